From an optimization exercise on the open Yosys and OpenROAD flow, aimed at small area, a short achievable clock period and few clock cycles per item; shortcuts taken in it are not production practice.
Only simulation tests tie the RTL to the original design; equivalence was not proved.
Runs are listed by start time; runs that overlapped did not see each other's results, and the first one shown may already differ from the original design.
Some runs may be left out. An edit can pass the tests and still lose a function that they never use.
Power figures rest on the tool's default switching activity, not on a simulated workload.

==> design/flow/design.v <==
module counter_4_bit  
     (
         input  wire       clk          ,
         input  wire       rst          ,
         input  wire       enable       ,
		 output wire [3:0] count       
     );
reg [3:0] data ;
always @(posedge clk or negedge rst)
     begin
	     if(!rst)
	         begin			 
			     data <= 4'b0000 ; 	
			 end
	     else if (enable)
		     begin
                 data <= data + 4'b0001  ; 					     
	         end	
	 end
assign count =  data ;
endmodule
module ifft_add_sub  
     (
         input  wire  signed [15:0]  op_1       ,      
         input  wire  signed [15:0]  op_2       ,      
		 output wire  signed [15:0]  sum_out    ,      
		 output wire  signed [15:0]  sub_out           
     );
assign sum_out = op_1 + op_2 ;
assign sub_out = op_1 - op_2 ;
endmodule
module ifft_complex_multipier  
     (
         input  wire signed [15:0] op_1_real   ,
         input  wire signed [15:0] op_1_imag   ,
         input  wire signed [15:0] op_2_real   ,		 
         input  wire signed [15:0] op_2_imag   ,
         output wire signed [15:0] result_real ,
         output wire signed [15:0] result_imag 
     );
reg signed [31:0] op1r_x_op2r ;
reg signed [31:0] op1r_x_op2i ;
reg signed [31:0] op1i_x_op2r ;
reg signed [31:0] op1i_x_op2i ;
reg signed [31:0] o_r ;
reg signed [31:0] o_i ;
always @(*)
     begin	 
         op1r_x_op2r = op_1_real*op_2_real;  
         op1r_x_op2i = op_1_real*op_2_imag;  
         op1i_x_op2r = op_1_imag*op_2_real;  
         op1i_x_op2i = op_1_imag*op_2_imag; 
         o_r = op1r_x_op2r-op1i_x_op2i;  
         o_i = op1i_x_op2r+op1r_x_op2i;
	 end	 
assign result_real = o_r[25:10];
assign result_imag = o_i[25:10];
endmodule
module ifft_controller  
     (
         input  wire       clk               ,
         input  wire       rst               ,
         input  wire       enable            ,
		 input wire [3:0]  count             ,
         output reg        wr_enable_ram_3   ,
         output reg        wr_enable_ram_1_2 ,
         output reg        i_o_ctrl          ,       
		 output reg        ctrl              ,
         output reg        shift             ,
		 output reg        sel               ,       
		 output reg        count_en          ,       
		 output reg        done              ,    
		 output reg [3:0]  ram_1_rd_add      ,
         output reg [3:0]  ram_2_rd_add      ,
		 output reg [2:0]  ram_3_rd_add      ,
		 output reg [3:0]  ram_1_2_wr_add    ,
		 output reg [2:0]  ram_3_wr_add      ,
		 output reg [3:0]  rom_rd_add        
     );
localparam  [6:0] idle            = 7'b0000000,
                  phase_a         = 7'b0000001,
                  phase_b_1       = 7'b0000011,
                  phase_b_2       = 7'b0000010,
                  phase_b_3       = 7'b0000110,
                  phase_b_4       = 7'b0000111,
                  phase_b_5       = 7'b0000101,
                  phase_b_6       = 7'b0000100,
                  phase_b_7       = 7'b0001100,
                  phase_b_8       = 7'b0001101,
                  phase_b_9       = 7'b0001111,
                  phase_b_10      = 7'b0001110,
                  phase_b_11      = 7'b0001010,
                  phase_b_12      = 7'b0001011,
                  phase_b_13      = 7'b0001001,
                  phase_b_14      = 7'b0001000,
                  phase_b_15      = 7'b0011000,
                  phase_b_16      = 7'b0011001,
                  phase_c_1       = 7'b0011011,
                  phase_c_2       = 7'b0011010,
                  phase_c_3       = 7'b0011110,
                  phase_c_4       = 7'b0011111,
                  phase_c_5       = 7'b0011101,
                  phase_c_6       = 7'b0011100,
                  phase_c_7       = 7'b0010100,
                  phase_c_8       = 7'b0010101,
                  phase_c_9       = 7'b0010111,
                  phase_c_10      = 7'b0010110,
                  phase_c_11      = 7'b0010010,
                  phase_c_12      = 7'b0010011,
                  phase_c_13      = 7'b0010001,
                  phase_c_14      = 7'b0010000,
                  phase_c_15      = 7'b0110000,
                  phase_c_16      = 7'b0110001,
                  phase_d_1       = 7'b0110011,
                  phase_d_2       = 7'b0110010,
                  phase_d_3       = 7'b0110110,
                  phase_d_4       = 7'b0110111,
                  phase_d_5       = 7'b0110101,
                  phase_d_6       = 7'b0110100,
                  phase_d_7       = 7'b0111100,
                  phase_d_8       = 7'b0111101,
                  phase_d_9       = 7'b0111111,
                  phase_d_10      = 7'b0111110,
                  phase_d_11      = 7'b0111010,
                  phase_d_12      = 7'b0111011,
                  phase_d_13      = 7'b0111001,
                  phase_d_14      = 7'b0111000,
                  phase_d_15      = 7'b0101000,
                  phase_d_16      = 7'b0101001,
                  phase_e_1       = 7'b0101011,
                  phase_e_2       = 7'b0101010,
                  phase_e_3       = 7'b0101110,
                  phase_e_4       = 7'b0101111,
                  phase_e_5       = 7'b0101101,
                  phase_e_6       = 7'b0101100,
                  phase_e_7       = 7'b0100100,
                  phase_e_8       = 7'b0100101,
                  phase_e_9       = 7'b0100111,
                  phase_e_10      = 7'b0100110,
                  phase_e_11      = 7'b0100010,
                  phase_e_12      = 7'b0100011,
                  phase_e_13      = 7'b0100001,
                  phase_e_14      = 7'b0100000,
                  phase_e_15      = 7'b1100000,
                  phase_e_16      = 7'b1100001;	
reg         [6:0] current_state , next_state ;
always @(posedge clk or negedge rst)
     begin
	     if(!rst)
	         begin			 
			     current_state <= idle ; 	
			 end	    
	     else 
		     begin
			     current_state <= next_state ; 	
			 end 			 
	 end	 
always @(*)
     begin
         wr_enable_ram_3   = 1'b0 ;
         wr_enable_ram_1_2 = 1'b0 ;
         i_o_ctrl          = 1'b0 ;           
		 ctrl              = 1'b0 ;           
         shift             = 1'b0 ;
         count_en          = 1'b0 ;
		 sel               = 1'b0 ;           
		 done              = 1'b0 ;           
		 ram_1_rd_add      = 4'b0000 ;
         ram_2_rd_add      = 4'b0000 ;
		 ram_3_rd_add      = 3'b000  ;
		 ram_1_2_wr_add    = 4'b0000 ;
		 ram_3_wr_add      = 3'b000  ;
		 rom_rd_add        = 4'b0000  ;
	     case(current_state)
		     idle : 
			         begin
					     wr_enable_ram_3   = 1'b0 ;
					     wr_enable_ram_1_2 = 1'b0 ;
					     i_o_ctrl          = 1'b0 ;   
					     ctrl              = 1'b0 ;   
					     shift             = 1'b0 ;
					     count_en          = 1'b0 ;
					     sel               = 1'b0 ;   
					     done              = 1'b0 ;   
					     ram_1_rd_add      = 4'b0000 ;
					     ram_2_rd_add      = 4'b0000 ;
					     ram_3_rd_add      = 3'b000  ;
					     ram_1_2_wr_add    = 4'b0000 ;
					     ram_3_wr_add      = 3'b000  ;
						 rom_rd_add        = 4'b0000  ;
					 end
		     phase_a : 
			         begin
					     wr_enable_ram_1_2 = 1'b1 ;
					     i_o_ctrl          = 1'b1 ;   
					     shift             = 1'b1 ;
					     count_en          = 1'b1 ;
					     sel               = 1'b1 ;    
					 end					 
             phase_b_1 : 
			         begin
                         wr_enable_ram_3   = 1'b1 ;
                         wr_enable_ram_1_2 = 1'b1 ;  
                         ram_1_rd_add      = 4'b0000 ;
                         ram_2_rd_add      = 4'b1000 ;
                         ram_1_2_wr_add    = 4'b0000 ;
                         ram_3_wr_add      = 3'b000  ;
					 end
             phase_b_2 : 
			         begin
                         wr_enable_ram_3   = 1'b1 ;
                         wr_enable_ram_1_2 = 1'b1 ;  
                         ram_1_rd_add      = 4'b0001 ;
                         ram_2_rd_add      = 4'b1001 ;
                         ram_1_2_wr_add    = 4'b0001 ;
                         ram_3_wr_add      = 3'b001  ;
					 end
             phase_b_3 : 
			         begin
					     wr_enable_ram_3   = 1'b1 ;
						 wr_enable_ram_1_2 = 1'b1 ;  
						 ram_1_rd_add      = 4'b0010 ;
						 ram_2_rd_add      = 4'b1010 ;
						 ram_1_2_wr_add    = 4'b0010 ;
						 ram_3_wr_add      = 3'b010  ;
					 end
             phase_b_4 : 
			         begin
					     wr_enable_ram_3   = 1'b1 ;
						 wr_enable_ram_1_2 = 1'b1 ;  
						 ram_1_rd_add      = 4'b0011 ;
						 ram_2_rd_add      = 4'b1011 ;
						 ram_1_2_wr_add    = 4'b0011 ;
						 ram_3_wr_add      = 3'b011  ;
					 end
             phase_b_5 : 
			         begin
					     wr_enable_ram_3   = 1'b1 ;
						 wr_enable_ram_1_2 = 1'b1 ;  
						 ram_1_rd_add      = 4'b0100 ;
						 ram_2_rd_add      = 4'b1100 ;
						 ram_1_2_wr_add    = 4'b1000 ;
						 ram_3_wr_add      = 3'b100  ;
					 end
             phase_b_6 : 
			         begin
					     wr_enable_ram_3   = 1'b1 ;
						 wr_enable_ram_1_2 = 1'b1 ;  
						 ram_1_rd_add      = 4'b0101 ;
						 ram_2_rd_add      = 4'b1101 ;
						 ram_1_2_wr_add    = 4'b1001 ;
						 ram_3_wr_add      = 3'b101  ;					    
					 end
             phase_b_7 : 
			         begin						    
					     wr_enable_ram_3   = 1'b1 ;
						 wr_enable_ram_1_2 = 1'b1 ;  
						 ram_1_rd_add      = 4'b0110 ;
						 ram_2_rd_add      = 4'b1110 ;
						 ram_1_2_wr_add    = 4'b1010 ;
						 ram_3_wr_add      = 3'b110  ;					  		 
					 end
             phase_b_8 : 
			         begin
					     wr_enable_ram_3   = 1'b1 ;
						 wr_enable_ram_1_2 = 1'b1 ;  
						 ram_1_rd_add      = 4'b0111 ;
						 ram_2_rd_add      = 4'b1111 ;
						 ram_1_2_wr_add    = 4'b1011 ;
						 ram_3_wr_add      = 3'b111  ;	
					 end
             phase_b_9 : 
			         begin
						 wr_enable_ram_1_2 = 1'b1 ;
						 ctrl              = 1'b1 ;    
						 ram_3_rd_add      = 3'b000  ;
						 ram_1_2_wr_add    = 4'b0100 ;
						 rom_rd_add        = 4'b0000  ;
					 end
             phase_b_10 : 
			         begin
						 wr_enable_ram_1_2 = 1'b1 ;
						 ctrl              = 1'b1 ;    
						 ram_3_rd_add      = 3'b001  ;
						 ram_1_2_wr_add    = 4'b0101 ;
						 rom_rd_add        = 3'b001  ;
					 end
             phase_b_11 : 
			         begin
						 wr_enable_ram_1_2 = 1'b1 ;
						 ctrl              = 1'b1 ;    
						 ram_3_rd_add      = 3'b010  ;
						 ram_1_2_wr_add    = 4'b0110 ;
						 rom_rd_add        = 4'b0010  ;
					 end
             phase_b_12 : 
			         begin
						 wr_enable_ram_1_2 = 1'b1 ;
						 ctrl              = 1'b1 ;    
						 ram_3_rd_add      = 3'b011  ;
						 ram_1_2_wr_add    = 4'b0111 ;
						 rom_rd_add        = 4'b0011  ;
					 end
             phase_b_13 : 
			         begin
						 wr_enable_ram_1_2 = 1'b1 ;
						 ctrl              = 1'b1 ;    
						 ram_3_rd_add      = 3'b100  ;
						 ram_1_2_wr_add    = 4'b1100 ;
						 rom_rd_add        = 4'b0100  ;
					 end
             phase_b_14 : 
			         begin
						 wr_enable_ram_1_2 = 1'b1 ;
						 ctrl              = 1'b1 ;    
						 ram_3_rd_add      = 3'b101  ;
						 ram_1_2_wr_add    = 4'b1101 ;
						 rom_rd_add        = 4'b0101  ;				    
					 end
             phase_b_15 : 
			         begin
						 wr_enable_ram_1_2 = 1'b1 ;
						 ctrl              = 1'b1 ;    
						 ram_3_rd_add      = 3'b110  ;
						 ram_1_2_wr_add    = 4'b1110 ;
						 rom_rd_add        = 4'b0110  ;	
					 end
             phase_b_16 : 
			         begin
						 wr_enable_ram_1_2 = 1'b1 ;
						 ctrl              = 1'b1 ;    
						 ram_3_rd_add      = 3'b111  ;
						 ram_1_2_wr_add    = 4'b1111 ;
						 rom_rd_add        = 4'b0111  ;	
					 end
             phase_c_1 : 
			         begin
                         wr_enable_ram_3   = 1'b1 ;
                         wr_enable_ram_1_2 = 1'b1 ;  
                         ram_1_rd_add      = 4'b0000 ;
                         ram_2_rd_add      = 4'b1000 ;
                         ram_1_2_wr_add    = 4'b0000 ;
                         ram_3_wr_add      = 3'b000  ;					     
					 end
             phase_c_2 : 
			         begin
                         wr_enable_ram_3   = 1'b1 ;
                         wr_enable_ram_1_2 = 1'b1 ;  
                         ram_1_rd_add      = 4'b0001 ;
                         ram_2_rd_add      = 4'b1001 ;
                         ram_1_2_wr_add    = 4'b0001 ;
                         ram_3_wr_add      = 3'b001  ;						    
					 end
             phase_c_3 : 
			         begin
                         wr_enable_ram_3   = 1'b1 ;
                         wr_enable_ram_1_2 = 1'b1 ;  
                         ram_1_rd_add      = 4'b0010 ;
                         ram_2_rd_add      = 4'b1010 ;
                         ram_1_2_wr_add    = 4'b1000 ;
                         ram_3_wr_add      = 3'b010  ;						    
					 end
             phase_c_4 : 
			         begin
                         wr_enable_ram_3   = 1'b1 ;
                         wr_enable_ram_1_2 = 1'b1 ;  
                         ram_1_rd_add      = 4'b0011 ;
                         ram_2_rd_add      = 4'b1011 ;
                         ram_1_2_wr_add    = 4'b1001 ;
                         ram_3_wr_add      = 3'b011  ;
					 end
             phase_c_5 :                                           
			         begin
						 wr_enable_ram_1_2 = 1'b1 ;
						 ctrl              = 1'b1 ;    
						 ram_3_rd_add      = 3'b000  ;
						 ram_1_2_wr_add    = 4'b0010 ;
						 rom_rd_add        = 4'b1000  ;						    
					 end
             phase_c_6 : 
			         begin
						 wr_enable_ram_1_2 = 1'b1 ;
						 ctrl              = 1'b1 ;    
						 ram_3_rd_add      = 3'b001  ;
						 ram_1_2_wr_add    = 4'b0011 ;
						 rom_rd_add        = 4'b1001  ;						    
					 end
             phase_c_7 : 
			         begin
						 wr_enable_ram_1_2 = 1'b1 ;
						 ctrl              = 1'b1 ;    
						 ram_3_rd_add      = 3'b010  ;
						 ram_1_2_wr_add    = 4'b1010 ;
						 rom_rd_add        = 4'b1010  ;						    
					 end
             phase_c_8 : 
			         begin
						 wr_enable_ram_1_2 = 1'b1 ;
						 ctrl              = 1'b1 ;    
						 ram_3_rd_add      = 3'b011  ;
						 ram_1_2_wr_add    = 4'b1011 ;
						 rom_rd_add        = 4'b1011  ;						    
					 end
             phase_c_9 :                                   
			         begin
                         wr_enable_ram_3   = 1'b1 ;
                         wr_enable_ram_1_2 = 1'b1 ;  
                         ram_1_rd_add      = 4'b0100 ;
                         ram_2_rd_add      = 4'b1100 ;
                         ram_1_2_wr_add    = 4'b0100 ;
                         ram_3_wr_add      = 3'b000  ;					    
					 end
             phase_c_10 : 
			         begin
                         wr_enable_ram_3   = 1'b1 ;
                         wr_enable_ram_1_2 = 1'b1 ;  
                         ram_1_rd_add      = 4'b0101 ;
                         ram_2_rd_add      = 4'b1101 ;
                         ram_1_2_wr_add    = 4'b0101 ;
                         ram_3_wr_add      = 3'b001  ;						    
					 end
             phase_c_11 : 
			         begin
                         wr_enable_ram_3   = 1'b1 ;
                         wr_enable_ram_1_2 = 1'b1 ;  
                         ram_1_rd_add      = 4'b0110 ;
                         ram_2_rd_add      = 4'b1110 ;
                         ram_1_2_wr_add    = 4'b1100 ;
                         ram_3_wr_add      = 3'b010  ;						    
					 end
             phase_c_12 : 
			         begin
                         wr_enable_ram_3   = 1'b1 ;
                         wr_enable_ram_1_2 = 1'b1 ;  
                         ram_1_rd_add      = 4'b0111 ;
                         ram_2_rd_add      = 4'b1111 ;
                         ram_1_2_wr_add    = 4'b1101 ;
                         ram_3_wr_add      = 3'b011  ;						    
					 end
             phase_c_13 : 
			         begin
						 wr_enable_ram_1_2 = 1'b1 ;
						 ctrl              = 1'b1 ;    
						 ram_3_rd_add      = 3'b000  ;
						 ram_1_2_wr_add    = 4'b0110 ;
						 rom_rd_add        = 4'b1000  ;							    
					 end
             phase_c_14 : 
			         begin
						 wr_enable_ram_1_2 = 1'b1 ;
						 ctrl              = 1'b1 ;    
						 ram_3_rd_add      = 3'b001  ;
						 ram_1_2_wr_add    = 4'b0111 ;
						 rom_rd_add        = 4'b1001  ;						    
					 end
             phase_c_15 : 
			         begin
						 wr_enable_ram_1_2 = 1'b1 ;
						 ctrl              = 1'b1 ;    
						 ram_3_rd_add      = 3'b010  ;
						 ram_1_2_wr_add    = 4'b1110 ;
						 rom_rd_add        = 4'b1010  ;						    
					 end
             phase_c_16 : 
			         begin
						 wr_enable_ram_1_2 = 1'b1 ;
						 ctrl              = 1'b1 ;    
						 ram_3_rd_add      = 3'b011  ;
						 ram_1_2_wr_add    = 4'b1111 ;
						 rom_rd_add        = 4'b1011  ;						    
					 end
             phase_d_1 :                                        
			         begin
                         wr_enable_ram_3   = 1'b1 ;
                         wr_enable_ram_1_2 = 1'b1 ;  
                         ram_1_rd_add      = 4'b0000 ;
                         ram_2_rd_add      = 4'b1000 ;
                         ram_1_2_wr_add    = 4'b0000 ;
                         ram_3_wr_add      = 3'b000  ;
					 end
             phase_d_2 : 
			         begin
                         wr_enable_ram_3   = 1'b1 ;
                         wr_enable_ram_1_2 = 1'b1 ;  
                         ram_1_rd_add      = 4'b0001 ;
                         ram_2_rd_add      = 4'b1001 ;
                         ram_1_2_wr_add    = 4'b1000 ;
                         ram_3_wr_add      = 3'b001  ;					    
					 end
             phase_d_3 : 
			         begin
						 wr_enable_ram_1_2 = 1'b1 ;
						 ctrl              = 1'b1 ;    
						 ram_3_rd_add      = 3'b000  ;
						 ram_1_2_wr_add    = 4'b0001;
						 rom_rd_add        = 4'b1100  ;						    
					 end
             phase_d_4 : 
			         begin
						 wr_enable_ram_1_2 = 1'b1 ;
						 ctrl              = 1'b1 ;    
						 ram_3_rd_add      = 3'b001  ;
						 ram_1_2_wr_add    = 4'b1001 ;
						 rom_rd_add        = 4'b1101  ;						    
					 end
             phase_d_5 :                                          
			         begin
					     wr_enable_ram_3   = 1'b1 ;
						 wr_enable_ram_1_2 = 1'b1 ;  
						 ram_1_rd_add      = 4'b0010 ;
						 ram_2_rd_add      = 4'b1010 ;
						 ram_1_2_wr_add    = 4'b0010 ;
						 ram_3_wr_add      = 3'b000  ;	 
					 end
             phase_d_6 : 
			         begin
					     wr_enable_ram_3   = 1'b1 ;
						 wr_enable_ram_1_2 = 1'b1 ;  
						 ram_1_rd_add      = 4'b0011 ;
						 ram_2_rd_add      = 4'b1011 ;
						 ram_1_2_wr_add    = 4'b1010 ;
						 ram_3_wr_add      = 3'b001  ;						    					  		 
					 end
             phase_d_7 : 
			         begin
						 wr_enable_ram_1_2 = 1'b1 ;
						 ctrl              = 1'b1 ;    
						 ram_3_rd_add      = 3'b000 ;
						 ram_1_2_wr_add    = 4'b0011 ;
						 rom_rd_add        = 4'b1100  ;						    
					 end
             phase_d_8 : 
			         begin
						 wr_enable_ram_1_2 = 1'b1 ;
						 ctrl              = 1'b1 ;    
						 ram_3_rd_add      = 3'b001 ;
						 ram_1_2_wr_add    = 4'b1011 ;
						 rom_rd_add        = 4'b1101  ;						    					  		 
					 end
             phase_d_9 :                                              
			         begin
					     wr_enable_ram_3   = 1'b1 ;
						 wr_enable_ram_1_2 = 1'b1 ;  
						 ram_1_rd_add      = 4'b0100 ;
						 ram_2_rd_add      = 4'b1100 ;
						 ram_1_2_wr_add    = 4'b0100 ;
						 ram_3_wr_add      = 3'b000  ;						    
					 end
             phase_d_10 : 
			         begin
					     wr_enable_ram_3   = 1'b1 ;
						 wr_enable_ram_1_2 = 1'b1 ;  
						 ram_1_rd_add      = 4'b0101 ;
						 ram_2_rd_add      = 4'b1101 ;
						 ram_1_2_wr_add    = 4'b1100 ;
						 ram_3_wr_add      = 3'b001  ;					    
					 end
             phase_d_11 : 
			         begin
						 wr_enable_ram_1_2 = 1'b1 ;
						 ctrl              = 1'b1 ;    
						 ram_3_rd_add      = 3'b000 ;
						 ram_1_2_wr_add    = 4'b0101 ;
						 rom_rd_add        = 4'b1100  ;						    
					 end
             phase_d_12 : 
			         begin
						 wr_enable_ram_1_2 = 1'b1 ;
						 ctrl              = 1'b1 ;    
						 ram_3_rd_add      = 3'b001 ;
						 ram_1_2_wr_add    = 4'b1101 ;
						 rom_rd_add        = 4'b1101  ;	
					 end
             phase_d_13 :                                          
			         begin
					     wr_enable_ram_3   = 1'b1 ;
						 wr_enable_ram_1_2 = 1'b1 ;  
						 ram_1_rd_add      = 4'b0110 ;
						 ram_2_rd_add      = 4'b1110 ;
						 ram_1_2_wr_add    = 4'b0110 ;
						 ram_3_wr_add      = 3'b000  ;						    					  		 
					 end
             phase_d_14 : 
			         begin
					     wr_enable_ram_3   = 1'b1 ;
						 wr_enable_ram_1_2 = 1'b1 ;  
						 ram_1_rd_add      = 4'b0111 ;
						 ram_2_rd_add      = 4'b1111 ;
						 ram_1_2_wr_add    = 4'b1110 ;
						 ram_3_wr_add      = 3'b001  ;						    					  		 
					 end
             phase_d_15 : 
			         begin
						 wr_enable_ram_1_2 = 1'b1 ;
						 ctrl              = 1'b1 ;    
						 ram_3_rd_add      = 3'b000 ;
						 ram_1_2_wr_add    = 4'b0111 ;
						 rom_rd_add        = 4'b1100  ;						    
					 end
             phase_d_16 : 
			         begin
						 wr_enable_ram_1_2 = 1'b1 ;
						 ctrl              = 1'b1 ;    
						 ram_3_rd_add      = 3'b001 ;
						 ram_1_2_wr_add    = 4'b1111 ;
						 rom_rd_add        = 4'b1101  ;						    					  		 
					 end
             phase_e_1 :                                                     
			         begin
					     wr_enable_ram_3   = 1'b1 ;
						 ram_1_rd_add      = 4'b0000 ;
						 ram_2_rd_add      = 4'b1000 ;
						 ram_3_wr_add      = 3'b000  ;
						 done              = 1'b1 ;						 
					 end
             phase_e_2 : 
			         begin
						 ctrl              = 1'b1 ;    
						 ram_3_rd_add      = 3'b000 ;
						 rom_rd_add        = 4'b1110  ;	
						 done              = 1'b1 ;						 
					 end
             phase_e_3 : 
			         begin
					     wr_enable_ram_3   = 1'b1 ;
						 ram_1_rd_add      = 4'b0001 ;
						 ram_2_rd_add      = 4'b1001 ;
						 ram_3_wr_add      = 3'b000  ;	
						 done              = 1'b1 ;						 
					 end
             phase_e_4 : 
			         begin
						 ctrl              = 1'b1 ;    
						 ram_3_rd_add      = 3'b000 ;
						 rom_rd_add        = 4'b1110  ;	
						 done              = 1'b1 ;						 
					 end
             phase_e_5 : 
			         begin
					     wr_enable_ram_3   = 1'b1 ;
						 ram_1_rd_add      = 4'b0010 ;
						 ram_2_rd_add      = 4'b1010 ;
						 ram_3_wr_add      = 3'b000  ;	
						 done              = 1'b1 ;						 
					 end
             phase_e_6 : 
			         begin
						 ctrl              = 1'b1 ;    
						 ram_3_rd_add      = 3'b000 ;
						 rom_rd_add        = 4'b1110  ;	
						 done              = 1'b1 ;						 
					 end
             phase_e_7 : 
			         begin
					     wr_enable_ram_3   = 1'b1 ;
						 ram_1_rd_add      = 4'b0011 ;
						 ram_2_rd_add      = 4'b1011;
						 ram_3_wr_add      = 3'b000  ;	
						 done              = 1'b1 ;						 
					 end
             phase_e_8 : 
			         begin
						 ctrl              = 1'b1 ;    
						 ram_3_rd_add      = 3'b000 ;
						 rom_rd_add        = 4'b1110  ;	
						 done              = 1'b1 ;						 
					 end
             phase_e_9 : 
			         begin
					     wr_enable_ram_3   = 1'b1 ;
						 ram_1_rd_add      = 4'b0100 ;
						 ram_2_rd_add      = 4'b1100 ;
						 ram_3_wr_add      = 3'b000  ;	
						 done              = 1'b1 ;						 
					 end
             phase_e_10 : 
			         begin
						 ctrl              = 1'b1 ;    
						 ram_3_rd_add      = 3'b000 ;
						 rom_rd_add        = 4'b1110  ;	
						 done              = 1'b1 ;						 
					 end
             phase_e_11 : 
			         begin
					     wr_enable_ram_3   = 1'b1 ;
						 ram_1_rd_add      = 4'b0101 ;
						 ram_2_rd_add      = 4'b1101 ;
						 ram_3_wr_add      = 3'b000  ;	
						 done              = 1'b1 ;						 
					 end
             phase_e_12 : 
			         begin
						 ctrl              = 1'b1 ;    
						 ram_3_rd_add      = 3'b000 ;
						 rom_rd_add        = 4'b1110  ;	
						 done              = 1'b1 ;						 
					 end
             phase_e_13 : 
			         begin
					     wr_enable_ram_3   = 1'b1 ;
						 ram_1_rd_add      = 4'b0110 ;
						 ram_2_rd_add      = 4'b1110 ;
						 ram_3_wr_add      = 3'b000  ;	
						 done              = 1'b1 ;						 
					 end
             phase_e_14 : 
			         begin
						 ctrl              = 1'b1 ;    
						 ram_3_rd_add      = 3'b000 ;
						 rom_rd_add        = 4'b1110  ;	
						 done              = 1'b1 ;						 
					 end
             phase_e_15 : 
			         begin
					     wr_enable_ram_3   = 1'b1 ;
						 ram_1_rd_add      = 4'b0111 ;
						 ram_2_rd_add      = 4'b1111 ;
						 ram_3_wr_add      = 3'b000  ;	
						 done              = 1'b1 ;			
						 done              = 1'b1 ;						 
					 end
             phase_e_16 : 
			         begin
						 ctrl              = 1'b1 ;    
						 ram_3_rd_add      = 3'b000 ;
						 rom_rd_add        = 4'b1110  ;
						 done              = 1'b1 ;						 
					 end				 
             default :
			 	     begin
					     wr_enable_ram_3   = 1'b0 ;
					     wr_enable_ram_1_2 = 1'b0 ;
					     i_o_ctrl          = 1'b0 ;   
					     ctrl              = 1'b0 ;   
					     shift             = 1'b0 ;
					     count_en          = 1'b0 ;
					     sel               = 1'b0 ;   
					     done              = 1'b0 ;   
					     ram_1_rd_add      = 4'b0000 ;
					     ram_2_rd_add      = 4'b0000 ;
					     ram_3_rd_add      = 3'b000  ;
					     ram_1_2_wr_add    = 4'b0000 ;
					     ram_3_wr_add      = 3'b000  ;
					     rom_rd_add        = 3'b000  ;
					 end						 
		 endcase
     end		 
always @(*)
     begin
	     case(current_state)
		     idle : 
			         begin
					     if (enable==1'b1)
					         begin
					 	  	     next_state = phase_a ;			 							 
					         end
					     else 
						     begin
							     next_state = idle ;							 							 
							 end					 
					 end
		     phase_a : 
			         begin
					     if (count == 4'b1111)
					         begin
					 	  	     next_state = phase_b_1 ;			 	  					 
					         end
					     else 
						     begin
							     next_state = phase_a ;							 							 
							 end					 
					 end					 
             phase_b_1 : 
			         begin
					 	 next_state = phase_b_2 ;			 							 
					 end
             phase_b_2 : 
			         begin
					 	 next_state = phase_b_3 ;			 							 
					 end
             phase_b_3 : 
			         begin
					 	 next_state = phase_b_4 ;			 							 
					 end
             phase_b_4 : 
			         begin
					 	 next_state = phase_b_5 ;			 							 
					 end
             phase_b_5 : 
			         begin
					 	 next_state = phase_b_6 ;			 							 
					 end
             phase_b_6 : 
			         begin
					 	 next_state = phase_b_7 ;			 							 
					 end
             phase_b_7 : 
			         begin
					 	 next_state = phase_b_8 ;			 							 
					 end
             phase_b_8 : 
			         begin
					 	 next_state = phase_b_9 ;			 							 
					 end
             phase_b_9 : 
			         begin
					 	 next_state = phase_b_10 ;			 							 
					 end
             phase_b_10 : 
			         begin
					 	 next_state = phase_b_11 ;			 							 
					 end
             phase_b_11 : 
			         begin
					 	 next_state = phase_b_12 ;			 							 
					 end
             phase_b_12 : 
			         begin
					 	 next_state = phase_b_13 ;			 							 
					 end
             phase_b_13 : 
			         begin
					 	 next_state = phase_b_14 ;			 							 
					 end
             phase_b_14 : 
			         begin
					 	 next_state = phase_b_15 ;			 							 
					 end
             phase_b_15 : 
			         begin
					 	 next_state = phase_b_16 ;			 							 
					 end
             phase_b_16 : 
			         begin
					 	 next_state = phase_c_1 ;		                 							 
					 end
             phase_c_1 : 
			         begin
					 	 next_state = phase_c_2 ;			 							 
					 end
             phase_c_2 : 
			         begin
					 	 next_state = phase_c_3 ;			 							 
					 end
             phase_c_3 : 
			         begin
					 	 next_state = phase_c_4 ;			 							 
					 end
             phase_c_4 : 
			         begin
					 	 next_state = phase_c_5 ;			 							 
					 end
             phase_c_5 : 
			         begin
					 	 next_state = phase_c_6 ;			 							 
					 end
             phase_c_6 : 
			         begin
					 	 next_state = phase_c_7 ;			 							 
					 end
             phase_c_7 : 
			         begin
					 	 next_state = phase_c_8 ;			 							 
					 end
             phase_c_8 : 
			         begin
					 	 next_state = phase_c_9 ;			 							 
					 end
             phase_c_9 : 
			         begin
					 	 next_state = phase_c_10 ;			 							 
					 end
             phase_c_10 : 
			         begin
					 	 next_state = phase_c_11 ;			 							 
					 end
             phase_c_11 : 
			         begin
					 	 next_state = phase_c_12 ;			 							 
					 end
             phase_c_12 : 
			         begin
					 	 next_state = phase_c_13 ;			 							 
					 end
             phase_c_13 : 
			         begin
					 	 next_state = phase_c_14 ;			 							 
					 end
             phase_c_14 : 
			         begin
					 	 next_state = phase_c_15 ;			 							 
					 end
             phase_c_15 : 
			         begin
					 	 next_state = phase_c_16 ;			 							 
					 end
             phase_c_16 : 
			         begin
					 	 next_state = phase_d_1 ;			 							 
					 end
             phase_d_1 : 
			         begin
					 	 next_state = phase_d_2 ;			 							 
					 end
             phase_d_2 : 
			         begin
					 	 next_state = phase_d_3 ;			 							 
					 end
             phase_d_3 : 
			         begin
					 	 next_state = phase_d_4 ;			 							 
					 end
             phase_d_4 : 
			         begin
					 	 next_state = phase_d_5 ;			 							 
					 end
             phase_d_5 : 
			         begin
					 	 next_state = phase_d_6 ;			 							 
					 end
             phase_d_6 : 
			         begin
					 	 next_state = phase_d_7 ;			 							 
					 end
             phase_d_7 : 
			         begin
					 	 next_state = phase_d_8 ;			 							 
					 end
             phase_d_8 : 
			         begin
					 	 next_state = phase_d_9 ;			 							 
					 end
             phase_d_9 : 
			         begin
					 	 next_state = phase_d_10 ;			 							 
					 end
             phase_d_10 : 
			         begin
					 	 next_state = phase_d_11 ;			 							 
					 end
             phase_d_11 : 
			         begin
					 	 next_state = phase_d_12 ;			 							 
					 end
             phase_d_12 : 
			         begin
					 	 next_state = phase_d_13 ;			 							 
					 end
             phase_d_13 : 
			         begin
					 	 next_state = phase_d_14 ;			 							 
					 end
             phase_d_14 : 
			         begin
					 	 next_state = phase_d_15 ;			 							 
					 end
             phase_d_15 : 
			         begin
					 	 next_state = phase_d_16 ;			 							 
					 end
             phase_d_16 : 
			         begin
					 	 next_state = phase_e_1 ;			 							 
					 end
             phase_e_1 : 
			         begin
					 	 next_state = phase_e_2 ;			 							 
					 end
             phase_e_2 : 
			         begin
					 	 next_state = phase_e_3 ;			 							 
					 end
             phase_e_3 : 
			         begin
					 	 next_state = phase_e_4 ;			 							 
					 end
             phase_e_4 : 
			         begin
					 	 next_state = phase_e_5 ;			 							 
					 end
             phase_e_5 : 
			         begin
					 	 next_state = phase_e_6 ;			 							 
					 end
             phase_e_6 : 
			         begin
					 	 next_state = phase_e_7 ;			 							 
					 end
             phase_e_7 : 
			         begin
					 	 next_state = phase_e_8 ;			 							 
					 end
             phase_e_8 : 
			         begin
					 	 next_state = phase_e_9 ;			 							 
					 end
             phase_e_9 : 
			         begin
					 	 next_state = phase_e_10 ;			 							 
					 end
             phase_e_10 : 
			         begin
					 	 next_state = phase_e_11 ;			 							 
					 end
             phase_e_11 : 
			         begin
					 	 next_state = phase_e_12 ;			 							 
					 end
             phase_e_12 : 
			         begin
					 	 next_state = phase_e_13 ;			 							 
					 end
             phase_e_13 : 
			         begin
					 	 next_state = phase_e_14 ;			 							 
					 end
             phase_e_14 : 
			         begin
					 	 next_state = phase_e_15 ;			 							 
					 end
             phase_e_15 : 
			         begin
					 	 next_state = phase_e_16 ;			 							 
					 end
             phase_e_16 : 
			         begin
					 	 next_state = idle ;			 							 
					 end					 
             default :
			 	     begin
				         next_state = idle ;			 							 
					 end						 
		 endcase
	 end			 
endmodule
module ifft_mux  
     (
         input  wire [15:0] in_0,
         input  wire [15:0] in_1,
         input  wire        sel ,
         output reg  [15:0] out 
     );
always @(*)
     begin
	     case(sel)
			 2'b0:  
			     begin
				     out = in_0;
				 end
			 2'b1:  
			     begin
				     out = in_1;
				 end
         endcase		 
	 end	 
endmodule
module ifft_mux_add  
     (
         input  wire [3:0] in_0,
         input  wire [3:0] in_1,
         input  wire        sel ,
         output reg  [3:0] out 
     );
always @(*)
     begin
	     case(sel)
			 2'b0:  
			     begin
				     out = in_0;
				 end
			 2'b1:  
			     begin
				     out = in_1;
				 end
         endcase		 
	 end	 
endmodule
module ifft_p2s  
     (
	     input   wire           clk      ,
	     input   wire           rst      ,
	     input   wire           wr_en    ,
	     input   wire           shift    ,
		 input   wire  [3:0]    count    ,   
         input   wire  [15:0]   in_0     ,
         input   wire  [15:0]   in_1     ,
         input   wire  [15:0]   in_2     ,
         input   wire  [15:0]   in_3     ,
         input   wire  [15:0]   in_4     ,
         input   wire  [15:0]   in_5     ,
         input   wire  [15:0]   in_6     ,
         input   wire  [15:0]   in_7     ,
         input   wire  [15:0]   in_8     ,
         input   wire  [15:0]   in_9     ,
         input   wire  [15:0]   in_10    ,
         input   wire  [15:0]   in_11    ,
		 output  wire  [15:0]   data_out     
     );
reg    [15:0] r_0     ;
reg    [15:0] r_1     ;
reg    [15:0] r_2     ;
reg    [15:0] r_3     ;
reg    [15:0] r_4     ;
reg    [15:0] r_5     ;
reg    [15:0] r_6     ;
reg    [15:0] r_7     ;
reg    [15:0] r_8     ;
reg    [15:0] r_9     ;
reg    [15:0] r_10    ;
reg    [15:0] r_11    ;
always @(posedge clk or negedge rst )
     begin
	     if(!rst)
		     begin
			     r_0   <= 16'h0000;
				 r_1   <= 16'h0000;
				 r_2   <= 16'h0000;
				 r_3   <= 16'h0000;
				 r_4   <= 16'h0000;
				 r_5   <= 16'h0000;
				 r_6   <= 16'h0000;
				 r_7   <= 16'h0000;
				 r_8   <= 16'h0000;
				 r_9   <= 16'h0000;
				 r_10  <= 16'h0000;
				 r_11  <= 16'h0000;
			 end
         else if(shift)
		     begin         
			     r_0   <= r_1      ;
			     r_1   <= r_2      ;
			     r_2   <= r_3      ;
			     r_3   <= r_4      ;
			     r_4   <= r_5      ;
			     r_5   <= r_6      ;
			     r_6   <= r_7      ;
			     r_7   <= r_8      ;
			     r_8   <= r_9      ;
			     r_9   <= r_10     ;
			     r_10  <= r_11     ;
			     r_11  <= 16'h0000 ;
             end			 
	     else if(wr_en) 
		     begin
 			     r_0   <= in_0 ;
			     r_1   <= in_1 ;
			     r_2   <= in_2 ;
			     r_3   <= in_3 ;
			     r_4   <= in_4 ;
			     r_5   <= in_5 ;
			     r_6   <= in_6 ;
			     r_7   <= in_7 ;
			     r_8   <= in_8 ;
			     r_9   <= in_9 ;
			     r_10  <= in_10;
			     r_11  <= in_11;	
			 end	
	 end	 
assign data_out = r_0 ;
endmodule
module ifft_ram  
    #( 
	     parameter DATA_WIDTH = 16, 
	     parameter ADDR_WIDTH = 4, 
	     parameter DEPTH      = 16
     )
     (
         input   wire                        clk                       ,
         input   wire                        rst                       ,
         input   wire                        wr_en                     ,
         input   wire  [ADDR_WIDTH-1:0]      rd_add                    ,
         input   wire  [ADDR_WIDTH-1:0]      wr_add                    ,
		   input   wire  [DATA_WIDTH-1:0]      data_in                   ,
		   output  wire   [DATA_WIDTH-1:0]      data_out                  
     );
reg   [DATA_WIDTH-1:0] mem [2**ADDR_WIDTH-1:0];
always @(posedge clk )
     begin
         if(wr_en) 
		     begin
 			     mem[wr_add] <= data_in ;
			 end				 
	 end	 
			assign	  data_out  = mem [rd_add] ;
endmodule
module ifft_tf_rom  
     (
         input  wire  [3 :0]   rd_add    ,
		 output reg   [15:0]   data_out_imag ,
		 output reg   [15:0]   data_out_real
     );
always @(*)
     begin
	     case(rd_add)
             4'b0000: data_out_imag=16'b0000000000000000;     
             4'b0001: data_out_imag=16'b0000000110000111;     
             4'b0010: data_out_imag=16'b0000001011010100;     
             4'b0011: data_out_imag=16'b0000001110110010;     
             4'b0100: data_out_imag=16'b0000010000000000;     
             4'b0101: data_out_imag=16'b0000001110110010;     
             4'b0110: data_out_imag=16'b0000001011010100;     
             4'b0111: data_out_imag=16'b0000000110000111;     
             4'b1000: data_out_imag=16'b0000000000000000;     
             4'b1001: data_out_imag=16'b0000001011010100;     
             4'b1010: data_out_imag=16'b0000010000000000;     
             4'b1011: data_out_imag=16'b0000001011010100;     
             4'b1100: data_out_imag=16'b0000000000000000;     
             4'b1101: data_out_imag=16'b0000010000000000;     
             4'b1110: data_out_imag=16'b0000000000000000;     
			 default: data_out_imag=16'b0000000000000000;     
         endcase    
	 end
always @(*)
     begin
	     case(rd_add)
             4'b0000: data_out_real=16'b0000010000000000;     
             4'b0001: data_out_real=16'b0000001110110010;     
             4'b0010: data_out_real=16'b0000001011010100;     
             4'b0011: data_out_real=16'b0000000110000111;     
             4'b0100: data_out_real=16'b0000000000000000;     
             4'b0101: data_out_real=16'b1111111001111000;     
             4'b0110: data_out_real=16'b1111110100101011;     
             4'b0111: data_out_real=16'b1111110001001101;     
             4'b1000: data_out_real=16'b0000010000000000;     
             4'b1001: data_out_real=16'b0000001011010100;     
             4'b1010: data_out_real=16'b0000000000000000;     
             4'b1011: data_out_real=16'b1111110100101011;     
             4'b1100: data_out_real=16'b0000010000000000;     
             4'b1101: data_out_real=16'b0000000000000000;     
             4'b1110: data_out_real=16'b0000010000000000;     
			 default: data_out_real=16'b0000000000000000;     
         endcase    
	 end
endmodule
module ifft_top 
     (
         input   wire           clk           ,                 
         input   wire           rst           ,                 
		 input   wire           ifft_enable   ,                 
		 input   wire  [15:0]   in_0_real     ,                 
         input   wire  [15:0]   in_1_real     ,                 
         input   wire  [15:0]   in_2_real     ,                 
         input   wire  [15:0]   in_3_real     ,                 
         input   wire  [15:0]   in_4_real     ,                 
         input   wire  [15:0]   in_5_real     ,                 
         input   wire  [15:0]   in_6_real     ,                 
         input   wire  [15:0]   in_7_real     ,                 
         input   wire  [15:0]   in_8_real     ,                 
         input   wire  [15:0]   in_9_real     ,                 
         input   wire  [15:0]   in_10_real    ,                 
         input   wire  [15:0]   in_11_real    ,                 
		 input   wire  [15:0]   in_0_imag     ,                 
         input   wire  [15:0]   in_1_imag     ,                 
         input   wire  [15:0]   in_2_imag     ,                 
         input   wire  [15:0]   in_3_imag     ,                 
         input   wire  [15:0]   in_4_imag     ,                 
         input   wire  [15:0]   in_5_imag     ,                 
         input   wire  [15:0]   in_6_imag     ,                 
         input   wire  [15:0]   in_7_imag     ,                 
         input   wire  [15:0]   in_8_imag     ,                 
         input   wire  [15:0]   in_9_imag     ,                 
         input   wire  [15:0]   in_10_imag    ,                 
         input   wire  [15:0]   in_11_imag    ,                 
		 output  wire  [15:0]   ifft_out_real ,                 
		 output  wire  [15:0]   ifft_out_imag ,                 
		 output  wire           finish                          
     );
wire [15:0] w_1 ;                                           
wire [15:0] w_2 ;                                           
wire [15:0] w_3 ;                                           
wire [15:0] w_4 ;                                           
wire [15:0] w_5 ;                                           
wire [15:0] w_6 ;                                           
wire [15:0] w_7 ;                                           
wire [15:0] w_8 ;                                           
wire [15:0] w_9 ;                                           
wire [15:0] w_10 ;                                          
wire [15:0] w_11;                                           
wire [15:0] w_12 ;                                          
wire [15:0] w_13;                                           
wire [15:0] w_14 ;                                          
wire [15:0] w_15;                                           
wire [15:0] w_16 ;                                          
wire [15:0] w_17;                                           
wire [15:0] w_18 ;                                          
wire [15:0] w_19;                                           
wire [15:0] w_20 ;                                          
wire [3:0]  wr_add_ram_1_2;                                 
wire [3:0]  wr_add_ctrl ;                                   
wire [3:0]  count ;                                         
wire [3:0]  ram_1_rd_add ;                                  
wire [3:0]  ram_2_rd_add ;                                  
wire [3:0]  rom_rd_add   ;                                  
wire [2:0]  ram_3_rd_add ;                                  
wire [2:0]  ram_3_wr_add ;                                  
wire        shift ;                                         
wire        sel ;                                           
wire        ctrl ;                                          
wire        count_en ;                                      
wire        wr_enable_ram_3  ;                              
wire        wr_enable_ram_1_2;                              
wire        i_o_ctrl ;                                      
ifft_controller  control_unit
     (
         .clk               (clk) ,
         .rst               (rst) ,
         .enable            (ifft_enable) ,
		 .count             (count) ,
         .wr_enable_ram_3   (wr_enable_ram_3) ,
         .wr_enable_ram_1_2 (wr_enable_ram_1_2) ,
         .i_o_ctrl          (i_o_ctrl) ,       
		 .ctrl              (ctrl) ,
         .shift             (shift) ,
		 .sel               (sel) ,            
		 .count_en          (count_en) ,       
		 .done              (finish) ,      
		 .ram_1_rd_add      (ram_1_rd_add) ,
         .ram_2_rd_add      (ram_2_rd_add) ,
		 .ram_3_rd_add      (ram_3_rd_add) ,
		 .ram_1_2_wr_add    (wr_add_ctrl) ,
		 .ram_3_wr_add      (ram_3_wr_add) ,
		 .rom_rd_add        (rom_rd_add) 
     );
ifft_add_sub   butterfly_real 
     (
         .op_1    (w_9)   ,      
         .op_2    (w_11)  ,      
		 .sum_out (w_17)  ,      
		 .sub_out (w_18)         
     );
ifft_add_sub   butterfly_imag 
     (
         .op_1    (w_10)  ,      
         .op_2    (w_12)  ,      
		 .sum_out (w_19)  ,      
		 .sub_out (w_20)         
     );
ifft_complex_multipier  complex_multipier
     (
         .op_1_real   (w_13),
         .op_1_imag   (w_14),
         .op_2_real   (w_7),		 
         .op_2_imag   (w_8),
         .result_real (w_15),
         .result_imag (w_16)
     );
ifft_tf_rom  rom_tf
     (
         .rd_add        (rom_rd_add),
		 .data_out_imag (w_8),
		 .data_out_real (w_7)
     );
ifft_ram   
    #( 
	     .DATA_WIDTH(16) , 
	     .ADDR_WIDTH(4 ) , 
	     .DEPTH     (16) 
     )
	 ram_1_real
     (
         .clk       (clk)   ,
         .rst       (rst)   ,
         .wr_en     (wr_enable_ram_1_2)   ,
         .rd_add    (ram_1_rd_add)   ,
         .wr_add    (wr_add_ram_1_2)   ,
		 .data_in   (w_3)   ,
		 .data_out  (w_9)   
     );
ifft_ram   
    #( 
	     .DATA_WIDTH(16) , 
	     .ADDR_WIDTH(4 ) , 
	     .DEPTH     (16) 
     )
	 ram_1_imag
     (
         .clk       (clk)   ,
         .rst       (rst)   ,
         .wr_en     (wr_enable_ram_1_2)   ,
         .rd_add    (ram_1_rd_add)   ,
         .wr_add    (wr_add_ram_1_2)   ,
		 .data_in   (w_4)   ,
		 .data_out  (w_10)   
     );
ifft_ram   
    #( 
	     .DATA_WIDTH(16) , 
	     .ADDR_WIDTH(4 ) , 
	     .DEPTH     (16) 
     )
	 ram_2_real
     (
         .clk       (clk)   ,
         .rst       (rst)   ,
         .wr_en     (wr_enable_ram_1_2)   ,
         .rd_add    (ram_2_rd_add)   ,
         .wr_add    (wr_add_ram_1_2)   ,
		 .data_in   (w_3)   ,
		 .data_out  (w_11)   
     );
ifft_ram   
    #( 
	     .DATA_WIDTH(16) , 
	     .ADDR_WIDTH(4 ) , 
	     .DEPTH     (16) 
     )
	 ram_2_imag
     (
         .clk       (clk)   ,
         .rst       (rst)   ,
         .wr_en     (wr_enable_ram_1_2)   ,
         .rd_add    (ram_2_rd_add)   ,
         .wr_add    (wr_add_ram_1_2)   ,
		 .data_in   (w_4)   ,
		 .data_out  (w_12)   
     );
ifft_ram   
    #( 
	     .DATA_WIDTH(16) , 
	     .ADDR_WIDTH(3 ) , 
	     .DEPTH     (16) 
     )
	 ram_3_real
     (
         .clk       (clk)   ,
         .rst       (rst)   ,
         .wr_en     (wr_enable_ram_3)   ,
         .rd_add    (ram_3_rd_add)   ,
         .wr_add    (ram_3_wr_add)   ,
		 .data_in   (w_18)   ,
		 .data_out  (w_13)   
     );
ifft_ram   
    #( 
	     .DATA_WIDTH(16) , 
	     .ADDR_WIDTH(3 ) , 
	     .DEPTH     (16) 
     )
	 ram_3_imag
     (
         .clk       (clk)   ,
         .rst       (rst)   ,
         .wr_en     (wr_enable_ram_3)   ,
         .rd_add    (ram_3_rd_add)   ,
         .wr_add    (ram_3_wr_add)   ,
		 .data_in   (w_20)   ,
		 .data_out  (w_14)   
     );
ifft_p2s  p2s_real
     (
	     .clk      (clk),
	     .rst      (rst),
	     .wr_en    (ifft_enable),
	     .shift    (shift),
		 .count    (count),   
         .in_0     (in_0_real ),
         .in_1     (in_1_real ),
         .in_2     (in_2_real ),
         .in_3     (in_3_real ),
         .in_4     (in_4_real ),
         .in_5     (in_5_real ),
         .in_6     (in_6_real ),
         .in_7     (in_7_real ),
         .in_8     (in_8_real ),
         .in_9     (in_9_real ),
         .in_10    (in_10_real),
         .in_11    (in_11_real),
		 .data_out (w_1)    
     );
ifft_p2s  p2s_imag
     (
	     .clk      (clk),
	     .rst      (rst),
	     .wr_en    (ifft_enable),
	     .shift    (shift),
		 .count    (count),   
         .in_0     (in_0_imag ),
         .in_1     (in_1_imag ),
         .in_2     (in_2_imag ),
         .in_3     (in_3_imag ),
         .in_4     (in_4_imag ),
         .in_5     (in_5_imag ),
         .in_6     (in_6_imag ),
         .in_7     (in_7_imag ),
         .in_8     (in_8_imag ),
         .in_9     (in_9_imag ),
         .in_10    (in_10_imag),
         .in_11    (in_11_imag),
		 .data_out (w_2)    
     );
counter_4_bit  counter_phase_a
     (
         .clk      (clk)         ,
         .rst      (rst)         ,
         .enable   (count_en)    ,
		 .count    (count)   
     );
ifft_mux_add   wr_address_mux_ram_1
     (
         .in_0 (wr_add_ctrl) ,
         .in_1 (count) ,
         .sel  (sel) ,
         .out  (wr_add_ram_1_2)
     );
ifft_mux  input_mux_real
     (
         .in_0 (w_5),
         .in_1 (w_1),
         .sel  (i_o_ctrl),
         .out  (w_3)
     );
ifft_mux  input_mux_imag
     (
         .in_0 (w_6),
         .in_1 (w_2),
         .sel  (i_o_ctrl),
         .out  (w_4)
     );	 
ifft_mux  ctrl_mux_real
     (
         .in_0 (w_17),
         .in_1 (w_15),
         .sel  (ctrl),
         .out  (w_5)
     );
ifft_mux  ctrl_mux_imag
     (
         .in_0 (w_19),
         .in_1 (w_16),
         .sel  (ctrl),
         .out  (w_6)
     );	 
assign ifft_out_real = w_3 ;                                           
assign ifft_out_imag = w_4 ;                                           
endmodule
==> design/flow/run.sh <==
#!/bin/bash
# synth_recipe.tcl (not shown) runs the flow's synth.tcl, then flattens the netlist and writes it again
# the make line also repeats each setting of config.mk as NAME=value (left out here)
make -C /OpenROAD-flow-scripts/flow DESIGN_CONFIG=/design/flow/config.mk WORK_HOME=/design/flow/orfs CLKGATE_MAP_FILE= SYNTH_SCRIPT=/design/flow/synth_recipe.tcl finish
==> design/flow/config.mk <==
export PLATFORM = sky130hd
export DESIGN_NAME = ifft_top
export DESIGN_NICKNAME = ifft_top
export VERILOG_FILES = /design/flow/design.v
export SDC_FILE = /design/flow/constraint.sdc
export NUM_CORES = 4
export LEC_CHECK = 0
export CAP_MARGIN = 20
export CORE_MARGIN = 2
export CORE_UTILIZATION = 40
export SLEW_MARGIN = 20
==> design/flow/constraint.sdc <==
create_clock -name core_clock -period 13.6 [get_ports {clk}]
set_input_delay 2.7200 -clock core_clock [delete_from_list [all_inputs] [get_ports {clk}]]
set_output_delay 2.7200 -clock core_clock [all_outputs]
set_load 0.01 [all_outputs]
==> results.txt, run 1 <==
Post-synth top area share - 0.2868
Setup violations, final - 0
Vert. Die Dim - 452.3 um
Max Fclk - 74.43 MHz
Hpwl dp - 197,300 um
Net load switching power - 1.609 mW
Core ar. - 199,700 um^2
Comb power frac - 0.042
Worst slack, placed - -0.2149 ns
Pwr Total - 7.431 mW
Relative slew slack - 0.1769
Worst vdd ir - 0.0001042 V
Max-Cap Viols - 0
Most common cell after layout, fill and taps aside - nand2_1
# IOs - 420
Hold Path Class - reg2reg
Final net count - 9,858
Initial antenna violation count - 29
Syn Area/Cell - 10.40 um^2
Die area - 204,600 um^2
Initial core utilization - 0.4027
Fillcell total - 18,290
Fraction of registers with async set or reset after synthesis - 0.3396
Fin crit period - 13.43 ns
CTS tree - yes
Non-Filler Instances - 11,080
Final worst slack - 0.1654 ns
Top post-synthesis cells by area - edfxtp_1, fa_1, dfrtp_1
Clock sink count - 1,163
Total Neg Setup Slack - 0 ns
Startpoint types - register
Arrival time worst endpoint - 10.71 ns
Residual DRC - 0
Rows - 164
Via count - 58,780
WL final - 267,200 um
Max FO, Critical Path - 8
Tcrit/Tclk final - 0.9878
Finished Core Util - 0.4786
Slowest library cell on the worst path - fa_1
Top_reg_cell synth - edfxtp_1
Post-DRT Antenna Nets - 0
Worst Tran Pin Value - 1.235 ns
Lkg Pwr - 41.95 nW
Critical path type - reg2out
Slew Viols, Final - 0
CP max stage delay - 0.58 ns
Total GRT Usage - 0.2587
Synthesized cell area - 80,400 um^2
Share of layout cells above drive strength 1 - 0.1096
Post-synth top area cell - edfxtp_1
Outcome - no timing/DRC/antenna violations
Area growth syn-to-layout - 18.85%
Port bufs - 419
Placed cells - 10,780
H-Tree Depth - 3
Gpl congestion - 0.9670
DR WL/cell - 24.12 um
Yosys reg bits - 1,163
Clock-pin slew on the worst setup and hold paths - 0.07 ns
Vias in the first global route - 59,920
Power Internal - 5.822 mW
CTS Buffer Depth - 3
Worst-Skew Late Latency - 0.76 ns
Pin count of the biggest net entering global routing - 269
Sequential power share - 0.529
Data required, critical path - 10.88 ns
Pwr per Cell Area - 77.76 nW/um^2
Area post-placement - 89,940 um^2
Die span in x - 452.3 um
First-pass GRT wire length - 394,300 um
Synth cell types - 95
Ys Warns - 9
Root Buffer - clkbuf_16
Hold Slack - 0.4596 ns
Net Sw Frac - 0.2165
Initial DRC count - 5,454
Worst Setup End Kind - primary output
Overflow left after global routing - 0
EDFF count, synth - 768
Clock buffer count from CTS - 109
Unrepaired setup endpoints after global routing - yes
CTS Hold Bufs - 0
Seq/Total Area, Yosys - 0.4098
Final Hold Viols - 0
Clock skew - 0.02926 ns
Vias/cell - 5.306
Design Area, Final - 95,560 um^2
Synth Instances - 7,734
Most frequent cells in the layout - nand2_1, inv_1, edfxtp_1
First drt pass iteration count - 5
Clock power frac - 0.429
-- worst max-delay path: cells and delay by family, from the launching register on --
kind / cells / cell delay [ns]
XOR/XNOR: 1 / 0.19
adder cells (fa/ha/maj): 11 / 4.76
buffers and inverters: 13 / 2.02
AND/OR/NAND/NOR: 2 / 0.32
AO/OA/AOI/OAI: 12 / 1.96
multiplexers: 1 / 0.30
flip-flops: 1 / 0.40
-- synth_stat cells, types with 250 or more instances --
| cell | count |
|---|---|
| nand2_1 | 1341 |
| inv_1 | 1052 |
| edfxtp_1 | 768 |
| fa_1 | 764 |
| nor2_1 | 523 |
| o21ai_0 | 479 |
| mux2i_1 | 432 |
| dfrtp_1 | 395 |
| ha_1 | 390 |
| clkbuf_1 | 337 |
| nand3_1 | 262 |
| a21oi_1 | 250 |
-- area by class of cell --
cell class	instances	area, um^2	share of cell area
antenna	12	30.03	0.0003142
clock buffer	140	2965	0.03103
inverter	1056	3979	0.04164
tap	2656	3323	0.03478
multi-input combinational	5107	43130	0.4514
sequential	1163	32950	0.3448
timing repair buffer	880	8423	0.08814
clock inverter	64	759.5	0.007948
-- power by group through the flow --
stage	registers, mW	clock network [mW]	logic [mW]
detailed placement	4.00	0	0.315
finish	3.93	3.19	0.311
floorplan	3.97	0	0.147
global route	3.94	3.37	0.345
CTS	3.93	3.24	0.315
global placement	4.00	0	0.305
-- flip-flops by register name, indices dropped and copies added (netlist names), 48 cells and up --
signal,flops
ram_2_imag.mem,176
ram_1_real.mem,48
ram_3_real.mem,128
ram_3_imag.mem,128
ram_1_imag.mem,80
ram_2_real.mem,208
-- logic make-up after synthesis --
logic type      Yosys count  synth area share
buf+inv                1466           0.06941
flops                  1163            0.4098
mux                     441           0.05551
xor+xnor                183           0.02071
compound gates         1029           0.07644
fa+ha+maj              1155            0.2510
simple gates           2297            0.1171
-- what timing repair did --
action | in CTS | in global routing
resized for setup | 119 | 153
buffers inserted | 34 | 41
setup endpoints to repair | 31 | 30
pin swaps | 30 | 59
hold endpoints to repair | 0 | 0
gates cloned | 3 | 4
-- routing by layer --
| metal | routed length (um) | GRT usage |
|---|---|---|
| met5 | 216 | 0 |
| met4 | 9141 | 0.08224 |
| met3 | 19050 | 0.04585 |
| met2 | 128500 | 0.4261 |
| met1 | 110300 | 0.3468 |
-- worst paths after layout --
path / from / slack [ns] / cells after the start / to
worst max-delay path: control_unit.current_state[1]$_DFF_PN0_ / 0.17 / 40 / ifft_out_imag[14]
worst min-delay path: p2s_imag.r_6[15]$_DFFE_PN0P_ / 0.46 / 2 / p2s_imag.r_5[15]$_DFFE_PN0P_
worst max register to register: control_unit.current_state[1]$_DFF_PN0_ / 3.30 / 40 / ram_2_real.mem[14][14]$_DFFE_PP_
worst min register to register: p2s_imag.r_6[15]$_DFFE_PN0P_ / 0.46 / 2 / p2s_imag.r_5[15]$_DFFE_PN0P_
max in group asynchronous: rst / 9.95 / 2 / control_unit.current_state[5]$_DFF_PN0_
min in group asynchronous: rst / 2.06 / 1 / p2s_imag.r_9[4]$_DFFE_PN0P_
Testbench counts, summed over its fixed seeds: cycles 41,472, items 512.
==> inputs of run 2 (changes only) <==
==> design/flow/design.v (replaced) <==
module ifft_top (
    input  wire        clk,
    input  wire        rst,
    input  wire        ifft_enable,
    input  wire [15:0] in_0_real,
    input  wire [15:0] in_1_real,
    input  wire [15:0] in_2_real,
    input  wire [15:0] in_3_real,
    input  wire [15:0] in_4_real,
    input  wire [15:0] in_5_real,
    input  wire [15:0] in_6_real,
    input  wire [15:0] in_7_real,
    input  wire [15:0] in_8_real,
    input  wire [15:0] in_9_real,
    input  wire [15:0] in_10_real,
    input  wire [15:0] in_11_real,
    input  wire [15:0] in_0_imag,
    input  wire [15:0] in_1_imag,
    input  wire [15:0] in_2_imag,
    input  wire [15:0] in_3_imag,
    input  wire [15:0] in_4_imag,
    input  wire [15:0] in_5_imag,
    input  wire [15:0] in_6_imag,
    input  wire [15:0] in_7_imag,
    input  wire [15:0] in_8_imag,
    input  wire [15:0] in_9_imag,
    input  wire [15:0] in_10_imag,
    input  wire [15:0] in_11_imag,
    output wire [15:0] ifft_out_real,
    output wire [15:0] ifft_out_imag,
    output wire        finish
);
  reg       busy;
  reg [4:0] t;
  reg       fin;
  wire      start = ~busy & ifft_enable;
  always @(posedge clk or negedge rst) begin
    if (!rst) begin
      busy <= 1'b0;
      t    <= 5'd0;
      fin  <= 1'b0;
    end else begin
      if (start) begin
        busy <= 1'b1;
        t    <= 5'd1;
      end else if (busy) begin
        t <= t + 5'd1;
        if (t == 5'd23) busy <= 1'b0;
      end
      fin <= busy & (t >= 5'd7) & (t <= 5'd22);
    end
  end
  assign finish = fin;
  wire [4:0] phA = t - 5'd1;    
  wire [4:0] phB = t - 5'd2;    
  wire [4:0] phC = t - 5'd3;    
  wire [1:0] rA = phA[3:2];
  wire [1:0] rB = phB[3:2], pB = phB[1:0];
  wire [1:0] rC = phC[3:2], pC = phC[1:0];
  wire [1:0] kO = t[1:0] + 2'd1;  
  reg [15:0] ar[0:3], ai[0:3], br[0:3], bi[0:3], cr[0:3], ci[0:3];
  integer i;
  always @(posedge clk) begin
    if (start) begin
      ar[0] <= in_0_real;  ai[0] <= in_0_imag;
      ar[1] <= in_1_real;  ai[1] <= in_1_imag;
      ar[2] <= in_2_real;  ai[2] <= in_2_imag;
      ar[3] <= in_3_real;  ai[3] <= in_3_imag;
      br[0] <= in_4_real;  bi[0] <= in_4_imag;
      br[1] <= in_5_real;  bi[1] <= in_5_imag;
      br[2] <= in_6_real;  bi[2] <= in_6_imag;
      br[3] <= in_7_real;  bi[3] <= in_7_imag;
      cr[0] <= in_8_real;  ci[0] <= in_8_imag;
      cr[1] <= in_9_real;  ci[1] <= in_9_imag;
      cr[2] <= in_10_real; ci[2] <= in_10_imag;
      cr[3] <= in_11_real; ci[3] <= in_11_imag;
    end else begin
      for (i = 0; i < 4; i = i + 1) begin
        ar[i] <= ar[(i+1)%4]; ai[i] <= ai[(i+1)%4];
        br[i] <= br[(i+1)%4]; bi[i] <= bi[(i+1)%4];
        cr[i] <= cr[(i+1)%4]; ci[i] <= ci[(i+1)%4];
      end
    end
  end
  reg [15:0] zr[0:3], zi[0:3];
  wire [15:0] zin_r, zin_i;
  always @(posedge clk) begin
    zr[0] <= zin_r; zi[0] <= zin_i;
    for (i = 1; i < 4; i = i + 1) begin
      zr[i] <= zr[i-1]; zi[i] <= zi[i-1];
    end
  end
  wire [15:0] ur = ar[0], ui = ai[0], vr = br[0], vi = bi[0], wr = cr[0], wi = ci[0];
  wire        sub_w = (rA == 2'd1);
  wire [15:0] s1r = sub_w ? ur - wr : ur + wr;
  wire [15:0] s1i = sub_w ? ui - wi : ui + wi;
  wire [15:0] pa_r = s1r + vr, pa_i = s1i + vi;
  wire [15:0] pm_r = s1r - vr, pm_i = s1i - vi;
  reg  [15:0] PAr, PAi, PBr, PBi, PA2r, PA2i;
  always @(posedge clk) begin
    PAr <= pa_r; PAi <= pa_i;
    case (rA)
      2'd0: begin PBr <= pm_r;  PBi <= pm_i;  end
      2'd1: begin PBr <= s1r;   PBi <= s1i;   end
      2'd2: begin PBr <= vr;    PBi <= vi;    end
      2'd3: begin PBr <= zr[1]; PBi <= zi[1]; end
    endcase
    PA2r <= PAr; PA2i <= PAi;
  end
  localparam M_ID = 3'd0, M_J = 3'd1, M_T1 = 3'd2, M_T3 = 3'd3,
             M_W1 = 3'd4, M_W3 = 3'd5, M_W5 = 3'd6, M_W7 = 3'd7;
  reg [2:0] mode;
  always @(*) begin
    case ({rB, pB})
      4'b00_00: mode = M_ID; 4'b00_01: mode = M_T1; 4'b00_10: mode = M_J;  4'b00_11: mode = M_T3;
      4'b01_00: mode = M_ID; 4'b01_01: mode = M_W1; 4'b01_10: mode = M_T1; 4'b01_11: mode = M_W3;
      4'b10_00: mode = M_J;  4'b10_01: mode = M_W5; 4'b10_10: mode = M_T3; 4'b10_11: mode = M_W7;
      default:  begin
        case (pB) 2'd0: mode = M_ID; 2'd1: mode = M_T1; 2'd2: mode = M_J; default: mode = M_T3; endcase
      end
    endcase
  end
  wire [25:0] dr = {{10{PBr[15]}}, PBr};
  wire [25:0] di = {{10{PBi[15]}}, PBi};
  reg        x1d, x1n, y1d, y1n, x2d, x2n, y2d, y2n, zc;    
  always @(*) begin
    case (mode)
      M_W1:    {x1d,x1n,y1d,y1n,x2d,x2n,y2d,y2n,zc} = 9'b00_11_10_00_0;
      M_W3:    {x1d,x1n,y1d,y1n,x2d,x2n,y2d,y2n,zc} = 9'b11_00_00_10_0;
      M_W5:    {x1d,x1n,y1d,y1n,x2d,x2n,y2d,y2n,zc} = 9'b11_01_00_11_1;
      default: {x1d,x1n,y1d,y1n,x2d,x2n,y2d,y2n,zc} = 9'b01_11_11_00_1;  
    endcase
  end
  wire [25:0] X1 = (x1d ? di : dr) ^ {26{x1n}};
  wire [25:0] Y1 = (y1d ? di : dr) ^ {26{y1n}};
  wire [25:0] X2 = (x2d ? di : dr) ^ {26{x2n}};
  wire [25:0] Y2 = (y2d ? di : dr) ^ {26{y2n}};
  wire [25:0] Z1 = zc ? ~dr : 26'd0;
  wire [25:0] Z2 = zc ? ~di : 26'd0;
  wire [25:0] k1 = (x1n ? 26'd946 : 26'd0) + (y1n ? 26'd391 : 26'd0) + {25'd0, zc};
  wire [25:0] k2 = (x2n ? 26'd946 : 26'd0) + (y2n ? 26'd391 : 26'd0) + {25'd0, zc};
  wire [25:0] cs_re = (X1 << 10) - (X1 << 6) - (X1 << 4) + (X1 << 1)
                    + (Y1 << 9) - (Y1 << 7) + (Y1 << 3) - Y1 + Z1 + k1;
  wire [25:0] cs_im = (X2 << 10) - (X2 << 6) - (X2 << 4) + (X2 << 1)
                    + (Y2 << 9) - (Y2 << 7) + (Y2 << 3) - Y2 + Z2 + k2;
  wire        t3 = (mode == M_T3);
  wire [25:0] hu = dr - di, hv = dr + di;
  wire [25:0] H1 = t3 ? ~hv : hu;
  wire [25:0] H2 = t3 ? hu : hv;
  wire [25:0] Zh1 = t3 ? ~dr : 26'd0;
  wire [25:0] Zh2 = t3 ? ~di : 26'd0;
  wire [25:0] kh1 = t3 ? 26'd725 : 26'd0;   
  wire [25:0] kh2 = t3 ? 26'd1 : 26'd0;
  wire [25:0] h_re = (H1 << 9) + (H1 << 8) - (H1 << 5) - (H1 << 3) - (H1 << 2) + Zh1 + kh1;
  wire [25:0] h_im = (H2 << 9) + (H2 << 8) - (H2 << 5) - (H2 << 3) - (H2 << 2) + Zh2 + kh2;
  reg [15:0] m_r, m_i;
  always @(*) begin
    case (mode)
      M_ID:       begin m_r = PBr;         m_i = PBi;         end
      M_J:        begin m_r = -PBi;        m_i = PBr;         end
      M_T1, M_T3: begin m_r = h_re[25:10]; m_i = h_im[25:10]; end
      default:    begin m_r = cs_re[25:10]; m_i = cs_im[25:10]; end
    endcase
  end
  reg [15:0] MRr, MRi;
  always @(posedge clk) begin
    MRr <= m_r; MRi <= m_i;
  end
  wire [15:0] za_r = zr[3], za_i = zi[3];
  wire [15:0] sum_r = za_r + MRr, sum_i = za_i + MRi;
  wire [15:0] dif_r = za_r - MRr, dif_i = za_i - MRi;
  reg  [15:0] gv_r, gv_i, zn_r, zn_i;
  always @(*) begin
    case (rC)
      2'd0:    begin gv_r = PA2r;  gv_i = PA2i;  zn_r = MRr;   zn_i = MRi;   end
      2'd1:    begin gv_r = za_r;  gv_i = za_i;  zn_r = MRr;   zn_i = MRi;   end
      2'd2:    begin gv_r = sum_r; gv_i = sum_i; zn_r = dif_r; zn_i = dif_i; end
      default: begin gv_r = MRr;   gv_i = MRi;   zn_r = dif_r; zn_i = dif_i; end
    endcase
  end
  assign zin_r = zn_r;
  assign zin_i = zn_i;
  reg [15:0] sr[0:2], si[0:2];
  reg [15:0] g0r, g0i, g1r, g1i, g2r, g2i, g3r, g3i;
  always @(posedge clk) begin
    sr[0] <= gv_r; si[0] <= gv_i;
    sr[1] <= sr[0]; si[1] <= si[0];
    sr[2] <= sr[1]; si[2] <= si[1];
    if (pC == 2'd3) begin
      g0r <= sr[2]; g0i <= si[2];
      g1r <= sr[1]; g1i <= si[1];
      g2r <= sr[0]; g2i <= si[0];
      g3r <= gv_r;  g3i <= gv_i;
    end
  end
  wire        swp = kO[1];               
  wire        n2  = kO[1];               
  wire        nr1 = (kO == 2'd1) | (kO == 2'd2);
  wire        nr3 = (kO == 2'd1) | (kO == 2'd3);
  wire        ni1 = (kO == 2'd1) | (kO == 2'd3);
  wire        ni3 = (kO == 2'd1) | (kO == 2'd2);
  wire [15:0] or1 = (swp ? g1i : g1r) ^ {16{nr1}};
  wire [15:0] or3 = (swp ? g3i : g3r) ^ {16{nr3}};
  wire [15:0] or2 = g2r ^ {16{n2}};
  wire [15:0] oi1 = (swp ? g1r : g1i) ^ {16{ni1}};
  wire [15:0] oi3 = (swp ? g3r : g3i) ^ {16{ni3}};
  wire [15:0] oi2 = g2i ^ {16{n2}};
  wire [1:0]  cor = nr1 + nr3 + n2;
  wire [1:0]  coi = ni1 + ni3 + n2;
  wire [15:0] o_r = g0r + or1 + or2 + or3 + {14'd0, cor};
  wire [15:0] o_i = g0i + oi1 + oi2 + oi3 + {14'd0, coi};
  reg  [15:0] OR, OI;
  always @(posedge clk) begin
    OR <= o_r; OI <= o_i;
  end
  assign ifft_out_real = OR;
  assign ifft_out_imag = OI;
endmodule
==> results.txt, run 2 <==
First-pass GRT wire length - 246,700 um (was 394,300 um)
Relative slew slack - 0.2343 (was 0.1769)
Startpoint types - register (unchanged)
Vert. Die Dim - 381.5 um (was 452.3 um)
Share of layout cells above drive strength 1 - 0.1189 (was 0.1096)
Synthesized cell area - 57,000 um^2 (was 80,400 um^2)
Initial antenna violation count - 20 (was 29)
Via count - 39,840 (was 58,780)
Residual DRC - 0 (unchanged)
Max-Cap Viols - 0 (unchanged)
Gpl congestion - 0.9482 (was 0.9670)
Total Neg Setup Slack - 0 ns (unchanged)
Post-synth top area share - 0.2698 (was 0.2868)
Post-DRT Antenna Nets - 0 (unchanged)
Total GRT Usage - 0.2214 (was 0.2587)
Worst-Skew Late Latency - 0.72 ns (was 0.76 ns)
Initial DRC count - 2,677 (was 5,454)
Yosys reg bits - 903 (was 1,163)
Synth cell types - 90 (was 95)
Clock buffer count from CTS - 94 (was 109)
R2r startpoint - t[0]$_DFFE_PN0P_ (was control_unit.current_state[1]$_DFF_PN0_)
Post-synth top area cell - dfxtp_1 (was edfxtp_1)
Most common cell after layout, fill and taps aside - inv_1 (was nand2_1)
Top post-synthesis cells by area - dfxtp_1, fa_1, ha_1 (was edfxtp_1, fa_1, dfrtp_1)
Die area - 145,500 um^2 (was 204,600 um^2)
Hold Path Class - reg2reg (unchanged)
Data required, critical path - 14.14 ns (was 10.88 ns)
Outcome - no timing/DRC/antenna violations (unchanged)
Syn Area/Cell - 10.44 um^2 (was 10.40 um^2)
H-Tree Depth - 3 (unchanged)
Reg2Reg Depth - 29 (was 40)
EDFF count, synth - 128 (was 768)
CP max stage delay - 0.76 ns (was 0.58 ns)
Pin count of the biggest net entering global routing - 183 (was 269)
Slew Viols, Final - 0 (unchanged)
WL final - 161,200 um (was 267,200 um)
Arrival time worst endpoint - 10.58 ns (was 10.71 ns)
Hpwl dp - 129,500 um (was 197,300 um)
Crit path to - MRi[8]$_DFF_P_ (was ifft_out_imag[14])
Critical path type - reg2reg (was reg2out)
DR WL/cell - 20.65 um (was 24.12 um)
Hold Slack - 0.3078 ns (was 0.4596 ns)
Core ar. - 141,400 um^2 (was 199,700 um^2)
Final Hold Viols - 0 (unchanged)
Worst Setup End Kind - register (was primary output)
Most frequent cells in the layout - inv_1, dfxtp_1, fa_1 (was nand2_1, inv_1, edfxtp_1)
Setup bufs post-CTS - 0 (was 34)
CTS Buffer Depth - 3 (unchanged)
Cts repair resizes - 0 (was 119)
Fillcell total - 13,100 (was 18,290)
Max Fclk - 99.58 MHz (was 74.43 MHz)
Worst reg-to-reg setup slack - 3.56 ns (was 3.30 ns)
Tcrit/Tclk final - 0.7384 (was 0.9878)
Clock-pin slew on the worst setup and hold paths - 0.06 ns (was 0.07 ns)
Count leader, synth - inv_1 (was nand2_1)
Initial core utilization - 0.4030 (was 0.4027)
Fraction of registers with async set or reset after synthesis - 0.007752 (was 0.3396)
Setup violations, final - 0 (unchanged)
CTS tree - yes (unchanged)
Slowest library cell on the worst path - clkinv_1 (was fa_1)
Worst path depth - 29 (was 40)
Area growth syn-to-layout - 16.90% (was 18.85%)
Worst Setup SP - t[0]$_DFFE_PN0P_ (was control_unit.current_state[1]$_DFF_PN0_)
Hold path start - zi[2][0]$_DFF_P_ (was p2s_imag.r_6[15]$_DFFE_PN0P_)
Worst R2R End - MRi[8]$_DFF_P_ (was ram_2_real.mem[14][14]$_DFFE_PP_)
Rows - 138 (was 164)
CP bufs+invs - 8 (was 13)
Fin crit period - 10.04 ns (was 13.43 ns)
Clock skew - 0.03708 ns (was 0.02926 ns)
Final net count - 7,055 (was 9,858)
Vias/cell - 5.105 (was 5.306)
Top delay family on crit path - adder cells (unchanged)
Max FO, Critical Path - 53 (was 8)
CTS Hold Bufs - 0 (unchanged)
Unrepaired setup endpoints after global routing - no (was yes)
Seq/Total Area, Yosys - 0.3403 (was 0.4098)
Vias in the first global route - 41,130 (was 59,920)
Port bufs - 419 (unchanged)
Synth Instances - 5,459 (was 7,734)
# IOs - 420 (unchanged)
Die span in x - 381.5 um (was 452.3 um)
Worst Tran Pin Value - 1.149 ns (was 1.235 ns)
Root Buffer - clkbuf_16 (unchanged)
Top_reg_cell synth - dfxtp_1 (was edfxtp_1)
First drt pass iteration count - 8 (was 5)
Post-synth top cells - inv_1, dfxtp_1, fa_1 (was nand2_1, inv_1, edfxtp_1)
Clock sink count - 903 (was 1,163)
Overflow left after global routing - 0 (unchanged)
Ys Warns - 11 (was 9)
-- run 2: area by class of cell --
class	instances	area, um^2	share of cell area
Sequential cell	903	19390	0.2911
Clock inverter	52	609.3	0.009145
Timing Repair Buffer	487	4717	0.07079
Multi-Input combinational cell	3530	33860	0.5082
Antenna cell	10	25.02	0.0003756
Inverter	808	3035	0.04556
Tap cell	1890	2365	0.03549
Clock buffer	124	2625	0.03940
-- run 2: how the worst min path moves through the flow --
stage	end	slack [ns]	cells past startpoint
6_report	zi[3][0]$_DFF_P_	0.31	0
5_1_grt	zi[3][0]$_DFF_P_	0.31	0
4_1_cts	zi[3][0]$_DFF_P_	0.31	0
3_5_place_dp	PA2i[3]$_DFF_P_	0.31	0
3_3_place_gp	zi[3][9]$_DFF_P_	0.31	0
2_1_floorplan	PA2i[0]$_DFF_P_	0.31	0
-- run 2: worst reg2reg max path: cells and delay by family, from the launching register on --
kind / cells / cell delay, ns
AO/OA/AOI/OAI: 7 / 1.62
adder cells (fa/ha/maj): 6 / 3.02
flip-flops: 1 / 0.57
XOR/XNOR: 1 / 0.18
buffers and inverters: 8 / 2.26
AND/OR/NAND/NOR: 7 / 2.23
-- run 2: per-layer routing --
layer / routed length [um] / vias up / track usage
li1: - / 18910 / -
met1: 67870 / 19400 / 0.2796
met2: 75600 / 1209 / 0.3679
met3: 12060 / 300 / 0.05677
met4: 5533 / 18 / 0.07305
met5: 111 / - / 0
-- run 2: kinds of logic (layout without fill, tap and decap cells) --
group	Yosys count	in the layout	share of synthesized area
fa+ha+maj	844	844	0.2430
mux	483	483	0.1054
xor+xnor	465	465	0.07170
flops	903	903	0.3403
other cells	0	10	0
simple gates	892	892	0.07350
buf+inv	1026	1471	0.06810
compound gates	846	846	0.09811
-- run 2: metrics by stage --
step / cells / instance area [um^2] / util / setup WS [ns]
3_5_place_dp: 7618 / 63370 / 0.4481 / 3.562
6_report: 7804 / 66630 / 0.4712 / 3.558
4_1_cts: 7794 / 66610 / 0.4710 / 3.549
3_3_place_gp: 7618 / 63370 / 0.4481 / 3.777
2_1_floorplan: 5459 / 57000 / - / 1.571
5_1_grt: 7797 / 66610 / 0.4711 / 2.754
Testbench counts for the RTL of run 2, summed over its fixed seeds: cycles 12,288, items 512.
Power of run 2 is left out: the tool's default activity adds up to more than one toggle a clock period on the data nets, which glitch-free logic cannot reach.
==> inputs of run 3 (changes only) <==
==> design/flow/design.v (replaced) <==
module ifft_top (
    input  wire        clk,
    input  wire        rst,
    input  wire        ifft_enable,
    input  wire [15:0] in_0_real,
    input  wire [15:0] in_1_real,
    input  wire [15:0] in_2_real,
    input  wire [15:0] in_3_real,
    input  wire [15:0] in_4_real,
    input  wire [15:0] in_5_real,
    input  wire [15:0] in_6_real,
    input  wire [15:0] in_7_real,
    input  wire [15:0] in_8_real,
    input  wire [15:0] in_9_real,
    input  wire [15:0] in_10_real,
    input  wire [15:0] in_11_real,
    input  wire [15:0] in_0_imag,
    input  wire [15:0] in_1_imag,
    input  wire [15:0] in_2_imag,
    input  wire [15:0] in_3_imag,
    input  wire [15:0] in_4_imag,
    input  wire [15:0] in_5_imag,
    input  wire [15:0] in_6_imag,
    input  wire [15:0] in_7_imag,
    input  wire [15:0] in_8_imag,
    input  wire [15:0] in_9_imag,
    input  wire [15:0] in_10_imag,
    input  wire [15:0] in_11_imag,
    output wire [15:0] ifft_out_real,
    output wire [15:0] ifft_out_imag,
    output wire        finish
);
  integer i;
  reg       busy;
  reg [4:0] t;
  reg       fin;
  wire      start = ~busy & ifft_enable;
  always @(posedge clk or negedge rst) begin
    if (!rst) begin
      busy <= 1'b0;
      t    <= 5'd0;
      fin  <= 1'b0;
    end else begin
      if (start) begin
        busy <= 1'b1;
        t    <= 5'd1;
      end else if (busy) begin
        t <= t + 5'd1;
        if (t == 5'd24) busy <= 1'b0;
      end
      fin <= busy & (t >= 5'd8) & (t <= 5'd23);
    end
  end
  assign finish = fin;
  reg [3:0] phA, phB1, phB2, phC;
  reg [1:0] kO;
  always @(posedge clk) begin
    phA  <= start ? 4'd0 : phA + 4'd1;
    phB1 <= phA;
    phB2 <= phB1;
    phC  <= phB2;
    kO   <= t[1:0] + 2'd2;    
  end
  wire [1:0] rA = phA[3:2];
  wire [1:0] rC = phC[3:2], pC = phC[1:0];
  reg [15:0] ar[0:3], ai[0:3], br[0:3], bi[0:3], cr[0:3], ci[0:3];
  always @(posedge clk) begin
    if (!busy) begin
      ar[0] <= in_0_real;  ai[0] <= in_0_imag;
      ar[1] <= in_1_real;  ai[1] <= in_1_imag;
      ar[2] <= in_2_real;  ai[2] <= in_2_imag;
      ar[3] <= in_3_real;  ai[3] <= in_3_imag;
      br[0] <= in_4_real;  bi[0] <= in_4_imag;
      br[1] <= in_5_real;  bi[1] <= in_5_imag;
      br[2] <= in_6_real;  bi[2] <= in_6_imag;
      br[3] <= in_7_real;  bi[3] <= in_7_imag;
      cr[0] <= in_8_real;  ci[0] <= in_8_imag;
      cr[1] <= in_9_real;  ci[1] <= in_9_imag;
      cr[2] <= in_10_real; ci[2] <= in_10_imag;
      cr[3] <= in_11_real; ci[3] <= in_11_imag;
    end else begin
      for (i = 0; i < 4; i = i + 1) begin
        ar[i] <= ar[(i+1)%4]; ai[i] <= ai[(i+1)%4];
        br[i] <= br[(i+1)%4]; bi[i] <= bi[(i+1)%4];
        cr[i] <= cr[(i+1)%4]; ci[i] <= ci[(i+1)%4];
      end
    end
  end
  reg  [15:0] zr[0:3], zi[0:3];
  wire [15:0] zin_r, zin_i;
  always @(posedge clk) begin
    zr[0] <= zin_r; zi[0] <= zin_i;
    for (i = 1; i < 4; i = i + 1) begin
      zr[i] <= zr[i-1]; zi[i] <= zi[i-1];
    end
  end
  wire        r0A = (rA == 2'd0), r1A = (rA == 2'd1);
  wire [15:0] wopr = cr[0] ^ {16{r1A}}, wopi = ci[0] ^ {16{r1A}};
  wire [15:0] vopr = r0A ? ~br[0] : 16'd0, vopi = r0A ? ~bi[0] : 16'd0;
  wire [1:0]  kA = {1'b0, r1A} + {1'b0, r0A};
  wire [15:0] pre_r = ar[0] + wopr + vopr + {14'd0, kA};
  wire [15:0] pre_i = ai[0] + wopi + vopi + {14'd0, kA};
  reg  [15:0] PBr, PBi;
  always @(posedge clk) begin
    case (rA)
      2'd0, 2'd1: begin PBr <= pre_r; PBi <= pre_i; end
      2'd2:       begin PBr <= br[0]; PBi <= bi[0]; end
      default:    begin PBr <= zr[0]; PBi <= zi[0]; end
    endcase
  end
  localparam M_ID = 3'd0, M_J = 3'd1, M_T1 = 3'd2, M_T3 = 3'd3,
             M_W1 = 3'd4, M_W3 = 3'd5, M_W5 = 3'd6, M_W7 = 3'd7;
  reg [2:0] modeA;
  always @(*) begin
    case (phA)
      4'd0:  modeA = M_ID; 4'd1:  modeA = M_T1; 4'd2:  modeA = M_J;  4'd3:  modeA = M_T3;
      4'd4:  modeA = M_ID; 4'd5:  modeA = M_W1; 4'd6:  modeA = M_T1; 4'd7:  modeA = M_W3;
      4'd8:  modeA = M_J;  4'd9:  modeA = M_W5; 4'd10: modeA = M_T3; 4'd11: modeA = M_W7;
      4'd12: modeA = M_ID; 4'd13: modeA = M_T1; 4'd14: modeA = M_J;  default: modeA = M_T3;
    endcase
  end
  reg [4:0]  cre, cim;
  reg        hs;
  always @(*) begin
    case (modeA)
      M_W1:    begin cre = 5'b00_11_0; cim = 5'b10_00_0; hs = 1'b0; end
      M_W3:    begin cre = 5'b11_00_0; cim = 5'b00_10_0; hs = 1'b0; end
      M_W5:    begin cre = 5'b11_01_1; cim = 5'b00_11_1; hs = 1'b0; end
      M_W7:    begin cre = 5'b01_11_1; cim = 5'b11_00_1; hs = 1'b0; end
      M_T1:    begin cre = 5'b00_11_0; cim = 5'b10_00_0; hs = 1'b1; end
      default: begin cre = 5'b01_11_1; cim = 5'b00_11_1; hs = 1'b1; end  
    endcase
  end
  function [10:0] kconst(input [4:0] c, input h);
    kconst = 11'd4 + {10'd0, h} + {10'd0, c[0]}
           + (c[3] ? (h ? 11'd724 : 11'd946) : 11'd0)
           + (c[1] ? (h ? 11'd724 : 11'd391) : 11'd0);
  endfunction
  reg [4:0]  creB, cimB;
  reg        hsB, byB, jB;
  reg [10:0] kreB, kimB;
  reg        byB2, jB2;
  always @(posedge clk) begin
    creB <= cre; cimB <= cim; hsB <= hs;
    kreB <= kconst(cre, hs); kimB <= kconst(cim, hs);
    byB  <= (modeA == M_ID) | (modeA == M_J);
    jB   <= (modeA == M_J);
    byB2 <= byB; jB2 <= jB;
  end
  wire [25:0] s_re, c_re, s_im, c_im;
  ifft_tw_comp u_re (.dr(PBr), .di(PBi), .src_im(1'b0), .ctl(creB), .hsel(hsB), .kc(kreB),
                     .s(s_re), .c(c_re));
  ifft_tw_comp u_im (.dr(PBr), .di(PBi), .src_im(1'b1), .ctl(cimB), .hsel(hsB), .kc(kimB),
                     .s(s_im), .c(c_im));
  wire [10:0] lo_re = {1'b0, s_re[9:0]} + {1'b0, c_re[9:0]};
  wire [10:0] lo_im = {1'b0, s_im[9:0]} + {1'b0, c_im[9:0]};
  reg  [15:0] SRr, CRr, SRi, CRi, BPr, BPi;
  reg         LCr, LCi;
  always @(posedge clk) begin
    SRr <= s_re[25:10]; CRr <= c_re[25:10]; LCr <= lo_re[10];
    SRi <= s_im[25:10]; CRi <= c_im[25:10]; LCi <= lo_im[10];
    BPr <= jB ? -PBi : PBr;
    BPi <= jB ? PBr : PBi;
  end
  wire [15:0] prod_r = SRr + CRr + {15'd0, LCr};
  wire [15:0] prod_i = SRi + CRi + {15'd0, LCi};
  reg  [15:0] MRr, MRi;
  always @(posedge clk) begin
    MRr <= byB2 ? BPr : prod_r;
    MRi <= byB2 ? BPi : prod_i;
  end
  wire        r0C = (rC == 2'd0);
  wire [15:0] z3r = zr[3], z3i = zi[3];
  wire [15:0] a1r = r0C ? ar[1] : z3r,  a1i = r0C ? ai[1] : z3i;
  wire [15:0] a2r = r0C ? cr[1] : MRr,  a2i = r0C ? ci[1] : MRi;
  wire [15:0] a3r = r0C ? br[1] : 16'd0, a3i = r0C ? bi[1] : 16'd0;
  wire [15:0] sum_r = a1r + a2r + a3r, sum_i = a1i + a2i + a3i;
  wire [15:0] dif_r = z3r - MRr, dif_i = z3i - MRi;
  reg  [15:0] gv_r, gv_i;
  always @(*) begin
    case (rC)
      2'd1:       begin gv_r = z3r;   gv_i = z3i;   end
      2'd3:       begin gv_r = MRr;   gv_i = MRi;   end
      default:    begin gv_r = sum_r; gv_i = sum_i; end
    endcase
  end
  assign zin_r = (rC == 2'd2) ? dif_r : MRr;
  assign zin_i = (rC == 2'd2) ? dif_i : MRi;
  reg [15:0] sr[0:2], si[0:2];
  reg [15:0] g0r, g0i, g1r, g1i, g2r, g2i, g3r, g3i;
  always @(posedge clk) begin
    sr[0] <= gv_r;  si[0] <= gv_i;
    sr[1] <= sr[0]; si[1] <= si[0];
    sr[2] <= sr[1]; si[2] <= si[1];
    if (pC == 2'd3) begin
      g0r <= sr[2]; g0i <= si[2];
      g1r <= sr[1]; g1i <= si[1];
      g2r <= sr[0]; g2i <= si[0];
      g3r <= gv_r;  g3i <= gv_i;
    end
  end
  reg swp, nr1, nr3, ni1, ni3;
  always @(posedge clk) begin
    swp <= kO[1];
    nr1 <= (kO == 2'd1) | (kO == 2'd2);
    nr3 <= (kO == 2'd1) | (kO == 2'd3);
    ni1 <= (kO == 2'd1) | (kO == 2'd3);
    ni3 <= (kO == 2'd1) | (kO == 2'd2);
  end
  wire        n2  = swp;
  wire [15:0] or1 = (swp ? g1i : g1r) ^ {16{nr1}};
  wire [15:0] or3 = (swp ? g3i : g3r) ^ {16{nr3}};
  wire [15:0] or2 = g2r ^ {16{n2}};
  wire [15:0] oi1 = (swp ? g1r : g1i) ^ {16{ni1}};
  wire [15:0] oi3 = (swp ? g3r : g3i) ^ {16{ni3}};
  wire [15:0] oi2 = g2i ^ {16{n2}};
  wire [1:0]  cor = nr1 + nr3 + n2;
  wire [1:0]  coi = ni1 + ni3 + n2;
  wire [15:0] o_r = g0r + or1 + or2 + or3 + {14'd0, cor};
  wire [15:0] o_i = g0i + oi1 + oi2 + oi3 + {14'd0, coi};
  reg  [15:0] OR, OI;
  always @(posedge clk) begin
    OR <= o_r; OI <= o_i;
  end
  assign ifft_out_real = OR;
  assign ifft_out_imag = OI;
endmodule
module ifft_tw_comp (
    input  wire [15:0] dr,
    input  wire [15:0] di,
    input  wire        src_im,
    input  wire [4:0]  ctl,      
    input  wire        hsel,
    input  wire [10:0] kc,
    output wire [25:0] s,
    output wire [25:0] c
);
  wire xs = ctl[4], xn = ctl[3], ys = ctl[2], yn = ctl[1], zc = ctl[0];
  wire [25:0] er = {{10{dr[15]}}, dr};
  wire [25:0] ei = {{10{di[15]}}, di};
  wire [25:0] X  = (xs ? ei : er) ^ {26{xn}};
  wire [25:0] Y  = (ys ? ei : er) ^ {26{yn}};
  wire [25:0] sv = src_im ? ei : er;
  wire [25:0] o0  = X << 10;
  wire [25:0] o1  = ~(X << 6);
  wire [25:0] o2  = hsel ? ~(X << 8) : ~(X << 4);
  wire [25:0] o3  = hsel ? (X << 4) : (X << 1);
  wire [25:0] o4  = hsel ? (X << 2) : 26'd0;
  wire [25:0] o5  = Y << 9;
  wire [25:0] o6  = hsel ? (Y << 8) : ~(Y << 7);
  wire [25:0] o7  = hsel ? ~(Y << 5) : (Y << 3);
  wire [25:0] o8  = hsel ? ~(Y << 3) : ~Y;
  wire [25:0] o9  = hsel ? ~(Y << 2) : 26'd0;
  wire [25:0] o10 = zc ? ~sv : 26'd0;
  wire [25:0] o11 = {15'd0, kc};
  wire [25:0] s1a, c1a, s1b, c1b, s1c, c1c, s1d, c1d;
  ifft_csa l1a (o0, o1, o2,  s1a, c1a);
  ifft_csa l1b (o3, o4, o5,  s1b, c1b);
  ifft_csa l1c (o6, o7, o8,  s1c, c1c);
  ifft_csa l1d (o9, o10, o11, s1d, c1d);
  wire [25:0] s2a, c2a, s2b, c2b;
  ifft_csa l2a (s1a, c1a, s1b, s2a, c2a);
  ifft_csa l2b (c1b, s1c, c1c, s2b, c2b);
  wire [25:0] s3a, c3a, s3b, c3b;
  ifft_csa l3a (s2a, c2a, s2b, s3a, c3a);
  ifft_csa l3b (c2b, s1d, c1d, s3b, c3b);
  wire [25:0] s4, c4;
  ifft_csa l4 (s3a, c3a, s3b, s4, c4);
  ifft_csa l5 (s4, c4, c3b, s, c);
endmodule
module ifft_csa (
    input  wire [25:0] a,
    input  wire [25:0] b,
    input  wire [25:0] d,
    output wire [25:0] s,
    output wire [25:0] c
);
  assign s = a ^ b ^ d;
  wire [25:0] m = (a & b) | (a & d) | (b & d);
  assign c = {m[24:0], 1'b0};
endmodule
--- a/design/flow/config.mk
+++ b/design/flow/config.mk
@@ -6,4 +6,5 @@
 export NUM_CORES = 4
 export LEC_CHECK = 0
+export ABC_CLOCK_PERIOD_IN_PS = 3500
 export CAP_MARGIN = 20
 export CORE_MARGIN = 2
==> results.txt, run 3 <==
# IOs - 420 (unchanged)
Post-synth top area cell - dfxtp_1 (unchanged)
CTS tree - yes (unchanged)
Top Usage Layer GRT - met2 (unchanged)
CP max stage delay - 0.90 ns (was 0.76 ns)
DR WL/cell - 20.28 um (was 20.65 um)
Outcome - no timing/DRC/antenna violations (unchanged)
Rows - 137 (was 138)
Slowest library cell on the worst path - dfxtp_4 (was clkinv_1)
First drt pass iteration count - 6 (was 8)
Share of layout cells above drive strength 1 - 0.1224 (was 0.1189)
Vias in the first global route - 38,010 (was 41,130)
Worst-Skew Late Latency - 0.77 ns (was 0.72 ns)
Port bufs - 419 (unchanged)
CTS Buffer Depth - 3 (unchanged)
Max-Cap Viols - 0 (unchanged)
Die span in x - 378.1 um (was 381.5 um)
Synth Instances - 5,171 (was 5,459)
Fillcell total - 12,880 (was 13,100)
Most common cell after layout, fill and taps aside - dfxtp_1 (was inv_1)
Final Hold Viols - 0 (unchanged)
Seq/Total Area, Yosys - 0.3793 (was 0.3403)
Pin count of the biggest net entering global routing - 86 (was 183)
Clock buffer count from CTS - 107 (was 94)
Top delay family on crit path - adder cells (unchanged)
Clock skew - 0.06467 ns (was 0.03708 ns)
Gpl congestion - 0.9268 (was 0.9482)
Post-synth top cells - dfxtp_1, inv_1, fa_1 (was inv_1, dfxtp_1, fa_1)
Hold Path Class - reg2reg (unchanged)
Tcrit/Tclk final - 0.4308 (was 0.7384)
Fraction of registers with async set or reset after synthesis - 0.007035 (was 0.007752)
Area growth syn-to-layout - 17.96% (was 16.90%)
Total Neg Setup Slack - 0 ns (unchanged)
Max FO, Critical Path - 82 (was 53)
Crit path to - LCr$_DFF_P_ (was MRi[8]$_DFF_P_)
Overflow left after global routing - 0 (unchanged)
Initial core utilization - 0.4022 (was 0.4030)
Post-synth top area share - 0.3075 (was 0.2698)
Yosys reg bits - 995 (was 903)
Hpwl dp - 121,000 um (was 129,500 um)
Final net count - 6,685 (was 7,055)
Top post-synthesis cells by area - dfxtp_1, fa_1, mux2_2 (was dfxtp_1, fa_1, ha_1)
Multi-input logic area - 31,070 um^2 (was 33,860 um^2)
Synth cell types - 76 (was 90)
Core ar. - 139,200 um^2 (was 141,400 um^2)
Setup bufs post-CTS - 0 (unchanged)
CP Cell Sequence - clkinv_2, buf_4, nand2_1, nand2_1, fa_1, inv_1, fa_1, inv_1, fa_1, fa_1, inv_1, fa_1, ha_1, or3_1, o21ai_0, a21oi_1
Clock sink count - 995 (was 903)
Die area - 143,000 um^2 (was 145,500 um^2)
Data required, critical path - 14.23 ns (was 14.14 ns)
Via count - 36,770 (was 39,840)
Vert. Die Dim - 378.1 um (was 381.5 um)
CP bufs+invs - 5 (was 8)
Worst R2R End - LCr$_DFF_P_ (was MRi[8]$_DFF_P_)
Clock-pin slew on the worst setup and hold paths - 0.06 ns (about the same)
Count leader, synth - dfxtp_1 (was inv_1)
Unrepaired setup endpoints after global routing - no (unchanged)
Ys Warns - 11 (unchanged)
Most frequent cells in the layout - dfxtp_1, inv_1, fa_1 (was inv_1, dfxtp_1, fa_1)
Worst Setup SP - hsB$_DFF_P_ (was t[0]$_DFFE_PN0P_)
CTS Hold Bufs - 0 (unchanged)
Most used cell, CP - fa_1
Post-DRT Antenna Nets - 0 (unchanged)
Slew Viols, Final - 0 (unchanged)
Syn Area/Cell - 10.83 um^2 (was 10.44 um^2)
Met2 Resource Use GR - 0.3550 (was 0.3679)
Residual DRC - 0 (unchanged)
Worst path depth - 16 (was 29)
Worst Tran Pin Value - 1.106 ns (was 1.149 ns)
Top_reg_cell synth - dfxtp_1 (unchanged)
Root Buffer - clkbuf_16 (unchanged)
GR met3 Demand/Resource - 0.04251 (was 0.05677)
Vias/cell - 4.895 (was 5.105)
Cts repair resizes - 0 (unchanged)
Critical path type - reg2reg (unchanged)
First-pass GRT wire length - 228,300 um (was 246,700 um)
Max Fclk - 170.7 MHz (was 99.58 MHz)
Relative slew slack - 0.2629 (was 0.2343)
H-Tree Depth - 3 (unchanged)
Initial antenna violation count - 7 (was 20)
Initial DRC count - 2,480 (was 2,677)
Worst reg-to-reg setup slack - 7.74 ns (was 3.56 ns)
Met1 usage - 0.2767 (was 0.2796)
Arrival time worst endpoint - 6.49 ns (was 10.58 ns)
Synthesized cell area - 55,980 um^2 (was 57,000 um^2)
FF+latch area - 21,260 um^2 (was 19,390 um^2)
Startpoint types - register (unchanged)
Total GRT Usage - 0.2123 (was 0.2214)
EDFF count, synth - 128 (unchanged)
Fin crit period - 5.859 ns (was 10.04 ns)
Reg2Reg Depth - 16 (was 29)
Worst Setup End Kind - register (unchanged)
Setup violations, final - 0 (unchanged)
R2r startpoint - hsB$_DFF_P_ (was t[0]$_DFFE_PN0P_)
WL final - 152,300 um (was 161,200 um)
[run 3: cell count changes after synthesis, moves of 37 or more]
| cell | previous run | this run |
|---|---|---|
| mux2_2 | 356 | 423 |
| xor2_1 | 133 | 96 |
| fa_1 | 438 | 499 |
| o21ai_0 | 174 | 211 |
| mux4_2 | 58 | 0 |
| dfxtp_1 | 768 | 860 |
| nor2_1 | 274 | 181 |
| a21oi_1 | 240 | 143 |
| nand2_1 | 269 | 320 |
| ha_1 | 406 | 260 |
| mux2i_1 | 69 | 200 |
[run 3: cell type report]
cell class / instances / area share
clock inverters: 51 / 0.01154
repair buffers: 449 / 0.06698
multi-input cells: 3195 / 0.4706
flip-flops and latches: 995 / 0.3219
well taps: 1876 / 0.03554
clock buffers: 150 / 0.04837
inverters: 791 / 0.04498
diodes: 4 / 0.0001516
[run 3: stage by stage]
| stage | instances | utilization | cell area, um^2 | hold slack (ns) | setup slack [ns] |
|---|---|---|---|---|---|
| floorplan | 5177 | - | 56010 | 0.3096 | 8.387 |
| global route | 7508 | 0.4744 | 66030 | 0.2759 | 7.362 |
| global placement | 7306 | 0.4459 | 62070 | 0.3098 | 7.763 |
| CTS | 7507 | 0.4743 | 66020 | 0.2707 | 7.734 |
| detailed placement | 7306 | 0.4459 | 62070 | 0.3121 | 7.728 |
| finish | 7511 | 0.4744 | 66040 | 0.2850 | 7.741 |
[run 3: cells by family (layout without fill, tap and decap cells)]
logic type / count (synthesis) / after routing / share of synthesized area
flip-flops: 995 / 995 / 0.3793
buffers and inverters: 987 / 1441 / 0.06640
AND/OR/NAND/NOR: 801 / 801 / 0.06660
adder cells (fa/ha/maj): 759 / 759 / 0.2365
multiplexers: 624 / 624 / 0.1211
AO/OA/AOI/OAI: 603 / 603 / 0.06732
XOR/XNOR: 400 / 400 / 0.06258
other: 2 / 12 / 0.0001341
[run 3: worst reg2reg max path, cell delays in order (launching register included)]
cell	delay (ns)
dfxtp_4	0.90
clkinv_2	0.65
buf_4	0.53
nand2_1	0.24
nand2_1	0.11
fa_1	0.49
inv_1	0.05
fa_1	0.50
inv_1	0.06
fa_1	0.50
fa_1	0.50
inv_1	0.05
fa_1	0.44
ha_1	0.31
or3_1	0.34
o21ai_0	0.09
a21oi_1	0.06
[run 3: worst min-delay path by stage]
stage / from / end / slack [ns] / cells past startpoint
floorplan: byB$_DFF_P_ / byB2$_DFF_P_ / 0.31 / 0
global placement: zr[1][15]$_DFF_P_ / zr[2][15]$_DFF_P_ / 0.31 / 0
detailed placement: phB2[0]$_DFF_P_ / phC[0]$_DFF_P_ / 0.31 / 0
CTS: zi[1][13]$_DFF_P_ / zi[2][13]$_DFF_P_ / 0.27 / 0
global route: zi[2][8]$_DFF_P_ / zi[3][8]$_DFF_P_ / 0.28 / 0
finish: zi[1][13]$_DFF_P_ / zi[2][13]$_DFF_P_ / 0.29 / 0
[run 3: per-layer routing]
metal	vias to the layer above	part of all wire	routed length, um
li1	17520	-	-
met1	18140	0.44	66310
met2	923	0.47	72220
met3	190	0.063	9548
met4	0	0.028	4274
met5	-	0	0
Testbench counts for the RTL of run 3, summed over its fixed seeds: cycles 12,800, items 512.
Power of run 3 is left out for the same reason.
==> inputs of run 4 (changes only) <==
--- a/design/flow/design.v
+++ b/design/flow/design.v
@@ -55,13 +55,23 @@
   reg [3:0] phA, phB1, phB2, phC;
   reg [1:0] kO;
-  always @(posedge clk) begin
-    phA  <= start ? 4'd0 : phA + 4'd1;
+  wire [3:0] phA_n = busy ? phA + 4'd1 : 4'd0;
+  reg  r0A, r1A, r2A, r3A;
+  reg  r0C, r1C, r2C, r3C, p3C;
+  always @(posedge clk) begin
+    phA  <= phA_n;
     phB1 <= phA;
     phB2 <= phB1;
     phC  <= phB2;
+    r0A  <= (phA_n[3:2] == 2'd0);
+    r1A  <= (phA_n[3:2] == 2'd1);
+    r2A  <= (phA_n[3:2] == 2'd2);
+    r3A  <= (phA_n[3:2] == 2'd3);
+    r0C  <= (phB2[3:2] == 2'd0);
+    r1C  <= (phB2[3:2] == 2'd1);
+    r2C  <= (phB2[3:2] == 2'd2);
+    r3C  <= (phB2[3:2] == 2'd3);
+    p3C  <= (phB2[1:0] == 2'd3);
     kO   <= t[1:0] + 2'd2;    
   end
-  wire [1:0] rA = phA[3:2];
-  wire [1:0] rC = phC[3:2], pC = phC[1:0];
   reg [15:0] ar[0:3], ai[0:3], br[0:3], bi[0:3], cr[0:3], ci[0:3];
   always @(posedge clk) begin
@@ -95,5 +105,4 @@
     end
   end
-  wire        r0A = (rA == 2'd0), r1A = (rA == 2'd1);
   wire [15:0] wopr = cr[0] ^ {16{r1A}}, wopi = ci[0] ^ {16{r1A}};
   wire [15:0] vopr = r0A ? ~br[0] : 16'd0, vopi = r0A ? ~bi[0] : 16'd0;
@@ -101,21 +110,16 @@
   wire [15:0] pre_r = ar[0] + wopr + vopr + {14'd0, kA};
   wire [15:0] pre_i = ai[0] + wopi + vopi + {14'd0, kA};
-  reg  [15:0] PBr, PBi;
-  always @(posedge clk) begin
-    case (rA)
-      2'd0, 2'd1: begin PBr <= pre_r; PBi <= pre_i; end
-      2'd2:       begin PBr <= br[0]; PBi <= bi[0]; end
-      default:    begin PBr <= zr[0]; PBi <= zi[0]; end
-    endcase
-  end
+  wire [15:0] pbr = r2A ? br[0] : r3A ? zr[0] : pre_r;
+  wire [15:0] pbi = r2A ? bi[0] : r3A ? zi[0] : pre_i;
   localparam M_ID = 3'd0, M_J = 3'd1, M_T1 = 3'd2, M_T3 = 3'd3,
              M_W1 = 3'd4, M_W3 = 3'd5, M_W5 = 3'd6, M_W7 = 3'd7;
-  reg [2:0] modeA;
+  reg [2:0] modeN, modeA;
+  always @(posedge clk) modeA <= modeN;
   always @(*) begin
-    case (phA)
-      4'd0:  modeA = M_ID; 4'd1:  modeA = M_T1; 4'd2:  modeA = M_J;  4'd3:  modeA = M_T3;
-      4'd4:  modeA = M_ID; 4'd5:  modeA = M_W1; 4'd6:  modeA = M_T1; 4'd7:  modeA = M_W3;
-      4'd8:  modeA = M_J;  4'd9:  modeA = M_W5; 4'd10: modeA = M_T3; 4'd11: modeA = M_W7;
-      4'd12: modeA = M_ID; 4'd13: modeA = M_T1; 4'd14: modeA = M_J;  default: modeA = M_T3;
+    case (phA_n)
+      4'd0:  modeN = M_ID; 4'd1:  modeN = M_T1; 4'd2:  modeN = M_J;  4'd3:  modeN = M_T3;
+      4'd4:  modeN = M_ID; 4'd5:  modeN = M_W1; 4'd6:  modeN = M_T1; 4'd7:  modeN = M_W3;
+      4'd8:  modeN = M_J;  4'd9:  modeN = M_W5; 4'd10: modeN = M_T3; 4'd11: modeN = M_W7;
+      4'd12: modeN = M_ID; 4'd13: modeN = M_T1; 4'd14: modeN = M_J;  default: modeN = M_T3;
     endcase
   end
@@ -137,38 +141,39 @@
            + (c[1] ? (h ? 11'd724 : 11'd391) : 11'd0);
   endfunction
-  reg [4:0]  creB, cimB;
-  reg        hsB, byB, jB;
-  reg [10:0] kreB, kimB;
-  reg        byB2, jB2;
-  always @(posedge clk) begin
-    creB <= cre; cimB <= cim; hsB <= hs;
+  wire byA = (modeA == M_ID) | (modeA == M_J);
+  wire jA  = (modeA == M_J);
+  reg [15:0] XRr, YRr, ZRr, XRi, YRi, ZRi;
+  reg        hsB, byB, byB2;
+  reg [10:0] kreB, kimB, kreB2, kimB2;
+  always @(posedge clk) begin
+    XRr <= byA ? (jA ? -pbi : pbr) : (cre[4] ? pbi : pbr) ^ {16{cre[3]}};
+    YRr <= (cre[2] ? pbi : pbr) ^ {16{cre[1]}};
+    ZRr <= cre[0] ? ~pbr : 16'd0;
+    XRi <= byA ? (jA ? pbr : pbi) : (cim[4] ? pbi : pbr) ^ {16{cim[3]}};
+    YRi <= (cim[2] ? pbi : pbr) ^ {16{cim[1]}};
+    ZRi <= cim[0] ? ~pbi : 16'd0;
+    hsB  <= hs;
+    byB  <= byA;
+    byB2 <= byB;
     kreB <= kconst(cre, hs); kimB <= kconst(cim, hs);
-    byB  <= (modeA == M_ID) | (modeA == M_J);
-    jB   <= (modeA == M_J);
-    byB2 <= byB; jB2 <= jB;
+    kreB2 <= kreB; kimB2 <= kimB;
   end
   wire [25:0] s_re, c_re, s_im, c_im;
-  ifft_tw_comp u_re (.dr(PBr), .di(PBi), .src_im(1'b0), .ctl(creB), .hsel(hsB), .kc(kreB),
-                     .s(s_re), .c(c_re));
-  ifft_tw_comp u_im (.dr(PBr), .di(PBi), .src_im(1'b1), .ctl(cimB), .hsel(hsB), .kc(kimB),
-                     .s(s_im), .c(c_im));
-  wire [10:0] lo_re = {1'b0, s_re[9:0]} + {1'b0, c_re[9:0]};
-  wire [10:0] lo_im = {1'b0, s_im[9:0]} + {1'b0, c_im[9:0]};
-  reg  [15:0] SRr, CRr, SRi, CRi, BPr, BPi;
-  reg         LCr, LCi;
-  always @(posedge clk) begin
-    SRr <= s_re[25:10]; CRr <= c_re[25:10]; LCr <= lo_re[10];
-    SRi <= s_im[25:10]; CRi <= c_im[25:10]; LCi <= lo_im[10];
-    BPr <= jB ? -PBi : PBr;
-    BPi <= jB ? PBr : PBi;
-  end
-  wire [15:0] prod_r = SRr + CRr + {15'd0, LCr};
-  wire [15:0] prod_i = SRi + CRi + {15'd0, LCi};
+  ifft_tw_comp u_re (.x(XRr), .y(YRr), .z(ZRr), .hsel(hsB), .s(s_re), .c(c_re));
+  ifft_tw_comp u_im (.x(XRi), .y(YRi), .z(ZRi), .hsel(hsB), .s(s_im), .c(c_im));
+  reg  [25:0] SRr, CRr, SRi, CRi;
+  reg  [15:0] BPr, BPi;
+  always @(posedge clk) begin
+    SRr <= s_re; CRr <= c_re;
+    SRi <= s_im; CRi <= c_im;
+    BPr <= XRr;  BPi <= XRi;
+  end
+  wire [25:0] prod_r = SRr + CRr + {15'd0, kreB2};
+  wire [25:0] prod_i = SRi + CRi + {15'd0, kimB2};
   reg  [15:0] MRr, MRi;
   always @(posedge clk) begin
-    MRr <= byB2 ? BPr : prod_r;
-    MRi <= byB2 ? BPi : prod_i;
-  end
-  wire        r0C = (rC == 2'd0);
+    MRr <= byB2 ? BPr : prod_r[25:10];
+    MRi <= byB2 ? BPi : prod_i[25:10];
+  end
   wire [15:0] z3r = zr[3], z3i = zi[3];
   wire [15:0] a1r = r0C ? ar[1] : z3r,  a1i = r0C ? ai[1] : z3i;
@@ -177,14 +182,8 @@
   wire [15:0] sum_r = a1r + a2r + a3r, sum_i = a1i + a2i + a3i;
   wire [15:0] dif_r = z3r - MRr, dif_i = z3i - MRi;
-  reg  [15:0] gv_r, gv_i;
-  always @(*) begin
-    case (rC)
-      2'd1:       begin gv_r = z3r;   gv_i = z3i;   end
-      2'd3:       begin gv_r = MRr;   gv_i = MRi;   end
-      default:    begin gv_r = sum_r; gv_i = sum_i; end
-    endcase
-  end
-  assign zin_r = (rC == 2'd2) ? dif_r : MRr;
-  assign zin_i = (rC == 2'd2) ? dif_i : MRi;
+  wire [15:0] gv_r = r1C ? z3r : r3C ? MRr : sum_r;
+  wire [15:0] gv_i = r1C ? z3i : r3C ? MRi : sum_i;
+  assign zin_r = r2C ? dif_r : MRr;
+  assign zin_i = r2C ? dif_i : MRi;
   reg [15:0] sr[0:2], si[0:2];
   reg [15:0] g0r, g0i, g1r, g1i, g2r, g2i, g3r, g3i;
@@ -193,5 +192,5 @@
     sr[1] <= sr[0]; si[1] <= si[0];
     sr[2] <= sr[1]; si[2] <= si[1];
-    if (pC == 2'd3) begin
+    if (p3C) begin
       g0r <= sr[2]; g0i <= si[2];
       g1r <= sr[1]; g1i <= si[1];
@@ -227,19 +226,13 @@
 endmodule
 module ifft_tw_comp (
-    input  wire [15:0] dr,
-    input  wire [15:0] di,
-    input  wire        src_im,
-    input  wire [4:0]  ctl,      
+    input  wire [15:0] x,
+    input  wire [15:0] y,
+    input  wire [15:0] z,
     input  wire        hsel,
-    input  wire [10:0] kc,
     output wire [25:0] s,
     output wire [25:0] c
 );
-  wire xs = ctl[4], xn = ctl[3], ys = ctl[2], yn = ctl[1], zc = ctl[0];
-  wire [25:0] er = {{10{dr[15]}}, dr};
-  wire [25:0] ei = {{10{di[15]}}, di};
-  wire [25:0] X  = (xs ? ei : er) ^ {26{xn}};
-  wire [25:0] Y  = (ys ? ei : er) ^ {26{yn}};
-  wire [25:0] sv = src_im ? ei : er;
+  wire [25:0] X = {{10{x[15]}}, x};
+  wire [25:0] Y = {{10{y[15]}}, y};
   wire [25:0] o0  = X << 10;
   wire [25:0] o1  = ~(X << 6);
@@ -252,11 +245,9 @@
   wire [25:0] o8  = hsel ? ~(Y << 3) : ~Y;
   wire [25:0] o9  = hsel ? ~(Y << 2) : 26'd0;
-  wire [25:0] o10 = zc ? ~sv : 26'd0;
-  wire [25:0] o11 = {15'd0, kc};
-  wire [25:0] s1a, c1a, s1b, c1b, s1c, c1c, s1d, c1d;
+  wire [25:0] o10 = {{10{z[15]}}, z};
+  wire [25:0] s1a, c1a, s1b, c1b, s1c, c1c;
   ifft_csa l1a (o0, o1, o2,  s1a, c1a);
   ifft_csa l1b (o3, o4, o5,  s1b, c1b);
   ifft_csa l1c (o6, o7, o8,  s1c, c1c);
-  ifft_csa l1d (o9, o10, o11, s1d, c1d);
   wire [25:0] s2a, c2a, s2b, c2b;
   ifft_csa l2a (s1a, c1a, s1b, s2a, c2a);
@@ -264,5 +255,5 @@
   wire [25:0] s3a, c3a, s3b, c3b;
   ifft_csa l3a (s2a, c2a, s2b, s3a, c3a);
-  ifft_csa l3b (c2b, s1d, c1d, s3b, c3b);
+  ifft_csa l3b (c2b, o9, o10, s3b, c3b);
   wire [25:0] s4, c4;
   ifft_csa l4 (s3a, c3a, s3b, s4, c4);
==> results.txt, run 4 <==
Arrival time worst endpoint - 6.48 ns (was 6.49 ns)
Port bufs - 419 (unchanged)
Total GRT Usage - 0.2189 (was 0.2123)
Finished Core Util - 0.4740 (was 0.4744)
Slowest library cell on the worst path - a21oi_1 (was dfxtp_4)
Top delay family on crit path - adder cells (unchanged)
Worst Tran Pin Value - 1.203 ns (was 1.106 ns)
Synth cell types - 90 (was 76)
CP bufs+invs - 3 (was 5)
Fillcell total - 13,140 (was 12,880)
Fin crit period - 5.831 ns (was 5.859 ns)
Root Buffer - clkbuf_16 (unchanged)
Max FO, Critical Path - 33 (was 82)
Data required, critical path - 14.25 ns (was 14.23 ns)
Outcome - no timing/DRC/antenna violations (unchanged)
Vert. Die Dim - 382.9 um (was 378.1 um)
Most used cell, CP - fa_1 (unchanged)
Post-synth top cells - dfxtp_1, inv_1, fa_1 (unchanged)
CTS Hold Bufs - 0 (unchanged)
Ys Warns - 11 (unchanged)
Synthesized cell area - 57,440 um^2 (was 55,980 um^2)
Initial core utilization - 0.4013 (was 0.4022)
Clock buffer count from CTS - 118 (was 107)
Total Neg Setup Slack - 0 ns (unchanged)
Hold Path Class - reg2reg (unchanged)
Top_reg_cell synth - dfxtp_1 (unchanged)
Hpwl dp - 128,500 um (was 121,000 um)
# IOs - 420 (unchanged)
Vias/cell - 4.949 (was 4.895)
Synth Instances - 5,195 (was 5,171)
Final net count - 6,744 (was 6,685)
Design Area, Final - 67,840 um^2 (was 66,040 um^2)
Setup bufs post-CTS - 0 (unchanged)
Startpoint types - register (unchanged)
H-Tree Depth - 3 (unchanged)
Initial antenna violation count - 14 (was 7)
Seq/Total Area, Yosys - 0.4088 (was 0.3793)
Max Fclk - 171.5 MHz (was 170.7 MHz)
Overflow left after global routing - 0 (unchanged)
Placed cells - 7,365 (was 7,306)
Setup violations, final - 0 (unchanged)
GR met3 Demand/Resource - 0.04976 (was 0.04251)
Syn Area/Cell - 11.06 um^2 (was 10.83 um^2)
Met2 Resource Use GR - 0.3584 (was 0.3550)
Die area - 146,600 um^2 (was 143,000 um^2)
Initial DRC count - 2,380 (was 2,480)
Clock-pin slew on the worst setup and hold paths - 0.06 ns (about the same)
Pin count of the biggest net entering global routing - 96 (was 86)
Yosys reg bits - 1,107 (was 995)
Post-DRT Antenna Nets - 0 (unchanged)
CTS tree - yes (unchanged)
Final Hold Viols - 0 (unchanged)
Post-synth top area cell - dfxtp_1 (unchanged)
Unrepaired setup endpoints after global routing - no (unchanged)
DR WL/cell - 21.12 um (was 20.28 um)
Non-Filler Instances - 7,592 (was 7,511)
Fraction of registers with async set or reset after synthesis - 0.006323 (was 0.007035)
Core ar. - 143,100 um^2 (was 139,200 um^2)
First drt pass iteration count - 5 (was 6)
Most frequent cells in the layout - dfxtp_1, inv_1, fa_1 (unchanged)
Top post-synthesis cells by area - dfxtp_1, fa_1, mux2_2 (unchanged)
Clock sink count - 1,107 (was 995)
Gpl congestion - 0.9143 (was 0.9268)
Count leader, synth - dfxtp_1 (unchanged)
EDFF count, synth - 128 (unchanged)
Most common cell after layout, fill and taps aside - dfxtp_1 (unchanged)
Post-synth top area share - 0.3388 (was 0.3075)
Relative slew slack - 0.1982 (was 0.2629)
WL final - 160,400 um (was 152,300 um)
Tcrit/Tclk final - 0.4287 (was 0.4308)
Slew Viols, Final - 0 (unchanged)
Area post-placement - 63,590 um^2 (was 62,070 um^2)
Max-Cap Viols - 0 (unchanged)
First-pass GRT wire length - 239,400 um (was 228,300 um)
Share of layout cells above drive strength 1 - 0.1281 (was 0.1224)
Worst Setup End Kind - register (unchanged)
Top Usage Layer GRT - met2 (unchanged)
Area growth syn-to-layout - 18.11% (was 17.96%)
Clock skew - 0.04646 ns (was 0.06467 ns)
Critical path type - reg2reg (unchanged)
Die span in x - 382.9 um (was 378.1 um)
Vias in the first global route - 38,480 (was 38,010)
Residual DRC - 0 (unchanged)
CP max stage delay - 0.64 ns (was 0.90 ns)
Met1 usage - 0.2896 (was 0.2767)
Rows - 139 (was 137)
CTS Buffer Depth - 3 (unchanged)
Worst-Skew Late Latency - 0.76 ns (was 0.77 ns)
CP Cell Sequence - buf_4, ha_1, inv_1, fa_1, inv_1, fa_1, ha_1, fa_1, a211oi_2, o21ai_1, a211o_1, a2111oi_0, or3_1, o21ai_1, xnor2_1, a21oi_1, mux2_2, a211o_1 (was clkinv_2, buf_4, nand2_1, nand2_1, fa_1, inv_1, fa_1, inv_1, fa_1, fa_1, inv_1, fa_1, ha_1, or3_1, o21ai_0, a21oi_1)
Via count - 37,570 (was 36,770)
Cts repair resizes - 0 (unchanged)
[run 4: cell count changes in the layout (fill, tap and decap cells not counted), sizes merged, moves of 36 or more]
cell and delta:
o21ai +36, nand2 +73, xnor2 -54, and2 +46
dfxtp +112, mux2i -116, inv -142
[run 4: layout make-up]
type                    instances  area [um^2]  share of cell area
inverters                     652         2447             0.03608
multi-input cells            3252        30820              0.4542
clock inverters                69        984.7             0.01451
well taps                    1903         2381             0.03510
clock buffers                 153         3256             0.04799
repair buffers                451         4434             0.06536
diodes                          5        12.51           0.0001844
flip-flops and latches       1107        23510              0.3465
[run 4: per-stage QoR]
step	hold WS (ns)	setup WS, ns
after floorplan	0.3096	8.348
after global placement	0.3096	7.809
after detailed placement	0.3121	7.745
after CTS	0.2951	7.776
after global routing	0.3054	7.484
final	0.2924	7.769
[run 4: worst paths after layout]
path	cells past startpoint	to	startpoint	slack (ns)
worst min-delay path	0	phB2[3]$_DFF_P_	phB1[3]$_DFF_P_	0.29
min in group asynchronous	1	t[1]$_DFFE_PN0P_	rst	2.24
worst max register to register	18	XRr[15]$_DFF_P_	r1A$_DFF_P_	7.77
worst min register to register	0	phB2[3]$_DFF_P_	phB1[3]$_DFF_P_	0.29
worst max-delay path	18	XRr[15]$_DFF_P_	r1A$_DFF_P_	7.77
max in group asynchronous	1	busy$_DFF_PN0_	rst	11.08
[run 4: logic make-up after synthesis]
family / Yosys count / synth area share
other: 2 / 0.0001308
buffers and inverters: 842 / 0.05527
multiplexers: 524 / 0.1011
AND/OR/NAND/NOR: 901 / 0.07226
flip-flops: 1107 / 0.4088
XOR/XNOR: 330 / 0.05032
adder cells (fa/ha/maj): 775 / 0.2335
AO/OA/AOI/OAI: 714 / 0.07862
[run 4: metal layers]
layer,share of wire,vias up
met4,0.025,2
met5,0.000062,-
met1,0.43,18470
li1,-,17830
met3,0.072,213
met2,0.47,1058
Testbench counts for the RTL of run 4, summed over its fixed seeds: cycles 12,800, items 512.
Power of run 4 is left out for the same reason.
==> inputs of run 5 (changes only) <==
--- a/design/flow/config.mk
+++ b/design/flow/config.mk
@@ -6,5 +6,5 @@
 export NUM_CORES = 4
 export LEC_CHECK = 0
-export ABC_CLOCK_PERIOD_IN_PS = 3500
+export ABC_CLOCK_PERIOD_IN_PS = 2500
 export CAP_MARGIN = 20
 export CORE_MARGIN = 2
==> results.txt, run 5 <==
Overflow left after global routing - 0 (unchanged)
Setup violations, final - 0 (unchanged)
Worst slack, placed - 7.745 ns (unchanged)
Vias in the first global route - 38,480 (unchanged)
Initial core utilization - 0.4013 (unchanged)
Startpoint types - register (unchanged)
Gpl congestion - 0.9143 (unchanged)
Slowest library cell on the worst path - a21oi_1 (unchanged)
Syn Area/Cell - 11.06 um^2 (unchanged)
# IOs - 420 (unchanged)
Clock buffer count from CTS - 118 (unchanged)
Top delay family on crit path - adder cells (unchanged)
EDFF count, synth - 128 (unchanged)
Unrepaired setup endpoints after global routing - no (unchanged)
Fin crit period - 5.831 ns (unchanged)
Initial DRC count - 2,380 (unchanged)
Top_reg_cell synth - dfxtp_1 (unchanged)
Most common cell after layout, fill and taps aside - dfxtp_1 (unchanged)
Total Neg Setup Slack - 0 ns (unchanged)
Worst-Skew Late Latency - 0.76 ns (about the same)
Critical path type - reg2reg (unchanged)
CP max stage delay - 0.64 ns (about the same)
Count leader, synth - dfxtp_1 (unchanged)
Fillcell total - 13,140 (unchanged)
Post-synth top area share - 0.3388 (unchanged)
First drt pass iteration count - 5 (unchanged)
Die span in x - 382.9 um (unchanged)
Arrival time worst endpoint - 6.48 ns (about the same)
Relative slew slack - 0.1982 (unchanged)
Via count - 37,570 (unchanged)
Clock sink count - 1,107 (unchanged)
Synth Instances - 5,195 (unchanged)
Max FO, Critical Path - 33 (unchanged)
Setup bufs post-CTS - 0 (unchanged)
Area post-placement - 63,590 um^2 (unchanged)
Clock skew - 0.04646 ns (unchanged)
CP Cell Sequence - buf_4, ha_1, inv_1, fa_1, inv_1, fa_1, ha_1, fa_1, a211oi_2, o21ai_1, a211o_1, a2111oi_0, or3_1, o21ai_1, xnor2_1, a21oi_1, mux2_2, a211o_1 (unchanged)
Die area - 146,600 um^2 (unchanged)
CTS Buffer Depth - 3 (unchanged)
Top post-synthesis cells by area - dfxtp_1, fa_1, mux2_2 (unchanged)
Design Area, Final - 67,840 um^2 (unchanged)
Pin count of the biggest net entering global routing - 96 (unchanged)
Fraction of registers with async set or reset after synthesis - 0.006323 (unchanged)
Synth cell types - 90 (unchanged)
Outcome - no timing/DRC/antenna violations (unchanged)
Rows - 139 (unchanged)
Hold Path Class - reg2reg (unchanged)
Placed cells - 7,365 (unchanged)
Ys Warns - 11 (unchanged)
Vias/cell - 4.949 (unchanged)
Non-Filler Instances - 7,592 (unchanged)
Final net count - 6,744 (unchanged)
Core ar. - 143,100 um^2 (unchanged)
Data required, critical path - 14.25 ns (about the same)
CTS Hold Bufs - 0 (unchanged)
Port bufs - 419 (unchanged)
Multi-input logic area - 30,820 um^2 (unchanged)
Slew Viols, Final - 0 (unchanged)
Max-Cap Viols - 0 (unchanged)
Synthesized cell area - 57,440 um^2 (unchanged)
Post-synth top area cell - dfxtp_1 (unchanged)
First-pass GRT wire length - 239,400 um (unchanged)
Most used cell, CP - fa_1 (unchanged)
CTS tree - yes (unchanged)
FF+latch area - 23,510 um^2 (unchanged)
Initial antenna violation count - 14 (unchanged)
CP bufs+invs - 3 (unchanged)
Final worst slack - 7.769 ns (unchanged)
Share of layout cells above drive strength 1 - 0.1281 (unchanged)
H-Tree Depth - 3 (unchanged)
Cts repair resizes - 0 (unchanged)
Total GRT Usage - 0.2189 (unchanged)
Area growth syn-to-layout - 18.11% (unchanged)
Residual DRC - 0 (unchanged)
DR WL/cell - 21.12 um (unchanged)
Yosys reg bits - 1,107 (unchanged)
Worst Tran Pin Value - 1.203 ns (unchanged)
Post-DRT Antenna Nets - 0 (unchanged)
Most frequent cells in the layout - dfxtp_1, inv_1, fa_1 (unchanged)
Hpwl dp - 128,500 um (unchanged)
Seq/Total Area, Yosys - 0.4088 (unchanged)
Tcrit/Tclk final - 0.4287 (unchanged)
Clock-pin slew on the worst setup and hold paths - 0.06 ns (about the same)
Worst Setup End Kind - register (unchanged)
Root Buffer - clkbuf_16 (unchanged)
Post-synth top cells - dfxtp_1, inv_1, fa_1 (unchanged)
Max Fclk - 171.5 MHz (unchanged)
Vert. Die Dim - 382.9 um (unchanged)
Final Hold Viols - 0 (unchanged)
WL final - 160,400 um (unchanged)
run 5: layout make-up:
| cell class | instances | share of cell area |
|---|---|---|
| antenna | 5 | 0.0001844 |
| clock buffer | 153 | 0.04799 |
| clock inverter | 69 | 0.01451 |
| inverter | 652 | 0.03608 |
| multi-input combinational | 3252 | 0.4542 |
| sequential | 1107 | 0.3465 |
| tap | 1903 | 0.03510 |
| timing repair buffer | 451 | 0.06536 |
run 5: routing by layer:
layer	vias up	track usage	share of wire
met3	213	0.04976	0.072
met5	-	0	0.000062
met2	1058	0.3584	0.47
met1	18470	0.2896	0.43
li1	17830	-	-
met4	2	0.06139	0.025
run 5: worst paths after layout:
kind	startpoint	depth (start not counted)	slack, ns	end
max reg2reg	r1A$_DFF_P_	18	7.77	XRr[15]$_DFF_P_
min in group asynchronous	rst	1	2.24	t[1]$_DFFE_PN0P_
max	r1A$_DFF_P_	18	7.77	XRr[15]$_DFF_P_
min	phB1[3]$_DFF_P_	0	0.29	phB2[3]$_DFF_P_
max in group asynchronous	rst	1	11.08	busy$_DFF_PN0_
min reg2reg	phB1[3]$_DFF_P_	0	0.29	phB2[3]$_DFF_P_
run 5: metrics by stage:
step                      hold WS, ns    util
after floorplan                0.3096       -
after global placement         0.3096  0.4442
after detailed placement       0.3121  0.4442
after CTS                      0.2951  0.4739
after global routing           0.3054  0.4739
final                          0.2924  0.4740
run 5: kinds of logic (layout without fill, tap and decap cells):
family                     after synthesis  count (layout)  share of synthesized area
DFF                                   1107            1107                     0.4088
and+or+nand+nor                        901             901                    0.07226
buffers and inverters                  842            1325                    0.05527
adders and majority gates              775             775                     0.2335
AOI/OAI and AO/OA                      714             714                    0.07862
muxes                                  524             524                     0.1011
xor gates and xnor gates               330             330                    0.05032
other                                    2              13                  0.0001308
Power of run 5 is left out for the same reason.
==> inputs of run 6 (changes only) <==
--- a/design/flow/design.v
+++ b/design/flow/design.v
@@ -107,13 +107,19 @@
   wire [15:0] wopr = cr[0] ^ {16{r1A}}, wopi = ci[0] ^ {16{r1A}};
   wire [15:0] vopr = r0A ? ~br[0] : 16'd0, vopi = r0A ? ~bi[0] : 16'd0;
-  wire [1:0]  kA = {1'b0, r1A} + {1'b0, r0A};
-  wire [15:0] pre_r = ar[0] + wopr + vopr + {14'd0, kA};
-  wire [15:0] pre_i = ai[0] + wopi + vopi + {14'd0, kA};
-  wire [15:0] pbr = r2A ? br[0] : r3A ? zr[0] : pre_r;
-  wire [15:0] pbi = r2A ? bi[0] : r3A ? zi[0] : pre_i;
+  wire [15:0] pre_r, pre_i;
+  ifft_add3 #(16) u_prr (ar[0], wopr, vopr, r0A | r1A, pre_r);
+  ifft_add3 #(16) u_pri (ai[0], wopi, vopi, r0A | r1A, pre_i);
+  reg  [15:0] PBr, PBi;
+  always @(posedge clk) begin
+    PBr <= r2A ? br[0] : r3A ? zr[0] : pre_r;
+    PBi <= r2A ? bi[0] : r3A ? zi[0] : pre_i;
+  end
   localparam M_ID = 3'd0, M_J = 3'd1, M_T1 = 3'd2, M_T3 = 3'd3,
              M_W1 = 3'd4, M_W3 = 3'd5, M_W5 = 3'd6, M_W7 = 3'd7;
-  reg [2:0] modeN, modeA;
-  always @(posedge clk) modeA <= modeN;
+  reg [2:0] modeN, modeA, modeA2;
+  always @(posedge clk) begin
+    modeA  <= modeN;
+    modeA2 <= modeA;
+  end
   always @(*) begin
     case (phA_n)
@@ -127,5 +133,5 @@
   reg        hs;
   always @(*) begin
-    case (modeA)
+    case (modeA2)
       M_W1:    begin cre = 5'b00_11_0; cim = 5'b10_00_0; hs = 1'b0; end
       M_W3:    begin cre = 5'b11_00_0; cim = 5'b00_10_0; hs = 1'b0; end
@@ -136,26 +142,21 @@
     endcase
   end
-  function [10:0] kconst(input [4:0] c, input h);
-    kconst = 11'd4 + {10'd0, h} + {10'd0, c[0]}
-           + (c[3] ? (h ? 11'd724 : 11'd946) : 11'd0)
-           + (c[1] ? (h ? 11'd724 : 11'd391) : 11'd0);
-  endfunction
-  wire byA = (modeA == M_ID) | (modeA == M_J);
-  wire jA  = (modeA == M_J);
+  wire byA2 = (modeA2 == M_ID) | (modeA2 == M_J);
+  wire jA2  = (modeA2 == M_J);
   reg [15:0] XRr, YRr, ZRr, XRi, YRi, ZRi;
-  reg        hsB, byB, byB2;
-  reg [10:0] kreB, kimB, kreB2, kimB2;
+  reg        hsB, byB, byC;
+  reg [3:0]  kreB, kimB, kreC, kimC;    
   always @(posedge clk) begin
-    XRr <= byA ? (jA ? -pbi : pbr) : (cre[4] ? pbi : pbr) ^ {16{cre[3]}};
-    YRr <= (cre[2] ? pbi : pbr) ^ {16{cre[1]}};
-    ZRr <= cre[0] ? ~pbr : 16'd0;
-    XRi <= byA ? (jA ? pbr : pbi) : (cim[4] ? pbi : pbr) ^ {16{cim[3]}};
-    YRi <= (cim[2] ? pbi : pbr) ^ {16{cim[1]}};
-    ZRi <= cim[0] ? ~pbi : 16'd0;
+    XRr <= byA2 ? (jA2 ? -PBi : PBr) : (cre[4] ? PBi : PBr) ^ {16{cre[3]}};
+    YRr <= (cre[2] ? PBi : PBr) ^ {16{cre[1]}};
+    ZRr <= cre[0] ? ~PBr : 16'd0;
+    XRi <= byA2 ? (jA2 ? PBr : PBi) : (cim[4] ? PBi : PBr) ^ {16{cim[3]}};
+    YRi <= (cim[2] ? PBi : PBr) ^ {16{cim[1]}};
+    ZRi <= cim[0] ? ~PBi : 16'd0;
     hsB  <= hs;
-    byB  <= byA;
-    byB2 <= byB;
-    kreB <= kconst(cre, hs); kimB <= kconst(cim, hs);
-    kreB2 <= kreB; kimB2 <= kimB;
+    byB  <= byA2;
+    byC  <= byB;
+    kreB <= {hs, cre[3], cre[1], cre[0]}; kimB <= {hs, cim[3], cim[1], cim[0]};
+    kreC <= kreB; kimC <= kimB;
   end
   wire [25:0] s_re, c_re, s_im, c_im;
@@ -163,29 +164,98 @@
   ifft_tw_comp u_im (.x(XRi), .y(YRi), .z(ZRi), .hsel(hsB), .s(s_im), .c(c_im));
   reg  [25:0] SRr, CRr, SRi, CRi;
-  reg  [15:0] BPr, BPi;
   always @(posedge clk) begin
-    SRr <= s_re; CRr <= c_re;
-    SRi <= s_im; CRi <= c_im;
-    BPr <= XRr;  BPi <= XRi;
-  end
-  wire [25:0] prod_r = SRr + CRr + {15'd0, kreB2};
-  wire [25:0] prod_i = SRi + CRi + {15'd0, kimB2};
-  reg  [15:0] MRr, MRi;
-  always @(posedge clk) begin
-    MRr <= byB2 ? BPr : prod_r[25:10];
-    MRi <= byB2 ? BPi : prod_i[25:10];
+    SRr <= byB ? {XRr, 10'd0} : s_re;  CRr <= byB ? 26'd0 : c_re;
+    SRi <= byB ? {XRi, 10'd0} : s_im;  CRi <= byB ? 26'd0 : c_im;
+  end
+  reg  [25:0] kpr, kmr, kpi, kmi;
+  always @(*) begin
+    case ({byC, kreC})
+      5'd0: begin kpr = 26'h08e00d1; kmr = 26'h3720330; end
+      5'd1: begin kpr = 26'h08e00d2; kmr = 26'h372032f; end
+      5'd2: begin kpr = 26'h08e0258; kmr = 26'h37201a9; end
+      5'd3: begin kpr = 26'h08e0259; kmr = 26'h37201a8; end
+      5'd4: begin kpr = 26'h08e0483; kmr = 26'h371ff7e; end
+      5'd5: begin kpr = 26'h08e0484; kmr = 26'h371ff7d; end
+      5'd6: begin kpr = 26'h08e060a; kmr = 26'h371fdf7; end
+      5'd7: begin kpr = 26'h08e060b; kmr = 26'h371fdf6; end
+      5'd8: begin kpr = 26'h3bf816c; kmr = 26'h0408295; end
+      5'd9: begin kpr = 26'h3bf816d; kmr = 26'h0408294; end
+      5'd10: begin kpr = 26'h3bf8440; kmr = 26'h0407fc1; end
+      5'd11: begin kpr = 26'h3bf8441; kmr = 26'h0407fc0; end
+      5'd12: begin kpr = 26'h3bf8440; kmr = 26'h0407fc1; end
+      5'd13: begin kpr = 26'h3bf8441; kmr = 26'h0407fc0; end
+      5'd14: begin kpr = 26'h3bf8714; kmr = 26'h0407ced; end
+      5'd15: begin kpr = 26'h3bf8715; kmr = 26'h0407cec; end
+      5'd16: begin kpr = 26'h0000000; kmr = 26'h0000401; end
+      5'd17: begin kpr = 26'h0000000; kmr = 26'h0000401; end
+      5'd18: begin kpr = 26'h0000000; kmr = 26'h0000401; end
+      5'd19: begin kpr = 26'h0000000; kmr = 26'h0000401; end
+      5'd20: begin kpr = 26'h0000000; kmr = 26'h0000401; end
+      5'd21: begin kpr = 26'h0000000; kmr = 26'h0000401; end
+      5'd22: begin kpr = 26'h0000000; kmr = 26'h0000401; end
+      5'd23: begin kpr = 26'h0000000; kmr = 26'h0000401; end
+      5'd24: begin kpr = 26'h0000000; kmr = 26'h0000401; end
+      5'd25: begin kpr = 26'h0000000; kmr = 26'h0000401; end
+      5'd26: begin kpr = 26'h0000000; kmr = 26'h0000401; end
+      5'd27: begin kpr = 26'h0000000; kmr = 26'h0000401; end
+      5'd28: begin kpr = 26'h0000000; kmr = 26'h0000401; end
+      5'd29: begin kpr = 26'h0000000; kmr = 26'h0000401; end
+      5'd30: begin kpr = 26'h0000000; kmr = 26'h0000401; end
+      5'd31: begin kpr = 26'h0000000; kmr = 26'h0000401; end
+    endcase
+  end
+  always @(*) begin
+    case ({byC, kimC})
+      5'd0: begin kpi = 26'h08e00d1; kmi = 26'h3720330; end
+      5'd1: begin kpi = 26'h08e00d2; kmi = 26'h372032f; end
+      5'd2: begin kpi = 26'h08e0258; kmi = 26'h37201a9; end
+      5'd3: begin kpi = 26'h08e0259; kmi = 26'h37201a8; end
+      5'd4: begin kpi = 26'h08e0483; kmi = 26'h371ff7e; end
+      5'd5: begin kpi = 26'h08e0484; kmi = 26'h371ff7d; end
+      5'd6: begin kpi = 26'h08e060a; kmi = 26'h371fdf7; end
+      5'd7: begin kpi = 26'h08e060b; kmi = 26'h371fdf6; end
+      5'd8: begin kpi = 26'h3bf816c; kmi = 26'h0408295; end
+      5'd9: begin kpi = 26'h3bf816d; kmi = 26'h0408294; end
+      5'd10: begin kpi = 26'h3bf8440; kmi = 26'h0407fc1; end
+      5'd11: begin kpi = 26'h3bf8441; kmi = 26'h0407fc0; end
+      5'd12: begin kpi = 26'h3bf8440; kmi = 26'h0407fc1; end
+      5'd13: begin kpi = 26'h3bf8441; kmi = 26'h0407fc0; end
+      5'd14: begin kpi = 26'h3bf8714; kmi = 26'h0407ced; end
+      5'd15: begin kpi = 26'h3bf8715; kmi = 26'h0407cec; end
+      5'd16: begin kpi = 26'h0000000; kmi = 26'h0000401; end
+      5'd17: begin kpi = 26'h0000000; kmi = 26'h0000401; end
+      5'd18: begin kpi = 26'h0000000; kmi = 26'h0000401; end
+      5'd19: begin kpi = 26'h0000000; kmi = 26'h0000401; end
+      5'd20: begin kpi = 26'h0000000; kmi = 26'h0000401; end
+      5'd21: begin kpi = 26'h0000000; kmi = 26'h0000401; end
+      5'd22: begin kpi = 26'h0000000; kmi = 26'h0000401; end
+      5'd23: begin kpi = 26'h0000000; kmi = 26'h0000401; end
+      5'd24: begin kpi = 26'h0000000; kmi = 26'h0000401; end
+      5'd25: begin kpi = 26'h0000000; kmi = 26'h0000401; end
+      5'd26: begin kpi = 26'h0000000; kmi = 26'h0000401; end
+      5'd27: begin kpi = 26'h0000000; kmi = 26'h0000401; end
+      5'd28: begin kpi = 26'h0000000; kmi = 26'h0000401; end
+      5'd29: begin kpi = 26'h0000000; kmi = 26'h0000401; end
+      5'd30: begin kpi = 26'h0000000; kmi = 26'h0000401; end
+      5'd31: begin kpi = 26'h0000000; kmi = 26'h0000401; end
+    endcase
   end
   wire [15:0] z3r = zr[3], z3i = zi[3];
-  wire [15:0] a1r = r0C ? ar[1] : z3r,  a1i = r0C ? ai[1] : z3i;
-  wire [15:0] a2r = r0C ? cr[1] : MRr,  a2i = r0C ? ci[1] : MRi;
-  wire [15:0] a3r = r0C ? br[1] : 16'd0, a3i = r0C ? bi[1] : 16'd0;
-  wire [15:0] sum_r = a1r + a2r + a3r, sum_i = a1i + a2i + a3i;
-  wire [15:0] dif_r = z3r - MRr, dif_i = z3i - MRi;
-  wire [15:0] gv_r = r1C ? z3r : r3C ? MRr : sum_r;
-  wire [15:0] gv_i = r1C ? z3i : r3C ? MRi : sum_i;
-  assign zin_r = r2C ? dif_r : MRr;
-  assign zin_i = r2C ? dif_i : MRi;
+  wire [15:0] zsr = r2C ? z3r : 16'd0, zsi = r2C ? z3i : 16'd0;
+  wire [25:0] psum_r, psum_i, pdif_r, pdif_i;
+  ifft_add4 #(26) u_psr (SRr, CRr, kpr, {zsr, 10'd0}, 1'b0, psum_r);
+  ifft_add4 #(26) u_psi (SRi, CRi, kpi, {zsi, 10'd0}, 1'b0, psum_i);
+  ifft_add4 #(26) u_pdr (~SRr, ~CRr, kmr, {z3r, 10'd0}, 1'b0, pdif_r);
+  ifft_add4 #(26) u_pdi (~SRi, ~CRi, kmi, {z3i, 10'd0}, 1'b0, pdif_i);
+  wire [15:0] q0r, q0i;
+  ifft_add3 #(16) u_q0r (ar[1], br[1], cr[1], 1'b0, q0r);
+  ifft_add3 #(16) u_q0i (ai[1], bi[1], ci[1], 1'b0, q0i);
+  wire [15:0] gv_r = r0C ? q0r : r1C ? z3r : psum_r[25:10];
+  wire [15:0] gv_i = r0C ? q0i : r1C ? z3i : psum_i[25:10];
+  assign zin_r = r2C ? pdif_r[25:10] : psum_r[25:10];
+  assign zin_i = r2C ? pdif_i[25:10] : psum_i[25:10];
   reg [15:0] sr[0:2], si[0:2];
   reg [15:0] g0r, g0i, g1r, g1i, g2r, g2i, g3r, g3i;
+  reg        rot;
   always @(posedge clk) begin
     sr[0] <= gv_r;  si[0] <= gv_i;
@@ -197,25 +267,20 @@
       g2r <= sr[0]; g2i <= si[0];
       g3r <= gv_r;  g3i <= gv_i;
+    end else if (rot) begin
+      g1r <= ~g1i; g1i <= g1r;
+      g3r <= ~g3i; g3i <= g3r;
     end
   end
-  reg swp, nr1, nr3, ni1, ni3;
+  reg n0, n1, n2, n3;
   always @(posedge clk) begin
-    swp <= kO[1];
-    nr1 <= (kO == 2'd1) | (kO == 2'd2);
-    nr3 <= (kO == 2'd1) | (kO == 2'd3);
-    ni1 <= (kO == 2'd1) | (kO == 2'd3);
-    ni3 <= (kO == 2'd1) | (kO == 2'd2);
-  end
-  wire        n2  = swp;
-  wire [15:0] or1 = (swp ? g1i : g1r) ^ {16{nr1}};
-  wire [15:0] or3 = (swp ? g3i : g3r) ^ {16{nr3}};
-  wire [15:0] or2 = g2r ^ {16{n2}};
-  wire [15:0] oi1 = (swp ? g1r : g1i) ^ {16{ni1}};
-  wire [15:0] oi3 = (swp ? g3r : g3i) ^ {16{ni3}};
-  wire [15:0] oi2 = g2i ^ {16{n2}};
-  wire [1:0]  cor = nr1 + nr3 + n2;
-  wire [1:0]  coi = ni1 + ni3 + n2;
-  wire [15:0] o_r = g0r + or1 + or2 + or3 + {14'd0, cor};
-  wire [15:0] o_i = g0i + oi1 + oi2 + oi3 + {14'd0, coi};
+    rot <= (kO == 2'd1);
+    n0  <= (kO != 2'd0);
+    n1  <= (kO == 2'd1) | (kO == 2'd3);
+    n2  <= kO[1];
+    n3  <= (kO == 2'd1) | (kO == 2'd2);
+  end
+  wire [15:0] o_r, o_i;
+  ifft_add4 #(16) u_or (g0r, g2r ^ {16{n2}}, g1r ^ {16{n1}}, g3r ^ {16{n3}}, n0, o_r);
+  ifft_add4 #(16) u_oi (g0i, g2i ^ {16{n2}}, g1i ^ {16{n1}}, g3i ^ {16{n3}}, n0, o_i);
   reg  [15:0] OR, OI;
   always @(posedge clk) begin
@@ -233,17 +298,21 @@
     output wire [25:0] c
 );
-  wire [25:0] X = {{10{x[15]}}, x};
-  wire [25:0] Y = {{10{y[15]}}, y};
-  wire [25:0] o0  = X << 10;
-  wire [25:0] o1  = ~(X << 6);
-  wire [25:0] o2  = hsel ? ~(X << 8) : ~(X << 4);
-  wire [25:0] o3  = hsel ? (X << 4) : (X << 1);
-  wire [25:0] o4  = hsel ? (X << 2) : 26'd0;
-  wire [25:0] o5  = Y << 9;
-  wire [25:0] o6  = hsel ? (Y << 8) : ~(Y << 7);
-  wire [25:0] o7  = hsel ? ~(Y << 5) : (Y << 3);
-  wire [25:0] o8  = hsel ? ~(Y << 3) : ~Y;
-  wire [25:0] o9  = hsel ? ~(Y << 2) : 26'd0;
-  wire [25:0] o10 = {{10{z[15]}}, z};
+  function [25:0] t(input [15:0] v, input integer k);
+    t = {10'd0, ~v[15], v[14:0]} << k;
+  endfunction
+  wire [15:0] nx = ~x, ny = ~y;
+  wire [15:0] xg = hsel ? x : 16'd0;
+  wire [15:0] yg = hsel ? ny : 16'd0;
+  wire [25:0] o0  = t(x, 10);
+  wire [25:0] o1  = t(nx, 6);
+  wire [25:0] o2  = hsel ? t(nx, 8) : t(nx, 4);
+  wire [25:0] o3  = hsel ? t(x, 4)  : t(x, 1);
+  wire [25:0] o4  = t(xg, 2);
+  wire [25:0] o5  = t(y, 9);
+  wire [25:0] o6  = hsel ? t(y, 8)  : t(ny, 7);
+  wire [25:0] o7  = hsel ? t(ny, 5) : t(y, 3);
+  wire [25:0] o8  = hsel ? t(ny, 3) : t(ny, 0);
+  wire [25:0] o9  = t(yg, 2);
+  wire [25:0] o10 = t(z, 0);
   wire [25:0] s1a, c1a, s1b, c1b, s1c, c1c;
   ifft_csa l1a (o0, o1, o2,  s1a, c1a);
@@ -260,4 +329,30 @@
   ifft_csa l5 (s4, c4, c3b, s, c);
 endmodule
+module ifft_add3 #(parameter W = 16) (
+    input  wire [W-1:0] a,
+    input  wire [W-1:0] b,
+    input  wire [W-1:0] d,
+    input  wire         ci,
+    output wire [W-1:0] y
+);
+  wire [W-1:0] s = a ^ b ^ d;
+  wire [W-1:0] m = (a & b) | (a & d) | (b & d);
+  assign y = s + {m[W-2:0], ci};
+endmodule
+module ifft_add4 #(parameter W = 16) (
+    input  wire [W-1:0] a,
+    input  wire [W-1:0] b,
+    input  wire [W-1:0] d,
+    input  wire [W-1:0] e,
+    input  wire         ci,
+    output wire [W-1:0] y
+);
+  wire [W-1:0] s1 = a ^ b ^ d;
+  wire [W-1:0] m1 = (a & b) | (a & d) | (b & d);
+  wire [W-1:0] c1 = {m1[W-2:0], ci};
+  wire [W-1:0] s2 = s1 ^ c1 ^ e;
+  wire [W-1:0] m2 = (s1 & c1) | (s1 & e) | (c1 & e);
+  assign y = s2 + {m2[W-2:0], ci};
+endmodule
 module ifft_csa (
     input  wire [25:0] a,
--- a/design/flow/config.mk
+++ b/design/flow/config.mk
@@ -6,5 +6,4 @@
 export NUM_CORES = 4
 export LEC_CHECK = 0
-export ABC_CLOCK_PERIOD_IN_PS = 2500
 export CAP_MARGIN = 20
 export CORE_MARGIN = 2
==> results.txt, run 6 <==
First-pass GRT wire length - 243,700 um (was 239,400 um)
Arrival time worst endpoint - 5.93 ns (was 6.48 ns)
Unrepaired setup endpoints after global routing - no (unchanged)
Setup violations, final - 0 (unchanged)
Top_reg_cell synth - dfxtp_1 (unchanged)
Initial DRC count - 2,091 (was 2,380)
Root Buffer - clkbuf_16 (unchanged)
Initial core utilization - 0.4036 (was 0.4013)
Vert. Die Dim - 390.2 um (was 382.9 um)
CTS tree - yes (unchanged)
Fin crit period - 5.326 ns (was 5.831 ns)
Slew Viols, Final - 0 (unchanged)
Clock sink count - 1,093 (was 1,107)
Synthesized cell area - 59,660 um^2 (was 57,440 um^2)
Most used cell, CP - fa_1 (unchanged)
Met2 Resource Use GR - 0.3578 (was 0.3584)
DR WL/cell - 20.30 um (was 21.12 um)
Max Fclk - 187.8 MHz (was 171.5 MHz)
Relative slew slack - 0.3083 (was 0.1982)
Fraction of registers with async set or reset after synthesis - 0.006404 (was 0.006323)
Hpwl dp - 128,800 um (was 128,500 um)
Post-synth top cells - dfxtp_1, inv_1, fa_1 (unchanged)
Yosys reg bits - 1,093 (was 1,107)
Clock buffer count from CTS - 118 (unchanged)
Cts repair resizes - 0 (unchanged)
Setup bufs post-CTS - 0 (unchanged)
Most frequent cells in the layout - dfxtp_1, inv_1, fa_1 (unchanged)
Gpl congestion - 0.9412 (was 0.9143)
Count leader, synth - dfxtp_1 (unchanged)
Overflow left after global routing - 0 (unchanged)
Ys Warns - 22 (was 11)
Vias/cell - 4.857 (was 4.949)
Max-Cap Viols - 0 (unchanged)
Met1 usage - 0.2744 (was 0.2896)
CTS Buffer Depth - 3 (unchanged)
Top Usage Layer GRT - met2 (unchanged)
Final net count - 7,123 (was 6,744)
Total GRT Usage - 0.2117 (was 0.2189)
GR met3 Demand/Resource - 0.04273 (was 0.04976)
Rows - 141 (was 139)
Via count - 38,300 (was 37,570)
Core ar. - 147,800 um^2 (was 143,100 um^2)
H-Tree Depth - 3 (unchanged)
Startpoint types - register (unchanged)
Post-synth top area cell - dfxtp_1 (unchanged)
Area post-placement - 65,790 um^2 (was 63,590 um^2)
Clock-pin slew on the worst setup and hold paths - 0.07 ns (was 0.06 ns)
Area growth syn-to-layout - 17.58% (was 18.11%)
Clock skew - 0.06899 ns (was 0.04646 ns)
Die area - 152,300 um^2 (was 146,600 um^2)
Share of layout cells above drive strength 1 - 0.1268 (was 0.1281)
Outcome - no timing/DRC/antenna violations (unchanged)
Top post-synthesis cells by area - dfxtp_1, fa_1, mux2_2 (unchanged)
Vias in the first global route - 40,210 (was 38,480)
EDFF count, synth - 128 (unchanged)
Die span in x - 390.2 um (was 382.9 um)
Critical path type - reg2reg (unchanged)
Fillcell total - 13,730 (was 13,140)
Total Neg Setup Slack - 0 ns (unchanged)
Tcrit/Tclk final - 0.3916 (was 0.4287)
Max FO, Critical Path - 93 (was 33)
Hold Path Class - reg2reg (unchanged)
Worst Setup End Kind - register (unchanged)
CTS Hold Bufs - 0 (unchanged)
Design Area, Final - 70,150 um^2 (was 67,840 um^2)
First drt pass iteration count - 5 (unchanged)
Synth Instances - 5,488 (was 5,195)
Post-synth top area share - 0.3214 (was 0.3388)
Pin count of the biggest net entering global routing - 174 (was 96)
CP max stage delay - 0.93 ns (was 0.64 ns)
Initial antenna violation count - 11 (was 14)
Worst-Skew Late Latency - 0.76 ns (about the same)
Port bufs - 419 (unchanged)
Post-DRT Antenna Nets - 0 (unchanged)
# IOs - 420 (unchanged)
Final Hold Viols - 0 (unchanged)
Data required, critical path - 14.20 ns (was 14.25 ns)
Worst Tran Pin Value - 1.035 ns (was 1.203 ns)
Residual DRC - 0 (unchanged)
Syn Area/Cell - 10.87 um^2 (was 11.06 um^2)
Slowest library cell on the worst path - dfxtp_4 (was a21oi_1)
CP Cell Sequence - inv_2, buf_4, nor2_1, a21oi_1, fa_1, fa_1, fa_1, fa_1, inv_1, fa_1, mux2_2 (was buf_4, ha_1, inv_1, fa_1, inv_1, fa_1, ha_1, fa_1, a211oi_2, o21ai_1, a211o_1, a2111oi_0, or3_1, o21ai_1, xnor2_1, a21oi_1, mux2_2, a211o_1)
Synth cell types - 89 (was 90)
Seq/Total Area, Yosys - 0.3888 (was 0.4088)
Most common cell after layout, fill and taps aside - dfxtp_1 (unchanged)
WL final - 160,000 um (was 160,400 um)
-- run 6: cells by family after synthesis --
family,after synthesis,synth area share
AO/OA/AOI/OAI,719,0.07675
XOR/XNOR,331,0.04859
adder cells (fa/ha/maj),885,0.2528
buffers and inverters,1087,0.06847
flip-flops,1093,0.3888
multiplexers,522,0.09735
other,2,0.0001259
AND/OR/NAND/NOR,849,0.06715
-- run 6: worst max-delay path, delay by kind of cell, from the launching register on --
kind                       cells  cell delay (ns)
AOI/OAI and AO/OA              1             0.10
adders and majority gates      5             2.47
buffers and inverters          3             0.97
muxes                          1             0.27
and+or+nand+nor                1             0.32
DFF                            1             0.93
-- run 6: metal layers --
layer	up-vias	routed length [um]
li1	18420	-
met1	18700	69310
met2	964	77020
met3	203	9563
met4	8	4093
met5	-	55
-- run 6: area by class of cell --
| type | count | area (um^2) | area share |
|---|---|---|---|
| multi-input combinational | 3310 | 32400 | 0.4618 |
| sequential | 1093 | 23220 | 0.3310 |
| timing repair buffer | 452 | 4467 | 0.06367 |
| clock buffer | 163 | 3364 | 0.04796 |
| inverter | 876 | 3288 | 0.04687 |
| tap | 1930 | 2415 | 0.03442 |
| clock inverter | 60 | 996.0 | 0.01420 |
| antenna | 1 | 2.502 | 0.00003567 |
-- run 6: through the flow --
step / hold slack (ns) / std cells / utilization / setup slack, ns
6_report: 0.3026 / 7885 / 0.4745 / 8.274
5_1_grt: 0.3117 / 7884 / 0.4745 / 8.123
4_1_cts: 0.2906 / 7884 / 0.4745 / 8.411
3_5_place_dp: 0.3121 / 7661 / 0.4450 / 8.425
3_3_place_gp: 0.3100 / 7661 / 0.4450 / 8.491
2_1_floorplan: 0.3096 / 5490 / - / 9.183
-- run 6: worst paths after layout --
kind	slack [ns]	endpoint	start	cells after the start
setup reg to reg	8.27	SRr[10]$_DFF_P_	hsB$_DFF_P_	11
hold reg to reg	0.30	zr[3][9]$_DFF_P_	zr[2][9]$_DFF_P_	0
setup / recovery	8.27	SRr[10]$_DFF_P_	hsB$_DFF_P_	11
min in group asynchronous	2.29	fin$_DFF_PN0_	rst	1
max in group asynchronous	10.93	busy$_DFF_PN0_	rst	1
hold / removal	0.30	zr[3][9]$_DFF_P_	zr[2][9]$_DFF_P_	0
Testbench counts for the RTL of run 6, summed over its fixed seeds: cycles 12,800, items 512.
Power of run 6 is left out for the same reason.
--- run 7: outline of the changes from run 6 ---
design/flow/design.v: 367 -> 383 lines; modules unchanged: 3
  ifft_top: edited, 291 -> 306 lines, shown in part
  ifft_add4: edited, 15 -> 16 lines
==> module ifft_top, changes in run 7, first 26 of 233 lines <==
@@ -47,59 +47,91 @@
       end else if (busy) begin
         t <= t + 5'd1;
-        if (t == 5'd24) busy <= 1'b0;
+        if (t == 5'd21) busy <= 1'b0;
       end
-      fin <= busy & (t >= 5'd8) & (t <= 5'd23);
+      fin <= busy & (t >= 5'd5) & (t <= 5'd20);
     end
   end
   assign finish = fin;
-  reg [3:0] phA, phB1, phB2, phC;
-  reg [1:0] kO;
-  wire [3:0] phA_n = busy ? phA + 4'd1 : 4'd0;
-  reg  r0A, r1A, r2A, r3A;
-  reg  r0C, r1C, r2C, r3C, p3C;
-  always @(posedge clk) begin
-    phA  <= phA_n;
-    phB1 <= phA;
-    phB2 <= phB1;
-    phC  <= phB2;
-    r0A  <= (phA_n[3:2] == 2'd0);
-    r1A  <= (phA_n[3:2] == 2'd1);
-    r2A  <= (phA_n[3:2] == 2'd2);
-    r3A  <= (phA_n[3:2] == 2'd3);
-    r0C  <= (phB2[3:2] == 2'd0);
==> module ifft_add4 as of run 7 <==
module ifft_add4 #(parameter W = 16) (
    input  wire [W-1:0] a,
    input  wire [W-1:0] b,
    input  wire [W-1:0] d,
    input  wire [W-1:0] e,
    input  wire         ci1,
    input  wire         ci2,
    output wire [W-1:0] y
);
  wire [W-1:0] s1 = a ^ b ^ d;
  wire [W-1:0] m1 = (a & b) | (a & d) | (b & d);
  wire [W-1:0] c1 = {m1[W-2:0], ci1};
  wire [W-1:0] s2 = s1 ^ c1 ^ e;
  wire [W-1:0] m2 = (s1 & c1) | (s1 & e) | (c1 & e);
  assign y = s2 + {m2[W-2:0], ci2};
endmodule
==> results.txt, run 7 <==
Outcome - no timing/DRC/antenna violations (unchanged)
CP Cell Sequence - nor2_4, buf_4, mux2i_1, xnor2_1, mux2_2, fa_1, ha_1, ha_1, o21a_1, o21ai_0, nand2b_1, and4_1, a2111oi_2, o31ai_1, a21oi_1, xor2_1, mux2i_1 (was inv_2, buf_4, nor2_1, a21oi_1, fa_1, fa_1, fa_1, fa_1, inv_1, fa_1, mux2_2)
Via count - 41,170 (was 38,300)
Syn Area/Cell - 10.97 um^2 (was 10.87 um^2)
Clock-pin slew on the worst setup and hold paths - 0.06 ns (was 0.07 ns)
H-Tree Depth - 3 (unchanged)
Most frequent cells in the layout - inv_1, dfxtp_1, fa_1 (was dfxtp_1, inv_1, fa_1)
Synthesized cell area - 62,850 um^2 (was 59,660 um^2)
Setup bufs post-CTS - 0 (unchanged)
Main combinational cell family by area after synthesis - adder cells (unchanged)
Clock skew - 0.07029 ns (was 0.06899 ns)
Gpl congestion - 0.9047 (was 0.9412)
Die area - 160,300 um^2 (was 152,300 um^2)
Final Hold Viols - 0 (unchanged)
Max FO, Critical Path - 48 (was 93)
Hpwl dp - 141,000 um (was 128,800 um)
# IOs - 420 (unchanged)
First drt pass iteration count - 6 (was 5)
Hold endpoint - zr[2][10]$_DFF_P_ (was zr[3][9]$_DFF_P_)
Adder-Cell Fraction of Synth Area - 0.2465 (was 0.2528)
Max-Cap Viols - 0 (unchanged)
First-pass GRT wire length - 267,200 um (was 243,700 um)
Relative slew slack - 0.2306 (was 0.3083)
Die span in x - 400.4 um (was 390.2 um)
DR WL/cell - 21.57 um (was 20.30 um)
Total GRT Usage - 0.2212 (was 0.2117)
CP bufs+invs - 1 (was 3)
Worst Setup SP - g0Q3$_DFF_P_ (was hsB$_DFF_P_)
Top_reg_cell synth - dfxtp_1 (unchanged)
Compound-gate portion of the synthesized area - 0.07788 (was 0.07675)
Root Buffer - clkbuf_16 (unchanged)
Residual DRC - 0 (unchanged)
Cts repair resizes - 0 (unchanged)
Pin count of the biggest net entering global routing - 96 (was 174)
Data required, critical path - 14.08 ns (was 14.20 ns)
Share of layout cells above drive strength 1 - 0.1142 (was 0.1268)
Post-synth top area cell - dfxtp_1 (unchanged)
Seq/Total Area, Yosys - 0.3904 (was 0.3888)
Synth Area in XOR/XNOR - 0.05596 (was 0.04859)
Setup violations, final - 0 (unchanged)
Top post-synthesis cells by area - dfxtp_1, fa_1, edfxtp_1 (was dfxtp_1, fa_1, mux2_2)
R2r startpoint - g0Q3$_DFF_P_ (was hsB$_DFF_P_)
Arrival time worst endpoint - 6.27 ns (was 5.93 ns)
Multi-input logic area - 34,330 um^2 (was 32,400 um^2)
Most common cell after layout, fill and taps aside - inv_1 (was dfxtp_1)
Max Fclk - 172.8 MHz (was 187.8 MHz)
Placed cells - 8,010 (was 7,661)
Area growth syn-to-layout - 16.11% (was 17.58%)
Port bufs - 419 (unchanged)
Synth Area in Simple Gates - 0.06980 (was 0.06715)
Final net count - 7,373 (was 7,123)
Post-synthesis mux area share - 0.09558 (was 0.09735)
Clock buffer count from CTS - 114 (was 118)
Worst-Skew Late Latency - 0.77 ns (was 0.76 ns)
Slowest library cell on the worst path - buf_4 (was dfxtp_4)
Fin crit period - 5.785 ns (was 5.326 ns)
Count leader, synth - inv_1 (was dfxtp_1)
Post-synth top area share - 0.2348 (was 0.3214)
EDFF count, synth - 320 (was 128)
Total Neg Setup Slack - 0 ns (unchanged)
FF+latch area - 24,570 um^2 (was 23,220 um^2)
Vias/cell - 5.004 (was 4.857)
Initial DRC count - 3,233 (was 2,091)
CP max stage delay - 0.74 ns (was 0.93 ns)
CTS Hold Bufs - 0 (unchanged)
CTS tree - yes (unchanged)
Tcrit/Tclk final - 0.4254 (was 0.3916)
WL final - 177,500 um (was 160,000 um)
Worst reg-to-reg setup slack - 7.81 ns (was 8.27 ns)
Hold path start - zr[1][10]$_DFF_P_ (was zr[2][9]$_DFF_P_)
Vias in the first global route - 42,730 (was 40,210)
Synth Instances - 5,727 (was 5,488)
Initial antenna violation count - 7 (was 11)
CTS Buffer Depth - 3 (unchanged)
Worst Setup End Kind - register (unchanged)
Top delay family on crit path - compound AO/OA/AOI/OAI gates (was adder cells)
Hold Path Class - reg2reg (unchanged)
Critical path type - reg2reg (unchanged)
Yosys reg bits - 1,064 (was 1,093)
Startpoint types - register (unchanged)
Overflow left after global routing - 0 (unchanged)
Clock sink count - 1,064 (was 1,093)
Hold Path Depth - 0 (unchanged)
Fillcell total - 14,440 (was 13,730)
Non-Filler Instances - 8,227 (was 7,885)
Unrepaired setup endpoints after global routing - no (unchanged)
Slew Viols, Final - 0 (unchanged)
Fraction of registers with async set or reset after synthesis - 0.006579 (was 0.006404)
Post-DRT Antenna Nets - 0 (unchanged)
Initial core utilization - 0.4024 (was 0.4036)
Vert. Die Dim - 400.4 um (was 390.2 um)
Worst Tran Pin Value - 1.146 ns (was 1.035 ns)
Rows - 145 (was 141)
Worst R2R End - s1i[15]$_DFFE_PP_ (was SRr[10]$_DFF_P_)
Core ar. - 156,200 um^2 (was 147,800 um^2)
Post-synth top cells - inv_1, dfxtp_1, fa_1 (was dfxtp_1, inv_1, fa_1)
Ys Warns - 18 (was 22)
Synth cell types - 83 (was 89)
Reg2Reg Depth - 17 (was 11)
## run 7: cell count changes in the layout (fill, tap and decap cells not counted), sizes merged, moves of 32 or more
| cell | change |
|---|---|
| dfxtp | -221 |
| o21ai | +42 |
| inv | -55 |
| nand2 | +66 |
| xor2 | +48 |
| a211oi | +32 |
| ha | +33 |
| mux2 | -38 |
| edfxtp | +192 |
| mux2i | +63 |
## run 7: final cells by class
| cell class | count | share of cell area |
|---|---|---|
| clock buffer | 171 | 0.04509 |
| tap | 2058 | 0.03529 |
| multi-input combinational | 3601 | 0.4704 |
| sequential | 1064 | 0.3367 |
| timing repair buffer | 458 | 0.06149 |
| inverter | 829 | 0.04269 |
| clock inverter | 41 | 0.008110 |
| antenna | 5 | 0.0001715 |
## run 7: how the worst max path moves through the flow
| stage | to | slack [ns] | cells after the start |
|---|---|---|---|
| after floorplan | s1i[15]$_DFFE_PP_ | 8.67 | 18 |
| after global placement | s3i[15]$_DFFE_PP_ | 7.98 | 17 |
| after detailed placement | s1i[15]$_DFFE_PP_ | 7.84 | 17 |
| after CTS | s1i[15]$_DFFE_PP_ | 7.85 | 17 |
| after global routing | s3i[15]$_DFFE_PP_ | 7.50 | 17 |
| final | s1i[15]$_DFFE_PP_ | 7.81 | 17 |
## run 7: cell families (layout without fill, tap and decap cells)
group                      after synthesis  after routing
AOI/OAI and AO/OA                      788            788
xor gates and xnor gates               399            399
adders and majority gates              918            918
buffers and inverters                 1064           1499
DFF                                   1064           1064
muxes                                  547            547
other                                    2              9
and+or+nand+nor                        945            945
## run 7: stage by stage
| stage | setup WS, ns | util | cell area [um^2] | hold WS, ns |
|---|---|---|---|---|
| final | 7.815 | 0.4672 | 72970 | 0.3029 |
| after detailed placement | 7.837 | 0.4422 | 69080 | 0.3121 |
| after floorplan | 8.667 | - | 62860 | 0.3096 |
| after CTS | 7.845 | 0.4671 | 72960 | 0.3168 |
| after global placement | 7.982 | 0.4422 | 69070 | 0.3100 |
| after global routing | 7.503 | 0.4671 | 72960 | 0.3230 |
## run 7: layer usage
layer	wire, um	GRT usage	up-vias
li1	-	-	19460
met3	11500	0.04203	247
met2	84450	0.3706	1240
met1	75070	0.2850	20230
met4	6459	0.07915	2
met5	12	0	-
Testbench counts for the RTL of run 7, summed over its fixed seeds: cycles 11,264, items 512.
Power of run 7 is left out for the same reason.
## Run 8: large edit since run 7, in outline
design/flow/design.v: 383 -> 394 lines; modules unchanged: 2
  ifft_top: edited, 306 -> 315 lines, shown in part
  ifft_tw_comp: edited, 39 -> 40 lines, not shown
  ifft_add3: edited, 11 -> 12 lines
==> module ifft_top, changes in run 8, first 25 of 270 lines <==
@@ -71,5 +71,5 @@
   reg        r2B1, r2B2, r2C;               
   reg  [3:1] weB1, weB2, weC;               
-  reg        ringG, g0Q1, g0Q2, g0Q3;       
+  reg        n8, sw4, n4r, n4i;             
   reg  [3:1] weG;                           
   reg        bl, bp3;                       
@@ -90,11 +90,11 @@
     weB2 <= weB1;
     weC  <= weB2;
-    ringG <= (tn <= 5'd3);
     weG[1] <= (tn == 5'd1);
     weG[2] <= (tn == 5'd2);
     weG[3] <= (tn == 5'd3);
-    g0Q1 <= (tn == 5'd8);
-    g0Q2 <= (tn == 5'd12);
-    g0Q3 <= (tn == 5'd16);
+    n8   <= (tn == 5'd11) | (tn == 5'd15);
+    sw4  <= (tn == 5'd11) | (tn == 5'd15);
+    n4r  <= (tn == 5'd7)  | (tn == 5'd11);
+    n4i  <= (tn == 5'd7)  | (tn == 5'd15);
     bl   <= (tn == 5'd4) | (tn == 5'd8) | (tn == 5'd12) | (tn == 5'd16);
     bp3  <= (tn == 5'd12) | (tn == 5'd16);
@@ -129,21 +129,24 @@
     end
==> module ifft_add3 as of run 8 <==
module ifft_add3 #(parameter W = 16) (
    input  wire [W-1:0] a,
    input  wire [W-1:0] b,
    input  wire [W-1:0] d,
    input  wire         ci1,
    input  wire         ci2,
    output wire [W-1:0] y
);
  wire [W-1:0] s = a ^ b ^ d;
  wire [W-1:0] m = (a & b) | (a & d) | (b & d);
  assign y = s + {m[W-2:0], ci1} + {{(W-1){1'b0}}, ci2};
endmodule
==> results.txt, run 8 <==
DR WL/cell - 21.20 um (was 21.57 um)
Final Hold Viols - 0 (unchanged)
Initial antenna violation count - 10 (was 7)
Share of layout cells above drive strength 1 - 0.1119 (was 0.1142)
Synth cell types - 89 (was 83)
Fraction of registers with async set or reset after synthesis - 0.006329 (was 0.006579)
CTS Buffer Depth - 3 (unchanged)
Root Buffer - clkbuf_16 (unchanged)
Data required, critical path - 14.29 ns (was 14.08 ns)
Vias in the first global route - 39,800 (was 42,730)
Pin count of the biggest net entering global routing - 186 (was 96)
Biggest regs - zi x63, zr x63
Most frequent cells in the layout - dfxtp_1, inv_1, fa_1 (was inv_1, dfxtp_1, fa_1)
H-Tree Depth - 3 (unchanged)
Post-synth top area share - 0.2572 (was 0.2348)
Clock-pin slew on the worst setup and hold paths - 0.06 ns (about the same)
Setup bufs post-CTS - 0 (unchanged)
Outcome - no timing/DRC/antenna violations (unchanged)
CTS Hold Bufs - 0 (unchanged)
Clock skew - 0.03520 ns (was 0.07029 ns)
Area growth syn-to-layout - 16.77% (was 16.11%)
Die span in x - 393.4 um (was 400.4 um)
CP max stage delay - 0.71 ns (was 0.74 ns)
# IOs - 420 (unchanged)
Tcrit/Tclk final - 0.3408 (was 0.4254)
Total GRT Usage - 0.2158 (was 0.2212)
Cts repair resizes - 0 (unchanged)
Vert. Die Dim - 393.4 um (was 400.4 um)
Worst reg-to-reg setup slack - 8.97 ns (was 7.81 ns)
CP bufs+invs - 3 (was 1)
Synthesized cell area - 60,640 um^2 (was 62,850 um^2)
Worst Setup End Kind - register (unchanged)
Relative slew slack - 0.2364 (was 0.2306)
CP Cell Sequence - buf_4, o21ai_0, fa_1, inv_1, fa_1, inv_1, fa_1, nor2b_1, o21ai_1, a21boi_0, o21ai_0, a21boi_1, o21bai_1, a31oi_1, or3_1, nand3_1 (was nor2_4, buf_4, mux2i_1, xnor2_1, mux2_2, fa_1, ha_1, ha_1, o21a_1, o21ai_0, nand2b_1, and4_1, a2111oi_2, o31ai_1, a21oi_1, xor2_1, mux2i_1)
Max Fclk - 215.8 MHz (was 172.8 MHz)
Final net count - 6,977 (was 7,373)
Synth Instances - 5,433 (was 5,727)
Startpoint types - register (unchanged)
Post-synth top cells - dfxtp_1, inv_1, fa_1 (was inv_1, dfxtp_1, fa_1)
Vias/cell - 4.941 (was 5.004)
Clock sink count - 1,106 (was 1,064)
Initial DRC count - 2,978 (was 3,233)
EDFF count, synth - 320 (unchanged)
Hold Path Class - reg2reg (unchanged)
Fin crit period - 4.634 ns (was 5.785 ns)
Slew Viols, Final - 0 (unchanged)
Overflow left after global routing - 0 (unchanged)
Slowest library cell on the worst path - dfxtp_4 (was buf_4)
Total Neg Setup Slack - 0 ns (unchanged)
Via count - 39,030 (was 41,170)
Seq/Total Area, Yosys - 0.4185 (was 0.3904)
Post-synth top area cell - dfxtp_1 (unchanged)
Residual DRC - 0 (unchanged)
Rows - 142 (was 145)
Top post-synthesis cells by area - dfxtp_1, fa_1, edfxtp_1 (unchanged)
Unrepaired setup endpoints after global routing - no (unchanged)
Ys Warns - 18 (unchanged)
Gpl congestion - 0.9019 (was 0.9047)
WL final - 167,500 um (was 177,500 um)
Hpwl dp - 133,400 um (was 141,000 um)
Clock buffer count from CTS - 118 (was 114)
Yosys reg bits - 1,106 (was 1,064)
Post-DRT Antenna Nets - 0 (unchanged)
Top delay family on crit path - compound AO/OA/AOI/OAI gates (unchanged)
Worst Tran Pin Value - 1.145 ns (was 1.146 ns)
Core ar. - 150,100 um^2 (was 156,200 um^2)
Syn Area/Cell - 11.16 um^2 (was 10.97 um^2)
Initial core utilization - 0.4039 (was 0.4024)
Max-Cap Viols - 0 (unchanged)
Top_reg_cell synth - dfxtp_1 (unchanged)
Hold Slack - 0.3195 ns (was 0.3029 ns)
Critical path type - reg2reg (unchanged)
First drt pass iteration count - 5 (was 6)
CTS tree - yes (unchanged)
First-pass GRT wire length - 251,100 um (was 267,200 um)
Worst-Skew Late Latency - 0.76 ns (was 0.77 ns)
Setup violations, final - 0 (unchanged)
Port bufs - 419 (unchanged)
Die area - 154,700 um^2 (was 160,300 um^2)
Max FO, Critical Path - 51 (was 48)
Most used cell, CP - fa_1
Count leader, synth - dfxtp_1 (was inv_1)
Arrival time worst endpoint - 5.33 ns (was 6.27 ns)
Most common cell after layout, fill and taps aside - dfxtp_1 (was inv_1)
[run 8: cells by family (layout without fill, tap and decap cells)]
family	Yosys count	after routing	share of synthesized area
AOI/OAI and AO/OA	708	708	0.07269
xor gates and xnor gates	371	371	0.05408
adders and majority gates	820	820	0.2300
buffers and inverters	965	1411	0.06008
DFF	1106	1106	0.4185
muxes	503	503	0.09070
other	1	5	0.00006184
and+or+nand+nor	959	959	0.07391
[run 8: area by class of cell]
class	instances	area [um^2]
Fill cell	13750	79320
Inverter	735	2763
Antenna cell	2	5.005
Timing Repair Buffer	457	4492
Clock inverter	46	571.8
Sequential cell	1106	25410
Multi-Input combinational cell	3364	31660
Tap cell	2016	2522
Clock buffer	173	3391
[run 8: path summary, 6_finish.rpt]
path | start | end | cells after the start
setup reg to reg | r3A$_DFF_P_ | PBr[14]$_DFF_P_ | 16
hold reg to reg | zr[1][10]$_DFF_P_ | zr[2][10]$_DFF_P_ | 0
min in group asynchronous | rst | t[4]$_DFFE_PN0P_ | 1
hold / removal | zr[1][10]$_DFF_P_ | zr[2][10]$_DFF_P_ | 0
max in group asynchronous | rst | busy$_DFF_PN0_ | 1
setup / recovery | r3A$_DFF_P_ | PBr[14]$_DFF_P_ | 16
[run 8: stage by stage]
stage | cell area (um^2) | util | setup WS (ns) | std cells
2_1_floorplan | 60650 | - | 9.071 | 5435
3_3_place_gp | 66840 | 0.4452 | 9.117 | 7678
3_5_place_dp | 66840 | 0.4452 | 9.011 | 7678
4_1_cts | 70800 | 0.4716 | 9.018 | 7897
5_1_grt | 70810 | 0.4717 | 8.629 | 7898
6_report | 70810 | 0.4717 | 8.966 | 7899
[run 8: routing by layer]
layer	part of all wire	wire length [um]	global-route usage	vias to the layer above
li1	-	-	-	18510
met1	0.43	71240	0.2818	19040
met2	0.45	75700	0.3374	1249
met3	0.082	13670	0.06021	231
met4	0.041	6833	0.08736	6
met5	0.00023	39	0	-
Testbench counts for the RTL of run 8, summed over its fixed seeds: cycles 11,264, items 512.
Power of run 8 is left out for the same reason.
==> inputs of run 9 (changes only) <==
--- a/design/flow/config.mk
+++ b/design/flow/config.mk
@@ -8,4 +8,4 @@
 export CAP_MARGIN = 20
 export CORE_MARGIN = 2
-export CORE_UTILIZATION = 40
+export CORE_UTILIZATION = 65
 export SLEW_MARGIN = 20
==> results.txt, run 9 <==
Hpwl dp - 127,000 um (was 133,400 um)
Biggest regs - zi x63, zr x63 (unchanged)
Worst reg-to-reg setup slack - 8.84 ns (was 8.97 ns)
Count leader, synth - dfxtp_1 (unchanged)
Vias/cell - 5.593 (was 4.941)
Worst Setup SP - sw4$_DFF_P_ (was r3A$_DFF_P_)
# IOs - 420 (unchanged)
Seq/Total Area, Yosys - 0.4185 (unchanged)
Fraction of registers with async set or reset after synthesis - 0.006329 (unchanged)
Post-synth top area share - 0.2572 (unchanged)
Hold Path Depth - 0 (unchanged)
Port bufs - 419 (unchanged)
Post-synth top cells - dfxtp_1, inv_1, fa_1 (unchanged)
Share of layout cells above drive strength 1 - 0.1093 (was 0.1119)
Data required, critical path - 14.12 ns (was 14.29 ns)
Finished Core Util - 0.7487 (was 0.4717)
Syn Area/Cell - 11.16 um^2 (unchanged)
Max FO, Critical Path - 34 (was 51)
Outcome - no timing/DRC/antenna violations (unchanged)
CTS tree - yes (unchanged)
Area post-placement - 65,790 um^2 (was 66,840 um^2)
Metal2 WL - 75,110 um (was 75,700 um)
Core ar. - 92,910 um^2 (was 150,100 um^2)
Worst Setup End Kind - register (unchanged)
R2r startpoint - sw4$_DFF_P_ (was r3A$_DFF_P_)
Fin crit period - 4.756 ns (was 4.634 ns)
Via count - 39,850 (was 39,030)
H-Tree Depth - 3 (unchanged)
Setup bufs post-CTS - 0 (unchanged)
Most frequent cells in the layout - dfxtp_1, inv_1, fa_1 (unchanged)
Slew Viols, Final - 0 (unchanged)
Tcrit/Tclk final - 0.3497 (was 0.3408)
Die span in x - 309.4 um (was 393.4 um)
Synthesized cell area - 60,640 um^2 (unchanged)
Synth Instances - 5,433 (unchanged)
Total GRT Usage - 0.3423 (was 0.2158)
CP Cell Sequence - buf_4, mux2i_1, xnor2_1, fa_1, fa_1, fa_1, a21o_1, a21oi_1, o21bai_1, a21o_1, a21oi_1, o21ai_0, a21oi_1, o311ai_0 (was buf_4, o21ai_0, fa_1, inv_1, fa_1, inv_1, fa_1, nor2b_1, o21ai_1, a21boi_0, o21ai_0, a21boi_1, o21bai_1, a31oi_1, or3_1, nand3_1)
Clock-pin slew on the worst setup and hold paths - 0.06 ns (about the same)
First-pass GRT wire length - 244,200 um (was 251,100 um)
Unrepaired setup endpoints after global routing - no (unchanged)
Design Area, Final - 69,560 um^2 (was 70,810 um^2)
Critical path type - reg2reg (unchanged)
Initial DRC count - 3,510 (was 2,978)
CP bufs+invs - 1 (was 3)
Top delay family on crit path - compound AO/OA/AOI/OAI gates (unchanged)
CP max stage delay - 0.66 ns (was 0.71 ns)
Gpl congestion - 0.9683 (was 0.9019)
Cts repair resizes - 0 (unchanged)
Final Hold Viols - 0 (unchanged)
Placed cells - 6,906 (was 7,678)
First drt pass iteration count - 6 (was 5)
Slowest library cell on the worst path - dfxtp_4 (unchanged)
Area growth syn-to-layout - 14.71% (was 16.77%)
Die area - 95,750 um^2 (was 154,700 um^2)
Worst path depth - 14 (was 16)
Vias in the first global route - 40,410 (was 39,800)
Clock sink count - 1,106 (unchanged)
Clock skew - 0.03118 ns (was 0.03520 ns)
Hold path start - weB2[2]$_DFF_P_ (was zr[1][10]$_DFF_P_)
Non-Filler Instances - 7,125 (was 7,899)
Reg2Reg Depth - 14 (was 16)
DR WL/cell - 22.65 um (was 21.20 um)
Yosys reg bits - 1,106 (unchanged)
Top sig layer - met5 (unchanged)
Top post-synthesis cells by area - dfxtp_1, fa_1, edfxtp_1 (unchanged)
Residual DRC - 0 (unchanged)
Total Neg Setup Slack - 0 ns (unchanged)
Arrival time worst endpoint - 5.28 ns (was 5.33 ns)
Ys Warns - 18 (unchanged)
Relative slew slack - 0.2591 (was 0.2364)
Synth cell types - 89 (unchanged)
Post-DRT Antenna Nets - 0 (unchanged)
Metal-1 WL - 66,450 um (was 71,240 um)
EDFF count, synth - 320 (unchanged)
Overflow left after global routing - 0 (unchanged)
Root Buffer - clkbuf_16 (unchanged)
Hold Path Class - reg2reg (unchanged)
WL final - 161,400 um (was 167,500 um)
Final net count - 6,962 (was 6,977)
Rows - 112 (was 142)
Initial core utilization - 0.6527 (was 0.4039)
Worst Tran Pin Value - 1.111 ns (was 1.145 ns)
Setup violations, final - 0 (unchanged)
Clock buffer count from CTS - 112 (was 118)
Metal3 WL - 13,650 um (was 13,670 um)
Pin count of the biggest net entering global routing - 164 (was 186)
Max Fclk - 210.3 MHz (was 215.8 MHz)
Vert. Die Dim - 309.4 um (was 393.4 um)
Post-synth top area cell - dfxtp_1 (unchanged)
Most common cell after layout, fill and taps aside - dfxtp_1 (unchanged)
Initial antenna violation count - 13 (was 10)
Worst-Skew Late Latency - 0.71 ns (was 0.76 ns)
Top_reg_cell synth - dfxtp_1 (unchanged)
CTS Buffer Depth - 3 (unchanged)
CTS Hold Bufs - 0 (unchanged)
Startpoint types - register (unchanged)
Max-Cap Viols - 0 (unchanged)
-- run 9: cell counts after synthesis --
Identical to the previous run, type by type.
-- run 9: metal layers --
layer	vias up	GRT usage
li1	18500	-
met1	19470	0.4645
met2	1572	0.5444
met3	291	0.07275
met4	12	0.1262
met5	-	0
-- run 9: worst paths after layout --
kind	to
worst max register to register	G0r[14]$_DFF_P_
min in group asynchronous	busy$_DFF_PN0_
worst max-delay path	G0r[14]$_DFF_P_
worst min-delay path	weC[2]$_DFF_P_
worst min register to register	weC[2]$_DFF_P_
max in group asynchronous	busy$_DFF_PN0_
-- run 9: cell type report --
type / instances / area, um^2
Antenna cell: 5 / 12.51
Clock buffer: 162 / 3244
Clock inverter: 51 / 480.5
Fill cell: 6484 / 23340
Inverter: 735 / 2763
Multi-Input combinational cell: 3364 / 31640
Sequential cell: 1106 / 25410
Tap cell: 1254 / 1569
Timing Repair Buffer: 448 / 4444
-- run 9: through the flow --
stage	setup slack (ns)	hold slack, ns
detailed placement	8.873	0.3121
finish	8.844	0.3120
global route	8.519	0.3195
global placement	8.969	0.3096
floorplan	9.071	0.3096
CTS	8.861	0.3156
-- run 9: kinds of logic (layout without fill, tap and decap cells) --
logic type                 Yosys count  after routing  share of synthesized area
muxes                              503            503                    0.09070
adders and majority gates          820            820                     0.2300
and+or+nand+nor                    959            959                    0.07391
other                                1              8                 0.00006184
buffers and inverters              965           1396                    0.06008
AOI/OAI and AO/OA                  708            708                    0.07269
DFF                               1106           1106                     0.4185
xor gates and xnor gates           371            371                    0.05408
Power of run 9 is left out for the same reason.
==> inputs of run 10 (changes only) <==
--- a/design/flow/config.mk
+++ b/design/flow/config.mk
@@ -8,4 +8,5 @@
 export CAP_MARGIN = 20
 export CORE_MARGIN = 2
-export CORE_UTILIZATION = 65
+export CORE_UTILIZATION = 60
+export PLACE_DENSITY = 0.8
 export SLEW_MARGIN = 20
==> results.txt, run 10 <==
Total Neg Setup Slack - 0 ns (unchanged)
Fraction of registers with async set or reset after synthesis - 0.006329 (unchanged)
H-Tree Depth - 3 (unchanged)
Slowest library cell on the worst path - xnor2_1 (was dfxtp_4)
Worst path depth - 13 (was 14)
Seq/Total Area, Yosys - 0.4185 (unchanged)
Reg2Reg Depth - 13 (was 14)
Die area - 103,600 um^2 (was 95,750 um^2)
Initial DRC count - 3,804 (was 3,510)
Top_reg_cell synth - dfxtp_1 (unchanged)
Hold path start - weB1[3]$_DFF_P_ (was weB2[2]$_DFF_P_)
Clock skew - 0.02599 ns (was 0.03118 ns)
Port bufs - 419 (unchanged)
Clock sink count - 1,106 (unchanged)
Synthesized cell area - 60,640 um^2 (unchanged)
Max Fclk - 213.2 MHz (was 210.3 MHz)
Top post-synthesis cells by area - dfxtp_1, fa_1, edfxtp_1 (unchanged)
Arrival time worst endpoint - 5.24 ns (was 5.28 ns)
Initial core utilization - 0.6055 (was 0.6527)
Most frequent cells in the layout - dfxtp_1, inv_1, fa_1 (unchanged)
Hpwl dp - 125,300 um (was 127,000 um)
Cts repair resizes - 0 (unchanged)
First drt pass iteration count - 8 (was 6)
Worst R2R End - g3i[5]$_DFFE_PP_ (was G0r[14]$_DFF_P_)
CTS Buffer Depth - 3 (unchanged)
CTS Hold Bufs - 0 (unchanged)
Vert. Die Dim - 321.9 um (was 309.4 um)
CTS tree - yes (unchanged)
First-pass GRT wire length - 244,800 um (was 244,200 um)
Clock-pin slew on the worst setup and hold paths - 0.07 ns (was 0.06 ns)
Most used cell, CP - a21oi_1
Final net count - 6,965 (was 6,962)
Root Buffer - clkbuf_16 (unchanged)
Biggest regs - zi x63, zr x63 (unchanged)
Worst Tran Pin Value - 1.257 ns (was 1.111 ns)
Syn Area/Cell - 11.16 um^2 (unchanged)
Max-Cap Viols - 0 (unchanged)
Synth Area in Simple Gates - 0.07391 (unchanged)
Relative slew slack - 0.1541 (was 0.2591)
Critical path type - reg2reg (unchanged)
Post-synthesis mux area share - 0.09070 (unchanged)
Core ar. - 100,100 um^2 (was 92,910 um^2)
Data required, critical path - 14.15 ns (was 14.12 ns)
Hold Path Class - reg2reg (unchanged)
Synth Instances - 5,433 (unchanged)
Synth cell types - 89 (unchanged)
Fin crit period - 4.690 ns (was 4.756 ns)
Area growth syn-to-layout - 15.07% (was 14.71%)
Pin count of the biggest net entering global routing - 84 (was 164)
Total GRT Usage - 0.3144 (was 0.3423)
Vias/cell - 5.597 (was 5.593)
Hold endpoint - weB2[3]$_DFF_P_ (was weC[2]$_DFF_P_)
Yosys reg bits - 1,106 (unchanged)
Compound-gate portion of the synthesized area - 0.07269 (unchanged)
Unrepaired setup endpoints after global routing - no (unchanged)
Worst slack, placed - 9.073 ns (was 8.873 ns)
Worst Setup End Kind - register (unchanged)
Max FO, Critical Path - 30 (was 34)
Main combinational cell family by area after synthesis - adder cells (unchanged)
Worst reg-to-reg setup slack - 8.91 ns (was 8.84 ns)
FF+latch area - 25,410 um^2 (unchanged)
Gpl congestion - 0.9841 (was 0.9683)
Slew Viols, Final - 0 (unchanged)
Most common cell after layout, fill and taps aside - dfxtp_1 (unchanged)
Synth Area in XOR/XNOR - 0.05408 (unchanged)
Fillcell total - 7,228 (was 6,484)
Startpoint types - register (unchanged)
Post-DRT Antenna Nets - 0 (unchanged)
CP max stage delay - 0.93 ns (was 0.66 ns)
CP Cell Sequence - buf_4, nand2_1, fa_1, inv_1, ha_1, nand3_1, or3_4, a21oi_4, nand2b_1, a21oi_1, xnor2_1, mux2i_1, a21oi_1 (was buf_4, mux2i_1, xnor2_1, fa_1, fa_1, fa_1, a21o_1, a21oi_1, o21bai_1, a21o_1, a21oi_1, o21ai_0, a21oi_1, o311ai_0)
EDFF count, synth - 320 (unchanged)
Tcrit/Tclk final - 0.3448 (was 0.3497)
Setup bufs post-CTS - 0 (unchanged)
CP bufs+invs - 2 (was 1)
# IOs - 420 (unchanged)
Clock buffer count from CTS - 113 (was 112)
DR WL/cell - 22.46 um (was 22.65 um)
Worst-Skew Late Latency - 0.71 ns (about the same)
R2r startpoint - r2C$_DFF_P_ (was sw4$_DFF_P_)
Multi-input logic area - 31,640 um^2 (about the same)
Rows - 116 (was 112)
Final Hold Viols - 0 (unchanged)
Top delay family on crit path - simple AND/OR/NAND/NOR gates (was compound AO/OA/AOI/OAI gates)
Overflow left after global routing - 0 (unchanged)
Setup violations, final - 0 (unchanged)
Ys Warns - 18 (unchanged)
Adder-Cell Fraction of Synth Area - 0.2300 (unchanged)
Post-synth top cells - dfxtp_1, inv_1, fa_1 (unchanged)
Outcome - no timing/DRC/antenna violations (unchanged)
Share of layout cells above drive strength 1 - 0.1118 (was 0.1093)
Initial antenna violation count - 6 (was 13)
Vias in the first global route - 41,230 (was 40,410)
Post-synth top area share - 0.2572 (unchanged)
Via count - 40,120 (was 39,850)
WL final - 161,000 um (was 161,400 um)
Hold Path Depth - 0 (unchanged)
Count leader, synth - dfxtp_1 (unchanged)
Final worst slack - 8.910 ns (was 8.844 ns)
Die span in x - 321.9 um (was 309.4 um)
Residual DRC - 0 (unchanged)
Post-synth top area cell - dfxtp_1 (unchanged)
-- run 10: cell counts after synthesis --
No cell type changed its count.
-- run 10: cells by family (layout without fill, tap and decap cells) --
| family | count (synthesis) | in the layout |
|---|---|---|
| other cells | 1 | 5 |
| compound gates | 708 | 708 |
| mux | 503 | 503 |
| xor+xnor | 371 | 371 |
| simple gates | 959 | 959 |
| buf+inv | 965 | 1398 |
| fa+ha+maj | 820 | 820 |
| flops | 1106 | 1106 |
-- run 10: stage by stage --
step	util	std cells	hold WS [ns]	cell area, um^2
floorplan	-	5435	0.3096	60650
global placement	0.6576	6953	0.3099	65860
detailed placement	0.6576	6953	0.3120	65860
CTS	0.6967	7166	0.3236	69770
global route	0.6967	7166	0.3234	69770
finish	0.6968	7168	0.3210	69780
-- run 10: how the worst max path moves through the flow --
stage,to,from
6_report,g3i[5]$_DFFE_PP_,r2C$_DFF_P_
5_1_grt,OR[14]$_DFF_P_,n2$_DFF_P_
2_1_floorplan,G0i[12]$_DFF_P_,sw4$_DFF_P_
3_3_place_gp,g3i[5]$_DFFE_PP_,r2C$_DFF_P_
3_5_place_dp,OR[14]$_DFF_P_,n2$_DFF_P_
4_1_cts,OR[14]$_DFF_P_,n2$_DFF_P_
-- run 10: cell type report --
| cell class | count | share of cell area |
|---|---|---|
| Sequential cell | 1106 | 0.3641 |
| Antenna cell | 2 | 0.00007172 |
| Timing Repair Buffer | 450 | 0.06344 |
| Multi-Input combinational cell | 3364 | 0.4534 |
| Inverter | 735 | 0.03957 |
| Tap cell | 1298 | 0.02327 |
| Clock buffer | 144 | 0.04436 |
| Clock inverter | 69 | 0.01174 |
-- run 10: metal layers --
metal  GRT usage  wire length [um]  up-vias
met4      0.1060              5881        6
li1            -                 -    18500
met1      0.4213             65800    19690
met5           0                36        -
met3     0.07577             14290      298
met2      0.5024             74970     1622
Power of run 10 is left out for the same reason.
--- run 11: outline of the changes from run 10 ---
design/flow/design.v: 394 -> 436 lines; modules unchanged: 4
  ifft_top: edited, 315 -> 283 lines, shown in part
  ifft_ctl: new, 74 lines, not shown
==> module ifft_top as of run 11, first 30 of 283 lines <==
module ifft_top (
    input  wire        clk,
    input  wire        rst,
    input  wire        ifft_enable,
    input  wire [15:0] in_0_real,
    input  wire [15:0] in_1_real,
    input  wire [15:0] in_2_real,
    input  wire [15:0] in_3_real,
    input  wire [15:0] in_4_real,
    input  wire [15:0] in_5_real,
    input  wire [15:0] in_6_real,
    input  wire [15:0] in_7_real,
    input  wire [15:0] in_8_real,
    input  wire [15:0] in_9_real,
    input  wire [15:0] in_10_real,
    input  wire [15:0] in_11_real,
    input  wire [15:0] in_0_imag,
    input  wire [15:0] in_1_imag,
    input  wire [15:0] in_2_imag,
    input  wire [15:0] in_3_imag,
    input  wire [15:0] in_4_imag,
    input  wire [15:0] in_5_imag,
    input  wire [15:0] in_6_imag,
    input  wire [15:0] in_7_imag,
    input  wire [15:0] in_8_imag,
    input  wire [15:0] in_9_imag,
    input  wire [15:0] in_10_imag,
    input  wire [15:0] in_11_imag,
    output wire [15:0] ifft_out_real,
    output wire [15:0] ifft_out_imag,
--- a/design/flow/config.mk
+++ b/design/flow/config.mk
@@ -8,5 +8,4 @@
 export CAP_MARGIN = 20
 export CORE_MARGIN = 2
-export CORE_UTILIZATION = 60
-export PLACE_DENSITY = 0.8
+export CORE_UTILIZATION = 40
 export SLEW_MARGIN = 20
==> results.txt, run 11 <==
Clock sink count - 1,153 (was 1,106)
Critical path type - reg2reg (unchanged)
Biggest regs - zi x63, zr x63 (unchanged)
Fraction of registers with async set or reset after synthesis - 0.01474 (was 0.006329)
Post-synth top area share - 0.2569 (was 0.2572)
Total Neg Setup Slack - 0 ns (unchanged)
Share of layout cells above drive strength 1 - 0.1025 (was 0.1118)
Synth Instances - 5,878 (was 5,433)
Clock-pin slew on the worst setup and hold paths - 0.06 ns (was 0.07 ns)
Max-Cap Viols - 0 (unchanged)
Final net count - 7,414 (was 6,965)
Vert. Die Dim - 402.7 um (was 321.9 um)
Outcome - no timing/DRC/antenna violations (unchanged)
Worst Tran Pin Value - 1.151 ns (was 1.257 ns)
Top post-synthesis cells by area - dfxtp_1, fa_1, edfxtp_1 (unchanged)
Fin crit period - 4.602 ns (was 4.690 ns)
Die area - 162,200 um^2 (was 103,600 um^2)
Hold Path Class - reg2reg (unchanged)
Vias/cell - 5.044 (was 5.597)
Post-DRT Antenna Nets - 0 (unchanged)
Most frequent cells in the layout - dfxtp_1, inv_1, fa_1 (unchanged)
Initial antenna violation count - 4 (was 6)
CTS tree - yes (unchanged)
Syn Area/Cell - 10.82 um^2 (was 11.16 um^2)
Max Fclk - 217.3 MHz (was 213.2 MHz)
Ys Warns - 20 (was 18)
CTS Buffer Depth - 3 (unchanged)
Die span in x - 402.7 um (was 321.9 um)
Overflow left after global routing - 0 (unchanged)
Most common cell after layout, fill and taps aside - dfxtp_1 (unchanged)
Unrepaired setup endpoints after global routing - no (unchanged)
CTS Hold Bufs - 0 (unchanged)
First drt pass iteration count - 5 (was 8)
Pin count of the biggest net entering global routing - 85 (was 84)
Area growth syn-to-layout - 16.99% (was 15.07%)
Arrival time worst endpoint - 5.25 ns (was 5.24 ns)
Initial DRC count - 3,292 (was 3,804)
Vias in the first global route - 43,060 (was 41,230)
Count leader, synth - dfxtp_1 (unchanged)
H-Tree Depth - 4 (was 3)
# IOs - 420 (unchanged)
Setup bufs post-CTS - 0 (unchanged)
Rows - 146 (was 116)
Tcrit/Tclk final - 0.3384 (was 0.3448)
Post-synth top area cell - dfxtp_1 (unchanged)
Clock buffer count from CTS - 131 (was 113)
Max FO, Critical Path - 16 (was 30)
Slew Viols, Final - 0 (unchanged)
EDFF count, synth - 320 (unchanged)
Startpoint types - register (unchanged)
Hpwl dp - 133,100 um (was 125,300 um)
DR WL/cell - 20.27 um (was 22.46 um)
Yosys reg bits - 1,153 (was 1,106)
Data required, critical path - 14.25 ns (was 14.15 ns)
Setup violations, final - 0 (unchanged)
Root Buffer - clkbuf_16 (unchanged)
ANT cells - 0 (was 2)
Top_reg_cell synth - dfxtp_1 (unchanged)
Port bufs - 419 (unchanged)
Via count - 42,330 (was 40,120)
First-pass GRT wire length - 260,500 um (was 244,800 um)
Post-synth top cells - dfxtp_1, inv_1, fa_1 (unchanged)
Relative slew slack - 0.2275 (was 0.1541)
WL final - 170,100 um (was 161,000 um)
Initial core utilization - 0.4020 (was 0.6055)
Synthesized cell area - 63,590 um^2 (was 60,640 um^2)
Synth cell types - 79 (was 89)
Final Hold Viols - 0 (unchanged)
Cts repair resizes - 0 (unchanged)
Residual DRC - 0 (unchanged)
Gpl congestion - 0.9192 (was 0.9841)
Clock skew - 0.06172 ns (was 0.02599 ns)
Total GRT Usage - 0.2099 (was 0.3144)
Worst-Skew Late Latency - 0.79 ns (was 0.71 ns)
Core ar. - 158,200 um^2 (was 100,100 um^2)
Worst Setup End Kind - register (unchanged)
Seq/Total Area, Yosys - 0.4147 (was 0.4185)
-- run 11: layout make-up --
cell class / count / area, um^2
multi-input cells: 3717 / 33440
repair buffers: 461 / 4509
clock buffers: 181 / 3699
flip-flops and latches: 1153 / 26390
well taps: 2072 / 2592
inverters: 749 / 2814
clock inverters: 59 / 942.2
fillers: 14720 / 83810
-- run 11: cells by family after synthesis --
family,share of synthesized area
xor+xnor,0.04819
flops,0.4147
other cells,0.00005897
compound gates,0.08813
buf+inv,0.05968
simple gates,0.08477
fa+ha+maj,0.2187
mux,0.08573
-- run 11: path summary, 6_finish.rpt --
check / start / endpoint / slack (ns) / depth (start not counted)
setup / recovery: u_ci.n1$_DFF_P_ / OI[15]$_DFF_P_ / 9.00 / 12
hold / removal: zi[1][10]$_DFF_P_ / zi[2][10]$_DFF_P_ / 0.31 / 0
setup reg to reg: u_ci.n1$_DFF_P_ / OI[15]$_DFF_P_ / 9.00 / 12
hold reg to reg: zi[1][10]$_DFF_P_ / zi[2][10]$_DFF_P_ / 0.31 / 0
max in group asynchronous: rst / busy$_DFF_PN0_ / 10.46 / 1
min in group asynchronous: rst / u_ci.tc[0]$_DFFE_PN0P_ / 2.46 / 1
-- run 11: metrics by stage --
step | util | worst slack, ns | instances | instance area (um^2) | hold slack, ns
floorplan | - | 9.204 | 5881 | 63600 | 0.3096
global placement | 0.4408 | 9.191 | 8151 | 69740 | 0.3097
detailed placement | 0.4408 | 9.043 | 8151 | 69740 | 0.3121
CTS | 0.4702 | 8.951 | 8391 | 74380 | 0.3092
global route | 0.4702 | 8.725 | 8392 | 74390 | 0.3101
finish | 0.4702 | 8.998 | 8392 | 74390 | 0.3094
-- run 11: worst max-delay path, cell delays in order, from the launching register on --
cell and delay, ns:
dfxtp_1 0.86, xor2_1 0.19, fa_1 0.57, fa_1 0.45, ha_1 0.31, a21o_1 0.17, a21oi_1 0.21, o21ai_0 0.14
a2111oi_0 0.61, o31a_1 0.25, nor3_1 0.10, o211ai_1 0.17, or3b_2 0.45
-- run 11: metal layers --
layer	GRT usage	vias up	share of wire
li1	-	20190	-
met1	0.2865	20660	0.45
met2	0.3416	1260	0.47
met3	0.04041	225	0.061
met4	0.05506	0	0.023
met5	0	-	0
Testbench counts for the RTL of run 11, summed over its fixed seeds: cycles 11,264, items 512.
Power of run 11 is left out for the same reason.
==> inputs of run 12 (changes only) <==
==> design/flow/design.v: back to that of run 8 <==
--- a/design/flow/config.mk
+++ b/design/flow/config.mk
@@ -9,3 +9,4 @@
 export CORE_MARGIN = 2
 export CORE_UTILIZATION = 40
+export CTS_BUF_LIST = sky130_fd_sc_hd__clkbuf_4 sky130_fd_sc_hd__clkbuf_8
 export SLEW_MARGIN = 20
==> results.txt, run 12 <==
Outcome - no timing/DRC/antenna violations (unchanged)
Worst reg-to-reg setup slack - 8.94 ns (was 9.00 ns)
Root Buffer - clkbuf_8 (was clkbuf_16)
Max Fclk - 214.4 MHz (was 217.3 MHz)
Compound-gate portion of the synthesized area - 0.07269 (was 0.08813)
Clock-pin slew on the worst setup and hold paths - 0.06 ns (about the same)
Max FO, Critical Path - 51 (was 16)
Synth cell types - 89 (was 79)
Die area - 154,700 um^2 (was 162,200 um^2)
Hold Path Class - reg2reg (unchanged)
Hold endpoint - modeA2[0]$_DFF_P_ (was zi[2][10]$_DFF_P_)
Post-synthesis mux area share - 0.09070 (was 0.08573)
Most common cell after layout, fill and taps aside - dfxtp_1 (unchanged)
Core ar. - 150,100 um^2 (was 158,200 um^2)
Hold Path Depth - 0 (unchanged)
Share of layout cells above drive strength 1 - 0.1345 (was 0.1025)
Vert. Die Dim - 393.4 um (was 402.7 um)
EDFF count, synth - 320 (unchanged)
Most frequent cells in the layout - dfxtp_1, inv_1, fa_1 (unchanged)
Worst-Skew Late Latency - 0.94 ns (was 0.79 ns)
Worst Tran Pin Value - 1.138 ns (was 1.151 ns)
Hold path start - modeA[0]$_DFF_P_ (was zi[1][10]$_DFF_P_)
Clock skew - 0.05768 ns (was 0.06172 ns)
First-pass GRT wire length - 253,800 um (was 260,500 um)
Top_reg_cell synth - dfxtp_1 (unchanged)
Worst slack, placed - 9.011 ns (was 9.043 ns)
R2r startpoint - r3A$_DFF_P_ (was u_ci.n1$_DFF_P_)
Startpoint types - register (unchanged)
Top post-synthesis cells by area - dfxtp_1, fa_1, edfxtp_1 (unchanged)
Yosys reg bits - 1,106 (was 1,153)
Data required, critical path - 14.44 ns (was 14.25 ns)
Area post-placement - 66,840 um^2 (was 69,740 um^2)
Initial antenna violation count - 10 (was 4)
Post-synth top cells - dfxtp_1, inv_1, fa_1 (unchanged)
CTS Hold Bufs - 0 (unchanged)
Main combinational cell family by area after synthesis - adder cells (unchanged)
DR WL/cell - 21.04 um (was 20.27 um)
Overflow left after global routing - 0 (unchanged)
Worst R2R End - PBr[14]$_DFF_P_ (was OI[15]$_DFF_P_)
Setup bufs post-CTS - 0 (unchanged)
Arrival time worst endpoint - 5.51 ns (was 5.25 ns)
Area growth syn-to-layout - 17.03% (was 16.99%)
Relative slew slack - 0.2409 (was 0.2275)
Initial core utilization - 0.4039 (was 0.4020)
Seq/Total Area, Yosys - 0.4185 (was 0.4147)
Hpwl dp - 133,400 um (was 133,100 um)
First drt pass iteration count - 7 (was 5)
Total GRT Usage - 0.2174 (was 0.2099)
Synthesized cell area - 60,640 um^2 (was 63,590 um^2)
Biggest regs - zi x63, zr x63 (unchanged)
Final Hold Viols - 0 (unchanged)
Total Neg Setup Slack - 0 ns (unchanged)
Ys Warns - 18 (was 20)
Slew Viols, Final - 0 (unchanged)
Synth Area in XOR/XNOR - 0.05408 (was 0.04819)
CTS Buffer Depth - 3 (unchanged)
Post-DRT Antenna Nets - 0 (unchanged)
Rows - 142 (was 146)
Syn Area/Cell - 11.16 um^2 (was 10.82 um^2)
Residual DRC - 0 (unchanged)
Worst Setup End Kind - register (unchanged)
Adder-Cell Fraction of Synth Area - 0.2300 (was 0.2187)
Max-Cap Viols - 0 (unchanged)
CTS tree - yes (unchanged)
Post-synth top area share - 0.2572 (was 0.2569)
Critical path type - reg2reg (unchanged)
Final net count - 7,043 (was 7,414)
H-Tree Depth - 4 (unchanged)
Fraction of registers with async set or reset after synthesis - 0.006329 (was 0.01474)
Reg2Reg Depth - 16 (was 12)
Port bufs - 419 (unchanged)
Pin count of the biggest net entering global routing - 186 (was 85)
Initial DRC count - 3,051 (was 3,292)
Synth Instances - 5,433 (was 5,878)
Design Area, Final - 70,970 um^2 (was 74,390 um^2)
Clock buffer count from CTS - 184 (was 131)
Post-synth top area cell - dfxtp_1 (unchanged)
Via count - 39,520 (was 42,330)
Gpl congestion - 0.9019 (was 0.9192)
Fin crit period - 4.665 ns (was 4.602 ns)
Vias/cell - 4.929 (was 5.044)
Cts repair resizes - 0 (unchanged)
Count leader, synth - dfxtp_1 (unchanged)
Die span in x - 393.4 um (was 402.7 um)
Finished Core Util - 0.4727 (was 0.4702)
Setup violations, final - 0 (unchanged)
Vias in the first global route - 40,210 (was 43,060)
Synth Area in Simple Gates - 0.07391 (was 0.08477)
Unrepaired setup endpoints after global routing - no (unchanged)
WL final - 168,700 um (was 170,100 um)
Tcrit/Tclk final - 0.3430 (was 0.3384)
# IOs - 420 (unchanged)
Final worst slack - 8.935 ns (was 8.998 ns)
Clock sink count - 1,106 (was 1,153)
Fillcell total - 13,740 (was 14,720)
## run 12: cell type report
type / count / area (um^2) / share of cell area
antenna: 3 / 7.507 / 0.0001058
clock buffer: 290 / 3566 / 0.05025
clock inverter: 46 / 551.8 / 0.007775
inverter: 735 / 2763 / 0.03893
multi-input combinational: 3364 / 31660 / 0.4461
sequential: 1106 / 25410 / 0.3580
tap: 2016 / 2522 / 0.03554
timing repair buffer: 457 / 4492 / 0.06329
## run 12: critical path, cell delays in order, from the launching register on
cell and delay [ns]:
dfxtp_4 0.71, buf_4 0.58, o21ai_0 0.24, fa_1 0.54, inv_1 0.05, fa_1 0.40, inv_1 0.09, fa_1 0.21
nor2b_1 0.06, o21ai_1 0.18, a21boi_0 0.14, o21ai_0 0.23, a21boi_1 0.16, o21bai_1 0.27, a31oi_1 0.20, or3_1 0.41
nand3_1 0.08
## run 12: kinds of logic (layout without fill, tap and decap cells)
group / after synthesis / count (layout)
buffers and inverters: 965 / 1528
flip-flops: 1106 / 1106
adder cells (fa/ha/maj): 820 / 820
XOR/XNOR: 371 / 371
AND/OR/NAND/NOR: 959 / 959
multiplexers: 503 / 503
AO/OA/AOI/OAI: 708 / 708
other: 1 / 6
## run 12: per-stage QoR
| stage | hold WS (ns) | cells |
|---|---|---|
| final | 0.3160 | 8017 |
| after global routing | 0.3212 | 8016 |
| after CTS | 0.3156 | 8014 |
| after detailed placement | 0.3121 | 7678 |
| after global placement | 0.3099 | 7678 |
| after floorplan | 0.3096 | 5435 |
## run 12: how the worst max path moves through the flow
stage / cells past startpoint / from / end
after floorplan: 16 / sw4$_DFF_P_ / G0i[12]$_DFF_P_
after global placement: 13 / u_psi.d[24]$_SDFF_PP0_ / g3r[15]$_DFFE_PP_
after detailed placement: 13 / u_psi.d[24]$_SDFF_PP0_ / g3r[15]$_DFFE_PP_
after CTS: 1 / OI[15]$_DFF_P_ / ifft_out_imag[15]
after global routing: 16 / r3A$_DFF_P_ / PBr[14]$_DFF_P_
final: 16 / r3A$_DFF_P_ / PBr[14]$_DFF_P_
## run 12: routing by layer
metal | vias up | track usage | share of wire
li1 | 18700 | - | -
met1 | 19430 | 0.2930 | 0.44
met2 | 1177 | 0.3523 | 0.47
met3 | 212 | 0.04842 | 0.065
met4 | 2 | 0.05790 | 0.023
met5 | - | 0 | 0.000042
Testbench counts for the RTL of run 12, summed over its fixed seeds: cycles 11,264, items 512.
Power of run 12 is left out for the same reason.
## Run 13: large edit since run 12, in outline
design/flow/design.v: 394 -> 440 lines; modules unchanged: 4
  ifft_top: edited, 315 -> 282 lines, shown in part
  ifft_ctl: new, 79 lines, not shown
==> module ifft_top as of run 13, first 30 of 282 lines <==
module ifft_top (
    input  wire        clk,
    input  wire        rst,
    input  wire        ifft_enable,
    input  wire [15:0] in_0_real,
    input  wire [15:0] in_1_real,
    input  wire [15:0] in_2_real,
    input  wire [15:0] in_3_real,
    input  wire [15:0] in_4_real,
    input  wire [15:0] in_5_real,
    input  wire [15:0] in_6_real,
    input  wire [15:0] in_7_real,
    input  wire [15:0] in_8_real,
    input  wire [15:0] in_9_real,
    input  wire [15:0] in_10_real,
    input  wire [15:0] in_11_real,
    input  wire [15:0] in_0_imag,
    input  wire [15:0] in_1_imag,
    input  wire [15:0] in_2_imag,
    input  wire [15:0] in_3_imag,
    input  wire [15:0] in_4_imag,
    input  wire [15:0] in_5_imag,
    input  wire [15:0] in_6_imag,
    input  wire [15:0] in_7_imag,
    input  wire [15:0] in_8_imag,
    input  wire [15:0] in_9_imag,
    input  wire [15:0] in_10_imag,
    input  wire [15:0] in_11_imag,
    output wire [15:0] ifft_out_real,
    output wire [15:0] ifft_out_imag,
--- a/design/flow/config.mk
+++ b/design/flow/config.mk
@@ -9,4 +9,3 @@
 export CORE_MARGIN = 2
 export CORE_UTILIZATION = 40
-export CTS_BUF_LIST = sky130_fd_sc_hd__clkbuf_4 sky130_fd_sc_hd__clkbuf_8
 export SLEW_MARGIN = 20
==> results.txt, run 13 <==
Clock skew - 0.06705 ns (was 0.05768 ns)
CTS Buffer Depth - 3 (unchanged)
Vert. Die Dim - 398.9 um (was 393.4 um)
Rows - 144 (was 142)
Synthesized cell area - 62,390 um^2 (was 60,640 um^2)
Fraction of registers with async set or reset after synthesis - 0.01081 (was 0.006329)
First-pass GRT wire length - 267,300 um (was 253,800 um)
Residual DRC - 0 (unchanged)
CP max stage delay - 0.82 ns (was 0.71 ns)
Synth Instances - 5,703 (was 5,433)
Max Fclk - 189.4 MHz (was 214.4 MHz)
Clock buffer count from CTS - 118 (was 184)
Final net count - 7,240 (was 7,043)
Initial antenna violation count - 16 (was 10)
EDFF count, synth - 320 (unchanged)
Tcrit/Tclk final - 0.3883 (was 0.3430)
First drt pass iteration count - 7 (unchanged)
Worst Setup SP - u_ctl.jm$_DFF_P_ (was r3A$_DFF_P_)
Arrival time worst endpoint - 5.75 ns (was 5.51 ns)
Clock-pin slew on the worst setup and hold paths - 0.07 ns (was 0.06 ns)
Via count - 41,240 (was 39,520)
Clock sink count - 1,110 (was 1,106)
Synth cell types - 82 (was 89)
Setup violations, final - 0 (unchanged)
Non-Filler Instances - 8,196 (was 8,017)
Top post-synthesis cells by area - dfxtp_1, fa_1, edfxtp_1 (unchanged)
Vias in the first global route - 42,700 (was 40,210)
Data required, critical path - 14.07 ns (was 14.44 ns)
H-Tree Depth - 3 (was 4)
Slowest library cell on the worst path - dfxtp_4 (unchanged)
Post-DRT Antenna Nets - 0 (unchanged)
Vias/cell - 5.032 (was 4.929)
CTS Hold Bufs - 0 (unchanged)
Setup bufs post-CTS - 0 (unchanged)
Worst-Skew Late Latency - 0.76 ns (was 0.94 ns)
Gpl congestion - 0.8968 (was 0.9019)
Initial core utilization - 0.4041 (was 0.4039)
Ys Warns - 11 (was 18)
Hpwl dp - 139,200 um (was 133,400 um)
Cts repair resizes - 0 (unchanged)
Die area - 159,200 um^2 (was 154,700 um^2)
Max-Cap Viols - 0 (unchanged)
Count leader, synth - inv_1 (was dfxtp_1)
Port bufs - 419 (unchanged)
Die span in x - 398.9 um (was 393.4 um)
Post-synth top area share - 0.2496 (was 0.2572)
Placed cells - 7,964 (was 7,678)
Fin crit period - 5.281 ns (was 4.665 ns)
Pin count of the biggest net entering global routing - 163 (was 186)
Core ar. - 154,400 um^2 (was 150,100 um^2)
Worst Tran Pin Value - 1.171 ns (was 1.138 ns)
Max FO, Critical Path - 68 (was 51)
Total GRT Usage - 0.2238 (was 0.2174)
Initial DRC count - 2,750 (was 3,051)
Top_reg_cell synth - dfxtp_1 (unchanged)
Startpoint types - register (unchanged)
Most common cell after layout, fill and taps aside - inv_1 (was dfxtp_1)
WL final - 176,900 um (was 168,700 um)
Critical path type - reg2reg (unchanged)
Final Hold Viols - 0 (unchanged)
Worst Setup End Kind - register (unchanged)
Post-synth top area cell - dfxtp_1 (unchanged)
Hold path start - u_ctl.weB2[3]$_DFF_P_ (was modeA[0]$_DFF_P_)
Area growth syn-to-layout - 16.77% (was 17.03%)
Hold Path Class - reg2reg (unchanged)
Biggest regs - zi x63, zr x63 (unchanged)
Relative slew slack - 0.2135 (was 0.2409)
Yosys reg bits - 1,110 (was 1,106)
Seq/Total Area, Yosys - 0.4085 (was 0.4185)
Root Buffer - clkbuf_16 (was clkbuf_8)
Overflow left after global routing - 0 (unchanged)
Outcome - no timing/DRC/antenna violations (unchanged)
Slew Viols, Final - 0 (unchanged)
# IOs - 420 (unchanged)
Post-synth top cells - inv_1, dfxtp_1, fa_1 (was dfxtp_1, inv_1, fa_1)
DR WL/cell - 21.58 um (was 21.04 um)
Most frequent cells in the layout - inv_1, dfxtp_1, fa_1 (was dfxtp_1, inv_1, fa_1)
Share of layout cells above drive strength 1 - 0.1121 (was 0.1345)
Top delay family on crit path - compound AO/OA/AOI/OAI gates (unchanged)
Unrepaired setup endpoints after global routing - no (unchanged)
CTS tree - yes (unchanged)
Total Neg Setup Slack - 0 ns (unchanged)
CP bufs+invs - 2 (was 3)
CP Cell Sequence - buf_4, mux2i_1, fa_1, inv_1, ha_1, a21o_1, a21oi_1, o21a_1, nor3_1, nor3_1, o31ai_1, a21oi_1, xor2_1, mux2i_1 (was buf_4, o21ai_0, fa_1, inv_1, fa_1, inv_1, fa_1, nor2b_1, o21ai_1, a21boi_0, o21ai_0, a21boi_1, o21bai_1, a31oi_1, or3_1, nand3_1)
Syn Area/Cell - 10.94 um^2 (was 11.16 um^2)
R2r startpoint - u_ctl.jm$_DFF_P_ (was r3A$_DFF_P_)
==> run 13: cell types whose count changed after synthesis, sizes merged, moves of 13 or more <==
cell	before	now
nor2	218	241
nand2b	48	34
xnor2	200	187
nand2	369	390
o21ai	252	278
inv	734	782
and3	16	37
mux2i	131	213
clkbuf	189	209
a21oi	179	227
==> run 13: routing by layer <==
metal,vias to the layer above,part of all wire,track usage
met5,-,0.00015,0
met4,4,0.032,0.07466
met3,245,0.060,0.03355
met2,1217,0.47,0.3668
met1,20320,0.44,0.3025
li1,19450,-,-
==> run 13: worst paths after layout <==
check                                       end  slack (ns)  cells past startpoint
hold reg to reg            u_ctl.weC[3]$_DFF_P_        0.32                      0
setup / recovery              s3i[13]$_DFFE_PP_        8.32                     14
setup reg to reg              s3i[13]$_DFFE_PP_        8.32                     14
hold / removal             u_ctl.weC[3]$_DFF_P_        0.32                      0
min in group asynchronous      t[1]$_DFFE_PN0P_        2.33                      1
max in group asynchronous        busy$_DFF_PN0_       10.84                      1
==> run 13: area by class of cell <==
cell class | instances | area (um^2)
Fill cell | 14150 | 81550
Multi-Input combinational cell | 3569 | 33050
Sequential cell | 1110 | 25520
Timing Repair Buffer | 460 | 4527
Clock buffer | 152 | 3356
Inverter | 782 | 2938
Tap cell | 2044 | 2557
Clock inverter | 73 | 895.9
Antenna cell | 6 | 15.01
==> run 13: cell families (layout without fill, tap and decap cells) <==
kind of cell / after synthesis / after routing / share of synthesized area
multiplexers: 592 / 592 / 0.1026
XOR/XNOR: 370 / 370 / 0.05218
other: 1 / 9 / 0.00006010
AND/OR/NAND/NOR: 1000 / 1000 / 0.07422
flip-flops: 1110 / 1110 / 0.4085
adder cells (fa/ha/maj): 812 / 812 / 0.2224
AO/OA/AOI/OAI: 792 / 792 / 0.07769
buffers and inverters: 1026 / 1467 / 0.06241
==> run 13: worst reg2reg max path, stage by stage, from the launching register on <==
cell     delay, ns
dfxtp_4       0.82
buf_4         0.82
mux2i_1       0.25
fa_1          0.63
inv_1         0.06
ha_1          0.28
a21o_1        0.17
a21oi_1       0.27
o21a_1        0.18
nor3_1        0.08
nor3_1        0.54
o31ai_1       0.17
a21oi_1       0.21
xor2_1        0.33
mux2i_1       0.18
==> run 13: through the flow <==
stage | setup WS [ns] | cell area (um^2) | hold WS, ns | util
2_1_floorplan | 8.670 | 62400 | 0.3096 | -
3_3_place_gp | 8.601 | 68570 | 0.3096 | 0.4441
3_5_place_dp | 8.444 | 68570 | 0.3121 | 0.4441
4_1_cts | 8.408 | 72820 | 0.3088 | 0.4716
5_1_grt | 8.032 | 72840 | 0.3283 | 0.4717
6_report | 8.319 | 72850 | 0.3169 | 0.4718
Testbench counts for the RTL of run 13, summed over its fixed seeds: cycles 10,752, items 512.
Power of run 13 is left out for the same reason.
==> inputs of run 14 (changes only) <==
--- a/design/flow/design.v
+++ b/design/flow/design.v
@@ -55,20 +55,23 @@
   localparam M_ID = 3'd0, M_J = 3'd1, M_T1 = 3'd2, M_T3 = 3'd3,
              M_W1 = 3'd4, M_W3 = 3'd5, M_W5 = 3'd6, M_W7 = 3'd7;
-  wire [2:0] modeA2_r;
-  wire       r0A_r, r1A_r, r2A_r, r3A_r, r2C_r, n8_r, sw4_r, n4_r, n4_i, bl_r, bp3_r, rot_r;
-  wire       jm_r, bp2_r, n0_r, n1_r, n2_r, n3_r, hsx_r, hsy_r, byB_r, byC_r;
+  wire [2:0] modeA2_r, modeA2_i;
+  wire       r0A_r, r1A_r, r2A_r, r3A_r, r2C_r, n8_r, sw4_r, n4_r, bl_r, bp3_r, rot_r, jm_r, bp2_r;
+  wire       n0_r, n1_r, n2_r, n3_r, hsx_r, hsy_r, byB_r, byC_r;
   wire [3:1] weC_r, weG_r;
-  ifft_ctl u_ctl (
+  wire       r0A_i, r1A_i, r2A_i, r3A_i, r2C_i, n8_i, sw4_i, n4_i, bl_i, bp3_i, rot_i, jm_i, bp2_i;
+  wire       n0_i, n1_i, n2_i, n3_i, hsx_i, hsy_i, byB_i, byC_i;
+  wire [3:1] weC_i, weG_i;
+  ifft_ctl #(.IM(0)) u_cr (
     .clk(clk), .rst(rst), .start(start), .busy(busy),
     .modeA2(modeA2_r), .r0A(r0A_r), .r1A(r1A_r), .r2A(r2A_r), .r3A(r3A_r), .r2C(r2C_r),
-    .weC(weC_r), .weG(weG_r), .n8(n8_r), .sw4(sw4_r), .n4r(n4_r), .n4i(n4_i), .bl(bl_r),
-    .bp3(bp3_r), .rot(rot_r), .n0(n0_r), .n1(n1_r), .n2(n2_r), .n3(n3_r), .hsx(hsx_r),
-    .hsy(hsy_r), .byB(byB_r), .byC(byC_r), .jm(jm_r), .bp2(bp2_r));
-  wire [2:0] modeA2_i = modeA2_r;
-  wire       r0A_i = r0A_r, r1A_i = r1A_r, r2A_i = r2A_r, r3A_i = r3A_r, r2C_i = r2C_r;
-  wire       n8_i = n8_r, sw4_i = sw4_r, bl_i = bl_r, bp3_i = bp3_r, rot_i = rot_r;
-  wire       jm_i = jm_r, bp2_i = bp2_r, n0_i = n0_r, n1_i = n1_r, n2_i = n2_r, n3_i = n3_r;
-  wire       hsx_i = hsx_r, hsy_i = hsy_r, byB_i = byB_r, byC_i = byC_r;
-  wire [3:1] weC_i = weC_r, weG_i = weG_r;
+    .weC(weC_r), .weG(weG_r), .n8(n8_r), .sw4(sw4_r), .n4(n4_r), .bl(bl_r), .bp3(bp3_r),
+    .rot(rot_r), .n0(n0_r), .n1(n1_r), .n2(n2_r), .n3(n3_r), .hsx(hsx_r), .hsy(hsy_r),
+    .byB(byB_r), .byC(byC_r), .jm(jm_r), .bp2(bp2_r));
+  ifft_ctl #(.IM(1)) u_ci (
+    .clk(clk), .rst(rst), .start(start), .busy(busy),
+    .modeA2(modeA2_i), .r0A(r0A_i), .r1A(r1A_i), .r2A(r2A_i), .r3A(r3A_i), .r2C(r2C_i),
+    .weC(weC_i), .weG(weG_i), .n8(n8_i), .sw4(sw4_i), .n4(n4_i), .bl(bl_i), .bp3(bp3_i),
+    .rot(rot_i), .n0(n0_i), .n1(n1_i), .n2(n2_i), .n3(n3_i), .hsx(hsx_i), .hsy(hsy_i),
+    .byB(byB_i), .byC(byC_i), .jm(jm_i), .bp2(bp2_i));
   reg [15:0] x0r, x0i, x4r, x4i, x8r, x8i;
   reg [15:0] ar[0:2], ai[0:2], br[0:2], bi[0:2], cr[0:2], ci[0:2];
@@ -360,5 +363,5 @@
   assign c = {m[24:0], 1'b0};
 endmodule
-module ifft_ctl (
+module ifft_ctl #(parameter IM = 0) (
     input  wire       clk,
     input  wire       rst,
@@ -370,5 +373,5 @@
     output reg  [3:1] weC,         
     output reg  [3:1] weG,         
-    output reg        n8, sw4, n4r, n4i,  
+    output reg        n8, sw4, n4,  
     output reg        bl, bp3,     
     output reg        rot, n0, n1, n2, n3,    
@@ -422,6 +425,5 @@
     n8   <= (tp == 5'd9) | (tp == 5'd13);
     sw4  <= (tp == 5'd9) | (tp == 5'd13);
-    n4r  <= (tp == 5'd5) | (tp == 5'd9);
-    n4i  <= (tp == 5'd5) | (tp == 5'd13);
+    n4   <= (tp == 5'd5) | (tp == (IM ? 5'd13 : 5'd9));
     bl   <= (tp == 5'd2) | (tp == 5'd6) | (tp == 5'd10) | (tp == 5'd14);
     bp3  <= (tp == 5'd10) | (tp == 5'd14);
==> results.txt, run 14 <==
EDFF count, synth - 320 (unchanged)
Post-synthesis mux area share - 0.1010 (was 0.1026)
Post-DRT Antenna Nets - 0 (unchanged)
Top post-synthesis cells by area - dfxtp_1, fa_1, edfxtp_1 (unchanged)
Vias/cell - 5.026 (was 5.032)
Max FO, Critical Path - 67 (was 68)
Biggest regs - zi x63, zr x63 (unchanged)
Hold path start - u_ci.hq$_DFF_P_ (was u_ctl.weB2[3]$_DFF_P_)
Final Hold Viols - 0 (unchanged)
WL final - 184,300 um (was 176,900 um)
Die span in x - 404.8 um (was 398.9 um)
Unrepaired setup endpoints after global routing - no (unchanged)
Arrival time worst endpoint - 5.55 ns (was 5.75 ns)
Initial DRC count - 3,126 (was 2,750)
Syn Area/Cell - 10.84 um^2 (was 10.94 um^2)
Worst path depth - 14 (unchanged)
Ys Warns - 12 (was 11)
Worst reg-to-reg setup slack - 8.65 ns (was 8.32 ns)
Post-synth top area share - 0.2554 (was 0.2496)
Compound-gate portion of the synthesized area - 0.07665 (was 0.07769)
Slowest library cell on the worst path - dfxtp_4 (unchanged)
Total Neg Setup Slack - 0 ns (unchanged)
Max Fclk - 202.0 MHz (was 189.4 MHz)
Outcome - no timing/DRC/antenna violations (unchanged)
Vert. Die Dim - 404.8 um (was 398.9 um)
First-pass GRT wire length - 274,400 um (was 267,300 um)
Fin crit period - 4.951 ns (was 5.281 ns)
CTS tree - yes (unchanged)
Relative slew slack - 0.1425 (was 0.2135)
CTS Hold Bufs - 0 (unchanged)
CP bufs+invs - 1 (was 2)
Hold Path Class - reg2reg (unchanged)
Hold endpoint - u_ci.hsy$_DFF_P_ (was u_ctl.weC[3]$_DFF_P_)
Cts repair resizes - 0 (unchanged)
Post-synth top area cell - dfxtp_1 (unchanged)
First drt pass iteration count - 5 (was 7)
Synth Area in Simple Gates - 0.07917 (was 0.07422)
Worst R2R End - g2r[14]$_DFFE_PP_ (was s3i[13]$_DFFE_PP_)
Pin count of the biggest net entering global routing - 89 (was 163)
Data required, critical path - 14.20 ns (was 14.07 ns)
Fraction of registers with async set or reset after synthesis - 0.01469 (was 0.01081)
Gpl congestion - 0.9257 (was 0.8968)
Port bufs - 419 (unchanged)
Yosys reg bits - 1,157 (was 1,110)
Die area - 163,900 um^2 (was 159,200 um^2)
Area growth syn-to-layout - 16.28% (was 16.77%)
Share of layout cells above drive strength 1 - 0.1074 (was 0.1121)
Slew Viols, Final - 0 (unchanged)
Final net count - 7,457 (was 7,240)
CP Cell Sequence - mux2i_1, fa_1, inv_1, ha_1, nor2_1, fa_1, nor2b_1, o21ai_0, a21boi_0, o21ai_0, a21oi_1, o21a_1, o311ai_0, mux2_2 (was buf_4, mux2i_1, fa_1, inv_1, ha_1, a21o_1, a21oi_1, o21a_1, nor3_1, nor3_1, o31ai_1, a21oi_1, xor2_1, mux2i_1)
Worst-Skew Late Latency - 0.79 ns (was 0.76 ns)
Synth Instances - 5,926 (was 5,703)
# IOs - 420 (unchanged)
Startpoint types - register (unchanged)
R2r startpoint - u_cr.jm$_DFF_P_ (was u_ctl.jm$_DFF_P_)
Worst Setup End Kind - register (unchanged)
DR WL/cell - 21.81 um (was 21.58 um)
Clock skew - 0.06826 ns (was 0.06705 ns)
Post-synth top cells - dfxtp_1, inv_1, fa_1 (was inv_1, dfxtp_1, fa_1)
Most common cell after layout, fill and taps aside - dfxtp_1 (was inv_1)
Critical path type - reg2reg (unchanged)
Most frequent cells in the layout - dfxtp_1, inv_1, fa_1 (was inv_1, dfxtp_1, fa_1)
Setup violations, final - 0 (unchanged)
Hold Path Depth - 0 (unchanged)
Overflow left after global routing - 0 (unchanged)
Initial core utilization - 0.4016 (was 0.4041)
Count leader, synth - dfxtp_1 (was inv_1)
Residual DRC - 0 (unchanged)
Hpwl dp - 145,700 um (was 139,200 um)
Synth cell types - 75 (was 82)
Setup bufs post-CTS - 0 (unchanged)
Total GRT Usage - 0.2252 (was 0.2238)
Clock sink count - 1,157 (was 1,110)
Clock buffer count from CTS - 121 (was 118)
CP max stage delay - 0.90 ns (was 0.82 ns)
Seq/Total Area, Yosys - 0.4116 (was 0.4085)
Main combinational cell family by area after synthesis - adder cells (unchanged)
Initial antenna violation count - 12 (was 16)
Vias in the first global route - 42,970 (was 42,700)
Clock-pin slew on the worst setup and hold paths - 0.07 ns (about the same)
Reg2Reg Depth - 14 (unchanged)
Tcrit/Tclk final - 0.3641 (was 0.3883)
Synth Area in XOR/XNOR - 0.05247 (was 0.05218)
Worst Tran Pin Value - 1.278 ns (was 1.171 ns)
CTS Buffer Depth - 3 (unchanged)
Synthesized cell area - 64,260 um^2 (was 62,390 um^2)
Core ar. - 160,000 um^2 (was 154,400 um^2)
H-Tree Depth - 3 (unchanged)
Max-Cap Viols - 0 (unchanged)
Adder-Cell Fraction of Synth Area - 0.2168 (was 0.2224)
Root Buffer - clkbuf_16 (unchanged)
Rows - 147 (was 144)
Hold Slack - 0.2779 ns (was 0.3169 ns)
Top_reg_cell synth - dfxtp_1 (unchanged)
Top delay family on crit path - compound AO/OA/AOI/OAI gates (unchanged)
Via count - 42,480 (was 41,240)
-- run 14: cell types whose count changed after synthesis, sizes merged, moves of 21 or more --
cell	previous run	this run
nor2	241	288
dfxtp	778	820
o211ai	33	70
a21oi	227	196
clkbuf	209	232
nand3	36	57
-- run 14: through the flow --
step,std cells,setup slack (ns),utilization,cell area [um^2]
floorplan,5929,9.262,-,64270
global placement,8216,8.888,0.4404,70470
detailed placement,8217,8.803,0.4404,70470
CTS,8446,8.748,0.4669,74710
global route,8450,8.356,0.4670,74720
finish,8452,8.649,0.4670,74730
-- run 14: logic make-up (layout without fill, tap and decap cells) --
| group | Yosys count | after routing |
|---|---|---|
| other cells | 1 | 10 |
| simple gates | 1103 | 1103 |
| mux | 601 | 601 |
| fa+ha+maj | 816 | 816 |
| xor+xnor | 385 | 385 |
| buf+inv | 1065 | 1496 |
| flops | 1157 | 1157 |
| compound gates | 798 | 798 |
-- run 14: metal layers --
metal | vias to the layer above | wire (um) | global-route usage
met3 | 213 | 9625 | 0.02704
met5 | - | 0 | 0
li1 | 20170 | - | -
met4 | 0 | 5085 | 0.06710
met2 | 1143 | 89530 | 0.3819
met1 | 20950 | 80100 | 0.3010
-- run 14: worst max path at each step --
stage	start	to	slack (ns)
2_1_floorplan	u_cr.r3A$_DFF_P_	PBr[14]$_DFF_P_	9.26
4_1_cts	u_cr.jm$_DFF_P_	g2r[15]$_DFFE_PP_	8.75
6_report	u_cr.jm$_DFF_P_	g2r[14]$_DFFE_PP_	8.65
3_5_place_dp	u_cr.jm$_DFF_P_	g2r[15]$_DFFE_PP_	8.80
3_3_place_gp	u_cr.jm$_DFF_P_	g2r[15]$_DFFE_PP_	8.89
5_1_grt	u_cr.jm$_DFF_P_	g2r[15]$_DFFE_PP_	8.36
-- run 14: cell type report --
cell class | instances | area [um^2]
diodes | 6 | 15.01
clock inverters | 50 | 666.9
well taps | 2086 | 2610
repair buffers | 464 | 4532
clock buffers | 179 | 3567
fillers | 14750 | 85290
inverters | 803 | 3017
flip-flops and latches | 1157 | 26470
multi-input cells | 3707 | 33840
-- run 14: worst reg2reg max path: stages (launching register included) --
cell and delay, ns:
dfxtp_4 0.90, mux2i_1 0.29, fa_1 0.61, inv_1 0.05, ha_1 0.18, nor2_1 0.15, fa_1 0.24, nor2b_1 0.05
o21ai_0 0.26, a21boi_0 0.17, o21ai_0 0.34, a21oi_1 0.24, o21a_1 0.26, o311ai_0 0.74, mux2_2 0.30
Testbench counts for the RTL of run 14, summed over its fixed seeds: cycles 10,752, items 512.
Power of run 14 is left out for the same reason.
==> inputs of run 15 (changes only) <==
--- a/design/flow/design.v
+++ b/design/flow/design.v
@@ -55,23 +55,21 @@
   localparam M_ID = 3'd0, M_J = 3'd1, M_T1 = 3'd2, M_T3 = 3'd3,
              M_W1 = 3'd4, M_W3 = 3'd5, M_W5 = 3'd6, M_W7 = 3'd7;
-  wire [2:0] modeA2_r, modeA2_i;
-  wire       r0A_r, r1A_r, r2A_r, r3A_r, r2C_r, n8_r, sw4_r, n4_r, bl_r, bp3_r, rot_r, jm_r, bp2_r;
-  wire       n0_r, n1_r, n2_r, n3_r, hsx_r, hsy_r, byB_r, byC_r;
+  wire [2:0] modeA2_r;
+  wire       r0A_r, r1A_r, r2A_r, r3A_r, r2C_r, n8_r, sw4_r, n4_r, n4_i, bl_r, bp3_r, rot_r;
+  wire       jm_r, bp2_r, n0_r, n1_r, n2_r, n3_r, hsx_r, hsy_r, byB_r, byC_r, injA, injC;
   wire [3:1] weC_r, weG_r;
-  wire       r0A_i, r1A_i, r2A_i, r3A_i, r2C_i, n8_i, sw4_i, n4_i, bl_i, bp3_i, rot_i, jm_i, bp2_i;
-  wire       n0_i, n1_i, n2_i, n3_i, hsx_i, hsy_i, byB_i, byC_i;
-  wire [3:1] weC_i, weG_i;
-  ifft_ctl #(.IM(0)) u_cr (
+  ifft_ctl u_ctl (
     .clk(clk), .rst(rst), .start(start), .busy(busy),
     .modeA2(modeA2_r), .r0A(r0A_r), .r1A(r1A_r), .r2A(r2A_r), .r3A(r3A_r), .r2C(r2C_r),
-    .weC(weC_r), .weG(weG_r), .n8(n8_r), .sw4(sw4_r), .n4(n4_r), .bl(bl_r), .bp3(bp3_r),
-    .rot(rot_r), .n0(n0_r), .n1(n1_r), .n2(n2_r), .n3(n3_r), .hsx(hsx_r), .hsy(hsy_r),
-    .byB(byB_r), .byC(byC_r), .jm(jm_r), .bp2(bp2_r));
-  ifft_ctl #(.IM(1)) u_ci (
-    .clk(clk), .rst(rst), .start(start), .busy(busy),
-    .modeA2(modeA2_i), .r0A(r0A_i), .r1A(r1A_i), .r2A(r2A_i), .r3A(r3A_i), .r2C(r2C_i),
-    .weC(weC_i), .weG(weG_i), .n8(n8_i), .sw4(sw4_i), .n4(n4_i), .bl(bl_i), .bp3(bp3_i),
-    .rot(rot_i), .n0(n0_i), .n1(n1_i), .n2(n2_i), .n3(n3_i), .hsx(hsx_i), .hsy(hsy_i),
-    .byB(byB_i), .byC(byC_i), .jm(jm_i), .bp2(bp2_i));
+    .weC(weC_r), .weG(weG_r), .n8(n8_r), .sw4(sw4_r), .n4r(n4_r), .n4i(n4_i), .bl(bl_r),
+    .bp3(bp3_r), .rot(rot_r), .n0(n0_r), .n1(n1_r), .n2(n2_r), .n3(n3_r), .hsx(hsx_r),
+    .hsy(hsy_r), .byB(byB_r), .byC(byC_r), .jm(jm_r), .bp2(bp2_r),
+    .injA(injA), .injC(injC));
+  wire [2:0] modeA2_i = modeA2_r;
+  wire       r0A_i = r0A_r, r1A_i = r1A_r, r2A_i = r2A_r, r3A_i = r3A_r, r2C_i = r2C_r;
+  wire       n8_i = n8_r, sw4_i = sw4_r, bl_i = bl_r, bp3_i = bp3_r, rot_i = rot_r;
+  wire       jm_i = jm_r, bp2_i = bp2_r, n0_i = n0_r, n1_i = n1_r, n2_i = n2_r, n3_i = n3_r;
+  wire       hsx_i = hsx_r, hsy_i = hsy_r, byB_i = byB_r, byC_i = byC_r;
+  wire [3:1] weC_i = weC_r, weG_i = weG_r;
   reg [15:0] x0r, x0i, x4r, x4i, x8r, x8i;
   reg [15:0] ar[0:2], ai[0:2], br[0:2], bi[0:2], cr[0:2], ci[0:2];
@@ -96,18 +94,13 @@
         cr[i] <= cr[(i+1)%3]; ci[i] <= ci[(i+1)%3];
       end
-    end
-  end
-  reg  [15:0] zr[0:3], zi[0:3];
-  always @(posedge clk) begin
-    zr[0] <= gv_r; zi[0] <= gv_i;
-    for (i = 1; i < 4; i = i + 1) begin
-      zr[i] <= zr[i-1]; zi[i] <= zi[i-1];
+      if (injA) begin ar[2] <= gv_r; ai[2] <= gv_i; end
+      if (injC) begin cr[0] <= gv_r; ci[0] <= gv_i; end
     end
   end
   wire        subA_r = r1A_r | r3A_r, subA_i = r1A_i | r3A_i;
-  wire [15:0] uopr = r3A_r ? {zr[3][14:0], 1'b0} : ar[0];
-  wire [15:0] uopi = r3A_i ? {zi[3][14:0], 1'b0} : ai[0];
-  wire [15:0] wopr = (r3A_r ? zr[0] : cr[0]) ^ {16{subA_r}};
-  wire [15:0] wopi = (r3A_i ? zi[0] : ci[0]) ^ {16{subA_i}};
+  wire [15:0] uopr = r3A_r ? {ar[2][14:0], 1'b0} : ar[0];
+  wire [15:0] uopi = r3A_i ? {ai[2][14:0], 1'b0} : ai[0];
+  wire [15:0] wopr = cr[0] ^ {16{subA_r}};
+  wire [15:0] wopi = ci[0] ^ {16{subA_i}};
   wire [15:0] vopr = r0A_r ? ~br[0] : 16'd0, vopi = r0A_i ? ~bi[0] : 16'd0;
   wire [15:0] pre_r, pre_i;
@@ -234,5 +227,5 @@
     endcase
   end
-  wire [15:0] zsr = r2C_r ? zr[2] : 16'd0, zsi = r2C_i ? zi[2] : 16'd0;
+  wire [15:0] zsr = r2C_r ? ar[0] : 16'd0, zsi = r2C_i ? ai[0] : 16'd0;
   wire [25:0] psum_r, psum_i;
   ifft_add4 #(26) u_psr (SRr, CRr, kpr, {zsr, 10'd0}, 1'b0, 1'b0, psum_r);
@@ -240,14 +233,15 @@
   wire [15:0] gv_r = psum_r[25:10], gv_i = psum_i[25:10];
   wire [15:0] q0v_r, q0v_i;
-  ifft_add3 #(16) u_q0r (jm_r ? ~ai[0] : ar[0], jm_r ? ~ci[0] : cr[0], jm_r ? bi[0] : br[0],
-                         jm_r, jm_r, q0v_r);
-  ifft_add3 #(16) u_q0i (jm_i ? ar[0] : ai[0], jm_i ? cr[0] : ci[0], jm_i ? ~br[0] : bi[0],
-                         jm_i, 1'b0, q0v_i);
-  wire [15:0] gbr = x8r ^ {16{n8_r}}, gbi = x8i ^ {16{n8_i}};
-  wire [15:0] gcr = (sw4_r ? x4i : x4r) ^ {16{n4_r}};
-  wire [15:0] gci = (sw4_i ? x4r : x4i) ^ {16{n4_i}};
+  ifft_add3 #(16) u_q0r (ar[0], br[0], cr[0], 1'b0, 1'b0, q0v_r);
+  ifft_add3 #(16) u_q0i (ai[0], bi[0], ci[0], 1'b0, 1'b0, q0v_i);
+  wire [15:0] gar = jm_r ? ~ai[2] : x0r;
+  wire [15:0] gai = jm_i ?  ar[2] : x0i;
+  wire [15:0] gbr = jm_r ? ~ci[2] : x8r ^ {16{n8_r}};
+  wire [15:0] gbi = jm_i ?  cr[2] : x8i ^ {16{n8_i}};
+  wire [15:0] gcr = jm_r ?  bi[2] : (sw4_r ? x4i : x4r) ^ {16{n4_r}};
+  wire [15:0] gci = jm_i ? ~br[2] : (sw4_i ? x4r : x4i) ^ {16{n4_i}};
   wire [15:0] g0v_r, g0v_i;
-  ifft_add3 #(16) u_g0r (x0r, gbr, gcr, n8_r, n4_r, g0v_r);
-  ifft_add3 #(16) u_g0i (x0i, gbi, gci, n8_i, n4_i, g0v_i);
+  ifft_add3 #(16) u_g0r (gar, gbr, gcr, n8_r | jm_r, n4_r | jm_r, g0v_r);
+  ifft_add3 #(16) u_g0i (gai, gbi, gci, n8_i, n4_i | jm_i, g0v_i);
   reg  [15:0] G0r, G0i;
   always @(posedge clk) begin
@@ -259,6 +253,6 @@
     if (weG_r[1] | weC_r[1]) s1r <= weG_r[1] ? q0v_r : gv_r;
     if (weG_i[1] | weC_i[1]) s1i <= weG_i[1] ? q0v_i : gv_i;
-    if (weG_r[2] | weC_r[2]) s2r <= weG_r[2] ? q0v_r : gv_r;
-    if (weG_i[2] | weC_i[2]) s2i <= weG_i[2] ? q0v_i : gv_i;
+    if (weG_r[2] | weC_r[2]) s2r <= weG_r[2] ? G0r : gv_r;
+    if (weG_i[2] | weC_i[2]) s2i <= weG_i[2] ? G0i : gv_i;
     if (weG_r[3] | weC_r[3]) s3r <= weG_r[3] ? q0v_r : gv_r;
     if (weG_i[3] | weC_i[3]) s3i <= weG_i[3] ? q0v_i : gv_i;
@@ -363,5 +357,5 @@
   assign c = {m[24:0], 1'b0};
 endmodule
-module ifft_ctl #(parameter IM = 0) (
+module ifft_ctl (
     input  wire       clk,
     input  wire       rst,
@@ -373,5 +367,5 @@
     output reg  [3:1] weC,         
     output reg  [3:1] weG,         
-    output reg        n8, sw4, n4,  
+    output reg        n8, sw4, n4r, n4i,  
     output reg        bl, bp3,     
     output reg        rot, n0, n1, n2, n3,    
@@ -379,5 +373,6 @@
     output reg        byB, byC,    
     output reg        jm,          
-    output reg        bp2          
+    output reg        bp2,         
+    output reg        injA, injC   
 );
   localparam M_ID = 3'd0, M_J = 3'd1, M_T1 = 3'd2, M_T3 = 3'd3,
@@ -420,13 +415,16 @@
     weC  <= weB2;
     weG[1] <= (tp == 5'd0);
-    weG[2] <= (tp == 5'd2) | (tp == 5'd5);
+    weG[2] <= (tp == 5'd4);
     weG[3] <= (tp == 5'd1);
-    jm   <= (tp == 5'd5);
+    jm   <= (tp == 5'd3);
     n8   <= (tp == 5'd9) | (tp == 5'd13);
     sw4  <= (tp == 5'd9) | (tp == 5'd13);
-    n4   <= (tp == 5'd5) | (tp == (IM ? 5'd13 : 5'd9));
+    n4r  <= (tp == 5'd5) | (tp == 5'd9);
+    n4i  <= (tp == 5'd5) | (tp == 5'd13);
     bl   <= (tp == 5'd2) | (tp == 5'd6) | (tp == 5'd10) | (tp == 5'd14);
     bp3  <= (tp == 5'd10) | (tp == 5'd14);
     bp2  <= (tp == 5'd2);
+    injA <= (tp >= 5'd5) & (tp <= 5'd7);
+    injC <= (tp >= 5'd8) & (tp <= 5'd10);
     rot  <= (kn == 2'd1);
     n0   <= (kn != 2'd0);
==> results.txt, run 15 <==
Outcome - no timing/DRC/antenna violations (unchanged)
Worst R2R End - g3r[13]$_DFFE_PP_ (was g2r[14]$_DFFE_PP_)
Top post-synthesis cells by area - dfxtp_1, fa_1, edfxtp_1 (unchanged)
Rows - 141 (was 147)
Most frequent cells in the layout - inv_1, dfxtp_1, fa_1 (was dfxtp_1, inv_1, fa_1)
Final net count - 7,148 (was 7,457)
Synth cell types - 82 (was 75)
Slew Viols, Final - 0 (unchanged)
Clock skew - 0.07629 ns (was 0.06826 ns)
H-Tree Depth - 3 (unchanged)
Post-synth top cells - inv_1, dfxtp_1, fa_1 (was dfxtp_1, inv_1, fa_1)
Initial DRC count - 4,114 (was 3,126)
Total Neg Setup Slack - 0 ns (unchanged)
Pin count of the biggest net entering global routing - 90 (was 89)
Worst Setup End Kind - register (unchanged)
WL final - 202,500 um (was 184,300 um)
Gpl congestion - 0.9468 (was 0.9257)
Metal-1 WL - 87,570 um (was 80,100 um)
Vias/cell - 5.284 (was 5.026)
Overflow left after global routing - 0 (unchanged)
Max Fclk - 195.7 MHz (was 202.0 MHz)
Post-synth top area cell - dfxtp_1 (unchanged)
R2r startpoint - u_psr.d[24]$_DFF_P_ (was u_cr.jm$_DFF_P_)
Hpwl dp - 161,200 um (was 145,700 um)
Hold Slack - 0.3238 ns (was 0.2779 ns)
Setup violations, final - 0 (unchanged)
Post-DRT Antenna Nets - 0 (unchanged)
Synth Instances - 5,621 (was 5,926)
Seq/Total Area, Yosys - 0.3848 (was 0.4116)
CTS Buffer Depth - 3 (unchanged)
Ys Warns - 15 (was 12)
Die area - 152,400 um^2 (was 163,900 um^2)
Critical path type - reg2reg (unchanged)
Worst Tran Pin Value - 1.195 ns (was 1.278 ns)
Metal3 WL - 15,240 um (was 9625 um)
Share of layout cells above drive strength 1 - 0.1023 (was 0.1074)
CTS Hold Bufs - 0 (unchanged)
Clock sink count - 985 (was 1,157)
Metal2 WL - 92,110 um (was 89,530 um)
Hold Path Class - reg2reg (unchanged)
Hold path start - u_ctl.hq$_DFF_P_ (was u_ci.hq$_DFF_P_)
First drt pass iteration count - 6 (was 5)
Setup bufs post-CTS - 0 (unchanged)
Post-synth top area share - 0.2189 (was 0.2554)
Yosys reg bits - 985 (was 1,157)
Synthesized cell area - 59,730 um^2 (was 64,260 um^2)
Hold endpoint - u_ctl.hsy$_DFF_P_ (was u_ci.hsy$_DFF_P_)
Port bufs - 419 (unchanged)
Vert. Die Dim - 390.4 um (was 404.8 um)
EDFF count, synth - 320 (unchanged)
Arrival time worst endpoint - 5.59 ns (was 5.55 ns)
Syn Area/Cell - 10.63 um^2 (was 10.84 um^2)
Root Buffer - clkbuf_16 (unchanged)
Cts repair resizes - 0 (unchanged)
Hold Path Depth - 0 (unchanged)
Area post-placement - 65,900 um^2 (was 70,470 um^2)
Unrepaired setup endpoints after global routing - no (unchanged)
Residual DRC - 0 (unchanged)
Top sig layer - met5 (was met4)
Tcrit/Tclk final - 0.3756 (was 0.3641)
Total GRT Usage - 0.2642 (was 0.2252)
Startpoint types - register (unchanged)
Fraction of registers with async set or reset after synthesis - 0.01218 (was 0.01469)
Core ar. - 148,000 um^2 (was 160,000 um^2)
Max FO, Critical Path - 9 (was 67)
Via count - 42,210 (was 42,480)
Area growth syn-to-layout - 16.78% (was 16.28%)
Reg2Reg Depth - 14 (unchanged)
Die span in x - 390.4 um (was 404.8 um)
Design Area, Final - 69,750 um^2 (was 74,730 um^2)
Fin crit period - 5.109 ns (was 4.951 ns)
First-pass GRT wire length - 291,900 um (was 274,400 um)
Count leader, synth - inv_1 (was dfxtp_1)
Worst reg-to-reg setup slack - 8.49 ns (was 8.65 ns)
Clock buffer count from CTS - 110 (was 121)
Vias in the first global route - 42,210 (was 42,970)
DR WL/cell - 25.35 um (was 21.81 um)
Initial antenna violation count - 32 (was 12)
Relative slew slack - 0.1974 (was 0.1425)
Final Hold Viols - 0 (unchanged)
CTS tree - yes (unchanged)
Initial core utilization - 0.4035 (was 0.4016)
# IOs - 420 (unchanged)
Max-Cap Viols - 0 (unchanged)
Data required, critical path - 14.08 ns (was 14.20 ns)
Most common cell after layout, fill and taps aside - inv_1 (was dfxtp_1)
Clock-pin slew on the worst setup and hold paths - 0.07 ns (about the same)
Top_reg_cell synth - dfxtp_1 (unchanged)
Worst-Skew Late Latency - 0.80 ns (was 0.79 ns)
Finished Core Util - 0.4712 (was 0.4670)
-- run 15: cell types whose count changed after synthesis, sizes merged, moves of 32 or more --
| cell | delta |
|---|---|
| o21ai | +38 |
| nand3 | -33 |
| mux2 | -53 |
| dfxtp | -167 |
| a21oi | +38 |
| inv | -72 |
| xor2 | +32 |
| o211ai | -47 |
-- run 15: critical path: stages (launching register included) --
cell and delay, ns:
dfxtp_1 0.79, fa_1 0.53, inv_1 0.07, fa_1 0.40, inv_1 0.07, ha_1 0.30
a21oi_1 0.16, o21ai_0 0.14, a221o_1 0.36, or3_1 0.33, o211ai_1 0.22, and2b_1 0.23
o21bai_1 0.10, xnor2_1 0.92, a221oi_1 0.18
-- run 15: cell type report --
| class | instances | area (um^2) |
|---|---|---|
| clock buffers | 153 | 3084 |
| diodes | 10 | 25.02 |
| multi-input cells | 3645 | 33080 |
| repair buffers | 481 | 4684 |
| well taps | 1930 | 2415 |
| flip-flops and latches | 985 | 23020 |
| fillers | 13630 | 78270 |
| clock inverters | 56 | 698.2 |
| inverters | 729 | 2741 |
-- run 15: kinds of logic after synthesis --
group / Yosys count / share of synthesized area
and+or+nand+nor: 1068 / 0.08210
buffers and inverters: 993 / 0.06262
DFF: 985 / 0.3848
AOI/OAI and AO/OA: 831 / 0.08382
adders and majority gates: 821 / 0.2337
muxes: 520 / 0.09398
xor gates and xnor gates: 402 / 0.05895
other: 1 / 0.00006279
-- run 15: through the flow --
step           worst slack (ns)  cells
3_5_place_dp              8.588   7768
4_1_cts                   8.591   7977
5_1_grt                   8.276   7983
6_report                  8.491   7989
3_3_place_gp              8.657   7768
2_1_floorplan             9.048   5623
-- run 15: worst max path at each step --
stage,start,to,cells past startpoint
after global placement,u_psr.d[24]$_DFF_P_,g3r[13]$_DFFE_PP_,14
after detailed placement,u_psr.d[23]$_DFF_P_,g3r[13]$_DFFE_PP_,13
final,u_psr.d[24]$_DFF_P_,g3r[13]$_DFFE_PP_,14
after global routing,u_ctl.jm$_DFF_P_,G0r[15]$_DFF_P_,13
after CTS,u_psr.d[24]$_DFF_P_,g3r[13]$_DFFE_PP_,14
after floorplan,u_ctl.n8$_DFF_P_,G0i[14]$_DFF_P_,19
-- run 15: metal layers --
metal  track usage  vias to the layer above
met5             0                        -
met4       0.09589                       18
met3       0.04807                      285
met2        0.4185                     1731
met1        0.3611                    20990
li1              -                    19180
Testbench counts for the RTL of run 15, summed over its fixed seeds: cycles 10,752, items 512.
Power of run 15 is left out for the same reason.
==> inputs of run 16 (changes only) <==
--- a/design/flow/design.v
+++ b/design/flow/design.v
@@ -56,6 +56,7 @@
              M_W1 = 3'd4, M_W3 = 3'd5, M_W5 = 3'd6, M_W7 = 3'd7;
   wire [2:0] modeA2_r;
-  wire       r0A_r, r1A_r, r2A_r, r3A_r, r2C_r, n8_r, sw4_r, n4_r, n4_i, bl_r, bp3_r, rot_r;
-  wire       jm_r, bp2_r, n0_r, n1_r, n2_r, n3_r, hsx_r, hsy_r, byB_r, byC_r, injA, injC;
+  wire       r0A_r, r1A_r, r2A_r, r3A_r, r2C_r, n8_r, sw4_r, n4_r, n4_i, bl_r, bp3_r;
+  wire       jm_r, bp2_r, n0_r, t01_r, t12_r, t23_r, hsx_r, hsy_r, byB_r, byC_r, injA, injC;
+  wire       hsx_i, hsy_i;
   wire [3:1] weC_r, weG_r;
   ifft_ctl u_ctl (
@@ -63,12 +64,12 @@
     .modeA2(modeA2_r), .r0A(r0A_r), .r1A(r1A_r), .r2A(r2A_r), .r3A(r3A_r), .r2C(r2C_r),
     .weC(weC_r), .weG(weG_r), .n8(n8_r), .sw4(sw4_r), .n4r(n4_r), .n4i(n4_i), .bl(bl_r),
-    .bp3(bp3_r), .rot(rot_r), .n0(n0_r), .n1(n1_r), .n2(n2_r), .n3(n3_r), .hsx(hsx_r),
-    .hsy(hsy_r), .byB(byB_r), .byC(byC_r), .jm(jm_r), .bp2(bp2_r),
+    .bp3(bp3_r), .n0(n0_r), .t01(t01_r), .t12(t12_r), .t23(t23_r), .hsx(hsx_r),
+    .hsy(hsy_r), .hsx2(hsx_i), .hsy2(hsy_i), .byB(byB_r), .byC(byC_r), .jm(jm_r), .bp2(bp2_r),
     .injA(injA), .injC(injC));
   wire [2:0] modeA2_i = modeA2_r;
   wire       r0A_i = r0A_r, r1A_i = r1A_r, r2A_i = r2A_r, r3A_i = r3A_r, r2C_i = r2C_r;
-  wire       n8_i = n8_r, sw4_i = sw4_r, bl_i = bl_r, bp3_i = bp3_r, rot_i = rot_r;
-  wire       jm_i = jm_r, bp2_i = bp2_r, n0_i = n0_r, n1_i = n1_r, n2_i = n2_r, n3_i = n3_r;
-  wire       hsx_i = hsx_r, hsy_i = hsy_r, byB_i = byB_r, byC_i = byC_r;
+  wire       n8_i = n8_r, sw4_i = sw4_r, bl_i = bl_r, bp3_i = bp3_r;
+  wire       jm_i = jm_r, bp2_i = bp2_r, n0_i = n0_r, t01_i = t01_r, t12_i = t12_r, t23_i = t23_r;
+  wire       byB_i = byB_r, byC_i = byC_r;
   wire [3:1] weC_i = weC_r, weG_i = weG_r;
   reg [15:0] x0r, x0i, x4r, x4i, x8r, x8i;
@@ -99,9 +100,10 @@
   end
   wire        subA_r = r1A_r | r3A_r, subA_i = r1A_i | r3A_i;
-  wire [15:0] uopr = r3A_r ? {ar[2][14:0], 1'b0} : ar[0];
-  wire [15:0] uopi = r3A_i ? {ai[2][14:0], 1'b0} : ai[0];
-  wire [15:0] wopr = cr[0] ^ {16{subA_r}};
-  wire [15:0] wopi = ci[0] ^ {16{subA_i}};
-  wire [15:0] vopr = r0A_r ? ~br[0] : 16'd0, vopi = r0A_i ? ~bi[0] : 16'd0;
+  wire [15:0] uopr = r3A_r ? {ar[2][14:0], 1'b0} : ar[0] & {16{~r2A_r}};
+  wire [15:0] uopi = r3A_i ? {ai[2][14:0], 1'b0} : ai[0] & {16{~r2A_i}};
+  wire [15:0] wopr = (cr[0] ^ {16{subA_r}}) & {16{~r2A_r}};
+  wire [15:0] wopi = (ci[0] ^ {16{subA_i}}) & {16{~r2A_i}};
+  wire [15:0] vopr = (br[0] ^ {16{r0A_r}}) & {16{r0A_r | r2A_r}};
+  wire [15:0] vopi = (bi[0] ^ {16{r0A_i}}) & {16{r0A_i | r2A_i}};
   wire [15:0] pre_r, pre_i;
   ifft_add3 #(16) u_prr (uopr, wopr, vopr, r0A_r, subA_r, pre_r);
@@ -109,6 +111,6 @@
   reg  [15:0] PBr, PBi;
   always @(posedge clk) begin
-    PBr <= r2A_r ? br[0] : pre_r;
-    PBi <= r2A_i ? bi[0] : pre_i;
+    PBr <= pre_r;
+    PBi <= pre_i;
   end
   reg [4:0]  cre, cim;
@@ -259,16 +261,20 @@
     if (bl_r) begin
       g0r <= G0r; g1r <= s1r; g2r <= bp2_r ? q0v_r : s2r; g3r <= bp3_r ? gv_r : s3r;
-    end else if (rot_r) begin
-      g1r <= ~g1i; g3r <= ~g3i;
+    end else if (t12_r) begin
+      g1r <= g1i; g2r <= ~g2r; g3r <= ~g3i;
+    end else if (t01_r | t23_r) begin
+      g1r <= ~g1r; g3r <= ~g3r;
     end
     if (bl_i) begin
       g0i <= G0i; g1i <= s1i; g2i <= bp2_i ? q0v_i : s2i; g3i <= bp3_i ? gv_i : s3i;
-    end else if (rot_i) begin
-      g1i <= g1r; g3i <= g3r;
+    end else if (t12_i) begin
+      g1i <= ~g1r; g2i <= ~g2i; g3i <= g3r;
+    end else if (t01_i | t23_i) begin
+      g1i <= ~g1i; g3i <= ~g3i;
     end
   end
   wire [15:0] o_r, o_i;
-  ifft_add4 #(16) u_or (g0r, g2r ^ {16{n2_r}}, g1r ^ {16{n1_r}}, g3r ^ {16{n3_r}}, n0_r, n0_r, o_r);
-  ifft_add4 #(16) u_oi (g0i, g2i ^ {16{n2_i}}, g1i ^ {16{n1_i}}, g3i ^ {16{n3_i}}, n0_i, n0_i, o_i);
+  ifft_add4 #(16) u_or (g0r, g2r, g1r, g3r, n0_r, n0_r, o_r);
+  ifft_add4 #(16) u_oi (g0i, g2i, g1i, g3i, n0_i, n0_i, o_i);
   reg  [15:0] OR, OI;
   always @(posedge clk) begin
@@ -369,6 +375,6 @@
     output reg        n8, sw4, n4r, n4i,  
     output reg        bl, bp3,     
-    output reg        rot, n0, n1, n2, n3,    
-    output reg        hsx, hsy,    
+    output reg        n0, t01, t12, t23,      
+    output reg        hsx, hsy, hsx2, hsy2,   
     output reg        byB, byC,    
     output reg        jm,          
@@ -397,5 +403,5 @@
   wire [1:0] kn = tp[1:0] + 2'd1;           
   reg  [2:0] modeA;
-  reg        r2B1, r2B2, hq, byA2n;
+  reg        r2B1, r2B2, hq, hq2;
   reg  [3:1] weB1, weB2;
   always @(posedge clk) begin
@@ -427,12 +433,14 @@
     injA <= (tp >= 5'd5) & (tp <= 5'd7);
     injC <= (tp >= 5'd8) & (tp <= 5'd10);
-    rot  <= (kn == 2'd1);
     n0   <= (kn != 2'd0);
-    n1   <= (kn == 2'd1) | (kn == 2'd3);
-    n2   <= kn[1];
-    n3   <= (kn == 2'd1) | (kn == 2'd2);
+    t01  <= (kn == 2'd0);
+    t12  <= (kn == 2'd1);
+    t23  <= (kn == 2'd2);
     hsx  <= (modeA2 == M_T1) | (modeA2 == M_T3);
     hq   <= (modeA == M_T1) | (modeA == M_T3);
     hsy  <= hq;
+    hsx2 <= (tp == 5'd2) | (tp == 5'd3) | (tp == 5'd4) | (tp == 5'd7) | (tp == 5'd12) | (tp == 5'd13);
+    hq2  <= (tp == 5'd1) | (tp == 5'd2) | (tp == 5'd3) | (tp == 5'd6) | (tp == 5'd11) | (tp == 5'd12);
+    hsy2 <= hq2;
     byB  <= (modeA2 == M_ID) | (modeA2 == M_J);
     byC  <= byB;
==> results.txt, run 16 <==
Root Buffer - clkbuf_16 (unchanged)
Worst R2R End - PBi[14]$_DFF_P_ (was g3r[13]$_DFFE_PP_)
Data required, critical path - 14.23 ns (was 14.08 ns)
Final Hold Viols - 0 (unchanged)
Top delay family on crit path - buffers and inverters (was adder cells)
Total Neg Setup Slack - 0 ns (unchanged)
First drt pass iteration count - 6 (unchanged)
Initial DRC count - 4,294 (was 4,114)
CP max stage delay - 0.60 ns (was 0.92 ns)
Startpoint types - register (unchanged)
Vias in the first global route - 42,720 (was 42,210)
Vias/cell - 5.358 (was 5.284)
Ys Warns - 15 (unchanged)
Tcrit/Tclk final - 0.3784 (was 0.3756)
WL final - 210,000 um (was 202,500 um)
Clock skew - 0.04449 ns (was 0.07629 ns)
Max Fclk - 194.3 MHz (was 195.7 MHz)
Relative slew slack - 0.1199 (was 0.1974)
Critical path type - reg2reg (unchanged)
Fraction of registers with async set or reset after synthesis - 0.01216 (was 0.01218)
Hold Path Class - reg2reg (unchanged)
Gpl congestion - 0.9612 (was 0.9468)
Seq/Total Area, Yosys - 0.3852 (was 0.3848)
Most frequent cells in the layout - inv_1, dfxtp_1, fa_1 (unchanged)
Hpwl dp - 168,600 um (was 161,200 um)
Worst Setup End Kind - register (unchanged)
# IOs - 420 (unchanged)
H-Tree Depth - 3 (unchanged)
Count leader, synth - inv_1 (unchanged)
Area post-placement - 65,870 um^2 (was 65,900 um^2)
CTS Buffer Depth - 3 (unchanged)
Initial antenna violation count - 24 (was 32)
Worst-Skew Late Latency - 0.75 ns (was 0.80 ns)
Die area - 152,500 um^2 (was 152,400 um^2)
Syn Area/Cell - 10.51 um^2 (was 10.63 um^2)
Worst slack, placed - 8.571 ns (was 8.588 ns)
Via count - 43,000 (was 42,210)
Post-synth top cells - inv_1, dfxtp_1, fa_1 (unchanged)
Synthesized cell area - 59,760 um^2 (was 59,730 um^2)
Overflow left after global routing - 0 (unchanged)
Synth cell types - 80 (was 82)
Final worst slack - 8.454 ns (was 8.491 ns)
CTS tree - yes (unchanged)
Most common cell after layout, fill and taps aside - inv_1 (unchanged)
Vert. Die Dim - 390.5 um (was 390.4 um)
CP bufs+invs - 4 (was 2)
Max-Cap Viols - 0 (unchanged)
Pin count of the biggest net entering global routing - 163 (was 90)
Rows - 141 (unchanged)
Unrepaired setup endpoints after global routing - no (unchanged)
R2r startpoint - u_ctl.injA$_DFF_P_ (was u_psr.d[24]$_DFF_P_)
Cts repair resizes - 0 (unchanged)
Slew Viols, Final - 0 (unchanged)
Synth Instances - 5,686 (was 5,621)
Reg2Reg Depth - 17 (was 14)
Design Area, Final - 69,530 um^2 (was 69,750 um^2)
Outcome - no timing/DRC/antenna violations (unchanged)
Finished Core Util - 0.4698 (was 0.4712)
Clock sink count - 987 (was 985)
CP Cell Sequence - buf_4, inv_2, nor2_2, buf_4, mux2i_1, fa_1, fa_1, inv_1, fa_1, a21o_1, a21o_1, a21oi_1, o21ai_0, a311o_1, a31oi_1, o21bai_1, xor2_1 (was fa_1, inv_1, fa_1, inv_1, ha_1, a21oi_1, o21ai_0, a221o_1, or3_1, o211ai_1, and2b_1, o21bai_1, xnor2_1, a221oi_1)
First-pass GRT wire length - 300,900 um (was 291,900 um)
Share of layout cells above drive strength 1 - 0.09928 (was 0.1023)
CTS Hold Bufs - 0 (unchanged)
Clock buffer count from CTS - 106 (was 110)
Setup violations, final - 0 (unchanged)
Slowest library cell on the worst path - fa_1 (was xnor2_1)
Yosys reg bits - 987 (was 985)
Top post-synthesis cells by area - dfxtp_1, fa_1, edfxtp_1 (unchanged)
Post-synth top area share - 0.2194 (was 0.2189)
Die span in x - 390.5 um (was 390.4 um)
Core ar. - 148,000 um^2 (unchanged)
Clock-pin slew on the worst setup and hold paths - 0.07 ns (about the same)
Setup bufs post-CTS - 0 (unchanged)
Fin crit period - 5.146 ns (was 5.109 ns)
Worst reg-to-reg setup slack - 8.45 ns (was 8.49 ns)
Port bufs - 419 (unchanged)
DR WL/cell - 26.17 um (was 25.35 um)
Worst Tran Pin Value - 1.314 ns (was 1.195 ns)
Most used cell, CP - fa_1
Arrival time worst endpoint - 5.77 ns (was 5.59 ns)
Final net count - 7,185 (was 7,148)
Max FO, Critical Path - 58 (was 9)
Crit path to - PBi[14]$_DFF_P_ (was g3r[13]$_DFFE_PP_)
Total GRT Usage - 0.2738 (was 0.2642)
Worst path depth - 17 (was 14)
Top_reg_cell synth - dfxtp_1 (unchanged)
Initial core utilization - 0.4038 (was 0.4035)
EDFF count, synth - 320 (unchanged)
Area growth syn-to-layout - 16.35% (was 16.78%)
Post-synth top area cell - dfxtp_1 (unchanged)
Worst Setup SP - u_ctl.injA$_DFF_P_ (was u_psr.d[24]$_DFF_P_)
Post-DRT Antenna Nets - 0 (unchanged)
Residual DRC - 0 (unchanged)
==> run 16: changes by cell type in the layout (fill, tap and decap cells not counted), sizes merged, moves of 17 or more <==
cell,change
inv,-57
xor2,-81
a211oi,+30
nand2b,-31
nor2,+17
mux2i,+29
nand2,+70
o21ai,+38
a31oi,+21
a21oi,+39
==> run 16: kinds of logic after synthesis <==
| group | Yosys count | synth area share |
|---|---|---|
| AND/OR/NAND/NOR | 1126 | 0.08429 |
| flip-flops | 987 | 0.3852 |
| AO/OA/AOI/OAI | 961 | 0.09564 |
| buffers and inverters | 945 | 0.05988 |
| adder cells (fa/ha/maj) | 803 | 0.2304 |
| multiplexers | 543 | 0.09764 |
| XOR/XNOR | 320 | 0.04690 |
| other | 1 | 0.00006275 |
==> run 16: layer usage <==
metal	share of wire	vias up	track usage	wire [um]
li1	-	19530	-	-
met1	0.43	21290	0.3836	90910
met2	0.44	1857	0.4184	92720
met3	0.088	312	0.05854	18540
met4	0.037	10	0.09442	7792
met5	0.00032	-	0	67
==> run 16: cell type report <==
class,count,area (um^2)
clock buffers,152,3156
multi-input cells,3757,33290
diodes,11,27.53
flip-flops and latches,987,23060
inverters,676,2542
well taps,1930,2415
clock inverters,44,476.7
repair buffers,468,4574
fillers,13700,78480
==> run 16: worst min path at each step <==
stage | startpoint | endpoint | depth (start not counted)
global placement | u_ctl.weB2[2]$_DFF_P_ | u_ctl.weC[2]$_DFF_P_ | 0
global route | u_ctl.r2B1$_DFF_P_ | u_ctl.r2B2$_DFF_P_ | 0
floorplan | u_ctl.hq$_DFF_P_ | u_ctl.hsy$_DFF_P_ | 0
finish | u_ctl.weB1[1]$_DFF_P_ | u_ctl.weB2[1]$_DFF_P_ | 0
detailed placement | u_ctl.weB2[2]$_DFF_P_ | u_ctl.weC[2]$_DFF_P_ | 0
CTS | u_ctl.weB2[2]$_DFF_P_ | u_ctl.weC[2]$_DFF_P_ | 0
==> run 16: stage by stage <==
| stage | hold WS [ns] | cells |
|---|---|---|
| 3_5_place_dp | 0.3121 | 7818 |
| 6_report | 0.3260 | 8025 |
| 3_3_place_gp | 0.3109 | 7818 |
| 2_1_floorplan | 0.3096 | 5689 |
| 4_1_cts | 0.3154 | 8014 |
| 5_1_grt | 0.3321 | 8015 |
Testbench counts for the RTL of run 16, summed over its fixed seeds: cycles 10,752, items 512.
Power of run 16 is left out for the same reason.
==> inputs of run 17 (changes only) <==
--- a/design/flow/design.v
+++ b/design/flow/design.v
@@ -136,19 +136,65 @@
   wire byA2_r = (modeA2_r == M_ID) | (modeA2_r == M_J), jA2_r = (modeA2_r == M_J);
   wire byA2_i = (modeA2_i == M_ID) | (modeA2_i == M_J), jA2_i = (modeA2_i == M_J);
-  reg [15:0] XRr, YRr, ZRr, XRi, YRi, ZRi;
+  reg [15:0] XRr, YRr, XRi, YRi;
+  reg        zcr, zyr, zci, zyi;
   reg [3:0]  kreB, kimB, kreC, kimC;    
   always @(posedge clk) begin
     XRr <= byA2_r ? (jA2_r ? -PBi : PBr) : (cre[4] ? PBi : PBr) ^ {16{cre[3]}};
     YRr <= (cre[2] ? PBi : PBr) ^ {16{cre[1]}};
-    ZRr <= cre[0] ? ~PBr : 16'd0;
+    zcr <= cre[0];
+    zyr <= (modeA2_r == M_W5);
     XRi <= byA2_i ? (jA2_i ? PBr : PBi) : (cim[4] ? PBi : PBr) ^ {16{cim[3]}};
     YRi <= (cim[2] ? PBi : PBr) ^ {16{cim[1]}};
-    ZRi <= cim[0] ? ~PBi : 16'd0;
+    zci <= cim[0];
+    zyi <= (modeA2_i == M_W5) | (modeA2_i == M_T3);
     kreB <= {hs_r, cre[3], cre[1], cre[0]}; kimB <= {hs_i, cim[3], cim[1], cim[0]};
     kreC <= kreB; kimC <= kimB;
   end
   wire [25:0] s_re, c_re, s_im, c_im;
-  ifft_tw_comp u_re (.x(XRr), .y(YRr), .z(ZRr), .hx(hsx_r), .hy(hsy_r), .s(s_re), .c(c_re));
-  ifft_tw_comp u_im (.x(XRi), .y(YRi), .z(ZRi), .hx(hsx_i), .hy(hsy_i), .s(s_im), .c(c_im));
+  wire [15:0] ZRr = (zyr ? YRr : XRr) & {16{zcr}};
+  wire [15:0] ZRi = (zyi ? YRi : XRi) & {16{zci}};
+  reg  [9:0]  klr, kli;    
+  always @(*) begin
+    case (kreB)
+      4'd0: klr = 10'h0d1;
+      4'd1: klr = 10'h0d2;
+      4'd2: klr = 10'h258;
+      4'd3: klr = 10'h259;
+      4'd4: klr = 10'h083;
+      4'd5: klr = 10'h084;
+      4'd6: klr = 10'h20a;
+      4'd7: klr = 10'h20b;
+      4'd8: klr = 10'h16c;
+      4'd9: klr = 10'h16d;
+      4'd10: klr = 10'h040;
+      4'd11: klr = 10'h041;
+      4'd12: klr = 10'h040;
+      4'd13: klr = 10'h041;
+      4'd14: klr = 10'h314;
+      4'd15: klr = 10'h315;
+    endcase
+  end
+  always @(*) begin
+    case (kimB)
+      4'd0: kli = 10'h0d1;
+      4'd1: kli = 10'h0d2;
+      4'd2: kli = 10'h258;
+      4'd3: kli = 10'h259;
+      4'd4: kli = 10'h083;
+      4'd5: kli = 10'h084;
+      4'd6: kli = 10'h20a;
+      4'd7: kli = 10'h20b;
+      4'd8: kli = 10'h16c;
+      4'd9: kli = 10'h16d;
+      4'd10: kli = 10'h040;
+      4'd11: kli = 10'h041;
+      4'd12: kli = 10'h040;
+      4'd13: kli = 10'h041;
+      4'd14: kli = 10'h314;
+      4'd15: kli = 10'h315;
+    endcase
+  end
+  ifft_tw_comp u_re (.x(XRr), .y(YRr), .z(ZRr), .kl(klr), .hx(hsx_r), .hy(hsy_r), .s(s_re), .c(c_re));
+  ifft_tw_comp u_im (.x(XRi), .y(YRi), .z(ZRi), .kl(kli), .hx(hsx_i), .hy(hsy_i), .s(s_im), .c(c_im));
   reg  [25:0] SRr, CRr, SRi, CRi;
   always @(posedge clk) begin
@@ -156,82 +202,83 @@
     SRi <= byB_i ? {XRi, 10'd0} : s_im;  CRi <= byB_i ? 26'd0 : c_im;
   end
-  reg  [25:0] kpr, kpi;
+  reg  [15:0] kpr, kpi;    
   always @(*) begin
     case ({byC_r, kreC})
-      5'd0: kpr = 26'h08e00d1;
-      5'd1: kpr = 26'h08e00d2;
-      5'd2: kpr = 26'h08e0258;
-      5'd3: kpr = 26'h08e0259;
-      5'd4: kpr = 26'h08e0483;
-      5'd5: kpr = 26'h08e0484;
-      5'd6: kpr = 26'h08e060a;
-      5'd7: kpr = 26'h08e060b;
-      5'd8: kpr = 26'h3bf816c;
-      5'd9: kpr = 26'h3bf816d;
-      5'd10: kpr = 26'h3bf8440;
-      5'd11: kpr = 26'h3bf8441;
-      5'd12: kpr = 26'h3bf8440;
-      5'd13: kpr = 26'h3bf8441;
-      5'd14: kpr = 26'h3bf8714;
-      5'd15: kpr = 26'h3bf8715;
-      5'd16: kpr = 26'h0000000;
-      5'd17: kpr = 26'h0000000;
-      5'd18: kpr = 26'h0000000;
-      5'd19: kpr = 26'h0000000;
-      5'd20: kpr = 26'h0000000;
-      5'd21: kpr = 26'h0000000;
-      5'd22: kpr = 26'h0000000;
-      5'd23: kpr = 26'h0000000;
-      5'd24: kpr = 26'h0000000;
-      5'd25: kpr = 26'h0000000;
-      5'd26: kpr = 26'h0000000;
-      5'd27: kpr = 26'h0000000;
-      5'd28: kpr = 26'h0000000;
-      5'd29: kpr = 26'h0000000;
-      5'd30: kpr = 26'h0000000;
-      5'd31: kpr = 26'h0000000;
+      5'd0: kpr = 16'h2380;
+      5'd1: kpr = 16'h2380;
+      5'd2: kpr = 16'h2380;
+      5'd3: kpr = 16'h2380;
+      5'd4: kpr = 16'h2381;
+      5'd5: kpr = 16'h2381;
+      5'd6: kpr = 16'h2381;
+      5'd7: kpr = 16'h2381;
+      5'd8: kpr = 16'hefe0;
+      5'd9: kpr = 16'hefe0;
+      5'd10: kpr = 16'hefe1;
+      5'd11: kpr = 16'hefe1;
+      5'd12: kpr = 16'hefe1;
+      5'd13: kpr = 16'hefe1;
+      5'd14: kpr = 16'hefe1;
+      5'd15: kpr = 16'hefe1;
+      5'd16: kpr = 16'h0000;
+      5'd17: kpr = 16'h0000;
+      5'd18: kpr = 16'h0000;
+      5'd19: kpr = 16'h0000;
+      5'd20: kpr = 16'h0000;
+      5'd21: kpr = 16'h0000;
+      5'd22: kpr = 16'h0000;
+      5'd23: kpr = 16'h0000;
+      5'd24: kpr = 16'h0000;
+      5'd25: kpr = 16'h0000;
+      5'd26: kpr = 16'h0000;
+      5'd27: kpr = 16'h0000;
+      5'd28: kpr = 16'h0000;
+      5'd29: kpr = 16'h0000;
+      5'd30: kpr = 16'h0000;
+      5'd31: kpr = 16'h0000;
     endcase
   end
   always @(*) begin
     case ({byC_i, kimC})
-      5'd0: kpi = 26'h08e00d1;
-      5'd1: kpi = 26'h08e00d2;
-      5'd2: kpi = 26'h08e0258;
-      5'd3: kpi = 26'h08e0259;
-      5'd4: kpi = 26'h08e0483;
-      5'd5: kpi = 26'h08e0484;
-      5'd6: kpi = 26'h08e060a;
-      5'd7: kpi = 26'h08e060b;
-      5'd8: kpi = 26'h3bf816c;
-      5'd9: kpi = 26'h3bf816d;
-      5'd10: kpi = 26'h3bf8440;
-      5'd11: kpi = 26'h3bf8441;
-      5'd12: kpi = 26'h3bf8440;
-      5'd13: kpi = 26'h3bf8441;
-      5'd14: kpi = 26'h3bf8714;
-      5'd15: kpi = 26'h3bf8715;
-      5'd16: kpi = 26'h0000000;
-      5'd17: kpi = 26'h0000000;
-      5'd18: kpi = 26'h0000000;
-      5'd19: kpi = 26'h0000000;
-      5'd20: kpi = 26'h0000000;
-      5'd21: kpi = 26'h0000000;
-      5'd22: kpi = 26'h0000000;
-      5'd23: kpi = 26'h0000000;
-      5'd24: kpi = 26'h0000000;
-      5'd25: kpi = 26'h0000000;
-      5'd26: kpi = 26'h0000000;
-      5'd27: kpi = 26'h0000000;
-      5'd28: kpi = 26'h0000000;
-      5'd29: kpi = 26'h0000000;
-      5'd30: kpi = 26'h0000000;
-      5'd31: kpi = 26'h0000000;
+      5'd0: kpi = 16'h2380;
+      5'd1: kpi = 16'h2380;
+      5'd2: kpi = 16'h2380;
+      5'd3: kpi = 16'h2380;
+      5'd4: kpi = 16'h2381;
+      5'd5: kpi = 16'h2381;
+      5'd6: kpi = 16'h2381;
+      5'd7: kpi = 16'h2381;
+      5'd8: kpi = 16'hefe0;
+      5'd9: kpi = 16'hefe0;
+      5'd10: kpi = 16'hefe1;
+      5'd11: kpi = 16'hefe1;
+      5'd12: kpi = 16'hefe1;
+      5'd13: kpi = 16'hefe1;
+      5'd14: kpi = 16'hefe1;
+      5'd15: kpi = 16'hefe1;
+      5'd16: kpi = 16'h0000;
+      5'd17: kpi = 16'h0000;
+      5'd18: kpi = 16'h0000;
+      5'd19: kpi = 16'h0000;
+      5'd20: kpi = 16'h0000;
+      5'd21: kpi = 16'h0000;
+      5'd22: kpi = 16'h0000;
+      5'd23: kpi = 16'h0000;
+      5'd24: kpi = 16'h0000;
+      5'd25: kpi = 16'h0000;
+      5'd26: kpi = 16'h0000;
+      5'd27: kpi = 16'h0000;
+      5'd28: kpi = 16'h0000;
+      5'd29: kpi = 16'h0000;
+      5'd30: kpi = 16'h0000;
+      5'd31: kpi = 16'h0000;
     endcase
   end
   wire [15:0] zsr = r2C_r ? ar[0] : 16'd0, zsi = r2C_i ? ai[0] : 16'd0;
-  wire [25:0] psum_r, psum_i;
-  ifft_add4 #(26) u_psr (SRr, CRr, kpr, {zsr, 10'd0}, 1'b0, 1'b0, psum_r);
-  ifft_add4 #(26) u_psi (SRi, CRi, kpi, {zsi, 10'd0}, 1'b0, 1'b0, psum_i);
-  wire [15:0] gv_r = psum_r[25:10], gv_i = psum_i[25:10];
+  wire [10:0] plo_r = {1'b0, SRr[9:0]} + {1'b0, CRr[9:0]};
+  wire [10:0] plo_i = {1'b0, SRi[9:0]} + {1'b0, CRi[9:0]};
+  wire [15:0] gv_r, gv_i;
+  ifft_add4 #(16) u_psr (SRr[25:10], CRr[25:10], kpr, zsr, plo_r[10], 1'b0, gv_r);
+  ifft_add4 #(16) u_psi (SRi[25:10], CRi[25:10], kpi, zsi, plo_i[10], 1'b0, gv_i);
   wire [15:0] q0v_r, q0v_i;
   ifft_add3 #(16) u_q0r (ar[0], br[0], cr[0], 1'b0, 1'b0, q0v_r);
@@ -288,4 +335,5 @@
     input  wire [15:0] y,
     input  wire [15:0] z,
+    input  wire [9:0]  kl,       
     input  wire        hx,       
     input  wire        hy,       
@@ -299,5 +347,5 @@
   wire [15:0] xg = hx ? x : 16'd0;
   wire [15:0] yg = hy ? ny : 16'd0;
-  wire [25:0] o0  = t(x, 10);
+  wire [25:0] o0  = t(x, 10) | {16'd0, kl};
   wire [25:0] o1  = t(nx, 6);
   wire [25:0] o5  = t(y, 9);
==> results.txt, run 17 <==
First-pass GRT wire length - 297,900 um (was 300,900 um)
WL final - 205,500 um (was 210,000 um)
Die span in x - 388.7 um (was 390.5 um)
Rows - 141 (unchanged)
Arrival time worst endpoint - 6.10 ns (was 5.77 ns)
Setup violations, final - 0 (unchanged)
Initial antenna violation count - 24 (unchanged)
Slew Viols, Final - 0 (unchanged)
Vert. Die Dim - 388.7 um (was 390.5 um)
Most used cell, CP - a21o_1 (was fa_1)
Core ar. - 147,300 um^2 (was 148,000 um^2)
CTS Buffer Depth - 3 (unchanged)
Port bufs - 419 (unchanged)
Fillcell total - 13,730 (was 13,700)
Vias in the first global route - 43,300 (was 42,720)
Final worst slack - 7.970 ns (was 8.454 ns)
Hold Path Class - reg2reg (unchanged)
EDFF count, synth - 320 (unchanged)
Total Neg Setup Slack - 0 ns (unchanged)
Total GRT Usage - 0.2700 (was 0.2738)
Top post-synthesis cells by area - dfxtp_1, fa_1, edfxtp_1 (unchanged)
Initial DRC count - 3,968 (was 4,294)
Overflow left after global routing - 0 (unchanged)
Most common cell after layout, fill and taps aside - inv_1 (unchanged)
Pin count of the biggest net entering global routing - 84 (was 163)
Critical path type - reg2reg (unchanged)
Clock sink count - 952 (was 987)
Gpl congestion - 0.9602 (was 0.9612)
Count leader, synth - inv_1 (unchanged)
Synth Instances - 5,666 (was 5,686)
Vias/cell - 5.386 (was 5.358)
Unrepaired setup endpoints after global routing - no (unchanged)
Top_reg_cell synth - dfxtp_1 (unchanged)
Share of layout cells above drive strength 1 - 0.1014 (was 0.09928)
Ys Warns - 15 (unchanged)
CTS Hold Bufs - 0 (unchanged)
Outcome - no timing/DRC/antenna violations (unchanged)
Clock skew - 0.04483 ns (was 0.04449 ns)
Via count - 43,200 (was 43,000)
CTS tree - yes (unchanged)
Clock-pin slew on the worst setup and hold paths - 0.06 ns (was 0.07 ns)
Cts repair resizes - 0 (unchanged)
Worst-Skew Late Latency - 0.76 ns (was 0.75 ns)
Synth cell types - 88 (was 80)
Slowest library cell on the worst path - a211oi_1 (was fa_1)
Clock buffer count from CTS - 108 (was 106)
Max-Cap Viols - 0 (unchanged)
Most frequent cells in the layout - inv_1, dfxtp_1, fa_1 (unchanged)
DR WL/cell - 25.62 um (was 26.17 um)
Yosys reg bits - 952 (was 987)
First drt pass iteration count - 6 (unchanged)
Area growth syn-to-layout - 16.57% (was 16.35%)
Worst slack, placed - 7.942 ns (was 8.571 ns)
Fraction of registers with async set or reset after synthesis - 0.01261 (was 0.01216)
# IOs - 420 (unchanged)
Synthesized cell area - 59,210 um^2 (was 59,760 um^2)
Worst Setup End Kind - register (unchanged)
Initial core utilization - 0.4019 (was 0.4038)
Post-DRT Antenna Nets - 0 (unchanged)
CP Cell Sequence - ha_1, a31o_2, a21o_1, a21o_1, a21o_1, a21oi_1, nor2_1, a211oi_1, fa_1, inv_1, ha_1, inv_1, fa_1, nor2b_1, o31a_1, o21ai_1, a21oi_1, and4_1, nor3_2, mux2i_1 (was buf_4, inv_2, nor2_2, buf_4, mux2i_1, fa_1, fa_1, inv_1, fa_1, a21o_1, a21o_1, a21oi_1, o21ai_0, a311o_1, a31oi_1, o21bai_1, xor2_1)
Residual DRC - 0 (unchanged)
Post-synth top area cell - dfxtp_1 (unchanged)
Die area - 151,100 um^2 (was 152,500 um^2)
Final Hold Viols - 0 (unchanged)
Setup bufs post-CTS - 0 (unchanged)
Seq/Total Area, Yosys - 0.3770 (was 0.3852)
Syn Area/Cell - 10.45 um^2 (was 10.51 um^2)
Worst Tran Pin Value - 1.246 ns (was 1.314 ns)
H-Tree Depth - 3 (unchanged)
Fin crit period - 5.630 ns (was 5.146 ns)
Root Buffer - clkbuf_16 (unchanged)
Final net count - 7,154 (was 7,185)
Post-synth top cells - inv_1, dfxtp_1, fa_1 (unchanged)
Hpwl dp - 164,700 um (was 168,600 um)
Max Fclk - 177.6 MHz (was 194.3 MHz)
Post-synth top area share - 0.2096 (was 0.2194)
Tcrit/Tclk final - 0.4140 (was 0.3784)
Max FO, Critical Path - 6 (was 58)
Relative slew slack - 0.1663 (was 0.1199)
Data required, critical path - 14.07 ns (was 14.23 ns)
CP max stage delay - 0.81 ns (was 0.60 ns)
Startpoint types - register (unchanged)
[run 17: changes by cell type in the layout (fill, tap and decap cells not counted), sizes merged, moves of 10 or more]
cell    previous run  this run
o21ai            350       340
nor3              38        60
mux2             320       340
clkbuf           152       162
nand2            467       449
inv              678       645
dfxtp            655       620
nor2             321       362
a22oi             16         6
a21oi            273       285
nor2b            120       142
nand3             35        45
xnor2            187       154
ha               306       275
[run 17: path summary, 6_finish.rpt]
check                                          start  slack, ns                 endpoint  cells after the start
max                                SRi[3]$_SDFF_PP0_       7.97        s3i[15]$_DFFE_PP_                     20
min                        u_ctl.modeA[0]$_SDFF_PP0_       0.33  u_ctl.modeA2[0]$_DFF_P_                      0
max reg2reg                        SRi[3]$_SDFF_PP0_       7.97        s3i[15]$_DFFE_PP_                     20
min reg2reg                u_ctl.modeA[0]$_SDFF_PP0_       0.33  u_ctl.modeA2[0]$_DFF_P_                      0
max in group asynchronous                        rst      10.53           busy$_DFF_PN0_                      1
min in group asynchronous                        rst       2.45         t[1]$_DFFE_PN0P_                      1
[run 17: metal layers]
metal,part of all wire,vias to the layer above,global-route usage
met1,0.41,21310,0.3509
met3,0.078,398,0.05359
met4,0.052,26,0.1290
met5,0.00078,-,0
li1,-,19680,-
met2,0.46,1791,0.4314
[run 17: area by class of cell]
cell class	count	area, um^2	area share
sequential	952	22360	0.3239
clock inverter	43	510.5	0.007396
antenna	6	15.01	0.0002175
multi-input combinational	3821	33520	0.4857
tap	1930	2415	0.03499
timing repair buffer	467	4567	0.06617
clock buffer	162	3227	0.04675
inverter	640	2407	0.03488
[run 17: worst max-delay path: cells and delay by family, from the launching register on]
family,cells,cell delay [ns]
AO/OA/AOI/OAI,9,2.57
AND/OR/NAND/NOR,4,1.13
adder cells (fa/ha/maj),4,1.06
flip-flops,1,0.30
buffers and inverters,2,0.15
multiplexers,1,0.15
[run 17: logic make-up after synthesis]
group / share of synthesized area
AO/OA/AOI/OAI: 0.1005
other: 0.0001268
buffers and inverters: 0.05746
XOR/XNOR: 0.04142
AND/OR/NAND/NOR: 0.09408
adder cells (fa/ha/maj): 0.2279
multiplexers: 0.1015
flip-flops: 0.3770
[run 17: through the flow]
step           utilization  instances  area, um^2  hold slack, ns
3_3_place_gp        0.4429       7809       65240          0.3104
2_1_floorplan            -       5669       59220          0.3096
3_5_place_dp        0.4429       7809       65250          0.3147
6_report            0.4685       8021       69020          0.3293
4_1_cts             0.4683       8014       68980          0.3305
5_1_grt             0.4684       8015       69000          0.3302
Testbench counts for the RTL of run 17, summed over its fixed seeds: cycles 10,752, items 512.
Power of run 17 is left out for the same reason.
==> inputs of run 18 (changes only) <==
--- a/design/flow/design.v
+++ b/design/flow/design.v
@@ -47,7 +47,7 @@
       end else if (busy) begin
         t <= t + 5'd1;
-        if (t == 5'd20) busy <= 1'b0;
+        if (t == 5'd21) busy <= 1'b0;
       end
-      fin <= busy & (t >= 5'd4) & (t <= 5'd19);
+      fin <= busy & (t >= 5'd5) & (t <= 5'd20);
     end
   end
@@ -57,5 +57,5 @@
   wire [2:0] modeA2_r;
   wire       r0A_r, r1A_r, r2A_r, r3A_r, r2C_r, n8_r, sw4_r, n4_r, n4_i, bl_r, bp3_r;
-  wire       jm_r, bp2_r, n0_r, t01_r, t12_r, t23_r, hsx_r, hsy_r, byB_r, byC_r, injA, injC;
+  wire       n0_r, t01_r, t12_r, t23_r, hsx_r, hsy_r, byB_r, byC_r, injA, injC;
   wire       hsx_i, hsy_i;
   wire [3:1] weC_r, weG_r;
@@ -65,10 +65,10 @@
     .weC(weC_r), .weG(weG_r), .n8(n8_r), .sw4(sw4_r), .n4r(n4_r), .n4i(n4_i), .bl(bl_r),
     .bp3(bp3_r), .n0(n0_r), .t01(t01_r), .t12(t12_r), .t23(t23_r), .hsx(hsx_r),
-    .hsy(hsy_r), .hsx2(hsx_i), .hsy2(hsy_i), .byB(byB_r), .byC(byC_r), .jm(jm_r), .bp2(bp2_r),
+    .hsy(hsy_r), .hsx2(hsx_i), .hsy2(hsy_i), .byB(byB_r), .byC(byC_r), 
     .injA(injA), .injC(injC));
   wire [2:0] modeA2_i = modeA2_r;
   wire       r0A_i = r0A_r, r1A_i = r1A_r, r2A_i = r2A_r, r3A_i = r3A_r, r2C_i = r2C_r;
   wire       n8_i = n8_r, sw4_i = sw4_r, bl_i = bl_r, bp3_i = bp3_r;
-  wire       jm_i = jm_r, bp2_i = bp2_r, n0_i = n0_r, t01_i = t01_r, t12_i = t12_r, t23_i = t23_r;
+  wire       n0_i = n0_r, t01_i = t01_r, t12_i = t12_r, t23_i = t23_r;
   wire       byB_i = byB_r, byC_i = byC_r;
   wire [3:1] weC_i = weC_r, weG_i = weG_r;
@@ -81,12 +81,12 @@
       x8r <= in_8_real;   x8i <= in_8_imag;
       ar[0] <= in_1_real;  ai[0] <= in_1_imag;
-      ar[1] <= in_3_real;  ai[1] <= in_3_imag;
-      ar[2] <= in_2_real;  ai[2] <= in_2_imag;
+      ar[1] <= in_2_real;  ai[1] <= in_2_imag;
+      ar[2] <= in_3_real;  ai[2] <= in_3_imag;
       br[0] <= in_5_real;  bi[0] <= in_5_imag;
-      br[1] <= in_7_real;  bi[1] <= in_7_imag;
-      br[2] <= in_6_real;  bi[2] <= in_6_imag;
+      br[1] <= in_6_real;  bi[1] <= in_6_imag;
+      br[2] <= in_7_real;  bi[2] <= in_7_imag;
       cr[0] <= in_9_real;  ci[0] <= in_9_imag;
-      cr[1] <= in_11_real; ci[1] <= in_11_imag;
-      cr[2] <= in_10_real; ci[2] <= in_10_imag;
+      cr[1] <= in_10_real; ci[1] <= in_10_imag;
+      cr[2] <= in_11_real; ci[2] <= in_11_imag;
     end else begin
       for (i = 0; i < 3; i = i + 1) begin
@@ -284,13 +284,10 @@
   ifft_add3 #(16) u_q0r (ar[0], br[0], cr[0], 1'b0, 1'b0, q0v_r);
   ifft_add3 #(16) u_q0i (ai[0], bi[0], ci[0], 1'b0, 1'b0, q0v_i);
-  wire [15:0] gar = jm_r ? ~ai[2] : x0r;
-  wire [15:0] gai = jm_i ?  ar[2] : x0i;
-  wire [15:0] gbr = jm_r ? ~ci[2] : x8r ^ {16{n8_r}};
-  wire [15:0] gbi = jm_i ?  cr[2] : x8i ^ {16{n8_i}};
-  wire [15:0] gcr = jm_r ?  bi[2] : (sw4_r ? x4i : x4r) ^ {16{n4_r}};
-  wire [15:0] gci = jm_i ? ~br[2] : (sw4_i ? x4r : x4i) ^ {16{n4_i}};
+  wire [15:0] gbr = x8r ^ {16{n8_r}}, gbi = x8i ^ {16{n8_i}};
+  wire [15:0] gcr = (sw4_r ? x4i : x4r) ^ {16{n4_r}};
+  wire [15:0] gci = (sw4_i ? x4r : x4i) ^ {16{n4_i}};
   wire [15:0] g0v_r, g0v_i;
-  ifft_add3 #(16) u_g0r (gar, gbr, gcr, n8_r | jm_r, n4_r | jm_r, g0v_r);
-  ifft_add3 #(16) u_g0i (gai, gbi, gci, n8_i, n4_i | jm_i, g0v_i);
+  ifft_add3 #(16) u_g0r (x0r, gbr, gcr, n8_r, n4_r, g0v_r);
+  ifft_add3 #(16) u_g0i (x0i, gbi, gci, n8_i, n4_i, g0v_i);
   reg  [15:0] G0r, G0i;
   always @(posedge clk) begin
@@ -302,10 +299,10 @@
     if (weG_r[1] | weC_r[1]) s1r <= weG_r[1] ? q0v_r : gv_r;
     if (weG_i[1] | weC_i[1]) s1i <= weG_i[1] ? q0v_i : gv_i;
-    if (weG_r[2] | weC_r[2]) s2r <= weG_r[2] ? G0r : gv_r;
-    if (weG_i[2] | weC_i[2]) s2i <= weG_i[2] ? G0i : gv_i;
+    if (weG_r[2] | weC_r[2]) s2r <= weG_r[2] ? q0v_r : gv_r;
+    if (weG_i[2] | weC_i[2]) s2i <= weG_i[2] ? q0v_i : gv_i;
     if (weG_r[3] | weC_r[3]) s3r <= weG_r[3] ? q0v_r : gv_r;
     if (weG_i[3] | weC_i[3]) s3i <= weG_i[3] ? q0v_i : gv_i;
     if (bl_r) begin
-      g0r <= G0r; g1r <= s1r; g2r <= bp2_r ? q0v_r : s2r; g3r <= bp3_r ? gv_r : s3r;
+      g0r <= G0r; g1r <= s1r; g2r <= s2r; g3r <= bp3_r ? gv_r : s3r;
     end else if (t12_r) begin
       g1r <= g1i; g2r <= ~g2r; g3r <= ~g3i;
@@ -314,5 +311,5 @@
     end
     if (bl_i) begin
-      g0i <= G0i; g1i <= s1i; g2i <= bp2_i ? q0v_i : s2i; g3i <= bp3_i ? gv_i : s3i;
+      g0i <= G0i; g1i <= s1i; g2i <= s2i; g3i <= bp3_i ? gv_i : s3i;
     end else if (t12_i) begin
       g1i <= ~g1r; g2i <= ~g2i; g3i <= g3r;
@@ -426,6 +423,4 @@
     output reg        hsx, hsy, hsx2, hsy2,   
     output reg        byB, byC,    
-    output reg        jm,          
-    output reg        bp2,         
     output reg        injA, injC   
 );
@@ -442,12 +437,12 @@
   always @(*) begin
     case (tp)
-      5'd0:  modeN = M_T1; 5'd1:  modeN = M_T3;
-      5'd2:  modeN = M_T1; 5'd3:  modeN = M_W1; 5'd4:  modeN = M_W3;
-      5'd5:  modeN = M_T3; 5'd6:  modeN = M_W5; 5'd7:  modeN = M_W7;
-      5'd9:  modeN = M_J;  5'd10: modeN = M_T1; 5'd11: modeN = M_T3;
+      5'd0:  modeN = M_T1; 5'd1:  modeN = M_J;  5'd2:  modeN = M_T3;
+      5'd3:  modeN = M_W1; 5'd4:  modeN = M_T1; 5'd5:  modeN = M_W3;
+      5'd6:  modeN = M_W5; 5'd7:  modeN = M_T3; 5'd8:  modeN = M_W7;
+      5'd10: modeN = M_T1; 5'd11: modeN = M_J;  5'd12: modeN = M_T3;
       default: modeN = M_ID;
     endcase
   end
-  wire [1:0] kn = tp[1:0] + 2'd1;           
+  wire [1:0] kn = tp[1:0];                  
   reg  [2:0] modeA;
   reg        r2B1, r2B2, hq, hq2;
@@ -456,29 +451,27 @@
     modeA  <= modeN;
     modeA2 <= modeA;
-    r0A  <= (tp <= 5'd1);
-    r1A  <= (tp >= 5'd2)  & (tp <= 5'd4);
-    r2A  <= (tp >= 5'd5)  & (tp <= 5'd7);
-    r3A  <= (tp >= 5'd9)  & (tp <= 5'd11);
-    r2B1 <= (tp >= 5'd6)  & (tp <= 5'd8);
+    r0A  <= (tp <= 5'd2);
+    r1A  <= (tp >= 5'd3)  & (tp <= 5'd5);
+    r2A  <= (tp >= 5'd6)  & (tp <= 5'd8);
+    r3A  <= (tp >= 5'd10) & (tp <= 5'd12);
+    r2B1 <= (tp >= 5'd7)  & (tp <= 5'd9);
     r2B2 <= r2B1;
     r2C  <= r2B2;
     weB1[1] <= (tp == 5'd1) | (tp == 5'd7) | (tp == 5'd11);
-    weB1[2] <= (tp == 5'd6) | (tp == 5'd10);
-    weB1[3] <= (tp == 5'd2) | (tp == 5'd8) | (tp == 5'd12);
+    weB1[2] <= (tp == 5'd2) | (tp == 5'd8) | (tp == 5'd12);
+    weB1[3] <= (tp == 5'd3) | (tp == 5'd9) | (tp == 5'd13);
     weB2 <= weB1;
     weC  <= weB2;
     weG[1] <= (tp == 5'd0);
-    weG[2] <= (tp == 5'd4);
-    weG[3] <= (tp == 5'd1);
-    jm   <= (tp == 5'd3);
-    n8   <= (tp == 5'd9) | (tp == 5'd13);
-    sw4  <= (tp == 5'd9) | (tp == 5'd13);
-    n4r  <= (tp == 5'd5) | (tp == 5'd9);
-    n4i  <= (tp == 5'd5) | (tp == 5'd13);
-    bl   <= (tp == 5'd2) | (tp == 5'd6) | (tp == 5'd10) | (tp == 5'd14);
-    bp3  <= (tp == 5'd10) | (tp == 5'd14);
-    bp2  <= (tp == 5'd2);
-    injA <= (tp >= 5'd5) & (tp <= 5'd7);
-    injC <= (tp >= 5'd8) & (tp <= 5'd10);
+    weG[2] <= (tp == 5'd1);
+    weG[3] <= (tp == 5'd2);
+    n8   <= (tp == 5'd10) | (tp == 5'd14);
+    sw4  <= (tp == 5'd10) | (tp == 5'd14);
+    n4r  <= (tp == 5'd6)  | (tp == 5'd10);
+    n4i  <= (tp == 5'd6)  | (tp == 5'd14);
+    bl   <= (tp == 5'd3) | (tp == 5'd7) | (tp == 5'd11) | (tp == 5'd15);
+    bp3  <= (tp == 5'd11) | (tp == 5'd15);
+    injA <= (tp >= 5'd6) & (tp <= 5'd8);
+    injC <= (tp >= 5'd9) & (tp <= 5'd11);
     n0   <= (kn != 2'd0);
     t01  <= (kn == 2'd0);
@@ -488,6 +481,6 @@
     hq   <= (modeA == M_T1) | (modeA == M_T3);
     hsy  <= hq;
-    hsx2 <= (tp == 5'd2) | (tp == 5'd3) | (tp == 5'd4) | (tp == 5'd7) | (tp == 5'd12) | (tp == 5'd13);
-    hq2  <= (tp == 5'd1) | (tp == 5'd2) | (tp == 5'd3) | (tp == 5'd6) | (tp == 5'd11) | (tp == 5'd12);
+    hsx2 <= (tp == 5'd2) | (tp == 5'd4) | (tp == 5'd6) | (tp == 5'd9) | (tp == 5'd12) | (tp == 5'd14);
+    hq2  <= (tp == 5'd1) | (tp == 5'd3) | (tp == 5'd5) | (tp == 5'd8) | (tp == 5'd11) | (tp == 5'd13);
     hsy2 <= hq2;
     byB  <= (modeA2 == M_ID) | (modeA2 == M_J);
==> results.txt, run 18 <==
Ys Warns - 15 (unchanged)
Yosys reg bits - 950 (was 952)
First-pass GRT wire length - 261,200 um (was 297,900 um)
WL final - 174,900 um (was 205,500 um)
Unrepaired setup endpoints after global routing - no (unchanged)
Final Hold Viols - 0 (unchanged)
Port bufs - 419 (unchanged)
Initial antenna violation count - 9 (was 24)
Worst Tran Pin Value - 1.175 ns (was 1.246 ns)
Total GRT Usage - 0.2367 (was 0.2700)
Top_reg_cell synth - dfxtp_1 (unchanged)
Top post-synthesis cells by area - dfxtp_1, fa_1, edfxtp_1 (unchanged)
Post-DRT Antenna Nets - 0 (unchanged)
Fraction of registers with async set or reset after synthesis - 0.01263 (was 0.01261)
Hold Path Class - reg2reg (unchanged)
Core ar. - 143,500 um^2 (was 147,300 um^2)
Post-synth top area cell - dfxtp_1 (unchanged)
Setup bufs post-CTS - 0 (unchanged)
Cts repair resizes - 0 (unchanged)
Rows - 139 (was 141)
Outcome - no timing/DRC/antenna violations (unchanged)
Via count - 40,480 (was 43,200)
Fin crit period - 5.326 ns (was 5.630 ns)
CTS Hold Bufs - 0 (unchanged)
Pin count of the biggest net entering global routing - 94 (was 84)
Synth cell types - 83 (was 88)
Max FO, Critical Path - 6 (unchanged)
Most frequent cells in the layout - inv_1, dfxtp_1, fa_1 (unchanged)
Slew Viols, Final - 0 (unchanged)
First drt pass iteration count - 6 (unchanged)
DR WL/cell - 22.48 um (was 25.62 um)
Final net count - 6,958 (was 7,154)
Worst Setup End Kind - register (unchanged)
Root Buffer - clkbuf_16 (unchanged)
Syn Area/Cell - 10.56 um^2 (was 10.45 um^2)
Arrival time worst endpoint - 5.78 ns (was 6.10 ns)
Critical path type - reg2reg (unchanged)
Data required, critical path - 14.06 ns (was 14.07 ns)
Gpl congestion - 0.9480 (was 0.9602)
Die span in x - 383.9 um (was 388.7 um)
Post-synth top area share - 0.2144 (was 0.2096)
CTS Buffer Depth - 3 (unchanged)
Initial DRC count - 3,542 (was 3,968)
Post-synth top cells - dfxtp_1, inv_1, fa_1 (was inv_1, dfxtp_1, fa_1)
Clock-pin slew on the worst setup and hold paths - 0.06 ns (about the same)
Overflow left after global routing - 0 (unchanged)
Worst-Skew Late Latency - 0.76 ns (about the same)
Most common cell after layout, fill and taps aside - inv_1 (unchanged)
Die area - 147,300 um^2 (was 151,100 um^2)
Total Neg Setup Slack - 0 ns (unchanged)
Clock skew - 0.06546 ns (was 0.04483 ns)
CTS tree - yes (unchanged)
Count leader, synth - dfxtp_1 (was inv_1)
Relative slew slack - 0.2083 (was 0.1663)
Clock buffer count from CTS - 103 (was 108)
Vias/cell - 5.203 (was 5.386)
Area growth syn-to-layout - 16.79% (was 16.57%)
Synthesized cell area - 57,720 um^2 (was 59,210 um^2)
Synth Instances - 5,468 (was 5,666)
Clock sink count - 950 (was 952)
Max-Cap Viols - 0 (unchanged)
Setup violations, final - 0 (unchanged)
Max Fclk - 187.8 MHz (was 177.6 MHz)
Vert. Die Dim - 383.9 um (was 388.7 um)
Share of layout cells above drive strength 1 - 0.1021 (was 0.1014)
Residual DRC - 0 (unchanged)
H-Tree Depth - 3 (unchanged)
Seq/Total Area, Yosys - 0.3860 (was 0.3770)
Startpoint types - register (unchanged)
# IOs - 420 (unchanged)
Initial core utilization - 0.4023 (was 0.4019)
Vias in the first global route - 40,800 (was 43,300)
Hpwl dp - 137,900 um (was 164,700 um)
EDFF count, synth - 320 (unchanged)
Tcrit/Tclk final - 0.3916 (was 0.4140)
## run 18: cell types whose count changed after synthesis, moves of 10 or more
cell,change
mux2i_1,-76
a21oi_1,-12
o21ai_0,+16
o21ai_1,-11
xor2_1,-20
a31oi_1,+18
inv_1,-23
nor3_1,-19
mux2_2,-10
nor2_1,-38
o21bai_1,+10
## run 18: cell families after synthesis
group / after synthesis / share of synthesized area
AOI/OAI and AO/OA: 999 / 0.1048
xor gates and xnor gates: 261 / 0.03961
adders and majority gates: 783 / 0.2350
buffers and inverters: 867 / 0.05686
DFF: 950 / 0.3860
muxes: 472 / 0.08901
other: 2 / 0.0001301
and+or+nand+nor: 1134 / 0.08847
## run 18: path summary, 6_finish.rpt
kind / startpoint / endpoint / slack, ns / depth (start not counted)
worst max-delay path: SRr[3]$_SDFF_PP0_ / s2r[15]$_DFFE_PP_ / 8.27 / 20
worst min-delay path: u_ctl.r2B1$_DFF_P_ / u_ctl.r2B2$_DFF_P_ / 0.32 / 0
worst max register to register: SRr[3]$_SDFF_PP0_ / s2r[15]$_DFFE_PP_ / 8.27 / 20
worst min register to register: u_ctl.r2B1$_DFF_P_ / u_ctl.r2B2$_DFF_P_ / 0.32 / 0
max in group asynchronous: rst / busy$_DFF_PN0_ / 10.88 / 1
min in group asynchronous: rst / u_ctl.tc[4]$_DFFE_PN0P_ / 2.32 / 1
## run 18: per-layer routing
| metal | up-vias | track usage | routed length (um) |
|---|---|---|---|
| met5 | - | 0 | 18 |
| met4 | 2 | 0.07255 | 5200 |
| li1 | 18950 | - | - |
| met3 | 211 | 0.03928 | 11640 |
| met2 | 1345 | 0.3787 | 80610 |
| met1 | 19980 | 0.3282 | 77450 |
## run 18: critical path: stages, from the launching register on
cell and delay [ns]:
dfxtp_1 0.30, ha_1 0.27, a31o_2 0.24, a21o_1 0.17, a21o_1 0.16, a21o_1 0.17
a21oi_1 0.14, nor2_1 0.06, a211oi_1 0.84, fa_1 0.32, inv_1 0.05, ha_1 0.22
inv_1 0.09, fa_1 0.25, nor2b_1 0.07, o21a_1 0.17, o21ai_0 0.35, a21oi_1 0.29
a221oi_1 0.39, xnor2_1 0.34, mux2i_1 0.14
## run 18: area by class of cell
class | count | area (um^2)
Tap cell | 1903 | 2381
Multi-Input combinational cell | 3654 | 32190
Antenna cell | 2 | 5.005
Fill cell | 13240 | 76080
Inverter | 616 | 2315
Timing Repair Buffer | 463 | 4524
Clock inverter | 53 | 664.4
Clock buffer | 139 | 3017
Sequential cell | 950 | 22310
## run 18: stage by stage
stage	cell area (um^2)	setup slack, ns	instances	utilization	hold WS, ns
floorplan	57730	9.216	5471	-	0.3096
global placement	63710	8.295	7586	0.4441	0.3098
detailed placement	63720	8.320	7586	0.4441	0.3120
CTS	67400	8.303	7778	0.4697	0.3256
global route	67400	7.823	7778	0.4697	0.3312
finish	67400	8.274	7780	0.4698	0.3238
Testbench counts for the RTL of run 18, summed over its fixed seeds: cycles 11,264, items 512.
Power of run 18 is left out for the same reason.
## Run 19: large edit since run 18, in outline
design/flow/design.v: 489 -> 447 lines; modules unchanged: 3
  ifft_top: edited, 329 -> 290 lines, not shown
  ifft_tw_comp: edited, 41 -> 40 lines
  ifft_ctl: edited, 80 -> 78 lines, not shown
==> module ifft_tw_comp, changes in run 19 <==
@@ -3,5 +3,4 @@
     input  wire [15:0] y,
     input  wire [15:0] z,
-    input  wire [9:0]  kl,       
     input  wire        hx,       
     input  wire        hy,       
@@ -15,5 +14,5 @@
   wire [15:0] xg = hx ? x : 16'd0;
   wire [15:0] yg = hy ? ny : 16'd0;
-  wire [25:0] o0  = t(x, 10) | {16'd0, kl};
+  wire [25:0] o0  = t(x, 10);
   wire [25:0] o1  = t(nx, 6);
   wire [25:0] o5  = t(y, 9);
==> results.txt, run 19 <==
Die area - 155,600 um^2 (was 147,300 um^2)
Clock skew - 0.1207 ns (was 0.06546 ns)
Vert. Die Dim - 394.5 um (was 383.9 um)
Top delay family on crit path - compound AO/OA/AOI/OAI gates (unchanged)
First drt pass iteration count - 6 (unchanged)
CP Cell Sequence - buf_4, nor2b_1, mux2i_1, fa_1, fa_1, inv_1, fa_1, a21o_1, a21oi_1, nor2b_1, o21ai_0, a211o_1, a21boi_0, o41a_1, xor2_1 (was ha_1, a31o_2, a21o_1, a21o_1, a21o_1, a21oi_1, nor2_1, a211oi_1, fa_1, inv_1, ha_1, inv_1, fa_1, nor2b_1, o21a_1, o21ai_0, a21oi_1, a221oi_1, xnor2_1, mux2i_1)
GR met3 Demand/Resource - 0.04108 (was 0.03928)
CP max stage delay - 0.86 ns (was 0.84 ns)
Most frequent cells in the layout - inv_1, dfxtp_1, fa_1 (unchanged)
Top Usage Layer GRT - met2 (unchanged)
Crit path to - PBr[14]$_DFF_P_ (was s2r[15]$_DFFE_PP_)
Synth Instances - 5,850 (was 5,468)
Setup bufs post-CTS - 0 (unchanged)
Yosys reg bits - 1,005 (was 950)
Share of layout cells above drive strength 1 - 0.09835 (was 0.1021)
Area growth syn-to-layout - 16.30% (was 16.79%)
First-pass GRT wire length - 272,800 um (was 261,200 um)
Startpoint types - register (unchanged)
Outcome - no timing/DRC/antenna violations (unchanged)
WL final - 182,800 um (was 174,900 um)
CTS tree - yes (unchanged)
Worst reg-to-reg setup slack - 8.77 ns (was 8.27 ns)
R2r startpoint - u_cr.r2A$_DFF_P_ (was SRr[3]$_SDFF_PP0_)
Placed cells - 8,062 (was 7,586)
Most used cell, CP - fa_1 (was a21o_1)
Critical path type - reg2reg (unchanged)
Die span in x - 394.5 um (was 383.9 um)
EDFF count, synth - 320 (unchanged)
Syn Area/Cell - 10.43 um^2 (was 10.56 um^2)
Residual DRC - 0 (unchanged)
Vias/cell - 5.189 (was 5.203)
Met1 usage - 0.3152 (was 0.3282)
Worst R2R End - PBr[14]$_DFF_P_ (was s2r[15]$_DFFE_PP_)
Unrepaired setup endpoints after global routing - no (unchanged)
Total GRT Usage - 0.2319 (was 0.2367)
Clock buffer count from CTS - 110 (was 103)
Seq/Total Area, Yosys - 0.3838 (was 0.3860)
CTS Hold Bufs - 0 (unchanged)
Hpwl dp - 144,300 um (was 137,900 um)
Ys Warns - 16 (was 15)
Post-DRT Antenna Nets - 0 (unchanged)
Fin crit period - 4.828 ns (was 5.326 ns)
Worst-Skew Late Latency - 0.78 ns (was 0.76 ns)
Slew Viols, Final - 0 (unchanged)
H-Tree Depth - 3 (unchanged)
Gpl congestion - 0.9542 (was 0.9480)
Via count - 42,890 (was 40,480)
Final Hold Viols - 0 (unchanged)
Initial antenna violation count - 2 (was 9)
Non-Filler Instances - 8,265 (was 7,780)
Slowest library cell on the worst path - nor2b_1 (was a211oi_1)
Port bufs - 419 (unchanged)
Hold Path Class - reg2reg (unchanged)
Synthesized cell area - 60,990 um^2 (was 57,720 um^2)
Most common cell after layout, fill and taps aside - inv_1 (unchanged)
Clock sink count - 1,005 (was 950)
Arrival time worst endpoint - 5.45 ns (was 5.78 ns)
Clock-pin slew on the worst setup and hold paths - 0.06 ns (about the same)
Count leader, synth - inv_1 (was dfxtp_1)
Overflow left after global routing - 0 (unchanged)
Root Buffer - clkbuf_16 (unchanged)
Met2 Resource Use GR - 0.3725 (was 0.3787)
Pin count of the biggest net entering global routing - 96 (was 94)
Synth cell types - 78 (was 83)
Worst Setup End Kind - register (unchanged)
CP bufs+invs - 2 (unchanged)
# IOs - 420 (unchanged)
Total Neg Setup Slack - 0 ns (unchanged)
Max FO, Critical Path - 33 (was 6)
Fillcell total - 14,250 (was 13,240)
Setup violations, final - 0 (unchanged)
Tcrit/Tclk final - 0.3550 (was 0.3916)
DR WL/cell - 22.12 um (was 22.48 um)
Worst Setup SP - u_cr.r2A$_DFF_P_ (was SRr[3]$_SDFF_PP0_)
Worst path depth - 15 (was 20)
Fraction of registers with async set or reset after synthesis - 0.01692 (was 0.01263)
CTS Buffer Depth - 3 (unchanged)
Reg2Reg Depth - 15 (was 20)
Initial DRC count - 3,306 (was 3,542)
Top_reg_cell synth - dfxtp_1 (unchanged)
Rows - 143 (was 139)
Post-synth top area cell - dfxtp_1 (unchanged)
Max Fclk - 207.1 MHz (was 187.8 MHz)
Data required, critical path - 14.22 ns (was 14.06 ns)
Hold Slack - 0.3143 ns (was 0.3238 ns)
Vias in the first global route - 43,440 (was 40,800)
Max-Cap Viols - 0 (unchanged)
Top post-synthesis cells by area - dfxtp_1, fa_1, edfxtp_1 (unchanged)
Post-synth top area share - 0.2192 (was 0.2144)
Final net count - 7,345 (was 6,958)
Cts repair resizes - 0 (unchanged)
Relative slew slack - 0.1948 (was 0.2083)
Initial core utilization - 0.4020 (was 0.4023)
Worst Tran Pin Value - 1.192 ns (was 1.175 ns)
Post-synth top cells - inv_1, dfxtp_1, fa_1 (was dfxtp_1, inv_1, fa_1)
Core ar. - 151,700 um^2 (was 143,500 um^2)
-- run 19: changes by cell type in the layout (fill, tap and decap cells not counted), moves of 19 or more --
| cell | before | now |
|---|---|---|
| inv_1 | 612 | 671 |
| xnor2_1 | 155 | 177 |
| ha_1 | 281 | 318 |
| and3_1 | 30 | 57 |
| a21oi_1 | 271 | 303 |
| a31oi_1 | 56 | 37 |
| a211oi_1 | 47 | 72 |
| mux2i_1 | 142 | 173 |
| nand2_1 | 457 | 420 |
| nand3_1 | 38 | 58 |
| nand2b_1 | 20 | 40 |
| nor2b_1 | 149 | 170 |
| dfxtp_1 | 604 | 660 |
| nor3_1 | 37 | 57 |
-- run 19: kinds of logic (layout without fill, tap and decap cells) --
kind of cell	after synthesis	after routing	share of synthesized area
fa+ha+maj	814	814	0.2280
xor+xnor	286	286	0.04107
flops	1005	1005	0.3838
buf+inv	958	1338	0.05896
compound gates	1055	1055	0.1046
other cells	1	6	0.00006148
mux	504	504	0.08950
simple gates	1227	1227	0.09403
-- run 19: worst min-delay path by stage --
| stage | endpoint | depth (start not counted) | slack, ns | from |
|---|---|---|---|---|
| 6_report | u_cr.weB2[3]$_DFF_P_ | 0 | 0.31 | u_cr.weB1[3]$_DFF_P_ |
| 5_1_grt | u_cr.weB2[3]$_DFF_P_ | 0 | 0.32 | u_cr.weB1[3]$_DFF_P_ |
| 4_1_cts | u_cr.weB2[3]$_DFF_P_ | 0 | 0.31 | u_cr.weB1[3]$_DFF_P_ |
| 3_5_place_dp | u_ci.weB2[3]$_DFF_P_ | 0 | 0.31 | u_ci.weB1[3]$_DFF_P_ |
| 3_3_place_gp | u_cr.injA$_DFF_P_ | 0 | 0.31 | u_cr.ia1$_DFF_P_ |
| 2_1_floorplan | u_ci.hsy$_DFF_P_ | 0 | 0.31 | u_ci.hq$_DFF_P_ |
-- run 19: layer usage --
layer | routed length (um) | part of all wire | vias to the layer above
met2 | 83660 | 0.46 | 1463
met1 | 80700 | 0.44 | 20960
met3 | 12040 | 0.066 | 272
met5 | 15 | 0.000082 | -
li1 | - | - | 20190
met4 | 6402 | 0.035 | 2
-- run 19: through the flow --
| step | area (um^2) | util | setup slack (ns) |
|---|---|---|---|
| floorplan | 61010 | - | 9.343 |
| global placement | 67020 | 0.4417 | 8.913 |
| detailed placement | 67030 | 0.4418 | 8.843 |
| CTS | 70930 | 0.4675 | 8.794 |
| global route | 70930 | 0.4675 | 8.502 |
| finish | 70940 | 0.4675 | 8.772 |
-- run 19: layout make-up --
type                       count  area [um^2]  share of cell area
antenna                        2        5.005          0.00007055
clock buffer                 148         3197             0.04507
clock inverter                53        703.2            0.009913
inverter                     676         2542             0.03584
multi-input combinational   3890        34020              0.4795
sequential                  1005        23420              0.3302
tap                         2030         2540             0.03581
timing repair buffer         461         4509             0.06357
Testbench counts for the RTL of run 19, summed over its fixed seeds: cycles 11,264, items 512.
Power of run 19 is left out for the same reason.
==> inputs of run 20 (changes only) <==
--- a/design/flow/design.v
+++ b/design/flow/design.v
@@ -55,23 +55,22 @@
   localparam M_ID = 3'd0, M_J = 3'd1, M_T1 = 3'd2, M_T3 = 3'd3,
              M_W1 = 3'd4, M_W3 = 3'd5, M_W5 = 3'd6, M_W7 = 3'd7;
-  wire [2:0] modeA2_r, modeA2_i;
-  wire       r0A_r, r1A_r, r2A_r, r3A_r, r2C_r, n8_r, sw4_r, n4_r, bl_r, bp3_r;
-  wire       n0_r, t01_r, t12_r, t23_r, hsx_r, hsy_r, byB_r, byC_r, injA_r, injC_r;
+  wire [2:0] modeA2_r;
+  wire       r0A_r, r1A_r, r2A_r, r3A_r, r2C_r, n8_r, sw4_r, n4_r, n4_i, bl_r, bp3_r;
+  wire       n0_r, t01_r, t12_r, t23_r, hsx_r, hsy_r, byB_r, byC_r, injA, injC;
+  wire       hsx_i, hsy_i;
   wire [3:1] weC_r, weG_r;
-  wire       r0A_i, r1A_i, r2A_i, r3A_i, r2C_i, n8_i, sw4_i, n4_i, bl_i, bp3_i;
-  wire       n0_i, t01_i, t12_i, t23_i, hsx_i, hsy_i, byB_i, byC_i, injA_i, injC_i;
-  wire [3:1] weC_i, weG_i;
-  ifft_ctl #(.IM(0)) u_cr (
+  ifft_ctl u_ctl (
     .clk(clk), .rst(rst), .start(start), .busy(busy),
     .modeA2(modeA2_r), .r0A(r0A_r), .r1A(r1A_r), .r2A(r2A_r), .r3A(r3A_r), .r2C(r2C_r),
-    .weC(weC_r), .weG(weG_r), .n8(n8_r), .sw4(sw4_r), .n4(n4_r), .bl(bl_r), .bp3(bp3_r),
-    .n0(n0_r), .t01(t01_r), .t12(t12_r), .t23(t23_r), .hsx(hsx_r), .hsy(hsy_r),
-    .byB(byB_r), .byC(byC_r), .injA(injA_r), .injC(injC_r));
-  ifft_ctl #(.IM(1)) u_ci (
-    .clk(clk), .rst(rst), .start(start), .busy(busy),
-    .modeA2(modeA2_i), .r0A(r0A_i), .r1A(r1A_i), .r2A(r2A_i), .r3A(r3A_i), .r2C(r2C_i),
-    .weC(weC_i), .weG(weG_i), .n8(n8_i), .sw4(sw4_i), .n4(n4_i), .bl(bl_i), .bp3(bp3_i),
-    .n0(n0_i), .t01(t01_i), .t12(t12_i), .t23(t23_i), .hsx(hsx_i), .hsy(hsy_i),
-    .byB(byB_i), .byC(byC_i), .injA(injA_i), .injC(injC_i));
+    .weC(weC_r), .weG(weG_r), .n8(n8_r), .sw4(sw4_r), .n4r(n4_r), .n4i(n4_i), .bl(bl_r),
+    .bp3(bp3_r), .n0(n0_r), .t01(t01_r), .t12(t12_r), .t23(t23_r), .hsx(hsx_r),
+    .hsy(hsy_r), .hsx2(hsx_i), .hsy2(hsy_i), .byB(byB_r), .byC(byC_r), 
+    .injA(injA), .injC(injC));
+  wire [2:0] modeA2_i = modeA2_r;
+  wire       r0A_i = r0A_r, r1A_i = r1A_r, r2A_i = r2A_r, r3A_i = r3A_r, r2C_i = r2C_r;
+  wire       n8_i = n8_r, sw4_i = sw4_r, bl_i = bl_r, bp3_i = bp3_r;
+  wire       n0_i = n0_r, t01_i = t01_r, t12_i = t12_r, t23_i = t23_r;
+  wire       byB_i = byB_r, byC_i = byC_r;
+  wire [3:1] weC_i = weC_r, weG_i = weG_r;
   reg [15:0] x0r, x0i, x4r, x4i, x8r, x8i;
   reg [15:0] ar[0:2], ai[0:2], br[0:2], bi[0:2], cr[0:2], ci[0:2];
@@ -96,8 +95,6 @@
         cr[i] <= cr[(i+1)%3]; ci[i] <= ci[(i+1)%3];
       end
-      if (injA_r) ar[2] <= gv_r;
-      if (injA_i) ai[2] <= gv_i;
-      if (injC_r) cr[0] <= gv_r;
-      if (injC_i) ci[0] <= gv_i;
+      if (injA) begin ar[2] <= gv_r; ai[2] <= gv_i; end
+      if (injC) begin cr[0] <= gv_r; ci[0] <= gv_i; end
     end
   end
@@ -368,5 +365,5 @@
   assign c = {m[24:0], 1'b0};
 endmodule
-module ifft_ctl #(parameter IM = 0) (
+module ifft_ctl (
     input  wire       clk,
     input  wire       rst,
@@ -378,8 +375,8 @@
     output reg  [3:1] weC,         
     output reg  [3:1] weG,         
-    output reg        n8, sw4, n4,  
+    output reg        n8, sw4, n4r, n4i,  
     output reg        bl, bp3,     
     output reg        n0, t01, t12, t23,      
-    output reg        hsx, hsy,    
+    output reg        hsx, hsy, hsx2, hsy2,   
     output reg        byB, byC,    
     output reg        injA, injC   
@@ -406,5 +403,5 @@
   wire [1:0] kn = tp[1:0];                  
   reg  [2:0] modeA;
-  reg        r2B1, r2B2, hq, ia1, sw1;
+  reg        r2B1, r2B2, hq, hq2;
   reg  [3:1] weB1, weB2;
   always @(posedge clk) begin
@@ -427,11 +424,10 @@
     weG[3] <= (tp == 5'd2);
     n8   <= (tp == 5'd10) | (tp == 5'd14);
-    sw1  <= (tp == 5'd9)  | (tp == 5'd13);
-    sw4  <= sw1;
-    n4   <= (tp == 5'd6)  | (tp == (IM ? 5'd14 : 5'd10));
+    sw4  <= (tp == 5'd10) | (tp == 5'd14);
+    n4r  <= (tp == 5'd6)  | (tp == 5'd10);
+    n4i  <= (tp == 5'd6)  | (tp == 5'd14);
     bl   <= (tp == 5'd3) | (tp == 5'd7) | (tp == 5'd11) | (tp == 5'd15);
     bp3  <= (tp == 5'd11) | (tp == 5'd15);
-    ia1  <= (tp >= 5'd5) & (tp <= 5'd7);
-    injA <= ia1;
+    injA <= (tp >= 5'd6) & (tp <= 5'd8);
     injC <= (tp >= 5'd9) & (tp <= 5'd11);
     n0   <= (kn != 2'd0);
@@ -442,4 +438,7 @@
     hq   <= (modeA == M_T1) | (modeA == M_T3);
     hsy  <= hq;
+    hsx2 <= (tp == 5'd2) | (tp == 5'd4) | (tp == 5'd6) | (tp == 5'd9) | (tp == 5'd12) | (tp == 5'd14);
+    hq2  <= (tp == 5'd1) | (tp == 5'd3) | (tp == 5'd5) | (tp == 5'd8) | (tp == 5'd11) | (tp == 5'd13);
+    hsy2 <= hq2;
     byB  <= (modeA2 == M_ID) | (modeA2 == M_J);
     byC  <= byB;
==> results.txt, run 20 <==
Gpl congestion - 0.9559 (was 0.9542)
Top delay family on crit path - compound AO/OA/AOI/OAI gates (unchanged)
Yosys reg bits - 955 (was 1,005)
Most frequent cells in the layout - inv_1, dfxtp_1, fa_1 (unchanged)
Max FO, Critical Path - 17 (was 33)
Count leader, synth - inv_1 (unchanged)
Initial DRC count - 3,401 (was 3,306)
DR WL/cell - 23.43 um (was 22.12 um)
Tcrit/Tclk final - 0.4013 (was 0.3550)
Synthesized cell area - 58,070 um^2 (was 60,990 um^2)
Clock skew - 0.05173 ns (was 0.1207 ns)
Worst R2R End - g3i[14]$_DFFE_PP_ (was PBr[14]$_DFF_P_)
Max Fclk - 183.2 MHz (was 207.1 MHz)
Die span in x - 385.0 um (was 394.5 um)
Hold path start - u_ctl.r2B2$_DFF_P_ (was u_cr.weB1[3]$_DFF_P_)
Seq/Total Area, Yosys - 0.3854 (was 0.3838)
Adder-Cell Fraction of Synth Area - 0.2387 (was 0.2280)
CP Cell Sequence - nand2_1, fa_1, inv_1, ha_1, a21o_1, a221oi_1, o21ba_2, o221a_2, o211ai_1, a21oi_1, o21bai_1, xnor2_1, o21ai_0 (was buf_4, nor2b_1, mux2i_1, fa_1, fa_1, inv_1, fa_1, a21o_1, a21oi_1, nor2b_1, o21ai_0, a211o_1, a21boi_0, o41a_1, xor2_1)
Post-synth top area share - 0.2148 (was 0.2192)
First-pass GRT wire length - 266,000 um (was 272,800 um)
CP max stage delay - 0.95 ns (was 0.86 ns)
Fin crit period - 5.458 ns (was 4.828 ns)
Post-synth top cells - inv_1, dfxtp_1, fa_1 (unchanged)
Synth Instances - 5,440 (was 5,850)
Post-synthesis mux area share - 0.09541 (was 0.08950)
Top sig layer - met5 (unchanged)
Max-Cap Viols - 0 (unchanged)
Fraction of registers with async set or reset after synthesis - 0.01257 (was 0.01692)
WL final - 182,000 um (was 182,800 um)
CTS tree - yes (unchanged)
Metal3 WL - 13,700 um (was 12,040 um)
Slowest library cell on the worst path - dfxtp_1 (was nor2b_1)
Compound-gate portion of the synthesized area - 0.08684 (was 0.1046)
Hpwl dp - 144,100 um (was 144,300 um)
Root Buffer - clkbuf_16 (unchanged)
Synth Area in Simple Gates - 0.08949 (was 0.09403)
Startpoint types - register (unchanged)
Clock buffer count from CTS - 107 (was 110)
Critical path type - reg2reg (unchanged)
Initial antenna violation count - 17 (was 2)
Final net count - 6,968 (was 7,345)
Worst path depth - 13 (was 15)
Setup bufs post-CTS - 0 (unchanged)
Cts repair resizes - 0 (unchanged)
Reg2Reg Depth - 13 (was 15)
Relative slew slack - 0.1514 (was 0.1948)
Pin count of the biggest net entering global routing - 167 (was 96)
Slew Viols, Final - 0 (unchanged)
Worst-Skew Late Latency - 0.75 ns (was 0.78 ns)
Data required, critical path - 14.05 ns (was 14.22 ns)
Vias/cell - 5.199 (was 5.189)
Overflow left after global routing - 0 (unchanged)
Clock-pin slew on the worst setup and hold paths - 0.06 ns (about the same)
Port bufs - 419 (unchanged)
Synth cell types - 74 (was 78)
Final Hold Viols - 0 (unchanged)
Via count - 40,380 (was 42,890)
Final worst slack - 8.142 ns (was 8.772 ns)
H-Tree Depth - 3 (unchanged)
Syn Area/Cell - 10.67 um^2 (was 10.43 um^2)
Residual DRC - 0 (unchanged)
Finished Core Util - 0.4711 (was 0.4675)
Synth Area in XOR/XNOR - 0.04631 (was 0.04107)
CTS Buffer Depth - 3 (unchanged)
Total GRT Usage - 0.2449 (was 0.2319)
Area growth syn-to-layout - 16.68% (was 16.30%)
Vert. Die Dim - 385.0 um (was 394.5 um)
# IOs - 420 (unchanged)
Main combinational cell family by area after synthesis - adder cells (unchanged)
Unrepaired setup endpoints after global routing - no (unchanged)
Initial core utilization - 0.4037 (was 0.4020)
Arrival time worst endpoint - 5.90 ns (was 5.45 ns)
Clock sink count - 955 (was 1,005)
Worst reg-to-reg setup slack - 8.14 ns (was 8.77 ns)
Die area - 148,200 um^2 (was 155,600 um^2)
CP bufs+invs - 1 (was 2)
R2r startpoint - u_ctl.r2C$_DFF_P_ (was u_cr.r2A$_DFF_P_)
Metal2 WL - 81,630 um (was 83,660 um)
Most common cell after layout, fill and taps aside - inv_1 (unchanged)
Fillcell total - 13,360 (was 14,250)
Post-synth top area cell - dfxtp_1 (unchanged)
Setup violations, final - 0 (unchanged)
Metal-1 WL - 81,310 um (was 80,700 um)
EDFF count, synth - 320 (unchanged)
Vias in the first global route - 39,980 (was 43,440)
Rows - 139 (was 143)
Core ar. - 143,800 um^2 (was 151,700 um^2)
Hold endpoint - u_ctl.r2C$_DFF_P_ (was u_cr.weB2[3]$_DFF_P_)
Post-DRT Antenna Nets - 0 (unchanged)
CTS Hold Bufs - 0 (unchanged)
Top_reg_cell synth - dfxtp_1 (unchanged)
Top post-synthesis cells by area - dfxtp_1, fa_1, edfxtp_1 (unchanged)
Worst Setup End Kind - register (unchanged)
First drt pass iteration count - 5 (was 6)
Share of layout cells above drive strength 1 - 0.1022 (was 0.09835)
Outcome - no timing/DRC/antenna violations (unchanged)
Worst slack, placed - 8.310 ns (was 8.843 ns)
Hold Path Depth - 0 (unchanged)
Hold Path Class - reg2reg (unchanged)
Ys Warns - 15 (was 16)
Worst Tran Pin Value - 1.264 ns (was 1.192 ns)
Total Neg Setup Slack - 0 ns (unchanged)
## run 20: metrics by stage
step | area [um^2] | hold WS [ns] | std cells
detailed placement | 64180 | 0.3121 | 7565
finish | 67750 | 0.3256 | 7767
global route | 67750 | 0.3309 | 7765
floorplan | 58080 | 0.3096 | 5443
CTS | 67750 | 0.3253 | 7765
global placement | 64170 | 0.3115 | 7565
## run 20: worst max-delay path by stage
stage	start	endpoint	slack (ns)
2_1_floorplan	u_ctl.n8$_DFF_P_	G0r[14]$_DFF_P_	8.79
3_3_place_gp	u_ctl.injA$_DFF_P_	PBi[14]$_DFF_P_	8.41
3_5_place_dp	u_ctl.injA$_DFF_P_	PBi[14]$_DFF_P_	8.31
4_1_cts	u_ctl.injA$_DFF_P_	PBi[14]$_DFF_P_	8.29
5_1_grt	u_ctl.r2C$_DFF_P_	ar[2][12]$_DFF_P_	7.89
6_report	u_ctl.r2C$_DFF_P_	g3i[14]$_DFFE_PP_	8.14
## run 20: cell type report
class | instances | area [um^2] | area share
tap | 1903 | 2381 | 0.03514
inverter | 639 | 2401 | 0.03544
multi-input combinational | 3597 | 32380 | 0.4779
antenna | 2 | 5.005 | 0.00007387
sequential | 955 | 22420 | 0.3308
clock inverter | 54 | 543.0 | 0.008015
timing repair buffer | 471 | 4597 | 0.06785
clock buffer | 146 | 3029 | 0.04471
## run 20: worst register-to-register path, stage by stage (launching register included)
cell      delay, ns
dfxtp_1        0.95
nand2_1        0.23
fa_1           0.58
inv_1          0.04
ha_1           0.38
a21o_1         0.20
a221oi_1       0.66
o21ba_2        0.22
o221a_2        0.26
o211ai_1       0.16
a21oi_1        0.25
o21bai_1       0.11
xnor2_1        0.92
o21ai_0        0.21
## run 20: metal layers
metal | vias to the layer above | track usage
li1 | 18780 | -
met1 | 19970 | 0.3452
met2 | 1397 | 0.3801
met3 | 224 | 0.04773
met4 | 8 | 0.07400
met5 | - | 0
## run 20: kinds of logic after synthesis
kind of cell	count (synthesis)
and+or+nand+nor	1112
DFF	955
buffers and inverters	891
AOI/OAI and AO/OA	851
adders and majority gates	810
muxes	513
xor gates and xnor gates	307
other	1
Testbench counts for the RTL of run 20, summed over its fixed seeds: cycles 11,264, items 512.
Power of run 20 is left out for the same reason.
==> inputs of run 21 (changes only) <==
==> design/flow/design.v: back to that of run 19 <==
--- a/design/flow/config.mk
+++ b/design/flow/config.mk
@@ -6,6 +6,6 @@
 export NUM_CORES = 4
 export LEC_CHECK = 0
-export CAP_MARGIN = 20
+export CAP_MARGIN = 80
 export CORE_MARGIN = 2
 export CORE_UTILIZATION = 40
-export SLEW_MARGIN = 20
+export SLEW_MARGIN = 80
==> results.txt, run 21 <==
Synth Area in Simple Gates - 0.09403 (was 0.08949)
Share of layout cells above drive strength 1 - 0.1959 (was 0.1022)
Max Fclk - 203.2 MHz (was 183.2 MHz)
EDFF count, synth - 320 (unchanged)
Synth Area in XOR/XNOR - 0.04107 (was 0.04631)
Met2 Resource Use GR - 0.3778 (was 0.3801)
Cts repair resizes - 0 (unchanged)
CP bufs+invs - 6 (was 1)
Most frequent cells in the layout - inv_1, fa_1, dfxtp_1 (was inv_1, dfxtp_1, fa_1)
Vias/cell - 5.204 (was 5.199)
Startpoint types - register (unchanged)
GR met3 Demand/Resource - 0.04389 (was 0.04773)
Unrepaired setup endpoints after global routing - no (unchanged)
WL final - 186,200 um (was 182,000 um)
H-Tree Depth - 3 (unchanged)
Vias in the first global route - 44,710 (was 39,980)
Post-DRT Antenna Nets - 0 (unchanged)
Syn Area/Cell - 10.43 um^2 (was 10.67 um^2)
Ys Warns - 16 (was 15)
Synth Instances - 5,850 (was 5,440)
Post-synth top cells - inv_1, dfxtp_1, fa_1 (unchanged)
Hold Path Class - reg2reg (unchanged)
CP Cell Sequence - inv_1, fa_1, inv_1, ha_1, inv_1, fa_1, nor2b_1, o21a_1, o21ai_2, a2111oi_4, clkdlybuf4s50_1, clkdlybuf4s50_1, o211ai_1, clkdlybuf4s50_1, a21boi_1, xnor2_2, mux2i_1 (was nand2_1, fa_1, inv_1, ha_1, a21o_1, a221oi_1, o21ba_2, o221a_2, o211ai_1, a21oi_1, o21bai_1, xnor2_1, o21ai_0)
Rows - 143 (was 139)
Post-synthesis mux area share - 0.08950 (was 0.09541)
Yosys reg bits - 1,005 (was 955)
Slew Viols, Final - 0 (unchanged)
Worst Setup End Kind - register (unchanged)
Top Usage Layer GRT - met2 (unchanged)
Hold path start - u_cr.weB1[2]$_DFF_P_ (was u_ctl.r2B2$_DFF_P_)
Count leader, synth - inv_1 (unchanged)
Critical path type - reg2reg (unchanged)
Top post-synthesis cells by area - dfxtp_1, fa_1, edfxtp_1 (unchanged)
Root Buffer - clkbuf_16 (unchanged)
CP max stage delay - 0.57 ns (was 0.95 ns)
Top delay family on crit path - buffers and inverters (was compound AO/OA/AOI/OAI gates)
Overflow left after global routing - 0 (unchanged)
Total Neg Setup Slack - 0 ns (unchanged)
Initial DRC count - 3,441 (was 3,401)
Compound-gate portion of the synthesized area - 0.1046 (was 0.08684)
Main combinational cell family by area after synthesis - adder cells (unchanged)
Clock skew - 0.08474 ns (was 0.05173 ns)
Die span in x - 394.5 um (was 385.0 um)
Initial antenna violation count - 6 (was 17)
Synthesized cell area - 60,990 um^2 (was 58,070 um^2)
Worst path depth - 17 (was 13)
Data required, critical path - 14.10 ns (was 14.05 ns)
Final Hold Viols - 0 (unchanged)
Seq/Total Area, Yosys - 0.3838 (was 0.3854)
Clock-pin slew on the worst setup and hold paths - 0.06 ns (about the same)
Slowest library cell on the worst path - clkdlybuf4s50_1 (was dfxtp_1)
FF+latch area - 23,770 um^2 (was 22,420 um^2)
Residual DRC - 0 (unchanged)
Via count - 43,830 (was 40,380)
Reg2Reg Depth - 17 (was 13)
Synth cell types - 78 (was 74)
DR WL/cell - 22.11 um (was 23.43 um)
Fin crit period - 4.922 ns (was 5.458 ns)
Setup violations, final - 0 (unchanged)
Final net count - 7,498 (was 6,968)
Tcrit/Tclk final - 0.3619 (was 0.4013)
Top_reg_cell synth - dfxtp_1 (unchanged)
Gpl congestion - 0.9542 (was 0.9559)
Max-Cap Viols - 0 (unchanged)
Multi-input logic area - 36,200 um^2 (was 32,380 um^2)
CTS Hold Bufs - 0 (unchanged)
Arrival time worst endpoint - 5.43 ns (was 5.90 ns)
Worst Setup SP - bi[0][0]$_DFF_P_ (was u_ctl.r2C$_DFF_P_)
First-pass GRT wire length - 278,800 um (was 266,000 um)
Met1 usage - 0.3170 (was 0.3452)
First drt pass iteration count - 5 (unchanged)
# IOs - 420 (unchanged)
Outcome - no timing/DRC/antenna violations (unchanged)
Finished Core Util - 0.4961 (was 0.4711)
Post-synth top area cell - dfxtp_1 (unchanged)
CTS Buffer Depth - 3 (unchanged)
Post-synth top area share - 0.2192 (was 0.2148)
Initial core utilization - 0.4020 (was 0.4037)
Setup bufs post-CTS - 0 (unchanged)
Worst-Skew Late Latency - 0.77 ns (was 0.75 ns)
Most common cell after layout, fill and taps aside - inv_1 (unchanged)
Hpwl dp - 149,200 um (was 144,100 um)
Port bufs - 419 (unchanged)
Area growth syn-to-layout - 23.41% (was 16.68%)
Clock sink count - 1,005 (was 955)
Core ar. - 151,700 um^2 (was 143,800 um^2)
Vert. Die Dim - 394.5 um (was 385.0 um)
Clock buffer count from CTS - 109 (was 107)
R2r startpoint - bi[0][0]$_DFF_P_ (was u_ctl.r2C$_DFF_P_)
Hold Path Depth - 0 (unchanged)
Pin count of the biggest net entering global routing - 56 (was 167)
Fraction of registers with async set or reset after synthesis - 0.01692 (was 0.01257)
Fillcell total - 13,820 (was 13,360)
CTS tree - yes (unchanged)
Die area - 155,600 um^2 (was 148,200 um^2)
Placed cells - 8,197 (was 7,565)
Non-Filler Instances - 8,423 (was 7,767)
Total GRT Usage - 0.2362 (was 0.2449)
Max FO, Critical Path - 3 (was 17)
Adder-Cell Fraction of Synth Area - 0.2280 (was 0.2387)
-- run 21: cell count changes after synthesis, moves of 13 or more --
cell	before	now
o21ai_0	279	356
dfxtp_1	623	668
clkbuf_1	211	254
inv_1	637	671
nand2_1	388	420
a21oi_1	273	303
nand3_1	34	58
nor2b_1	149	170
mux2i_1	189	173
a211oi_1	58	72
xor2_1	123	109
and3_1	44	57
nor3_1	44	57
-- run 21: worst reg2reg max path: cells and delay by family, from the launching register on --
kind | cells | cell delay (ns)
xor gates and xnor gates | 1 | 0.19
adders and majority gates | 3 | 1.02
DFF | 1 | 0.48
buffers and inverters | 6 | 1.81
AOI/OAI and AO/OA | 5 | 0.87
and+or+nand+nor | 1 | 0.14
muxes | 1 | 0.15
-- run 21: layout make-up --
cell class | instances | area share
flip-flops and latches | 1005 | 0.3158
multi-input cells | 3890 | 0.4809
diodes | 2 | 0.00006649
repair buffers | 615 | 0.08544
clock inverters | 49 | 0.007380
clock buffers | 156 | 0.04249
well taps | 2030 | 0.03374
inverters | 676 | 0.03418
-- run 21: cell families (layout without fill, tap and decap cells) --
family | Yosys count | after routing
buffers and inverters | 958 | 1496
flip-flops | 1005 | 1005
other | 1 | 6
AO/OA/AOI/OAI | 1055 | 1055
multiplexers | 504 | 504
adder cells (fa/ha/maj) | 814 | 814
XOR/XNOR | 286 | 286
AND/OR/NAND/NOR | 1227 | 1227
-- run 21: final timing paths --
| path | slack (ns) | to |
|---|---|---|
| max | 8.68 | s2i[13]$_DFFE_PP_ |
| min | 0.32 | u_cr.weB2[2]$_DFF_P_ |
| max reg2reg | 8.68 | s2i[13]$_DFFE_PP_ |
| min reg2reg | 0.32 | u_cr.weB2[2]$_DFF_P_ |
| max in group asynchronous | 11.55 | u_cr.tc[3]$_DFFE_PN0P_ |
| min in group asynchronous | 1.78 | t[0]$_DFFE_PN0P_ |
-- run 21: routing by layer --
layer | share of wire | vias to the layer above
li1 | - | 20500
met1 | 0.44 | 21610
met2 | 0.46 | 1442
met3 | 0.067 | 284
met4 | 0.040 | 2
met5 | 0.000086 | -
-- run 21: through the flow --
stage          hold WS (ns)  instance area (um^2)  worst slack (ns)
3_3_place_gp         0.3102                 67020             8.913
5_1_grt              0.3303                 75270             8.494
3_5_place_dp         0.3121                 70670             8.934
6_report             0.3192                 75270             8.678
4_1_cts              0.3235                 74420             8.876
2_1_floorplan        0.3096                 61010             9.343
Testbench counts for the RTL of run 21, summed over its fixed seeds: cycles 11,264, items 512.
Power of run 21 is left out for the same reason.
==> inputs of run 22 (changes only) <==
==> design/flow/design.v: back to that of run 8 <==
==> results.txt, run 22 <==
Fin crit period - 4.415 ns (was 4.922 ns)
Rows - 142 (was 143)
CP bufs+invs - 1 (was 6)
Syn Area/Cell - 11.16 um^2 (was 10.43 um^2)
First drt pass iteration count - 5 (unchanged)
CP Cell Sequence - clkdlybuf4s50_1 (was inv_1, fa_1, inv_1, ha_1, inv_1, fa_1, nor2b_1, o21a_1, o21ai_2, a2111oi_4, clkdlybuf4s50_1, clkdlybuf4s50_1, o211ai_1, clkdlybuf4s50_1, a21boi_1, xnor2_2, mux2i_1)
Hold Path Class - reg2reg (unchanged)
Residual DRC - 0 (unchanged)
Yosys reg bits - 1,106 (was 1,005)
Root Buffer - clkbuf_16 (unchanged)
Setup bufs post-CTS - 0 (unchanged)
Hpwl dp - 138,400 um (was 149,200 um)
Metal2 WL - 81,030 um (was 85,260 um)
Area growth syn-to-layout - 23.75% (was 23.41%)
Ys Warns - 18 (was 16)
Worst-Skew Late Latency - 0.79 ns (was 0.77 ns)
Clock buffer count from CTS - 116 (was 109)
Tcrit/Tclk final - 0.3246 (was 0.3619)
Final Hold Viols - 0 (unchanged)
Max FO, Critical Path - 1 (was 3)
Clock sink count - 1,106 (was 1,005)
Port bufs - 419 (unchanged)
DR WL/cell - 21.17 um (was 22.11 um)
Synth cell types - 89 (was 78)
Top delay family on crit path - buffers and inverters (unchanged)
Synth Instances - 5,433 (was 5,850)
CTS Hold Bufs - 0 (unchanged)
Arrival time worst endpoint - 1.69 ns (was 5.43 ns)
Final net count - 7,114 (was 7,498)
Top_reg_cell synth - dfxtp_1 (unchanged)
Post-synth top area cell - dfxtp_1 (unchanged)
Total GRT Usage - 0.2190 (was 0.2362)
Outcome - no timing/DRC/antenna violations (unchanged)
Metal-1 WL - 75,430 um (was 81,200 um)
Post-synth top cells - dfxtp_1, inv_1, fa_1 (was inv_1, dfxtp_1, fa_1)
Pin count of the biggest net entering global routing - 52 (was 56)
Max-Cap Viols - 0 (unchanged)
Seq/Total Area, Yosys - 0.4185 (was 0.3838)
CP max stage delay - 0.55 ns (was 0.57 ns)
CTS tree - yes (unchanged)
Clock-pin slew on the worst setup and hold paths - 0.06 ns (about the same)
Die span in x - 393.4 um (was 394.5 um)
Synthesized cell area - 60,640 um^2 (was 60,990 um^2)
Initial DRC count - 2,737 (was 3,441)
Via count - 39,800 (was 43,830)
H-Tree Depth - 3 (unchanged)
Vias in the first global route - 41,020 (was 44,710)
Slew Viols, Final - 0 (unchanged)
Fraction of registers with async set or reset after synthesis - 0.006329 (was 0.01692)
Setup violations, final - 0 (unchanged)
EDFF count, synth - 320 (unchanged)
Vias/cell - 4.953 (was 5.204)
Gpl congestion - 0.9019 (was 0.9542)
Startpoint types - register (unchanged)
Most frequent cells in the layout - inv_1, dfxtp_1, fa_1 (was inv_1, fa_1, dfxtp_1)
First-pass GRT wire length - 257,200 um (was 278,800 um)
Data required, critical path - 10.88 ns (was 14.10 ns)
Biggest regs - zi x63, zr x63
Unrepaired setup endpoints after global routing - no (unchanged)
Post-synth top area share - 0.2572 (was 0.2192)
Post-DRT Antenna Nets - 0 (unchanged)
Initial antenna violation count - 7 (was 6)
Top sig layer - met5 (unchanged)
WL final - 170,100 um (was 186,200 um)
Overflow left after global routing - 0 (unchanged)
Initial core utilization - 0.4039 (was 0.4020)
Worst Setup End Kind - primary output (was register)
ANT cells - 0 (was 2)
Vert. Die Dim - 393.4 um (was 394.5 um)
Most common cell after layout, fill and taps aside - inv_1 (unchanged)
Critical path type - reg2out (was reg2reg)
Share of layout cells above drive strength 1 - 0.1953 (was 0.1959)
Cts repair resizes - 0 (unchanged)
Top post-synthesis cells by area - dfxtp_1, fa_1, edfxtp_1 (unchanged)
# IOs - 420 (unchanged)
Max Fclk - 226.5 MHz (was 203.2 MHz)
Count leader, synth - dfxtp_1 (was inv_1)
Metal3 WL - 9869 um (was 12,390 um)
Worst reg-to-reg setup slack - 9.20 ns (was 8.68 ns)
CTS Buffer Depth - 3 (unchanged)
Core ar. - 150,100 um^2 (was 151,700 um^2)
Die area - 154,700 um^2 (was 155,600 um^2)
Clock skew - 0.08589 ns (was 0.08474 ns)
Total Neg Setup Slack - 0 ns (unchanged)
Slowest library cell on the worst path - clkdlybuf4s50_1 (unchanged)
==> run 22: logic make-up (layout without fill, tap and decap cells) <==
group / Yosys count / after routing / synth area share
DFF: 1106 / 1106 / 0.4185
buffers and inverters: 965 / 1550 / 0.06008
and+or+nand+nor: 959 / 959 / 0.07391
adders and majority gates: 820 / 820 / 0.2300
AOI/OAI and AO/OA: 708 / 708 / 0.07269
muxes: 503 / 503 / 0.09070
xor gates and xnor gates: 371 / 371 / 0.05408
other: 1 / 3 / 0.00006184
==> run 22: area by class of cell <==
cell class,instances,area [um^2]
flip-flops and latches,1106,25630
clock inverters,60,650.6
repair buffers,596,6431
multi-input cells,3364,33600
well taps,2016,2522
clock buffers,159,3431
inverters,735,2780
fillers,13310,75090
==> run 22: worst paths after layout <==
path | start | to | cells past startpoint
worst max-delay path | OI[15]$_DFF_P_ | ifft_out_imag[15] | 1
worst min-delay path | zi[1][0]$_DFF_P_ | zi[2][0]$_DFF_P_ | 0
worst max register to register | n1$_DFF_P_ | OI[15]$_DFF_P_ | 16
worst min register to register | zi[1][0]$_DFF_P_ | zi[2][0]$_DFF_P_ | 0
max in group asynchronous | rst | t[0]$_DFFE_PN0P_ | 1
min in group asynchronous | rst | busy$_DFF_PN0_ | 1
==> run 22: layer usage <==
layer / vias to the layer above / global-route usage
li1: 18830 / -
met1: 19740 / 0.2981
met2: 1040 / 0.3620
met3: 195 / 0.03625
met4: 6 / 0.05570
met5: - / 0
==> run 22: through the flow <==
| step | hold WS [ns] | area (um^2) | worst slack (ns) | utilization | cells |
|---|---|---|---|---|---|
| 4_1_cts | 0.3259 | 74320 | 9.095 | 0.4951 | 8029 |
| 6_report | 0.3226 | 75050 | 9.185 | 0.4999 | 8036 |
| 2_1_floorplan | 0.3096 | 60650 | 9.071 | - | 5435 |
| 3_3_place_gp | 0.3099 | 66840 | 9.117 | 0.4452 | 7678 |
| 5_1_grt | 0.3284 | 75050 | 8.916 | 0.4999 | 8036 |
| 3_5_place_dp | 0.3121 | 70240 | 9.203 | 0.4679 | 7810 |
Testbench counts for the RTL of run 22, summed over its fixed seeds: cycles 11,264, items 512.
Power of run 22 is left out for the same reason.
--- run 23: outline of the changes from run 22 ---
design/flow/design.v: 394 -> 454 lines; modules unchanged: 4
  ifft_top: edited, 315 -> 293 lines, shown in part
  ifft_ctl: new, 82 lines, not shown
==> module ifft_top as of run 23, first 29 of 293 lines <==
module ifft_top (
    input  wire        clk,
    input  wire        rst,
    input  wire        ifft_enable,
    input  wire [15:0] in_0_real,
    input  wire [15:0] in_1_real,
    input  wire [15:0] in_2_real,
    input  wire [15:0] in_3_real,
    input  wire [15:0] in_4_real,
    input  wire [15:0] in_5_real,
    input  wire [15:0] in_6_real,
    input  wire [15:0] in_7_real,
    input  wire [15:0] in_8_real,
    input  wire [15:0] in_9_real,
    input  wire [15:0] in_10_real,
    input  wire [15:0] in_11_real,
    input  wire [15:0] in_0_imag,
    input  wire [15:0] in_1_imag,
    input  wire [15:0] in_2_imag,
    input  wire [15:0] in_3_imag,
    input  wire [15:0] in_4_imag,
    input  wire [15:0] in_5_imag,
    input  wire [15:0] in_6_imag,
    input  wire [15:0] in_7_imag,
    input  wire [15:0] in_8_imag,
    input  wire [15:0] in_9_imag,
    input  wire [15:0] in_10_imag,
    input  wire [15:0] in_11_imag,
    output wire [15:0] ifft_out_real,
--- a/design/flow/config.mk
+++ b/design/flow/config.mk
@@ -6,6 +6,6 @@
 export NUM_CORES = 4
 export LEC_CHECK = 0
-export CAP_MARGIN = 80
+export CAP_MARGIN = 20
 export CORE_MARGIN = 2
 export CORE_UTILIZATION = 40
-export SLEW_MARGIN = 80
+export SLEW_MARGIN = 20
==> results.txt, run 23 <==
Outcome - no timing/DRC/antenna violations (unchanged)
Fin crit period - 4.949 ns (was 4.415 ns)
Total GRT Usage - 0.2536 (was 0.2190)
Via count - 44,510 (was 39,800)
Post-synth top area cell - dfxtp_1 (unchanged)
Most frequent cells in the layout - inv_1, dfxtp_1, fa_1 (unchanged)
Synth cell types - 81 (was 89)
Setup violations, final - 0 (unchanged)
Startpoint types - register (unchanged)
Data required, critical path - 14.28 ns (was 10.88 ns)
Residual DRC - 0 (unchanged)
EDFF count, synth - 320 (unchanged)
H-Tree Depth - 3 (unchanged)
Slew Viols, Final - 0 (unchanged)
Unrepaired setup endpoints after global routing - no (unchanged)
Critical path type - reg2reg (was reg2out)
Pin count of the biggest net entering global routing - 86 (was 52)
Post-synth top area share - 0.2179 (was 0.2572)
Top_reg_cell synth - dfxtp_1 (unchanged)
Hold Slack - 0.3193 ns (was 0.3226 ns)
Vias in the first global route - 44,550 (was 41,020)
Synth Instances - 5,945 (was 5,433)
Die span in x - 396.9 um (was 393.4 um)
Gpl congestion - 0.9712 (was 0.9019)
Die area - 157,500 um^2 (was 154,700 um^2)
Most common cell after layout, fill and taps aside - inv_1 (unchanged)
Clock skew - 0.09891 ns (was 0.08589 ns)
WL final - 202,300 um (was 170,100 um)
Share of layout cells above drive strength 1 - 0.1002 (was 0.1953)
Seq/Total Area, Yosys - 0.3804 (was 0.4185)
Initial DRC count - 4,119 (was 2,737)
CTS Hold Bufs - 0 (unchanged)
Hold path start - u_ci.r2B2$_DFF_P_ (was zi[1][0]$_DFF_P_)
Core ar. - 153,700 um^2 (was 150,100 um^2)
DR WL/cell - 24.15 um (was 21.17 um)
Area post-placement - 67,790 um^2 (was 70,240 um^2)
Clock buffer count from CTS - 110 (was 116)
Max FO, Critical Path - 33 (was 1)
# IOs - 420 (unchanged)
Arrival time worst endpoint - 5.63 ns (was 1.69 ns)
Hold Path Class - reg2reg (unchanged)
First-pass GRT wire length - 295,000 um (was 257,200 um)
Reg2Reg Depth - 16 (unchanged)
Worst reg-to-reg setup slack - 8.65 ns (was 9.20 ns)
Vias/cell - 5.314 (was 4.953)
Port bufs - 419 (unchanged)
Post-DRT Antenna Nets - 0 (unchanged)
Vert. Die Dim - 396.9 um (was 393.4 um)
Initial core utilization - 0.4018 (was 0.4039)
Max-Cap Viols - 0 (unchanged)
Clock sink count - 1,009 (was 1,106)
Tcrit/Tclk final - 0.3639 (was 0.3246)
Ys Warns - 16 (was 18)
Max Fclk - 202.1 MHz (was 226.5 MHz)
Hold Path Depth - 0 (unchanged)
Cts repair resizes - 0 (unchanged)
Yosys reg bits - 1,009 (was 1,106)
Initial antenna violation count - 21 (was 7)
Count leader, synth - inv_1 (was dfxtp_1)
Worst R2R End - PBi[14]$_DFF_P_ (was OI[15]$_DFF_P_)
Rows - 144 (was 142)
Overflow left after global routing - 0 (unchanged)
CTS tree - yes (unchanged)
R2r startpoint - u_ci.r2A$_DFF_P_ (was n1$_DFF_P_)
Syn Area/Cell - 10.39 um^2 (was 11.16 um^2)
Multi-input logic area - 34,600 um^2 (was 33,600 um^2)
Synthesized cell area - 61,740 um^2 (was 60,640 um^2)
Clock-pin slew on the worst setup and hold paths - 0.07 ns (was 0.06 ns)
Root Buffer - clkbuf_16 (unchanged)
Fraction of registers with async set or reset after synthesis - 0.01685 (was 0.006329)
Relative slew slack - 0.2167
Top post-synthesis cells by area - dfxtp_1, fa_1, edfxtp_1 (unchanged)
Total Neg Setup Slack - 0 ns (unchanged)
Worst Setup End Kind - register (was primary output)
Hpwl dp - 163,300 um (was 138,400 um)
FF+latch area - 23,520 um^2 (was 25,630 um^2)
First drt pass iteration count - 6 (was 5)
Final Hold Viols - 0 (unchanged)
Worst-Skew Late Latency - 0.80 ns (was 0.79 ns)
Area growth syn-to-layout - 16.21% (was 23.75%)
Setup bufs post-CTS - 0 (unchanged)
Hold endpoint - u_ci.r2C$_DFF_P_ (was zi[2][0]$_DFF_P_)
CTS Buffer Depth - 3 (unchanged)
Fillcell total - 14,290 (was 13,310)
Final net count - 7,423 (was 7,114)
Worst Tran Pin Value - 1.145 ns
Post-synth top cells - inv_1, dfxtp_1, fa_1 (was dfxtp_1, inv_1, fa_1)
Design Area, Final - 71,760 um^2 (was 75,050 um^2)
run 23: critical path, stage by stage, from the launching register on:
cell and delay [ns]:
dfxtp_1 0.31, buf_4 0.30, nor2b_1 0.89, mux2i_1 0.25
fa_1 0.62, fa_1 0.21, inv_1 0.08, fa_1 0.46
a21o_1 0.20, a21oi_1 0.24, o21bai_1 0.09, a21o_1 0.20
a21oi_1 0.28, o211ai_1 0.18, a31o_2 0.25, a21oi_1 0.19
xnor2_1 0.16
run 23: per-stage QoR:
stage,util,setup WS [ns],cells
CTS,0.4666,8.792,8370
global route,0.4668,8.385,8372
detailed placement,0.4411,8.783,8163
finish,0.4669,8.651,8377
floorplan,-,9.343,5948
global placement,0.4411,8.871,8163
run 23: per-layer routing:
metal / share of wire / global-route usage / vias to the layer above
met5: 0.00027 / 0 / -
met4: 0.031 / 0.07747 / 8
met1: 0.42 / 0.3392 / 22060
met2: 0.48 / 0.4206 / 1623
li1: - / - / 20530
met3: 0.069 / 0.04068 / 290
run 23: worst max path at each step:
stage,from,to
2_1_floorplan,zyi$_DFF_P_,SRi[12]$_DFF_P_
3_3_place_gp,u_ci.r2A$_DFF_P_,PBi[14]$_DFF_P_
3_5_place_dp,u_ci.r2A$_DFF_P_,PBi[14]$_DFF_P_
4_1_cts,u_ci.r2A$_DFF_P_,PBi[14]$_DFF_P_
5_1_grt,u_ci.r2A$_DFF_P_,PBi[15]$_DFF_P_
6_report,u_ci.r2A$_DFF_P_,PBi[14]$_DFF_P_
run 23: area by class of cell:
cell class                 instances  area share
multi-input combinational       3958      0.4822
clock inverter                    50    0.009660
inverter                         687     0.03601
antenna                            5   0.0001744
clock buffer                     157     0.04499
timing repair buffer             467     0.06358
tap                             2044     0.03564
sequential                      1009      0.3277
run 23: logic make-up (layout without fill, tap and decap cells):
logic type                 after synthesis  count (layout)  share of synthesized area
and+or+nand+nor                       1248            1248                    0.09494
AOI/OAI and AO/OA                     1067            1067                     0.1052
DFF                                   1009            1009                     0.3804
buffers and inverters                  981            1361                    0.05964
adders and majority gates              803             803                     0.2230
muxes                                  564             564                    0.09818
xor gates and xnor gates               272             272                    0.03858
other                                    1               9                 0.00006073
Testbench counts for the RTL of run 23, summed over its fixed seeds: cycles 10,752, items 512.
Power of run 23 is left out for the same reason.
==> run 24: too many edits to list; what changed since run 23 <==
design/flow/design.v: 454 -> 447 lines; modules unchanged: 4
  ifft_top: edited, 293 -> 264 lines, not shown
  ifft_ctl: edited, 82 -> 104 lines, not shown
==> results.txt, run 24 <==
Most common cell after layout, fill and taps aside - inv_1 (unchanged)
Max FO, Critical Path - 16 (was 33)
WL final - 183,100 um (was 202,300 um)
EDFF count, synth - 320 (unchanged)
Clock skew - 0.04431 ns (was 0.09891 ns)
Yosys reg bits - 923 (was 1,009)
Finished Core Util - 0.4700 (was 0.4669)
Pin count of the biggest net entering global routing - 87 (was 86)
Post-synth top area cell - dfxtp_1 (unchanged)
Max-Cap Viols - 0 (unchanged)
Unrepaired setup endpoints after global routing - no (unchanged)
Critical path type - reg2reg (unchanged)
Seq/Total Area, Yosys - 0.3705 (was 0.3804)
Arrival time worst endpoint - 6.10 ns (was 5.63 ns)
First drt pass iteration count - 5 (was 6)
CP max stage delay - 0.92 ns (was 0.89 ns)
Vias/cell - 5.232 (was 5.314)
Worst Setup End Kind - register (unchanged)
Core ar. - 145,700 um^2 (was 153,700 um^2)
Area growth syn-to-layout - 16.62% (was 16.21%)
Fillcell total - 13,580 (was 14,290)
Cts repair resizes - 0 (unchanged)
Final Hold Viols - 0 (unchanged)
Synth cell types - 92 (was 81)
Hold Slack - 0.3254 ns (was 0.3193 ns)
H-Tree Depth - 3 (unchanged)
Most used cell, CP - fa_1
Fin crit period - 5.516 ns (was 4.949 ns)
Share of layout cells above drive strength 1 - 0.09876 (was 0.1002)
Startpoint types - register (unchanged)
Synth Instances - 5,568 (was 5,945)
Outcome - no timing/DRC/antenna violations (unchanged)
Total GRT Usage - 0.2425 (was 0.2536)
CTS Hold Bufs - 0 (unchanged)
Tcrit/Tclk final - 0.4056 (was 0.3639)
Clock-pin slew on the worst setup and hold paths - 0.06 ns (was 0.07 ns)
Ys Warns - 16 (unchanged)
Root Buffer - clkbuf_16 (unchanged)
Initial core utilization - 0.4031 (was 0.4018)
Final net count - 7,087 (was 7,423)
CTS Buffer Depth - 3 (unchanged)
Area post-placement - 64,740 um^2 (was 67,790 um^2)
Clock sink count - 923 (was 1,009)
Vias in the first global route - 42,430 (was 44,550)
Hpwl dp - 145,500 um (was 163,300 um)
Initial antenna violation count - 9 (was 21)
Clock buffer count from CTS - 106 (was 110)
Via count - 41,340 (was 44,510)
Overflow left after global routing - 0 (unchanged)
Port bufs - 419 (unchanged)
Worst Tran Pin Value - 1.177 ns (was 1.145 ns)
Residual DRC - 0 (unchanged)
Post-synth top cells - inv_1, dfxtp_1, fa_1 (unchanged)
Synthesized cell area - 58,740 um^2 (was 61,740 um^2)
Syn Area/Cell - 10.55 um^2 (was 10.39 um^2)
Total Neg Setup Slack - 0 ns (unchanged)
Slew Viols, Final - 0 (unchanged)
Die area - 149,900 um^2 (was 157,500 um^2)
Hold Path Class - reg2reg (unchanged)
Worst-Skew Late Latency - 0.75 ns (was 0.80 ns)
Initial DRC count - 2,810 (was 4,119)
Post-DRT Antenna Nets - 0 (unchanged)
CP Cell Sequence - mux2i_1, xnor2_1, inv_1, fa_1, inv_1, fa_1, fa_1, inv_1, fa_1, fa_1, inv_1, fa_1, nor2_1, a21oi_1 (was buf_4, nor2b_1, mux2i_1, fa_1, fa_1, inv_1, fa_1, a21o_1, a21oi_1, o21bai_1, a21o_1, a21oi_1, o211ai_1, a31o_2, a21oi_1, xnor2_1)
Vert. Die Dim - 387.2 um (was 396.9 um)
Post-synth top area share - 0.1997 (was 0.2179)
Top post-synthesis cells by area - dfxtp_1, fa_1, edfxtp_1 (unchanged)
Multi-input logic area - 33,590 um^2 (was 34,600 um^2)
Rows - 140 (was 144)
DR WL/cell - 23.18 um (was 24.15 um)
FF+latch area - 21,780 um^2 (was 23,520 um^2)
Setup violations, final - 0 (unchanged)
Design Area, Final - 68,500 um^2 (was 71,760 um^2)
CTS tree - yes (unchanged)
Data required, critical path - 14.19 ns (was 14.28 ns)
Count leader, synth - inv_1 (unchanged)
Relative slew slack - 0.2126 (was 0.2167)
Gpl congestion - 0.9523 (was 0.9712)
Setup bufs post-CTS - 0 (unchanged)
First-pass GRT wire length - 273,400 um (was 295,000 um)
Max Fclk - 181.3 MHz (was 202.1 MHz)
ANT cells - 0 (was 5)
Die span in x - 387.2 um (was 396.9 um)
Slowest library cell on the worst path - dfxtp_1 (was nor2b_1)
Most frequent cells in the layout - inv_1, dfxtp_1, fa_1 (unchanged)
Top_reg_cell synth - dfxtp_1 (unchanged)
Fraction of registers with async set or reset after synthesis - 0.01842 (was 0.01685)
# IOs - 420 (unchanged)
run 24: logic make-up after synthesis:
family / Yosys count / synth area share
simple gates: 1122 / 0.08899
other cells: 1 / 0.00006384
flops: 923 / 0.3705
compound gates: 914 / 0.09634
fa+ha+maj: 813 / 0.2354
xor+xnor: 370 / 0.05530
buf+inv: 901 / 0.05809
mux: 524 / 0.09532
run 24: worst paths after layout:
| path | from | endpoint | slack (ns) | depth (start not counted) |
|---|---|---|---|---|
| max | u_ci.cB[2]$_SDFF_PP1_ | SRi[15]$_DFF_P_ | 8.08 | 14 |
| min | u_cr.ic1$_DFF_P_ | u_cr.injC$_DFF_P_ | 0.33 | 0 |
| max reg2reg | u_ci.cB[2]$_SDFF_PP1_ | SRi[15]$_DFF_P_ | 8.08 | 14 |
| min reg2reg | u_cr.ic1$_DFF_P_ | u_cr.injC$_DFF_P_ | 0.33 | 0 |
| max in group asynchronous | rst | busy$_DFF_PN0_ | 11.15 | 1 |
| min in group asynchronous | rst | u_cr.tc[2]$_DFFE_PN0P_ | 2.00 | 1 |
run 24: cell type report:
class	count	share of cell area
clock inverter	72	0.01229
tap	1917	0.03501
multi-input combinational	3745	0.4903
clock buffer	129	0.04252
timing repair buffer	466	0.06630
inverter	649	0.03563
sequential	923	0.3179
run 24: worst max-delay path, delay by kind of cell, from the launching register on:
family          cells  cell delay [ns]
mux                 1             0.20
flops               1             0.92
compound gates      1             0.06
fa+ha+maj           6             3.02
buf+inv             4             0.33
simple gates        1             0.10
xor+xnor            1             0.71
run 24: per-layer routing:
layer	vias up	routed length (um)	track usage
met3	314	12740	0.05015
met4	8	7185	0.08580
li1	19280	-	-
met5	-	57	0
met2	1382	83790	0.3909
met1	20350	79350	0.3225
run 24: through the flow:
step	setup WS, ns	cells
6_report	8.084	7901
5_1_grt	7.850	7901
4_1_cts	8.113	7901
3_5_place_dp	8.181	7700
3_3_place_gp	8.196	7700
2_1_floorplan	8.722	5569
Testbench counts for the RTL of run 24, summed over its fixed seeds: cycles 10,752, items 512.
Power of run 24 is left out for the same reason.
## Run 25: large edit since run 24, in outline
design/flow/design.v: 447 -> 459 lines; modules unchanged: 3
  ifft_top: edited, 264 -> 272 lines, not shown
  ifft_tw_comp: edited, 40 -> 40 lines, not shown
  ifft_ctl: edited, 104 -> 108 lines, not shown
==> results.txt, run 25 <==
Post-DRT Antenna Nets - 0 (unchanged)
CP bufs+invs - 2 (was 4)
Setup bufs post-CTS - 0 (unchanged)
Rows - 142 (was 140)
Syn Area/Cell - 10.37 um^2 (was 10.55 um^2)
Fillcell total - 14,240 (was 13,580)
Multi-input logic area - 35,280 um^2 (was 33,590 um^2)
Post-synth top area cell - dfxtp_1 (unchanged)
Total Neg Setup Slack - 0 ns (unchanged)
Initial DRC count - 4,297 (was 2,810)
Worst Setup End Kind - register (unchanged)
Via count - 44,100 (was 41,340)
Fin crit period - 5.693 ns (was 5.516 ns)
Worst slack, placed - 8.037 ns (was 8.181 ns)
Final worst slack - 7.907 ns (was 8.084 ns)
Unrepaired setup endpoints after global routing - no (unchanged)
Synthesized cell area - 60,720 um^2 (was 58,740 um^2)
Most frequent cells in the layout - inv_1, dfxtp_1, fa_1 (unchanged)
CP max stage delay - 0.94 ns (was 0.92 ns)
Clock skew - 0.09018 ns (was 0.04431 ns)
Initial core utilization - 0.4040 (was 0.4031)
Slew Viols, Final - 0 (unchanged)
Setup violations, final - 0 (unchanged)
Count leader, synth - inv_1 (unchanged)
Area growth syn-to-layout - 16.46% (was 16.62%)
Design Area, Final - 70,710 um^2 (was 68,500 um^2)
# IOs - 420 (unchanged)
Gpl congestion - 0.9479 (was 0.9523)
CTS Hold Bufs - 0 (unchanged)
Top post-synthesis cells by area - dfxtp_1, fa_1, edfxtp_1 (unchanged)
Arrival time worst endpoint - 6.33 ns (was 6.10 ns)
Yosys reg bits - 925 (was 923)
Data required, critical path - 14.24 ns (was 14.19 ns)
CP Cell Sequence - clkinv_1, nor2_1, mux2i_1, fa_1, fa_1, inv_1, fa_1, a21o_1, a21oi_1, o21bai_1, a21oi_1, o21bai_1, a211oi_1, o21ai_1, a31o_1, a21oi_1, xnor2_1 (was mux2i_1, xnor2_1, inv_1, fa_1, inv_1, fa_1, fa_1, inv_1, fa_1, fa_1, inv_1, fa_1, nor2_1, a21oi_1)
Ys Warns - 16 (unchanged)
DR WL/cell - 25.71 um (was 23.18 um)
Die span in x - 393.6 um (was 387.2 um)
Max-Cap Viols - 0 (unchanged)
Fraction of registers with async set or reset after synthesis - 0.01838 (was 0.01842)
Max Fclk - 175.6 MHz (was 181.3 MHz)
CTS tree - yes (unchanged)
FF+latch area - 21,830 um^2 (was 21,780 um^2)
First drt pass iteration count - 6 (was 5)
Top delay family on crit path - compound AO/OA/AOI/OAI gates (was adder cells)
Worst R2R End - PBi[14]$_DFF_P_ (was SRi[15]$_DFF_P_)
Seq/Total Area, Yosys - 0.3591 (was 0.3705)
Hold path start - u_cr.ic1$_DFF_P_ (unchanged)
Most common cell after layout, fill and taps aside - inv_1 (unchanged)
Vias in the first global route - 44,330 (was 42,430)
Vert. Die Dim - 393.6 um (was 387.2 um)
Outcome - no timing/DRC/antenna violations (unchanged)
Post-synth top cells - inv_1, dfxtp_1, fa_1 (unchanged)
Share of layout cells above drive strength 1 - 0.09517 (was 0.09876)
Slowest library cell on the worst path - nor2_1 (was dfxtp_1)
Overflow left after global routing - 0 (unchanged)
Final net count - 7,440 (was 7,087)
Reg2Reg Depth - 17 (was 14)
Synth cell types - 83 (was 92)
H-Tree Depth - 3 (unchanged)
Worst-Skew Late Latency - 0.77 ns (was 0.75 ns)
Hold Path Class - reg2reg (unchanged)
Max FO, Critical Path - 18 (was 16)
WL final - 213,500 um (was 183,100 um)
Pin count of the biggest net entering global routing - 83 (was 87)
Relative slew slack - 0.2176 (was 0.2126)
Worst reg-to-reg setup slack - 7.91 ns (was 8.08 ns)
Clock-pin slew on the worst setup and hold paths - 0.06 ns (about the same)
Area post-placement - 67,040 um^2 (was 64,740 um^2)
Top_reg_cell synth - dfxtp_1 (unchanged)
Critical path type - reg2reg (unchanged)
Startpoint types - register (unchanged)
Clock sink count - 925 (was 923)
Vias/cell - 5.311 (was 5.232)
Post-synth top area share - 0.1939 (was 0.1997)
First-pass GRT wire length - 307,900 um (was 273,400 um)
Initial antenna violation count - 17 (was 9)
Cts repair resizes - 0 (unchanged)
Synth Instances - 5,853 (was 5,568)
Die area - 154,900 um^2 (was 149,900 um^2)
Root Buffer - clkbuf_16 (unchanged)
Hold endpoint - u_cr.injC$_DFF_P_ (unchanged)
R2r startpoint - u_ci.r2A$_DFF_P_ (was u_ci.cB[2]$_SDFF_PP1_)
Worst Tran Pin Value - 1.172 ns (was 1.177 ns)
Port bufs - 419 (unchanged)
Final Hold Viols - 0 (unchanged)
CTS Buffer Depth - 3 (unchanged)
Clock buffer count from CTS - 104 (was 106)
Hpwl dp - 172,100 um (was 145,500 um)
EDFF count, synth - 320 (unchanged)
Residual DRC - 0 (unchanged)
Total GRT Usage - 0.2717 (was 0.2425)
Tcrit/Tclk final - 0.4186 (was 0.4056)
Core ar. - 150,300 um^2 (was 145,700 um^2)
Hold Path Depth - 0 (unchanged)
==> run 25: cell count changes in the layout (fill, tap and decap cells not counted), sizes merged, moves of 15 or more <==
cell	before	now
inv	655	740
fa	488	532
mux2	283	298
and2	68	52
clkbuf	129	160
clkinv	47	26
mux2i	241	282
diode	0	15
o21a	35	16
o21ai	290	323
a21oi	254	303
nand2	364	458
==> run 25: worst max-delay path by stage <==
stage / from / endpoint / slack [ns] / cells past startpoint
floorplan: u_ci.cB[2]$_SDFF_PP1_ / SRi[18]$_DFF_P_ / 8.91 / 16
global placement: u_cr.r2A$_DFF_P_ / PBr[14]$_DFF_P_ / 8.15 / 16
detailed placement: u_ci.r2A$_DFF_P_ / PBi[14]$_DFF_P_ / 8.04 / 17
CTS: u_ci.r2A$_DFF_P_ / PBi[14]$_DFF_P_ / 8.00 / 17
global route: u_ci.r2A$_DFF_P_ / PBi[14]$_DFF_P_ / 7.32 / 17
finish: u_ci.r2A$_DFF_P_ / PBi[14]$_DFF_P_ / 7.91 / 17
==> run 25: cell type report <==
cell class / count / share of cell area
multi-input combinational: 3937 / 0.4989
sequential: 925 / 0.3087
timing repair buffer: 481 / 0.06589
clock buffer: 160 / 0.04577
inverter: 737 / 0.03916
tap: 2016 / 0.03567
clock inverter: 33 / 0.005450
antenna: 15 / 0.0005308
==> run 25: cell families after synthesis <==
| group | Yosys count | synth area share |
|---|---|---|
| simple gates | 1184 | 0.08787 |
| compound gates | 922 | 0.09028 |
| fa+ha+maj | 867 | 0.2444 |
| flops | 925 | 0.3591 |
| other cells | 2 | 0.0001237 |
| xor+xnor | 380 | 0.05494 |
| mux | 580 | 0.1018 |
| buf+inv | 993 | 0.06147 |
==> run 25: per-layer routing <==
layer | share of wire | track usage | wire length, um | vias to the layer above
met1 | 0.44 | 0.3865 | 94920 | 21900
li1 | - | - | - | 20070
met3 | 0.084 | 0.05361 | 17900 | 289
met2 | 0.44 | 0.4159 | 94030 | 1837
met4 | 0.031 | 0.08463 | 6664 | 2
met5 | 0.000061 | 0 | 13 | -
==> run 25: stage by stage <==
step	hold slack, ns	instances	util
detailed placement	0.3121	8096	0.4460
CTS	0.3290	8289	0.4701
finish	0.3269	8304	0.4705
floorplan	0.3096	5855	-
global route	0.3365	8295	0.4703
global placement	0.3139	8096	0.4459
==> run 25: worst register-to-register path: stages, from the launching register on <==
cell,delay [ns]
dfxtp_1,0.69
clkinv_1,0.61
nor2_1,0.94
mux2i_1,0.24
fa_1,0.62
fa_1,0.20
inv_1,0.07
fa_1,0.45
a21o_1,0.17
a21oi_1,0.21
o21bai_1,0.09
a21oi_1,0.23
o21bai_1,0.12
a211oi_1,0.30
o21ai_1,0.14
a31o_1,0.22
a21oi_1,0.17
xnor2_1,0.14
Testbench counts for the RTL of run 25, summed over its fixed seeds: cycles 10,240, items 512.
Power of run 25 is left out for the same reason.
==> inputs of run 26 (changes only) <==
--- a/design/flow/design.v
+++ b/design/flow/design.v
@@ -297,17 +297,17 @@
   wire [25:0] o8  = hy ? t(ny, 3) : t(ny, 0);
   wire [25:0] o9  = t(yg, 2);
+  wire [25:0] a1, b1, a2, b2;
+  ifft_csa l0a (o0, o1, o5, a1, b1);
+  ifft_csa l0b (a1, b1, o10, a2, b2);
   wire [25:0] s1a, c1a, s1b, c1b, s1c, c1c;
-  ifft_csa l1a (o0, o1, o2,  s1a, c1a);
-  ifft_csa l1b (o3, o4, o5,  s1b, c1b);
-  ifft_csa l1c (o6, o7, o8,  s1c, c1c);
+  ifft_csa l1a (o2, o3, o4, s1a, c1a);
+  ifft_csa l1b (o6, o7, o8, s1b, c1b);
+  ifft_csa l1c (o9, a2, b2, s1c, c1c);
   wire [25:0] s2a, c2a, s2b, c2b;
   ifft_csa l2a (s1a, c1a, s1b, s2a, c2a);
   ifft_csa l2b (c1b, s1c, c1c, s2b, c2b);
-  wire [25:0] s3a, c3a, s3b, c3b;
-  ifft_csa l3a (s2a, c2a, s2b, s3a, c3a);
-  ifft_csa l3b (c2b, o9, o10, s3b, c3b);
-  wire [25:0] s4, c4;
-  ifft_csa l4 (s3a, c3a, s3b, s4, c4);
-  ifft_csa l5 (s4, c4, c3b, s, c);
+  wire [25:0] s3, c3;
+  ifft_csa l3 (s2a, c2a, s2b, s3, c3);
+  ifft_csa l4 (s3, c3, c2b, s, c);
 endmodule
 module ifft_add3 #(parameter W = 16) (
==> results.txt, run 26 <==
Most frequent cells in the layout - inv_1, dfxtp_1, fa_1 (unchanged)
Initial antenna violation count - 21 (was 17)
Hold Path Class - reg2reg (unchanged)
First-pass GRT wire length - 309,600 um (was 307,900 um)
Outcome - no timing/DRC/antenna violations (unchanged)
Initial core utilization - 0.4036 (was 0.4040)
CTS Hold Bufs - 0 (unchanged)
Fraction of registers with async set or reset after synthesis - 0.01838 (unchanged)
Port bufs - 419 (unchanged)
Slowest library cell on the worst path - dfxtp_1 (was nor2_1)
Seq/Total Area, Yosys - 0.3553 (was 0.3591)
Total Neg Setup Slack - 0 ns (unchanged)
Vert. Die Dim - 395.7 um (was 393.6 um)
Fin crit period - 5.662 ns (was 5.693 ns)
Hpwl dp - 173,900 um (was 172,100 um)
Unrepaired setup endpoints after global routing - no (unchanged)
Root Buffer - clkbuf_16 (unchanged)
Synth Instances - 5,953 (was 5,853)
WL final - 213,800 um (was 213,500 um)
Most common cell after layout, fill and taps aside - inv_1 (unchanged)
Max Fclk - 176.6 MHz (was 175.6 MHz)
Count leader, synth - inv_1 (unchanged)
Clock skew - 0.08895 ns (was 0.09018 ns)
First drt pass iteration count - 6 (unchanged)
Arrival time worst endpoint - 6.24 ns (was 6.33 ns)
Worst-Skew Late Latency - 0.75 ns (was 0.77 ns)
CP bufs+invs - 3 (was 2)
Final Hold Viols - 0 (unchanged)
Overflow left after global routing - 0 (unchanged)
Core ar. - 152,100 um^2 (was 150,300 um^2)
CP max stage delay - 0.77 ns (was 0.94 ns)
Via count - 44,750 (was 44,100)
Tcrit/Tclk final - 0.4163 (was 0.4186)
Critical path type - reg2reg (unchanged)
Worst Tran Pin Value - 1.206 ns (was 1.172 ns)
Residual DRC - 0 (unchanged)
# IOs - 420 (unchanged)
Die span in x - 395.7 um (was 393.6 um)
Post-DRT Antenna Nets - 0 (unchanged)
Total GRT Usage - 0.2702 (was 0.2717)
Gpl congestion - 0.9462 (was 0.9479)
Vias in the first global route - 44,910 (was 44,330)
Post-synth top area share - 0.1918 (was 0.1939)
Setup violations, final - 0 (unchanged)
Final net count - 7,548 (was 7,440)
Post-synth top cells - inv_1, dfxtp_1, fa_1 (unchanged)
Vias/cell - 5.319 (was 5.311)
Rows - 143 (was 142)
H-Tree Depth - 3 (unchanged)
Pin count of the biggest net entering global routing - 99 (was 83)
Top post-synthesis cells by area - dfxtp_1, fa_1, edfxtp_1 (unchanged)
Max FO, Critical Path - 19 (was 18)
Clock-pin slew on the worst setup and hold paths - 0.07 ns (was 0.06 ns)
Syn Area/Cell - 10.31 um^2 (was 10.37 um^2)
Clock buffer count from CTS - 104 (unchanged)
Setup bufs post-CTS - 0 (unchanged)
CTS tree - yes (unchanged)
Cts repair resizes - 0 (unchanged)
Most used cell, CP - fa_1
Yosys reg bits - 925 (unchanged)
Share of layout cells above drive strength 1 - 0.09095 (was 0.09517)
Relative slew slack - 0.1932 (was 0.2176)
Synth cell types - 79 (was 83)
DR WL/cell - 25.41 um (was 25.71 um)
Data required, critical path - 14.17 ns (was 14.24 ns)
Startpoint types - register (unchanged)
Finished Core Util - 0.4686 (was 0.4705)
Slew Viols, Final - 0 (unchanged)
Synthesized cell area - 61,380 um^2 (was 60,720 um^2)
EDFF count, synth - 320 (unchanged)
Post-synth top area cell - dfxtp_1 (unchanged)
Initial DRC count - 3,840 (was 4,297)
Ys Warns - 16 (unchanged)
Die area - 156,600 um^2 (was 154,900 um^2)
Clock sink count - 925 (unchanged)
CP Cell Sequence - nor2b_1, buf_6, mux2i_1, fa_1, inv_1, fa_1, inv_1, fa_1, nor2b_1, o21ai_0, a21boi_0, o21ai_0, a21boi_0, o2111ai_1, a31oi_1, or4b_2, nand3_1 (was clkinv_1, nor2_1, mux2i_1, fa_1, fa_1, inv_1, fa_1, a21o_1, a21oi_1, o21bai_1, a21oi_1, o21bai_1, a211oi_1, o21ai_1, a31o_1, a21oi_1, xnor2_1)
Worst Setup End Kind - register (unchanged)
Max-Cap Viols - 0 (unchanged)
Top_reg_cell synth - dfxtp_1 (unchanged)
Top delay family on crit path - simple AND/OR/NAND/NOR gates (was compound AO/OA/AOI/OAI gates)
CTS Buffer Depth - 3 (unchanged)
Area growth syn-to-layout - 16.11% (was 16.46%)
==> run 26: cell count changes in the layout (fill, tap and decap cells not counted), moves of 18 or more <==
cell      change
nor3_1       +20
nor2_1       +34
o21ai_0      +20
ha_1         +18
o21ai_1      -23
inv_1        -35
nand2b_1     +25
nand2_1      -27
==> run 26: worst register-to-register path: cells and delay by family (launching register included) <==
kind	cells	cell delay, ns
mux	1	0.11
flops	1	0.77
simple gates	4	1.79
fa+ha+maj	3	1.20
compound gates	6	1.26
buf+inv	3	0.37
==> run 26: cell families (layout without fill, tap and decap cells) <==
logic type	Yosys count	in the layout	synth area share
buffers and inverters	959	1382	0.05885
other	1	9	0.00006110
adders and majority gates	875	875	0.2419
xor gates and xnor gates	383	383	0.05466
muxes	581	581	0.1008
DFF	925	925	0.3553
AOI/OAI and AO/OA	933	933	0.09049
and+or+nand+nor	1296	1296	0.09798
==> run 26: path summary, 6_finish.rpt <==
path,startpoint,endpoint,slack [ns],depth (start not counted)
min in group asynchronous,rst,u_cr.tc[2]$_DFFE_PN0P_,2.51,1
min reg2reg,u_cr.ic1$_DFF_P_,u_cr.injC$_DFF_P_,0.33,0
max reg2reg,u_cr.r2A$_DFF_P_,PBr[14]$_DFF_P_,7.94,17
max,u_cr.r2A$_DFF_P_,PBr[14]$_DFF_P_,7.94,17
max in group asynchronous,rst,busy$_DFF_PN0_,10.37,1
min,u_cr.ic1$_DFF_P_,u_cr.injC$_DFF_P_,0.33,0
==> run 26: layer usage <==
| layer | global-route usage | share of wire | vias to the layer above |
|---|---|---|---|
| li1 | - | - | 20500 |
| met1 | 0.3734 | 0.44 | 22250 |
| met2 | 0.4275 | 0.46 | 1690 |
| met3 | 0.04336 | 0.065 | 306 |
| met4 | 0.09825 | 0.040 | 10 |
| met5 | 0 | 0.00029 | - |
==> run 26: cell type report <==
type                    instances  area (um^2)
inverters                     697         2619
fillers                     14390        80820
repair buffers                490         4731
multi-input cells            4070        36030
clock inverters                47        501.7
diodes                          7        17.52
clock buffers                 148         3000
flip-flops and latches        925        21830
well taps                    2030         2540
==> run 26: stage by stage <==
step                      hold slack [ns]  worst slack, ns  cells  instance area, um^2
after floorplan                    0.3096            8.520   5954                61380
after global placement             0.3124            7.771   8211                67690
after detailed placement           0.3154            8.031   8212                67730
after CTS                          0.3289            8.020   8407                71230
after global routing               0.3308            7.632   8412                71260
final                              0.3291            7.938   8414                71260
Testbench counts for the RTL of run 26, summed over its fixed seeds: cycles 10,240, items 512.
Power of run 26 is left out for the same reason.
==> inputs of run 27 (changes only) <==
==> design/flow/design.v: back to that of run 20 <==
--- a/design/flow/config.mk
+++ b/design/flow/config.mk
@@ -6,6 +6,6 @@
 export NUM_CORES = 4
 export LEC_CHECK = 0
-export CAP_MARGIN = 20
+export CAP_MARGIN = 80
 export CORE_MARGIN = 2
 export CORE_UTILIZATION = 40
-export SLEW_MARGIN = 20
+export SLEW_MARGIN = 80
==> results.txt, run 27 <==
Outcome - no timing/DRC/antenna violations (unchanged)
Post-synth top area share - 0.2148 (was 0.1918)
Vert. Die Dim - 385.0 um (was 395.7 um)
Slew Viols, Final - 0 (unchanged)
Clock sink count - 955 (was 925)
Hold path start - u_ctl.weB1[3]$_DFF_P_ (was u_cr.ic1$_DFF_P_)
Die area - 148,200 um^2 (was 156,600 um^2)
Ys Warns - 15 (was 16)
Setup bufs post-CTS - 0 (unchanged)
Root Buffer - clkbuf_16 (unchanged)
Worst-Skew Late Latency - 0.78 ns (was 0.75 ns)
# IOs - 420 (unchanged)
Worst R2R End - G0r[14]$_DFF_P_ (was PBr[14]$_DFF_P_)
Synth Instances - 5,440 (was 5,953)
Clock buffer count from CTS - 109 (was 104)
Overflow left after global routing - 0 (unchanged)
Hold endpoint - u_ctl.weB2[3]$_DFF_P_ (was u_cr.injC$_DFF_P_)
Synth cell types - 74 (was 79)
Rows - 139 (was 143)
CP Cell Sequence - buf_6, buf_6, buf_8, buf_16, mux2i_1, xnor2_1, fa_1, fa_2, fa_2, a21o_1, a21oi_1, o21bai_1, a21o_1, a21oi_1, o21ai_1, a2111oi_2, nor3_1, xor2_1 (was nor2b_1, buf_6, mux2i_1, fa_1, inv_1, fa_1, inv_1, fa_1, nor2b_1, o21ai_0, a21boi_0, o21ai_0, a21boi_0, o2111ai_1, a31oi_1, or4b_2, nand3_1)
Total Neg Setup Slack - 0 ns (unchanged)
Syn Area/Cell - 10.67 um^2 (was 10.31 um^2)
Clock-pin slew on the worst setup and hold paths - 0.06 ns (was 0.07 ns)
Initial DRC count - 3,210 (was 3,840)
Startpoint types - register (unchanged)
Max-Cap Viols - 0 (unchanged)
Core ar. - 143,800 um^2 (was 152,100 um^2)
Port bufs - 419 (unchanged)
Initial core utilization - 0.4037 (was 0.4036)
H-Tree Depth - 3 (unchanged)
Fin crit period - 4.759 ns (was 5.662 ns)
Hold Path Class - reg2reg (unchanged)
Vias/cell - 5.172 (was 5.319)
Via count - 41,020 (was 44,750)
Top post-synthesis cells by area - dfxtp_1, fa_1, edfxtp_1 (unchanged)
DR WL/cell - 23.28 um (was 25.41 um)
CTS tree - yes (unchanged)
Slowest library cell on the worst path - fa_1 (was dfxtp_1)
CTS Hold Bufs - 0 (unchanged)
Worst Setup End Kind - register (unchanged)
WL final - 184,600 um (was 213,800 um)
First drt pass iteration count - 5 (was 6)
Fillcell total - 12,800 (was 14,390)
Tcrit/Tclk final - 0.3499 (was 0.4163)
Seq/Total Area, Yosys - 0.3854 (was 0.3553)
Post-synth top area cell - dfxtp_1 (unchanged)
EDFF count, synth - 320 (unchanged)
Gpl congestion - 0.9559 (was 0.9462)
Share of layout cells above drive strength 1 - 0.2045 (was 0.09095)
Area growth syn-to-layout - 25.03% (was 16.11%)
Cts repair resizes - 0 (unchanged)
Most frequent cells in the layout - inv_1, fa_1, dfxtp_1 (was inv_1, dfxtp_1, fa_1)
CTS Buffer Depth - 3 (unchanged)
Pin count of the biggest net entering global routing - 51 (was 99)
Yosys reg bits - 955 (was 925)
Final net count - 7,125 (was 7,548)
Residual DRC - 0 (unchanged)
Hpwl dp - 150,400 um (was 173,900 um)
Clock skew - 0.1153 ns (was 0.08895 ns)
Post-synth top cells - inv_1, dfxtp_1, fa_1 (unchanged)
Die span in x - 385.0 um (was 395.7 um)
Worst reg-to-reg setup slack - 8.84 ns (was 7.94 ns)
Reg2Reg Depth - 18 (was 17)
Most common cell after layout, fill and taps aside - inv_1 (unchanged)
CP max stage delay - 0.47 ns (was 0.77 ns)
First-pass GRT wire length - 272,100 um (was 309,600 um)
Final Hold Viols - 0 (unchanged)
R2r startpoint - u_ctl.n8$_DFF_P_ (was u_cr.r2A$_DFF_P_)
Top_reg_cell synth - dfxtp_1 (unchanged)
Max FO, Critical Path - 17 (was 19)
Post-DRT Antenna Nets - 0 (unchanged)
Hold Path Depth - 0 (unchanged)
Setup violations, final - 0 (unchanged)
Synthesized cell area - 58,070 um^2 (was 61,380 um^2)
Count leader, synth - inv_1 (unchanged)
Fraction of registers with async set or reset after synthesis - 0.01257 (was 0.01838)
Unrepaired setup endpoints after global routing - no (unchanged)
Vias in the first global route - 41,160 (was 44,910)
Worst Setup SP - u_ctl.n8$_DFF_P_ (was u_cr.r2A$_DFF_P_)
Arrival time worst endpoint - 5.41 ns (was 6.24 ns)
Total GRT Usage - 0.2492 (was 0.2702)
Max Fclk - 210.1 MHz (was 176.6 MHz)
Critical path type - reg2reg (unchanged)
Initial antenna violation count - 22 (was 21)
Data required, critical path - 14.25 ns (was 14.17 ns)
-- run 27: cell families (layout without fill, tap and decap cells) --
kind of cell	Yosys count	after routing	share of synthesized area
AND/OR/NAND/NOR	1112	1112	0.08949
other	1	6	0.00006458
adder cells (fa/ha/maj)	810	810	0.2387
multiplexers	513	513	0.09541
AO/OA/AOI/OAI	851	851	0.08684
buffers and inverters	891	1473	0.05779
flip-flops	955	955	0.3854
XOR/XNOR	307	307	0.04631
-- run 27: layout make-up --
cell class / instances / area [um^2] / area share
clock inverters: 57 / 760.7 / 0.01048
repair buffers: 626 / 6680 / 0.09201
multi-input cells: 3597 / 34560 / 0.4760
clock buffers: 151 / 3082 / 0.04245
flip-flops and latches: 955 / 22700 / 0.3127
diodes: 2 / 5.005 / 0.00006894
inverters: 639 / 2434 / 0.03352
well taps: 1903 / 2381 / 0.03280
-- run 27: how the worst max path moves through the flow --
stage | depth (start not counted) | slack (ns) | to
global route | 18 | 8.57 | G0r[14]$_DFF_P_
finish | 18 | 8.84 | G0r[14]$_DFF_P_
global placement | 16 | 8.41 | PBi[14]$_DFF_P_
CTS | 18 | 8.82 | G0r[14]$_DFF_P_
floorplan | 16 | 8.79 | G0r[14]$_DFF_P_
detailed placement | 18 | 8.82 | G0r[14]$_DFF_P_
-- run 27: critical path, delay by kind of cell, from the launching register on --
family	cells	cell delay, ns
compound gates	7	1.44
fa+ha+maj	3	1.31
buf+inv	4	0.86
flops	1	0.38
xor+xnor	2	0.31
mux	1	0.23
simple gates	1	0.11
-- run 27: per-layer routing --
metal | vias to the layer above | part of all wire | track usage
met5 | - | 0.00075 | 0
met4 | 22 | 0.030 | 0.06930
met3 | 251 | 0.076 | 0.05584
met2 | 1376 | 0.45 | 0.3867
met1 | 20300 | 0.44 | 0.3493
li1 | 19060 | - | -
-- run 27: through the flow --
step | utilization | hold slack, ns | instances | cell area, um^2 | setup slack, ns
3_3_place_gp | 0.4461 | 0.3115 | 7565 | 64170 | 8.409
2_1_floorplan | - | 0.3096 | 5443 | 58080 | 8.794
4_1_cts | 0.5000 | 0.3236 | 7916 | 71910 | 8.815
3_5_place_dp | 0.4733 | 0.3121 | 7708 | 68070 | 8.824
5_1_grt | 0.5047 | 0.3322 | 7928 | 72590 | 8.572
6_report | 0.5048 | 0.3116 | 7930 | 72600 | 8.841
Testbench counts for the RTL of run 27, summed over its fixed seeds: cycles 11,264, items 512.
Power of run 27 is left out for the same reason.
==> inputs of run 28 (changes only) <==
--- a/design/flow/config.mk
+++ b/design/flow/config.mk
@@ -6,6 +6,6 @@
 export NUM_CORES = 4
 export LEC_CHECK = 0
-export CAP_MARGIN = 80
+export CAP_MARGIN = 50
 export CORE_MARGIN = 2
 export CORE_UTILIZATION = 40
-export SLEW_MARGIN = 80
+export SLEW_MARGIN = 50
==> results.txt, run 28 <==
Outcome - no timing/DRC/antenna violations (unchanged)
Vias in the first global route - 40,230 (was 41,160)
Pin count of the biggest net entering global routing - 96 (was 51)
Port bufs - 419 (unchanged)
Initial DRC count - 3,278 (was 3,210)
Yosys reg bits - 955 (unchanged)
Initial antenna violation count - 24 (was 22)
Hold path start - u_ctl.hq2$_DFF_P_ (was u_ctl.weB1[3]$_DFF_P_)
Synthesized cell area - 58,070 um^2 (unchanged)
Hold Path Class - reg2reg (unchanged)
Data required, critical path - 14.23 ns (was 14.25 ns)
Worst slack, placed - 8.498 ns (was 8.824 ns)
CP bufs+invs - 1 (was 4)
Clock skew - 0.04118 ns (was 0.1153 ns)
# IOs - 420 (unchanged)
DR WL/cell - 23.34 um (was 23.28 um)
CTS Buffer Depth - 3 (unchanged)
Setup violations, final - 0 (unchanged)
CTS Hold Bufs - 0 (unchanged)
Post-synth top area share - 0.2148 (unchanged)
Setup bufs post-CTS - 0 (unchanged)
Crit path to - G0r[14]$_DFF_P_ (unchanged)
Startpoint types - register (unchanged)
Worst Setup End Kind - register (unchanged)
Initial core utilization - 0.4037 (unchanged)
Die span in x - 385.0 um (unchanged)
Unrepaired setup endpoints after global routing - no (unchanged)
First-pass GRT wire length - 267,300 um (was 272,100 um)
Multi-input logic area - 32,560 um^2 (was 34,560 um^2)
Fillcell total - 13,280 (was 12,800)
Area growth syn-to-layout - 17.55% (was 25.03%)
CP max stage delay - 0.70 ns (was 0.47 ns)
Finished Core Util - 0.4746 (was 0.5048)
Top delay family on crit path - compound AO/OA/AOI/OAI gates (unchanged)
Slowest library cell on the worst path - dfxtp_4 (was fa_1)
Total GRT Usage - 0.2453 (was 0.2492)
Worst reg-to-reg setup slack - 8.52 ns (was 8.84 ns)
Final Hold Viols - 0 (unchanged)
Share of layout cells above drive strength 1 - 0.1088 (was 0.2045)
Vert. Die Dim - 385.0 um (unchanged)
Post-synth top area cell - dfxtp_1 (unchanged)
Gpl congestion - 0.9559 (unchanged)
CP Cell Sequence - buf_4, mux2i_1, xnor2_1, fa_1, fa_1, fa_1, a21o_1, a21oi_1, o21bai_1, a21o_1, a21oi_1, o21ai_0, a2111oi_0, nor3_1, xor2_1 (was buf_6, buf_6, buf_8, buf_16, mux2i_1, xnor2_1, fa_1, fa_2, fa_2, a21o_1, a21oi_1, o21bai_1, a21o_1, a21oi_1, o21ai_1, a2111oi_2, nor3_1, xor2_1)
Overflow left after global routing - 0 (unchanged)
Clock-pin slew on the worst setup and hold paths - 0.06 ns (about the same)
Cts repair resizes - 0 (unchanged)
Seq/Total Area, Yosys - 0.3854 (unchanged)
Critical path type - reg2reg (unchanged)
Most common cell after layout, fill and taps aside - inv_1 (unchanged)
First drt pass iteration count - 6 (was 5)
Post-synth top cells - inv_1, dfxtp_1, fa_1 (unchanged)
Final net count - 6,970 (was 7,125)
CTS tree - yes (unchanged)
Tcrit/Tclk final - 0.3737 (was 0.3499)
Vias/cell - 5.181 (was 5.172)
Via count - 40,290 (was 41,020)
Total Neg Setup Slack - 0 ns (unchanged)
Synth Instances - 5,440 (unchanged)
Top_reg_cell synth - dfxtp_1 (unchanged)
Worst Tran Pin Value - 0.7419 ns
Worst Setup SP - u_ctl.n8$_DFF_P_ (unchanged)
Max Fclk - 196.8 MHz (was 210.1 MHz)
R2r startpoint - u_ctl.n8$_DFF_P_ (unchanged)
Root Buffer - clkbuf_16 (unchanged)
Syn Area/Cell - 10.67 um^2 (unchanged)
Clock sink count - 955 (unchanged)
EDFF count, synth - 320 (unchanged)
Max FO, Critical Path - 33 (was 17)
WL final - 181,500 um (was 184,600 um)
FF+latch area - 22,420 um^2 (was 22,700 um^2)
Reg2Reg Depth - 15 (was 18)
Hpwl dp - 144,100 um (was 150,400 um)
Clock buffer count from CTS - 106 (was 109)
Top post-synthesis cells by area - dfxtp_1, fa_1, edfxtp_1 (unchanged)
Residual DRC - 0 (unchanged)
Count leader, synth - inv_1 (unchanged)
Worst path depth - 15 (was 18)
Post-DRT Antenna Nets - 0 (unchanged)
Slew Viols, Final - 0 (unchanged)
Synth cell types - 74 (unchanged)
Relative slew slack - 0.5029
Final worst slack - 8.518 ns (was 8.841 ns)
Most frequent cells in the layout - inv_1, dfxtp_1, fa_1 (was inv_1, fa_1, dfxtp_1)
Worst-Skew Late Latency - 0.75 ns (was 0.78 ns)
Most used cell, CP - fa_1
Non-Filler Instances - 7,775 (was 7,930)
Worst R2R End - G0r[14]$_DFF_P_ (unchanged)
Placed cells - 7,566 (was 7,708)
Max-Cap Viols - 0 (unchanged)
Rows - 139 (unchanged)
Fin crit period - 5.082 ns (was 4.759 ns)
Core ar. - 143,800 um^2 (unchanged)
Die area - 148,200 um^2 (unchanged)
H-Tree Depth - 3 (unchanged)
Arrival time worst endpoint - 5.71 ns (was 5.41 ns)
Fraction of registers with async set or reset after synthesis - 0.01257 (unchanged)
Ys Warns - 15 (unchanged)
[run 28: cell counts after synthesis]
No cell type changed its count.
[run 28: final cells by class]
cell class,instances,area share
diodes,6,0.0002200
multi-input cells,3597,0.4770
repair buffers,474,0.06872
flip-flops and latches,955,0.3285
clock inverters,61,0.01204
inverters,639,0.03521
clock buffers,140,0.04337
well taps,1903,0.03488
[run 28: how the worst min path moves through the flow]
stage                                 to  slack [ns]  cells past startpoint
floorplan              u_ctl.hsy$_DFF_P_        0.31                      0
global placement    u_ctl.weC[1]$_DFF_P_        0.31                      0
detailed placement  u_ctl.weC[1]$_DFF_P_        0.31                      0
CTS                   u_ctl.r2B2$_DFF_P_        0.32                      0
global route        u_ctl.weC[3]$_DFF_P_        0.33                      0
finish                u_ctl.hsy2$_DFF_P_        0.33                      0
[run 28: worst register-to-register path, delay by kind of cell, from the launching register on]
| family | cells | cell delay [ns] |
|---|---|---|
| DFF | 1 | 0.70 |
| muxes | 1 | 0.31 |
| adders and majority gates | 3 | 1.36 |
| buffers and inverters | 1 | 0.62 |
| xor gates and xnor gates | 2 | 0.34 |
| AOI/OAI and AO/OA | 7 | 1.53 |
| and+or+nand+nor | 1 | 0.12 |
[run 28: metal layers]
layer	wire length (um)	part of all wire	global-route usage
met5	92	0.00051	0
met2	82630	0.46	0.3816
met4	4277	0.024	0.06720
met1	80550	0.44	0.3448
met3	13940	0.077	0.05247
[run 28: through the flow]
step	area [um^2]	hold WS (ns)
2_1_floorplan	58080	0.3096
3_3_place_gp	64170	0.3115
3_5_place_dp	64410	0.3121
4_1_cts	68190	0.3245
5_1_grt	68240	0.3318
6_report	68260	0.3264
[run 28: kinds of logic (layout without fill, tap and decap cells)]
group	count (synthesis)	count (layout)	synth area share
AO/OA/AOI/OAI	851	851	0.08684
buffers and inverters	891	1314	0.05779
other	1	10	0.00006458
flip-flops	955	955	0.3854
adder cells (fa/ha/maj)	810	810	0.2387
XOR/XNOR	307	307	0.04631
AND/OR/NAND/NOR	1112	1112	0.08949
multiplexers	513	513	0.09541
Power of run 28 is left out for the same reason.
==> inputs of run 29 (changes only) <==
==> design/flow/design.v: back to that of run 23 <==
--- a/design/flow/config.mk
+++ b/design/flow/config.mk
@@ -6,6 +6,6 @@
 export NUM_CORES = 4
 export LEC_CHECK = 0
-export CAP_MARGIN = 50
+export CAP_MARGIN = 80
 export CORE_MARGIN = 2
 export CORE_UTILIZATION = 40
-export SLEW_MARGIN = 50
+export SLEW_MARGIN = 80
==> results.txt, run 29 <==
Outcome - no timing/DRC/antenna violations (unchanged)
Hold Path Depth - 0 (unchanged)
Top_reg_cell synth - dfxtp_1 (unchanged)
Slew Viols, Final - 0 (unchanged)
Residual DRC - 0 (unchanged)
CP Cell Sequence - buf_6, nor2_4, buf_2, buf_2, xnor2_1, nand2b_1, fa_1, inv_1, ha_1, nor2b_1, o21ai_1, a21boi_2, o211ai_1, a21oi_2, a2111oi_4, clkdlybuf4s50_1, clkdlybuf4s50_1, o311ai_1, a21oi_1, xnor2_1 (was buf_4, mux2i_1, xnor2_1, fa_1, fa_1, fa_1, a21o_1, a21oi_1, o21bai_1, a21o_1, a21oi_1, o21ai_0, a2111oi_0, nor3_1, xor2_1)
DR WL/cell - 23.97 um (was 23.34 um)
Synthesized cell area - 61,740 um^2 (was 58,070 um^2)
Pin count of the biggest net entering global routing - 55 (was 96)
Via count - 45,620 (was 40,290)
Post-synth top area cell - dfxtp_1 (unchanged)
Slowest library cell on the worst path - clkdlybuf4s50_1 (was dfxtp_4)
Cts repair resizes - 0 (unchanged)
Final Hold Viols - 0 (unchanged)
Vias/cell - 5.318 (was 5.181)
Max-Cap Viols - 0 (unchanged)
EDFF count, synth - 320 (unchanged)
Ys Warns - 16 (was 15)
Non-Filler Instances - 8,578 (was 7,775)
CTS Hold Bufs - 0 (unchanged)
Setup violations, final - 0 (unchanged)
Top delay family on crit path - buffers and inverters (was compound AO/OA/AOI/OAI gates)
Initial antenna violation count - 30 (was 24)
Worst reg-to-reg setup slack - 8.69 ns (was 8.52 ns)
Final net count - 7,620 (was 6,970)
First drt pass iteration count - 5 (was 6)
Post-DRT Antenna Nets - 0 (unchanged)
Initial core utilization - 0.4018 (was 0.4037)
Post-synth top cells - inv_1, dfxtp_1, fa_1 (unchanged)
CTS Buffer Depth - 3 (unchanged)
Total Neg Setup Slack - 0 ns (unchanged)
CP max stage delay - 0.58 ns (was 0.70 ns)
Worst path depth - 20 (was 15)
Vert. Die Dim - 396.9 um (was 385.0 um)
First-pass GRT wire length - 302,000 um (was 267,300 um)
Max Fclk - 203.8 MHz (was 196.8 MHz)
Worst Setup SP - u_ci.r3A$_DFF_P_ (was u_ctl.n8$_DFF_P_)
Die span in x - 396.9 um (was 385.0 um)
CTS tree - yes (unchanged)
Setup bufs post-CTS - 0 (unchanged)
Clock skew - 0.08614 ns (was 0.04118 ns)
Crit path to - PBi[15]$_DFF_P_ (was G0r[14]$_DFF_P_)
Tcrit/Tclk final - 0.3608 (was 0.3737)
Area post-placement - 72,580 um^2 (was 64,410 um^2)
Clock buffer count from CTS - 111 (was 106)
Initial DRC count - 4,055 (was 3,278)
Syn Area/Cell - 10.39 um^2 (was 10.67 um^2)
Root Buffer - clkbuf_16 (unchanged)
Count leader, synth - inv_1 (unchanged)
Most common cell after layout, fill and taps aside - inv_1 (unchanged)
Hold Path Class - reg2reg (unchanged)
Worst R2R End - PBi[15]$_DFF_P_ (was G0r[14]$_DFF_P_)
Design Area, Final - 77,260 um^2 (was 68,260 um^2)
Synth cell types - 81 (was 74)
Arrival time worst endpoint - 5.58 ns (was 5.71 ns)
Worst slack, placed - 8.670 ns (was 8.498 ns)
Startpoint types - register (unchanged)
Critical path type - reg2reg (unchanged)
Synth Instances - 5,945 (was 5,440)
Overflow left after global routing - 0 (unchanged)
Post-synth top area share - 0.2179 (was 0.2148)
R2r startpoint - u_ci.r3A$_DFF_P_ (was u_ctl.n8$_DFF_P_)
Final worst slack - 8.694 ns (was 8.518 ns)
Worst Setup End Kind - register (unchanged)
Max FO, Critical Path - 32 (was 33)
Vias in the first global route - 46,130 (was 40,230)
Fin crit period - 4.906 ns (was 5.082 ns)
Area growth syn-to-layout - 25.12% (was 17.55%)
Hold path start - u_ci.r2B2$_DFF_P_ (was u_ctl.hq2$_DFF_P_)
Unrepaired setup endpoints after global routing - no (unchanged)
Yosys reg bits - 1,009 (was 955)
Data required, critical path - 14.28 ns (was 14.23 ns)
Clock-pin slew on the worst setup and hold paths - 0.07 ns (was 0.06 ns)
Clock sink count - 1,009 (was 955)
H-Tree Depth - 3 (unchanged)
Seq/Total Area, Yosys - 0.3804 (was 0.3854)
Die area - 157,500 um^2 (was 148,200 um^2)
Port bufs - 419 (unchanged)
Share of layout cells above drive strength 1 - 0.2151 (was 0.1088)
Worst-Skew Late Latency - 0.78 ns (was 0.75 ns)
Most frequent cells in the layout - inv_1, fa_1, dfxtp_1 (was inv_1, dfxtp_1, fa_1)
Hpwl dp - 169,000 um (was 144,100 um)
Top post-synthesis cells by area - dfxtp_1, fa_1, edfxtp_1 (unchanged)
Rows - 144 (was 139)
WL final - 205,600 um (was 181,500 um)
Reg2Reg Depth - 20 (was 15)
Fraction of registers with async set or reset after synthesis - 0.01685 (was 0.01257)
# IOs - 420 (unchanged)
CP bufs+invs - 6 (was 1)
Placed cells - 8,346 (was 7,566)
Gpl congestion - 0.9712 (was 0.9559)
Core ar. - 153,700 um^2 (was 143,800 um^2)
Total GRT Usage - 0.2584 (was 0.2453)
[run 29: cell types whose count changed in the layout (fill, tap and decap cells not counted), moves of 29 or more]
| cell | change |
|---|---|
| buf_1 | +30 |
| buf_2 | +62 |
| buf_6 | +29 |
| buf_8 | +30 |
| dfxtp_1 | -166 |
| dfxtp_2 | +184 |
| dfxtp_4 | +31 |
| inv_1 | +43 |
| o21ai_1 | +99 |
| xnor2_1 | -79 |
| xnor2_2 | +56 |
| xor2_1 | -45 |
[run 29: routing by layer]
metal	wire length, um	part of all wire	GRT usage	vias up
li1	-	-	-	20960
met1	84600	0.41	0.3392	22650
met2	98030	0.48	0.4278	1668
met3	15790	0.077	0.04875	332
met4	7126	0.035	0.08603	14
met5	81	0.00039	0	-
[run 29: area by class of cell]
cell class                      count  area, um^2
Antenna cell                        6       15.01
Multi-Input combinational cell   3958       37530
Clock buffer                      151        3152
Inverter                          687        2615
Clock inverter                     60       665.6
Tap cell                         2044        2557
Fill cell                       13680       76430
Sequential cell                  1009       23910
Timing Repair Buffer              663        6819
[run 29: worst min-delay path by stage]
stage / end / slack [ns]
final: u_ci.r2C$_DFF_P_ / 0.32
after global routing: u_ci.r2C$_DFF_P_ / 0.33
after CTS: u_ci.weB2[1]$_DFF_P_ / 0.32
after detailed placement: u_ci.weB2[1]$_DFF_P_ / 0.31
after global placement: u_cr.weC[3]$_DFF_P_ / 0.31
after floorplan: u_ci.hsy$_DFF_P_ / 0.31
[run 29: cell families after synthesis]
family	share of synthesized area
AOI/OAI and AO/OA	0.1052
xor gates and xnor gates	0.03858
adders and majority gates	0.2230
buffers and inverters	0.05964
DFF	0.3804
muxes	0.09818
other	0.00006073
and+or+nand+nor	0.09494
[run 29: worst reg2reg max path: stages (launching register included)]
cell and delay, ns:
dfxtp_1 0.31, buf_6 0.18, nor2_4 0.16, buf_2 0.20, buf_2 0.23, xnor2_1 0.14
nand2b_1 0.09, fa_1 0.50, inv_1 0.08, ha_1 0.30, nor2b_1 0.13, o21ai_1 0.19
a21boi_2 0.12, o211ai_1 0.24, a21oi_2 0.13, a2111oi_4 0.35, clkdlybuf4s50_1 0.58, clkdlybuf4s50_1 0.52
o311ai_1 0.11, a21oi_1 0.18, xnor2_1 0.14
[run 29: per-stage QoR]
stage	util	hold slack (ns)
after floorplan	-	0.3096
after global placement	0.4411	0.3096
after detailed placement	0.4722	0.3121
after CTS	0.4971	0.3227
after global routing	0.5026	0.3251
final	0.5027	0.3219
Testbench counts for the RTL of run 29, summed over its fixed seeds: cycles 10,752, items 512.
Power of run 29 is left out for the same reason.
==> inputs of run 30 (changes only) <==
--- a/design/flow/design.v
+++ b/design/flow/design.v
@@ -55,23 +55,22 @@
   localparam M_ID = 3'd0, M_J = 3'd1, M_T1 = 3'd2, M_T3 = 3'd3,
              M_W1 = 3'd4, M_W3 = 3'd5, M_W5 = 3'd6, M_W7 = 3'd7;
-  wire [2:0] modeA2_r, modeA2_i;
-  wire       r0A_r, r1A_r, r2A_r, r3A_r, r2C_r, n8_r, sw4_r, n4_r, bl_r, bp3_r, jm_r, bp2_r;
-  wire       n0_r, t01_r, t12_r, t23_r, hsx_r, hsy_r, byB_r, byC_r, injA_r, injC_r;
+  wire [2:0] modeA2_r;
+  wire       r0A_r, r1A_r, r2A_r, r3A_r, r2C_r, n8_r, sw4_r, n4_r, n4_i, bl_r, bp3_r;
+  wire       jm_r, bp2_r, n0_r, t01_r, t12_r, t23_r, hsx_r, hsy_r, byB_r, byC_r, injA, injC;
+  wire       hsx_i, hsy_i;
   wire [3:1] weC_r, weG_r;
-  wire       r0A_i, r1A_i, r2A_i, r3A_i, r2C_i, n8_i, sw4_i, n4_i, bl_i, bp3_i, jm_i, bp2_i;
-  wire       n0_i, t01_i, t12_i, t23_i, hsx_i, hsy_i, byB_i, byC_i, injA_i, injC_i;
-  wire [3:1] weC_i, weG_i;
-  ifft_ctl #(.IM(0)) u_cr (
+  ifft_ctl u_ctl (
     .clk(clk), .rst(rst), .start(start), .busy(busy),
     .modeA2(modeA2_r), .r0A(r0A_r), .r1A(r1A_r), .r2A(r2A_r), .r3A(r3A_r), .r2C(r2C_r),
-    .weC(weC_r), .weG(weG_r), .n8(n8_r), .sw4(sw4_r), .n4(n4_r), .bl(bl_r), .bp3(bp3_r),
-    .n0(n0_r), .t01(t01_r), .t12(t12_r), .t23(t23_r), .hsx(hsx_r), .hsy(hsy_r),
-    .byB(byB_r), .byC(byC_r), .jm(jm_r), .bp2(bp2_r), .injA(injA_r), .injC(injC_r));
-  ifft_ctl #(.IM(1)) u_ci (
-    .clk(clk), .rst(rst), .start(start), .busy(busy),
-    .modeA2(modeA2_i), .r0A(r0A_i), .r1A(r1A_i), .r2A(r2A_i), .r3A(r3A_i), .r2C(r2C_i),
-    .weC(weC_i), .weG(weG_i), .n8(n8_i), .sw4(sw4_i), .n4(n4_i), .bl(bl_i), .bp3(bp3_i),
-    .n0(n0_i), .t01(t01_i), .t12(t12_i), .t23(t23_i), .hsx(hsx_i), .hsy(hsy_i),
-    .byB(byB_i), .byC(byC_i), .jm(jm_i), .bp2(bp2_i), .injA(injA_i), .injC(injC_i));
+    .weC(weC_r), .weG(weG_r), .n8(n8_r), .sw4(sw4_r), .n4r(n4_r), .n4i(n4_i), .bl(bl_r),
+    .bp3(bp3_r), .n0(n0_r), .t01(t01_r), .t12(t12_r), .t23(t23_r), .hsx(hsx_r),
+    .hsy(hsy_r), .hsx2(hsx_i), .hsy2(hsy_i), .byB(byB_r), .byC(byC_r), .jm(jm_r), .bp2(bp2_r),
+    .injA(injA), .injC(injC));
+  wire [2:0] modeA2_i = modeA2_r;
+  wire       r0A_i = r0A_r, r1A_i = r1A_r, r2A_i = r2A_r, r3A_i = r3A_r, r2C_i = r2C_r;
+  wire       n8_i = n8_r, sw4_i = sw4_r, bl_i = bl_r, bp3_i = bp3_r;
+  wire       jm_i = jm_r, bp2_i = bp2_r, n0_i = n0_r, t01_i = t01_r, t12_i = t12_r, t23_i = t23_r;
+  wire       byB_i = byB_r, byC_i = byC_r;
+  wire [3:1] weC_i = weC_r, weG_i = weG_r;
   reg [15:0] x0r, x0i, x4r, x4i, x8r, x8i;
   reg [15:0] ar[0:2], ai[0:2], br[0:2], bi[0:2], cr[0:2], ci[0:2];
@@ -96,8 +95,6 @@
         cr[i] <= cr[(i+1)%3]; ci[i] <= ci[(i+1)%3];
       end
-      if (injA_r) ar[2] <= gv_r;
-      if (injA_i) ai[2] <= gv_i;
-      if (injC_r) cr[0] <= gv_r;
-      if (injC_i) ci[0] <= gv_i;
+      if (injA) begin ar[2] <= gv_r; ai[2] <= gv_i; end
+      if (injC) begin cr[0] <= gv_r; ci[0] <= gv_i; end
     end
   end
@@ -371,5 +368,5 @@
   assign c = {m[24:0], 1'b0};
 endmodule
-module ifft_ctl #(parameter IM = 0) (
+module ifft_ctl (
     input  wire       clk,
     input  wire       rst,
@@ -381,8 +378,8 @@
     output reg  [3:1] weC,         
     output reg  [3:1] weG,         
-    output reg        n8, sw4, n4,  
+    output reg        n8, sw4, n4r, n4i,  
     output reg        bl, bp3,     
     output reg        n0, t01, t12, t23,      
-    output reg        hsx, hsy,    
+    output reg        hsx, hsy, hsx2, hsy2,   
     output reg        byB, byC,    
     output reg        jm,          
@@ -411,5 +408,5 @@
   wire [1:0] kn = tp[1:0] + 2'd1;           
   reg  [2:0] modeA;
-  reg        r2B1, r2B2, hq, ia1, sw1;
+  reg        r2B1, r2B2, hq, hq2;
   reg  [3:1] weB1, weB2;
   always @(posedge clk) begin
@@ -433,12 +430,11 @@
     jm   <= (tp == 5'd3);
     n8   <= (tp == 5'd9) | (tp == 5'd13);
-    sw1  <= (tp == 5'd8) | (tp == 5'd12);
-    sw4  <= sw1;
-    n4   <= (tp == 5'd5) | (tp == (IM ? 5'd13 : 5'd9));
+    sw4  <= (tp == 5'd9) | (tp == 5'd13);
+    n4r  <= (tp == 5'd5) | (tp == 5'd9);
+    n4i  <= (tp == 5'd5) | (tp == 5'd13);
     bl   <= (tp == 5'd2) | (tp == 5'd6) | (tp == 5'd10) | (tp == 5'd14);
     bp3  <= (tp == 5'd10) | (tp == 5'd14);
     bp2  <= (tp == 5'd2);
-    ia1  <= (tp >= 5'd4) & (tp <= 5'd6);
-    injA <= ia1;
+    injA <= (tp >= 5'd5) & (tp <= 5'd7);
     injC <= (tp >= 5'd8) & (tp <= 5'd10);
     n0   <= (kn != 2'd0);
@@ -449,4 +445,7 @@
     hq   <= (modeA == M_T1) | (modeA == M_T3);
     hsy  <= hq;
+    hsx2 <= (tp == 5'd2) | (tp == 5'd3) | (tp == 5'd4) | (tp == 5'd7) | (tp == 5'd12) | (tp == 5'd13);
+    hq2  <= (tp == 5'd1) | (tp == 5'd2) | (tp == 5'd3) | (tp == 5'd6) | (tp == 5'd11) | (tp == 5'd12);
+    hsy2 <= hq2;
     byB  <= (modeA2 == M_ID) | (modeA2 == M_J);
     byC  <= byB;
==> results.txt, run 30 <==
Synth Instances - 5,833 (was 5,945)
# IOs - 420 (unchanged)
Total GRT Usage - 0.2859 (was 0.2584)
Via count - 46,010 (was 45,620)
Compound-gate portion of the synthesized area - 0.1080 (was 0.1052)
Clock-pin slew on the worst setup and hold paths - 0.06 ns (was 0.07 ns)
Seq/Total Area, Yosys - 0.3714 (was 0.3804)
Fraction of registers with async set or reset after synthesis - 0.01254 (was 0.01685)
Post-synth top cells - inv_1, dfxtp_1, fa_1 (unchanged)
Post-synth top area cell - dfxtp_1 (unchanged)
Residual DRC - 0 (unchanged)
Critical path type - reg2reg (unchanged)
First drt pass iteration count - 6 (was 5)
Clock buffer count from CTS - 106 (was 111)
Tcrit/Tclk final - 0.4133 (was 0.3608)
First-pass GRT wire length - 316,700 um (was 302,000 um)
Worst Setup End Kind - register (unchanged)
Yosys reg bits - 957 (was 1,009)
Data required, critical path - 14.27 ns (was 14.28 ns)
EDFF count, synth - 320 (unchanged)
Root Buffer - clkbuf_16 (unchanged)
Ys Warns - 15 (was 16)
Final net count - 7,533 (was 7,620)
Final Hold Viols - 0 (unchanged)
Initial core utilization - 0.4031 (was 0.4018)
Clock skew - 0.04878 ns (was 0.08614 ns)
Synth Area in XOR/XNOR - 0.04106 (was 0.03858)
Synth cell types - 85 (was 81)
Port bufs - 419 (unchanged)
Vias/cell - 5.438 (was 5.318)
H-Tree Depth - 3 (unchanged)
Die area - 154,000 um^2 (was 157,500 um^2)
Unrepaired setup endpoints after global routing - no (unchanged)
Rows - 142 (was 144)
Worst-Skew Late Latency - 0.76 ns (was 0.78 ns)
Clock sink count - 957 (was 1,009)
Post-DRT Antenna Nets - 0 (unchanged)
Multi-input logic area - 37,010 um^2 (was 37,530 um^2)
Share of layout cells above drive strength 1 - 0.2163 (was 0.2151)
Synthesized cell area - 60,370 um^2 (was 61,740 um^2)
Setup bufs post-CTS - 0 (unchanged)
Startpoint types - register (unchanged)
Hold Path Class - reg2reg (unchanged)
Post-synth top area share - 0.2073 (was 0.2179)
Core ar. - 149,800 um^2 (was 153,700 um^2)
Post-synthesis mux area share - 0.09753 (was 0.09818)
Hpwl dp - 181,600 um (was 169,000 um)
Syn Area/Cell - 10.35 um^2 (was 10.39 um^2)
CTS Buffer Depth - 3 (unchanged)
WL final - 221,900 um (was 205,600 um)
Max-Cap Viols - 0 (unchanged)
Max Fclk - 177.9 MHz (was 203.8 MHz)
Area growth syn-to-layout - 25.89% (was 25.12%)
Fillcell total - 13,400 (was 13,680)
Slew Viols, Final - 0 (unchanged)
Top post-synthesis cells by area - dfxtp_1, fa_1, edfxtp_1 (unchanged)
Overflow left after global routing - 0 (unchanged)
Setup violations, final - 0 (unchanged)
Worst slack, placed - 8.007 ns (was 8.670 ns)
CTS Hold Bufs - 0 (unchanged)
Vert. Die Dim - 392.5 um (was 396.9 um)
Worst reg-to-reg setup slack - 7.98 ns (was 8.69 ns)
DR WL/cell - 26.22 um (was 23.97 um)
FF+latch area - 22,850 um^2 (was 23,910 um^2)
Fin crit period - 5.621 ns (was 4.906 ns)
Die span in x - 392.5 um (was 396.9 um)
Total Neg Setup Slack - 0 ns (unchanged)
Most common cell after layout, fill and taps aside - inv_1 (unchanged)
Initial DRC count - 4,988 (was 4,055)
CTS tree - yes (unchanged)
Synth Area in Simple Gates - 0.09393 (was 0.09494)
Arrival time worst endpoint - 6.29 ns (was 5.58 ns)
Outcome - no timing/DRC/antenna violations (unchanged)
Most frequent cells in the layout - inv_1, fa_1, nand2_1 (was inv_1, fa_1, dfxtp_1)
Max FO, Critical Path - 28 (was 32)
Gpl congestion - 0.9770 (was 0.9712)
Top_reg_cell synth - dfxtp_1 (unchanged)
Cts repair resizes - 0 (unchanged)
Adder-Cell Fraction of Synth Area - 0.2279 (was 0.2230)
Vias in the first global route - 45,150 (was 46,130)
Final worst slack - 7.979 ns (was 8.694 ns)
Count leader, synth - inv_1 (unchanged)
Pin count of the biggest net entering global routing - 50 (was 55)
Main combinational cell family by area after synthesis - adder cells (unchanged)
Initial antenna violation count - 20 (was 30)
==> run 30: final timing paths <==
path | from | end | depth (start not counted)
min reg2reg | u_ctl.weB2[3]$_DFF_P_ | u_ctl.weC[3]$_DFF_P_ | 0
max | u_ctl.jm$_DFF_P_ | G0r[13]$_DFF_P_ | 18
min | u_ctl.weB2[3]$_DFF_P_ | u_ctl.weC[3]$_DFF_P_ | 0
min in group asynchronous | rst | u_ctl.tc[3]$_DFFE_PN0P_ | 1
max reg2reg | u_ctl.jm$_DFF_P_ | G0r[13]$_DFF_P_ | 18
max in group asynchronous | rst | busy$_DFF_PN0_ | 1
==> run 30: per-stage QoR <==
| stage | hold WS, ns | util | area (um^2) | std cells |
|---|---|---|---|---|
| 2_1_floorplan | 0.3096 | - | 60380 | 5836 |
| 3_3_place_gp | 0.3103 | 0.4440 | 66500 | 8036 |
| 3_5_place_dp | 0.3118 | 0.4780 | 71590 | 8238 |
| 4_1_cts | 0.3247 | 0.5025 | 75260 | 8438 |
| 5_1_grt | 0.3244 | 0.5073 | 75980 | 8453 |
| 6_report | 0.3238 | 0.5074 | 76000 | 8461 |
==> run 30: cells by family after synthesis <==
kind of cell             Yosys count
adder cells (fa/ha/maj)          802
other                              1
AO/OA/AOI/OAI                   1064
multiplexers                     547
AND/OR/NAND/NOR                 1218
flip-flops                       957
XOR/XNOR                         283
buffers and inverters            961
==> run 30: critical path, cell delays in order (launching register included) <==
cell and delay, ns:
dfxtp_4 0.43, buf_6 0.21, buf_6 0.21, buf_8 0.23, buf_16 0.20, o21ai_0 0.15
fa_1 0.52, fa_1 0.44, a21o_1 0.21, a21oi_4 0.23, o2111ai_4 0.16, a2111oi_4 0.32
clkdlybuf4s50_1 0.53, clkdlybuf4s50_1 0.47, clkdlybuf4s25_1 0.27, clkdlybuf4s50_1 0.49, nor2_1 0.07, a31oi_1 0.23
xnor2_1 0.14
==> run 30: routing by layer <==
layer	track usage	share of wire
met1	0.3951	0.43
met2	0.4369	0.44
met3	0.06085	0.087
met4	0.1115	0.044
met5	0	0.00026
==> run 30: final cells by class <==
cell class	instances	area share
Sequential cell	957	0.3006
Clock inverter	46	0.006799
Antenna cell	9	0.0002963
Timing Repair Buffer	690	0.09705
Inverter	671	0.03362
Multi-Input combinational cell	3918	0.4870
Tap cell	2016	0.03319
Clock buffer	154	0.04149
Testbench counts for the RTL of run 30, summed over its fixed seeds: cycles 10,752, items 512.
Power of run 30 is left out for the same reason.
--- run 31: outline of the changes from run 30 ---
design/flow/design.v: 453 -> 399 lines; modules unchanged: 4
  ifft_top: edited, 290 -> 320 lines, not shown
  removed: ifft_ctl
--- a/design/flow/config.mk
+++ b/design/flow/config.mk
@@ -6,6 +6,6 @@
 export NUM_CORES = 4
 export LEC_CHECK = 0
-export CAP_MARGIN = 80
+export CAP_MARGIN = 20
 export CORE_MARGIN = 2
 export CORE_UTILIZATION = 40
-export SLEW_MARGIN = 80
+export SLEW_MARGIN = 20
==> results.txt, run 31 <==
Die area - 162,200 um^2 (was 154,000 um^2)
Slew Viols, Final - 0 (unchanged)
Share of layout cells above drive strength 1 - 0.1104 (was 0.2163)
Die span in x - 402.8 um (was 392.5 um)
Biggest regs - zi x63, zr x63
Worst reg-to-reg setup slack - 8.75 ns (was 7.98 ns)
Fraction of registers with async set or reset after synthesis - 0.006323 (was 0.01254)
Top_reg_cell synth - dfxtp_1 (unchanged)
First-pass GRT wire length - 276,400 um (was 316,700 um)
Total GRT Usage - 0.2282 (was 0.2859)
CTS tree - yes (unchanged)
Most common cell after layout, fill and taps aside - inv_1 (unchanged)
Worst-Skew Late Latency - 0.79 ns (was 0.76 ns)
Syn Area/Cell - 10.89 um^2 (was 10.35 um^2)
Fin crit period - 4.854 ns (was 5.621 ns)
CTS Buffer Depth - 3 (unchanged)
Core ar. - 158,200 um^2 (was 149,800 um^2)
Via count - 42,440 (was 46,010)
Max FO, Critical Path - 60 (was 28)
Outcome - no timing/DRC/antenna violations (unchanged)
# IOs - 420 (unchanged)
Tcrit/Tclk final - 0.3569 (was 0.4133)
Relative slew slack - 0.2442
CTS Hold Bufs - 0 (unchanged)
Arrival time worst endpoint - 5.55 ns (was 6.29 ns)
Hold path start - zr[1][6]$_DFF_P_ (was u_ctl.weB2[3]$_DFF_P_)
Worst R2R End - PBi[14]$_DFF_P_ (was G0r[13]$_DFF_P_)
Initial core utilization - 0.4021 (was 0.4031)
Cts repair resizes - 0 (unchanged)
Most frequent cells in the layout - inv_1, dfxtp_1, fa_1 (was inv_1, fa_1, nand2_1)
Worst Setup End Kind - register (unchanged)
Overflow left after global routing - 0 (unchanged)
Hold Path Class - reg2reg (unchanged)
Design Area, Final - 74,170 um^2 (was 76,000 um^2)
First drt pass iteration count - 6 (unchanged)
Finished Core Util - 0.4689 (was 0.5074)
Hpwl dp - 148,500 um (was 181,600 um)
Gpl congestion - 0.9348 (was 0.9770)
Hold endpoint - zr[2][6]$_DFF_P_ (was u_ctl.weC[3]$_DFF_P_)
Area growth syn-to-layout - 16.62% (was 25.89%)
H-Tree Depth - 3 (unchanged)
Reg2Reg Depth - 16 (was 18)
Post-synth top cells - inv_1, dfxtp_1, fa_1 (unchanged)
Vias in the first global route - 43,560 (was 45,150)
EDFF count, synth - 320 (unchanged)
Post-synth top area share - 0.2455 (was 0.2073)
Critical path type - reg2reg (unchanged)
Rows - 146 (was 142)
Placed cells - 8,137 (was 8,238)
Residual DRC - 0 (unchanged)
WL final - 185,900 um (was 221,900 um)
Vias/cell - 5.071 (was 5.438)
Initial DRC count - 3,233 (was 4,988)
Max-Cap Viols - 0 (unchanged)
Startpoint types - register (unchanged)
Clock buffer count from CTS - 121 (was 106)
Final Hold Viols - 0 (unchanged)
Hold Path Depth - 0 (unchanged)
R2r startpoint - r3A$_DFF_P_ (was u_ctl.jm$_DFF_P_)
Synth Instances - 5,842 (was 5,833)
Post-DRT Antenna Nets - 0 (unchanged)
DR WL/cell - 22.21 um (was 26.22 um)
Post-synth top area cell - dfxtp_1 (unchanged)
Area post-placement - 69,880 um^2 (was 71,590 um^2)
Worst Tran Pin Value - 1.131 ns
Port bufs - 419 (unchanged)
Ys Warns - 18 (was 15)
Yosys reg bits - 1,107 (was 957)
Total Neg Setup Slack - 0 ns (unchanged)
Clock-pin slew on the worst setup and hold paths - 0.07 ns (was 0.06 ns)
Multi-input logic area - 34,130 um^2 (was 37,010 um^2)
Setup bufs post-CTS - 0 (unchanged)
Initial antenna violation count - 24 (was 20)
Clock sink count - 1,107 (was 957)
Count leader, synth - inv_1 (unchanged)
Synth cell types - 83 (was 85)
Root Buffer - clkbuf_16 (unchanged)
Clock skew - 0.1132 ns (was 0.04878 ns)
Unrepaired setup endpoints after global routing - no (unchanged)
Synthesized cell area - 63,600 um^2 (was 60,370 um^2)
FF+latch area - 25,440 um^2 (was 22,850 um^2)
Setup violations, final - 0 (unchanged)
Fillcell total - 14,610 (was 13,400)
Max Fclk - 206.0 MHz (was 177.9 MHz)
Data required, critical path - 14.30 ns (was 14.27 ns)
Vert. Die Dim - 402.8 um (was 392.5 um)
Seq/Total Area, Yosys - 0.3993 (was 0.3714)
Pin count of the biggest net entering global routing - 166 (was 50)
Top post-synthesis cells by area - dfxtp_1, fa_1, edfxtp_1 (unchanged)
Final net count - 7,444 (was 7,533)
Non-Filler Instances - 8,369 (was 8,461)
run 31: area by class of cell:
type / count / area share
multi-input combinational: 3650 / 0.4601
sequential: 1107 / 0.3430
timing repair buffer: 465 / 0.06137
clock buffer: 170 / 0.04828
inverter: 843 / 0.04269
tap: 2072 / 0.03495
clock inverter: 60 / 0.009581
antenna: 2 / 0.00006747
run 31: worst max-delay path by stage:
stage	slack, ns	endpoint	from
after CTS	8.79	PBi[14]$_DFF_P_	r3A$_DFF_P_
final	8.75	PBi[14]$_DFF_P_	r3A$_DFF_P_
after global placement	8.92	PBi[14]$_DFF_P_	r3A$_DFF_P_
after global routing	8.37	PBi[14]$_DFF_P_	r3A$_DFF_P_
after detailed placement	8.83	PBi[14]$_DFF_P_	r3A$_DFF_P_
after floorplan	9.06	G0r[12]$_DFF_P_	sw4$_DFF_P_
run 31: per-layer routing:
| metal | routed length, um | part of all wire | up-vias | GRT usage |
|---|---|---|---|---|
| met4 | 6682 | 0.036 | 18 | 0.07517 |
| met1 | 80830 | 0.43 | 20880 | 0.3065 |
| met5 | 115 | 0.00062 | - | 0 |
| met3 | 12770 | 0.069 | 272 | 0.04604 |
| met2 | 85460 | 0.46 | 1398 | 0.3689 |
| li1 | - | - | 19870 | - |
run 31: cells by family after synthesis:
kind of cell,Yosys count,share of synthesized area
DFF,1107,0.3993
buffers and inverters,1087,0.06435
and+or+nand+nor,1001,0.07316
adders and majority gates,869,0.2331
AOI/OAI and AO/OA,822,0.08026
muxes,535,0.09175
xor gates and xnor gates,420,0.05795
other,1,0.00005896
run 31: stage by stage:
step,setup slack [ns],hold WS [ns]
final,8.746,0.3210
after global routing,8.371,0.3313
after CTS,8.788,0.3232
after detailed placement,8.835,0.3121
after global placement,8.924,0.3099
after floorplan,9.063,0.3096
run 31: worst max-delay path, cell delays in order, from the launching register on:
cell and delay [ns]:
dfxtp_4 0.65, buf_4 0.66, o21ai_0 0.25, fa_1 0.54, inv_1 0.05, fa_1 0.41
inv_1 0.09, fa_1 0.21, nor2b_1 0.05, o21ai_0 0.21, a21boi_0 0.15, o21ai_0 0.23
a21oi_1 0.13, o2111ai_1 0.29, a311oi_1 0.19, or4_1 0.50, nand3_1 0.11
Testbench counts for the RTL of run 31, summed over its fixed seeds: cycles 10,752, items 512.
Power of run 31 is left out for the same reason.
==> inputs of run 32 (changes only) <==
--- a/design/flow/config.mk
+++ b/design/flow/config.mk
@@ -6,6 +6,6 @@
 export NUM_CORES = 4
 export LEC_CHECK = 0
-export CAP_MARGIN = 20
+export CAP_MARGIN = 80
 export CORE_MARGIN = 2
 export CORE_UTILIZATION = 40
-export SLEW_MARGIN = 20
+export SLEW_MARGIN = 80
==> results.txt, run 32 <==
Clock sink count - 1,107 (unchanged)
Rows - 146 (unchanged)
First-pass GRT wire length - 283,000 um (was 276,400 um)
Unrepaired setup endpoints after global routing - no (unchanged)
Fin crit period - 4.546 ns (was 4.854 ns)
Arrival time worst endpoint - 5.07 ns (was 5.55 ns)
Total GRT Usage - 0.2334 (was 0.2282)
Most frequent cells in the layout - inv_1, dfxtp_1, fa_1 (unchanged)
H-Tree Depth - 4 (was 3)
Port bufs - 419 (unchanged)
Startpoint types - register (unchanged)
# IOs - 420 (unchanged)
Synth Instances - 5,842 (unchanged)
CP bufs+invs - 6 (was 3)
Hold Path Class - reg2reg (unchanged)
Post-synth top area cell - dfxtp_1 (unchanged)
Max Fclk - 220.0 MHz (was 206.0 MHz)
Top_reg_cell synth - dfxtp_1 (unchanged)
Reg2Reg Depth - 18 (was 16)
Slowest library cell on the worst path - fa_1 (was buf_4)
Cts repair resizes - 0 (unchanged)
Setup bufs post-CTS - 0 (unchanged)
Die span in x - 402.8 um (unchanged)
Post-synth top cells - inv_1, dfxtp_1, fa_1 (unchanged)
Synthesized cell area - 63,600 um^2 (unchanged)
Synth cell types - 83 (unchanged)
Pin count of the biggest net entering global routing - 50 (was 166)
Area growth syn-to-layout - 23.60% (was 16.62%)
Fillcell total - 14,160 (was 14,610)
Most common cell after layout, fill and taps aside - inv_1 (unchanged)
Syn Area/Cell - 10.89 um^2 (unchanged)
CP max stage delay - 0.53 ns (was 0.66 ns)
Biggest regs - zi x63, zr x63 (unchanged)
DR WL/cell - 22.22 um (was 22.21 um)
Data required, critical path - 14.12 ns (was 14.30 ns)
EDFF count, synth - 320 (unchanged)
Critical path type - reg2reg (unchanged)
Residual DRC - 0 (unchanged)
Vias in the first global route - 44,570 (was 43,560)
Seq/Total Area, Yosys - 0.3993 (unchanged)
Final Hold Viols - 0 (unchanged)
Worst path depth - 18 (was 16)
Worst Setup End Kind - register (unchanged)
Max FO, Critical Path - 6 (was 60)
Via count - 43,290 (was 42,440)
Post-DRT Antenna Nets - 0 (unchanged)
Vias/cell - 5.079 (was 5.071)
Initial DRC count - 2,955 (was 3,233)
Setup violations, final - 0 (unchanged)
Fraction of registers with async set or reset after synthesis - 0.006323 (unchanged)
CTS Hold Bufs - 0 (unchanged)
Yosys reg bits - 1,107 (unchanged)
Clock-pin slew on the worst setup and hold paths - 0.06 ns (was 0.07 ns)
Clock buffer count from CTS - 130 (was 121)
Overflow left after global routing - 0 (unchanged)
Top post-synthesis cells by area - dfxtp_1, fa_1, edfxtp_1 (unchanged)
Root Buffer - clkbuf_16 (unchanged)
Gpl congestion - 0.9348 (unchanged)
Hpwl dp - 154,100 um (was 148,500 um)
Clock skew - 0.05286 ns (was 0.1132 ns)
WL final - 189,400 um (was 185,900 um)
Final net count - 7,599 (was 7,444)
Tcrit/Tclk final - 0.3342 (was 0.3569)
Hold Path Depth - 0 (unchanged)
Ys Warns - 18 (unchanged)
Initial core utilization - 0.4021 (unchanged)
Max-Cap Viols - 0 (unchanged)
CTS tree - yes (unchanged)
Slew Viols, Final - 0 (unchanged)
Outcome - no timing/DRC/antenna violations (unchanged)
Core ar. - 158,200 um^2 (unchanged)
Worst-Skew Late Latency - 0.79 ns (about the same)
Top delay family on crit path - compound AO/OA/AOI/OAI gates (unchanged)
Initial antenna violation count - 19 (was 24)
Post-synth top area share - 0.2455 (unchanged)
CTS Buffer Depth - 3 (unchanged)
Vert. Die Dim - 402.8 um (unchanged)
Die area - 162,200 um^2 (unchanged)
Share of layout cells above drive strength 1 - 0.1936 (was 0.1104)
Total Neg Setup Slack - 0 ns (unchanged)
First drt pass iteration count - 6 (unchanged)
Count leader, synth - inv_1 (unchanged)
CP Cell Sequence - inv_1, fa_1, inv_1, ha_1, ha_1, o21ai_0, a21oi_2, o211ai_1, buf_2, a21o_1, and3_2, o41ai_4, clkdlybuf4s25_1, buf_1, a21oi_2, xnor2_4, buf_4, a221o_1 (was buf_4, o21ai_0, fa_1, inv_1, fa_1, inv_1, fa_1, nor2b_1, o21ai_0, a21boi_0, o21ai_0, a21oi_1, o2111ai_1, a311oi_1, or4_1, nand3_1)
## run 32: cell types whose count changed in the layout (fill, tap and decap cells not counted), sizes merged
cell	previous run	this run
clkdlybuf4s15	0	1
buf	46	181
diode	2	4
inv	850	855
clkinvlp	4	7
clkdlybuf4s50	419	420
clkdlybuf4s25	0	3
dlymetal6s2s	0	1
bufinv	9	10
clkdlybuf4s18	0	2
## run 32: cells by family (layout without fill, tap and decap cells)
| kind of cell | count (synthesis) | count (layout) | share of synthesized area |
|---|---|---|---|
| DFF | 1107 | 1107 | 0.3993 |
| xor gates and xnor gates | 420 | 420 | 0.05795 |
| AOI/OAI and AO/OA | 822 | 822 | 0.08026 |
| other | 1 | 7 | 0.00005896 |
| and+or+nand+nor | 1001 | 1001 | 0.07316 |
| muxes | 535 | 535 | 0.09175 |
| buffers and inverters | 1087 | 1690 | 0.06435 |
| adders and majority gates | 869 | 869 | 0.2331 |
## run 32: cell type report
class / count / area (um^2) / share of cell area
tap: 2072 / 2592 / 0.03298
sequential: 1107 / 25670 / 0.3265
clock inverter: 69 / 834.6 / 0.01062
timing repair buffer: 611 / 6543 / 0.08322
inverter: 843 / 3197 / 0.04066
multi-input combinational: 3650 / 36140 / 0.4597
clock buffer: 167 / 3628 / 0.04616
antenna: 4 / 10.01 / 0.0001273
## run 32: worst paths after layout
check                      slack [ns]                 to              start
min in group asynchronous        1.77     busy$_DFF_PN0_                rst
setup / recovery                 9.05  g3i[11]$_DFFE_PP_  SRi[5]$_SDFF_PP0_
hold reg to reg                  0.32    weB2[1]$_DFF_P_    weB1[1]$_DFF_P_
setup reg to reg                 9.05  g3i[11]$_DFFE_PP_  SRi[5]$_SDFF_PP0_
max in group asynchronous       11.65     busy$_DFF_PN0_                rst
hold / removal                   0.32    weB2[1]$_DFF_P_    weB1[1]$_DFF_P_
## run 32: worst reg2reg max path, cell delays in order (launching register included)
cell,delay [ns]
dfxtp_1,0.31
inv_1,0.05
fa_1,0.53
inv_1,0.05
ha_1,0.26
ha_1,0.27
o21ai_0,0.11
a21oi_2,0.18
o211ai_1,0.14
buf_2,0.18
a21o_1,0.23
and3_2,0.31
o41ai_4,0.35
clkdlybuf4s25_1,0.36
buf_1,0.20
a21oi_2,0.12
xnor2_4,0.15
buf_4,0.19
a221o_1,0.32
## run 32: layer usage
layer / vias up / routed length, um / GRT usage / part of all wire
met4: 22 / 6742 / 0.08312 / 0.036
met1: 21470 / 82550 / 0.3147 / 0.44
met5: - / 137 / 0 / 0.00072
li1: 20180 / - / - / -
met3: 273 / 12470 / 0.04794 / 0.066
met2: 1341 / 87470 / 0.3721 / 0.46
## run 32: through the flow
step                      hold WS [ns]    util  setup slack (ns)  instances  instance area (um^2)
after CTS                       0.3233  0.4934             9.111       8512                 78060
after detailed placement        0.3121  0.4652             9.330       8276                 73600
final                           0.3153  0.4969             9.054       8523                 78610
after floorplan                 0.3096       -             9.063       5844                 63610
after global placement          0.3099  0.4417             8.924       8137                 69880
after global routing            0.3227  0.4969             8.859       8519                 78600
Power of run 32 is left out for the same reason.
==> run 33: too many edits to list; what changed since run 32 <==
design/flow/design.v: 399 -> 470 lines; modules unchanged: 4
  ifft_top: edited, 320 -> 260 lines, shown in part
  ifft_ctl: new, 116 lines, not shown
  ifft_opnd: new, 15 lines, not shown
==> module ifft_top as of run 33, first 28 of 260 lines <==
module ifft_top (
    input  wire        clk,
    input  wire        rst,
    input  wire        ifft_enable,
    input  wire [15:0] in_0_real,
    input  wire [15:0] in_1_real,
    input  wire [15:0] in_2_real,
    input  wire [15:0] in_3_real,
    input  wire [15:0] in_4_real,
    input  wire [15:0] in_5_real,
    input  wire [15:0] in_6_real,
    input  wire [15:0] in_7_real,
    input  wire [15:0] in_8_real,
    input  wire [15:0] in_9_real,
    input  wire [15:0] in_10_real,
    input  wire [15:0] in_11_real,
    input  wire [15:0] in_0_imag,
    input  wire [15:0] in_1_imag,
    input  wire [15:0] in_2_imag,
    input  wire [15:0] in_3_imag,
    input  wire [15:0] in_4_imag,
    input  wire [15:0] in_5_imag,
    input  wire [15:0] in_6_imag,
    input  wire [15:0] in_7_imag,
    input  wire [15:0] in_8_imag,
    input  wire [15:0] in_9_imag,
    input  wire [15:0] in_10_imag,
    input  wire [15:0] in_11_imag,
--- a/design/flow/config.mk
+++ b/design/flow/config.mk
@@ -6,6 +6,6 @@
 export NUM_CORES = 4
 export LEC_CHECK = 0
-export CAP_MARGIN = 80
+export CAP_MARGIN = 20
 export CORE_MARGIN = 2
 export CORE_UTILIZATION = 40
-export SLEW_MARGIN = 80
+export SLEW_MARGIN = 20
==> results.txt, run 33 <==
Synthesized cell area - 63,050 um^2 (was 63,600 um^2)
# IOs - 420 (unchanged)
Metal3 WL - 21,670 um (was 12,470 um)
Max FO, Critical Path - 6 (unchanged)
CTS Hold Bufs - 0 (unchanged)
Die area - 160,800 um^2 (was 162,200 um^2)
Most frequent cells in the layout - inv_1, dfxtp_1, fa_1 (unchanged)
Worst-Skew Late Latency - 0.78 ns (was 0.79 ns)
Clock-pin slew on the worst setup and hold paths - 0.07 ns (was 0.06 ns)
Multi-input logic area - 37,410 um^2 (was 36,140 um^2)
DR WL/cell - 26.22 um (was 22.22 um)
Clock buffer count from CTS - 104 (was 130)
Initial core utilization - 0.4032 (was 0.4021)
Max-Cap Viols - 0 (unchanged)
Post-synth top area cell - dfxtp_1 (unchanged)
Seq/Total Area, Yosys - 0.3522 (was 0.3993)
Area growth syn-to-layout - 16.09% (was 23.60%)
FF+latch area - 22,230 um^2 (was 25,670 um^2)
WL final - 226,000 um (was 189,400 um)
Non-Filler Instances - 8,621 (was 8,523)
Total Neg Setup Slack - 0 ns (unchanged)
Placed cells - 8,422 (was 8,276)
Fin crit period - 5.016 ns (was 4.546 ns)
CP Cell Sequence - inv_1, ha_1, nor2b_1, a21oi_1, or2_2, fa_1, inv_1, ha_1, ha_1, nand3_1, nor4_1, o21a_1, o211ai_1, a21oi_1, nor3_1, xnor2_1, o221ai_1 (was inv_1, fa_1, inv_1, ha_1, ha_1, o21ai_0, a21oi_2, o211ai_1, buf_2, a21o_1, and3_2, o41ai_4, clkdlybuf4s25_1, buf_1, a21oi_2, xnor2_4, buf_4, a221o_1)
First drt pass iteration count - 6 (unchanged)
Gpl congestion - 0.9646 (was 0.9348)
Share of layout cells above drive strength 1 - 0.1002 (was 0.1936)
Rows - 145 (was 146)
Core ar. - 156,400 um^2 (was 158,200 um^2)
Initial antenna violation count - 32 (was 19)
Post-DRT Antenna Nets - 0 (unchanged)
Count leader, synth - inv_1 (unchanged)
Die span in x - 401.0 um (was 402.8 um)
Ys Warns - 16 (was 18)
Yosys reg bits - 945 (was 1,107)
Unrepaired setup endpoints after global routing - no (unchanged)
Worst Setup End Kind - register (unchanged)
Metal2 WL - 95,920 um (was 87,470 um)
Post-synth top cells - inv_1, dfxtp_1, fa_1 (unchanged)
Top post-synthesis cells by area - dfxtp_1, fa_1, edfxtp_1 (unchanged)
Synth cell types - 82 (was 83)
Clock skew - 0.07083 ns (was 0.05286 ns)
Most common cell after layout, fill and taps aside - inv_1 (unchanged)
Via count - 46,400 (was 43,290)
Initial DRC count - 4,663 (was 2,955)
Hpwl dp - 181,600 um (was 154,100 um)
CP max stage delay - 0.70 ns (was 0.53 ns)
Top sig layer - met5 (unchanged)
Worst Tran Pin Value - 1.267 ns
Most used cell, CP - ha_1
Tcrit/Tclk final - 0.3688 (was 0.3342)
Clock sink count - 945 (was 1,107)
Port bufs - 419 (unchanged)
First-pass GRT wire length - 322,900 um (was 283,000 um)
Overflow left after global routing - 0 (unchanged)
Total GRT Usage - 0.2765 (was 0.2334)
Post-synth top area share - 0.1930 (was 0.2455)
Final net count - 7,733 (was 7,599)
Vias/cell - 5.383 (was 5.079)
Setup bufs post-CTS - 0 (unchanged)
Syn Area/Cell - 10.29 um^2 (was 10.89 um^2)
Fraction of registers with async set or reset after synthesis - 0.01799 (was 0.006323)
Vias in the first global route - 45,670 (was 44,570)
Startpoint types - register (unchanged)
H-Tree Depth - 3 (was 4)
Critical path type - reg2reg (unchanged)
Cts repair resizes - 0 (unchanged)
EDFF count, synth - 320 (unchanged)
Vert. Die Dim - 401.0 um (was 402.8 um)
Arrival time worst endpoint - 5.50 ns (was 5.07 ns)
Relative slew slack - 0.1312
Slew Viols, Final - 0 (unchanged)
Hold Path Class - reg2reg (unchanged)
Outcome - no timing/DRC/antenna violations (unchanged)
Fillcell total - 14,760 (was 14,160)
Slowest library cell on the worst path - xnor2_1 (was fa_1)
Pin count of the biggest net entering global routing - 87 (was 50)
CTS tree - yes (unchanged)
Synth Instances - 6,126 (was 5,842)
Root Buffer - clkbuf_16 (unchanged)
Metal-1 WL - 101,000 um (was 82,550 um)
Setup violations, final - 0 (unchanged)
Data required, critical path - 14.08 ns (was 14.12 ns)
Residual DRC - 0 (unchanged)
Top_reg_cell synth - dfxtp_1 (unchanged)
Final Hold Viols - 0 (unchanged)
CTS Buffer Depth - 3 (unchanged)
Max Fclk - 199.4 MHz (was 220.0 MHz)
run 33: cell type report:
type,count,share of cell area
Clock inverter,46,0.006615
Sequential cell,945,0.3037
Timing Repair Buffer,492,0.06478
Inverter,678,0.03484
Clock buffer,150,0.04362
Multi-Input combinational cell,4249,0.5111
Antenna cell,3,0.0001026
Tap cell,2058,0.03518
run 33: worst paths after layout:
kind | start | end | slack [ns] | cells after the start
min in group asynchronous | rst | u_ci.tc[1]$_DFFE_PN0P_ | 2.51 | 1
worst max register to register | u_ci.kC[1]$_SDFF_PP0_ | g3i[15]$_DFFE_PP_ | 8.58 | 17
worst min register to register | u_cr.ic1$_DFF_P_ | u_cr.injC$_DFF_P_ | 0.30 | 0
max in group asynchronous | rst | busy$_DFF_PN0_ | 10.36 | 1
worst max-delay path | u_ci.kC[1]$_SDFF_PP0_ | g3i[15]$_DFFE_PP_ | 8.58 | 17
worst min-delay path | u_cr.ic1$_DFF_P_ | u_cr.injC$_DFF_P_ | 0.30 | 0
run 33: per-stage QoR:
step                      instance area (um^2)  setup slack (ns)  hold slack [ns]    util
after detailed placement                 69500             8.537           0.3121  0.4444
after global placement                   69500             8.607           0.3129  0.4444
after CTS                                73180             8.513           0.2961  0.4679
final                                    73200             8.584           0.3010  0.4681
after global routing                     73190             8.229           0.3140  0.4680
after floorplan                          63060             8.971           0.3096       -
run 33: logic make-up after synthesis:
logic type,share of synthesized area
fa+ha+maj,0.2365
flops,0.3522
xor+xnor,0.06277
simple gates,0.1017
buf+inv,0.05574
compound gates,0.08872
mux,0.1024
other cells,0.00005947
run 33: worst max-delay path: cells and delay by family, from the launching register on:
family,cells,cell delay [ns]
buffers and inverters,2,0.16
DFF,1,0.39
AOI/OAI and AO/OA,5,1.04
xor gates and xnor gates,1,0.70
adders and majority gates,4,1.25
and+or+nand+nor,5,1.21
run 33: metal layers:
layer	GRT usage	vias to the layer above
li1	-	21120
met3	0.07301	331
met2	0.4105	2017
met5	0	-
met4	0.08110	18
met1	0.3938	22920
Testbench counts for the RTL of run 33, summed over its fixed seeds: cycles 10,752, items 512.
Power of run 33 is left out for the same reason.
==> run 34: too many edits to list; what changed since run 33 <==
design/flow/design.v: 470 -> 406 lines; modules unchanged: 4
  ifft_top: edited, 260 -> 327 lines, shown in part
  removed: ifft_ctl, ifft_opnd
==> module ifft_top as of run 34, first 42 of 327 lines <==
module ifft_top (
    input  wire        clk,
    input  wire        rst,
    input  wire        ifft_enable,
    input  wire [15:0] in_0_real,
    input  wire [15:0] in_1_real,
    input  wire [15:0] in_2_real,
    input  wire [15:0] in_3_real,
    input  wire [15:0] in_4_real,
    input  wire [15:0] in_5_real,
    input  wire [15:0] in_6_real,
    input  wire [15:0] in_7_real,
    input  wire [15:0] in_8_real,
    input  wire [15:0] in_9_real,
    input  wire [15:0] in_10_real,
    input  wire [15:0] in_11_real,
    input  wire [15:0] in_0_imag,
    input  wire [15:0] in_1_imag,
    input  wire [15:0] in_2_imag,
    input  wire [15:0] in_3_imag,
    input  wire [15:0] in_4_imag,
    input  wire [15:0] in_5_imag,
    input  wire [15:0] in_6_imag,
    input  wire [15:0] in_7_imag,
    input  wire [15:0] in_8_imag,
    input  wire [15:0] in_9_imag,
    input  wire [15:0] in_10_imag,
    input  wire [15:0] in_11_imag,
    output wire [15:0] ifft_out_real,
    output wire [15:0] ifft_out_imag,
    output wire        finish
);
  integer i;
  reg       busy;
  reg [4:0] t;
  reg       fin;
  wire      start = ~busy & ifft_enable;
  always @(posedge clk or negedge rst) begin
    if (!rst) begin
      busy <= 1'b0;
      t    <= 5'd0;
      fin  <= 1'b0;
==> results.txt, run 34 <==
Outcome - no timing/DRC/antenna violations (unchanged)
Slowest library cell on the worst path - dfxtp_4 (was xnor2_1)
Hold Slack - 0.3027 ns (was 0.3010 ns)
Setup violations, final - 0 (unchanged)
Fillcell total - 14,760 (about the same)
Startpoint types - register (unchanged)
# IOs - 420 (unchanged)
Clock sink count - 1,113 (was 945)
Root Buffer - clkbuf_16 (unchanged)
Synth Instances - 5,840 (was 6,126)
Initial antenna violation count - 22 (was 32)
Arrival time worst endpoint - 5.49 ns (was 5.50 ns)
Vias in the first global route - 43,110 (was 45,670)
WL final - 182,900 um (was 226,000 um)
Post-synth top cells - inv_1, dfxtp_1, fa_1 (unchanged)
Top post-synthesis cells by area - dfxtp_1, fa_1, edfxtp_1 (unchanged)
Synth cell types - 72 (was 82)
Critical path type - reg2reg (unchanged)
Initial DRC count - 3,084 (was 4,663)
Fin crit period - 4.804 ns (was 5.016 ns)
H-Tree Depth - 3 (unchanged)
Hpwl dp - 146,100 um (was 181,600 um)
Clock buffer count from CTS - 118 (was 104)
Post-synth top area cell - dfxtp_1 (unchanged)
Relative slew slack - 0.1046 (was 0.1312)
Data required, critical path - 14.29 ns (was 14.08 ns)
First-pass GRT wire length - 273,500 um (was 322,900 um)
Clock skew - 0.05368 ns (was 0.07083 ns)
Reg2Reg Depth - 14 (was 17)
Final net count - 7,444 (was 7,733)
Setup bufs post-CTS - 0 (unchanged)
Share of layout cells above drive strength 1 - 0.1045 (was 0.1002)
Hold endpoint - zr[2][13]$_DFF_P_ (was u_cr.injC$_DFF_P_)
Unrepaired setup endpoints after global routing - no (unchanged)
Total GRT Usage - 0.2253 (was 0.2765)
Max FO, Critical Path - 65 (was 6)
First drt pass iteration count - 5 (was 6)
Area growth syn-to-layout - 16.34% (was 16.09%)
Hold Path Class - reg2reg (unchanged)
Hold Path Depth - 0 (unchanged)
Post-DRT Antenna Nets - 0 (unchanged)
Max-Cap Viols - 0 (unchanged)
Most used cell, CP - fa_1 (was ha_1)
Ys Warns - 18 (was 16)
Count leader, synth - inv_1 (unchanged)
CP Cell Sequence - mux2i_1, xnor2_1, fa_1, fa_1, fa_1, a21o_1, a21oi_1, o21ai_0, a31oi_1, o21ai_0, o41ai_1, o21bai_1, a21oi_1, xnor2_1 (was inv_1, ha_1, nor2b_1, a21oi_1, or2_2, fa_1, inv_1, ha_1, ha_1, nand3_1, nor4_1, o21a_1, o211ai_1, a21oi_1, nor3_1, xnor2_1, o221ai_1)
Rows - 146 (was 145)
R2r startpoint - sw4$_DFF_P_ (was u_ci.kC[1]$_SDFF_PP0_)
Residual DRC - 0 (unchanged)
Slew Viols, Final - 0 (unchanged)
Vert. Die Dim - 401.9 um (was 401.0 um)
CTS Buffer Depth - 3 (unchanged)
EDFF count, synth - 320 (unchanged)
Overflow left after global routing - 0 (unchanged)
Syn Area/Cell - 10.85 um^2 (was 10.29 um^2)
Gpl congestion - 0.9151 (was 0.9646)
Vias/cell - 5.033 (was 5.383)
Worst reg-to-reg setup slack - 8.80 ns (was 8.58 ns)
CP max stage delay - 1.03 ns (was 0.70 ns)
Tcrit/Tclk final - 0.3532 (was 0.3688)
Worst Setup End Kind - register (unchanged)
Final Hold Viols - 0 (unchanged)
CTS tree - yes (unchanged)
Fraction of registers with async set or reset after synthesis - 0.006289 (was 0.01799)
Pin count of the biggest net entering global routing - 97 (was 87)
Port bufs - 419 (unchanged)
Worst-Skew Late Latency - 0.76 ns (was 0.78 ns)
Hold path start - zr[1][13]$_DFF_P_ (was u_cr.ic1$_DFF_P_)
Biggest regs - zi x63, zr x63
Cts repair resizes - 0 (unchanged)
Core ar. - 157,800 um^2 (was 156,400 um^2)
Die span in x - 401.9 um (was 401.0 um)
Max Fclk - 208.2 MHz (was 199.4 MHz)
Yosys reg bits - 1,113 (was 945)
CTS Hold Bufs - 0 (unchanged)
Worst Setup SP - sw4$_DFF_P_ (was u_ci.kC[1]$_SDFF_PP0_)
Most frequent cells in the layout - inv_1, dfxtp_1, fa_1 (unchanged)
Via count - 42,110 (was 46,400)
Clock-pin slew on the worst setup and hold paths - 0.07 ns (about the same)
Post-synth top area share - 0.2484 (was 0.1930)
Worst Tran Pin Value - 1.332 ns (was 1.267 ns)
Worst R2R End - G0r[14]$_DFF_P_ (was g3i[15]$_DFFE_PP_)
DR WL/cell - 21.85 um (was 26.22 um)
Synthesized cell area - 63,340 um^2 (was 63,050 um^2)
Initial core utilization - 0.4013 (was 0.4032)
Die area - 161,500 um^2 (was 160,800 um^2)
Total Neg Setup Slack - 0 ns (unchanged)
Most common cell after layout, fill and taps aside - inv_1 (unchanged)
Top_reg_cell synth - dfxtp_1 (unchanged)
Seq/Total Area, Yosys - 0.4029 (was 0.3522)
run 34: through the flow:
step / utilization / setup slack [ns] / cells / cell area [um^2]
after floorplan: - / 8.840 / 5842 / 63350
after global placement: 0.4410 / 8.905 / 8139 / 69610
after detailed placement: 0.4411 / 8.809 / 8140 / 69620
after CTS: 0.4667 / 8.777 / 8358 / 73670
after global routing: 0.4668 / 8.437 / 8358 / 73670
final: 0.4669 / 8.796 / 8367 / 73690
run 34: area by class of cell:
type | count | area [um^2] | share of cell area
Multi-Input combinational cell | 3654 | 33810 | 0.4588
Sequential cell | 1113 | 25550 | 0.3468
Timing Repair Buffer | 462 | 4514 | 0.06126
Clock buffer | 171 | 3430 | 0.04654
Tap cell | 2072 | 2592 | 0.03518
Clock inverter | 47 | 618.1 | 0.008388
Inverter | 839 | 3152 | 0.04277
Antenna cell | 9 | 22.52 | 0.0003056
run 34: cell families after synthesis:
| group | share of synthesized area |
|---|---|
| other | 0.00005920 |
| xor gates and xnor gates | 0.05503 |
| DFF | 0.4029 |
| AOI/OAI and AO/OA | 0.07949 |
| muxes | 0.09103 |
| buffers and inverters | 0.06371 |
| adders and majority gates | 0.2341 |
| and+or+nand+nor | 0.07366 |
run 34: worst max-delay path by stage:
stage,endpoint,cells after the start
2_1_floorplan,G0r[14]$_DFF_P_,16
6_report,G0r[14]$_DFF_P_,14
3_5_place_dp,G0r[14]$_DFF_P_,14
3_3_place_gp,G0r[14]$_DFF_P_,14
4_1_cts,G0r[14]$_DFF_P_,14
5_1_grt,G0r[14]$_DFF_P_,14
run 34: worst max-delay path: cells and delay by family, from the launching register on:
kind,cells,cell delay [ns]
DFF,1,1.03
AOI/OAI and AO/OA,8,1.66
xor gates and xnor gates,2,0.30
muxes,1,0.31
adders and majority gates,3,1.37
run 34: routing by layer:
metal / routed length (um) / up-vias / part of all wire / global-route usage
met3: 11820 / 221 / 0.065 / 0.04129
met1: 81490 / 20740 / 0.45 / 0.3088
met5: 122 / - / 0.00067 / 0
li1: - / 19860 / - / -
met2: 84240 / 1278 / 0.46 / 0.3624
met4: 5186 / 18 / 0.028 / 0.06780
Testbench counts for the RTL of run 34, summed over its fixed seeds: cycles 10,752, items 512.
Power of run 34 is left out for the same reason.
==> inputs of run 35 (changes only) <==
--- a/design/flow/config.mk
+++ b/design/flow/config.mk
@@ -8,4 +8,5 @@
 export CAP_MARGIN = 20
 export CORE_MARGIN = 2
-export CORE_UTILIZATION = 40
+export CORE_UTILIZATION = 60
+export PLACE_DENSITY = 0.8
 export SLEW_MARGIN = 20
==> results.txt, run 35 <==
Outcome - no timing/DRC/antenna violations (unchanged)
H-Tree Depth - 3 (unchanged)
GR met3 Demand/Resource - 0.06434 (was 0.04129)
Clock-pin slew on the worst setup and hold paths - 0.07 ns (about the same)
Initial DRC count - 4,177 (was 3,084)
Synth Area in Simple Gates - 0.07366 (unchanged)
Total GRT Usage - 0.3210 (was 0.2253)
Yosys reg bits - 1,113 (unchanged)
Final net count - 7,426 (was 7,444)
Initial antenna violation count - 9 (was 22)
Pin count of the biggest net entering global routing - 171 (was 97)
Overflow left after global routing - 0 (unchanged)
Port bufs - 419 (unchanged)
Clock buffer count from CTS - 112 (was 118)
Vias/cell - 5.651 (was 5.033)
First drt pass iteration count - 6 (was 5)
Top post-synthesis cells by area - dfxtp_1, fa_1, edfxtp_1 (unchanged)
Top Usage Layer GRT - met2 (unchanged)
Core ar. - 105,000 um^2 (was 157,800 um^2)
Post-DRT Antenna Nets - 0 (unchanged)
Max-Cap Viols - 0 (unchanged)
Clock skew - 0.06631 ns (was 0.05368 ns)
Root Buffer - clkbuf_16 (unchanged)
Post-synth top area cell - dfxtp_1 (unchanged)
Met1 usage - 0.4168 (was 0.3088)
Data required, critical path - 14.16 ns (was 14.29 ns)
DR WL/cell - 22.70 um (was 21.85 um)
Post-synth top cells - inv_1, dfxtp_1, fa_1 (unchanged)
Biggest regs - zi x63, zr x63 (unchanged)
Synth Instances - 5,840 (unchanged)
Main combinational cell family by area after synthesis - adder cells (unchanged)
Most frequent cells in the layout - inv_1, dfxtp_1, fa_1 (unchanged)
Count leader, synth - inv_1 (unchanged)
Vias in the first global route - 43,450 (was 43,110)
Residual DRC - 0 (unchanged)
CTS tree - yes (unchanged)
Syn Area/Cell - 10.85 um^2 (unchanged)
Area growth syn-to-layout - 14.47% (was 16.34%)
Seq/Total Area, Yosys - 0.4029 (unchanged)
Fraction of registers with async set or reset after synthesis - 0.006289 (unchanged)
Rows - 119 (was 146)
Most used cell, CP - o21ai_0 (was fa_1)
Slew Viols, Final - 0 (unchanged)
WL final - 174,000 um (was 182,900 um)
Max FO, Critical Path - 50 (was 65)
# IOs - 420 (unchanged)
CTS Buffer Depth - 3 (unchanged)
Final Hold Viols - 0 (unchanged)
Synth Area in XOR/XNOR - 0.05503 (unchanged)
Setup bufs post-CTS - 0 (unchanged)
Compound-gate portion of the synthesized area - 0.07949 (unchanged)
Met2 Resource Use GR - 0.5204 (was 0.3624)
Tcrit/Tclk final - 0.3429 (was 0.3532)
Startpoint types - register (unchanged)
Max Fclk - 214.4 MHz (was 208.2 MHz)
Die span in x - 328.9 um (was 401.9 um)
Fin crit period - 4.664 ns (was 4.804 ns)
CP max stage delay - 0.47 ns (was 1.03 ns)
Ys Warns - 18 (unchanged)
Vert. Die Dim - 328.9 um (was 401.9 um)
Slowest library cell on the worst path - fa_1 (was dfxtp_4)
Unrepaired setup endpoints after global routing - no (unchanged)
CP Cell Sequence - buf_4, nand2_1, o21ai_0, fa_1, inv_1, fa_1, inv_1, fa_1, nor2b_1, o21ai_0, a21boi_0, o21ai_0, o21ai_0, a21o_1, a21oi_1, xor2_1, o21ai_0 (was mux2i_1, xnor2_1, fa_1, fa_1, fa_1, a21o_1, a21oi_1, o21ai_0, a31oi_1, o21ai_0, o41ai_1, o21bai_1, a21oi_1, xnor2_1)
EDFF count, synth - 320 (unchanged)
First-pass GRT wire length - 260,300 um (was 273,500 um)
Cts repair resizes - 0 (unchanged)
Worst-Skew Late Latency - 0.73 ns (was 0.76 ns)
Gpl congestion - 0.9647 (was 0.9151)
Worst Tran Pin Value - 1.327 ns (was 1.332 ns)
Setup violations, final - 0 (unchanged)
Hold Path Class - reg2reg (unchanged)
Total Neg Setup Slack - 0 ns (unchanged)
Synthesized cell area - 63,340 um^2 (unchanged)
Share of layout cells above drive strength 1 - 0.1013 (was 0.1045)
Post-synth top area share - 0.2484 (unchanged)
Hpwl dp - 136,100 um (was 146,100 um)
Relative slew slack - 0.1058 (was 0.1046)
Initial core utilization - 0.6034 (was 0.4013)
Most common cell after layout, fill and taps aside - inv_1 (unchanged)
Post-synthesis mux area share - 0.09103 (unchanged)
Die area - 108,200 um^2 (was 161,500 um^2)
Via count - 43,300 (was 42,110)
Worst Setup End Kind - register (unchanged)
Adder-Cell Fraction of Synth Area - 0.2341 (unchanged)
Synth cell types - 72 (unchanged)
Arrival time worst endpoint - 5.22 ns (was 5.49 ns)
Clock sink count - 1,113 (unchanged)
CTS Hold Bufs - 0 (unchanged)
Top_reg_cell synth - dfxtp_1 (unchanged)
Critical path type - reg2reg (unchanged)
run 35: worst paths after layout:
check	startpoint	to	slack, ns	cells after the start
setup / recovery	r3A$_DFF_P_	PBr[12]$_DFF_P_	8.94	17
setup reg to reg	r3A$_DFF_P_	PBr[12]$_DFF_P_	8.94	17
hold / removal	zr[1][3]$_DFF_P_	zr[2][3]$_DFF_P_	0.32	0
hold reg to reg	zr[1][3]$_DFF_P_	zr[2][3]$_DFF_P_	0.32	0
min in group asynchronous	rst	fin$_DFF_PN0_	2.27	1
max in group asynchronous	rst	busy$_DFF_PN0_	11.05	1
run 35: routing by layer:
| metal | part of all wire | vias to the layer above |
|---|---|---|
| li1 | - | 19810 |
| met1 | 0.39 | 21220 |
| met2 | 0.48 | 1883 |
| met3 | 0.086 | 383 |
| met4 | 0.050 | 6 |
| met5 | 0.00021 | - |
run 35: layout make-up:
type	instances	area [um^2]
Tap cell	1391	1740
Inverter	839	3152
Fill cell	7651	32470
Multi-Input combinational cell	3654	33820
Clock inverter	60	701.9
Antenna cell	5	12.51
Sequential cell	1113	25560
Timing Repair Buffer	450	4439
Clock buffer	151	3083
run 35: worst max-delay path, delay by kind of cell (launching register included):
family | cells | cell delay, ns
and+or+nand+nor | 2 | 0.27
AOI/OAI and AO/OA | 8 | 2.03
buffers and inverters | 3 | 0.60
DFF | 1 | 0.31
adders and majority gates | 3 | 1.11
xor gates and xnor gates | 1 | 0.14
run 35: cells by family after synthesis:
group | after synthesis
xor+xnor | 398
mux | 528
simple gates | 1013
buf+inv | 1075
compound gates | 843
fa+ha+maj | 869
flops | 1113
other cells | 1
run 35: through the flow:
step	setup slack [ns]	hold WS [ns]	util	cell area, um^2	cells
6_report	8.936	0.3178	0.6907	72500	7663
4_1_cts	8.941	0.3158	0.6905	72480	7658
3_3_place_gp	9.127	0.3103	0.6544	68690	7447
3_5_place_dp	9.013	0.3121	0.6544	68690	7447
5_1_grt	8.676	0.3161	0.6906	72500	7661
2_1_floorplan	8.840	0.3096	-	63350	5842
Power of run 35 is left out for the same reason.
==> inputs of run 36 (changes only) <==
--- a/design/flow/design.v
+++ b/design/flow/design.v
@@ -73,4 +73,5 @@
   reg  [3:1] weB1, weB2, weC;               
   reg        n8, sw4, n4r, n4i;             
+  reg        n8i, sw4i, sq1, nq1, nq2, wq1, wq2, wq3;
   reg  [3:1] weG;                           
   reg        bp2;                           
@@ -103,5 +104,13 @@
     bp2  <= (tn == 5'd3);
     n8   <= (tn == 5'd10) | (tn == 5'd14);
-    sw4  <= (tn == 5'd10) | (tn == 5'd14);
+    sq1  <= (tn == 5'd9)  | (tn == 5'd13);
+    sw4  <= sq1;
+    nq1  <= (tn == 5'd8)  | (tn == 5'd12);
+    nq2  <= nq1;
+    n8i  <= nq2;
+    wq1  <= (tn == 5'd7)  | (tn == 5'd11);
+    wq2  <= wq1;
+    wq3  <= wq2;
+    sw4i <= wq3;
     n4r  <= (tn == 5'd6)  | (tn == 5'd10);
     n4i  <= (tn == 5'd6)  | (tn == 5'd14);
@@ -290,10 +299,10 @@
   ifft_add3 #(16) u_jr (~ai[2], ~ci[2], bi[2], 1'b1, 1'b1, jv_r);
   ifft_add3 #(16) u_ji (ar[2], cr[2], ~br[2], 1'b1, 1'b0, jv_i);
-  wire [15:0] gbr = x8r ^ {16{n8}}, gbi = x8i ^ {16{n8}};
-  wire [15:0] gcr = (sw4 ? x4i : x4r) ^ {16{n4r}};
-  wire [15:0] gci = (sw4 ? x4r : x4i) ^ {16{n4i}};
+  wire [15:0] gbr = x8r ^ {16{n8}}, gbi = x8i ^ {16{n8i}};
+  wire [15:0] gcr = (sw4  ? x4i : x4r) ^ {16{n4r}};
+  wire [15:0] gci = (sw4i ? x4r : x4i) ^ {16{n4i}};
   wire [15:0] g0v_r, g0v_i;
   ifft_add3 #(16) u_g0r (x0r, gbr, gcr, n8, n4r, g0v_r);
-  ifft_add3 #(16) u_g0i (x0i, gbi, gci, n8, n4i, g0v_i);
+  ifft_add3 #(16) u_g0i (x0i, gbi, gci, n8i, n4i, g0v_i);
   reg  [15:0] G0r, G0i;
   always @(posedge clk) begin
==> results.txt, run 36 <==
Ys Warns - 18 (unchanged)
Initial antenna violation count - 11 (was 9)
Clock buffer count from CTS - 113 (was 112)
Most common cell after layout, fill and taps aside - inv_1 (unchanged)
Critical path type - reg2reg (unchanged)
Fraction of registers with async set or reset after synthesis - 0.006256 (was 0.006289)
Count leader, synth - inv_1 (unchanged)
H-Tree Depth - 3 (unchanged)
Max Fclk - 218.5 MHz (was 214.4 MHz)
Residual DRC - 0 (unchanged)
# IOs - 420 (unchanged)
Overflow left after global routing - 0 (unchanged)
Worst-Skew Late Latency - 0.75 ns (was 0.73 ns)
Final net count - 7,464 (was 7,426)
Tcrit/Tclk final - 0.3365 (was 0.3429)
Post-synth top area share - 0.2483 (was 0.2484)
Top post-synthesis cells by area - dfxtp_1, fa_1, edfxtp_1 (unchanged)
CTS tree - yes (unchanged)
Hpwl dp - 136,900 um (was 136,100 um)
Biggest regs - zi x63, zr x63 (unchanged)
Initial core utilization - 0.6057 (was 0.6034)
Fillcell total - 7,666 (was 7,651)
Arrival time worst endpoint - 5.04 ns (was 5.22 ns)
Root Buffer - clkbuf_16 (unchanged)
Data required, critical path - 14.07 ns (was 14.16 ns)
Most frequent cells in the layout - inv_1, dfxtp_1, fa_1 (unchanged)
EDFF count, synth - 320 (unchanged)
Total Neg Setup Slack - 0 ns (unchanged)
Final Hold Viols - 0 (unchanged)
WL final - 174,200 um (was 174,000 um)
Synth Instances - 5,872 (was 5,840)
Seq/Total Area, Yosys - 0.4016 (was 0.4029)
Core ar. - 105,400 um^2 (was 105,000 um^2)
Unrepaired setup endpoints after global routing - no (unchanged)
Worst Setup End Kind - register (unchanged)
Area growth syn-to-layout - 14.59% (was 14.47%)
Synthesized cell area - 63,850 um^2 (was 63,340 um^2)
Clock sink count - 1,119 (was 1,113)
Worst Tran Pin Value - 1.096 ns (was 1.327 ns)
Post-synth top cells - inv_1, dfxtp_1, fa_1 (unchanged)
Port bufs - 419 (unchanged)
Total GRT Usage - 0.3198 (was 0.3210)
Vias in the first global route - 44,280 (was 43,450)
Yosys reg bits - 1,119 (was 1,113)
Initial DRC count - 4,296 (was 4,177)
Setup bufs post-CTS - 0 (unchanged)
First-pass GRT wire length - 261,900 um (was 260,300 um)
Die area - 109,000 um^2 (was 108,200 um^2)
CTS Buffer Depth - 3 (unchanged)
Top_reg_cell synth - dfxtp_1 (unchanged)
Outcome - no timing/DRC/antenna violations (unchanged)
Vias/cell - 5.648 (was 5.651)
FF+latch area - 25,660 um^2 (was 25,560 um^2)
Fin crit period - 4.576 ns (was 4.664 ns)
Cts repair resizes - 0 (unchanged)
Via count - 43,500 (was 43,300)
Post-synth top area cell - dfxtp_1 (unchanged)
Synth cell types - 91 (was 72)
Vert. Die Dim - 330.2 um (was 328.9 um)
Multi-input logic area - 34,120 um^2 (was 33,820 um^2)
Pin count of the biggest net entering global routing - 92 (was 171)
Slew Viols, Final - 0 (unchanged)
Syn Area/Cell - 10.87 um^2 (was 10.85 um^2)
CTS Hold Bufs - 0 (unchanged)
Die span in x - 330.2 um (was 328.9 um)
Max FO, Critical Path - 32 (was 50)
First drt pass iteration count - 8 (was 6)
DR WL/cell - 22.62 um (was 22.70 um)
Setup violations, final - 0 (unchanged)
Rows - 119 (unchanged)
Clock-pin slew on the worst setup and hold paths - 0.07 ns (about the same)
Hold Path Class - reg2reg (unchanged)
Startpoint types - register (unchanged)
Gpl congestion - 0.9862 (was 0.9647)
Share of layout cells above drive strength 1 - 0.1050 (was 0.1013)
Relative slew slack - 0.2682 (was 0.1058)
Post-DRT Antenna Nets - 0 (unchanged)
Max-Cap Viols - 0 (unchanged)
Clock skew - 0.05489 ns (was 0.06631 ns)
[run 36: cell families (layout without fill, tap and decap cells)]
family / count (synthesis) / after routing / synth area share
mux: 522 / 522 / 0.08956
flops: 1119 / 1119 / 0.4016
other cells: 1 / 7 / 0.00005873
xor+xnor: 414 / 414 / 0.05691
compound gates: 794 / 794 / 0.07635
buf+inv: 1071 / 1504 / 0.06420
fa+ha+maj: 875 / 875 / 0.2332
simple gates: 1076 / 1076 / 0.07813
[run 36: per-stage QoR]
step                      hold WS (ns)    util  std cells  instance area [um^2]  setup slack (ns)
after floorplan                 0.3096       -       5874                 63850             9.364
after global placement          0.3096  0.6557       7483                 69120             9.159
after detailed placement        0.3120  0.6557       7483                 69120             9.088
after CTS                       0.3037  0.6936       7697                 73120             9.082
after global routing            0.3169  0.6939       7698                 73150             8.853
final                           0.3006  0.6940       7702                 73160             9.024
[run 36: critical path, stage by stage, from the launching register on]
cell and delay (ns):
dfxtp_1 0.31, buf_4 0.37, nand2_1 0.17, fa_1 0.56
inv_1 0.05, ha_1 0.35, a21oi_1 0.18, o21ai_1 0.23
or3_1 0.40, o21ai_1 0.46, a21oi_1 0.22, a31oi_1 0.24
xor2_1 0.56, mux2i_1 0.17
[run 36: path summary, 6_finish.rpt]
kind | depth (start not counted) | from | to | slack [ns]
setup reg to reg | 13 | r2C$_DFF_P_ | s1r[14]$_DFFE_PP_ | 9.02
hold / removal | 0 | zi[1][11]$_DFF_P_ | zi[2][11]$_DFF_P_ | 0.30
setup / recovery | 13 | r2C$_DFF_P_ | s1r[14]$_DFFE_PP_ | 9.02
min in group asynchronous | 1 | rst | busy$_DFF_PN0_ | 2.24
hold reg to reg | 0 | zi[1][11]$_DFF_P_ | zi[2][11]$_DFF_P_ | 0.30
max in group asynchronous | 1 | rst | busy$_DFF_PN0_ | 11.08
[run 36: layout make-up]
cell class / instances / area share
repair buffers: 457 / 0.06150
clock inverters: 60 / 0.009919
inverters: 833 / 0.04277
clock buffers: 154 / 0.04481
diodes: 4 / 0.0001368
flip-flops and latches: 1119 / 0.3507
multi-input cells: 3684 / 0.4663
well taps: 1391 / 0.02379
[run 36: layer usage]
| metal | wire, um | global-route usage | vias to the layer above |
|---|---|---|---|
| met2 | 83470 | 0.5246 | 1882 |
| met5 | 37 | 0 | - |
| met4 | 9396 | 0.1595 | 6 |
| met3 | 14250 | 0.06149 | 409 |
| li1 | - | - | 19920 |
| met1 | 67070 | 0.4063 | 21280 |
Testbench counts for the RTL of run 36, summed over its fixed seeds: cycles 10,752, items 512.
Power of run 36 is left out for the same reason.
==> inputs of run 37 (changes only) <==
--- a/design/flow/design.v
+++ b/design/flow/design.v
@@ -182,5 +182,6 @@
   wire byA2 = (modeA2 == M_ID) | (modeA2 == M_J);
   wire jA2  = (modeA2 == M_J);
-  reg [15:0] XRr, YRr, ZRr, XRi, YRi, ZRi;
+  reg [15:0] XRr, YRr, XRi, YRi;
+  reg        zcr, zyr, zci, zyi;
   reg        hsB, byB, byC;
   reg        hq2, hsB2, hq1, hq1b, hsB3, hsB4;
@@ -197,8 +198,10 @@
     XRr <= byA2 ? (jA2 ? -PBi : PBr) : (cre[4] ? PBi : PBr) ^ {16{cre[3]}};
     YRr <= (cre[2] ? PBi : PBr) ^ {16{cre[1]}};
-    ZRr <= cre[0] ? ~PBr : 16'd0;
+    zcr <= cre[0];
+    zyr <= (modeA2 == M_W5);
     XRi <= byA2 ? (jA2 ? PBr : PBi) : (cim[4] ? PBi : PBr) ^ {16{cim[3]}};
     YRi <= (cim[2] ? PBi : PBr) ^ {16{cim[1]}};
-    ZRi <= cim[0] ? ~PBi : 16'd0;
+    zci <= cim[0];
+    zyi <= (modeA2 == M_W5) | (modeA2 == M_T3);
     hsB  <= hs;
     byB  <= byA2;
@@ -208,4 +211,6 @@
   end
   wire [25:0] s_re, c_re, s_im, c_im;
+  wire [15:0] ZRr = (zyr ? YRr : XRr) & {16{zcr}};
+  wire [15:0] ZRi = (zyi ? YRi : XRi) & {16{zci}};
   ifft_tw_comp u_re (.x(XRr), .y(YRr), .z(ZRr), .hx(hsB), .hy(hsB2), .s(s_re), .c(c_re));
   ifft_tw_comp u_im (.x(XRi), .y(YRi), .z(ZRi), .hx(hsB3), .hy(hsB4), .s(s_im), .c(c_im));
==> results.txt, run 37 <==
Most used cell, CP - fa_1
Biggest regs - zi x63, zr x63 (unchanged)
Core ar. - 105,400 um^2 (unchanged)
Synth cell types - 90 (was 91)
Startpoint types - register (unchanged)
Port bufs - 419 (unchanged)
Initial antenna violation count - 13 (was 11)
Die area - 109,100 um^2 (was 109,000 um^2)
EDFF count, synth - 320 (unchanged)
Setup bufs post-CTS - 0 (unchanged)
Top post-synthesis cells by area - dfxtp_1, fa_1, edfxtp_1 (unchanged)
Vias/cell - 5.770 (was 5.648)
Clock skew - 0.03576 ns (was 0.05489 ns)
Initial core utilization - 0.6059 (was 0.6057)
Max FO, Critical Path - 16 (was 32)
Post-synth top cells - inv_1, dfxtp_1, fa_1 (unchanged)
# IOs - 420 (unchanged)
First-pass GRT wire length - 277,500 um (was 261,900 um)
Pin count of the biggest net entering global routing - 98 (was 92)
CTS Hold Bufs - 0 (unchanged)
CP max stage delay - 0.97 ns (was 0.56 ns)
CTS Buffer Depth - 3 (unchanged)
Cts repair resizes - 0 (unchanged)
Yosys reg bits - 1,089 (was 1,119)
Slowest library cell on the worst path - dfxtp_1 (was fa_1)
Outcome - no timing/DRC/antenna violations (unchanged)
CP bufs+invs - 0 (was 2)
H-Tree Depth - 3 (unchanged)
Hpwl dp - 147,800 um (was 136,900 um)
Post-synth top area share - 0.2388 (was 0.2483)
Clock-pin slew on the worst setup and hold paths - 0.07 ns (about the same)
Worst Setup End Kind - register (unchanged)
Die span in x - 330.3 um (was 330.2 um)
Unrepaired setup endpoints after global routing - no (unchanged)
Clock sink count - 1,089 (was 1,119)
Ys Warns - 18 (unchanged)
Seq/Total Area, Yosys - 0.3920 (was 0.4016)
Worst R2R End - G0i[14]$_DFF_P_ (was s1r[14]$_DFFE_PP_)
Relative slew slack - 0.2050 (was 0.2682)
Total GRT Usage - 0.3436 (was 0.3198)
Fraction of registers with async set or reset after synthesis - 0.006428 (was 0.006256)
Non-Filler Instances - 7,728 (was 7,702)
Most frequent cells in the layout - inv_1, dfxtp_1, fa_1 (unchanged)
R2r startpoint - sw4i$_DFF_P_ (was r2C$_DFF_P_)
Initial DRC count - 4,719 (was 4,296)
Data required, critical path - 14.19 ns (was 14.07 ns)
Arrival time worst endpoint - 5.17 ns (was 5.04 ns)
Final Hold Viols - 0 (unchanged)
Post-synth top area cell - dfxtp_1 (unchanged)
Worst reg-to-reg setup slack - 9.02 ns (about the same)
Max-Cap Viols - 0 (unchanged)
Clock buffer count from CTS - 110 (was 113)
Top_reg_cell synth - dfxtp_1 (unchanged)
Via count - 44,590 (was 43,500)
Root Buffer - clkbuf_16 (unchanged)
Critical path type - reg2reg (unchanged)
Overflow left after global routing - 0 (unchanged)
Tcrit/Tclk final - 0.3364 (was 0.3365)
Count leader, synth - inv_1 (unchanged)
Vias in the first global route - 44,920 (was 44,280)
Synthesized cell area - 63,870 um^2 (was 63,850 um^2)
Setup violations, final - 0 (unchanged)
CP Cell Sequence - mux2i_1, xnor2_1, fa_1, fa_1, fa_1, a21o_1, a21oi_1, nor2b_1, o21ai_0, a211oi_1, o31ai_1, a21oi_1, xor2_1 (was buf_4, nand2_1, fa_1, inv_1, ha_1, a21oi_1, o21ai_1, or3_1, o21ai_1, a21oi_1, a31oi_1, xor2_1, mux2i_1)
Vert. Die Dim - 330.3 um (was 330.2 um)
First drt pass iteration count - 17 (was 8)
Reg2Reg Depth - 13 (unchanged)
Worst Tran Pin Value - 1.185 ns (was 1.096 ns)
Share of layout cells above drive strength 1 - 0.1094 (was 0.1050)
Final net count - 7,490 (was 7,464)
Fin crit period - 4.575 ns (was 4.576 ns)
DR WL/cell - 24.19 um (was 22.62 um)
Gpl congestion - 0.9832 (was 0.9862)
Hold Path Class - reg2reg (unchanged)
CTS tree - yes (unchanged)
Residual DRC - 0 (unchanged)
Total Neg Setup Slack - 0 ns (unchanged)
Placed cells - 7,512 (was 7,483)
Max Fclk - 218.6 MHz (was 218.5 MHz)
Hold path start - zr[1][4]$_DFF_P_ (was zi[1][11]$_DFF_P_)
WL final - 186,900 um (was 174,200 um)
Hold Path Depth - 0 (unchanged)
Slew Viols, Final - 0 (unchanged)
Fillcell total - 7,730 (was 7,666)
Post-DRT Antenna Nets - 0 (unchanged)
Synth Instances - 5,910 (was 5,872)
Most common cell after layout, fill and taps aside - inv_1 (unchanged)
Worst-Skew Late Latency - 0.73 ns (was 0.75 ns)
Top delay family on crit path - adder cells (was compound AO/OA/AOI/OAI gates)
Area growth syn-to-layout - 14.36% (was 14.59%)
Rows - 119 (unchanged)
Hold endpoint - zr[2][4]$_DFF_P_ (was zi[2][11]$_DFF_P_)
Syn Area/Cell - 10.81 um^2 (was 10.87 um^2)
run 37: layout make-up:
class,instances,area [um^2],area share
diodes,5,12.51,0.0001713
inverters,819,3077,0.04212
flip-flops and latches,1089,25060,0.3431
clock inverters,69,681.9,0.009336
repair buffers,451,4454,0.06098
multi-input cells,3763,34840,0.4770
clock buffers,141,3171,0.04341
well taps,1391,1740,0.02383
run 37: cell families (layout without fill, tap and decap cells):
group / after synthesis / after routing / share of synthesized area
xor gates and xnor gates: 385 / 385 / 0.05280
muxes: 543 / 543 / 0.09323
adders and majority gates: 869 / 869 / 0.2322
DFF: 1089 / 1089 / 0.3920
other: 1 / 8 / 0.00005871
AOI/OAI and AO/OA: 901 / 901 / 0.08845
and+or+nand+nor: 1062 / 1062 / 0.07864
buffers and inverters: 1060 / 1480 / 0.06261
run 37: worst max-delay path by stage:
stage / start / to / slack (ns) / cells past startpoint
finish: sw4i$_DFF_P_ / G0i[14]$_DFF_P_ / 9.02 / 13
global route: sw4i$_DFF_P_ / G0i[14]$_DFF_P_ / 8.80 / 13
CTS: u_psr.d[24]$_DFF_P_ / s2i[15]$_DFFE_PP_ / 9.07 / 13
detailed placement: u_psr.d[24]$_DFF_P_ / s2i[15]$_DFFE_PP_ / 9.08 / 13
global placement: u_psr.d[24]$_DFF_P_ / s2i[15]$_DFFE_PP_ / 9.12 / 13
floorplan: r3A$_DFF_P_ / PBr[12]$_DFF_P_ / 9.19 / 17
run 37: stage by stage:
step	hold slack [ns]	utilization	setup WS, ns	instance area, um^2
after floorplan	0.3096	-	9.194	63880
after global placement	0.3099	0.6559	9.121	69150
after detailed placement	0.3118	0.6559	9.084	69150
after CTS	0.3172	0.6925	9.074	73000
after global routing	0.3137	0.6928	8.801	73030
final	0.3223	0.6929	9.025	73040
run 37: metal layers:
metal | wire (um) | track usage | share of wire | vias up
li1 | - | - | - | 20240
met1 | 75080 | 0.4654 | 0.40 | 21840
met2 | 83440 | 0.5293 | 0.45 | 2115
met3 | 18610 | 0.07585 | 0.10 | 392
met4 | 9774 | 0.1589 | 0.052 | 6
met5 | 43 | 0 | 0.00023 | -
Testbench counts for the RTL of run 37, summed over its fixed seeds: cycles 10,752, items 512.
Power of run 37 is left out for the same reason.

-- re-timing with driven ports --
In the flow no input, the clock included, has a driving cell. The finished layouts below were timed again as built, in two steps. Step 1 assumes that a clkbuf_16 drives the clock port and a buf_2 every other input. Step 2 adds t to the input delays and takes it off the output delays; t is the mean of the earliest and latest rising clock arrival at the registers after step 1. Input paths then give back, and output paths get back, about the clock's delay inside the block. a / b / c = ideal / step 1 / step 2; a / b = the first two.
run | t (ns) | slack for setup (ns) | worst setup path at the end
run 1 | 0.826 | 0.165 / 0.086 / 0.912 | register to output
run 2 | 0.771 | 3.558 / 3.558 / 3.558 | register to register
run 3 | 0.803 | 7.741 / 7.741 / 7.741 | register to register
run 4 | 0.817 | 7.769 / 7.769 / 7.769 | register to register
run 5 | 0.817 | 7.769 / 7.769 / 7.769 | register to register
run 6 | 0.810 | 8.274 / 8.274 / 8.274 | register to register
run 7 | 0.814 | 7.815 / 7.815 / 7.815 | register to register
run 8 | 0.822 | 8.966 / 8.966 / 8.966 | register to register
run 9 | 0.774 | 8.844 / 8.844 / 8.844 | register to register
run 10 | 0.774 | 8.910 / 8.910 / 8.910 | register to register
run 11 | 0.843 | 8.998 / 8.992 / 8.998 | register to register
run 12 | 0.996 | 8.935 / 8.935 / 8.935 | register to register
run 13 | 0.820 | 8.319 / 8.319 / 8.319 | register to register
run 14 | 0.829 | 8.649 / 8.649 / 8.649 | register to register
run 15 | 0.844 | 8.491 / 8.491 / 8.491 | register to register
run 16 | 0.809 | 8.454 / 8.454 / 8.454 | register to register
run 17 | 0.817 | 7.970 / 7.970 / 7.970 | register to register
run 18 | 0.802 | 8.274 / 8.274 / 8.274 | register to register
run 19 | 0.802 | 8.772 / 8.772 / 8.772 | register to register
run 20 | 0.796 | 8.142 / 8.142 / 8.142 | register to register
run 21 | 0.815 | 8.678 / 8.678 / 8.678 | register to register
run 22 | 0.827 | 9.185 / 9.104 / 9.197 | register to register
run 23 | 0.831 | 8.651 / 8.651 / 8.651 | register to register
run 24 | 0.812 | 8.084 / 8.084 / 8.084 | register to register
run 25 | 0.812 | 7.907 / 7.907 / 7.907 | register to register
run 26 | 0.791 | 7.938 / 7.938 / 7.938 | register to register
run 27 | 0.796 | 8.841 / 8.841 / 8.841 | register to register
run 28 | 0.807 | 8.518 / 8.518 / 8.518 | register to register
run 29 | 0.816 | 8.694 / 8.694 / 8.694 | register to register
run 30 | 0.811 | 7.979 / 7.979 / 7.979 | register to register
run 31 | 0.810 | 8.746 / 8.746 / 8.746 | register to register
run 32 | 0.855 | 9.054 / 9.054 / 9.054 | register to register
run 33 | 0.816 | 8.584 / 8.584 / 8.584 | register to register
run 34 | 0.808 | 8.796 / 8.796 / 8.796 | register to register
run 35 | 0.776 | 8.936 / 8.936 / 8.936 | register to register
run 36 | 0.794 | 9.024 / 9.024 / 9.024 | register to register
run 37 | 0.795 | 9.025 / 9.025 / 9.025 | register to register
After both steps setup and hold are still met in every run listed.
